From an optimization exercise on the open Yosys and OpenROAD flow, aimed at a short achievable clock period and few clock cycles; shortcuts taken in it are not production practice.
RTL that was checked went through simulation tests only; none was proved equivalent to the original.
Runs are listed by start time; runs that overlapped did not see each other's results, and the first one shown may already differ from the original design.
Some runs may be left out. An edit can pass the tests and still lose a function that they never use.
For runs 1 to 4, 6 to 8, 10 to 14 and 17 to 20, only the layout was checked, not whether the RTL still works.
No activity file was given, so power comes from the tool's default toggle rates.

[flow/config.mk]
export PLATFORM = sky130hd
export DESIGN_NAME = srisc_top
export DESIGN_NICKNAME = srisc_top
export VERILOG_FILES = /design/flow/design.v
export SDC_FILE = /design/flow/constraint.sdc
export NUM_CORES = 4
export LEC_CHECK = 0
export CAP_MARGIN = 20
export CORE_MARGIN = 2
export CORE_UTILIZATION = 40
export SLEW_MARGIN = 20
[flow/constraint.sdc]
create_clock -name core_clock -period 5.0 [get_ports {clk}]
set_input_delay 1.0000 -clock core_clock [delete_from_list [all_inputs] [get_ports {clk}]]
set_output_delay 1.0000 -clock core_clock [all_outputs]
set_load 0.01 [all_outputs]
[flow/design.v]
module srisc_top(clk, reset, sw, ledr, halt, ram_addr, ram_write, ram_din, ram_dout);
	input clk, reset;
	input [7:0] sw;
	output reg [7:0] ledr;
	output reg halt;
	output [7:0] ram_addr;
	output ram_write;
	output [15:0] ram_din;
	input [15:0] ram_dout;
	reg [7:0] pa;           
	reg pw;                 
	reg [15:0] pd;          
	reg pf_v;               
	reg pl_v;               
	reg [2:0] pl_rd;
	reg pl_ram, pl_sw;
	reg [7:0] pcf, pcf1;    
	assign ram_addr = pa;
	assign ram_write = pw;
	assign ram_din = pd;
	reg d_v;                
	reg [7:0] d_pc, d_pc1, d_pc2;
	reg lw_v;               
	reg [2:0] lw_rd;
	reg lw_ram, lw_sw;
	reg [15:0] R [0:7];
	reg fN, fV, fZ;
	reg e_v;
	reg [7:0] e_pc, e_pc1, e_tgt, e_tgt1;
	reg [15:0] e_a, e_b, e_c;
	reg [1:0] e_sh;
	reg e_add, e_and, e_mvn;    
	reg e_wr;
	reg [2:0] e_wrd;
	reg e_cmp, e_ld, e_st, e_bcc, e_bx, e_halt, e_pred, e_rd7;
	reg [2:0] e_cond;
	reg [8:0] e_imm5;
	wire kill_e = pw & e_v & (pa == e_pc);    
	wire ex = e_v & ~kill_e & ~halt;
	reg [15:0] shB, stdata;
	always_comb begin
		case (e_sh)
			2'b00: shB = e_b;
			2'b01: shB = {e_b[14:0], 1'b0};
			2'b10: shB = {1'b0, e_b[15:1]};
			default: shB = {e_b[15], e_b[15:1]};
		endcase
		case (e_sh)
			2'b00: stdata = e_c;
			2'b01: stdata = {e_c[14:0], 1'b0};
			2'b10: stdata = {1'b0, e_c[15:1]};
			default: stdata = {e_c[15], e_c[15:1]};
		endcase
	end
	wire [15:0] sum = e_a + shB;
	wire [15:0] res = e_add ? sum : e_and ? (e_a & shB) : e_mvn ? ~shB : shB;
	wire [15:0] diff = e_a - shB;
	wire [8:0] addr9 = e_a[8:0] + e_imm5;
	reg taken;
	always_comb begin
		case (e_cond)
			3'b000: taken = 1'b1;
			3'b001: taken = fZ;
			3'b010: taken = ~fZ;
			3'b011: taken = fN ^ fV;
			default: taken = (fN ^ fV) | fZ;
		endcase
	end
	wire e_redir = ex & (e_bx | (e_bcc & (taken ^ e_pred)));
	wire [7:0] e_tsel  = e_bx ? (e_rd7 ? e_pc1 : e_c[7:0]) : (taken ? e_tgt : e_pc1);
	wire [7:0] e_tsel1 = e_bx ? (e_rd7 ? e_pc1 + 8'd1 : e_c[7:0] + 8'd1) : (taken ? e_tgt1 : e_pc1 + 8'd1);
	wire ex_ld = ex & e_ld;
	wire ex_st = ex & e_st;
	wire ex_stram = ex_st & ~addr9[8];
	wire ex_port = ex_ld | ex_stram;
	wire we_e = ex & e_wr;
	wire [15:0] I = ram_dout;
	wire [2:0] op3 = I[15:13];
	wire [1:0] op2 = I[12:11];
	wire [2:0] rn = I[10:8], rd = I[7:5], rm = I[2:0];
	wire is_movi = (op3 == 3'b110) & op2[1];
	wire is_mov  = (op3 == 3'b110) & ~op2[1];
	wire is_alu  = (op3 == 3'b101);
	wire is_add  = is_alu & (op2 == 2'b00);
	wire is_cmp  = is_alu & (op2 == 2'b01);
	wire is_and  = is_alu & (op2 == 2'b10);
	wire is_mvn  = is_alu & (op2 == 2'b11);
	wire is_ldr  = (op3 == 3'b011);
	wire is_str  = (op3 == 3'b100);
	wire is_bcc  = (op3 == 3'b001);
	wire is_br   = (op3 == 3'b010);
	wire is_bl   = is_br & (op2 == 2'b11);
	wire is_blx  = is_br & (op2 == 2'b10);
	wire is_bx   = is_br & ~op2[0];           
	wire is_halt = (op3 == 3'b111);
	wire use_rn = (is_alu & ~is_mvn) | is_ldr | is_str;
	wire use_rm = is_alu | is_mov;
	wire use_rd = is_str | is_bx;
	wire hz_e = e_v & e_ld & ((use_rn & (rn == e_wrd)) | (use_rm & (rm == e_wrd)) | (use_rd & (rd == e_wrd)));
	wire hz_p = pl_v & ((use_rn & (rn == pl_rd)) | (use_rm & (rm == pl_rd)) | (use_rd & (rd == pl_rd)));
	wire hazard = d_v & (hz_e | hz_p);
	wire skill_d = pw & d_v & (pa == d_pc);   
	wire d_redir = d_v & ((is_bcc & ((rn == 3'b000) | I[7])) | is_bl);
	wire [7:0] d_tgt  = d_pc1 + I[7:0];
	wire [7:0] d_tgt1 = d_pc2 + I[7:0];
	wire [15:0] rA = (we_e & (e_wrd == rn)) ? res : R[rn];
	wire [15:0] rB = (we_e & (e_wrd == rm)) ? res : R[rm];
	wire [15:0] rC = (we_e & (e_wrd == rd)) ? res : R[rd];
	wire d_go = d_v & ~kill_e & ~e_redir & ~skill_d & ~hazard & ~halt;
	reg [7:0] nf, nf1;
	reg squash;
	always_comb begin
		squash = 1'b1;
		if (kill_e) begin
			nf = e_pc; nf1 = e_pc1;
		end else if (e_redir) begin
			nf = e_tsel; nf1 = e_tsel1;
		end else if (skill_d | hazard) begin
			nf = d_pc; nf1 = d_pc1;
		end else if (d_redir) begin
			nf = d_tgt; nf1 = d_tgt1;
		end else begin
			nf = pcf; nf1 = pcf1; squash = 1'b0;
		end
	end
	wire [15:0] lw_data = lw_ram ? ram_dout : lw_sw ? {8'b0, sw} : 16'b0;
	wire lw_we = lw_v & ~(we_e & (e_wrd == lw_rd));
	always_ff @(posedge clk) begin
		if (we_e) R[e_wrd] <= res;
		if (lw_we) R[lw_rd] <= lw_data;
		if (ex & e_cmp) begin
			fN <= diff[15];
			fV <= (e_a[15] & ~shB[15] & ~diff[15]) | (~e_a[15] & shB[15] & diff[15]);
			fZ <= (e_a == shB);
		end
		if (ex_st & (addr9 == 9'h100)) ledr <= stdata[7:0];
		pd <= stdata;
		pl_rd <= e_wrd;
		pl_ram <= ~addr9[8];
		pl_sw <= (addr9 == 9'h140);
		if (ex_port) begin
			pa <= addr9[7:0];
			pcf <= nf; pcf1 <= nf1;
		end else begin
			pa <= nf;
			pcf <= nf1; pcf1 <= nf1 + 8'd1;
		end
		d_pc <= pa;
		d_pc1 <= pa + 8'd1;
		d_pc2 <= pa + 8'd2;
		lw_rd <= pl_rd;
		lw_ram <= pl_ram;
		lw_sw <= pl_sw;
		e_pc <= d_pc;
		e_pc1 <= d_pc1;
		e_tgt <= d_tgt;
		e_tgt1 <= d_tgt1;
		e_a <= rA;
		e_b <= is_movi ? {{8{I[7]}}, I[7:0]} : is_br ? {8'b0, d_pc1} : rB;
		e_c <= rC;
		e_sh <= (is_movi | is_br) ? 2'b00 : I[4:3];
		e_add <= is_add;
		e_and <= is_and;
		e_mvn <= is_mvn;
		e_wr <= is_movi | is_mov | is_add | is_and | is_mvn | is_bl | is_blx;
		e_wrd <= is_movi ? rn : (is_bl | is_blx) ? 3'd7 : rd;
		e_cmp <= is_cmp;
		e_ld <= is_ldr;
		e_st <= is_str;
		e_bcc <= is_bcc;
		e_bx <= is_bx;
		e_halt <= is_halt;
		e_pred <= (rn == 3'b000) | I[7];
		e_rd7 <= is_blx & (rd == 3'd7);
		e_cond <= rn;
		e_imm5 <= {{4{I[4]}}, I[4:0]};
		if (reset) begin
			pa <= 8'd0;
			pcf <= 8'd1;
			pcf1 <= 8'd2;
			pw <= 1'b0;
			pf_v <= 1'b1;
			pl_v <= 1'b0;
			d_v <= 1'b0;
			lw_v <= 1'b0;
			e_v <= 1'b0;
			halt <= 1'b0;
		end else begin
			pw <= ex_stram;
			pf_v <= ~ex_port;
			pl_v <= ex_ld;
			d_v <= pf_v & ~squash;
			lw_v <= pl_v & ~(we_e & (e_wrd == pl_rd));
			e_v <= d_go;
			if (ex & e_halt) halt <= 1'b1;
		end
	end
endmodule
[flow/run.sh]
#!/bin/bash
# synth_recipe.tcl (not shown) runs the flow's synth.tcl, then flattens the netlist and writes it again
# the make line also repeats each setting of config.mk as NAME=value (left out here)
make -C /OpenROAD-flow-scripts/flow DESIGN_CONFIG=/design/flow/config.mk WORK_HOME=/design/flow/orfs CLKGATE_MAP_FILE= SYNTH_SCRIPT=/design/flow/synth_recipe.tcl finish
==> summary.txt, run 1 <==
# TYPE chip_impl_metric gauge
chip_impl_metric{name="max-cap-violations",unit=""} 0
chip_impl_metric{name="num_antenna_cells",unit=""} 0
chip_impl_info{name="rsz0062_at_grt",value="false"} 1
chip_impl_metric{name="synth.lib_cells_used.distinct",unit=""} 89
chip_impl_metric{name="cts.repair_timing.setup_buffer_count",unit=""} 0
chip_impl_metric{name="final_clock_skew",unit="ns"} 0.0320
chip_impl_metric{name="synth.ff_latch_count",unit=""} 324
chip_impl_metric{name="drt_iter0_markers",unit=""} 1343
chip_impl_info{name="synth_largest_area_cell",value="edfxtp_1"} 1
chip_impl_info{name="worst_setup_path_start_kind",value="flip-flop"} 1
chip_impl_metric{name="clockPowerShare",unit=""} 0.386
chip_impl_metric{name="power_frac_seq",unit=""} 0.403
chip_impl_metric{name="detailroute.via_count",unit=""} 15008
chip_impl_metric{name="rr_worst_depth",unit=""} 15
chip_impl_info{name="timing.critical_path.to_type",value="flip-flop"} 1
chip_impl_metric{name="antenna_left",unit=""} 0
chip_impl_metric{name="fraction_of_layout_cells_with_a_size_suffix_above_1",unit=""} 0.156
chip_impl_metric{name="ys_async_sr_fraction",unit=""} 0
chip_impl_metric{name="cts.hold.buffers_added",unit=""} 0
chip_impl_info{name="path_class",value="flip-flop to flip-flop"} 1
chip_impl_metric{name="min_period",unit="ns"} 4.53
chip_impl_metric{name="hold_ws",unit="ns"} 0.337
chip_impl_metric{name="drt_pass1_iterations",unit=""} 5
chip_impl_metric{name="fp.dieW",unit="um"} 224
chip_impl_metric{name="vdd_drop_max",unit="uV"} 242
chip_impl_metric{name="io_pins",unit=""} 60
chip_impl_metric{name="critPathMaxFanout",unit=""} 45
chip_impl_info{name="netlist_top_cells_area",value="edfxtp_1 22%, dfxtp_1 19%, mux4_2 11%"} 1
chip_impl_metric{name="post_synthesis_area_per_instance",unit="sq um"} 10.5
chip_impl_metric{name="core_area",unit="sq um"} 47700
chip_impl_metric{name="routed_wire_length_per_instance",unit="um"} 24.6
chip_impl_metric{name="endpoints_failing_hold",unit=""} 0
chip_impl_metric{name="synth_enable_flop_cells",unit=""} 139
chip_impl_metric{name="power_density",unit="nW/um^2"} 358
chip_impl_metric{name="syn-instance-count",unit=""} 1840
chip_impl_metric{name="hpwlAfterDp",unit="um"} 42900
chip_impl_metric{name="setup_total_negative_slack",unit="ns"} 0
chip_impl_metric{name="die_y",unit="um"} 224
chip_impl_metric{name="num_rows",unit=""} 80
chip_impl_metric{name="max_freq",unit="MHz"} 221
chip_impl_info{name="regToRegEndpoint",value="R[6][14]"} 1
chip_impl_metric{name="cts_inserted_buffers",unit=""} 39
chip_impl_metric{name="arrival_time_reported_for_the_critical_path_endpoint",unit="ns"} 4.82
chip_impl_metric{name="clk_pin_slew",unit="ns"} 0.06
chip_impl_metric{name="io_buffer_count",unit=""} 59
chip_impl_metric{name="worstMarginPinSlew",unit="ns"} 0.936
chip_impl_metric{name="cp_data_required_time",unit="ns"} 5.29
chip_impl_metric{name="combinationalPowerShare",unit=""} 0.212
chip_impl_metric{name="gr_util_all_layers",unit=""} 0.245
chip_impl_metric{name="timing.final.max_slew_violations",unit=""} 0
chip_impl_metric{name="die_area",unit="sq um"} 50200
chip_impl_metric{name="num-nets-final",unit=""} 1949
chip_impl_metric{name="clk_path_buf_depth",unit=""} 3
chip_impl_metric{name="grt_first_pass_wirelength",unit="um"} 92000
chip_impl_metric{name="post_cts_resize_count",unit=""} 0
chip_impl_metric{name="holdPathStages",unit=""} 0
chip_impl_metric{name="synth.cell_area",unit="sq um"} 19400
chip_impl_info{name="tritoncts_clock_tree",value="yes"} 1
chip_impl_metric{name="postRouteWirelength",unit="um"} 61600
chip_impl_metric{name="internal_power",unit="mW"} 5.55
chip_impl_info{name="run_status",value="complete, no violations"} 1
chip_impl_metric{name="timing.max_slew.rel_slack",unit=""} 0.374
chip_impl_info{name="hold_path.class",value="flip-flop to flip-flop"} 1
chip_impl_metric{name="finalCritPeriodShare",unit=""} 0.906
chip_impl_info{name="crit-reg2reg-launch",value="e_sh[1]"} 1
chip_impl_metric{name="grt_max_degree",unit=""} 62
chip_impl_metric{name="netSwitchingFraction",unit=""} 0.296
chip_impl_metric{name="setup_violations",unit=""} 0
chip_impl_info{name="ctsRootBufferMaster",value="clkbuf_16"} 1
chip_impl_metric{name="synth_warnings",unit=""} 1
chip_impl_metric{name="worst-r2r-setup-slack",unit="ns"} 0.47
chip_impl_metric{name="area_growth_from_synthesis_to_layout",unit="%"} 13.7
chip_impl_metric{name="gp_congestion",unit=""} 0.927
chip_impl_metric{name="number_of_global_route_vias_before_repair",unit=""} 14831
chip_impl_info{name="critPathCapture",value="R[6][14]"} 1
chip_impl_metric{name="vias_per_cell",unit=""} 6.00
chip_impl_metric{name="cellLeakagePower",unit="nW"} 8.63
chip_impl_metric{name="htreeDepth",unit=""} 2
chip_impl_metric{name="cts_sinks",unit=""} 324
chip_impl_info{name="synth_ff_type",value="dfxtp_1"} 1
chip_impl_metric{name="gr-total-overflow",unit=""} 0
chip_impl_metric{name="synth-seq-area-share",unit=""} 0.406
chip_impl_metric{name="fin_util",unit=""} 0.461
chip_impl_metric{name="switching_power",unit="mW"} 2.33
chip_impl_metric{name="synthesis.nets",unit=""} 1933
chip_impl_metric{name="layout.filler_cells",unit=""} 4361
chip_impl_metric{name="synthDominantCellAreaShare",unit=""} 0.215
chip_impl_metric{name="clk_latency",unit="ns"} 0.58
chip_impl_metric{name="post-route-drc-count",unit=""} 0
chip_impl_metric{name="antenna_found_initial",unit=""} 4
chip_impl_metric{name="initial_core_util",unit=""} 0.406
chip_impl_info{name="timing.critical_path.from",value="e_sh[1]"} 1
final cells by class:
| type | instances | area (sq um) | area share |
|---|---|---|---|
| Multi-Input combinational cell | 1303 | 10700 | 0.486 |
| Inverter | 57 | 214 | 0.00971 |
| Clock buffer | 51 | 1100 | 0.0500 |
| Timing Repair Buffer | 131 | 1090 | 0.0493 |
| Tap cell | 615 | 769 | 0.0349 |
| Clock inverter | 19 | 264 | 0.0120 |
| Sequential cell | 324 | 7880 | 0.358 |
critical path: stages, from the launching register on:
cell	delay, ns
dfxtp_2	0.47
buf_4	0.43
nor2_1	0.11
a21oi_1	0.27
inv_1	0.12
ha_1	0.34
a21o_1	0.19
a21oi_1	0.22
o21bai_1	0.12
a2111oi_0	0.83
nor4_1	0.21
nor3_1	0.31
nor4_1	0.09
a211oi_1	0.20
buf_4	0.23
mux2i_1	0.10
state kept, by name, summed over array words and instances (netlist names), 16 cells and up:
| register | cells |
|---|---|
| e_a | 16 |
| R | 128 |
| pd | 16 |
| e_b | 16 |
| e_c | 16 |
synth_stat cells, types with 5 or more instances:
cell,number
a21oi_1,186
dfxtp_1,185
mux2i_1,156
edfxtp_1,139
nand2_1,119
clkbuf_1,97
mux4_2,96
nor2_1,80
xnor2_1,70
o21ai_0,66
a211oi_1,64
ha_1,63
inv_1,55
nor2b_1,55
xor2_1,41
buf_2,38
nand3_1,33
o21ai_1,27
nor3_1,23
buf_1,17
mux2_2,16
and3_1,14
nand4_1,14
a21o_1,11
or3_1,11
nand2b_1,9
o211ai_1,9
o21a_1,9
a22oi_1,8
a22o_1,7
nor3b_1,7
o21bai_1,6
and2_1,5
nor4_1,5
metal layers:
layer / track usage / vias up / wire [um]
met4: 0.0886 / 4 / 2000
met1: 0.324 / 7376 / 25900
li1: - / 6855 / -
met5: 0 / - / 25
met3: 0.0548 / 122 / 5420
met2: 0.393 / 651 / 28200
power groups by stage:
stage	Sequential [mW]	Clock (mW)	Combinational [mW]
detailed placement	3.22	0	1.64
CTS	3.17	3.08	1.65
global route	3.19	3.18	1.82
floorplan	3.13	0	1.17
global placement	3.22	0	1.62
finish	3.17	3.04	1.67
kinds of logic (layout without fill, tap and decap cells):
logic type	after synthesis	in the layout	share of synthesized area
flops	324	324	0.406
mux	271	271	0.203
simple gates	406	406	0.107
xor+xnor	111	111	0.0501
compound gates	448	448	0.144
buf+inv	213	258	0.0445
fa+ha+maj	67	67	0.0448
cells in the final DEF, fill, tap and decap left out, types with 6 or more instances in the layout:
cell type | netlist | layout
mux2_2 | 16 | 16
nand2_1 | 119 | 119
ha_1 | 63 | 63
edfxtp_1 | 139 | 139
a22oi_1 | 8 | 8
o21a_1 | 9 | 9
a21o_1 | 11 | 11
xnor2_1 | 70 | 70
nor3b_1 | 7 | 7
o211ai_1 | 9 | 9
dfxtp_1 | 185 | 182
nand2b_1 | 9 | 9
nand4_1 | 14 | 14
xor2_1 | 41 | 41
nor2b_1 | 55 | 55
nor2_1 | 80 | 78
or3_1 | 11 | 11
inv_1 | 55 | 55
clkbuf_8 | 0 | 6
clkdlybuf4s50_1 | 0 | 50
mux2i_1 | 156 | 155
mux4_2 | 96 | 96
clkbuf_16 | 0 | 40
and3_1 | 14 | 14
o21ai_1 | 27 | 27
o21ai_0 | 66 | 61
buf_4 | 4 | 72
bufinv_16 | 0 | 6
buf_2 | 38 | 9
clkinv_2 | 0 | 6
nand3_1 | 33 | 33
a21oi_1 | 186 | 186
nor3_1 | 23 | 22
a211oi_1 | 64 | 64
a22o_1 | 7 | 7
how the worst min path moves through the flow:
stage / from / to / slack [ns]
global route: pl_ram / lw_ram / 0.34
global placement: pl_ram / lw_ram / 0.32
detailed placement: pl_ram / lw_ram / 0.32
finish: pl_ram / lw_ram / 0.34
floorplan: pl_ram / lw_ram / 0.31
CTS: pl_ram / lw_ram / 0.34
metrics by stage:
stage | setup WS (ns) | cell area [sq um] | std cells | power, mW
finish | 0.471 | 22000 | 2500 | 7.88
global route | 0.114 | 22000 | 2500 | 8.19
CTS | 0.542 | 22000 | 2500 | 7.90
detailed placement | 0.466 | 20700 | 2430 | 4.87
global placement | 0.474 | 20700 | 2430 | 4.84
floorplan | 0.799 | 19400 | 1840 | 4.30
==> inputs of run 2 (changes only) <==
--- a/flow/config.mk
+++ b/flow/config.mk
@@ -5,7 +5,9 @@
 export SDC_FILE = /design/flow/constraint.sdc
 export NUM_CORES = 4
 export LEC_CHECK = 0
+export ABC_CLOCK_PERIOD_IN_PS = 2000
 export CAP_MARGIN = 20
 export CORE_MARGIN = 2
 export CORE_UTILIZATION = 40
+export SETUP_SLACK_MARGIN = 3
 export SLEW_MARGIN = 20
==> run 2 against run 1 <==
Still clean; flip-flop and latch count unchanged; count of clock-buffer cells in the layout up 5; clock power down 1%; critical path depth is 1 higher; die area stayed put; sequential share of layout area down 7.0 points; first-iteration DRC count rose by 41%; combinational power up about 50%; highest routed layer is now met4.
==> summary.txt, run 2 <==
# TYPE chip_impl_metric gauge
chip_impl_info{name="run_status",value="complete, no violations"} 1
chip_impl_metric{name="critPathMaxFanout",unit=""} 6
chip_impl_metric{name="syn-instance-count",unit=""} 1840
chip_impl_metric{name="setup_total_negative_slack",unit="ns"} 0
chip_impl_metric{name="cts.hold.buffers_added",unit=""} 0
chip_impl_metric{name="arrival_time_reported_for_the_critical_path_endpoint",unit="ns"} 3.83
chip_impl_metric{name="gr_util_all_layers",unit=""} 0.287
chip_impl_metric{name="timing.max_slew.rel_slack",unit=""} 0.393
chip_impl_metric{name="postLayoutSetupSlackWorst",unit="ns"} 1.48
chip_impl_metric{name="die_area",unit="sq um"} 50200
chip_impl_info{name="top_register",value="R"} 1
chip_impl_metric{name="clockPowerShare",unit=""} 0.344
chip_impl_metric{name="largest_reg_flops",unit=""} 128
chip_impl_info{name="synth_commonest_cells",value="186 x a21oi_1, 185 x dfxtp_1, 156 x mux2i_1, 139 x edfxtp_1, 119 x nand2_1"} 1
chip_impl_metric{name="power_density",unit="nW/um^2"} 315
chip_impl_metric{name="stdcell_count",unit=""} 2775
chip_impl_info{name="cell_with_the_most_instances_after_synthesis",value="a21oi_1"} 1
chip_impl_metric{name="grt_util_met2",unit=""} 0.460
chip_impl_metric{name="gr-usage-met3",unit=""} 0.0455
chip_impl_metric{name="num-nets-final",unit=""} 2222
chip_impl_metric{name="io_buffer_count",unit=""} 59
chip_impl_metric{name="cellLeakagePower",unit="nW"} 11.0
chip_impl_info{name="rsz0062_at_grt",value="true"} 1
chip_impl_metric{name="setup_violations",unit=""} 0
chip_impl_metric{name="final_clock_skew",unit="ns"} 0.0328
chip_impl_metric{name="power_frac_seq",unit=""} 0.367
chip_impl_metric{name="htreeDepth",unit=""} 2
chip_impl_info{name="worst_setup_path_start_kind",value="flip-flop"} 1
chip_impl_info{name="leading_cell_types_in_the_layout_fill_and_taps_excluded",value="178 x buf_4, 151 x dfxtp_1, 147 x mux2i_1"} 1
chip_impl_metric{name="vdd_drop_max",unit="uV"} 225
chip_impl_metric{name="detailroute.via_count",unit=""} 16926
chip_impl_metric{name="min_period",unit="ns"} 3.52
chip_impl_metric{name="number_of_global_route_vias_before_repair",unit=""} 16440
chip_impl_metric{name="combinationalPowerShare",unit=""} 0.289
chip_impl_metric{name="gp_congestion",unit=""} 0.911
chip_impl_info{name="hold_path.class",value="flip-flop to flip-flop"} 1
chip_impl_metric{name="core_area",unit="sq um"} 47700
chip_impl_info{name="path_class",value="flip-flop to flip-flop"} 1
chip_impl_info{name="synth_ff_type",value="dfxtp_1"} 1
chip_impl_metric{name="hold_ws",unit="ns"} 0.329
chip_impl_info{name="tritoncts_clock_tree",value="yes"} 1
chip_impl_metric{name="synth_enable_flop_cells",unit=""} 139
chip_impl_info{name="most_crowded_layer_after_global_routing",value="met2"} 1
chip_impl_info{name="synth_largest_area_cell",value="edfxtp_1"} 1
chip_impl_metric{name="placement.cell_area",unit="sq um"} 21200
chip_impl_metric{name="gr-total-overflow",unit=""} 0
chip_impl_metric{name="totalPowerFinal",unit="mW"} 8.71
chip_impl_metric{name="routed_wire_length_per_instance",unit="um"} 27.3
chip_impl_metric{name="area_growth_from_synthesis_to_layout",unit="%"} 42.6
chip_impl_info{name="ctsRootBufferMaster",value="clkbuf_16"} 1
chip_impl_metric{name="fin_util",unit=""} 0.579
chip_impl_metric{name="dp_slack",unit="ns"} 0.399
chip_impl_info{name="netlist_top_cells_area",value="edfxtp_1 22%, dfxtp_1 19%, mux4_2 11%"} 1
chip_impl_metric{name="antenna_left",unit=""} 0
chip_impl_metric{name="max_freq",unit="MHz"} 284
chip_impl_metric{name="netSwitchingFraction",unit=""} 0.316
chip_impl_metric{name="synth_warnings",unit=""} 1
chip_impl_metric{name="num_antenna_cells",unit=""} 0
chip_impl_metric{name="gr_met1_demand_resource",unit=""} 0.374
chip_impl_metric{name="timing.final.max_slew_violations",unit=""} 0
chip_impl_metric{name="internal_power",unit="mW"} 5.96
chip_impl_metric{name="fraction_of_layout_cells_with_a_size_suffix_above_1",unit=""} 0.428
chip_impl_metric{name="synthesis.nets",unit=""} 1933
chip_impl_metric{name="vias_per_cell",unit=""} 6.10
chip_impl_metric{name="finalCritPeriodShare",unit=""} 0.703
chip_impl_metric{name="clk_latency",unit="ns"} 0.60
chip_impl_metric{name="cp_data_required_time",unit="ns"} 5.31
chip_impl_metric{name="postRouteWirelength",unit="um"} 75800
chip_impl_metric{name="synth-seq-area-share",unit=""} 0.406
chip_impl_metric{name="switching_power",unit="mW"} 2.75
chip_impl_metric{name="synth.cell_area",unit="sq um"} 19400
chip_impl_metric{name="post-route-drc-count",unit=""} 0
chip_impl_metric{name="grt_first_pass_wirelength",unit="um"} 107000
chip_impl_metric{name="io_pins",unit=""} 60
chip_impl_metric{name="initial_core_util",unit=""} 0.406
chip_impl_metric{name="drt_pass1_iterations",unit=""} 6
chip_impl_info{name="timing.critical_path.to_type",value="flip-flop"} 1
chip_impl_metric{name="dpl.cell_count",unit=""} 2414
chip_impl_metric{name="synth.ff_latch_count",unit=""} 324
chip_impl_metric{name="clk_path_buf_depth",unit=""} 3
chip_impl_metric{name="cts_inserted_buffers",unit=""} 39
chip_impl_metric{name="final_design_area_no_fill",unit="sq um"} 27600
chip_impl_metric{name="synth.lib_cells_used.distinct",unit=""} 89
chip_impl_metric{name="die_y",unit="um"} 224
chip_impl_metric{name="layout.filler_cells",unit=""} 3804
chip_impl_metric{name="cts_sinks",unit=""} 324
chip_impl_metric{name="clk_pin_slew",unit="ns"} 0.06
chip_impl_info{name="layout.cells.most_common",value="buf_4"} 1
chip_impl_metric{name="ys_async_sr_fraction",unit=""} 0
chip_impl_metric{name="synthDominantCellAreaShare",unit=""} 0.215
chip_impl_metric{name="drt_iter0_markers",unit=""} 1899
chip_impl_metric{name="num_rows",unit=""} 80
chip_impl_metric{name="post_synthesis_area_per_instance",unit="sq um"} 10.5
chip_impl_metric{name="hpwlAfterDp",unit="um"} 44300
chip_impl_metric{name="antenna_found_initial",unit=""} 1
chip_impl_metric{name="fp.dieW",unit="um"} 224
chip_impl_metric{name="endpoints_failing_hold",unit=""} 0
chip_impl_metric{name="worstMarginPinSlew",unit="ns"} 0.908
chip_impl_metric{name="max-cap-violations",unit=""} 0
chip_impl_metric{name="grt_max_degree",unit=""} 54
## run 2: changes by cell type in the layout (fill, tap and decap cells not counted), sizes merged, moves of 4 or more
| cell | previous run | this run |
|---|---|---|
| clkbuf | 51 | 62 |
| bufinv | 6 | 2 |
| buf | 81 | 380 |
| clkdlybuf4s50 | 50 | 9 |
| bufbuf | 0 | 5 |
## run 2: critical path: stages, from the launching register on
cell	delay, ns
dfxtp_4	0.38
buf_12	0.13
a22o_4	0.26
ha_4	0.16
fa_2	0.36
a21o_1	0.21
a21oi_2	0.21
o21bai_4	0.09
a2111oi_4	0.29
buf_4	0.20
nor4_4	0.05
nor3_2	0.24
nor4_2	0.07
a211oi_2	0.16
buf_4	0.18
buf_8	0.15
a21oi_1	0.08
## run 2: power groups by stage
stage               clock network, mW  registers, mW  logic (mW)
floorplan                           0           3.14        1.33
global placement                    0           3.25        1.70
detailed placement                  0           3.25        1.74
CTS                              3.03           3.18        2.16
global route                     3.13           3.21        2.66
finish                           3.00           3.20        2.51
## run 2: cell type report
| cell class | count | area [sq um] | area share |
|---|---|---|---|
| well taps | 615 | 769 | 0.0278 |
| clock inverters | 16 | 143 | 0.00516 |
| flip-flops and latches | 324 | 7960 | 0.288 |
| clock buffers | 56 | 1200 | 0.0436 |
| inverters | 57 | 221 | 0.00801 |
| repair buffers | 402 | 4600 | 0.167 |
| multi-input cells | 1305 | 12700 | 0.461 |
## run 2: logic make-up after synthesis
| logic type | after synthesis | share of synthesized area |
|---|---|---|
| simple gates | 406 | 0.107 |
| buf+inv | 213 | 0.0445 |
| compound gates | 448 | 0.144 |
| mux | 271 | 0.203 |
| xor+xnor | 111 | 0.0501 |
| fa+ha+maj | 67 | 0.0448 |
| flops | 324 | 0.406 |
## run 2: routing by layer
metal,part of all wire,up-vias
met2,0.46,899
met4,0.060,0
li1,-,7426
met5,0,-
met1,0.40,8382
met3,0.088,219
## run 2: worst paths after layout
path	startpoint	endpoint	slack, ns	cells past startpoint
worst min-delay path	pl_sw	lw_sw	0.33	0
worst min register to register	pl_sw	lw_sw	0.33	0
worst max-delay path	e_sh[1]	R[2][14]	1.48	16
worst max register to register	e_sh[1]	R[2][14]	1.48	16
## run 2: repair_timing
action	4_1_cts	5_1_grt
endpoints found under the setup margin	399	384
gates resized for setup	521	176
cloned	15	11
setup buffers	177	86
pin swaps	97	71
==> inputs of run 3 (changes only) <==
--- a/flow/design.v
+++ b/flow/design.v
@@ -35,6 +35,48 @@
 	reg e_cmp, e_ld, e_st, e_bcc, e_bx, e_halt, e_pred, e_rd7;
 	reg [2:0] e_cond;
 	reg [8:0] e_imm5;
+	function automatic [15:0] add16(input [15:0] a, input [15:0] b, input cin);
+		reg [15:0] g, p, G, P, Gn, Pn;
+		integer i, d;
+		begin
+			g = a & b; p = a ^ b;
+			G = g; P = p;
+			G[0] = g[0] | (p[0] & cin);
+			for (d = 1; d < 16; d = d * 2) begin
+				Gn = G; Pn = P;
+				for (i = d; i < 16; i = i + 1) begin
+					Gn[i] = G[i] | (P[i] & G[i-d]);
+					Pn[i] = P[i] & P[i-d];
+				end
+				G = Gn; P = Pn;
+			end
+			add16 = p ^ {G[14:0], cin};
+		end
+	endfunction
+	function automatic [8:0] add9(input [8:0] a, input [8:0] b);
+		reg [8:0] g, p, G, P, Gn, Pn;
+		integer i, d;
+		begin
+			g = a & b; p = a ^ b;
+			G = g; P = p;
+			for (d = 1; d < 9; d = d * 2) begin
+				Gn = G; Pn = P;
+				for (i = d; i < 9; i = i + 1) begin
+					Gn[i] = G[i] | (P[i] & G[i-d]);
+					Pn[i] = P[i] & P[i-d];
+				end
+				G = Gn; P = Pn;
+			end
+			add9 = p ^ {G[7:0], 1'b0};
+		end
+	endfunction
+	function automatic [7:0] add8(input [7:0] a, input [7:0] b);
+		reg [8:0] r;
+		begin
+			r = add9({1'b0, a}, {1'b0, b});
+			add8 = r[7:0];
+		end
+	endfunction
 	wire kill_e = pw & e_v & (pa == e_pc);    
 	wire ex = e_v & ~kill_e & ~halt;
 	reg [15:0] shB, stdata;
@@ -52,10 +94,10 @@
 			default: stdata = {e_c[15], e_c[15:1]};
 		endcase
 	end
-	wire [15:0] sum = e_a + shB;
+	wire [15:0] sum = add16(e_a, shB, 1'b0);
 	wire [15:0] res = e_add ? sum : e_and ? (e_a & shB) : e_mvn ? ~shB : shB;
-	wire [15:0] diff = e_a - shB;
-	wire [8:0] addr9 = e_a[8:0] + e_imm5;
+	wire [15:0] diff = add16(e_a, ~shB, 1'b1);
+	wire [8:0] addr9 = add9(e_a[8:0], e_imm5);
 	reg taken;
 	always_comb begin
 		case (e_cond)
@@ -101,8 +143,8 @@
 	wire hazard = d_v & (hz_e | hz_p);
 	wire skill_d = pw & d_v & (pa == d_pc);   
 	wire d_redir = d_v & ((is_bcc & ((rn == 3'b000) | I[7])) | is_bl);
-	wire [7:0] d_tgt  = d_pc1 + I[7:0];
-	wire [7:0] d_tgt1 = d_pc2 + I[7:0];
+	wire [7:0] d_tgt  = add8(d_pc1, I[7:0]);
+	wire [7:0] d_tgt1 = add8(d_pc2, I[7:0]);
 	wire [15:0] rA = (we_e & (e_wrd == rn)) ? res : R[rn];
 	wire [15:0] rB = (we_e & (e_wrd == rm)) ? res : R[rm];
 	wire [15:0] rC = (we_e & (e_wrd == rd)) ? res : R[rd];
--- a/flow/config.mk
+++ b/flow/config.mk
@@ -5,7 +5,7 @@
 export SDC_FILE = /design/flow/constraint.sdc
 export NUM_CORES = 4
 export LEC_CHECK = 0
-export ABC_CLOCK_PERIOD_IN_PS = 2000
+export ABC_CLOCK_PERIOD_IN_PS = 1500
 export CAP_MARGIN = 20
 export CORE_MARGIN = 2
 export CORE_UTILIZATION = 40
==> run 3 against run 2 <==
Still clean; maximum frequency up 3.6%; cell area is 0.97% higher; flip-flop and latch count unchanged; combinational power increased by about 10%; critical path depth stayed put; global-route usage increased by 0.46 points; core utilization grew 0.32 points; setup slack gained 0.12 ns; clock skew fell by 0.016 ns; via count grew 1.6%; die area is 0.76% higher; register-to-register slack improved by 0.12 ns.
==> summary.txt, run 3 <==
# TYPE chip_impl_metric gauge
chip_impl_metric{name="io_pins",unit=""} 60
chip_impl_metric{name="io_buffer_count",unit=""} 59
chip_impl_metric{name="die_area",unit="sq um"} 50600
chip_impl_metric{name="cellLeakagePower",unit="nW"} 10.9
chip_impl_metric{name="power_density",unit="nW/um^2"} 322
chip_impl_metric{name="postRouteWirelength",unit="um"} 76000
chip_impl_metric{name="post_synthesis_area_per_instance",unit="sq um"} 10.5
chip_impl_metric{name="post_synthesis_xor_xnor_area_fraction",unit=""} 0.0480
chip_impl_metric{name="postLayoutSetupSlackWorst",unit="ns"} 1.61
chip_impl_metric{name="initial_core_util",unit=""} 0.407
chip_impl_metric{name="cts.hold.buffers_added",unit=""} 0
chip_impl_metric{name="number_of_global_route_vias_before_repair",unit=""} 16539
chip_impl_metric{name="largest_reg_flops",unit=""} 128
chip_impl_metric{name="antenna_left",unit=""} 0
chip_impl_metric{name="arrival_time_reported_for_the_critical_path_endpoint",unit="ns"} 3.88
chip_impl_metric{name="clk_path_buf_depth",unit=""} 3
chip_impl_info{name="leading_cell_types_in_the_layout_fill_and_taps_excluded",value="190 x buf_4, 156 x dfxtp_1, 139 x edfxtp_1"} 1
chip_impl_metric{name="vdd_drop_max",unit="uV"} 206
chip_impl_metric{name="fp.dieW",unit="um"} 225
chip_impl_metric{name="ys_async_sr_fraction",unit=""} 0
chip_impl_info{name="run_status",value="complete, no violations"} 1
chip_impl_info{name="netlist_top_cells_area",value="edfxtp_1 21%, dfxtp_1 19%, mux4_2 11%"} 1
chip_impl_metric{name="drt_iter0_markers",unit=""} 1986
chip_impl_metric{name="clk_pin_slew",unit="ns"} 0.06
chip_impl_metric{name="yosys-mux-area-fraction",unit=""} 0.198
chip_impl_metric{name="drt_pass1_iterations",unit=""} 6
chip_impl_metric{name="hpwlAfterDp",unit="um"} 44300
chip_impl_metric{name="grt_max_degree",unit=""} 68
chip_impl_metric{name="fin_util",unit=""} 0.582
chip_impl_metric{name="gr_util_all_layers",unit=""} 0.292
chip_impl_metric{name="hold_ws",unit="ns"} 0.336
chip_impl_metric{name="routed_wire_length_per_instance",unit="um"} 27.0
chip_impl_metric{name="synth-seq-area-share",unit=""} 0.403
chip_impl_info{name="synth_top_family_by_area",value="multiplexers"} 1
chip_impl_metric{name="max-cap-violations",unit=""} 0
chip_impl_metric{name="layout.filler_cells",unit=""} 3778
chip_impl_metric{name="num_rows",unit=""} 80
chip_impl_metric{name="area_growth_from_synthesis_to_layout",unit="%"} 42.8
chip_impl_metric{name="synth_compound_gate_area_share",unit=""} 0.151
chip_impl_metric{name="cts_inserted_buffers",unit=""} 41
chip_impl_info{name="tritoncts_clock_tree",value="yes"} 1
chip_impl_metric{name="setup_violations",unit=""} 0
chip_impl_metric{name="synth.ff_latch_count",unit=""} 324
chip_impl_metric{name="grt_first_pass_wirelength",unit="um"} 109000
chip_impl_info{name="hold_path.class",value="flip-flop to flip-flop"} 1
chip_impl_metric{name="htreeDepth",unit=""} 2
chip_impl_info{name="synth_commonest_cells",value="203 x a21oi_1, 185 x dfxtp_1, 139 x edfxtp_1, 139 x mux2i_1, 134 x nand2_1"} 1
chip_impl_metric{name="core_area",unit="sq um"} 47900
chip_impl_info{name="synth_largest_area_cell",value="edfxtp_1"} 1
chip_impl_info{name="top_register",value="R"} 1
chip_impl_metric{name="timing.max_slew.rel_slack",unit=""} 0.263
chip_impl_info{name="cell_with_the_most_instances_after_synthesis",value="a21oi_1"} 1
chip_impl_metric{name="clk_latency",unit="ns"} 0.57
chip_impl_metric{name="worst-r2r-setup-slack",unit="ns"} 1.61
chip_impl_metric{name="antenna_found_initial",unit=""} 3
chip_impl_info{name="worst_setup_path_start_kind",value="flip-flop"} 1
chip_impl_metric{name="yosys.area_share.simple",unit=""} 0.110
chip_impl_metric{name="worstMarginPinSlew",unit="ns"} 1.10
chip_impl_metric{name="synthDominantCellAreaShare",unit=""} 0.214
chip_impl_metric{name="setup_total_negative_slack",unit="ns"} 0
chip_impl_metric{name="die_y",unit="um"} 225
chip_impl_info{name="crit-reg2reg-launch",value="e_sh[0]"} 1
chip_impl_metric{name="syn-instance-count",unit=""} 1868
chip_impl_metric{name="finalCritPeriodShare",unit=""} 0.679
chip_impl_info{name="ctsRootBufferMaster",value="clkbuf_16"} 1
chip_impl_metric{name="timing.final.max_slew_violations",unit=""} 0
chip_impl_metric{name="synth.cell_area",unit="sq um"} 19500
chip_impl_metric{name="cp_data_required_time",unit="ns"} 5.48
chip_impl_metric{name="gp_congestion",unit=""} 0.908
chip_impl_metric{name="post-route-drc-count",unit=""} 0
chip_impl_metric{name="synth_warnings",unit=""} 1
chip_impl_metric{name="synth_enable_flop_cells",unit=""} 139
chip_impl_metric{name="endpoints_failing_hold",unit=""} 0
chip_impl_metric{name="fraction_of_layout_cells_with_a_size_suffix_above_1",unit=""} 0.449
chip_impl_metric{name="num-nets-final",unit=""} 2264
chip_impl_info{name="holdCritStartpoint",value="pl_ram"} 1
chip_impl_info{name="path_class",value="flip-flop to flip-flop"} 1
chip_impl_metric{name="synthesis.nets",unit=""} 1961
chip_impl_metric{name="min_period",unit="ns"} 3.39
chip_impl_info{name="timing.critical_path.to_type",value="flip-flop"} 1
chip_impl_info{name="timing.critical_path.from",value="e_sh[0]"} 1
chip_impl_metric{name="totalPowerFinal",unit="mW"} 8.98
chip_impl_metric{name="dp_slack",unit="ns"} 0.559
chip_impl_metric{name="vias_per_cell",unit=""} 6.10
chip_impl_metric{name="gr-total-overflow",unit=""} 0
chip_impl_metric{name="cts_sinks",unit=""} 324
chip_impl_info{name="rsz0062_at_grt",value="true"} 1
chip_impl_info{name="layout.cells.most_common",value="buf_4"} 1
chip_impl_metric{name="synth.lib_cells_used.distinct",unit=""} 83
chip_impl_metric{name="detailroute.via_count",unit=""} 17197
chip_impl_metric{name="max_freq",unit="MHz"} 295
chip_impl_metric{name="post_synth_fa_ha_maj_area_fraction",unit=""} 0.0444
chip_impl_info{name="synth_ff_type",value="dfxtp_1"} 1
chip_impl_metric{name="critPathMaxFanout",unit=""} 6
chip_impl_metric{name="final_clock_skew",unit="ns"} 0.0169
run 3: changes by cell type after synthesis, moves of 13 or more:
cell | previous run | this run
nand2_1 | 119 | 134
nand3_1 | 33 | 46
mux2i_1 | 156 | 139
o211ai_1 | 9 | 25
o21ai_1 | 27 | 2
a21oi_1 | 186 | 203
run 3: repair_timing:
item	4_1_cts	5_1_grt
pin swaps	108	75
setup buffers	203	72
setup endpoints to repair	390	386
cloned	19	3
resized for setup	552	139
run 3: where the power goes:
group | internal, mW | leakage (nW) | switching, mW | total, mW
sequential | 2.99 | 2.81 | 0.208 | 3.19
clock | 1.77 | 0.665 | 1.25 | 3.02
combinational | 1.35 | 7.43 | 1.42 | 2.77
total | 6.10 | 10.9 | 2.88 | 8.98
run 3: cells by family after synthesis:
logic type | after synthesis
multiplexers | 262
flip-flops | 324
adder cells (fa/ha/maj) | 67
XOR/XNOR | 107
AO/OA/AOI/OAI | 470
buffers and inverters | 209
AND/OR/NAND/NOR | 429
run 3: critical path, cell delays in order (launching register included):
cell and delay [ns]:
dfxtp_4 0.38, mux2i_1 0.22, nor2_1 0.07, a21oi_2 0.15, inv_2 0.06, fa_2 0.35
a21o_1 0.21, a21oi_4 0.16, o211ai_1 0.19, a311o_1 0.44, a21oi_2 0.18, xnor2_2 0.13
mux2i_2 0.08, buf_4 0.17, buf_8 0.14, mux2_2 0.26, o21ai_1 0.10
run 3: final cells by class:
cell class / count / area, sq um / share of cell area
clock inverters: 20 / 205 / 0.00735
inverters: 53 / 204 / 0.00731
flip-flops and latches: 324 / 7950 / 0.285
repair buffers: 411 / 4440 / 0.159
multi-input cells: 1340 / 13200 / 0.473
clock buffers: 55 / 1140 / 0.0409
diodes: 2 / 5.00 / 0.000179
well taps: 615 / 769 / 0.0276
run 3: final timing paths:
kind,endpoint,depth (start not counted)
setup / recovery,e_b[12],16
hold / removal,lw_ram,0
setup reg to reg,e_b[12],16
hold reg to reg,lw_ram,0
run 3: metrics by stage:
step	instances	area, sq um
2_1_floorplan	1868	21100
3_3_place_gp	2446	21600
3_5_place_dp	2446	21600
4_1_cts	2743	26700
5_1_grt	2818	27900
6_report	2820	27900
run 3: metal layers:
metal	global-route usage	vias to the layer above	share of wire
li1	-	7577	-
met1	0.381	8521	0.40
met2	0.470	871	0.47
met3	0.0535	226	0.087
met4	0.134	2	0.048
met5	0	-	0.00017
==> inputs of run 4 (changes only) <==
--- a/flow/design.v
+++ b/flow/design.v
@@ -7,34 +7,6 @@
 	output ram_write;
 	output [15:0] ram_din;
 	input [15:0] ram_dout;
-	reg [7:0] pa;           
-	reg pw;                 
-	reg [15:0] pd;          
-	reg pf_v;               
-	reg pl_v;               
-	reg [2:0] pl_rd;
-	reg pl_ram, pl_sw;
-	reg [7:0] pcf, pcf1;    
-	assign ram_addr = pa;
-	assign ram_write = pw;
-	assign ram_din = pd;
-	reg d_v;                
-	reg [7:0] d_pc, d_pc1, d_pc2;
-	reg lw_v;               
-	reg [2:0] lw_rd;
-	reg lw_ram, lw_sw;
-	reg [15:0] R [0:7];
-	reg fN, fV, fZ;
-	reg e_v;
-	reg [7:0] e_pc, e_pc1, e_tgt, e_tgt1;
-	reg [15:0] e_a, e_b, e_c;
-	reg [1:0] e_sh;
-	reg e_add, e_and, e_mvn;    
-	reg e_wr;
-	reg [2:0] e_wrd;
-	reg e_cmp, e_ld, e_st, e_bcc, e_bx, e_halt, e_pred, e_rd7;
-	reg [2:0] e_cond;
-	reg [8:0] e_imm5;
 	function automatic [15:0] add16(input [15:0] a, input [15:0] b, input cin);
 		reg [15:0] g, p, G, P, Gn, Pn;
 		integer i, d;
@@ -77,27 +49,66 @@
 			add8 = r[7:0];
 		end
 	endfunction
+	reg [7:0] pa;           
+	reg pw;                 
+	reg [15:0] pd;          
+	reg pf_v;               
+	reg pl_v;               
+	reg [2:0] pl_rd;
+	reg pl_ram, pl_sw;
+	reg [7:0] pcf;          
+	assign ram_addr = pa;
+	assign ram_write = pw;
+	assign ram_din = pd;
+	reg d_v;                
+	reg [7:0] d_pc, d_pc1, d_pc2;
+	reg lw_v;               
+	reg [2:0] lw_rd;
+	reg lw_ram, lw_sw;
+	reg [15:0] R [0:7];
+	reg fN, fV, fZ;
+	reg e_v;
+	reg [7:0] e_pc, e_pc1, e_tgt, e_tgt1;
+	reg [15:0] e_a, e_b, e_c;
+	reg e_fa, e_fc;             
+	reg [7:0] e_bsel;           
+	reg [1:0] e_sh;
+	reg e_add, e_and, e_mvn;    
+	reg e_wr;
+	reg [2:0] e_wrd;
+	reg e_cmp, e_ld, e_st, e_bcc, e_bx, e_halt, e_pred, e_rd7;
+	reg e_bxd;                  
+	reg [2:0] e_cond;
+	reg [8:0] e_imm5;
+	reg w_we;
+	reg [2:0] w_rd;
+	reg [15:0] w_res;
 	wire kill_e = pw & e_v & (pa == e_pc);    
 	wire ex = e_v & ~kill_e & ~halt;
-	reg [15:0] shB, stdata;
+	wire [15:0] opA = e_fa ? w_res : e_a;
+	wire [15:0] opC = e_fc ? w_res : e_c;
+	wire [15:0] shB =
+		({16{e_bsel[0]}} & e_b) |
+		({16{e_bsel[1]}} & {e_b[14:0], 1'b0}) |
+		({16{e_bsel[2]}} & {1'b0, e_b[15:1]}) |
+		({16{e_bsel[3]}} & {e_b[15], e_b[15:1]}) |
+		({16{e_bsel[4]}} & w_res) |
+		({16{e_bsel[5]}} & {w_res[14:0], 1'b0}) |
+		({16{e_bsel[6]}} & {1'b0, w_res[15:1]}) |
+		({16{e_bsel[7]}} & {w_res[15], w_res[15:1]});
+	reg [15:0] stdata;
 	always_comb begin
 		case (e_sh)
-			2'b00: shB = e_b;
-			2'b01: shB = {e_b[14:0], 1'b0};
-			2'b10: shB = {1'b0, e_b[15:1]};
-			default: shB = {e_b[15], e_b[15:1]};
+			2'b00: stdata = opC;
+			2'b01: stdata = {opC[14:0], 1'b0};
+			2'b10: stdata = {1'b0, opC[15:1]};
+			default: stdata = {opC[15], opC[15:1]};
 		endcase
-		case (e_sh)
-			2'b00: stdata = e_c;
-			2'b01: stdata = {e_c[14:0], 1'b0};
-			2'b10: stdata = {1'b0, e_c[15:1]};
-			default: stdata = {e_c[15], e_c[15:1]};
-		endcase
-	end
-	wire [15:0] sum = add16(e_a, shB, 1'b0);
-	wire [15:0] res = e_add ? sum : e_and ? (e_a & shB) : e_mvn ? ~shB : shB;
-	wire [15:0] diff = add16(e_a, ~shB, 1'b1);
-	wire [8:0] addr9 = add9(e_a[8:0], e_imm5);
+	end
+	wire [15:0] sum = add16(opA, shB, 1'b0);
+	wire [15:0] res = e_add ? sum : e_and ? (opA & shB) : e_mvn ? ~shB : shB;
+	wire [15:0] diff = add16(opA, ~shB, 1'b1);
+	wire [8:0] addr9 = add9(opA[8:0], e_imm5);
 	reg taken;
 	always_comb begin
 		case (e_cond)
@@ -108,9 +119,9 @@
 			default: taken = (fN ^ fV) | fZ;
 		endcase
 	end
-	wire e_redir = ex & (e_bx | (e_bcc & (taken ^ e_pred)));
-	wire [7:0] e_tsel  = e_bx ? (e_rd7 ? e_pc1 : e_c[7:0]) : (taken ? e_tgt : e_pc1);
-	wire [7:0] e_tsel1 = e_bx ? (e_rd7 ? e_pc1 + 8'd1 : e_c[7:0] + 8'd1) : (taken ? e_tgt1 : e_pc1 + 8'd1);
+	wire e_redir = ex & ((e_bx & ~e_bxd) | (e_bcc & (taken ^ e_pred)));
+	wire [7:0] e_tsel  = e_bx ? (e_rd7 ? e_pc1 : opC[7:0]) : (taken ? e_tgt : e_pc1);
+	wire [7:0] e_tsel1 = e_bx ? (e_rd7 ? e_pc1 + 8'd1 : opC[7:0] + 8'd1) : (taken ? e_tgt1 : e_pc1 + 8'd1);
 	wire ex_ld = ex & e_ld;
 	wire ex_st = ex & e_st;
 	wire ex_stram = ex_st & ~addr9[8];
@@ -142,12 +153,19 @@
 	wire hz_p = pl_v & ((use_rn & (rn == pl_rd)) | (use_rm & (rm == pl_rd)) | (use_rd & (rd == pl_rd)));
 	wire hazard = d_v & (hz_e | hz_p);
 	wire skill_d = pw & d_v & (pa == d_pc);   
-	wire d_redir = d_v & ((is_bcc & ((rn == 3'b000) | I[7])) | is_bl);
-	wire [7:0] d_tgt  = add8(d_pc1, I[7:0]);
-	wire [7:0] d_tgt1 = add8(d_pc2, I[7:0]);
-	wire [15:0] rA = (we_e & (e_wrd == rn)) ? res : R[rn];
-	wire [15:0] rB = (we_e & (e_wrd == rm)) ? res : R[rm];
-	wire [15:0] rC = (we_e & (e_wrd == rd)) ? res : R[rd];
+	wire e_w7 = e_v & e_wr & (e_wrd == 3'd7);
+	wire w_w7 = w_we & (w_rd == 3'd7);
+	wire d_bx7 = is_bx & (rd == 3'd7) & ~e_w7 & ~w_w7;
+	wire d_redir = d_v & ((is_bcc & ((rn == 3'b000) | I[7])) | is_bl | d_bx7);
+	wire [7:0] d_tgt  = ~is_br ? add8(d_pc1, I[7:0]) : (is_bl ? add8(d_pc1, I[7:0]) : op2[1] ? d_pc1 : R[7][7:0]);
+	wire [7:0] d_tgt1 = ~is_br ? add8(d_pc2, I[7:0]) : (is_bl ? add8(d_pc2, I[7:0]) : op2[1] ? d_pc2 : R[7][7:0] + 8'd1);
+	wire [15:0] rA = (w_we & (w_rd == rn)) ? w_res : R[rn];
+	wire [15:0] rB = (w_we & (w_rd == rm)) ? w_res : R[rm];
+	wire [15:0] rC = (w_we & (w_rd == rd)) ? w_res : R[rd];
+	wire fwd_n = e_v & e_wr & (e_wrd == rn);
+	wire fwd_m = e_v & e_wr & (e_wrd == rm) & (is_alu | is_mov);
+	wire fwd_d = e_v & e_wr & (e_wrd == rd);
+	wire [1:0] d_sh = (is_movi | is_br) ? 2'b00 : I[4:3];
 	wire d_go = d_v & ~kill_e & ~e_redir & ~skill_d & ~hazard & ~halt;
 	reg [7:0] nf, nf1;
 	reg squash;
@@ -162,18 +180,20 @@
 		end else if (d_redir) begin
 			nf = d_tgt; nf1 = d_tgt1;
 		end else begin
-			nf = pcf; nf1 = pcf1; squash = 1'b0;
+			nf = pcf; nf1 = pcf + 8'd1; squash = 1'b0;
 		end
 	end
 	wire [15:0] lw_data = lw_ram ? ram_dout : lw_sw ? {8'b0, sw} : 16'b0;
-	wire lw_we = lw_v & ~(we_e & (e_wrd == lw_rd));
+	wire lw_we = lw_v & ~(w_we & (w_rd == lw_rd));
 	always_ff @(posedge clk) begin
-		if (we_e) R[e_wrd] <= res;
+		if (w_we) R[w_rd] <= w_res;
 		if (lw_we) R[lw_rd] <= lw_data;
+		w_res <= res;
+		w_rd <= e_wrd;
 		if (ex & e_cmp) begin
 			fN <= diff[15];
-			fV <= (e_a[15] & ~shB[15] & ~diff[15]) | (~e_a[15] & shB[15] & diff[15]);
-			fZ <= (e_a == shB);
+			fV <= (opA[15] & ~shB[15] & ~diff[15]) | (~opA[15] & shB[15] & diff[15]);
+			fZ <= (opA == shB);
 		end
 		if (ex_st & (addr9 == 9'h100)) ledr <= stdata[7:0];
 		pd <= stdata;
@@ -182,10 +202,10 @@
 		pl_sw <= (addr9 == 9'h140);
 		if (ex_port) begin
 			pa <= addr9[7:0];
-			pcf <= nf; pcf1 <= nf1;
+			pcf <= nf;
 		end else begin
 			pa <= nf;
-			pcf <= nf1; pcf1 <= nf1 + 8'd1;
+			pcf <= nf1;
 		end
 		d_pc <= pa;
 		d_pc1 <= pa + 8'd1;
@@ -200,7 +220,11 @@
 		e_a <= rA;
 		e_b <= is_movi ? {{8{I[7]}}, I[7:0]} : is_br ? {8'b0, d_pc1} : rB;
 		e_c <= rC;
-		e_sh <= (is_movi | is_br) ? 2'b00 : I[4:3];
+		e_fa <= fwd_n;
+		e_fc <= fwd_d;
+		e_bsel <= {fwd_m & (d_sh == 2'b11), fwd_m & (d_sh == 2'b10), fwd_m & (d_sh == 2'b01), fwd_m & (d_sh == 2'b00),
+		           ~fwd_m & (d_sh == 2'b11), ~fwd_m & (d_sh == 2'b10), ~fwd_m & (d_sh == 2'b01), ~fwd_m & (d_sh == 2'b00)};
+		e_sh <= d_sh;
 		e_add <= is_add;
 		e_and <= is_and;
 		e_mvn <= is_mvn;
@@ -214,18 +238,19 @@
 		e_halt <= is_halt;
 		e_pred <= (rn == 3'b000) | I[7];
 		e_rd7 <= is_blx & (rd == 3'd7);
+		e_bxd <= d_bx7;
 		e_cond <= rn;
 		e_imm5 <= {{4{I[4]}}, I[4:0]};
 		if (reset) begin
 			pa <= 8'd0;
 			pcf <= 8'd1;
-			pcf1 <= 8'd2;
 			pw <= 1'b0;
 			pf_v <= 1'b1;
 			pl_v <= 1'b0;
 			d_v <= 1'b0;
 			lw_v <= 1'b0;
 			e_v <= 1'b0;
+			w_we <= 1'b0;
 			halt <= 1'b0;
 		end else begin
 			pw <= ex_stram;
@@ -234,7 +259,8 @@
 			d_v <= pf_v & ~squash;
 			lw_v <= pl_v & ~(we_e & (e_wrd == pl_rd));
 			e_v <= d_go;
-			if (ex & e_halt) halt <= 1'b1;
+			w_we <= we_e;
+			if ((ex & e_halt) | (d_go & is_halt & ~ex_stram)) halt <= 1'b1;
 		end
 	end
 endmodule
==> run 4 against run 3 <==
Still clean on timing, DRC and antenna; non-clock buffer count down 122; count of clock-buffer cells in the layout up 7; combinational power down 21%; power down 0.56%; core utilization down 4.4 points; wire length about the same; critical path type unchanged.
==> summary.txt, run 4 <==
# TYPE chip_impl_metric gauge
chip_impl_metric{name="antenna_left",unit=""} 0
chip_impl_metric{name="timing.max_slew.rel_slack",unit=""} 0.274
chip_impl_metric{name="syn-instance-count",unit=""} 2056
chip_impl_info{name="critPathCapture",value="ledr[6]"} 1
chip_impl_metric{name="min_period",unit="ns"} 3.34
chip_impl_metric{name="timing.final.max_slew_violations",unit=""} 0
chip_impl_metric{name="synth-seq-area-share",unit=""} 0.405
chip_impl_metric{name="max_freq",unit="MHz"} 299
chip_impl_metric{name="initial_core_util",unit=""} 0.406
chip_impl_info{name="synth_commonest_cells",value="245 x nand2_1, 211 x o21ai_0, 205 x dfxtp_1, 139 x edfxtp_1, 136 x nor2_1"} 1
chip_impl_metric{name="dp_slack",unit="ns"} 0.722
chip_impl_metric{name="stdcell_count",unit=""} 2944
chip_impl_metric{name="cts_sinks",unit=""} 344
chip_impl_metric{name="synth.cell_area",unit="sq um"} 20500
chip_impl_metric{name="synthesis.nets",unit=""} 2148
chip_impl_metric{name="fraction_of_layout_cells_with_a_size_suffix_above_1",unit=""} 0.342
chip_impl_metric{name="grt_max_degree",unit=""} 35
chip_impl_metric{name="die_y",unit="um"} 230
chip_impl_info{name="critPathMostFrequentCell",value="o21a_1"} 1
chip_impl_metric{name="postRouteWirelength",unit="um"} 76000
chip_impl_metric{name="cts_inserted_buffers",unit=""} 43
chip_impl_metric{name="postLayoutSetupSlackWorst",unit="ns"} 1.66
chip_impl_metric{name="drt_pass1_iterations",unit=""} 6
chip_impl_metric{name="core_area",unit="sq um"} 50400
chip_impl_info{name="worstPathCellList",value="buf_12 -> buf_4 -> buf_4 -> mux2_2 -> ha_4 -> o21a_1 -> o21a_1 -> o21a_1 -> xnor2_2 -> or4_4 -> nor4b_4 -> buf_6"} 1
chip_impl_metric{name="synth.lib_cells_used.distinct",unit=""} 89
chip_impl_metric{name="gr_util_all_layers",unit=""} 0.260
chip_impl_metric{name="antenna_found_initial",unit=""} 2
chip_impl_metric{name="synth_warnings",unit=""} 1
chip_impl_metric{name="finalCritPeriodShare",unit=""} 0.669
chip_impl_metric{name="io_buffer_count",unit=""} 59
chip_impl_info{name="crit-reg2reg-launch",value="e_fa"} 1
chip_impl_metric{name="totalPowerFinal",unit="mW"} 8.93
chip_impl_metric{name="clk_pin_slew",unit="ns"} 0.06
chip_impl_metric{name="cellLeakagePower",unit="nW"} 10.4
chip_impl_metric{name="num_antenna_cells",unit=""} 0
chip_impl_metric{name="layout.area.seq",unit="sq um"} 8370
chip_impl_metric{name="power_density",unit="nW/um^2"} 330
chip_impl_info{name="hold_path.class",value="flip-flop to flip-flop"} 1
chip_impl_metric{name="fin_util",unit=""} 0.538
chip_impl_metric{name="rr_worst_depth",unit=""} 12
chip_impl_metric{name="clk_latency",unit="ns"} 0.58
chip_impl_metric{name="cp_slowest_stage_delay",unit="ns"} 0.57
chip_impl_metric{name="die_area",unit="sq um"} 53000
chip_impl_metric{name="worst-r2r-setup-slack",unit="ns"} 1.66
chip_impl_metric{name="vias_per_cell",unit=""} 6.03
chip_impl_metric{name="io_pins",unit=""} 60
chip_impl_info{name="cell_with_the_most_instances_after_synthesis",value="nand2_1"} 1
chip_impl_metric{name="clk_path_buf_depth",unit=""} 3
chip_impl_info{name="leading_cell_types_in_the_layout_fill_and_taps_excluded",value="223 x nand2_1, 163 x o21ai_0, 156 x dfxtp_1"} 1
chip_impl_info{name="run_status",value="complete, no violations"} 1
chip_impl_metric{name="layout.filler_cells",unit=""} 4282
chip_impl_metric{name="fp.dieW",unit="um"} 230
chip_impl_metric{name="footprint_of_the_multi_input_gates",unit="sq um"} 12900
chip_impl_info{name="rsz0062_at_grt",value="true"} 1
chip_impl_metric{name="dpl.cell_count",unit=""} 2671
chip_impl_metric{name="setup_violations",unit=""} 0
chip_impl_metric{name="endpoints_failing_hold",unit=""} 0
chip_impl_info{name="ctsRootBufferMaster",value="clkbuf_16"} 1
chip_impl_info{name="regToRegEndpoint",value="ledr[6]"} 1
chip_impl_metric{name="routed_wire_length_per_instance",unit="um"} 25.8
chip_impl_info{name="synth_ff_type",value="dfxtp_1"} 1
chip_impl_metric{name="hpwlAfterDp",unit="um"} 46800
chip_impl_info{name="tritoncts_clock_tree",value="yes"} 1
chip_impl_metric{name="num_rows",unit=""} 82
chip_impl_metric{name="area_growth_from_synthesis_to_layout",unit="%"} 32.4
chip_impl_metric{name="synthDominantCellAreaShare",unit=""} 0.204
chip_impl_info{name="path_class",value="flip-flop to flip-flop"} 1
chip_impl_info{name="cp_slowest_cell",value="or4_4"} 1
chip_impl_metric{name="critPathMaxFanout",unit=""} 8
chip_impl_metric{name="drt_iter0_markers",unit=""} 1798
chip_impl_metric{name="num-nets-final",unit=""} 2329
chip_impl_metric{name="setup_total_negative_slack",unit="ns"} 0
chip_impl_metric{name="post_synthesis_area_per_instance",unit="sq um"} 9.95
chip_impl_info{name="synth_largest_area_cell",value="edfxtp_1"} 1
chip_impl_metric{name="final_clock_skew",unit="ns"} 0.0317
chip_impl_metric{name="post-route-drc-count",unit=""} 0
chip_impl_info{name="timing.critical_path.from",value="e_fa"} 1
chip_impl_info{name="layout.cells.most_common",value="nand2_1"} 1
chip_impl_info{name="top_register",value="R"} 1
chip_impl_metric{name="detailroute.via_count",unit=""} 17753
chip_impl_metric{name="htreeDepth",unit=""} 2
chip_impl_metric{name="grt_first_pass_wirelength",unit="um"} 104000
chip_impl_metric{name="max-cap-violations",unit=""} 0
chip_impl_info{name="worst_setup_path_start_kind",value="flip-flop"} 1
chip_impl_info{name="timing.critical_path.to_type",value="flip-flop"} 1
chip_impl_metric{name="vdd_drop_max",unit="uV"} 229
chip_impl_metric{name="gr-total-overflow",unit=""} 0
chip_impl_metric{name="ys_async_sr_fraction",unit=""} 0
chip_impl_metric{name="largest_reg_flops",unit=""} 128
chip_impl_info{name="netlist_top_cells_area",value="edfxtp_1 20%, dfxtp_1 20%, mux4_2 11%"} 1
chip_impl_metric{name="worstMarginPinSlew",unit="ns"} 1.09
chip_impl_metric{name="cp_data_required_time",unit="ns"} 5.26
chip_impl_metric{name="number_of_global_route_vias_before_repair",unit=""} 16583
chip_impl_metric{name="arrival_time_reported_for_the_critical_path_endpoint",unit="ns"} 3.60
chip_impl_metric{name="cts.hold.buffers_added",unit=""} 0
chip_impl_metric{name="synth.ff_latch_count",unit=""} 344
chip_impl_metric{name="gp_congestion",unit=""} 0.896
chip_impl_metric{name="synth_enable_flop_cells",unit=""} 139
==> run 4: changes by cell type in the layout (fill, tap and decap cells not counted), sizes merged, moves of 21 or more <==
cell    change
a211oi     -21
mux2i      -38
a21oi      -94
nand2     +113
nor2b      -37
a22oi      +42
buf       -134
clkbuf     +21
nor2       +60
o21ai     +134
==> run 4: worst min path at each step <==
stage / startpoint / end / slack [ns] / cells past startpoint
global placement: pl_sw / lw_sw / 0.32 / 0
CTS: pl_sw / lw_sw / 0.34 / 0
floorplan: pl_ram / lw_ram / 0.31 / 0
detailed placement: pl_sw / lw_sw / 0.32 / 0
finish: pl_sw / lw_sw / 0.34 / 0
global route: pl_sw / lw_sw / 0.35 / 0
==> run 4: logic make-up (layout without fill, tap and decap cells) <==
group | after synthesis | after routing | synth area share
AO/OA/AOI/OAI | 519 | 520 | 0.158
XOR/XNOR | 117 | 117 | 0.0501
adder cells (fa/ha/maj) | 66 | 66 | 0.0418
buffers and inverters | 214 | 427 | 0.0433
flip-flops | 344 | 344 | 0.405
multiplexers | 240 | 240 | 0.179
AND/OR/NAND/NOR | 556 | 558 | 0.124
==> run 4: routing by layer <==
layer	GRT usage	vias to the layer above	share of wire
met1	0.340	8645	0.39
met5	0	-	0
met4	0.118	0	0.065
li1	-	7939	-
met2	0.421	920	0.46
met3	0.0445	249	0.086
==> run 4: through the flow <==
step | hold slack (ns) | cell area [sq um]
5_1_grt | 0.352 | 27100
4_1_cts | 0.341 | 25300
6_report | 0.344 | 27100
3_3_place_gp | 0.325 | 22000
3_5_place_dp | 0.319 | 22000
2_1_floorplan | 0.310 | 21500
==> run 4: final cells by class <==
class	count	area share
repair buffers	289	0.123
clock inverters	18	0.00961
multi-input cells	1501	0.475
well taps	672	0.0310
clock buffers	62	0.0442
inverters	58	0.00841
flip-flops and latches	344	0.309
==> run 4: what timing repair did <==
| action | in CTS | in global routing |
|---|---|---|
| gates resized for setup | 427 | 195 |
| setup buffers | 95 | 72 |
| cloned | 10 | 16 |
| setup endpoints to repair | 424 | 261 |
| pin swaps | 82 | 68 |
==> run 4: worst max-delay path, delay by kind of cell, from the launching register on <==
family | cells | cell delay (ns)
DFF | 1 | 0.34
AOI/OAI and AO/OA | 3 | 0.55
buffers and inverters | 4 | 0.49
adders and majority gates | 1 | 0.26
xor gates and xnor gates | 1 | 0.15
muxes | 1 | 0.41
and+or+nand+nor | 2 | 0.81
==> run 4: power by group <==
| part | switching [mW] | internal (mW) |
|---|---|---|
| clock | 1.29 | 1.94 |
| combinational | 1.17 | 1.02 |
| sequential | 0.341 | 3.18 |
==> inputs of run 5 (changes only) <==
--- a/flow/design.v
+++ b/flow/design.v
@@ -57,16 +57,26 @@
 	reg [2:0] pl_rd;
 	reg pl_ram, pl_sw;
 	reg [7:0] pcf;          
+	localparam NBT = 4;
+	reg [NBT-1:0] bt_v;
+	reg [7:0] bt_tag [0:NBT-1];
+	reg [7:0] bt_tgt [0:NBT-1];
+	reg [7:0] bt_tgt1 [0:NBT-1];
+	reg [1:0] bt_ptr;
 	assign ram_addr = pa;
 	assign ram_write = pw;
 	assign ram_din = pd;
 	reg d_v;                
+	reg d_btb;              
 	reg [7:0] d_pc, d_pc1, d_pc2;
 	reg lw_v;               
 	reg [2:0] lw_rd;
 	reg lw_ram, lw_sw;
 	reg [15:0] R [0:7];
 	reg fN, fV, fZ;
+	reg led_w;
+	reg [8:0] led_a;
+	reg [7:0] led_d;
 	reg e_v;
 	reg [7:0] e_pc, e_pc1, e_tgt, e_tgt1;
 	reg [15:0] e_a, e_b, e_c;
@@ -156,7 +166,9 @@
 	wire e_w7 = e_v & e_wr & (e_wrd == 3'd7);
 	wire w_w7 = w_we & (w_rd == 3'd7);
 	wire d_bx7 = is_bx & (rd == 3'd7) & ~e_w7 & ~w_w7;
-	wire d_redir = d_v & ((is_bcc & ((rn == 3'b000) | I[7])) | is_bl | d_bx7);
+	wire d_pt = (is_bcc & ((rn == 3'b000) | I[7])) | is_bl;    
+	wire d_redir = d_v & ~d_btb & (d_pt | d_bx7);
+	wire d_unbtb = d_v & d_btb & ~d_pt;                          
 	wire [7:0] d_tgt  = ~is_br ? add8(d_pc1, I[7:0]) : (is_bl ? add8(d_pc1, I[7:0]) : op2[1] ? d_pc1 : R[7][7:0]);
 	wire [7:0] d_tgt1 = ~is_br ? add8(d_pc2, I[7:0]) : (is_bl ? add8(d_pc2, I[7:0]) : op2[1] ? d_pc2 : R[7][7:0] + 8'd1);
 	wire [15:0] rA = (w_we & (w_rd == rn)) ? w_res : R[rn];
@@ -167,6 +179,19 @@
 	wire fwd_d = e_v & e_wr & (e_wrd == rd);
 	wire [1:0] d_sh = (is_movi | is_br) ? 2'b00 : I[4:3];
 	wire d_go = d_v & ~kill_e & ~e_redir & ~skill_d & ~hazard & ~halt;
+	reg [NBT-1:0] bt_hv;
+	reg [7:0] bt_t, bt_t1;
+	integer bi;
+	always_comb begin
+		bt_t = 8'd0; bt_t1 = 8'd0;
+		for (bi = 0; bi < NBT; bi = bi + 1) begin
+			bt_hv[bi] = bt_v[bi] & (bt_tag[bi] == pa);
+			bt_t = bt_t | ({8{bt_hv[bi]}} & bt_tgt[bi]);
+			bt_t1 = bt_t1 | ({8{bt_hv[bi]}} & bt_tgt1[bi]);
+		end
+	end
+	wire bt_hit = pf_v & (|bt_hv);
+	wire bt_ins = d_go & d_pt & ~d_btb;
 	reg [7:0] nf, nf1;
 	reg squash;
 	always_comb begin
@@ -179,6 +204,10 @@
 			nf = d_pc; nf1 = d_pc1;
 		end else if (d_redir) begin
 			nf = d_tgt; nf1 = d_tgt1;
+		end else if (d_unbtb) begin
+			nf = d_pc1; nf1 = d_pc2;
+		end else if (bt_hit) begin
+			nf = bt_t; nf1 = bt_t1; squash = 1'b0;
 		end else begin
 			nf = pcf; nf1 = pcf + 8'd1; squash = 1'b0;
 		end
@@ -195,7 +224,9 @@
 			fV <= (opA[15] & ~shB[15] & ~diff[15]) | (~opA[15] & shB[15] & diff[15]);
 			fZ <= (opA == shB);
 		end
-		if (ex_st & (addr9 == 9'h100)) ledr <= stdata[7:0];
+		led_a <= addr9;
+		led_d <= stdata[7:0];
+		if (led_w & (led_a == 9'h100)) ledr <= led_d;
 		pd <= stdata;
 		pl_rd <= e_wrd;
 		pl_ram <= ~addr9[8];
@@ -207,6 +238,16 @@
 			pa <= nf;
 			pcf <= nf1;
 		end
+		for (bi = 0; bi < NBT; bi = bi + 1)
+			if (pw & (bt_tag[bi] == pa)) bt_v[bi] <= 1'b0;
+		if (bt_ins) begin
+			bt_v[bt_ptr] <= 1'b1;
+			bt_tag[bt_ptr] <= d_pc;
+			bt_tgt[bt_ptr] <= d_tgt;
+			bt_tgt1[bt_ptr] <= d_tgt1;
+			bt_ptr <= bt_ptr + 2'd1;
+		end
+		d_btb <= bt_hit & ~squash;
 		d_pc <= pa;
 		d_pc1 <= pa + 8'd1;
 		d_pc2 <= pa + 8'd2;
@@ -244,6 +285,8 @@
 		if (reset) begin
 			pa <= 8'd0;
 			pcf <= 8'd1;
+			bt_v <= {NBT{1'b0}};
+			bt_ptr <= 2'd0;
 			pw <= 1'b0;
 			pf_v <= 1'b1;
 			pl_v <= 1'b0;
@@ -252,7 +295,9 @@
 			e_v <= 1'b0;
 			w_we <= 1'b0;
 			halt <= 1'b0;
+			led_w <= 1'b0;
 		end else begin
+			led_w <= ex_st;
 			pw <= ex_stram;
 			pf_v <= ~ex_port;
 			pl_v <= ex_ld;
@@ -260,7 +305,7 @@
 			lw_v <= pl_v & ~(we_e & (e_wrd == pl_rd));
 			e_v <= d_go;
 			w_we <= we_e;
-			if ((ex & e_halt) | (d_go & is_halt & ~ex_stram)) halt <= 1'b1;
+			if ((ex & e_halt) | (d_go & is_halt & ~ex_st)) halt <= 1'b1;
 		end
 	end
 endmodule
--- a/flow/config.mk
+++ b/flow/config.mk
@@ -5,7 +5,7 @@
 export SDC_FILE = /design/flow/constraint.sdc
 export NUM_CORES = 4
 export LEC_CHECK = 0
-export ABC_CLOCK_PERIOD_IN_PS = 1500
+export ABC_CLOCK_PERIOD_IN_PS = 700
 export CAP_MARGIN = 20
 export CORE_MARGIN = 2
 export CORE_UTILIZATION = 40
==> run 5 against run 4 <==
Maximum frequency is 1.6% higher; power is 23% higher; first-iteration DRC count is 43% higher; global-route usage is 1.4 points higher; count of clock-buffer cells in the layout is 7 higher; synthesized area is 23% higher; clock skew is 0.023 ns higher; sequential share of layout area is 4.7 points higher; flip-flop and latch count is 113 higher; cell count is 18% higher; largest power group unchanged.
==> summary.txt, run 5 <==
# TYPE chip_impl_metric gauge
chip_impl_info{name="run_status",value="complete, no violations"} 1
chip_impl_metric{name="cp_slowest_stage_delay",unit="ns"} 0.44
chip_impl_metric{name="synth_warnings",unit=""} 1
chip_impl_metric{name="fp.dieW",unit="um"} 255
chip_impl_info{name="cp_top_family",value="compound AO/OA/AOI/OAI gates"} 1
chip_impl_info{name="timing.critical_path.from",value="w_res[3]"} 1
chip_impl_info{name="tritoncts_clock_tree",value="yes"} 1
chip_impl_info{name="hold_path.class",value="flip-flop to flip-flop"} 1
chip_impl_metric{name="setup_violations",unit=""} 0
chip_impl_metric{name="worstMarginPinSlew",unit="ns"} 0.938
chip_impl_metric{name="routed_wire_length_per_instance",unit="um"} 26.7
chip_impl_info{name="rsz0062_at_grt",value="true"} 1
chip_impl_metric{name="fin_util",unit=""} 0.520
chip_impl_metric{name="synth.ff_latch_count",unit=""} 457
chip_impl_metric{name="clk_pin_slew",unit="ns"} 0.06
chip_impl_info{name="leading_cell_types_in_the_layout_fill_and_taps_excluded",value="242 x nand2_1, 235 x edfxtp_1, 171 x dfxtp_1"} 1
chip_impl_metric{name="drt_iter0_markers",unit=""} 2568
chip_impl_metric{name="synth_enable_flop_cells",unit=""} 235
chip_impl_metric{name="max_freq",unit="MHz"} 304
chip_impl_metric{name="post-route-drc-count",unit=""} 0
chip_impl_metric{name="syn-instance-count",unit=""} 2410
chip_impl_metric{name="die_area",unit="sq um"} 65100
chip_impl_metric{name="largest_reg_flops",unit=""} 128
chip_impl_metric{name="critPathBufInv",unit=""} 2
chip_impl_info{name="netlist_top_cells_area",value="edfxtp_1 28%, dfxtp_1 18%, mux4_2 8.6%"} 1
chip_impl_metric{name="min_period",unit="ns"} 3.29
chip_impl_metric{name="grt_max_degree",unit=""} 38
chip_impl_metric{name="fraction_of_layout_cells_with_a_size_suffix_above_1",unit=""} 0.322
chip_impl_metric{name="final_clock_skew",unit="ns"} 0.0543
chip_impl_metric{name="finalCritPeriodShare",unit=""} 0.659
chip_impl_metric{name="synth.lib_cells_used.distinct",unit=""} 87
chip_impl_metric{name="arrival_time_reported_for_the_critical_path_endpoint",unit="ns"} 3.84
chip_impl_metric{name="gr-total-overflow",unit=""} 0
chip_impl_metric{name="critPathMaxFanout",unit=""} 16
chip_impl_metric{name="initial_core_util",unit=""} 0.402
chip_impl_metric{name="num_antenna_cells",unit=""} 0
chip_impl_metric{name="synthesis.nets",unit=""} 2510
chip_impl_metric{name="holdPathStages",unit=""} 0
chip_impl_info{name="whs_endpoint",value="lw_ram"} 1
chip_impl_metric{name="cp_data_required_time",unit="ns"} 5.54
chip_impl_metric{name="postRouteWirelength",unit="um"} 93100
chip_impl_metric{name="endpoints_failing_hold",unit=""} 0
chip_impl_metric{name="hold_ws",unit="ns"} 0.325
chip_impl_metric{name="cellLeakagePower",unit="nW"} 12.0
chip_impl_metric{name="drt_pass1_iterations",unit=""} 8
chip_impl_metric{name="gp_congestion",unit=""} 0.941
chip_impl_info{name="cp_slowest_cell",value="or3_4"} 1
chip_impl_info{name="layout.cells.most_common",value="nand2_1"} 1
chip_impl_metric{name="io_pins",unit=""} 60
chip_impl_metric{name="num-nets-final",unit=""} 2694
chip_impl_metric{name="synthDominantCellAreaShare",unit=""} 0.280
chip_impl_metric{name="gr_util_all_layers",unit=""} 0.274
chip_impl_metric{name="cts_inserted_buffers",unit=""} 50
chip_impl_info{name="worstPathCellList",value="buf_4 -> mux2_2 -> ha_1 -> o21a_1 -> o31a_1 -> o41ai_4 -> mux2_4 -> o21ba_4 -> or3_4 -> buf_6 -> o21ai_1"} 1
chip_impl_info{name="holdCritStartpoint",value="pl_ram"} 1
chip_impl_metric{name="totalPowerFinal",unit="mW"} 11.0
chip_impl_metric{name="num_rows",unit=""} 92
chip_impl_info{name="path_class",value="flip-flop to flip-flop"} 1
chip_impl_metric{name="vias_per_cell",unit=""} 6.10
chip_impl_metric{name="detailroute.via_count",unit=""} 21257
chip_impl_info{name="worst_setup_path_start_kind",value="flip-flop"} 1
chip_impl_metric{name="synth-seq-area-share",unit=""} 0.456
chip_impl_metric{name="grt_first_pass_wirelength",unit="um"} 131000
chip_impl_info{name="top_register",value="R"} 1
chip_impl_metric{name="antenna_left",unit=""} 0
chip_impl_info{name="cell_with_the_most_instances_after_synthesis",value="nand2_1"} 1
chip_impl_metric{name="core_area",unit="sq um"} 62700
chip_impl_info{name="ctsRootBufferMaster",value="clkbuf_16"} 1
chip_impl_info{name="timing.critical_path.to_type",value="flip-flop"} 1
chip_impl_metric{name="clk_latency",unit="ns"} 0.64
chip_impl_metric{name="area_growth_from_synthesis_to_layout",unit="%"} 29.3
chip_impl_metric{name="max-cap-violations",unit=""} 0
chip_impl_metric{name="worst-r2r-setup-slack",unit="ns"} 1.71
chip_impl_metric{name="io_buffer_count",unit=""} 59
chip_impl_info{name="regToRegEndpoint",value="pa[5]"} 1
chip_impl_info{name="synth_ff_type",value="edfxtp_1"} 1
chip_impl_metric{name="cts_sinks",unit=""} 457
chip_impl_metric{name="timing.final.max_slew_violations",unit=""} 0
chip_impl_metric{name="htreeDepth",unit=""} 2
chip_impl_metric{name="ys_async_sr_fraction",unit=""} 0
chip_impl_metric{name="hpwlAfterDp",unit="um"} 60000
chip_impl_metric{name="power_density",unit="nW/um^2"} 338
chip_impl_info{name="synth_commonest_cells",value="252 x nand2_1, 235 x edfxtp_1, 222 x dfxtp_1, 216 x o21ai_0, 136 x nor2_1"} 1
chip_impl_metric{name="setup_total_negative_slack",unit="ns"} 0
chip_impl_metric{name="timing.max_slew.rel_slack",unit=""} 0.374
chip_impl_metric{name="antenna_found_initial",unit=""} 3
chip_impl_metric{name="vdd_drop_max",unit="uV"} 222
chip_impl_metric{name="synth.cell_area",unit="sq um"} 25200
chip_impl_metric{name="number_of_global_route_vias_before_repair",unit=""} 19717
chip_impl_metric{name="rr_worst_depth",unit=""} 11
chip_impl_info{name="crit-reg2reg-launch",value="w_res[3]"} 1
chip_impl_info{name="synth_largest_area_cell",value="edfxtp_1"} 1
chip_impl_metric{name="post_synthesis_area_per_instance",unit="sq um"} 10.5
chip_impl_metric{name="clk_path_buf_depth",unit=""} 3
chip_impl_metric{name="die_y",unit="um"} 255
[run 5: cell types whose count changed after synthesis, moves of 11 or more]
cell | previous run | this run
a22oi_1 | 51 | 63
clkbuf_1 | 93 | 106
dfxtp_1 | 205 | 222
edfxtp_1 | 139 | 235
inv_1 | 57 | 75
nand3_1 | 52 | 64
nand4_1 | 6 | 30
nor3_1 | 26 | 42
o21ai_1 | 2 | 15
o22ai_1 | 4 | 15
xor2_1 | 38 | 62
[run 5: worst max path at each step]
stage,slack [ns],to,depth (start not counted)
after floorplan,1.74,pcf[2],15
after global placement,0.66,bt_tag[0][4],8
after detailed placement,0.64,bt_tag[0][0],8
after CTS,1.77,pa[5],13
after global routing,1.62,pcf[2],12
final,1.71,pa[5],11
[run 5: cell type report]
class / instances / area [sq um]
flip-flops and latches: 457 / 11600
clock inverters: 25 / 272
well taps: 846 / 1060
repair buffers: 301 / 3310
clock buffers: 69 / 1400
inverters: 77 / 299
fillers: 5378 / 30100
multi-input cells: 1707 / 14700
[run 5: where the power goes]
group | switching [mW] | total (mW) | leakage (nW) | internal (mW)
Sequential | 0.349 | 4.62 | 3.99 | 4.27
Clock | 1.63 | 3.81 | 0.807 | 2.18
Combinational | 1.45 | 2.59 | 7.24 | 1.14
Total | 3.43 | 11.0 | 12.0 | 7.59
[run 5: logic make-up (layout without fill, tap and decap cells)]
kind of cell,after synthesis,count (layout),synth area share
AO/OA/AOI/OAI,608,608,0.152
XOR/XNOR,140,140,0.0486
adder cells (fa/ha/maj),74,74,0.0379
buffers and inverters,252,472,0.0404
flip-flops,457,457,0.456
multiplexers,227,227,0.140
AND/OR/NAND/NOR,652,658,0.125
[run 5: per-stage QoR]
step,instances,area [sq um],setup WS (ns)
global placement,3207,27400,0.658
floorplan,2410,26500,1.74
global route,3482,32600,1.62
finish,3482,32600,1.71
detailed placement,3207,27400,0.644
CTS,3420,31400,1.77
[run 5: layer usage]
| layer | part of all wire | wire (um) | global-route usage | vias to the layer above |
|---|---|---|---|---|
| li1 | - | - | - | 9387 |
| met1 | 0.41 | 38500 | 0.391 | 10426 |
| met2 | 0.44 | 41300 | 0.426 | 1219 |
| met3 | 0.11 | 9790 | 0.0502 | 223 |
| met4 | 0.038 | 3490 | 0.0760 | 2 |
| met5 | 0.00014 | 13 | 0 | - |
[run 5: worst register-to-register path, cell delays in order, from the launching register on]
cell and delay (ns):
dfxtp_1 0.30, buf_4 0.20, mux2_2 0.35, ha_1 0.35, o21a_1 0.21, o31a_1 0.15
o41ai_4 0.39, mux2_4 0.37, o21ba_4 0.22, or3_4 0.44, buf_6 0.15, o21ai_1 0.10
[run 5: timing repair]
| item | in CTS | in global routing |
|---|---|---|
| setup endpoints to repair | 596 | 421 |
| buffers inserted | 104 | 54 |
| pin swaps | 73 | 34 |
| hold buffers | 0 | 0 |
| gates cloned | 15 | 8 |
| resized for setup | 482 | 135 |
Testbench counts for the RTL of run 5, summed over its fixed seeds: cycles 44,260.
==> inputs of run 6 (changes only) <==
--- a/flow/design.v
+++ b/flow/design.v
@@ -68,6 +68,8 @@
 	assign ram_din = pd;
 	reg d_v;                
 	reg d_btb;              
+	reg d_hold;             
+	reg [15:0] hold_ir;
 	reg [7:0] d_pc, d_pc1, d_pc2;
 	reg lw_v;               
 	reg [2:0] lw_rd;
@@ -80,9 +82,7 @@
 	reg e_v;
 	reg [7:0] e_pc, e_pc1, e_tgt, e_tgt1;
 	reg [15:0] e_a, e_b, e_c;
-	reg e_fa, e_fc;             
-	reg [7:0] e_bsel;           
-	reg [1:0] e_sh;
+	reg e_ins;                  
 	reg e_add, e_and, e_mvn;    
 	reg e_wr;
 	reg [2:0] e_wrd;
@@ -95,28 +95,13 @@
 	reg [15:0] w_res;
 	wire kill_e = pw & e_v & (pa == e_pc);    
 	wire ex = e_v & ~kill_e & ~halt;
-	wire [15:0] opA = e_fa ? w_res : e_a;
-	wire [15:0] opC = e_fc ? w_res : e_c;
-	wire [15:0] shB =
-		({16{e_bsel[0]}} & e_b) |
-		({16{e_bsel[1]}} & {e_b[14:0], 1'b0}) |
-		({16{e_bsel[2]}} & {1'b0, e_b[15:1]}) |
-		({16{e_bsel[3]}} & {e_b[15], e_b[15:1]}) |
-		({16{e_bsel[4]}} & w_res) |
-		({16{e_bsel[5]}} & {w_res[14:0], 1'b0}) |
-		({16{e_bsel[6]}} & {1'b0, w_res[15:1]}) |
-		({16{e_bsel[7]}} & {w_res[15], w_res[15:1]});
-	reg [15:0] stdata;
-	always_comb begin
-		case (e_sh)
-			2'b00: stdata = opC;
-			2'b01: stdata = {opC[14:0], 1'b0};
-			2'b10: stdata = {1'b0, opC[15:1]};
-			default: stdata = {opC[15], opC[15:1]};
-		endcase
-	end
+	wire [15:0] opA = e_a;
+	wire [15:0] shB = e_b;      
+	wire [15:0] opC = e_c;
+	wire [15:0] stdata = e_c;   
 	wire [15:0] sum = add16(opA, shB, 1'b0);
-	wire [15:0] res = e_add ? sum : e_and ? (opA & shB) : e_mvn ? ~shB : shB;
+	wire [15:0] ee = e_and ? (opA & shB) : e_mvn ? ~shB : shB;    
+	wire [15:0] res = e_add ? sum : ee;
 	wire [15:0] diff = add16(opA, ~shB, 1'b1);
 	wire [8:0] addr9 = add9(opA[8:0], e_imm5);
 	reg taken;
@@ -135,9 +120,9 @@
 	wire ex_ld = ex & e_ld;
 	wire ex_st = ex & e_st;
 	wire ex_stram = ex_st & ~addr9[8];
-	wire ex_port = ex_ld | ex_stram;
+	wire ex_port = ex_ld | ex_st;      
 	wire we_e = ex & e_wr;
-	wire [15:0] I = ram_dout;
+	wire [15:0] I = d_hold ? hold_ir : ram_dout;
 	wire [2:0] op3 = I[15:13];
 	wire [1:0] op2 = I[12:11];
 	wire [2:0] rn = I[10:8], rd = I[7:5], rm = I[2:0];
@@ -166,19 +151,34 @@
 	wire e_w7 = e_v & e_wr & (e_wrd == 3'd7);
 	wire w_w7 = w_we & (w_rd == 3'd7);
 	wire d_bx7 = is_bx & (rd == 3'd7) & ~e_w7 & ~w_w7;
-	wire d_pt = (is_bcc & ((rn == 3'b000) | I[7])) | is_bl;    
+	wire z_now = (e_v & e_cmp) ? (e_a == e_b) : fZ;
+	wire d_zc = (rn == 3'b001) | (rn == 3'b010);
+	wire d_bt = (rn == 3'b000) | (d_zc ? (z_now ^ rn[1]) : I[7]);
+	wire d_pt = (is_bcc & d_bt) | is_bl;    
 	wire d_redir = d_v & ~d_btb & (d_pt | d_bx7);
 	wire d_unbtb = d_v & d_btb & ~d_pt;                          
-	wire [7:0] d_tgt  = ~is_br ? add8(d_pc1, I[7:0]) : (is_bl ? add8(d_pc1, I[7:0]) : op2[1] ? d_pc1 : R[7][7:0]);
-	wire [7:0] d_tgt1 = ~is_br ? add8(d_pc2, I[7:0]) : (is_bl ? add8(d_pc2, I[7:0]) : op2[1] ? d_pc2 : R[7][7:0] + 8'd1);
-	wire [15:0] rA = (w_we & (w_rd == rn)) ? w_res : R[rn];
-	wire [15:0] rB = (w_we & (w_rd == rm)) ? w_res : R[rm];
-	wire [15:0] rC = (w_we & (w_rd == rd)) ? w_res : R[rd];
-	wire fwd_n = e_v & e_wr & (e_wrd == rn);
-	wire fwd_m = e_v & e_wr & (e_wrd == rm) & (is_alu | is_mov);
-	wire fwd_d = e_v & e_wr & (e_wrd == rd);
+	wire d_isbx = is_br & ~is_bl;
+	wire [7:0] d_tgt  = d_isbx ? (op2[1] ? d_pc1 : R[7][7:0]) : add8(d_pc1, I[7:0]);
+	wire [7:0] d_tgt1 = d_isbx ? (op2[1] ? d_pc2 : R[7][7:0] + 8'd1) : add8(d_pc2, I[7:0]);
+	wire e_early = e_v & e_wr & ~e_add;
+	wire [15:0] rA = (e_early & (e_wrd == rn)) ? ee : (w_we & (w_rd == rn)) ? w_res : R[rn];
+	wire [15:0] rB = (e_early & (e_wrd == rm)) ? ee : (w_we & (w_rd == rm)) ? w_res : R[rm];
+	wire [15:0] rC = (e_early & (e_wrd == rd)) ? ee : (w_we & (w_rd == rd)) ? w_res : R[rd];
 	wire [1:0] d_sh = (is_movi | is_br) ? 2'b00 : I[4:3];
-	wire d_go = d_v & ~kill_e & ~e_redir & ~skill_d & ~hazard & ~halt;
+	wire [1:0] d_shc = is_str ? I[4:3] : 2'b00;
+	function automatic [15:0] shf(input [15:0] x, input [1:0] sh);
+		case (sh)
+			2'b00: shf = x;
+			2'b01: shf = {x[14:0], 1'b0};
+			2'b10: shf = {1'b0, x[15:1]};
+			default: shf = {x[15], x[15:1]};
+		endcase
+	endfunction
+	wire dstall = d_v & e_v & e_wr & e_add &
+		((use_rn & (rn == e_wrd)) | (use_rm & (rm == e_wrd)) | (use_rd & (rd == e_wrd)));
+	wire d_ok = d_v & ~kill_e & ~e_redir & ~skill_d & ~hazard & ~halt;
+	wire d_go = d_ok & ~dstall;
+	wire d_wait = d_ok & dstall;
 	reg [NBT-1:0] bt_hv;
 	reg [7:0] bt_t, bt_t1;
 	integer bi;
@@ -191,27 +191,36 @@
 		end
 	end
 	wire bt_hit = pf_v & (|bt_hv);
-	wire bt_ins = d_go & d_pt & ~d_btb;
-	reg [7:0] nf, nf1;
+	wire sel_e = kill_e | e_redir | skill_d;
+	wire [7:0] nfa  = kill_e ? e_pc  : e_redir ? e_tsel  : d_pc;
+	wire [7:0] nfa1 = kill_e ? e_pc1 : e_redir ? e_tsel1 : d_pc1;
+	wire use_tgt = ~sel_e & ~hazard & ~dstall & d_redir;
+	reg [7:0] nfo, nfo1;
 	reg squash;
 	always_comb begin
 		squash = 1'b1;
-		if (kill_e) begin
-			nf = e_pc; nf1 = e_pc1;
-		end else if (e_redir) begin
-			nf = e_tsel; nf1 = e_tsel1;
-		end else if (skill_d | hazard) begin
-			nf = d_pc; nf1 = d_pc1;
+		if (sel_e) begin
+			nfo = nfa; nfo1 = nfa1;
+		end else if (hazard) begin
+			nfo = d_pc; nfo1 = d_pc1;
+		end else if (dstall) begin
+			if (pf_v) begin
+				nfo = pa; nfo1 = pcf;
+			end else begin
+				nfo = pcf; nfo1 = pcf + 8'd1; squash = 1'b0;
+			end
 		end else if (d_redir) begin
-			nf = d_tgt; nf1 = d_tgt1;
+			nfo = pcf; nfo1 = pcf;           
 		end else if (d_unbtb) begin
-			nf = d_pc1; nf1 = d_pc2;
+			nfo = d_pc1; nfo1 = d_pc2;
 		end else if (bt_hit) begin
-			nf = bt_t; nf1 = bt_t1; squash = 1'b0;
+			nfo = bt_t; nfo1 = bt_t1; squash = 1'b0;
 		end else begin
-			nf = pcf; nf1 = pcf + 8'd1; squash = 1'b0;
+			nfo = pcf; nfo1 = pcf + 8'd1; squash = 1'b0;
 		end
 	end
+	wire [7:0] nf  = use_tgt ? d_tgt  : nfo;
+	wire [7:0] nf1 = use_tgt ? d_tgt1 : nfo1;
 	wire [15:0] lw_data = lw_ram ? ram_dout : lw_sw ? {8'b0, sw} : 16'b0;
 	wire lw_we = lw_v & ~(w_we & (w_rd == lw_rd));
 	always_ff @(posedge clk) begin
@@ -240,17 +249,20 @@
 		end
 		for (bi = 0; bi < NBT; bi = bi + 1)
 			if (pw & (bt_tag[bi] == pa)) bt_v[bi] <= 1'b0;
-		if (bt_ins) begin
+		if (ex & e_ins) begin
 			bt_v[bt_ptr] <= 1'b1;
-			bt_tag[bt_ptr] <= d_pc;
-			bt_tgt[bt_ptr] <= d_tgt;
-			bt_tgt1[bt_ptr] <= d_tgt1;
+			bt_tag[bt_ptr] <= e_pc;
+			bt_tgt[bt_ptr] <= e_tgt;
+			bt_tgt1[bt_ptr] <= e_tgt1;
 			bt_ptr <= bt_ptr + 2'd1;
 		end
-		d_btb <= bt_hit & ~squash;
-		d_pc <= pa;
-		d_pc1 <= pa + 8'd1;
-		d_pc2 <= pa + 8'd2;
+		hold_ir <= I;
+		if (~d_wait) begin
+			d_btb <= bt_hit & ~squash;
+			d_pc <= pa;
+			d_pc1 <= pa + 8'd1;
+			d_pc2 <= pa + 8'd2;
+		end
 		lw_rd <= pl_rd;
 		lw_ram <= pl_ram;
 		lw_sw <= pl_sw;
@@ -259,13 +271,9 @@
 		e_tgt <= d_tgt;
 		e_tgt1 <= d_tgt1;
 		e_a <= rA;
-		e_b <= is_movi ? {{8{I[7]}}, I[7:0]} : is_br ? {8'b0, d_pc1} : rB;
-		e_c <= rC;
-		e_fa <= fwd_n;
-		e_fc <= fwd_d;
-		e_bsel <= {fwd_m & (d_sh == 2'b11), fwd_m & (d_sh == 2'b10), fwd_m & (d_sh == 2'b01), fwd_m & (d_sh == 2'b00),
-		           ~fwd_m & (d_sh == 2'b11), ~fwd_m & (d_sh == 2'b10), ~fwd_m & (d_sh == 2'b01), ~fwd_m & (d_sh == 2'b00)};
-		e_sh <= d_sh;
+		e_b <= is_movi ? {{8{I[7]}}, I[7:0]} : is_br ? {8'b0, d_pc1} : shf(rB, d_sh);
+		e_c <= shf(rC, d_shc);
+		e_ins <= d_pt & ~d_btb;
 		e_add <= is_add;
 		e_and <= is_and;
 		e_mvn <= is_mvn;
@@ -277,7 +285,7 @@
 		e_bcc <= is_bcc;
 		e_bx <= is_bx;
 		e_halt <= is_halt;
-		e_pred <= (rn == 3'b000) | I[7];
+		e_pred <= d_bt;
 		e_rd7 <= is_blx & (rd == 3'd7);
 		e_bxd <= d_bx7;
 		e_cond <= rn;
@@ -291,6 +299,7 @@
 			pf_v <= 1'b1;
 			pl_v <= 1'b0;
 			d_v <= 1'b0;
+			d_hold <= 1'b0;
 			lw_v <= 1'b0;
 			e_v <= 1'b0;
 			w_we <= 1'b0;
@@ -301,7 +310,8 @@
 			pw <= ex_stram;
 			pf_v <= ~ex_port;
 			pl_v <= ex_ld;
-			d_v <= pf_v & ~squash;
+			d_v <= d_wait | (pf_v & ~squash);
+			d_hold <= d_wait;
 			lw_v <= pl_v & ~(we_e & (e_wrd == pl_rd));
 			e_v <= d_go;
 			w_we <= we_e;
--- a/flow/config.mk
+++ b/flow/config.mk
@@ -5,7 +5,7 @@
 export SDC_FILE = /design/flow/constraint.sdc
 export NUM_CORES = 4
 export LEC_CHECK = 0
-export ABC_CLOCK_PERIOD_IN_PS = 700
+export ABC_CLOCK_PERIOD_IN_PS = 1500
 export CAP_MARGIN = 20
 export CORE_MARGIN = 2
 export CORE_UTILIZATION = 40
==> run 6 against run 5 <==
Clock skew is 0.024 ns lower; still clean on timing, DRC and antenna; flip-flop and latch count is 2 lower; power is 9.0% higher; critical path type unchanged.
==> summary.txt, run 6 <==
# TYPE chip_impl_metric gauge
chip_impl_metric{name="gp_congestion",unit=""} 0.988
chip_impl_metric{name="dr_wl_met3",unit="um"} 16600
chip_impl_metric{name="io_pins",unit=""} 60
chip_impl_metric{name="critPathBufInv",unit=""} 7
chip_impl_info{name="path_class",value="flip-flop to flip-flop"} 1
chip_impl_info{name="synth_ff_type",value="edfxtp_1"} 1
chip_impl_metric{name="core_area",unit="sq um"} 65500
chip_impl_metric{name="vias_per_cell",unit=""} 6.57
chip_impl_metric{name="cp_data_required_time",unit="ns"} 5.52
chip_impl_metric{name="synth.cell_area",unit="sq um"} 26400
chip_impl_metric{name="fin_util",unit=""} 0.582
chip_impl_metric{name="die_y",unit="um"} 261
chip_impl_metric{name="num-nets-final",unit=""} 3465
chip_impl_metric{name="synth.ff_latch_count",unit=""} 455
chip_impl_info{name="netlist_top_cells_area",value="edfxtp_1 29%, dfxtp_1 15%, nand2_1 9.9%"} 1
chip_impl_metric{name="layout.filler_cells",unit=""} 5332
chip_impl_metric{name="io_buffer_count",unit=""} 59
chip_impl_metric{name="grt_max_degree",unit=""} 63
chip_impl_metric{name="holdPathStages",unit=""} 0
chip_impl_metric{name="min_period",unit="ns"} 3.46
chip_impl_metric{name="rr_worst_depth",unit=""} 17
chip_impl_metric{name="cts.hold.buffers_added",unit=""} 0
chip_impl_metric{name="layout.area.seq",unit="sq um"} 11800
chip_impl_metric{name="met2_length",unit="um"} 56400
chip_impl_metric{name="timing.max_slew.rel_slack",unit=""} 0.406
chip_impl_metric{name="number_of_global_route_vias_before_repair",unit=""} 26070
chip_impl_metric{name="initial_core_util",unit=""} 0.403
chip_impl_metric{name="cp_slowest_stage_delay",unit="ns"} 0.56
chip_impl_metric{name="final_clock_skew",unit="ns"} 0.0301
chip_impl_metric{name="synthDominantCellAreaShare",unit=""} 0.295
chip_impl_metric{name="fp.dieW",unit="um"} 261
chip_impl_metric{name="cp.depth",unit=""} 17
chip_impl_info{name="top_register",value="R"} 1
chip_impl_metric{name="antenna_left",unit=""} 0
chip_impl_metric{name="finalCritPeriodShare",unit=""} 0.691
chip_impl_info{name="cp_top_family",value="compound AO/OA/AOI/OAI gates"} 1
chip_impl_metric{name="ys_async_sr_fraction",unit=""} 0
chip_impl_info{name="cell_with_the_most_instances_after_synthesis",value="nand2_1"} 1
chip_impl_metric{name="dp_slack",unit="ns"} 0.457
chip_impl_metric{name="max_freq",unit="MHz"} 289
chip_impl_metric{name="worstMarginPinSlew",unit="ns"} 0.890
chip_impl_metric{name="gr_util_all_layers",unit=""} 0.359
chip_impl_metric{name="largest_reg_flops",unit=""} 128
chip_impl_info{name="timing.critical_path.to_type",value="flip-flop"} 1
chip_impl_metric{name="footprint_of_the_multi_input_gates",unit="sq um"} 16700
chip_impl_metric{name="clk_pin_slew",unit="ns"} 0.06
chip_impl_metric{name="cts_sinks",unit=""} 455
chip_impl_metric{name="arrival_time_reported_for_the_critical_path_endpoint",unit="ns"} 3.97
chip_impl_info{name="synth_commonest_cells",value="697 x nand2_1, 259 x edfxtp_1, 244 x o21ai_0, 196 x dfxtp_1, 156 x clkbuf_1"} 1
chip_impl_metric{name="num_antenna_cells",unit=""} 0
chip_impl_metric{name="clk_latency",unit="ns"} 0.65
chip_impl_info{name="rsz0062_at_grt",value="true"} 1
chip_impl_info{name="tritoncts_clock_tree",value="yes"} 1
chip_impl_metric{name="critPathMaxFanout",unit=""} 8
chip_impl_metric{name="routed_wire_length_per_instance",unit="um"} 31.4
chip_impl_metric{name="clk_path_buf_depth",unit=""} 3
chip_impl_info{name="worstPathCellList",value="buf_12 -> mux2i_4 -> inv_4 -> buf_12 -> buf_4 -> buf_12 -> clkbuf_16 -> buf_12 -> nand2_1 -> and3_1 -> a31oi_1 -> a21oi_2 -> a211oi_2 -> a21oi_2 -> a21oi_1 -> o211ai_1 -> a22oi_1"} 1
chip_impl_metric{name="syn-instance-count",unit=""} 3010
chip_impl_metric{name="vdd_drop_max",unit="uV"} 270
chip_impl_metric{name="endpoints_failing_hold",unit=""} 0
chip_impl_info{name="ctsRootBufferMaster",value="clkbuf_16"} 1
chip_impl_metric{name="power_density",unit="nW/um^2"} 315
chip_impl_metric{name="synth_enable_flop_cells",unit=""} 259
chip_impl_metric{name="hpwlAfterDp",unit="um"} 74800
chip_impl_metric{name="synthesis.nets",unit=""} 3109
chip_impl_metric{name="max-cap-violations",unit=""} 0
chip_impl_metric{name="die_area",unit="sq um"} 68000
chip_impl_metric{name="detailroute.via_count",unit=""} 28093
chip_impl_metric{name="post-route-drc-count",unit=""} 0
chip_impl_info{name="worst_setup_path_start_kind",value="flip-flop"} 1
chip_impl_metric{name="timing.final.max_slew_violations",unit=""} 0
chip_impl_info{name="synth_largest_area_cell",value="edfxtp_1"} 1
chip_impl_metric{name="setup_violations",unit=""} 0
chip_impl_metric{name="synth_warnings",unit=""} 1
chip_impl_info{name="hold_path.class",value="flip-flop to flip-flop"} 1
chip_impl_metric{name="htreeDepth",unit=""} 2
chip_impl_info{name="layout.cells.most_common",value="nand2_1"} 1
chip_impl_metric{name="area_growth_from_synthesis_to_layout",unit="%"} 44.5
chip_impl_metric{name="postRouteWirelength",unit="um"} 134000
chip_impl_metric{name="num_rows",unit=""} 94
chip_impl_metric{name="m1WireLength",unit="um"} 46400
chip_impl_info{name="run_status",value="complete, no violations"} 1
chip_impl_metric{name="synth-seq-area-share",unit=""} 0.443
chip_impl_metric{name="setup_total_negative_slack",unit="ns"} 0
chip_impl_metric{name="drt_pass1_iterations",unit=""} 8
chip_impl_metric{name="antenna_found_initial",unit=""} 3
chip_impl_metric{name="postLayoutSetupSlackWorst",unit="ns"} 1.54
chip_impl_metric{name="cellLeakagePower",unit="nW"} 14.8
chip_impl_metric{name="drt_iter0_markers",unit=""} 3960
chip_impl_metric{name="post_synthesis_area_per_instance",unit="sq um"} 8.77
chip_impl_metric{name="cts_inserted_buffers",unit=""} 52
chip_impl_info{name="leading_cell_types_in_the_layout_fill_and_taps_excluded",value="641 x nand2_1, 259 x edfxtp_1, 237 x buf_4"} 1
chip_impl_info{name="top_layer",value="met5"} 1
chip_impl_metric{name="worst-r2r-setup-slack",unit="ns"} 1.54
chip_impl_info{name="critPathMostFrequentCell",value="buf_12"} 1
chip_impl_metric{name="fraction_of_layout_cells_with_a_size_suffix_above_1",unit=""} 0.349
chip_impl_metric{name="synth.lib_cells_used.distinct",unit=""} 93
chip_impl_metric{name="gr-total-overflow",unit=""} 0
chip_impl_metric{name="grt_first_pass_wirelength",unit="um"} 179000
chip_impl_info{name="cp_slowest_cell",value="a21oi_2"} 1
[run 6: changes by cell type in the layout (fill, tap and decap cells not counted), moves of 59 or more]
cell     previous run  this run
nand2_1           242       641
mux4_2             96         0
nand3_1            48       123
o21ai_1            42       101
o21ai_0           165       100
buf_4             148       237
[run 6: routing by layer]
layer	vias up	track usage
met3	839	0.0852
met5	-	0
met2	2222	0.557
met1	13404	0.432
li1	11622	-
met4	6	0.274
[run 6: kinds of logic after synthesis]
logic type                 count (synthesis)  share of synthesized area
AOI/OAI and AO/OA                        784                      0.195
xor gates and xnor gates                 152                     0.0504
adders and majority gates                 73                     0.0357
buffers and inverters                    307                     0.0475
DFF                                      455                      0.443
muxes                                     59                     0.0279
and+or+nand+nor                         1180                      0.200
[run 6: timing repair]
action / in CTS / in global routing
endpoints found under the setup margin: 541 / 512
setup buffers: 224 / 87
cloned: 48 / 21
pin swaps: 173 / 146
gates resized for setup: 827 / 313
[run 6: path summary, 6_finish.rpt]
kind,to,start
hold reg to reg,lw_ram,pl_ram
setup / recovery,e_b[6],d_hold
setup reg to reg,e_b[6],d_hold
hold / removal,lw_ram,pl_ram
[run 6: worst reg2reg max path: cells and delay by family (launching register included)]
kind,cells,cell delay (ns)
AND/OR/NAND/NOR,2,0.22
flip-flops,1,0.40
buffers and inverters,7,1.02
multiplexers,1,0.33
AO/OA/AOI/OAI,7,1.38
[run 6: where the power goes]
part	leakage, nW	switching, mW	total (mW)	internal, mW
Sequential	4.06	0.499	4.80	4.30
Combinational	9.86	1.70	3.02	1.31
Clock	0.907	1.72	4.20	2.48
[run 6: cell type report]
type | count | share of cell area
Clock inverter | 27 | 0.00951
Timing Repair Buffer | 511 | 0.165
Sequential cell | 455 | 0.310
Multi-Input combinational cell | 2265 | 0.439
Clock buffer | 71 | 0.0393
Tap cell | 864 | 0.0283
Inverter | 81 | 0.00892
[run 6: through the flow]
step	cells	hold WS (ns)	power (mW)	instance area, sq um
floorplan	3010	0.310	5.95	27100
global placement	3796	0.316	6.76	28300
detailed placement	3796	0.316	6.80	28300
CTS	4166	0.328	11.5	35800
global route	4274	0.329	12.3	38100
finish	4274	0.327	12.0	38100
==> inputs of run 7 (changes only) <==
--- a/flow/design.v
+++ b/flow/design.v
@@ -67,10 +67,16 @@
 	assign ram_write = pw;
 	assign ram_din = pd;
 	reg d_v;                
-	reg d_btb;              
+	reg d_btbr;             
 	reg d_hold;             
 	reg [15:0] hold_ir;
-	reg [7:0] d_pc, d_pc1, d_pc2;
+	reg [7:0] d_pcr, d_pc1r, d_pc2r;    
+	reg [7:0] h_pc, h_pc1, h_pc2;       
+	reg h_btb;
+	wire [7:0] d_pc  = d_hold ? h_pc  : d_pcr;
+	wire [7:0] d_pc1 = d_hold ? h_pc1 : d_pc1r;
+	wire [7:0] d_pc2 = d_hold ? h_pc2 : d_pc2r;
+	wire d_btb = d_hold ? h_btb : d_btbr;
 	reg lw_v;               
 	reg [2:0] lw_rd;
 	reg lw_ram, lw_sw;
@@ -151,15 +157,31 @@
 	wire e_w7 = e_v & e_wr & (e_wrd == 3'd7);
 	wire w_w7 = w_we & (w_rd == 3'd7);
 	wire d_bx7 = is_bx & (rd == 3'd7) & ~e_w7 & ~w_w7;
-	wire z_now = (e_v & e_cmp) ? (e_a == e_b) : fZ;
-	wire d_zc = (rn == 3'b001) | (rn == 3'b010);
-	wire d_bt = (rn == 3'b000) | (d_zc ? (z_now ^ rn[1]) : I[7]);
-	wire d_pt = (is_bcc & d_bt) | is_bl;    
-	wire d_redir = d_v & ~d_btb & (d_pt | d_bx7);
+	wire e_cmpv = e_v & e_cmp;
+	wire z_now = e_cmpv ? (e_a == e_b) : fZ;
+	wire lt_now = e_cmpv ? ($signed(e_a) < $signed(e_b)) : (fN ^ fV);
+	wire [15:0] Ir = ram_dout;
+	wire r_bcc = (Ir[15:13] == 3'b001);
+	wire r_bl  = (Ir[15:11] == 5'b01011);
+	reg d_bt;
+	always_comb begin
+		case (Ir[10:8])
+			3'b000: d_bt = 1'b1;
+			3'b001: d_bt = z_now;
+			3'b010: d_bt = ~z_now;
+			3'b011: d_bt = lt_now;
+			3'b100: d_bt = lt_now | z_now;
+			default: d_bt = Ir[7];
+		endcase
+	end
+	wire d_pt = ~d_hold & ((r_bcc & d_bt) | r_bl);    
+	wire d_redir = d_v & ~d_btb & d_pt;
+	wire d_redir7 = d_v & ~d_btb & d_bx7;
 	wire d_unbtb = d_v & d_btb & ~d_pt;                          
-	wire d_isbx = is_br & ~is_bl;
-	wire [7:0] d_tgt  = d_isbx ? (op2[1] ? d_pc1 : R[7][7:0]) : add8(d_pc1, I[7:0]);
-	wire [7:0] d_tgt1 = d_isbx ? (op2[1] ? d_pc2 : R[7][7:0] + 8'd1) : add8(d_pc2, I[7:0]);
+	wire [7:0] d_tgt  = add8(d_pc1r, Ir[7:0]);
+	wire [7:0] d_tgt1 = add8(d_pc2r, Ir[7:0]);
+	wire [7:0] d_tgt7  = op2[1] ? d_pc1 : R[7][7:0];
+	wire [7:0] d_tgt71 = op2[1] ? d_pc2 : R[7][7:0] + 8'd1;
 	wire e_early = e_v & e_wr & ~e_add;
 	wire [15:0] rA = (e_early & (e_wrd == rn)) ? ee : (w_we & (w_rd == rn)) ? w_res : R[rn];
 	wire [15:0] rB = (e_early & (e_wrd == rm)) ? ee : (w_we & (w_rd == rm)) ? w_res : R[rm];
@@ -194,7 +216,7 @@
 	wire sel_e = kill_e | e_redir | skill_d;
 	wire [7:0] nfa  = kill_e ? e_pc  : e_redir ? e_tsel  : d_pc;
 	wire [7:0] nfa1 = kill_e ? e_pc1 : e_redir ? e_tsel1 : d_pc1;
-	wire use_tgt = ~sel_e & ~hazard & ~dstall & d_redir;
+	wire use_tgt = ~sel_e & d_redir;
 	reg [7:0] nfo, nfo1;
 	reg squash;
 	always_comb begin
@@ -211,6 +233,8 @@
 			end
 		end else if (d_redir) begin
 			nfo = pcf; nfo1 = pcf;           
+		end else if (d_redir7) begin
+			nfo = d_tgt7; nfo1 = d_tgt71;
 		end else if (d_unbtb) begin
 			nfo = d_pc1; nfo1 = d_pc2;
 		end else if (bt_hit) begin
@@ -257,12 +281,14 @@
 			bt_ptr <= bt_ptr + 2'd1;
 		end
 		hold_ir <= I;
-		if (~d_wait) begin
-			d_btb <= bt_hit & ~squash;
-			d_pc <= pa;
-			d_pc1 <= pa + 8'd1;
-			d_pc2 <= pa + 8'd2;
-		end
+		d_btbr <= bt_hit & ~squash;
+		d_pcr <= pa;
+		d_pc1r <= pa + 8'd1;
+		d_pc2r <= pa + 8'd2;
+		h_btb <= d_btb;
+		h_pc <= d_pc;
+		h_pc1 <= d_pc1;
+		h_pc2 <= d_pc2;
 		lw_rd <= pl_rd;
 		lw_ram <= pl_ram;
 		lw_sw <= pl_sw;
==> run 7 against run 6 <==
Core utilization up 0.62 points; critical path type unchanged; critical path depth down 4; highest routed layer is now met4; worst hold slack improved by 0.0039 ns.
==> summary.txt, run 7 <==
# TYPE chip_impl_metric gauge
chip_impl_metric{name="cts.hold.buffers_added",unit=""} 0
chip_impl_metric{name="initial_core_util",unit=""} 0.403
chip_impl_metric{name="power_density",unit="nW/um^2"} 316
chip_impl_metric{name="synth_warnings",unit=""} 1
chip_impl_metric{name="synth.ff_latch_count",unit=""} 464
chip_impl_info{name="timing.critical_path.to_type",value="flip-flop"} 1
chip_impl_metric{name="gp_congestion",unit=""} 1.04
chip_impl_info{name="ctsRootBufferMaster",value="clkbuf_16"} 1
chip_impl_info{name="leading_cell_types_in_the_layout_fill_and_taps_excluded",value="629 x nand2_1, 269 x buf_4, 235 x edfxtp_1"} 1
chip_impl_metric{name="synthesis.nets",unit=""} 3142
chip_impl_metric{name="synth.cell_area",unit="sq um"} 26400
chip_impl_metric{name="synth_enable_flop_cells",unit=""} 235
chip_impl_metric{name="max_freq",unit="MHz"} 286
chip_impl_info{name="crit-reg2reg-launch",value="e_b[15]"} 1
chip_impl_metric{name="io_buffer_count",unit=""} 59
chip_impl_metric{name="hpwlAfterDp",unit="um"} 77200
chip_impl_metric{name="ys_async_sr_fraction",unit=""} 0
chip_impl_metric{name="cp_data_required_time",unit="ns"} 5.46
chip_impl_metric{name="dpl.cell_count",unit=""} 3855
chip_impl_metric{name="footprint_of_the_multi_input_gates",unit="sq um"} 17000
chip_impl_metric{name="critPathMaxFanout",unit=""} 7
chip_impl_metric{name="htreeDepth",unit=""} 2
chip_impl_metric{name="synth-seq-area-share",unit=""} 0.441
chip_impl_metric{name="min_period",unit="ns"} 3.50
chip_impl_metric{name="drt_iter0_markers",unit=""} 3523
chip_impl_metric{name="grt_first_pass_wirelength",unit="um"} 180000
chip_impl_metric{name="worstMarginPinSlew",unit="ns"} 0.870
chip_impl_info{name="layout.cells.most_common",value="nand2_1"} 1
chip_impl_metric{name="gr_util_all_layers",unit=""} 0.363
chip_impl_metric{name="detailroute.via_count",unit=""} 27694
chip_impl_info{name="run_status",value="complete, no violations"} 1
chip_impl_metric{name="gr-total-overflow",unit=""} 0
chip_impl_metric{name="vdd_drop_max",unit="uV"} 336
chip_impl_info{name="synth_ff_type",value="edfxtp_1"} 1
chip_impl_metric{name="antenna_left",unit=""} 0
chip_impl_metric{name="layout.area.seq",unit="sq um"} 11800
chip_impl_info{name="tritoncts_clock_tree",value="yes"} 1
chip_impl_info{name="synth_largest_area_cell",value="edfxtp_1"} 1
chip_impl_metric{name="holdPathStages",unit=""} 0
chip_impl_metric{name="cts_sinks",unit=""} 464
chip_impl_metric{name="synthDominantCellAreaShare",unit=""} 0.267
chip_impl_info{name="worst_setup_path_start_kind",value="flip-flop"} 1
chip_impl_metric{name="max-cap-violations",unit=""} 0
chip_impl_metric{name="worst-r2r-setup-slack",unit="ns"} 1.50
chip_impl_metric{name="die_area",unit="sq um"} 68100
chip_impl_info{name="path_class",value="flip-flop to flip-flop"} 1
chip_impl_metric{name="number_of_global_route_vias_before_repair",unit=""} 25861
chip_impl_metric{name="placement.cell_area",unit="sq um"} 28900
chip_impl_metric{name="final_design_area_no_fill",unit="sq um"} 38500
chip_impl_metric{name="io_pins",unit=""} 60
chip_impl_metric{name="antenna_found_initial",unit=""} 3
chip_impl_metric{name="die_y",unit="um"} 261
chip_impl_metric{name="final_clock_skew",unit="ns"} 0.0350
chip_impl_metric{name="grt_max_degree",unit=""} 66
chip_impl_metric{name="syn-instance-count",unit=""} 3043
chip_impl_metric{name="rr_worst_depth",unit=""} 13
chip_impl_metric{name="clk_latency",unit="ns"} 0.63
chip_impl_info{name="rsz0062_at_grt",value="true"} 1
chip_impl_metric{name="area_growth_from_synthesis_to_layout",unit="%"} 46.0
chip_impl_metric{name="largest_reg_flops",unit=""} 128
chip_impl_metric{name="timing.final.max_slew_violations",unit=""} 0
chip_impl_metric{name="timing.max_slew.rel_slack",unit=""} 0.414
chip_impl_metric{name="fp.dieW",unit="um"} 261
chip_impl_info{name="top_register",value="R"} 1
chip_impl_metric{name="cellLeakagePower",unit="nW"} 15.1
chip_impl_info{name="cell_with_the_most_instances_after_synthesis",value="nand2_1"} 1
chip_impl_info{name="holdCritStartpoint",value="pl_ram"} 1
chip_impl_metric{name="postRouteWirelength",unit="um"} 134000
chip_impl_info{name="hold_path.class",value="flip-flop to flip-flop"} 1
chip_impl_metric{name="arrival_time_reported_for_the_critical_path_endpoint",unit="ns"} 3.96
chip_impl_metric{name="routed_wire_length_per_instance",unit="um"} 30.9
chip_impl_info{name="netlist_top_cells_area",value="edfxtp_1 27%, dfxtp_1 17%, nand2_1 10%"} 1
chip_impl_metric{name="dp_slack",unit="ns"} 0.553
chip_impl_metric{name="layout.filler_cells",unit=""} 5391
chip_impl_metric{name="postLayoutSetupSlackWorst",unit="ns"} 1.50
chip_impl_metric{name="clk_pin_slew",unit="ns"} 0.06
chip_impl_metric{name="num-nets-final",unit=""} 3528
chip_impl_metric{name="cts_inserted_buffers",unit=""} 54
chip_impl_metric{name="endpoints_failing_hold",unit=""} 0
chip_impl_metric{name="core_area",unit="sq um"} 65500
chip_impl_info{name="timing.critical_path.from",value="e_b[15]"} 1
chip_impl_metric{name="post_synthesis_area_per_instance",unit="sq um"} 8.67
chip_impl_info{name="synth_commonest_cells",value="704 x nand2_1, 236 x o21ai_0, 235 x edfxtp_1, 229 x dfxtp_1, 145 x nor2_1"} 1
chip_impl_metric{name="num_rows",unit=""} 94
chip_impl_metric{name="stdcell_count",unit=""} 4341
chip_impl_metric{name="synth.lib_cells_used.distinct",unit=""} 97
chip_impl_metric{name="hold_ws",unit="ns"} 0.331
chip_impl_metric{name="drt_pass1_iterations",unit=""} 15
chip_impl_metric{name="setup_total_negative_slack",unit="ns"} 0
chip_impl_metric{name="vias_per_cell",unit=""} 6.38
chip_impl_metric{name="post-route-drc-count",unit=""} 0
chip_impl_metric{name="clk_path_buf_depth",unit=""} 3
chip_impl_metric{name="finalCritPeriodShare",unit=""} 0.699
chip_impl_metric{name="setup_violations",unit=""} 0
chip_impl_metric{name="fraction_of_layout_cells_with_a_size_suffix_above_1",unit=""} 0.364
[run 7: layout make-up]
type / count / share of cell area
Sequential cell: 464 / 0.305
Tap cell: 864 / 0.0280
Clock inverter: 32 / 0.00889
Antenna cell: 3 / 0.000195
Inverter: 99 / 0.0112
Multi-Input combinational cell: 2276 / 0.440
Timing Repair Buffer: 531 / 0.166
Timing Repair inverter: 3 / 0.000812
Clock buffer: 69 / 0.0392
[run 7: power breakdown]
part           total (mW)  switching (mW)  internal [mW]  leakage, nW
combinational        3.13            1.75           1.39         10.1
clock                4.20            1.74           2.45        0.916
sequential           4.86           0.494           4.36         4.04
[run 7: cells by family (layout without fill, tap and decap cells)]
group / after synthesis / after routing / share of synthesized area
AOI/OAI and AO/OA: 771 / 774 / 0.192
buffers and inverters: 319 / 734 / 0.0487
DFF: 464 / 464 / 0.441
and+or+nand+nor: 1176 / 1189 / 0.195
other: 0 / 3 / 0
adders and majority gates: 73 / 73 / 0.0357
xor gates and xnor gates: 160 / 160 / 0.0531
muxes: 80 / 80 / 0.0345
[run 7: repair_timing]
item | CTS | global route
pin swaps | 198 | 124
endpoints found under the setup margin | 524 | 495
gates resized for setup | 753 | 384
gates cloned | 51 | 19
setup buffers | 232 | 80
[run 7: routing by layer]
metal / share of wire / wire (um) / global-route usage
met5: 0 / 0 / 0
met1: 0.36 / 48300 / 0.446
met2: 0.43 / 58300 / 0.581
met3: 0.10 / 14100 / 0.0651
met4: 0.10 / 13600 / 0.249
[run 7: worst paths after layout]
| check | endpoint |
|---|---|
| max | pcf[7] |
| min | lw_ram |
| max reg2reg | pcf[7] |
| min reg2reg | lw_ram |
[run 7: worst max-delay path, stage by stage, from the launching register on]
cell,delay [ns]
dfxtp_1,0.39
ha_4,0.31
nand4_1,0.20
nor4_4,0.26
buf_4,0.19
mux2i_2,0.23
a21oi_2,0.10
o31a_4,0.35
a2111o_1,0.57
buf_4,0.19
o22ai_2,0.15
a211oi_2,0.07
nor3_2,0.20
a211oi_1,0.11
[run 7: metrics by stage]
stage               power (mW)  utilization
floorplan                 6.09            -
global placement          6.96        0.441
detailed placement        6.99        0.441
CTS                       11.7        0.552
global route              12.5        0.588
finish                    12.2        0.588
==> inputs of run 8 (changes only) <==
--- a/flow/design.v
+++ b/flow/design.v
@@ -89,6 +89,7 @@
 	reg [7:0] e_pc, e_pc1, e_tgt, e_tgt1;
 	reg [15:0] e_a, e_b, e_c;
 	reg e_ins;                  
+	reg e_z8;                   
 	reg e_add, e_and, e_mvn;    
 	reg e_wr;
 	reg [2:0] e_wrd;
@@ -120,7 +121,7 @@
 			default: taken = (fN ^ fV) | fZ;
 		endcase
 	end
-	wire e_redir = ex & ((e_bx & ~e_bxd) | (e_bcc & (taken ^ e_pred)));
+	wire e_redir = ex & ((e_bx & ~e_bxd) | (e_bcc & (taken ^ e_pred) & ~e_z8));
 	wire [7:0] e_tsel  = e_bx ? (e_rd7 ? e_pc1 : opC[7:0]) : (taken ? e_tgt : e_pc1);
 	wire [7:0] e_tsel1 = e_bx ? (e_rd7 ? e_pc1 + 8'd1 : opC[7:0] + 8'd1) : (taken ? e_tgt1 : e_pc1 + 8'd1);
 	wire ex_ld = ex & e_ld;
@@ -150,13 +151,30 @@
 	wire use_rn = (is_alu & ~is_mvn) | is_ldr | is_str;
 	wire use_rm = is_alu | is_mov;
 	wire use_rd = is_str | is_bx;
-	wire hz_e = e_v & e_ld & ((use_rn & (rn == e_wrd)) | (use_rm & (rm == e_wrd)) | (use_rd & (rd == e_wrd)));
-	wire hz_p = pl_v & ((use_rn & (rn == pl_rd)) | (use_rm & (rm == pl_rd)) | (use_rd & (rd == pl_rd)));
-	wire hazard = d_v & (hz_e | hz_p);
+	wire [15:0] lw_data = lw_ram ? ram_dout : lw_sw ? {8'b0, sw} : 16'b0;
+	reg [15:0] Rb [0:7];
+	reg [7:0] blk;
+	integer ri;
+	always_comb begin
+		for (ri = 0; ri < 8; ri = ri + 1) begin
+			if (e_early & (e_wrd == ri)) Rb[ri] = ee;
+			else if (w_we & (w_rd == ri)) Rb[ri] = w_res;
+			else if (lw_v & (lw_rd == ri)) Rb[ri] = lw_data;
+			else Rb[ri] = R[ri];
+			blk[ri] = (e_v & (e_add | e_ld) & (e_wrd == ri)) | (pl_v & (pl_rd == ri));
+		end
+	end
+	function automatic [15:0] rsel(input [2:0] idx);
+		integer k;
+		begin
+			rsel = 16'd0;
+			for (k = 0; k < 8; k = k + 1)
+				rsel = rsel | ({16{idx == k}} & Rb[k]);
+		end
+	endfunction
 	wire skill_d = pw & d_v & (pa == d_pc);   
-	wire e_w7 = e_v & e_wr & (e_wrd == 3'd7);
-	wire w_w7 = w_we & (w_rd == 3'd7);
-	wire d_bx7 = is_bx & (rd == 3'd7) & ~e_w7 & ~w_w7;
+	wire d_bx7 = is_bx & (rd == 3'd7) & ~(lw_v & (lw_rd == 3'd7));
+	wire [15:0] R7b = (e_early & (e_wrd == 3'd7)) ? ee : (w_we & (w_rd == 3'd7)) ? w_res : R[7];
 	wire e_cmpv = e_v & e_cmp;
 	wire z_now = e_cmpv ? (e_a == e_b) : fZ;
 	wire lt_now = e_cmpv ? ($signed(e_a) < $signed(e_b)) : (fN ^ fV);
@@ -174,18 +192,17 @@
 			default: d_bt = Ir[7];
 		endcase
 	end
-	wire d_pt = ~d_hold & ((r_bcc & d_bt) | r_bl);    
-	wire d_redir = d_v & ~d_btb & d_pt;
+	wire d_z8 = (Ir[7:0] == 8'd0);
+	wire d_pt = ~d_hold & ~d_z8 & ((r_bcc & d_bt) | r_bl);
 	wire d_redir7 = d_v & ~d_btb & d_bx7;
-	wire d_unbtb = d_v & d_btb & ~d_pt;                          
 	wire [7:0] d_tgt  = add8(d_pc1r, Ir[7:0]);
 	wire [7:0] d_tgt1 = add8(d_pc2r, Ir[7:0]);
-	wire [7:0] d_tgt7  = op2[1] ? d_pc1 : R[7][7:0];
-	wire [7:0] d_tgt71 = op2[1] ? d_pc2 : R[7][7:0] + 8'd1;
+	wire [7:0] d_tgt7  = op2[1] ? d_pc1 : R7b[7:0];
+	wire [7:0] d_tgt71 = op2[1] ? d_pc2 : R7b[7:0] + 8'd1;
 	wire e_early = e_v & e_wr & ~e_add;
-	wire [15:0] rA = (e_early & (e_wrd == rn)) ? ee : (w_we & (w_rd == rn)) ? w_res : R[rn];
-	wire [15:0] rB = (e_early & (e_wrd == rm)) ? ee : (w_we & (w_rd == rm)) ? w_res : R[rm];
-	wire [15:0] rC = (e_early & (e_wrd == rd)) ? ee : (w_we & (w_rd == rd)) ? w_res : R[rd];
+	wire [15:0] rA = rsel(rn);
+	wire [15:0] rB = rsel(rm);
+	wire [15:0] rC = rsel(rd);
 	wire [1:0] d_sh = (is_movi | is_br) ? 2'b00 : I[4:3];
 	wire [1:0] d_shc = is_str ? I[4:3] : 2'b00;
 	function automatic [15:0] shf(input [15:0] x, input [1:0] sh);
@@ -196,9 +213,8 @@
 			default: shf = {x[15], x[15:1]};
 		endcase
 	endfunction
-	wire dstall = d_v & e_v & e_wr & e_add &
-		((use_rn & (rn == e_wrd)) | (use_rm & (rm == e_wrd)) | (use_rd & (rd == e_wrd)));
-	wire d_ok = d_v & ~kill_e & ~e_redir & ~skill_d & ~hazard & ~halt;
+	wire dstall = d_v & ((use_rn & blk[rn]) | (use_rm & blk[rm]) | (use_rd & blk[rd]));
+	wire d_ok = d_v & ~kill_e & ~e_redir & ~skill_d & ~halt;
 	wire d_go = d_ok & ~dstall;
 	wire d_wait = d_ok & dstall;
 	reg [NBT-1:0] bt_hv;
@@ -216,36 +232,37 @@
 	wire sel_e = kill_e | e_redir | skill_d;
 	wire [7:0] nfa  = kill_e ? e_pc  : e_redir ? e_tsel  : d_pc;
 	wire [7:0] nfa1 = kill_e ? e_pc1 : e_redir ? e_tsel1 : d_pc1;
-	wire use_tgt = ~sel_e & d_redir;
-	reg [7:0] nfo, nfo1;
-	reg squash;
+	wire pri = sel_e | dstall;
+	reg [7:0] nfb, nfb1;
+	reg sqb;
 	always_comb begin
-		squash = 1'b1;
+		sqb = 1'b1;
 		if (sel_e) begin
-			nfo = nfa; nfo1 = nfa1;
-		end else if (hazard) begin
-			nfo = d_pc; nfo1 = d_pc1;
+			nfb = nfa; nfb1 = nfa1;
 		end else if (dstall) begin
 			if (pf_v) begin
-				nfo = pa; nfo1 = pcf;
+				nfb = pa; nfb1 = pcf;
 			end else begin
-				nfo = pcf; nfo1 = pcf + 8'd1; squash = 1'b0;
+				nfb = pcf; nfb1 = pcf + 8'd1; sqb = 1'b0;
 			end
-		end else if (d_redir) begin
-			nfo = pcf; nfo1 = pcf;           
 		end else if (d_redir7) begin
-			nfo = d_tgt7; nfo1 = d_tgt71;
-		end else if (d_unbtb) begin
-			nfo = d_pc1; nfo1 = d_pc2;
+			nfb = d_tgt7; nfb1 = d_tgt71;
 		end else if (bt_hit) begin
-			nfo = bt_t; nfo1 = bt_t1; squash = 1'b0;
+			nfb = bt_t; nfb1 = bt_t1; sqb = 1'b0;
 		end else begin
-			nfo = pcf; nfo1 = pcf + 8'd1; squash = 1'b0;
+			nfb = pcf; nfb1 = pcf + 8'd1; sqb = 1'b0;
 		end
 	end
-	wire [7:0] nf  = use_tgt ? d_tgt  : nfo;
-	wire [7:0] nf1 = use_tgt ? d_tgt1 : nfo1;
-	wire [15:0] lw_data = lw_ram ? ram_dout : lw_sw ? {8'b0, sw} : 16'b0;
+	wire gate = ~pri & d_v;
+	wire use_tgt = gate & ~d_btb;     
+	wire use_undo = gate & d_btb;     
+	wire [7:0] nfT  = use_tgt ? d_tgt : nfb;
+	wire [7:0] nfT1 = use_tgt ? d_tgt1 : nfb1;
+	wire [7:0] nfN  = use_undo ? d_pc1 : nfb;
+	wire [7:0] nfN1 = use_undo ? d_pc2 : nfb1;
+	wire [7:0] nf  = d_pt ? nfT : nfN;
+	wire [7:0] nf1 = d_pt ? nfT1 : nfN1;
+	wire squash = sqb | (d_pt ? use_tgt : use_undo);
 	wire lw_we = lw_v & ~(w_we & (w_rd == lw_rd));
 	always_ff @(posedge clk) begin
 		if (w_we) R[w_rd] <= w_res;
@@ -312,8 +329,9 @@
 		e_bx <= is_bx;
 		e_halt <= is_halt;
 		e_pred <= d_bt;
+		e_z8 <= d_z8;
 		e_rd7 <= is_blx & (rd == 3'd7);
-		e_bxd <= d_bx7;
+		e_bxd <= d_bx7 & ~d_btb;
 		e_cond <= rn;
 		e_imm5 <= {{4{I[4]}}, I[4:0]};
 		if (reset) begin
==> run 8 against run 7 <==
Cell count up 14%; critical path depth up 3; synthesized area increased by 10%; via count grew 21%; cell area grew 16%; register-to-register slack better by 0.19 ns; clock skew fell by 0.0073 ns; core utilization increased by 3.5 points; flip-flop and latch count rose by 1; clock power is 1% lower; maximum frequency rose by 5.6%.
==> summary.txt, run 8 <==
# TYPE chip_impl_metric gauge
chip_impl_metric{name="detailroute.via_count",unit=""} 33384
chip_impl_info{name="cell_with_the_most_instances_after_synthesis",value="nand2_1"} 1
chip_impl_metric{name="min_period",unit="ns"} 3.31
chip_impl_metric{name="synth-seq-area-share",unit=""} 0.401
chip_impl_metric{name="max-cap-violations",unit=""} 0
chip_impl_metric{name="endpoints_failing_hold",unit=""} 0
chip_impl_metric{name="ys_async_sr_fraction",unit=""} 0
chip_impl_metric{name="layout.filler_cells",unit=""} 5795
chip_impl_metric{name="initial_core_util",unit=""} 0.405
chip_impl_metric{name="vdd_drop_max",unit="uV"} 259
chip_impl_info{name="run_status",value="complete, no violations"} 1
chip_impl_info{name="worstPathCellList",value="buf_6 -> buf_12 -> mux2i_4 -> buf_6 -> nand3_1 -> a21oi_1 -> nand3_1 -> or3_4 -> a21boi_4 -> buf_12 -> buf_8 -> buf_6 -> a22oi_2 -> o21ai_2 -> a21oi_1 -> o221ai_1"} 1
chip_impl_metric{name="vias_per_cell",unit=""} 6.75
chip_impl_metric{name="synthDominantCellAreaShare",unit=""} 0.243
chip_impl_metric{name="cp_slowest_stage_delay",unit="ns"} 0.50
chip_impl_metric{name="fraction_of_layout_cells_with_a_size_suffix_above_1",unit=""} 0.447
chip_impl_metric{name="num_rows",unit=""} 98
chip_impl_metric{name="cts_sinks",unit=""} 465
chip_impl_metric{name="synth.cell_area",unit="sq um"} 29100
chip_impl_metric{name="drt_pass1_iterations",unit=""} 9
chip_impl_metric{name="cts_inserted_buffers",unit=""} 54
chip_impl_metric{name="clk_pin_slew",unit="ns"} 0.06
chip_impl_metric{name="htreeDepth",unit=""} 2
chip_impl_metric{name="setup_total_negative_slack",unit="ns"} 0
chip_impl_info{name="cp_slowest_cell",value="or3_4"} 1
chip_impl_metric{name="gp_congestion",unit=""} 1.07
chip_impl_metric{name="area_growth_from_synthesis_to_layout",unit="%"} 53.7
chip_impl_metric{name="cp_data_required_time",unit="ns"} 5.57
chip_impl_metric{name="fp.dieW",unit="um"} 274
chip_impl_metric{name="cellLeakagePower",unit="nW"} 17.0
chip_impl_metric{name="final_clock_skew",unit="ns"} 0.0276
chip_impl_metric{name="power_density",unit="nW/um^2"} 347
chip_impl_metric{name="clk_latency",unit="ns"} 0.68
chip_impl_metric{name="max_freq",unit="MHz"} 302
chip_impl_metric{name="hold_ws",unit="ns"} 0.320
chip_impl_info{name="cp_top_family",value="compound AO/OA/AOI/OAI gates"} 1
chip_impl_metric{name="gr_util_all_layers",unit=""} 0.414
chip_impl_info{name="synth_largest_area_cell",value="edfxtp_1"} 1
chip_impl_info{name="ctsRootBufferMaster",value="clkbuf_16"} 1
chip_impl_metric{name="antenna_found_initial",unit=""} 3
chip_impl_metric{name="synth.ff_latch_count",unit=""} 465
chip_impl_metric{name="io_pins",unit=""} 60
chip_impl_metric{name="largest_reg_flops",unit=""} 128
chip_impl_info{name="critPathMostFrequentCell",value="buf_6"} 1
chip_impl_metric{name="arrival_time_reported_for_the_critical_path_endpoint",unit="ns"} 3.88
chip_impl_metric{name="timing.final.max_slew_violations",unit=""} 0
chip_impl_metric{name="synth.lib_cells_used.distinct",unit=""} 103
chip_impl_metric{name="totalPowerFinal",unit="mW"} 15.5
chip_impl_info{name="layout.cells.most_common",value="buf_4"} 1
chip_impl_info{name="leading_cell_types_in_the_layout_fill_and_taps_excluded",value="473 x buf_4, 309 x nand2_1, 283 x nor2_1"} 1
chip_impl_metric{name="drt_iter0_markers",unit=""} 4946
chip_impl_metric{name="routed_wire_length_per_instance",unit="um"} 33.4
chip_impl_metric{name="synth_warnings",unit=""} 2
chip_impl_info{name="tritoncts_clock_tree",value="yes"} 1
chip_impl_metric{name="setup_violations",unit=""} 0
chip_impl_metric{name="hpwlAfterDp",unit="um"} 104000
chip_impl_info{name="synth_commonest_cells",value="379 x nand2_1, 321 x nor2_1, 235 x edfxtp_1, 234 x o21ai_0, 230 x dfxtp_1"} 1
chip_impl_info{name="rsz0062_at_grt",value="true"} 1
chip_impl_metric{name="die_y",unit="um"} 274
chip_impl_metric{name="antenna_left",unit=""} 0
chip_impl_metric{name="number_of_global_route_vias_before_repair",unit=""} 30775
chip_impl_info{name="netlist_top_cells_area",value="edfxtp_1 24%, dfxtp_1 16%, nand2_1 4.9%"} 1
chip_impl_info{name="path_class",value="flip-flop to flip-flop"} 1
chip_impl_info{name="worst_setup_path_start_kind",value="flip-flop"} 1
chip_impl_metric{name="grt_max_degree",unit=""} 47
chip_impl_metric{name="critPathBufInv",unit=""} 6
chip_impl_metric{name="timing.max_slew.rel_slack",unit=""} 0.349
chip_impl_metric{name="gr-total-overflow",unit=""} 0
chip_impl_metric{name="critPathMaxFanout",unit=""} 8
chip_impl_metric{name="io_buffer_count",unit=""} 59
chip_impl_metric{name="grt_first_pass_wirelength",unit="um"} 223000
chip_impl_metric{name="cts.hold.buffers_added",unit=""} 0
chip_impl_info{name="hold_path.class",value="flip-flop to flip-flop"} 1
chip_impl_metric{name="num-nets-final",unit=""} 4046
chip_impl_info{name="synth_ff_type",value="edfxtp_1"} 1
chip_impl_metric{name="post_synthesis_area_per_instance",unit="sq um"} 8.63
chip_impl_info{name="top_register",value="R"} 1
chip_impl_metric{name="worstMarginPinSlew",unit="ns"} 0.975
chip_impl_metric{name="synthesis.nets",unit=""} 3470
chip_impl_metric{name="finalCritPeriodShare",unit=""} 0.662
chip_impl_metric{name="die_area",unit="sq um"} 74900
chip_impl_metric{name="postRouteWirelength",unit="um"} 165000
chip_impl_metric{name="syn-instance-count",unit=""} 3371
chip_impl_metric{name="core_area",unit="sq um"} 71700
chip_impl_metric{name="synth_enable_flop_cells",unit=""} 235
chip_impl_metric{name="clk_path_buf_depth",unit=""} 3
chip_impl_metric{name="post-route-drc-count",unit=""} 0
chip_impl_info{name="timing.critical_path.to_type",value="flip-flop"} 1
-- run 8: per-stage QoR --
stage | util | std cells | instance area, sq um | worst slack, ns
finish | 0.623 | 4945 | 44700 | 1.69
global placement | 0.450 | 4274 | 32300 | 0.447
detailed placement | 0.450 | 4275 | 32300 | 0.431
floorplan | - | 3371 | 30700 | 1.60
global route | 0.623 | 4942 | 44700 | 1.65
CTS | 0.576 | 4788 | 41300 | 1.85
-- run 8: final cells by class --
class | instances | area, sq um | share of cell area
repair buffers | 783 | 7840 | 0.175
flip-flops and latches | 465 | 11800 | 0.265
diodes | 3 | 7.51 | 0.000168
clock buffers | 64 | 1430 | 0.0320
clock inverters | 37 | 397 | 0.00887
multi-input cells | 2547 | 21600 | 0.484
inverters | 96 | 393 | 0.00879
well taps | 950 | 1190 | 0.0266
-- run 8: metal layers --
| layer | part of all wire | GRT usage | wire length (um) |
|---|---|---|---|
| met5 | 0.00090 | 0.00385 | 148 |
| met4 | 0.11 | 0.343 | 18400 |
| met3 | 0.12 | 0.122 | 20100 |
| met2 | 0.42 | 0.629 | 70200 |
| met1 | 0.34 | 0.483 | 56400 |
-- run 8: report_power, final --
part | total (mW) | switching (mW) | internal, mW
sequential | 5.21 | 0.616 | 4.60
clock | 4.15 | 1.83 | 2.33
combinational | 6.13 | 3.65 | 2.49
-- run 8: path summary, 6_finish.rpt --
check / to / cells after the start / slack (ns) / start
worst max-delay path: pa[2] / 16 / 1.69 / d_hold
worst min-delay path: pd[13] / 0 / 0.32 / e_c[13]
worst max register to register: pa[2] / 16 / 1.69 / d_hold
worst min register to register: pd[13] / 0 / 0.32 / e_c[13]
-- run 8: logic make-up after synthesis --
| family | count (synthesis) | share of synthesized area |
|---|---|---|
| adder cells (fa/ha/maj) | 73 | 0.0324 |
| AO/OA/AOI/OAI | 1085 | 0.248 |
| flip-flops | 465 | 0.401 |
| buffers and inverters | 383 | 0.0540 |
| multiplexers | 118 | 0.0431 |
| AND/OR/NAND/NOR | 1101 | 0.177 |
| XOR/XNOR | 146 | 0.0440 |
-- run 8: timing repair --
action | in CTS | in global routing
setup buffers | 387 | 135
pin swaps | 246 | 262
hold endpoints to repair | 0 | 0
endpoints found under the setup margin | 518 | 459
gates resized for setup | 1092 | 430
cloned | 25 | 19
==> inputs of run 9 (changes only) <==
==> flow/design.v: back to that of run 5 <==
==> run 9 against run 8 <==
Still clean on timing, DRC and antenna; sequential power decreased by 11%; clock power decreased by 8.2%; synthesized area decreased by 13%; register-to-register slack improved by 0.02 ns; critical path depth decreased by 5; global-route usage decreased by 14 points; setup slack improved by 0.017 ns.
==> summary.txt, run 9 <==
# TYPE chip_impl_metric gauge
chip_impl_metric{name="post_synthesis_xor_xnor_area_fraction",unit=""} 0.0486
chip_impl_metric{name="grt_max_degree",unit=""} 38
chip_impl_metric{name="cts.hold.buffers_added",unit=""} 0
chip_impl_metric{name="final_clock_skew",unit="ns"} 0.0543
chip_impl_metric{name="ys_async_sr_fraction",unit=""} 0
chip_impl_metric{name="drt_pass1_iterations",unit=""} 8
chip_impl_metric{name="stdcell_count",unit=""} 3482
chip_impl_metric{name="fraction_of_layout_cells_with_a_size_suffix_above_1",unit=""} 0.322
chip_impl_info{name="synth_top_family_by_area",value="compound AO/OA/AOI/OAI gates"} 1
chip_impl_metric{name="routed_wire_length_per_instance",unit="um"} 26.7
chip_impl_metric{name="vias_per_cell",unit=""} 6.10
chip_impl_info{name="top_register",value="R"} 1
chip_impl_info{name="tritoncts_clock_tree",value="yes"} 1
chip_impl_metric{name="totalPowerFinal",unit="mW"} 11.0
chip_impl_metric{name="synth_enable_flop_cells",unit=""} 235
chip_impl_metric{name="arrival_time_reported_for_the_critical_path_endpoint",unit="ns"} 3.84
chip_impl_metric{name="placement.cell_area",unit="sq um"} 27400
chip_impl_metric{name="io_buffer_count",unit=""} 59
chip_impl_metric{name="detailroute.via_count",unit=""} 21257
chip_impl_info{name="rsz0062_at_grt",value="true"} 1
chip_impl_metric{name="critPathMaxFanout",unit=""} 16
chip_impl_metric{name="clk_pin_slew",unit="ns"} 0.06
chip_impl_metric{name="initial_core_util",unit=""} 0.402
chip_impl_metric{name="synth.cell_area",unit="sq um"} 25200
chip_impl_info{name="run_status",value="complete, no violations"} 1
chip_impl_metric{name="hpwlAfterDp",unit="um"} 60000
chip_impl_info{name="timing.critical_path.to_type",value="flip-flop"} 1
chip_impl_metric{name="number_of_global_route_vias_before_repair",unit=""} 19717
chip_impl_metric{name="yosys-mux-area-fraction",unit=""} 0.140
chip_impl_metric{name="post_synth_fa_ha_maj_area_fraction",unit=""} 0.0379
chip_impl_metric{name="htreeDepth",unit=""} 2
chip_impl_info{name="worst_setup_path_start_kind",value="flip-flop"} 1
chip_impl_metric{name="post_synthesis_area_per_instance",unit="sq um"} 10.5
chip_impl_metric{name="cp_data_required_time",unit="ns"} 5.54
chip_impl_metric{name="cellLeakagePower",unit="nW"} 12.0
chip_impl_metric{name="yosys.area_share.simple",unit=""} 0.125
chip_impl_metric{name="synthDominantCellAreaShare",unit=""} 0.280
chip_impl_metric{name="timing.final.max_slew_violations",unit=""} 0
chip_impl_metric{name="antenna_found_initial",unit=""} 3
chip_impl_metric{name="vdd_drop_max",unit="uV"} 222
chip_impl_info{name="ctsRootBufferMaster",value="clkbuf_16"} 1
chip_impl_info{name="synth_largest_area_cell",value="edfxtp_1"} 1
chip_impl_metric{name="postRouteWirelength",unit="um"} 93100
chip_impl_metric{name="die_area",unit="sq um"} 65100
chip_impl_metric{name="timing.max_slew.rel_slack",unit=""} 0.374
chip_impl_metric{name="fp.dieW",unit="um"} 255
chip_impl_metric{name="clk_latency",unit="ns"} 0.64
chip_impl_metric{name="post-route-drc-count",unit=""} 0
chip_impl_metric{name="final_design_area_no_fill",unit="sq um"} 32600
chip_impl_metric{name="num_antenna_cells",unit=""} 0
chip_impl_metric{name="finalCritPeriodShare",unit=""} 0.659
chip_impl_metric{name="layout.area.seq",unit="sq um"} 11600
chip_impl_metric{name="die_y",unit="um"} 255
chip_impl_info{name="cell_with_the_most_instances_after_synthesis",value="nand2_1"} 1
chip_impl_metric{name="antenna_left",unit=""} 0
chip_impl_metric{name="num_rows",unit=""} 92
chip_impl_metric{name="max_freq",unit="MHz"} 304
chip_impl_metric{name="clk_path_buf_depth",unit=""} 3
chip_impl_metric{name="syn-instance-count",unit=""} 2410
chip_impl_metric{name="synth_compound_gate_area_share",unit=""} 0.152
chip_impl_metric{name="min_period",unit="ns"} 3.29
chip_impl_metric{name="cts_sinks",unit=""} 457
chip_impl_metric{name="setup_total_negative_slack",unit="ns"} 0
chip_impl_metric{name="endpoints_failing_hold",unit=""} 0
chip_impl_metric{name="synth-seq-area-share",unit=""} 0.456
chip_impl_metric{name="power_density",unit="nW/um^2"} 338
chip_impl_metric{name="worstMarginPinSlew",unit="ns"} 0.938
chip_impl_info{name="leading_cell_types_in_the_layout_fill_and_taps_excluded",value="242 x nand2_1, 235 x edfxtp_1, 171 x dfxtp_1"} 1
chip_impl_metric{name="synth.ff_latch_count",unit=""} 457
chip_impl_info{name="netlist_top_cells_area",value="edfxtp_1 28%, dfxtp_1 18%, mux4_2 8.6%"} 1
chip_impl_metric{name="io_pins",unit=""} 60
chip_impl_metric{name="footprint_of_the_multi_input_gates",unit="sq um"} 14700
chip_impl_metric{name="synthesis.nets",unit=""} 2510
chip_impl_metric{name="gr-total-overflow",unit=""} 0
chip_impl_info{name="path_class",value="flip-flop to flip-flop"} 1
chip_impl_metric{name="layout.filler_cells",unit=""} 5378
chip_impl_metric{name="grt_first_pass_wirelength",unit="um"} 131000
chip_impl_metric{name="drt_iter0_markers",unit=""} 2568
chip_impl_metric{name="largest_reg_flops",unit=""} 128
chip_impl_info{name="synth_commonest_cells",value="252 x nand2_1, 235 x edfxtp_1, 222 x dfxtp_1, 216 x o21ai_0, 136 x nor2_1"} 1
chip_impl_metric{name="setup_violations",unit=""} 0
chip_impl_metric{name="synth.lib_cells_used.distinct",unit=""} 87
chip_impl_metric{name="num-nets-final",unit=""} 2694
chip_impl_metric{name="max-cap-violations",unit=""} 0
chip_impl_metric{name="gr_util_all_layers",unit=""} 0.274
chip_impl_metric{name="area_growth_from_synthesis_to_layout",unit="%"} 29.3
chip_impl_metric{name="dpl.cell_count",unit=""} 3207
chip_impl_metric{name="cts_inserted_buffers",unit=""} 50
chip_impl_info{name="synth_ff_type",value="edfxtp_1"} 1
chip_impl_info{name="layout.cells.most_common",value="nand2_1"} 1
chip_impl_metric{name="core_area",unit="sq um"} 62700
chip_impl_metric{name="synth_warnings",unit=""} 1
chip_impl_metric{name="gp_congestion",unit=""} 0.941
chip_impl_info{name="hold_path.class",value="flip-flop to flip-flop"} 1
-- run 9: cell types whose count changed after synthesis, sizes merged, moves of 25 or more --
cell	before	now
o22ai	163	15
a211oi	142	43
a211o	40	7
buf	102	69
clkbuf	185	106
mux4	0	96
o22a	25	0
and2	40	11
a21oi	154	114
o311ai	31	5
nand2	379	252
nor3	104	42
o21ai	260	231
nor2	322	137
-- run 9: stage by stage --
stage	util	hold WS (ns)	setup slack (ns)
detailed placement	0.437	0.312	0.644
CTS	0.501	0.328	1.77
finish	0.520	0.325	1.71
global route	0.520	0.332	1.62
global placement	0.437	0.310	0.658
floorplan	-	0.310	1.74
-- run 9: metal layers --
metal	vias to the layer above	GRT usage	wire length [um]	part of all wire
met4	2	0.0760	3490	0.038
met2	1219	0.426	41300	0.44
met5	-	0	13	0.00014
met3	223	0.0502	9790	0.11
met1	10426	0.391	38500	0.41
li1	9387	-	-	-
-- run 9: kinds of logic (layout without fill, tap and decap cells) --
logic type,Yosys count,in the layout
buffers and inverters,252,472
and+or+nand+nor,652,658
AOI/OAI and AO/OA,608,608
muxes,227,227
adders and majority gates,74,74
xor gates and xnor gates,140,140
DFF,457,457
-- run 9: layout make-up --
cell class	instances	share of cell area
tap	846	0.0325
multi-input combinational	1707	0.450
inverter	77	0.00917
clock inverter	25	0.00833
sequential	457	0.356
timing repair buffer	301	0.101
clock buffer	69	0.0431
-- run 9: timing repair --
item,CTS,global route
pin swaps,73,34
gates cloned,15,8
setup endpoints to repair,596,421
buffers inserted,104,54
gates resized for setup,482,135
-- run 9: where the power goes --
part           switching (mW)  internal (mW)  leakage (nW)  total [mW]
sequential              0.349           4.27          3.99        4.62
combinational            1.45           1.14          7.24        2.59
clock                    1.63           2.18         0.807        3.81
-- run 9: critical path, cell delays in order, from the launching register on --
cell	delay [ns]
dfxtp_1	0.30
buf_4	0.20
mux2_2	0.35
ha_1	0.35
o21a_1	0.21
o31a_1	0.15
o41ai_4	0.39
mux2_4	0.37
o21ba_4	0.21
or3_4	0.44
buf_6	0.15
o21ai_1	0.10
-- run 9: worst paths after layout --
| path | slack, ns | cells past startpoint | end | from |
|---|---|---|---|---|
| worst max-delay path | 1.71 | 11 | pa[5] | w_res[3] |
| worst min-delay path | 0.33 | 0 | lw_ram | pl_ram |
| worst max register to register | 1.71 | 11 | pa[5] | w_res[3] |
| worst min register to register | 0.33 | 0 | lw_ram | pl_ram |
Testbench counts for the RTL of run 9, summed over its fixed seeds: cycles 44,260.
==> inputs of run 10 (changes only) <==
==> flow/design.v (replaced) <==
module srisc_top(clk, reset, sw, ledr, halt, ram_addr, ram_write, ram_din, ram_dout);
	input clk, reset;
	input [7:0] sw;
	output reg [7:0] ledr;
	output reg halt;
	output [7:0] ram_addr;
	output ram_write;
	output [15:0] ram_din;
	input [15:0] ram_dout;
	function automatic [15:0] add16(input [15:0] a, input [15:0] b, input cin);
		reg [15:0] g, p, G, P, Gn, Pn;
		integer i, d;
		begin
			g = a & b; p = a ^ b;
			G = g; P = p;
			G[0] = g[0] | (p[0] & cin);
			for (d = 1; d < 16; d = d * 2) begin
				Gn = G; Pn = P;
				for (i = d; i < 16; i = i + 1) begin
					Gn[i] = G[i] | (P[i] & G[i-d]);
					Pn[i] = P[i] & P[i-d];
				end
				G = Gn; P = Pn;
			end
			add16 = p ^ {G[14:0], cin};
		end
	endfunction
	function automatic [8:0] add9(input [8:0] a, input [8:0] b);
		reg [8:0] g, p, G, P, Gn, Pn;
		integer i, d;
		begin
			g = a & b; p = a ^ b;
			G = g; P = p;
			for (d = 1; d < 9; d = d * 2) begin
				Gn = G; Pn = P;
				for (i = d; i < 9; i = i + 1) begin
					Gn[i] = G[i] | (P[i] & G[i-d]);
					Pn[i] = P[i] & P[i-d];
				end
				G = Gn; P = Pn;
			end
			add9 = p ^ {G[7:0], 1'b0};
		end
	endfunction
	function automatic [7:0] add8(input [7:0] a, input [7:0] b);
		reg [8:0] r;
		begin
			r = add9({1'b0, a}, {1'b0, b});
			add8 = r[7:0];
		end
	endfunction
	reg [7:0] pa;           
	reg pw;                 
	reg [7:0] pa_n;
	reg pw_n;
	wire [7:0] pai = ~pa_n;
	wire pwi = ~pw_n;
	reg [15:0] pd;          
	reg pf_v;               
	reg pl_v;               
	reg [2:0] pl_rd;
	reg pl_ram, pl_sw;
	reg [7:0] pcf;          
	localparam NBT = 4;
	reg [NBT-1:0] bt_v;
	reg [7:0] bt_tag [0:NBT-1];
	reg [7:0] bt_tgt [0:NBT-1];
	reg [7:0] bt_tgt1 [0:NBT-1];
	reg [1:0] bt_ptr;
	assign ram_addr = pa;
	assign ram_write = pw;
	assign ram_din = pd;
	reg d_v;                
	reg d_btbr;             
	reg d_hold;             
	reg [15:0] hold_ir;
	reg [7:0] d_pcr, d_pc1r, d_pc2r;    
	reg [7:0] h_pc, h_pc1, h_pc2;       
	reg h_btb;
	wire [7:0] d_pc  = d_hold ? h_pc  : d_pcr;
	wire [7:0] d_pc1 = d_hold ? h_pc1 : d_pc1r;
	wire [7:0] d_pc2 = d_hold ? h_pc2 : d_pc2r;
	wire d_btb = d_hold ? h_btb : d_btbr;
	reg lw_v;               
	reg [2:0] lw_rd;
	reg lw_ram, lw_sw;
	reg [15:0] R [0:7];
	reg fN, fV, fZ;
	reg led_w;
	reg [8:0] led_a;
	reg [7:0] led_d;
	reg e_v;
	reg [7:0] e_pc, e_pc1, e_tgt, e_tgt1;
	reg [15:0] e_a, e_b, e_c;
	reg e_ins;                  
	reg e_z8;                   
	reg e_add, e_and, e_mvn;    
	reg e_wr;
	reg [2:0] e_wrd;
	reg e_cmp, e_ld, e_st, e_bcc, e_bx, e_halt, e_pred, e_rd7;
	reg e_bxd;                  
	reg [2:0] e_cond;
	reg [8:0] e_imm5;
	reg w_we;
	reg [2:0] w_rd;
	reg [15:0] w_res;
	wire kill_e = pwi & e_v & (pai == e_pc);    
	wire ex = e_v & ~kill_e & ~halt;
	wire [15:0] opA = e_a;
	wire [15:0] shB = e_b;      
	wire [15:0] opC = e_c;
	wire [15:0] stdata = e_c;   
	wire [15:0] sum = add16(opA, shB, 1'b0);
	wire [15:0] ee = e_and ? (opA & shB) : e_mvn ? ~shB : shB;    
	wire [15:0] res = e_add ? sum : ee;
	wire [15:0] diff = add16(opA, ~shB, 1'b1);
	wire [8:0] addr9 = add9(opA[8:0], e_imm5);
	reg taken;
	always_comb begin
		case (e_cond)
			3'b000: taken = 1'b1;
			3'b001: taken = fZ;
			3'b010: taken = ~fZ;
			3'b011: taken = fN ^ fV;
			default: taken = (fN ^ fV) | fZ;
		endcase
	end
	wire e_redir = ex & ((e_bx & ~e_bxd) | (e_bcc & (taken ^ e_pred) & ~e_z8));
	wire [7:0] e_tsel  = e_bx ? (e_rd7 ? e_pc1 : opC[7:0]) : (taken ? e_tgt : e_pc1);
	wire [7:0] e_tsel1 = e_bx ? (e_rd7 ? e_pc1 + 8'd1 : opC[7:0] + 8'd1) : (taken ? e_tgt1 : e_pc1 + 8'd1);
	wire ex_ld = ex & e_ld;
	wire ex_st = ex & e_st;
	wire ex_stram = ex_st & ~addr9[8];
	wire ex_port = ex_ld | ex_st;      
	wire we_e = ex & e_wr;
	wire [15:0] I = d_hold ? hold_ir : ram_dout;
	wire [2:0] op3 = I[15:13];
	wire [1:0] op2 = I[12:11];
	wire [2:0] rn = I[10:8], rd = I[7:5], rm = I[2:0];
	wire is_movi = (op3 == 3'b110) & op2[1];
	wire is_mov  = (op3 == 3'b110) & ~op2[1];
	wire is_alu  = (op3 == 3'b101);
	wire is_add  = is_alu & (op2 == 2'b00);
	wire is_cmp  = is_alu & (op2 == 2'b01);
	wire is_and  = is_alu & (op2 == 2'b10);
	wire is_mvn  = is_alu & (op2 == 2'b11);
	wire is_ldr  = (op3 == 3'b011);
	wire is_str  = (op3 == 3'b100);
	wire is_bcc  = (op3 == 3'b001);
	wire is_br   = (op3 == 3'b010);
	wire is_bl   = is_br & (op2 == 2'b11);
	wire is_blx  = is_br & (op2 == 2'b10);
	wire is_bx   = is_br & ~op2[0];           
	wire is_halt = (op3 == 3'b111);
	wire use_rn = (is_alu & ~is_mvn) | is_ldr | is_str;
	wire use_rm = is_alu | is_mov;
	wire use_rd = is_str | is_bx;
	wire [15:0] lw_data = lw_ram ? ram_dout : lw_sw ? {8'b0, sw} : 16'b0;
	reg [15:0] Rb [0:7];
	reg [7:0] blk;
	integer ri;
	always_comb begin
		for (ri = 0; ri < 8; ri = ri + 1) begin
			if (e_early & (e_wrd == ri)) Rb[ri] = ee;
			else if (w_we & (w_rd == ri)) Rb[ri] = w_res;
			else if (lw_v & (lw_rd == ri)) Rb[ri] = lw_data;
			else Rb[ri] = R[ri];
			blk[ri] = (e_v & (e_add | e_ld) & (e_wrd == ri)) | (pl_v & (pl_rd == ri));
		end
	end
	function automatic [15:0] rsel(input [2:0] idx);
		integer k;
		begin
			rsel = 16'd0;
			for (k = 0; k < 8; k = k + 1)
				rsel = rsel | ({16{idx == k}} & Rb[k]);
		end
	endfunction
	wire skill_d = pwi & d_v & (pai == d_pc);   
	wire d_bx7 = is_bx & (rd == 3'd7) & ~(lw_v & (lw_rd == 3'd7));
	wire [15:0] R7b = (e_early & (e_wrd == 3'd7)) ? ee : (w_we & (w_rd == 3'd7)) ? w_res : R[7];
	wire e_cmpv = e_v & e_cmp;
	wire z_now = e_cmpv ? (e_a == e_b) : fZ;
	wire lt_now = e_cmpv ? ($signed(e_a) < $signed(e_b)) : (fN ^ fV);
	wire [15:0] Ir = ram_dout;
	wire r_bcc = (Ir[15:13] == 3'b001);
	wire r_bl  = (Ir[15:11] == 5'b01011);
	reg d_bt;
	always_comb begin
		case (Ir[10:8])
			3'b000: d_bt = 1'b1;
			3'b001: d_bt = z_now;
			3'b010: d_bt = ~z_now;
			3'b011: d_bt = lt_now;
			3'b100: d_bt = lt_now | z_now;
			default: d_bt = Ir[7];
		endcase
	end
	wire d_z8 = (Ir[7:0] == 8'd0);
	wire d_pt = ~d_hold & ~d_z8 & ((r_bcc & d_bt) | r_bl);
	wire d_redir7 = d_v & ~d_btb & d_bx7;
	wire [7:0] d_tgt  = add8(d_pc1r, Ir[7:0]);
	wire [7:0] d_tgt1 = add8(d_pc2r, Ir[7:0]);
	wire [7:0] d_tgt7  = op2[1] ? d_pc1 : R7b[7:0];
	wire [7:0] d_tgt71 = op2[1] ? d_pc2 : R7b[7:0] + 8'd1;
	wire e_early = e_v & e_wr & ~e_add;
	wire [15:0] rA = rsel(rn);
	wire [15:0] rB = rsel(rm);
	wire [15:0] rC = rsel(rd);
	wire [1:0] d_sh = (is_movi | is_br) ? 2'b00 : I[4:3];
	wire [1:0] d_shc = is_str ? I[4:3] : 2'b00;
	function automatic [15:0] shf(input [15:0] x, input [1:0] sh);
		case (sh)
			2'b00: shf = x;
			2'b01: shf = {x[14:0], 1'b0};
			2'b10: shf = {1'b0, x[15:1]};
			default: shf = {x[15], x[15:1]};
		endcase
	endfunction
	wire dstall = d_v & ((use_rn & blk[rn]) | (use_rm & blk[rm]) | (use_rd & blk[rd]));
	wire d_ok = d_v & ~kill_e & ~e_redir & ~skill_d & ~halt;
	wire d_go = d_ok & ~dstall;
	wire d_wait = d_ok & dstall;
	reg [NBT-1:0] bt_hv;
	reg [7:0] bt_t, bt_t1;
	integer bi;
	always_comb begin
		bt_t = 8'd0; bt_t1 = 8'd0;
		for (bi = 0; bi < NBT; bi = bi + 1) begin
			bt_hv[bi] = bt_v[bi] & (bt_tag[bi] == pai);
			bt_t = bt_t | ({8{bt_hv[bi]}} & bt_tgt[bi]);
			bt_t1 = bt_t1 | ({8{bt_hv[bi]}} & bt_tgt1[bi]);
		end
	end
	wire bt_hit = pf_v & (|bt_hv);
	wire sel_e = kill_e | e_redir | skill_d;
	wire [7:0] nfa  = kill_e ? e_pc  : e_redir ? e_tsel  : d_pc;
	wire [7:0] nfa1 = kill_e ? e_pc1 : e_redir ? e_tsel1 : d_pc1;
	wire pri = sel_e | dstall;
	reg [7:0] nfb, nfb1;
	reg sqb;
	always_comb begin
		sqb = 1'b1;
		if (sel_e) begin
			nfb = nfa; nfb1 = nfa1;
		end else if (dstall) begin
			if (pf_v) begin
				nfb = pai; nfb1 = pcf;
			end else begin
				nfb = pcf; nfb1 = pcf + 8'd1; sqb = 1'b0;
			end
		end else if (d_redir7) begin
			nfb = d_tgt7; nfb1 = d_tgt71;
		end else if (bt_hit) begin
			nfb = bt_t; nfb1 = bt_t1; sqb = 1'b0;
		end else begin
			nfb = pcf; nfb1 = pcf + 8'd1; sqb = 1'b0;
		end
	end
	wire gate = ~pri & d_v;
	wire use_tgt = gate & ~d_btb;     
	wire use_undo = gate & d_btb;     
	wire [7:0] nfT  = use_tgt ? d_tgt : nfb;
	wire [7:0] nfT1 = use_tgt ? d_tgt1 : nfb1;
	wire [7:0] nfN  = use_undo ? d_pc1 : nfb;
	wire [7:0] nfN1 = use_undo ? d_pc2 : nfb1;
	wire [7:0] nf  = d_pt ? nfT : nfN;
	wire [7:0] nf1 = d_pt ? nfT1 : nfN1;
	wire squash = sqb | (d_pt ? use_tgt : use_undo);
	wire lw_we = lw_v & ~(w_we & (w_rd == lw_rd));
	always_ff @(posedge clk) begin
		if (w_we) R[w_rd] <= w_res;
		if (lw_we) R[lw_rd] <= lw_data;
		w_res <= res;
		w_rd <= e_wrd;
		if (ex & e_cmp) begin
			fN <= diff[15];
			fV <= (opA[15] & ~shB[15] & ~diff[15]) | (~opA[15] & shB[15] & diff[15]);
			fZ <= (opA == shB);
		end
		led_a <= addr9;
		led_d <= stdata[7:0];
		if (led_w & (led_a == 9'h100)) ledr <= led_d;
		pd <= stdata;
		pl_rd <= e_wrd;
		pl_ram <= ~addr9[8];
		pl_sw <= (addr9 == 9'h140);
		if (ex_port) begin
			pa <= addr9[7:0];
			pa_n <= ~addr9[7:0];
			pcf <= nf;
		end else begin
			pa <= nf;
			pa_n <= ~nf;
			pcf <= nf1;
		end
		for (bi = 0; bi < NBT; bi = bi + 1)
			if (pwi & (bt_tag[bi] == pai)) bt_v[bi] <= 1'b0;
		if (ex & e_ins) begin
			bt_v[bt_ptr] <= 1'b1;
			bt_tag[bt_ptr] <= e_pc;
			bt_tgt[bt_ptr] <= e_tgt;
			bt_tgt1[bt_ptr] <= e_tgt1;
			bt_ptr <= bt_ptr + 2'd1;
		end
		hold_ir <= I;
		d_btbr <= bt_hit & ~squash;
		d_pcr <= pai;
		d_pc1r <= pai + 8'd1;
		d_pc2r <= pai + 8'd2;
		h_btb <= d_btb;
		h_pc <= d_pc;
		h_pc1 <= d_pc1;
		h_pc2 <= d_pc2;
		lw_rd <= pl_rd;
		lw_ram <= pl_ram;
		lw_sw <= pl_sw;
		e_pc <= d_pc;
		e_pc1 <= d_pc1;
		e_tgt <= d_tgt;
		e_tgt1 <= d_tgt1;
		e_a <= rA;
		e_b <= is_movi ? {{8{I[7]}}, I[7:0]} : is_br ? {8'b0, d_pc1} : shf(rB, d_sh);
		e_c <= shf(rC, d_shc);
		e_ins <= d_pt & ~d_btb;
		e_add <= is_add;
		e_and <= is_and;
		e_mvn <= is_mvn;
		e_wr <= is_movi | is_mov | is_add | is_and | is_mvn | is_bl | is_blx;
		e_wrd <= is_movi ? rn : (is_bl | is_blx) ? 3'd7 : rd;
		e_cmp <= is_cmp;
		e_ld <= is_ldr;
		e_st <= is_str;
		e_bcc <= is_bcc;
		e_bx <= is_bx;
		e_halt <= is_halt;
		e_pred <= d_bt;
		e_z8 <= d_z8;
		e_rd7 <= is_blx & (rd == 3'd7);
		e_bxd <= d_bx7 & ~d_btb;
		e_cond <= rn;
		e_imm5 <= {{4{I[4]}}, I[4:0]};
		if (reset) begin
			pa <= 8'd0;
			pa_n <= 8'hff;
			pcf <= 8'd1;
			bt_v <= {NBT{1'b0}};
			bt_ptr <= 2'd0;
			pw <= 1'b0;
			pw_n <= 1'b1;
			pf_v <= 1'b1;
			pl_v <= 1'b0;
			d_v <= 1'b0;
			d_hold <= 1'b0;
			lw_v <= 1'b0;
			e_v <= 1'b0;
			w_we <= 1'b0;
			halt <= 1'b0;
			led_w <= 1'b0;
		end else begin
			led_w <= ex_st;
			pw <= ex_stram;
			pw_n <= ~ex_stram;
			pf_v <= ~ex_port;
			pl_v <= ex_ld;
			d_v <= d_wait | (pf_v & ~squash);
			d_hold <= d_wait;
			lw_v <= pl_v & ~(we_e & (e_wrd == pl_rd));
			e_v <= d_go;
			w_we <= we_e;
			if ((ex & e_halt) | (d_go & is_halt & ~ex_st)) halt <= 1'b1;
		end
	end
endmodule
==> run 10 against run 9 <==
Cell count rose by 42%; largest cell class unchanged; register-to-register slack worse by 0.22 ns; critical path depth increased by 1; clock power is 15% higher; still clean on timing, DRC and antenna; largest power group is now combinational logic; global-route usage rose by 13 points; cell area grew 37%.
==> summary.txt, run 10 <==
# TYPE chip_impl_metric gauge
chip_impl_metric{name="grt_first_pass_wirelength",unit="um"} 220000
chip_impl_metric{name="drt_iter0_markers",unit=""} 5044
chip_impl_metric{name="synth.cell_area",unit="sq um"} 29500
chip_impl_metric{name="timing.final.max_slew_violations",unit=""} 0
chip_impl_metric{name="dpl.cell_count",unit=""} 4332
chip_impl_metric{name="num_rows",unit=""} 99
chip_impl_metric{name="die_y",unit="um"} 276
chip_impl_metric{name="die_area",unit="sq um"} 76000
chip_impl_metric{name="min_period",unit="ns"} 3.51
chip_impl_metric{name="holdPathStages",unit=""} 0
chip_impl_metric{name="io_pins",unit=""} 60
chip_impl_metric{name="synth.lib_cells_used.distinct",unit=""} 100
chip_impl_metric{name="vdd_drop_max",unit="uV"} 298
chip_impl_metric{name="fraction_of_layout_cells_with_a_size_suffix_above_1",unit=""} 0.427
chip_impl_info{name="regToRegEndpoint",value="pcf[7]"} 1
chip_impl_metric{name="hold_ws",unit="ns"} 0.318
chip_impl_metric{name="routed_wire_length_per_instance",unit="um"} 33.2
chip_impl_info{name="whs_endpoint",value="pd[13]"} 1
chip_impl_metric{name="max_freq",unit="MHz"} 285
chip_impl_metric{name="synth_enable_flop_cells",unit=""} 235
chip_impl_metric{name="antenna_found_initial",unit=""} 3
chip_impl_metric{name="hpwlAfterDp",unit="um"} 103000
chip_impl_metric{name="num-nets-final",unit=""} 4051
chip_impl_info{name="timing.critical_path.to_type",value="flip-flop"} 1
chip_impl_metric{name="rr_worst_depth",unit=""} 12
chip_impl_metric{name="worstMarginPinSlew",unit="ns"} 1.04
chip_impl_metric{name="setup_total_negative_slack",unit="ns"} 0
chip_impl_metric{name="syn-instance-count",unit=""} 3430
chip_impl_metric{name="htreeDepth",unit=""} 2
chip_impl_metric{name="synthesis.nets",unit=""} 3529
chip_impl_metric{name="max-cap-violations",unit=""} 0
chip_impl_metric{name="postRouteWirelength",unit="um"} 165000
chip_impl_metric{name="grt_max_degree",unit=""} 48
chip_impl_info{name="netlist_top_cells_area",value="edfxtp_1 24%, dfxtp_1 16%, nand2_1 5.0%"} 1
chip_impl_metric{name="cellLeakagePower",unit="nW"} 17.0
chip_impl_info{name="synth_commonest_cells",value="392 x nand2_1, 344 x nor2_1, 257 x o21ai_0, 239 x dfxtp_1, 235 x edfxtp_1"} 1
chip_impl_metric{name="gr_util_all_layers",unit=""} 0.403
chip_impl_metric{name="cts_inserted_buffers",unit=""} 54
chip_impl_metric{name="cp_data_required_time",unit="ns"} 5.58
chip_impl_metric{name="number_of_global_route_vias_before_repair",unit=""} 30648
chip_impl_metric{name="dp_slack",unit="ns"} 0.276
chip_impl_info{name="layout.cells.most_common",value="buf_4"} 1
chip_impl_info{name="run_status",value="complete, no violations"} 1
chip_impl_metric{name="fp.dieW",unit="um"} 276
chip_impl_metric{name="endpoints_failing_hold",unit=""} 0
chip_impl_info{name="crit-reg2reg-launch",value="pl_rd[0]"} 1
chip_impl_metric{name="clk_latency",unit="ns"} 0.66
chip_impl_metric{name="setup_violations",unit=""} 0
chip_impl_metric{name="vias_per_cell",unit=""} 6.78
chip_impl_metric{name="synth-seq-area-share",unit=""} 0.401
chip_impl_metric{name="clk_pin_slew",unit="ns"} 0.07
chip_impl_metric{name="timing.max_slew.rel_slack",unit=""} 0.300
chip_impl_metric{name="cp_slowest_stage_delay",unit="ns"} 0.46
chip_impl_metric{name="postLayoutSetupSlackWorst",unit="ns"} 1.49
chip_impl_info{name="worstPathCellList",value="buf_12 -> nand4_1 -> buf_6 -> nand2_1 -> a22o_2 -> or3_1 -> nor4_2 -> mux2i_2 -> a22oi_2 -> a311oi_1 -> o221a_2 -> a211o_1"} 1
chip_impl_info{name="path_class",value="flip-flop to flip-flop"} 1
chip_impl_metric{name="ys_async_sr_fraction",unit=""} 0
chip_impl_metric{name="critPathBufInv",unit=""} 2
chip_impl_metric{name="io_buffer_count",unit=""} 59
chip_impl_info{name="cell_with_the_most_instances_after_synthesis",value="nand2_1"} 1
chip_impl_metric{name="gr-total-overflow",unit=""} 0
chip_impl_metric{name="antenna_left",unit=""} 0
chip_impl_metric{name="post-route-drc-count",unit=""} 0
chip_impl_metric{name="cts.hold.buffers_added",unit=""} 0
chip_impl_metric{name="critPathMaxFanout",unit=""} 20
chip_impl_info{name="synth_ff_type",value="dfxtp_1"} 1
chip_impl_metric{name="finalCritPeriodShare",unit=""} 0.703
chip_impl_info{name="holdCritStartpoint",value="e_c[13]"} 1
chip_impl_info{name="hold_path.class",value="flip-flop to flip-flop"} 1
chip_impl_metric{name="initial_core_util",unit=""} 0.404
chip_impl_info{name="worst_setup_path_start_kind",value="flip-flop"} 1
chip_impl_metric{name="fin_util",unit=""} 0.611
chip_impl_info{name="leading_cell_types_in_the_layout_fill_and_taps_excluded",value="420 x buf_4, 321 x nand2_1, 309 x nor2_1"} 1
chip_impl_metric{name="final_clock_skew",unit="ns"} 0.0560
chip_impl_info{name="cp_top_family",value="compound AO/OA/AOI/OAI gates"} 1
chip_impl_info{name="tritoncts_clock_tree",value="yes"} 1
chip_impl_info{name="ctsRootBufferMaster",value="clkbuf_16"} 1
chip_impl_metric{name="largest_reg_flops",unit=""} 128
chip_impl_metric{name="cts_sinks",unit=""} 474
chip_impl_metric{name="area_growth_from_synthesis_to_layout",unit="%"} 51.3
chip_impl_metric{name="clk_path_buf_depth",unit=""} 3
chip_impl_metric{name="drt_pass1_iterations",unit=""} 19
chip_impl_info{name="synth_largest_area_cell",value="edfxtp_1"} 1
chip_impl_metric{name="power_density",unit="nW/um^2"} 344
chip_impl_metric{name="worst-r2r-setup-slack",unit="ns"} 1.49
chip_impl_metric{name="post_synthesis_area_per_instance",unit="sq um"} 8.61
chip_impl_metric{name="synth_warnings",unit=""} 2
chip_impl_metric{name="gp_congestion",unit=""} 1.04
chip_impl_info{name="cp_slowest_cell",value="or3_1"} 1
chip_impl_metric{name="synth.ff_latch_count",unit=""} 474
chip_impl_metric{name="arrival_time_reported_for_the_critical_path_endpoint",unit="ns"} 4.09
chip_impl_metric{name="core_area",unit="sq um"} 73100
chip_impl_info{name="rsz0062_at_grt",value="true"} 1
chip_impl_metric{name="detailroute.via_count",unit=""} 33606
chip_impl_info{name="top_register",value="R"} 1
chip_impl_metric{name="synthDominantCellAreaShare",unit=""} 0.239
chip_impl_metric{name="stdcell_count",unit=""} 4959
## run 10: timing repair
action / in CTS / in global routing
pin swaps: 252 / 200
cloned: 46 / 17
gates resized for setup: 1139 / 412
setup endpoints to repair: 532 / 516
buffers inserted: 313 / 147
## run 10: worst register-to-register path: stages (launching register included)
cell and delay (ns):
dfxtp_4 0.39, buf_12 0.18, nand4_1 0.18, buf_6 0.24, nand2_1 0.08, a22o_2 0.32
or3_1 0.47, nor4_2 0.38, mux2i_2 0.44, a22oi_2 0.14, a311oi_1 0.32, o221a_2 0.23
a211o_1 0.09
## run 10: worst max-delay path by stage
stage                  from  endpoint  slack, ns  depth (start not counted)
2_1_floorplan   ram_dout[9]    pcf[7]       1.51                         13
3_3_place_gp   ram_dout[13]   pa_n[7]       0.28                         13
3_5_place_dp   ram_dout[13]   pa_n[7]       0.28                         13
4_1_cts              e_a[0]    pcf[7]       1.59                         14
5_1_grt            pl_rd[0]    pcf[4]       1.48                         15
6_report           pl_rd[0]    pcf[7]       1.49                         12
## run 10: cells by family after synthesis
logic type | synth area share
and+or+nand+nor | 0.177
AOI/OAI and AO/OA | 0.249
DFF | 0.401
buffers and inverters | 0.0522
xor gates and xnor gates | 0.0436
muxes | 0.0457
adders and majority gates | 0.0319
## run 10: cell type report
| class | instances | area [sq um] |
|---|---|---|
| fillers | 5897 | 28400 |
| multi-input cells | 2603 | 21600 |
| flip-flops and latches | 474 | 12000 |
| repair buffers | 728 | 7530 |
| clock buffers | 68 | 1550 |
| well taps | 959 | 1200 |
| clock inverters | 32 | 385 |
| inverters | 91 | 349 |
| diodes | 4 | 10.0 |
## run 10: routing by layer
metal	part of all wire	GRT usage	vias up	wire length [um]
met1	0.34	0.474	16004	55900
met3	0.11	0.0856	984	18900
met4	0.12	0.345	4	19300
li1	-	-	13871	-
met2	0.43	0.627	2743	70400
met5	0.00014	0	-	23
## run 10: power breakdown
part           leakage [nW]  internal [mW]  switching [mW]  total (mW)
Clock                 0.936           2.53            1.85        4.38
Sequential             4.13           4.68           0.747        5.43
Combinational          11.9           2.29            3.28        5.57
Total                  17.0           9.50            5.87        15.4
## run 10: through the flow
step	power, mW	instance area [sq um]
after floorplan	7.71	30900
after global placement	9.31	32500
after CTS	14.6	41700
final	15.4	44700
after global routing	15.7	44700
after detailed placement	9.32	32500
==> inputs of run 11 (changes only) <==
--- a/flow/design.v
+++ b/flow/design.v
@@ -59,7 +59,8 @@
 	reg pf_v;               
 	reg pl_v;               
 	reg [2:0] pl_rd;
-	reg pl_ram, pl_sw;
+	reg pl_ram;
+	reg [8:0] pl_a9;
 	reg [7:0] pcf;          
 	localparam NBT = 4;
 	reg [NBT-1:0] bt_v;
@@ -74,6 +75,7 @@
 	reg d_btbr;             
 	reg d_hold;             
 	reg [15:0] hold_ir;
+	reg [7:0] h_seln, h_selm, h_seld;
 	reg [7:0] d_pcr, d_pc1r, d_pc2r;    
 	reg [7:0] h_pc, h_pc1, h_pc2;       
 	reg h_btb;
@@ -168,17 +170,22 @@
 			blk[ri] = (e_v & (e_add | e_ld) & (e_wrd == ri)) | (pl_v & (pl_rd == ri));
 		end
 	end
-	function automatic [15:0] rsel(input [2:0] idx);
+	function automatic [15:0] rsel(input [7:0] oh);
 		integer k;
 		begin
 			rsel = 16'd0;
 			for (k = 0; k < 8; k = k + 1)
-				rsel = rsel | ({16{idx == k}} & Rb[k]);
+				rsel = rsel | ({16{oh[k]}} & Rb[k]);
 		end
 	endfunction
+	wire [7:0] seln = d_hold ? h_seln : (8'd1 << ram_dout[10:8]);
+	wire [7:0] selm = d_hold ? h_selm : (8'd1 << ram_dout[2:0]);
+	wire [7:0] seld = d_hold ? h_seld : (8'd1 << ram_dout[7:5]);
 	wire skill_d = pwi & d_v & (pai == d_pc);   
-	wire d_bx7 = is_bx & (rd == 3'd7) & ~(lw_v & (lw_rd == 3'd7));
-	wire [15:0] R7b = (e_early & (e_wrd == 3'd7)) ? ee : (w_we & (w_rd == 3'd7)) ? w_res : R[7];
+	wire d_bx7 = is_bx & (rd == 3'd7) & ~(lw_v & (lw_rd == 3'd7)) & ~(e_v & e_wr & (e_wrd == 3'd7));
+	wire w_w7 = w_we & (w_rd == 3'd7);
+	wire [7:0] R7b  = w_w7 ? w_res[7:0] : R[7][7:0];
+	wire [7:0] R7b1 = w_w7 ? w_res[7:0] + 8'd1 : R[7][7:0] + 8'd1;
 	wire e_cmpv = e_v & e_cmp;
 	wire z_now = e_cmpv ? (e_a == e_b) : fZ;
 	wire lt_now = e_cmpv ? ($signed(e_a) < $signed(e_b)) : (fN ^ fV);
@@ -201,12 +208,12 @@
 	wire d_redir7 = d_v & ~d_btb & d_bx7;
 	wire [7:0] d_tgt  = add8(d_pc1r, Ir[7:0]);
 	wire [7:0] d_tgt1 = add8(d_pc2r, Ir[7:0]);
-	wire [7:0] d_tgt7  = op2[1] ? d_pc1 : R7b[7:0];
-	wire [7:0] d_tgt71 = op2[1] ? d_pc2 : R7b[7:0] + 8'd1;
+	wire [7:0] d_tgt7  = op2[1] ? d_pc1 : R7b;
+	wire [7:0] d_tgt71 = op2[1] ? d_pc2 : R7b1;
 	wire e_early = e_v & e_wr & ~e_add;
-	wire [15:0] rA = rsel(rn);
-	wire [15:0] rB = rsel(rm);
-	wire [15:0] rC = rsel(rd);
+	wire [15:0] rA = rsel(seln);
+	wire [15:0] rB = rsel(selm);
+	wire [15:0] rC = rsel(seld);
 	wire [1:0] d_sh = (is_movi | is_br) ? 2'b00 : I[4:3];
 	wire [1:0] d_shc = is_str ? I[4:3] : 2'b00;
 	function automatic [15:0] shf(input [15:0] x, input [1:0] sh);
@@ -217,7 +224,7 @@
 			default: shf = {x[15], x[15:1]};
 		endcase
 	endfunction
-	wire dstall = d_v & ((use_rn & blk[rn]) | (use_rm & blk[rm]) | (use_rd & blk[rd]));
+	wire dstall = d_v & ((use_rn & (|(seln & blk))) | (use_rm & (|(selm & blk))) | (use_rd & (|(seld & blk))));
 	wire d_ok = d_v & ~kill_e & ~e_redir & ~skill_d & ~halt;
 	wire d_go = d_ok & ~dstall;
 	wire d_wait = d_ok & dstall;
@@ -266,7 +273,9 @@
 	wire [7:0] nfN1 = use_undo ? d_pc2 : nfb1;
 	wire [7:0] nf  = d_pt ? nfT : nfN;
 	wire [7:0] nf1 = d_pt ? nfT1 : nfN1;
-	wire squash = sqb | (d_pt ? use_tgt : use_undo);
+	wire sqT = sqb | use_tgt;
+	wire sqN = sqb | use_undo;
+	wire squash = d_pt ? sqT : sqN;
 	wire lw_we = lw_v & ~(w_we & (w_rd == lw_rd));
 	always_ff @(posedge clk) begin
 		if (w_we) R[w_rd] <= w_res;
@@ -284,7 +293,7 @@
 		pd <= stdata;
 		pl_rd <= e_wrd;
 		pl_ram <= ~addr9[8];
-		pl_sw <= (addr9 == 9'h140);
+		pl_a9 <= addr9;
 		if (ex_port) begin
 			pa <= addr9[7:0];
 			pa_n <= ~addr9[7:0];
@@ -304,7 +313,10 @@
 			bt_ptr <= bt_ptr + 2'd1;
 		end
 		hold_ir <= I;
-		d_btbr <= bt_hit & ~squash;
+		h_seln <= seln;
+		h_selm <= selm;
+		h_seld <= seld;
+		d_btbr <= d_pt ? (bt_hit & ~sqT) : (bt_hit & ~sqN);
 		d_pcr <= pai;
 		d_pc1r <= pai + 8'd1;
 		d_pc2r <= pai + 8'd2;
@@ -314,7 +326,7 @@
 		h_pc2 <= d_pc2;
 		lw_rd <= pl_rd;
 		lw_ram <= pl_ram;
-		lw_sw <= pl_sw;
+		lw_sw <= (pl_a9 == 9'h140);
 		e_pc <= d_pc;
 		e_pc1 <= d_pc1;
 		e_tgt <= d_tgt;
@@ -363,12 +375,12 @@
 			pw_n <= ~ex_stram;
 			pf_v <= ~ex_port;
 			pl_v <= ex_ld;
-			d_v <= d_wait | (pf_v & ~squash);
+			d_v <= d_pt ? (d_wait | (pf_v & ~sqT)) : (d_wait | (pf_v & ~sqN));
 			d_hold <= d_wait;
 			lw_v <= pl_v & ~(we_e & (e_wrd == pl_rd));
 			e_v <= d_go;
 			w_we <= we_e;
-			if ((ex & e_halt) | (d_go & is_halt & ~ex_st)) halt <= 1'b1;
+			if ((ex & e_halt) | (d_ok & ~d_hold & (Ir[15:13] == 3'b111) & ~ex_st)) halt <= 1'b1;
 		end
 	end
 endmodule
==> run 11 against run 10 <==
Power fell by 13%; die area rose by 1.0%; register-to-register slack improved by 0.22 ns; core utilization rose by 0.096 points; flip-flop and latch count rose by 23; critical path type unchanged; global-route usage fell by 4.2 points; largest cell class unchanged; critical path depth fell by 3.
==> summary.txt, run 11 <==
# TYPE chip_impl_metric gauge
chip_impl_metric{name="antenna_left",unit=""} 0
chip_impl_metric{name="cp_data_required_time",unit="ns"} 5.62
chip_impl_metric{name="cts_sinks",unit=""} 497
chip_impl_metric{name="setup_violations",unit=""} 0
chip_impl_metric{name="combinationalPowerShare",unit=""} 0.279
chip_impl_info{name="hold_path.class",value="flip-flop to flip-flop"} 1
chip_impl_metric{name="clk_path_buf_depth",unit=""} 3
chip_impl_metric{name="grt_max_degree",unit=""} 32
chip_impl_metric{name="fraction_of_layout_cells_with_a_size_suffix_above_1",unit=""} 0.446
chip_impl_info{name="cell_with_the_most_instances_after_synthesis",value="nand2_1"} 1
chip_impl_metric{name="drt_iter0_markers",unit=""} 5318
chip_impl_info{name="worst_setup_path_start_kind",value="flip-flop"} 1
chip_impl_metric{name="detailroute.via_count",unit=""} 33736
chip_impl_metric{name="layout.filler_cells",unit=""} 5940
chip_impl_metric{name="routed_wire_length_per_instance",unit="um"} 31.3
chip_impl_metric{name="synthDominantCellAreaShare",unit=""} 0.236
chip_impl_metric{name="min_period",unit="ns"} 3.30
chip_impl_metric{name="clk_latency",unit="ns"} 0.68
chip_impl_metric{name="timing.final.max_slew_violations",unit=""} 0
chip_impl_metric{name="clockPowerShare",unit=""} 0.328
chip_impl_metric{name="syn-instance-count",unit=""} 3403
chip_impl_metric{name="max-cap-violations",unit=""} 0
chip_impl_metric{name="synth_warnings",unit=""} 2
chip_impl_metric{name="netSwitchingFraction",unit=""} 0.351
chip_impl_metric{name="clk_pin_slew",unit="ns"} 0.07
chip_impl_metric{name="gr-total-overflow",unit=""} 0
chip_impl_metric{name="area_growth_from_synthesis_to_layout",unit="%"} 52.2
chip_impl_info{name="path_class",value="flip-flop to flip-flop"} 1
chip_impl_metric{name="power_density",unit="nW/um^2"} 295
chip_impl_metric{name="switching_power",unit="mW"} 4.70
chip_impl_info{name="rsz0062_at_grt",value="true"} 1
chip_impl_metric{name="initial_core_util",unit=""} 0.402
chip_impl_metric{name="worstMarginPinSlew",unit="ns"} 1.15
chip_impl_metric{name="totalPowerFinal",unit="mW"} 13.4
chip_impl_metric{name="synth-seq-area-share",unit=""} 0.412
chip_impl_metric{name="cellLeakagePower",unit="nW"} 17.3
chip_impl_metric{name="number_of_global_route_vias_before_repair",unit=""} 28948
chip_impl_metric{name="cts_inserted_buffers",unit=""} 57
chip_impl_metric{name="gp_congestion",unit=""} 1.06
chip_impl_metric{name="largest_reg_flops",unit=""} 128
chip_impl_info{name="ctsRootBufferMaster",value="clkbuf_16"} 1
chip_impl_info{name="netlist_top_cells_area",value="edfxtp_1 24%, dfxtp_1 18%, nand2_1 4.4%"} 1
chip_impl_metric{name="io_pins",unit=""} 60
chip_impl_info{name="tritoncts_clock_tree",value="yes"} 1
chip_impl_metric{name="arrival_time_reported_for_the_critical_path_endpoint",unit="ns"} 3.92
chip_impl_info{name="run_status",value="complete, no violations"} 1
chip_impl_metric{name="fin_util",unit=""} 0.612
chip_impl_metric{name="post_synthesis_area_per_instance",unit="sq um"} 8.77
chip_impl_metric{name="drt_pass1_iterations",unit=""} 10
chip_impl_metric{name="final_clock_skew",unit="ns"} 0.0528
chip_impl_metric{name="hpwlAfterDp",unit="um"} 98100
chip_impl_metric{name="fp.dieW",unit="um"} 277
chip_impl_metric{name="critPathMaxFanout",unit=""} 17
chip_impl_metric{name="num-nets-final",unit=""} 4108
chip_impl_metric{name="layout.area.seq",unit="sq um"} 12500
chip_impl_metric{name="post-route-drc-count",unit=""} 0
chip_impl_metric{name="cts.hold.buffers_added",unit=""} 0
chip_impl_info{name="synth_largest_area_cell",value="edfxtp_1"} 1
chip_impl_metric{name="synth.lib_cells_used.distinct",unit=""} 101
chip_impl_info{name="top_register",value="R"} 1
chip_impl_metric{name="num_rows",unit=""} 100
chip_impl_info{name="timing.critical_path.to_type",value="flip-flop"} 1
chip_impl_metric{name="vdd_drop_max",unit="uV"} 240
chip_impl_metric{name="gr_util_all_layers",unit=""} 0.361
chip_impl_metric{name="synth_enable_flop_cells",unit=""} 235
chip_impl_info{name="synth_ff_type",value="dfxtp_1"} 1
chip_impl_metric{name="grt_first_pass_wirelength",unit="um"} 206000
chip_impl_info{name="layout.cells.most_common",value="buf_4"} 1
chip_impl_metric{name="antenna_found_initial",unit=""} 7
chip_impl_metric{name="postRouteWirelength",unit="um"} 157000
chip_impl_metric{name="footprint_of_the_multi_input_gates",unit="sq um"} 21400
chip_impl_metric{name="max_freq",unit="MHz"} 303
chip_impl_metric{name="setup_total_negative_slack",unit="ns"} 0
chip_impl_metric{name="endpoints_failing_hold",unit=""} 0
chip_impl_metric{name="synth.cell_area",unit="sq um"} 29800
chip_impl_metric{name="finalCritPeriodShare",unit=""} 0.660
chip_impl_info{name="synth_commonest_cells",value="350 x nand2_1, 337 x nor2_1, 262 x dfxtp_1, 236 x o21ai_0, 235 x edfxtp_1"} 1
chip_impl_metric{name="synth.ff_latch_count",unit=""} 497
chip_impl_metric{name="power_frac_seq",unit=""} 0.393
chip_impl_metric{name="die_y",unit="um"} 277
chip_impl_metric{name="core_area",unit="sq um"} 74200
chip_impl_metric{name="ys_async_sr_fraction",unit=""} 0
chip_impl_metric{name="internal_power",unit="mW"} 8.69
chip_impl_metric{name="timing.max_slew.rel_slack",unit=""} 0.230
chip_impl_metric{name="io_buffer_count",unit=""} 59
chip_impl_metric{name="htreeDepth",unit=""} 2
chip_impl_metric{name="synthesis.nets",unit=""} 3502
chip_impl_metric{name="vias_per_cell",unit=""} 6.71
chip_impl_info{name="leading_cell_types_in_the_layout_fill_and_taps_excluded",value="494 x buf_4, 293 x nor2_1, 277 x nand2_1"} 1
chip_impl_metric{name="die_area",unit="sq um"} 76800
==> run 11: cell types whose count changed in the layout (fill, tap and decap cells not counted), sizes merged, moves of 12 or more <==
cell	before	now
o22ai	149	180
inv	92	118
a211o	55	42
a31oi	29	17
or2	17	4
nor4	33	50
and2	40	25
buf	700	763
dfxtp	239	262
nand2	406	363
nor3	93	113
o211ai	44	31
==> run 11: kinds of logic (layout without fill, tap and decap cells) <==
logic type	after synthesis	in the layout	share of synthesized area
AO/OA/AOI/OAI	1087	1088	0.243
XOR/XNOR	146	146	0.0428
adder cells (fa/ha/maj)	73	73	0.0316
buffers and inverters	398	1024	0.0552
flip-flops	497	497	0.412
multiplexers	108	108	0.0387
other	0	4	0
AND/OR/NAND/NOR	1094	1121	0.176
==> run 11: final timing paths <==
check | from | endpoint | slack (ns) | cells past startpoint
setup / recovery | w_res[2] | pcf[5] | 1.70 | 9
hold / removal | e_c[15] | pd[15] | 0.33 | 0
setup reg to reg | w_res[2] | pcf[5] | 1.70 | 9
hold reg to reg | e_c[15] | pd[15] | 0.33 | 0
==> run 11: worst max-delay path, cell delays in order, from the launching register on <==
cell	delay (ns)
dfxtp_1	0.98
mux2i_2	0.48
a21oi_1	0.61
nand2_1	0.14
a221o_1	0.37
a21oi_1	0.18
o21ai_2	0.08
o211ai_1	0.15
o211ai_1	0.15
nand4_1	0.10
==> run 11: layout make-up <==
type                    instances  area share
flip-flops and latches        497       0.275
diodes                          4    0.000220
clock inverters                40     0.00879
well taps                     969      0.0267
repair buffers                798       0.175
multi-input cells            2536       0.471
inverters                     119      0.0102
clock buffers                  67      0.0331
==> run 11: repair_timing <==
action,in CTS,in global routing
buffers inserted,296,250
endpoints found under the hold margin,0,0
pin swaps,145,219
gates cloned,23,35
gates resized for setup,890,635
setup endpoints to repair,547,416
==> run 11: routing by layer <==
metal,track usage,up-vias,routed length (um)
met1,0.499,16139,59000
met2,0.535,2840,64900
met5,0,-,29
met3,0.0954,827,22100
li1,-,13926,-
met4,0.147,4,11100
==> run 11: power groups by stage <==
stage	logic [mW]	clock network [mW]	registers, mW
floorplan	1.73	0	4.91
global placement	2.41	0	5.31
global route	3.86	4.54	5.26
finish	3.73	4.39	5.26
detailed placement	2.40	0	5.31
CTS	3.10	4.37	5.22
==> run 11: per-stage QoR <==
| step | instances | setup slack [ns] | hold slack (ns) | cell area (sq um) |
|---|---|---|---|---|
| floorplan | 3403 | 1.60 | 0.310 | 31400 |
| global placement | 4315 | 0.328 | 0.312 | 32800 |
| detailed placement | 4315 | 0.397 | 0.312 | 32800 |
| CTS | 4741 | 1.79 | 0.326 | 40100 |
| global route | 5027 | 1.68 | 0.333 | 45400 |
| finish | 5030 | 1.70 | 0.326 | 45400 |
==> inputs of run 12 (changes only) <==
--- a/flow/design.v
+++ b/flow/design.v
@@ -94,6 +94,7 @@
 	reg e_v;
 	reg [7:0] e_pc, e_pc1, e_tgt, e_tgt1;
 	reg [15:0] e_a, e_b, e_c;
+	reg [15:0] e_an, e_bn;      
 	reg e_ins;                  
 	reg e_z8;                   
 	reg e_add, e_and, e_mvn;    
@@ -108,11 +109,11 @@
 	reg [15:0] w_res;
 	wire kill_e = pwi & e_v & (pai == e_pc);    
 	wire ex = e_v & ~kill_e & ~halt;
-	wire [15:0] opA = e_a;
-	wire [15:0] shB = e_b;      
+	wire [15:0] opA = ~e_an;
+	wire [15:0] shB = ~e_bn;    
 	wire [15:0] opC = e_c;
 	wire [15:0] stdata = e_c;   
-	wire [15:0] sum = add16(opA, shB, 1'b0);
+	wire [15:0] sum = add16(e_a, e_b, 1'b0);
 	wire [15:0] ee = e_and ? (opA & shB) : e_mvn ? ~shB : shB;    
 	wire [15:0] res = e_add ? sum : ee;
 	wire [15:0] diff = add16(opA, ~shB, 1'b1);
@@ -187,8 +188,8 @@
 	wire [7:0] R7b  = w_w7 ? w_res[7:0] : R[7][7:0];
 	wire [7:0] R7b1 = w_w7 ? w_res[7:0] + 8'd1 : R[7][7:0] + 8'd1;
 	wire e_cmpv = e_v & e_cmp;
-	wire z_now = e_cmpv ? (e_a == e_b) : fZ;
-	wire lt_now = e_cmpv ? ($signed(e_a) < $signed(e_b)) : (fN ^ fV);
+	wire z_now = e_cmpv ? (opA == shB) : fZ;
+	wire lt_now = e_cmpv ? ($signed(opA) < $signed(shB)) : (fN ^ fV);
 	wire [15:0] Ir = ram_dout;
 	wire r_bcc = (Ir[15:13] == 3'b001);
 	wire r_bl  = (Ir[15:11] == 5'b01011);
@@ -224,6 +225,7 @@
 			default: shf = {x[15], x[15:1]};
 		endcase
 	endfunction
+	wire [15:0] d_bv = is_movi ? {{8{I[7]}}, I[7:0]} : is_br ? {8'b0, d_pc1} : shf(rB, d_sh);
 	wire dstall = d_v & ((use_rn & (|(seln & blk))) | (use_rm & (|(selm & blk))) | (use_rd & (|(seld & blk))));
 	wire d_ok = d_v & ~kill_e & ~e_redir & ~skill_d & ~halt;
 	wire d_go = d_ok & ~dstall;
@@ -332,7 +334,9 @@
 		e_tgt <= d_tgt;
 		e_tgt1 <= d_tgt1;
 		e_a <= rA;
-		e_b <= is_movi ? {{8{I[7]}}, I[7:0]} : is_br ? {8'b0, d_pc1} : shf(rB, d_sh);
+		e_b <= d_bv;
+		e_an <= ~rA;
+		e_bn <= ~d_bv;
 		e_c <= shf(rC, d_shc);
 		e_ins <= d_pt & ~d_btb;
 		e_add <= is_add;
--- a/flow/config.mk
+++ b/flow/config.mk
@@ -9,5 +9,5 @@
 export CAP_MARGIN = 20
 export CORE_MARGIN = 2
 export CORE_UTILIZATION = 40
-export SETUP_SLACK_MARGIN = 3
+export SETUP_SLACK_MARGIN = 1.8
 export SLEW_MARGIN = 20
==> run 12 against run 11 <==
Sequential power grew 2%; synthesized cell count grew 2.9%; wire length shrank 11%; critical path depth grew 6; clock power grew 8.9%; cell count shrank 6.5%; sequential share of layout area grew 6.9 points; core utilization shrank 11 points; critical path type unchanged.
==> summary.txt, run 12 <==
# TYPE chip_impl_metric gauge
chip_impl_metric{name="syn-instance-count",unit=""} 3501
chip_impl_info{name="timing.critical_path.from",value="e_bn[8]"} 1
chip_impl_info{name="rsz0062_at_grt",value="true"} 1
chip_impl_metric{name="footprint_of_the_multi_input_gates",unit="sq um"} 17400
chip_impl_metric{name="power_density",unit="nW/um^2"} 344
chip_impl_info{name="cell_with_the_most_instances_after_synthesis",value="nand2_1"} 1
chip_impl_metric{name="finalCritPeriodShare",unit=""} 0.797
chip_impl_metric{name="grt_max_degree",unit=""} 34
chip_impl_metric{name="die_y",unit="um"} 280
chip_impl_metric{name="worst-r2r-setup-slack",unit="ns"} 1.02
chip_impl_metric{name="min_period",unit="ns"} 3.98
chip_impl_metric{name="synth.lib_cells_used.distinct",unit=""} 81
chip_impl_metric{name="cts_inserted_buffers",unit=""} 60
chip_impl_metric{name="fp.dieW",unit="um"} 280
chip_impl_metric{name="post-route-drc-count",unit=""} 0
chip_impl_metric{name="timing.final.max_slew_violations",unit=""} 0
chip_impl_metric{name="postRouteWirelength",unit="um"} 140000
chip_impl_metric{name="post_synthesis_area_per_instance",unit="sq um"} 8.70
chip_impl_metric{name="timing.max_slew.rel_slack",unit=""} 0.195
chip_impl_metric{name="totalPowerFinal",unit="mW"} 13.0
chip_impl_info{name="synth_ff_type",value="dfxtp_1"} 1
chip_impl_info{name="ctsRootBufferMaster",value="clkbuf_16"} 1
chip_impl_metric{name="max-cap-violations",unit=""} 0
chip_impl_metric{name="critPathBufInv",unit=""} 4
chip_impl_metric{name="area_growth_from_synthesis_to_layout",unit="%"} 24.0
chip_impl_metric{name="num_rows",unit=""} 101
chip_impl_metric{name="vdd_drop_max",unit="uV"} 281
chip_impl_info{name="run_status",value="complete, no violations"} 1
chip_impl_metric{name="io_pins",unit=""} 60
chip_impl_metric{name="arrival_time_reported_for_the_critical_path_endpoint",unit="ns"} 4.49
chip_impl_metric{name="io_buffer_count",unit=""} 59
chip_impl_metric{name="clk_path_buf_depth",unit=""} 3
chip_impl_metric{name="synthDominantCellAreaShare",unit=""} 0.232
chip_impl_metric{name="synthesis.nets",unit=""} 3613
chip_impl_metric{name="num-nets-final",unit=""} 3782
chip_impl_info{name="worstPathCellList",value="inv_2 -> ha_4 -> or4_4 -> or4_4 -> o31a_1 -> mux2i_1 -> a21oi_2 -> nor4_4 -> o21a_2 -> buf_12 -> mux2i_4 -> buf_4 -> buf_6 -> and3_4 -> o32ai_2"} 1
chip_impl_metric{name="grt_first_pass_wirelength",unit="um"} 196000
chip_impl_info{name="whs_endpoint",value="pd[13]"} 1
chip_impl_metric{name="gp_congestion",unit=""} 0.988
chip_impl_metric{name="clk_latency",unit="ns"} 0.66
chip_impl_info{name="critPathMostFrequentCell",value="or4_4"} 1
chip_impl_metric{name="cts.hold.buffers_added",unit=""} 0
chip_impl_info{name="hold_path.class",value="flip-flop to flip-flop"} 1
chip_impl_info{name="crit-reg2reg-launch",value="e_bn[8]"} 1
chip_impl_metric{name="die_area",unit="sq um"} 78400
chip_impl_metric{name="synth_enable_flop_cells",unit=""} 235
chip_impl_metric{name="gr-total-overflow",unit=""} 0
chip_impl_metric{name="max_freq",unit="MHz"} 251
chip_impl_metric{name="drt_pass1_iterations",unit=""} 6
chip_impl_metric{name="synth_warnings",unit=""} 2
chip_impl_metric{name="final_clock_skew",unit="ns"} 0.0420
chip_impl_metric{name="antenna_left",unit=""} 0
chip_impl_metric{name="number_of_global_route_vias_before_repair",unit=""} 27301
chip_impl_metric{name="synth.cell_area",unit="sq um"} 30500
chip_impl_metric{name="layout.area.seq",unit="sq um"} 13000
chip_impl_metric{name="cp_slowest_stage_delay",unit="ns"} 0.57
chip_impl_info{name="synth_commonest_cells",value="374 x nand2_1, 342 x nor2_1, 294 x dfxtp_1, 241 x clkbuf_1, 241 x o21ai_0"} 1
chip_impl_metric{name="hpwlAfterDp",unit="um"} 99600
chip_impl_metric{name="holdPathStages",unit=""} 0
chip_impl_info{name="layout.cells.most_common",value="nand2_1"} 1
chip_impl_info{name="timing.critical_path.to_type",value="flip-flop"} 1
chip_impl_metric{name="setup_violations",unit=""} 0
chip_impl_metric{name="synth.ff_latch_count",unit=""} 529
chip_impl_info{name="cp_slowest_cell",value="or4_4"} 1
chip_impl_metric{name="layout.filler_cells",unit=""} 7085
chip_impl_metric{name="gr_util_all_layers",unit=""} 0.342
chip_impl_metric{name="cp_data_required_time",unit="ns"} 5.51
chip_impl_metric{name="synth-seq-area-share",unit=""} 0.425
chip_impl_metric{name="setup_total_negative_slack",unit="ns"} 0
chip_impl_metric{name="htreeDepth",unit=""} 2
chip_impl_metric{name="fraction_of_layout_cells_with_a_size_suffix_above_1",unit=""} 0.209
chip_impl_metric{name="vias_per_cell",unit=""} 6.46
chip_impl_metric{name="drt_iter0_markers",unit=""} 4495
chip_impl_metric{name="cts_sinks",unit=""} 529
chip_impl_info{name="regToRegEndpoint",value="pcf[7]"} 1
chip_impl_info{name="path_class",value="flip-flop to flip-flop"} 1
chip_impl_metric{name="critPathMaxFanout",unit=""} 8
chip_impl_metric{name="core_area",unit="sq um"} 75700
chip_impl_info{name="synth_largest_area_cell",value="edfxtp_1"} 1
chip_impl_info{name="tritoncts_clock_tree",value="yes"} 1
chip_impl_metric{name="ys_async_sr_fraction",unit=""} 0
chip_impl_metric{name="antenna_found_initial",unit=""} 4
chip_impl_info{name="holdCritStartpoint",value="e_c[13]"} 1
chip_impl_metric{name="detailroute.via_count",unit=""} 30376
chip_impl_metric{name="endpoints_failing_hold",unit=""} 0
chip_impl_metric{name="routed_wire_length_per_instance",unit="um"} 29.7
chip_impl_info{name="leading_cell_types_in_the_layout_fill_and_taps_excluded",value="363 x nand2_1, 331 x nor2_1, 269 x buf_4"} 1
chip_impl_info{name="worst_setup_path_start_kind",value="flip-flop"} 1
chip_impl_metric{name="cellLeakagePower",unit="nW"} 14.6
chip_impl_metric{name="clk_pin_slew",unit="ns"} 0.07
chip_impl_metric{name="largest_reg_flops",unit=""} 128
chip_impl_metric{name="initial_core_util",unit=""} 0.403
chip_impl_info{name="cp_top_family",value="simple AND/OR/NAND/NOR gates"} 1
chip_impl_info{name="netlist_top_cells_area",value="edfxtp_1 23%, dfxtp_1 19%, nand2_1 4.6%"} 1
chip_impl_metric{name="worstMarginPinSlew",unit="ns"} 1.19
chip_impl_info{name="top_register",value="R"} 1
chip_impl_metric{name="rr_worst_depth",unit=""} 15
-- run 12: how the worst max path moves through the flow --
stage | to | slack [ns] | cells past startpoint
floorplan | pcf[6] | 1.25 | 13
global placement | e_b[12] | 0.39 | 13
detailed placement | e_c[10] | 0.35 | 13
CTS | pa_n[4] | 1.0 | 13
global route | pcf[7] | 0.90 | 15
finish | pcf[7] | 1.02 | 15
-- run 12: cells by family (layout without fill, tap and decap cells) --
| kind of cell | count (synthesis) | after routing | synth area share |
|---|---|---|---|
| compound gates | 1127 | 1127 | 0.245 |
| fa+ha+maj | 86 | 86 | 0.0363 |
| flops | 529 | 529 | 0.425 |
| other cells | 0 | 5 | 0 |
| xor+xnor | 146 | 146 | 0.0420 |
| buf+inv | 435 | 654 | 0.0542 |
| simple gates | 1075 | 1077 | 0.163 |
| mux | 103 | 103 | 0.0347 |
-- run 12: layout make-up --
class	instances	share of cell area
timing repair buffer	385	0.0899
antenna	5	0.000331
sequential	529	0.344
inverter	154	0.0155
clock inverter	39	0.0115
timing repair inverter	1	0.000199
clock buffer	75	0.0449
multi-input combinational	2539	0.461
tap	978	0.0324
-- run 12: through the flow --
stage / std cells / cell area [sq um] / hold WS, ns / util / setup slack [ns]
after floorplan: 3501 / 30600 / 0.310 / - / 1.25
after global placement: 4460 / 33000 / 0.311 / 0.436 / 0.388
after detailed placement: 4460 / 33000 / 0.312 / 0.436 / 0.352
after CTS: 4639 / 36500 / 0.326 / 0.483 / 0.996
after global routing: 4700 / 37800 / 0.328 / 0.499 / 0.899
final: 4705 / 37800 / 0.325 / 0.499 / 1.02
-- run 12: what timing repair did --
action	in CTS	in global routing
pin swaps	48	47
gates cloned	4	4
endpoints found under the setup margin	151	81
gates resized for setup	220	202
endpoints found under the hold margin	0	0
setup buffers	61	57
-- run 12: report_power, final --
group / total [mW] / switching [mW] / internal [mW]
clock: 4.78 / 1.99 / 2.78
sequential: 5.39 / 0.466 / 4.93
combinational: 2.84 / 1.77 / 1.07
total: 13.0 / 4.23 / 8.78
-- run 12: per-layer routing --
metal  routed length (um)  GRT usage  vias to the layer above
met5                   39          0                        -
met4                 5520      0.110                        6
met3                18800     0.0953                      367
met2                56000      0.482                     2177
met1                59300      0.501                    14597
li1                     -          -                    13229
-- run 12: worst reg2reg max path: stages (launching register included) --
cell and delay, ns:
dfxtp_2 0.36, inv_2 0.05, ha_4 0.21, or4_4 0.54, or4_4 0.57, o31a_1 0.36
mux2i_1 0.21, a21oi_2 0.08, nor4_4 0.18, o21a_2 0.23, buf_12 0.12, mux2i_4 0.42
buf_4 0.19, buf_6 0.08, and3_4 0.18, o32ai_2 0.07
==> inputs of run 13 (changes only) <==
--- a/flow/design.v
+++ b/flow/design.v
@@ -245,19 +245,14 @@
 	wire sel_e = kill_e | e_redir | skill_d;
 	wire [7:0] nfa  = kill_e ? e_pc  : e_redir ? e_tsel  : d_pc;
 	wire [7:0] nfa1 = kill_e ? e_pc1 : e_redir ? e_tsel1 : d_pc1;
-	wire pri = sel_e | dstall;
+	wire [7:0] nfs  = sel_e ? nfa  : pf_v ? pai : pcf;
+	wire [7:0] nfs1 = sel_e ? nfa1 : pf_v ? pcf : pcf + 8'd1;
 	reg [7:0] nfb, nfb1;
 	reg sqb;
 	always_comb begin
 		sqb = 1'b1;
 		if (sel_e) begin
 			nfb = nfa; nfb1 = nfa1;
-		end else if (dstall) begin
-			if (pf_v) begin
-				nfb = pai; nfb1 = pcf;
-			end else begin
-				nfb = pcf; nfb1 = pcf + 8'd1; sqb = 1'b0;
-			end
 		end else if (d_redir7) begin
 			nfb = d_tgt7; nfb1 = d_tgt71;
 		end else if (bt_hit) begin
@@ -266,18 +261,18 @@
 			nfb = pcf; nfb1 = pcf + 8'd1; sqb = 1'b0;
 		end
 	end
-	wire gate = ~pri & d_v;
+	wire gate = ~sel_e & d_v;
 	wire use_tgt = gate & ~d_btb;     
 	wire use_undo = gate & d_btb;     
 	wire [7:0] nfT  = use_tgt ? d_tgt : nfb;
 	wire [7:0] nfT1 = use_tgt ? d_tgt1 : nfb1;
 	wire [7:0] nfN  = use_undo ? d_pc1 : nfb;
 	wire [7:0] nfN1 = use_undo ? d_pc2 : nfb1;
-	wire [7:0] nf  = d_pt ? nfT : nfN;
-	wire [7:0] nf1 = d_pt ? nfT1 : nfN1;
+	wire [7:0] nf  = dstall ? nfs  : d_pt ? nfT : nfN;
+	wire [7:0] nf1 = dstall ? nfs1 : d_pt ? nfT1 : nfN1;
 	wire sqT = sqb | use_tgt;
 	wire sqN = sqb | use_undo;
-	wire squash = d_pt ? sqT : sqN;
+	wire squash = dstall ? (sel_e | pf_v) : d_pt ? sqT : sqN;
 	wire lw_we = lw_v & ~(w_we & (w_rd == lw_rd));
 	always_ff @(posedge clk) begin
 		if (w_we) R[w_rd] <= w_res;
@@ -379,7 +374,7 @@
 			pw_n <= ~ex_stram;
 			pf_v <= ~ex_port;
 			pl_v <= ex_ld;
-			d_v <= d_pt ? (d_wait | (pf_v & ~sqT)) : (d_wait | (pf_v & ~sqN));
+			d_v <= dstall ? d_ok : d_pt ? (pf_v & ~sqT) : (pf_v & ~sqN);
 			d_hold <= d_wait;
 			lw_v <= pl_v & ~(we_e & (e_wrd == pl_rd));
 			e_v <= d_go;
==> run 13 against run 12 <==
Clock skew fell by 0.0090 ns; wire length is 1.6% higher; die area grew 1.6%; via count rose by 0.28%; maximum frequency increased by 23%; combinational power decreased by 7.0%; worst hold slack is essentially flat; sequential share of layout area increased by 0.19 points; synthesized cell count up 1.7%; cell count is 1.4% higher; largest power group unchanged.
==> summary.txt, run 13 <==
# TYPE chip_impl_metric gauge
chip_impl_info{name="run_status",value="complete, no violations"} 1
chip_impl_metric{name="synthDominantCellAreaShare",unit=""} 0.228
chip_impl_info{name="critPathCapture",value="pcf[3]"} 1
chip_impl_metric{name="number_of_global_route_vias_before_repair",unit=""} 28660
chip_impl_metric{name="grt_first_pass_wirelength",unit="um"} 200000
chip_impl_metric{name="critPathBufInv",unit=""} 3
chip_impl_info{name="ctsRootBufferMaster",value="clkbuf_16"} 1
chip_impl_info{name="cp_slowest_cell",value="a211oi_2"} 1
chip_impl_metric{name="arrival_time_reported_for_the_critical_path_endpoint",unit="ns"} 3.85
chip_impl_info{name="holdCritStartpoint",value="pl_ram"} 1
chip_impl_metric{name="clk_pin_slew",unit="ns"} 0.07
chip_impl_metric{name="endpoints_failing_hold",unit=""} 0
chip_impl_metric{name="post_synthesis_xor_xnor_area_fraction",unit=""} 0.0404
chip_impl_info{name="synth_largest_area_cell",value="edfxtp_1"} 1
chip_impl_info{name="tritoncts_clock_tree",value="yes"} 1
chip_impl_metric{name="hpwlAfterDp",unit="um"} 102000
chip_impl_metric{name="gr-total-overflow",unit=""} 0
chip_impl_info{name="netlist_top_cells_area",value="edfxtp_1 23%, dfxtp_1 19%, nor2_1 4.6%"} 1
chip_impl_info{name="top_register",value="R"} 1
chip_impl_metric{name="worstMarginPinSlew",unit="ns"} 1.22
chip_impl_metric{name="layout.filler_cells",unit=""} 7382
chip_impl_metric{name="cellLeakagePower",unit="nW"} 14.5
chip_impl_info{name="cell_with_the_most_instances_after_synthesis",value="nor2_1"} 1
chip_impl_metric{name="io_buffer_count",unit=""} 59
chip_impl_info{name="timing.critical_path.from",value="e_bn[2]"} 1
chip_impl_metric{name="power_frac_seq",unit=""} 0.435
chip_impl_metric{name="cp.depth",unit=""} 14
chip_impl_metric{name="initial_core_util",unit=""} 0.402
chip_impl_metric{name="antenna_left",unit=""} 0
chip_impl_info{name="hold_path.class",value="flip-flop to flip-flop"} 1
chip_impl_info{name="leading_cell_types_in_the_layout_fill_and_taps_excluded",value="363 x nor2_1, 349 x nand2_1, 256 x dfxtp_1"} 1
chip_impl_metric{name="clk_path_buf_depth",unit=""} 3
chip_impl_metric{name="cts_sinks",unit=""} 529
chip_impl_metric{name="die_y",unit="um"} 282
chip_impl_info{name="worst_setup_path_start_kind",value="flip-flop"} 1
chip_impl_metric{name="setup_violations",unit=""} 0
chip_impl_metric{name="num-nets-final",unit=""} 3786
chip_impl_metric{name="netSwitchingFraction",unit=""} 0.331
chip_impl_metric{name="synth_warnings",unit=""} 2
chip_impl_metric{name="postRouteWirelength",unit="um"} 142000
chip_impl_metric{name="htreeDepth",unit=""} 2
chip_impl_info{name="crit-reg2reg-launch",value="e_bn[2]"} 1
chip_impl_metric{name="gp_congestion",unit=""} 1.06
chip_impl_metric{name="gr_util_all_layers",unit=""} 0.346
chip_impl_metric{name="syn-instance-count",unit=""} 3562
chip_impl_metric{name="holdPathStages",unit=""} 0
chip_impl_metric{name="drt_iter0_markers",unit=""} 3884
chip_impl_info{name="synth_commonest_cells",value="382 x nor2_1, 366 x nand2_1, 294 x dfxtp_1, 248 x o21ai_0, 235 x edfxtp_1"} 1
chip_impl_info{name="synth_top_family_by_area",value="compound AO/OA/AOI/OAI gates"} 1
chip_impl_metric{name="die_area",unit="sq um"} 79700
chip_impl_metric{name="vdd_drop_max",unit="uV"} 266
chip_impl_metric{name="max_freq",unit="MHz"} 308
chip_impl_metric{name="timing.max_slew.rel_slack",unit=""} 0.181
chip_impl_metric{name="fin_util",unit=""} 0.489
chip_impl_info{name="rsz0062_at_grt",value="true"} 1
chip_impl_info{name="cp_top_family",value="compound AO/OA/AOI/OAI gates"} 1
chip_impl_metric{name="worst-r2r-setup-slack",unit="ns"} 1.76
chip_impl_metric{name="final_clock_skew",unit="ns"} 0.0330
chip_impl_metric{name="layout.area.seq",unit="sq um"} 13000
chip_impl_metric{name="post_synth_fa_ha_maj_area_fraction",unit=""} 0.0357
chip_impl_metric{name="grt_max_degree",unit=""} 37
chip_impl_metric{name="hold_ws",unit="ns"} 0.325
chip_impl_metric{name="synth.lib_cells_used.distinct",unit=""} 107
chip_impl_metric{name="synth-seq-area-share",unit=""} 0.418
chip_impl_metric{name="num_rows",unit=""} 102
chip_impl_metric{name="vias_per_cell",unit=""} 6.39
chip_impl_metric{name="core_area",unit="sq um"} 77100
chip_impl_info{name="timing.critical_path.to_type",value="flip-flop"} 1
chip_impl_metric{name="post_synthesis_area_per_instance",unit="sq um"} 8.69
chip_impl_metric{name="synth_enable_flop_cells",unit=""} 235
chip_impl_metric{name="yosys-mux-area-fraction",unit=""} 0.0293
chip_impl_metric{name="rr_worst_depth",unit=""} 14
chip_impl_metric{name="synth_compound_gate_area_share",unit=""} 0.236
chip_impl_metric{name="critPathMaxFanout",unit=""} 6
chip_impl_info{name="layout.cells.most_common",value="nor2_1"} 1
chip_impl_metric{name="switching_power",unit="mW"} 4.18
chip_impl_metric{name="clockPowerShare",unit=""} 0.356
chip_impl_info{name="worstPathCellList",value="inv_1 -> ha_4 -> nor4_4 -> nand4_1 -> o311ai_2 -> o2111ai_1 -> a211oi_2 -> o21ai_4 -> buf_12 -> buf_8 -> nor2_4 -> o21ai_1 -> a311oi_1 -> o21a_1"} 1
chip_impl_metric{name="io_pins",unit=""} 60
chip_impl_metric{name="synth.ff_latch_count",unit=""} 529
chip_impl_metric{name="area_growth_from_synthesis_to_layout",unit="%"} 21.6
chip_impl_metric{name="synth.cell_area",unit="sq um"} 31000
chip_impl_metric{name="max-cap-violations",unit=""} 0
chip_impl_metric{name="drt_pass1_iterations",unit=""} 8
chip_impl_metric{name="setup_total_negative_slack",unit="ns"} 0
chip_impl_metric{name="cts.hold.buffers_added",unit=""} 0
chip_impl_metric{name="finalCritPeriodShare",unit=""} 0.649
chip_impl_metric{name="fraction_of_layout_cells_with_a_size_suffix_above_1",unit=""} 0.209
chip_impl_metric{name="yosys.area_share.simple",unit=""} 0.181
chip_impl_metric{name="largest_reg_flops",unit=""} 128
chip_impl_metric{name="footprint_of_the_multi_input_gates",unit="sq um"} 17900
chip_impl_info{name="synth_ff_type",value="dfxtp_1"} 1
chip_impl_metric{name="min_period",unit="ns"} 3.24
chip_impl_metric{name="timing.final.max_slew_violations",unit=""} 0
chip_impl_info{name="regToRegEndpoint",value="pcf[3]"} 1
chip_impl_metric{name="combinationalPowerShare",unit=""} 0.209
chip_impl_metric{name="power_density",unit="nW/um^2"} 335
chip_impl_metric{name="ys_async_sr_fraction",unit=""} 0
chip_impl_metric{name="routed_wire_length_per_instance",unit="um"} 29.8
chip_impl_metric{name="cts_inserted_buffers",unit=""} 60
chip_impl_metric{name="internal_power",unit="mW"} 8.44
chip_impl_metric{name="post-route-drc-count",unit=""} 0
chip_impl_metric{name="fp.dieW",unit="um"} 282
chip_impl_metric{name="detailroute.via_count",unit=""} 30460
chip_impl_metric{name="antenna_found_initial",unit=""} 6
chip_impl_metric{name="cp_slowest_stage_delay",unit="ns"} 0.36
chip_impl_info{name="path_class",value="flip-flop to flip-flop"} 1
chip_impl_metric{name="cp_data_required_time",unit="ns"} 5.61
chip_impl_metric{name="synthesis.nets",unit=""} 3674
chip_impl_metric{name="clk_latency",unit="ns"} 0.65
-- run 13: layout make-up --
type / count / share of cell area
multi-input combinational: 2600 / 0.475
sequential: 529 / 0.346
timing repair buffer: 329 / 0.0756
clock buffer: 79 / 0.0459
tap: 1040 / 0.0345
inverter: 154 / 0.0154
clock inverter: 35 / 0.00754
antenna: 3 / 0.000199
-- run 13: repair_timing --
item,in CTS,in global routing
gates resized for setup,230,257
pin swaps,27,44
gates cloned,2,2
setup endpoints to repair,123,91
buffers inserted,59,41
-- run 13: worst min-delay path by stage --
| stage | slack (ns) | endpoint |
|---|---|---|
| floorplan | 0.31 | lw_ram |
| global placement | 0.31 | lw_ram |
| detailed placement | 0.31 | pd[15] |
| CTS | 0.33 | pd[15] |
| global route | 0.33 | pd[9] |
| finish | 0.33 | lw_ram |
-- run 13: per-layer routing --
metal / track usage / share of wire
met1: 0.438 / 0.39
met5: 0 / 0.00027
met3: 0.0681 / 0.098
met4: 0.222 / 0.077
met2: 0.539 / 0.44
-- run 13: stage by stage --
| step | setup WS, ns | cell area (sq um) | cells | power [mW] |
|---|---|---|---|---|
| after floorplan | 1.79 | 31100 | 3562 | 6.75 |
| after global placement | 0.315 | 33100 | 4547 | 7.83 |
| after detailed placement | 0.260 | 33100 | 4548 | 7.84 |
| after CTS | 1.78 | 36300 | 4723 | 12.4 |
| after global routing | 1.62 | 37700 | 4767 | 13.0 |
| final | 1.76 | 37700 | 4769 | 12.6 |
-- run 13: kinds of logic (layout without fill, tap and decap cells) --
| family | Yosys count | in the layout |
|---|---|---|
| simple gates | 1185 | 1188 |
| flops | 529 | 529 |
| mux | 86 | 86 |
| fa+ha+maj | 86 | 86 |
| other cells | 0 | 3 |
| compound gates | 1097 | 1097 |
| buf+inv | 436 | 597 |
| xor+xnor | 143 | 143 |
-- run 13: power groups by stage --
stage | clock network, mW | registers (mW) | logic [mW]
detailed placement | 0 | 5.56 | 2.28
finish | 4.50 | 5.49 | 2.64
CTS | 4.53 | 5.47 | 2.43
floorplan | 0 | 5.18 | 1.57
global route | 4.71 | 5.51 | 2.80
global placement | 0 | 5.56 | 2.27
==> inputs of run 14 (changes only) <==
--- a/flow/config.mk
+++ b/flow/config.mk
@@ -8,6 +8,7 @@
 export ABC_CLOCK_PERIOD_IN_PS = 1500
 export CAP_MARGIN = 20
 export CORE_MARGIN = 2
-export CORE_UTILIZATION = 40
-export SETUP_SLACK_MARGIN = 1.8
+export CORE_UTILIZATION = 60
+export PLACE_DENSITY = 0.75
+export SETUP_SLACK_MARGIN = 3
 export SLEW_MARGIN = 20
==> run 14 against run 13 <==
The flow now stops in global routing; synthesized cell count unchanged; synthesized area unchanged.
==> summary.txt, run 14 <==
# TYPE chip_impl_metric gauge
chip_impl_metric{name="ys_async_sr_fraction",unit=""} 0
chip_impl_metric{name="die_y",unit="um"} 231
chip_impl_metric{name="post_synthesis_area_per_instance",unit="sq um"} 8.69
chip_impl_metric{name="io_buffer_count",unit=""} 59
chip_impl_info{name="ctsRootBufferMaster",value="clkbuf_16"} 1
chip_impl_info{name="first-error",value="[ERROR GRT-0116] Global routing finished with congestion. Check the congestion regions in the DRC Viewer."} 1
chip_impl_metric{name="htreeDepth",unit=""} 2
chip_impl_metric{name="grt_first_pass_wirelength",unit="um"} 343000
chip_impl_metric{name="synth_warnings",unit=""} 2
chip_impl_metric{name="synthDominantCellAreaShare",unit=""} 0.228
chip_impl_metric{name="syn-instance-count",unit=""} 3562
chip_impl_info{name="cell_with_the_most_instances_after_synthesis",value="nor2_1"} 1
chip_impl_info{name="synth_largest_area_cell",value="edfxtp_1"} 1
chip_impl_info{name="last-stage-reached",value="global routing"} 1
chip_impl_metric{name="synth-seq-area-share",unit=""} 0.418
chip_impl_metric{name="synth.lib_cells_used.distinct",unit=""} 107
chip_impl_metric{name="synth.cell_area",unit="sq um"} 31000
chip_impl_metric{name="gr-total-overflow",unit=""} 1309
chip_impl_metric{name="cts_sinks",unit=""} 529
chip_impl_metric{name="number_of_global_route_vias_before_repair",unit=""} 45560
chip_impl_metric{name="grt_max_degree",unit=""} 34
chip_impl_metric{name="io_pins",unit=""} 60
chip_impl_metric{name="synth_enable_flop_cells",unit=""} 235
chip_impl_metric{name="gr_util_all_layers",unit=""} 0.866
chip_impl_info{name="netlist_top_cells_area",value="edfxtp_1 23%, dfxtp_1 19%, nor2_1 4.6%"} 1
chip_impl_metric{name="synthesis.nets",unit=""} 3674
chip_impl_metric{name="clk_path_buf_depth",unit=""} 3
chip_impl_metric{name="initial_core_util",unit=""} 0.605
chip_impl_info{name="run_status",value="stopped before the end"} 1
chip_impl_metric{name="fp.dieW",unit="um"} 231
chip_impl_metric{name="cts_inserted_buffers",unit=""} 56
chip_impl_metric{name="cts.hold.buffers_added",unit=""} 0
chip_impl_metric{name="synth.ff_latch_count",unit=""} 529
chip_impl_metric{name="hpwlAfterDp",unit="um"} 103000
chip_impl_info{name="synth_ff_type",value="dfxtp_1"} 1
chip_impl_metric{name="gp_congestion",unit=""} 1.12
chip_impl_info{name="synth_commonest_cells",value="382 x nor2_1, 366 x nand2_1, 294 x dfxtp_1, 248 x o21ai_0, 235 x edfxtp_1"} 1
chip_impl_metric{name="num_rows",unit=""} 83
==> run 14: timing repair <==
item,4_1_cts
resized for setup,1318
pin swaps,301
buffers inserted,457
gates cloned,38
setup endpoints to repair,594
==> run 14: logic make-up after synthesis <==
| kind of cell | share of synthesized area |
|---|---|
| buffers and inverters | 0.0591 |
| adders and majority gates | 0.0357 |
| and+or+nand+nor | 0.181 |
| DFF | 0.418 |
| AOI/OAI and AO/OA | 0.236 |
| xor gates and xnor gates | 0.0404 |
| muxes | 0.0293 |
==> run 14: worst max path at each step <==
stage / cells after the start / slack, ns / end
3_3_place_gp: 12 / 0.49 / pa_n[5]
2_1_floorplan: 10 / 1.86 / pa[1]
4_1_cts: 15 / 1.86 / pcf[3]
3_5_place_dp: 11 / 0.53 / pcf[3]
==> run 14: stage by stage <==
| step | power (mW) | utilization | std cells | setup WS (ns) | instance area (sq um) |
|---|---|---|---|---|---|
| after CTS | 13.2 | 0.870 | 4773 | 1.86 | 44500 |
| after detailed placement | 8.00 | 0.654 | 4175 | 0.533 | 33500 |
| after global placement | 7.90 | 0.654 | 4175 | 0.494 | 33500 |
| after floorplan | 6.95 | - | 3562 | 1.86 | 32500 |
==> run 14: per-layer routing <==
layer,overflow,global-route usage
met2,861,1.04
met4,383,0.914
met3,29,0.716
met5,3,0.396
met1,33,0.840
==> run 14: power by group through the flow <==
| stage | combinational [mW] | clock, mW | sequential, mW |
|---|---|---|---|
| 2_1_floorplan | 1.76 | 0 | 5.19 |
| 3_3_place_gp | 2.37 | 0 | 5.53 |
| 3_5_place_dp | 2.45 | 0 | 5.55 |
| 4_1_cts | 3.36 | 4.42 | 5.46 |
==> inputs of run 15 (changes only) <==
--- a/flow/design.v
+++ b/flow/design.v
@@ -189,7 +189,7 @@
 	wire [7:0] R7b1 = w_w7 ? w_res[7:0] + 8'd1 : R[7][7:0] + 8'd1;
 	wire e_cmpv = e_v & e_cmp;
 	wire z_now = e_cmpv ? (opA == shB) : fZ;
-	wire lt_now = e_cmpv ? ($signed(opA) < $signed(shB)) : (fN ^ fV);
+	wire lt_now = e_cmpv ? ((opA[15] ^ shB[15]) ? opA[15] : (opA[14:0] < shB[14:0])) : (fN ^ fV);
 	wire [15:0] Ir = ram_dout;
 	wire r_bcc = (Ir[15:13] == 3'b001);
 	wire r_bl  = (Ir[15:11] == 5'b01011);
--- a/flow/config.mk
+++ b/flow/config.mk
@@ -8,7 +8,6 @@
 export ABC_CLOCK_PERIOD_IN_PS = 1500
 export CAP_MARGIN = 20
 export CORE_MARGIN = 2
-export CORE_UTILIZATION = 60
-export PLACE_DENSITY = 0.75
-export SETUP_SLACK_MARGIN = 3
+export CORE_UTILIZATION = 40
+export SETUP_SLACK_MARGIN = 1.8
 export SLEW_MARGIN = 20
==> run 15 against run 14 <==
Now clean on timing, DRC and antenna; synthesized cell count fell by 1.3%; synthesized area fell by 0.30%.
==> summary.txt, run 15 <==
# TYPE chip_impl_metric gauge
chip_impl_info{name="run_status",value="complete, no violations"} 1
chip_impl_metric{name="dp_slack",unit="ns"} 0.394
chip_impl_metric{name="min_period",unit="ns"} 3.45
chip_impl_metric{name="timing.max_slew.rel_slack",unit=""} 0.227
chip_impl_metric{name="worstMarginPinSlew",unit="ns"} 1.15
chip_impl_info{name="cp_top_family",value="simple AND/OR/NAND/NOR gates"} 1
chip_impl_metric{name="initial_core_util",unit=""} 0.405
chip_impl_metric{name="gr_util_all_layers",unit=""} 0.352
chip_impl_metric{name="cp_slowest_stage_delay",unit="ns"} 0.52
chip_impl_metric{name="num_rows",unit=""} 101
chip_impl_metric{name="fp.dieW",unit="um"} 282
chip_impl_info{name="leading_cell_types_in_the_layout_fill_and_taps_excluded",value="360 x nor2_1, 319 x nand2_1, 293 x buf_4"} 1
chip_impl_info{name="tritoncts_clock_tree",value="yes"} 1
chip_impl_metric{name="finalCritPeriodShare",unit=""} 0.690
chip_impl_metric{name="number_of_global_route_vias_before_repair",unit=""} 28887
chip_impl_metric{name="power_density",unit="nW/um^2"} 338
chip_impl_metric{name="critPathMaxFanout",unit=""} 29
chip_impl_metric{name="fin_util",unit=""} 0.514
chip_impl_metric{name="hpwlAfterDp",unit="um"} 101000
chip_impl_metric{name="arrival_time_reported_for_the_critical_path_endpoint",unit="ns"} 4.06
chip_impl_metric{name="cts.hold.buffers_added",unit=""} 0
chip_impl_metric{name="setup_violations",unit=""} 0
chip_impl_metric{name="synth_compound_gate_area_share",unit=""} 0.243
chip_impl_metric{name="setup_total_negative_slack",unit="ns"} 0
chip_impl_metric{name="die_area",unit="sq um"} 79400
chip_impl_info{name="synth_commonest_cells",value="369 x nor2_1, 333 x nand2_1, 294 x dfxtp_1, 236 x o21ai_0, 235 x edfxtp_1"} 1
chip_impl_metric{name="grt_max_degree",unit=""} 37
chip_impl_metric{name="grt_first_pass_wirelength",unit="um"} 203000
chip_impl_metric{name="clk_pin_slew",unit="ns"} 0.06
chip_impl_metric{name="area_growth_from_synthesis_to_layout",unit="%"} 26.9
chip_impl_info{name="worstPathCellList",value="buf_12 -> buf_16 -> mux2i_4 -> inv_2 -> nor2_1 -> a21boi_0 -> o311ai_2 -> buf_4 -> and2_1 -> buf_6 -> o21ai_1 -> and4_1 -> or4_1 -> a31oi_1"} 1
chip_impl_metric{name="post-route-drc-count",unit=""} 0
chip_impl_metric{name="antenna_left",unit=""} 0
chip_impl_metric{name="postRouteWirelength",unit="um"} 146000
chip_impl_metric{name="final_clock_skew",unit="ns"} 0.0460
chip_impl_metric{name="totalPowerFinal",unit="mW"} 13.2
chip_impl_metric{name="hold_ws",unit="ns"} 0.325
chip_impl_metric{name="gr-total-overflow",unit=""} 0
chip_impl_info{name="cell_with_the_most_instances_after_synthesis",value="nor2_1"} 1
chip_impl_info{name="top_register",value="R"} 1
chip_impl_metric{name="synth.cell_area",unit="sq um"} 30900
chip_impl_metric{name="die_y",unit="um"} 282
chip_impl_metric{name="synth_enable_flop_cells",unit=""} 235
chip_impl_metric{name="post_synthesis_area_per_instance",unit="sq um"} 8.78
chip_impl_metric{name="detailroute.via_count",unit=""} 30885
chip_impl_info{name="synth_ff_type",value="dfxtp_1"} 1
chip_impl_metric{name="fraction_of_layout_cells_with_a_size_suffix_above_1",unit=""} 0.249
chip_impl_metric{name="syn-instance-count",unit=""} 3515
chip_impl_metric{name="io_pins",unit=""} 60
chip_impl_metric{name="num-nets-final",unit=""} 3862
chip_impl_metric{name="synth_warnings",unit=""} 2
chip_impl_metric{name="postLayoutSetupSlackWorst",unit="ns"} 1.55
chip_impl_metric{name="vias_per_cell",unit=""} 6.39
chip_impl_metric{name="gp_congestion",unit=""} 1.04
chip_impl_metric{name="cts_inserted_buffers",unit=""} 60
chip_impl_metric{name="layout.area.seq",unit="sq um"} 13100
chip_impl_info{name="rsz0062_at_grt",value="true"} 1
chip_impl_info{name="ctsRootBufferMaster",value="clkbuf_16"} 1
chip_impl_metric{name="max-cap-violations",unit=""} 0
chip_impl_metric{name="post_synth_fa_ha_maj_area_fraction",unit=""} 0.0366
chip_impl_info{name="timing.critical_path.to_type",value="flip-flop"} 1
chip_impl_metric{name="critPathBufInv",unit=""} 5
chip_impl_metric{name="cellLeakagePower",unit="nW"} 15.2
chip_impl_metric{name="clk_latency",unit="ns"} 0.68
chip_impl_metric{name="yosys-mux-area-fraction",unit=""} 0.0257
chip_impl_info{name="netlist_top_cells_area",value="edfxtp_1 23%, dfxtp_1 19%, nor2_1 4.5%"} 1
chip_impl_metric{name="drt_pass1_iterations",unit=""} 9
chip_impl_metric{name="synth-seq-area-share",unit=""} 0.419
chip_impl_info{name="synth_top_family_by_area",value="compound AO/OA/AOI/OAI gates"} 1
chip_impl_info{name="hold_path.class",value="flip-flop to flip-flop"} 1
chip_impl_metric{name="synth.ff_latch_count",unit=""} 529
chip_impl_info{name="path_class",value="flip-flop to flip-flop"} 1
chip_impl_metric{name="synthDominantCellAreaShare",unit=""} 0.229
chip_impl_metric{name="io_buffer_count",unit=""} 59
chip_impl_info{name="layout.cells.most_common",value="nor2_1"} 1
chip_impl_metric{name="antenna_found_initial",unit=""} 5
chip_impl_metric{name="htreeDepth",unit=""} 2
chip_impl_metric{name="cts_sinks",unit=""} 529
chip_impl_info{name="cp_slowest_cell",value="or4_1"} 1
chip_impl_metric{name="endpoints_failing_hold",unit=""} 0
chip_impl_metric{name="post_synthesis_xor_xnor_area_fraction",unit=""} 0.0406
chip_impl_metric{name="ys_async_sr_fraction",unit=""} 0
chip_impl_metric{name="largest_reg_flops",unit=""} 128
chip_impl_metric{name="synth.lib_cells_used.distinct",unit=""} 115
chip_impl_info{name="synth_largest_area_cell",value="edfxtp_1"} 1
chip_impl_metric{name="timing.final.max_slew_violations",unit=""} 0
chip_impl_metric{name="layout.filler_cells",unit=""} 7075
chip_impl_metric{name="vdd_drop_max",unit="uV"} 247
chip_impl_metric{name="synthesis.nets",unit=""} 3629
chip_impl_metric{name="clk_path_buf_depth",unit=""} 3
chip_impl_metric{name="routed_wire_length_per_instance",unit="um"} 30.2
chip_impl_metric{name="max_freq",unit="MHz"} 290
chip_impl_metric{name="cp_data_required_time",unit="ns"} 5.61
chip_impl_metric{name="footprint_of_the_multi_input_gates",unit="sq um"} 18100
chip_impl_metric{name="core_area",unit="sq um"} 76200
chip_impl_metric{name="yosys.area_share.simple",unit=""} 0.175
chip_impl_metric{name="drt_iter0_markers",unit=""} 4007
chip_impl_info{name="worst_setup_path_start_kind",value="flip-flop"} 1
-- run 15: timing repair --
action | in CTS | in global routing
endpoints found under the setup margin | 123 | 95
endpoints found under the hold margin | 0 | 0
buffers inserted | 104 | 79
pin swaps | 77 | 70
gates cloned | 4 | 7
resized for setup | 339 | 217
-- run 15: logic make-up (layout without fill, tap and decap cells) --
| group | count (synthesis) | after routing |
|---|---|---|
| mux | 75 | 75 |
| xor+xnor | 143 | 143 |
| simple gates | 1128 | 1133 |
| buf+inv | 434 | 712 |
| flops | 529 | 529 |
| compound gates | 1118 | 1118 |
| other cells | 0 | 2 |
| fa+ha+maj | 88 | 88 |
-- run 15: cell type report --
| type | count | area share |
|---|---|---|
| diodes | 2 | 0.000128 |
| clock buffers | 71 | 0.0415 |
| clock inverters | 41 | 0.0126 |
| inverters | 151 | 0.0145 |
| multi-input cells | 2557 | 0.461 |
| flip-flops and latches | 529 | 0.333 |
| well taps | 1030 | 0.0329 |
| repair buffers | 449 | 0.104 |
-- run 15: power by group --
part | total (mW) | switching (mW) | internal [mW]
Combinational | 2.99 | 1.83 | 1.16
Clock | 4.78 | 1.99 | 2.79
Sequential | 5.44 | 0.504 | 4.94
-- run 15: worst paths after layout --
| check | from | to | slack [ns] | cells past startpoint |
|---|---|---|---|---|
| worst max register to register | d_hold | pcf[6] | 1.55 | 14 |
| worst min register to register | pl_ram | lw_ram | 0.33 | 0 |
| worst min-delay path | pl_ram | lw_ram | 0.33 | 0 |
| worst max-delay path | d_hold | pcf[6] | 1.55 | 14 |
-- run 15: stage by stage --
step | cell area (sq um) | std cells
finish | 39200 | 4830
floorplan | 31200 | 3515
CTS | 37700 | 4742
global placement | 33300 | 4522
detailed placement | 33300 | 4522
global route | 39200 | 4829
-- run 15: routing by layer --
layer  wire [um]  global-route usage
met5          59                   0
met4       11900               0.236
met3       14800              0.0791
met2       64100               0.552
met1       55000               0.433
Testbench counts for the RTL of run 15, summed over its fixed seeds: cycles 43,063.
==> inputs of run 16 (changes only) <==
--- a/flow/design.v
+++ b/flow/design.v
@@ -183,10 +183,10 @@
 	wire [7:0] selm = d_hold ? h_selm : (8'd1 << ram_dout[2:0]);
 	wire [7:0] seld = d_hold ? h_seld : (8'd1 << ram_dout[7:5]);
 	wire skill_d = pwi & d_v & (pai == d_pc);   
-	wire d_bx7 = is_bx & (rd == 3'd7) & ~(lw_v & (lw_rd == 3'd7)) & ~(e_v & e_wr & (e_wrd == 3'd7));
 	wire w_w7 = w_we & (w_rd == 3'd7);
-	wire [7:0] R7b  = w_w7 ? w_res[7:0] : R[7][7:0];
-	wire [7:0] R7b1 = w_w7 ? w_res[7:0] + 8'd1 : R[7][7:0] + 8'd1;
+	wire d_bx7 = is_bx & (rd == 3'd7) & ~(lw_v & (lw_rd == 3'd7)) & ~(e_v & e_wr & (e_wrd == 3'd7)) & ~w_w7;
+	wire [7:0] R7b  = R[7][7:0];
+	wire [7:0] R7b1 = R[7][7:0] + 8'd1;
 	wire e_cmpv = e_v & e_cmp;
 	wire z_now = e_cmpv ? (opA == shB) : fZ;
 	wire lt_now = e_cmpv ? ((opA[15] ^ shB[15]) ? opA[15] : (opA[14:0] < shB[14:0])) : (fN ^ fV);
==> run 16 against run 15 <==
Still clean on timing, DRC and antenna; combinational power shrank about 10%; wire length shrank 6.4%; synthesized area shrank 0.91%; worst hold slack gained 0.00067 ns; synthesized cell count shrank 1.3%; sequential power grew 1%; cell area shrank 2.0%; via count shrank 2.6%; first-iteration DRC count shrank 9.7%; count of clock-buffer cells in the layout grew 7; sequential share of layout area grew 0.70 points; register-to-register slack gained 0.13 ns; largest cell class unchanged.
==> summary.txt, run 16 <==
# TYPE chip_impl_metric gauge
chip_impl_info{name="run_status",value="complete, no violations"} 1
chip_impl_metric{name="totalPowerFinal",unit="mW"} 12.8
chip_impl_metric{name="io_pins",unit=""} 60
chip_impl_metric{name="cellLeakagePower",unit="nW"} 14.8
chip_impl_info{name="top_register",value="R"} 1
chip_impl_metric{name="synth.cell_area",unit="sq um"} 30600
chip_impl_info{name="layout.cells.most_common",value="nand2_1"} 1
chip_impl_metric{name="dp_slack",unit="ns"} 0.175
chip_impl_metric{name="initial_core_util",unit=""} 0.403
chip_impl_metric{name="cp_data_required_time",unit="ns"} 5.58
chip_impl_metric{name="vdd_drop_max",unit="uV"} 239
chip_impl_info{name="critPathMostFrequentCell",value="o21bai_1"} 1
chip_impl_metric{name="cts_sinks",unit=""} 529
chip_impl_metric{name="ys_async_sr_fraction",unit=""} 0
chip_impl_info{name="leading_cell_types_in_the_layout_fill_and_taps_excluded",value="341 x nand2_1, 325 x nor2_1, 280 x buf_4"} 1
chip_impl_metric{name="syn-instance-count",unit=""} 3468
chip_impl_metric{name="grt_first_pass_wirelength",unit="um"} 193000
chip_impl_info{name="netlist_top_cells_area",value="edfxtp_1 23%, dfxtp_1 19%, nand2_1 4.3%"} 1
chip_impl_metric{name="setup_total_negative_slack",unit="ns"} 0
chip_impl_metric{name="die_area",unit="sq um"} 78700
chip_impl_metric{name="number_of_global_route_vias_before_repair",unit=""} 27609
chip_impl_metric{name="worstMarginPinSlew",unit="ns"} 1.20
chip_impl_metric{name="synthesis.nets",unit=""} 3582
chip_impl_metric{name="timing.max_slew.rel_slack",unit=""} 0.193
chip_impl_metric{name="synth_warnings",unit=""} 2
chip_impl_info{name="worstPathCellList",value="clkdlybuf4s15_2 -> ha_1 -> fa_1 -> a21o_1 -> a21oi_2 -> o21bai_1 -> a21oi_1 -> xnor2_1 -> and2_4 -> o32ai_2 -> o21bai_1 -> a31oi_1 -> or2_4"} 1
chip_impl_metric{name="gp_congestion",unit=""} 1.03
chip_impl_info{name="timing.critical_path.to_type",value="flip-flop"} 1
chip_impl_info{name="path_class",value="input port to flip-flop"} 1
chip_impl_info{name="ctsRootBufferMaster",value="clkbuf_16"} 1
chip_impl_metric{name="layout.filler_cells",unit=""} 7076
chip_impl_metric{name="antenna_left",unit=""} 0
chip_impl_metric{name="synth_enable_flop_cells",unit=""} 235
chip_impl_metric{name="min_period",unit="ns"} 3.48
chip_impl_metric{name="grt_max_degree",unit=""} 36
chip_impl_metric{name="postRouteWirelength",unit="um"} 136000
chip_impl_metric{name="stdcell_count",unit=""} 4675
chip_impl_metric{name="endpoints_failing_hold",unit=""} 0
chip_impl_metric{name="largest_reg_flops",unit=""} 128
chip_impl_metric{name="power_density",unit="nW/um^2"} 333
chip_impl_metric{name="post_synthesis_area_per_instance",unit="sq um"} 8.82
chip_impl_info{name="worst_setup_path_start_kind",value="input port"} 1
chip_impl_info{name="cell_with_the_most_instances_after_synthesis",value="nand2_1"} 1
chip_impl_metric{name="vias_per_cell",unit=""} 6.44
chip_impl_metric{name="critPathMaxFanout",unit=""} 7
chip_impl_metric{name="synth.ff_latch_count",unit=""} 529
chip_impl_info{name="synth_commonest_cells",value="354 x nand2_1, 341 x nor2_1, 294 x dfxtp_1, 246 x o21ai_0, 235 x edfxtp_1"} 1
chip_impl_metric{name="core_area",unit="sq um"} 75800
chip_impl_metric{name="antenna_found_initial",unit=""} 4
chip_impl_info{name="synth_ff_type",value="dfxtp_1"} 1
chip_impl_metric{name="num-nets-final",unit=""} 3759
chip_impl_metric{name="die_y",unit="um"} 281
chip_impl_metric{name="finalCritPeriodShare",unit=""} 0.696
chip_impl_metric{name="drt_pass1_iterations",unit=""} 7
chip_impl_metric{name="num_rows",unit=""} 101
chip_impl_metric{name="timing.final.max_slew_violations",unit=""} 0
chip_impl_metric{name="synth-seq-area-share",unit=""} 0.423
chip_impl_metric{name="fp.dieW",unit="um"} 281
chip_impl_metric{name="area_growth_from_synthesis_to_layout",unit="%"} 25.4
chip_impl_info{name="rsz0062_at_grt",value="true"} 1
chip_impl_info{name="synth_largest_area_cell",value="edfxtp_1"} 1
chip_impl_metric{name="routed_wire_length_per_instance",unit="um"} 29.2
chip_impl_metric{name="htreeDepth",unit=""} 2
chip_impl_metric{name="layout.area.seq",unit="sq um"} 13100
chip_impl_metric{name="drt_iter0_markers",unit=""} 3617
chip_impl_metric{name="final_clock_skew",unit="ns"} 0.0710
chip_impl_metric{name="clk_path_buf_depth",unit=""} 3
chip_impl_metric{name="arrival_time_reported_for_the_critical_path_endpoint",unit="ns"} 4.06
chip_impl_metric{name="postLayoutSetupSlackWorst",unit="ns"} 1.52
chip_impl_metric{name="clk_latency",unit="ns"} 0.69
chip_impl_metric{name="hpwlAfterDp",unit="um"} 96800
chip_impl_info{name="hold_path.class",value="flip-flop to flip-flop"} 1
chip_impl_metric{name="max_freq",unit="MHz"} 287
chip_impl_metric{name="cp_slowest_stage_delay",unit="ns"} 0.41
chip_impl_metric{name="clk_pin_slew",unit="ns"} 0.06
chip_impl_info{name="tritoncts_clock_tree",value="yes"} 1
chip_impl_metric{name="synth.lib_cells_used.distinct",unit=""} 94
chip_impl_metric{name="dpl.cell_count",unit=""} 4394
chip_impl_metric{name="max-cap-violations",unit=""} 0
chip_impl_metric{name="io_buffer_count",unit=""} 59
chip_impl_metric{name="gr_util_all_layers",unit=""} 0.333
chip_impl_info{name="cp_slowest_cell",value="xnor2_1"} 1
chip_impl_metric{name="detailroute.via_count",unit=""} 30087
chip_impl_metric{name="synthDominantCellAreaShare",unit=""} 0.231
chip_impl_metric{name="fraction_of_layout_cells_with_a_size_suffix_above_1",unit=""} 0.236
chip_impl_metric{name="gr-total-overflow",unit=""} 0
chip_impl_metric{name="footprint_of_the_multi_input_gates",unit="sq um"} 18000
chip_impl_metric{name="setup_violations",unit=""} 0
chip_impl_metric{name="post-route-drc-count",unit=""} 0
chip_impl_metric{name="cts_inserted_buffers",unit=""} 58
## run 16: timing repair
action	CTS	global route
hold buffers	0	0
pin swaps	28	71
endpoints found under the hold margin	0	0
setup endpoints to repair	218	74
gates cloned	1	7
setup buffers	86	75
gates resized for setup	285	265
## run 16: per-layer routing
metal | track usage | share of wire | vias to the layer above
met5 | 0 | 0 | -
met4 | 0.227 | 0.090 | 0
met3 | 0.0603 | 0.097 | 573
met2 | 0.522 | 0.44 | 2033
met1 | 0.418 | 0.38 | 14260
li1 | - | - | 13221
## run 16: worst paths after layout
kind	to	startpoint	cells after the start	slack (ns)
setup / recovery	pa_n[6]	ram_dout[0]	13	1.52
hold / removal	pd[11]	e_c[11]	0	0.33
setup reg to reg	pa_n[6]	pa_n[3]	13	1.68
hold reg to reg	pd[11]	e_c[11]	0	0.33
## run 16: kinds of logic after synthesis
family,after synthesis,synth area share
AO/OA/AOI/OAI,1108,0.245
AND/OR/NAND/NOR,1087,0.169
flip-flops,529,0.423
buffers and inverters,431,0.0568
XOR/XNOR,138,0.0395
adder cells (fa/ha/maj),88,0.0370
multiplexers,87,0.0298
## run 16: critical path, delay by kind of cell
family	cells	cell delay, ns
adders and majority gates	2	0.69
xor gates and xnor gates	1	0.41
and+or+nand+nor	2	0.58
buffers and inverters	1	0.30
AOI/OAI and AO/OA	7	1.06
## run 16: area by class of cell
cell class,count,share of cell area
Tap cell,978,0.0319
Clock inverter,31,0.0107
Multi-Input combinational cell,2509,0.469
Clock buffer,78,0.0425
Inverter,148,0.0147
Sequential cell,529,0.340
Antenna cell,3,0.000196
Timing Repair Buffer,399,0.0911
## run 16: where the power goes
part | switching, mW | total [mW] | leakage (nW) | internal (mW)
registers | 0.573 | 5.51 | 4.58 | 4.94
logic | 1.62 | 2.69 | 9.23 | 1.07
clock network | 1.92 | 4.59 | 1.00 | 2.67
total | 4.12 | 12.8 | 14.8 | 8.67
## run 16: stage by stage
step	hold slack (ns)	instance area, sq um	utilization
after floorplan	0.310	30800	-
after global placement	0.310	32800	0.432
after detailed placement	0.315	32800	0.432
after CTS	0.329	36500	0.482
after global routing	0.330	38400	0.506
final	0.326	38400	0.506
Testbench counts for the RTL of run 16, summed over its fixed seeds: cycles 43,063.
==> inputs of run 17 (changes only) <==
--- a/flow/design.v
+++ b/flow/design.v
@@ -268,8 +268,14 @@
 	wire [7:0] nfT1 = use_tgt ? d_tgt1 : nfb1;
 	wire [7:0] nfN  = use_undo ? d_pc1 : nfb;
 	wire [7:0] nfN1 = use_undo ? d_pc2 : nfb1;
-	wire [7:0] nf  = dstall ? nfs  : d_pt ? nfT : nfN;
-	wire [7:0] nf1 = dstall ? nfs1 : d_pt ? nfT1 : nfN1;
+	wire [7:0] nfNs  = dstall ? nfs  : nfN;
+	wire [7:0] nfNs1 = dstall ? nfs1 : nfN1;
+	wire [7:0] nf  = d_pt ? nfT : nfNs;
+	wire [7:0] nf1 = d_pt ? nfT1 : nfNs1;
+	wire [7:0] paT  = ex_port ? addr9[7:0] : nfT;
+	wire [7:0] paN  = ex_port ? addr9[7:0] : nfNs;
+	wire [7:0] pcfT = ex_port ? nfT : nfT1;
+	wire [7:0] pcfN = ex_port ? nfNs : nfNs1;
 	wire sqT = sqb | use_tgt;
 	wire sqN = sqb | use_undo;
 	wire squash = dstall ? (sel_e | pf_v) : d_pt ? sqT : sqN;
@@ -291,15 +297,9 @@
 		pl_rd <= e_wrd;
 		pl_ram <= ~addr9[8];
 		pl_a9 <= addr9;
-		if (ex_port) begin
-			pa <= addr9[7:0];
-			pa_n <= ~addr9[7:0];
-			pcf <= nf;
-		end else begin
-			pa <= nf;
-			pa_n <= ~nf;
-			pcf <= nf1;
-		end
+		pa <= d_pt ? paT : paN;
+		pa_n <= d_pt ? ~paT : ~paN;
+		pcf <= d_pt ? pcfT : pcfN;
 		for (bi = 0; bi < NBT; bi = bi + 1)
 			if (pwi & (bt_tag[bi] == pai)) bt_v[bi] <= 1'b0;
 		if (ex & e_ins) begin
==> run 17 against run 16 <==
Synthesized area is 0.42% higher; clock skew down 0.022 ns; die area up 0.41%; worst hold slack got worse by 0.0015 ns; synthesized cell count decreased by 0.84%; largest power group unchanged.
==> summary.txt, run 17 <==
# TYPE chip_impl_metric gauge
chip_impl_info{name="run_status",value="complete, no violations"} 1
chip_impl_metric{name="max-cap-violations",unit=""} 0
chip_impl_metric{name="critPathBufInv",unit=""} 4
chip_impl_metric{name="synth-seq-area-share",unit=""} 0.421
chip_impl_metric{name="synth_enable_flop_cells",unit=""} 235
chip_impl_metric{name="holdPathStages",unit=""} 0
chip_impl_metric{name="gr_util_all_layers",unit=""} 0.347
chip_impl_metric{name="hpwlAfterDp",unit="um"} 99900
chip_impl_metric{name="stdcell_count",unit=""} 4686
chip_impl_metric{name="number_of_global_route_vias_before_repair",unit=""} 27684
chip_impl_metric{name="io_buffer_count",unit=""} 59
chip_impl_metric{name="timing.final.max_slew_violations",unit=""} 0
chip_impl_metric{name="htreeDepth",unit=""} 2
chip_impl_info{name="synth_commonest_cells",value="362 x nor2_1, 318 x nand2_1, 294 x dfxtp_1, 235 x edfxtp_1, 212 x o21ai_0"} 1
chip_impl_metric{name="synth.lib_cells_used.distinct",unit=""} 104
chip_impl_info{name="layout.cells.most_common",value="nor2_1"} 1
chip_impl_metric{name="gr_met1_demand_resource",unit=""} 0.486
chip_impl_metric{name="max_freq",unit="MHz"} 303
chip_impl_metric{name="worst-r2r-setup-slack",unit="ns"} 1.70
chip_impl_metric{name="clockPowerShare",unit=""} 0.370
chip_impl_info{name="top_register",value="R"} 1
chip_impl_metric{name="internal_power",unit="mW"} 8.93
chip_impl_metric{name="die_area",unit="sq um"} 79000
chip_impl_metric{name="switching_power",unit="mW"} 4.35
chip_impl_metric{name="dpl.cell_count",unit=""} 4438
chip_impl_metric{name="die_y",unit="um"} 281
chip_impl_metric{name="antenna_found_initial",unit=""} 4
chip_impl_metric{name="endpoints_failing_hold",unit=""} 0
chip_impl_metric{name="io_pins",unit=""} 60
chip_impl_metric{name="drt_pass1_iterations",unit=""} 9
chip_impl_metric{name="core_area",unit="sq um"} 75900
chip_impl_metric{name="vdd_drop_max",unit="uV"} 212
chip_impl_info{name="holdCritStartpoint",value="pl_ram"} 1
chip_impl_info{name="synth_largest_area_cell",value="edfxtp_1"} 1
chip_impl_info{name="cp_slowest_cell",value="dfxtp_4"} 1
chip_impl_info{name="path_class",value="flip-flop to flip-flop"} 1
chip_impl_metric{name="clk_latency",unit="ns"} 0.68
chip_impl_metric{name="detailroute.via_count",unit=""} 30453
chip_impl_metric{name="postRouteWirelength",unit="um"} 142000
chip_impl_info{name="regToRegEndpoint",value="pa_n[3]"} 1
chip_impl_metric{name="grt_first_pass_wirelength",unit="um"} 200000
chip_impl_info{name="synth_ff_type",value="dfxtp_1"} 1
chip_impl_metric{name="netSwitchingFraction",unit=""} 0.327
chip_impl_metric{name="grt_max_degree",unit=""} 33
chip_impl_metric{name="worstMarginPinSlew",unit="ns"} 1.38
chip_impl_metric{name="setup_total_negative_slack",unit="ns"} 0
chip_impl_metric{name="setup_violations",unit=""} 0
chip_impl_metric{name="largest_reg_flops",unit=""} 128
chip_impl_metric{name="timing.max_slew.rel_slack",unit=""} 0.0757
chip_impl_metric{name="cts_inserted_buffers",unit=""} 60
chip_impl_metric{name="synth.ff_latch_count",unit=""} 529
chip_impl_metric{name="cts.hold.buffers_added",unit=""} 0
chip_impl_metric{name="antenna_left",unit=""} 0
chip_impl_metric{name="num-nets-final",unit=""} 3714
chip_impl_metric{name="clk_pin_slew",unit="ns"} 0.08
chip_impl_metric{name="arrival_time_reported_for_the_critical_path_endpoint",unit="ns"} 3.86
chip_impl_info{name="worstPathCellList",value="buf_8 -> mux2i_2 -> buf_4 -> inv_1 -> o21ai_1 -> o41ai_2 -> o311ai_4 -> nand2_1 -> buf_12 -> a211oi_1 -> o31a_1 -> a211oi_2 -> or3_1"} 1
chip_impl_metric{name="num_rows",unit=""} 101
chip_impl_info{name="most_crowded_layer_after_global_routing",value="met2"} 1
chip_impl_metric{name="gp_congestion",unit=""} 1.04
chip_impl_metric{name="area_growth_from_synthesis_to_layout",unit="%"} 24.3
chip_impl_metric{name="synthDominantCellAreaShare",unit=""} 0.230
chip_impl_metric{name="post-route-drc-count",unit=""} 0
chip_impl_info{name="ctsRootBufferMaster",value="clkbuf_16"} 1
chip_impl_metric{name="grt_util_met2",unit=""} 0.493
chip_impl_metric{name="finalCritPeriodShare",unit=""} 0.661
chip_impl_info{name="worst_setup_path_start_kind",value="flip-flop"} 1
chip_impl_info{name="timing.critical_path.to_type",value="flip-flop"} 1
chip_impl_metric{name="synth.cell_area",unit="sq um"} 30700
chip_impl_info{name="hold_path.class",value="flip-flop to flip-flop"} 1
chip_impl_metric{name="syn-instance-count",unit=""} 3439
chip_impl_metric{name="dp_slack",unit="ns"} 0.383
chip_impl_metric{name="routed_wire_length_per_instance",unit="um"} 30.3
chip_impl_metric{name="synthesis.nets",unit=""} 3553
chip_impl_info{name="whs_endpoint",value="lw_ram"} 1
chip_impl_info{name="cp_top_family",value="compound AO/OA/AOI/OAI gates"} 1
chip_impl_info{name="timing.critical_path.from",value="d_hold"} 1
chip_impl_metric{name="fraction_of_layout_cells_with_a_size_suffix_above_1",unit=""} 0.240
chip_impl_metric{name="fp.dieW",unit="um"} 281
chip_impl_metric{name="rr_worst_depth",unit=""} 13
chip_impl_metric{name="combinationalPowerShare",unit=""} 0.217
chip_impl_metric{name="clk_path_buf_depth",unit=""} 3
chip_impl_metric{name="gr-usage-met3",unit=""} 0.105
chip_impl_info{name="cell_with_the_most_instances_after_synthesis",value="nor2_1"} 1
chip_impl_metric{name="min_period",unit="ns"} 3.30
chip_impl_metric{name="synth_warnings",unit=""} 2
chip_impl_metric{name="power_density",unit="nW/um^2"} 348
chip_impl_metric{name="ys_async_sr_fraction",unit=""} 0
chip_impl_metric{name="drt_iter0_markers",unit=""} 4752
chip_impl_info{name="tritoncts_clock_tree",value="yes"} 1
chip_impl_metric{name="power_frac_seq",unit=""} 0.413
chip_impl_info{name="crit-reg2reg-launch",value="d_hold"} 1
chip_impl_metric{name="cp_data_required_time",unit="ns"} 5.55
chip_impl_metric{name="initial_core_util",unit=""} 0.405
chip_impl_metric{name="final_clock_skew",unit="ns"} 0.0495
chip_impl_metric{name="vias_per_cell",unit=""} 6.50
chip_impl_info{name="leading_cell_types_in_the_layout_fill_and_taps_excluded",value="340 x nor2_1, 305 x nand2_1, 266 x buf_4"} 1
chip_impl_metric{name="cellLeakagePower",unit="nW"} 14.7
chip_impl_metric{name="cp_slowest_stage_delay",unit="ns"} 0.43
chip_impl_info{name="rsz0062_at_grt",value="true"} 1
chip_impl_metric{name="cts_sinks",unit=""} 529
chip_impl_metric{name="post_synthesis_area_per_instance",unit="sq um"} 8.93
chip_impl_metric{name="critPathMaxFanout",unit=""} 22
chip_impl_metric{name="gr-total-overflow",unit=""} 0
chip_impl_metric{name="postLayoutSetupSlackWorst",unit="ns"} 1.70
chip_impl_info{name="netlist_top_cells_area",value="edfxtp_1 23%, dfxtp_1 19%, nor2_1 4.4%"} 1
==> run 17: cell count changes in the layout (fill, tap and decap cells not counted), sizes merged, moves of 11 or more <==
cell / delta
mux2i: -16
inv: -11
o211ai: -19
nor3: +11
nor2: +20
xor2: +13
o22ai: +20
xnor2: -11
a22oi: +17
nand2: -35
a211oi: +29
buf: -24
o21ai: -23
a31o: -11
==> run 17: what timing repair did <==
action | in CTS | in global routing
buffers inserted | 72 | 48
pin swaps | 45 | 70
gates resized for setup | 275 | 230
setup endpoints to repair | 189 | 73
gates cloned | 5 | 5
==> run 17: metrics by stage <==
| stage | power (mW) | hold WS [ns] | util | instance area [sq um] |
|---|---|---|---|---|
| after floorplan | 6.71 | 0.310 | - | 31000 |
| after global placement | 7.85 | 0.310 | 0.435 | 33000 |
| after detailed placement | 7.86 | 0.312 | 0.435 | 33000 |
| after CTS | 13.0 | 0.327 | 0.486 | 36900 |
| after global routing | 13.6 | 0.329 | 0.503 | 38200 |
| final | 13.3 | 0.325 | 0.503 | 38200 |
==> run 17: cell type report <==
class / count / area (sq um)
fill: 7095 / 37800
multi-input combinational: 2501 / 17900
sequential: 529 / 13100
timing repair buffer: 373 / 3300
clock buffer: 72 / 1600
tap: 1030 / 1290
clock inverter: 42 / 583
inverter: 135 / 507
antenna: 4 / 10.0
==> run 17: kinds of logic (layout without fill, tap and decap cells) <==
logic type	Yosys count	in the layout	share of synthesized area
compound gates	1117	1117	0.248
simple gates	1076	1080	0.169
xor+xnor	140	140	0.0399
mux	76	76	0.0269
flops	529	529	0.421
other cells	0	4	0
fa+ha+maj	88	88	0.0368
buf+inv	413	622	0.0577
==> run 17: worst max-delay path by stage <==
stage | endpoint | cells past startpoint
detailed placement | e_b[15] | 13
finish | pa_n[3] | 13
global route | pa_n[2] | 14
CTS | pcf[0] | 11
global placement | e_b[15] | 13
floorplan | pcf[7] | 12
==> run 17: routing by layer <==
metal  up-vias  wire (um)
li1      13143          -
met1     14662      58500
met2      2203      57900
met3       439      19000
met4         6       6630
met5         -        135
==> run 17: power groups by stage <==
stage	logic, mW	registers, mW	clock network, mW
6_report	2.89	5.49	4.91
5_1_grt	3.02	5.50	5.10
4_1_cts	2.59	5.45	4.93
3_5_place_dp	2.33	5.52	0
3_3_place_gp	2.32	5.53	0
2_1_floorplan	1.53	5.17	0
==> inputs of run 18 (changes only) <==
--- a/flow/design.v
+++ b/flow/design.v
@@ -49,6 +49,16 @@
 			add8 = r[7:0];
 		end
 	endfunction
+	function automatic [7:0] addcs8(input [7:0] a, input [7:0] b);
+		reg [4:0] lo;
+		reg [3:0] h0, h1;
+		begin
+			lo = {1'b0, a[3:0]} + {1'b0, b[3:0]};
+			h0 = a[7:4] + b[7:4];
+			h1 = a[7:4] + b[7:4] + 4'd1;
+			addcs8 = {lo[4] ? h1 : h0, lo[3:0]};
+		end
+	endfunction
 	reg [7:0] pa;           
 	reg pw;                 
 	reg [7:0] pa_n;
@@ -207,8 +217,8 @@
 	wire d_z8 = (Ir[7:0] == 8'd0);
 	wire d_pt = ~d_hold & ~d_z8 & ((r_bcc & d_bt) | r_bl);
 	wire d_redir7 = d_v & ~d_btb & d_bx7;
-	wire [7:0] d_tgt  = add8(d_pc1r, Ir[7:0]);
-	wire [7:0] d_tgt1 = add8(d_pc2r, Ir[7:0]);
+	wire [7:0] d_tgt  = addcs8(d_pc1r, Ir[7:0]);
+	wire [7:0] d_tgt1 = addcs8(d_pc2r, Ir[7:0]);
 	wire [7:0] d_tgt7  = op2[1] ? d_pc1 : R7b;
 	wire [7:0] d_tgt71 = op2[1] ? d_pc2 : R7b1;
 	wire e_early = e_v & e_wr & ~e_add;
==> run 18 against run 17 <==
Global-route usage decreased by 0.22 points; worst hold slack improved by 0.0021 ns; via count is essentially flat; core utilization hardly changed; sequential share of layout area shrank 0.58 points; synthesized area increased by 1.2%; non-clock buffer count rose by 23; sequential power is essentially flat; critical endpoint is now pcf[1].
==> summary.txt, run 18 <==
# TYPE chip_impl_metric gauge
chip_impl_info{name="run_status",value="complete, no violations"} 1
chip_impl_metric{name="cts_sinks",unit=""} 529
chip_impl_info{name="path_class",value="flip-flop to flip-flop"} 1
chip_impl_info{name="whs_endpoint",value="pd[10]"} 1
chip_impl_metric{name="rr_worst_depth",unit=""} 14
chip_impl_metric{name="synth_enable_flop_cells",unit=""} 235
chip_impl_metric{name="synthesis.nets",unit=""} 3624
chip_impl_metric{name="clockPowerShare",unit=""} 0.357
chip_impl_metric{name="max-cap-violations",unit=""} 0
chip_impl_metric{name="clk_pin_slew",unit="ns"} 0.06
chip_impl_metric{name="fp.dieW",unit="um"} 283
chip_impl_metric{name="synth-seq-area-share",unit=""} 0.416
chip_impl_metric{name="synth.ff_latch_count",unit=""} 529
chip_impl_metric{name="detailroute.via_count",unit=""} 30425
chip_impl_metric{name="hpwlAfterDp",unit="um"} 100000
chip_impl_metric{name="grt_first_pass_wirelength",unit="um"} 200000
chip_impl_metric{name="finalCritPeriodShare",unit=""} 0.677
chip_impl_metric{name="grt_max_degree",unit=""} 37
chip_impl_metric{name="clk_path_buf_depth",unit=""} 3
chip_impl_info{name="regToRegEndpoint",value="pcf[1]"} 1
chip_impl_metric{name="fraction_of_layout_cells_with_a_size_suffix_above_1",unit=""} 0.245
chip_impl_info{name="synth_commonest_cells",value="362 x nor2_1, 350 x nand2_1, 294 x dfxtp_1, 235 x edfxtp_1, 214 x o21ai_0"} 1
chip_impl_metric{name="footprint_of_the_multi_input_gates",unit="sq um"} 18300
chip_impl_metric{name="max_freq",unit="MHz"} 295
chip_impl_metric{name="internal_power",unit="mW"} 8.75
chip_impl_metric{name="layout.area.seq",unit="sq um"} 13000
chip_impl_info{name="crit-reg2reg-launch",value="e_bn[13]"} 1
chip_impl_metric{name="antenna_found_initial",unit=""} 6
chip_impl_metric{name="initial_core_util",unit=""} 0.403
chip_impl_info{name="netlist_top_cells_area",value="edfxtp_1 23%, dfxtp_1 19%, nor2_1 4.4%"} 1
chip_impl_info{name="worst_setup_path_start_kind",value="flip-flop"} 1
chip_impl_metric{name="io_pins",unit=""} 60
chip_impl_metric{name="syn-instance-count",unit=""} 3506
chip_impl_metric{name="cellLeakagePower",unit="nW"} 14.9
chip_impl_metric{name="timing.final.max_slew_violations",unit=""} 0
chip_impl_info{name="ctsRootBufferMaster",value="clkbuf_16"} 1
chip_impl_metric{name="synthDominantCellAreaShare",unit=""} 0.227
chip_impl_metric{name="core_area",unit="sq um"} 77200
chip_impl_metric{name="setup_total_negative_slack",unit="ns"} 0
chip_impl_metric{name="routed_wire_length_per_instance",unit="um"} 29.9
chip_impl_metric{name="timing.max_slew.rel_slack",unit=""} 0.266
chip_impl_metric{name="power_density",unit="nW/um^2"} 333
chip_impl_info{name="rsz0062_at_grt",value="true"} 1
chip_impl_metric{name="arrival_time_reported_for_the_critical_path_endpoint",unit="ns"} 3.94
chip_impl_metric{name="number_of_global_route_vias_before_repair",unit=""} 28135
chip_impl_metric{name="synth_warnings",unit=""} 2
chip_impl_metric{name="setup_violations",unit=""} 0
chip_impl_info{name="layout.cells.most_common",value="nor2_1"} 1
chip_impl_metric{name="io_buffer_count",unit=""} 59
chip_impl_metric{name="final_design_area_no_fill",unit="sq um"} 38800
chip_impl_metric{name="placement.cell_area",unit="sq um"} 33500
chip_impl_metric{name="post-route-drc-count",unit=""} 0
chip_impl_metric{name="holdPathStages",unit=""} 0
chip_impl_metric{name="drt_iter0_markers",unit=""} 3463
chip_impl_metric{name="switching_power",unit="mW"} 4.18
chip_impl_metric{name="postRouteWirelength",unit="um"} 143000
chip_impl_metric{name="combinationalPowerShare",unit=""} 0.221
chip_impl_metric{name="drt_pass1_iterations",unit=""} 8
chip_impl_metric{name="cts_inserted_buffers",unit=""} 61
chip_impl_metric{name="endpoints_failing_hold",unit=""} 0
chip_impl_metric{name="power_frac_seq",unit=""} 0.422
chip_impl_info{name="leading_cell_types_in_the_layout_fill_and_taps_excluded",value="344 x nor2_1, 340 x nand2_1, 276 x buf_4"} 1
chip_impl_info{name="synth_ff_type",value="dfxtp_1"} 1
chip_impl_metric{name="final_clock_skew",unit="ns"} 0.0419
chip_impl_info{name="timing.critical_path.to_type",value="flip-flop"} 1
chip_impl_info{name="synth_largest_area_cell",value="edfxtp_1"} 1
chip_impl_metric{name="netSwitchingFraction",unit=""} 0.323
chip_impl_metric{name="die_y",unit="um"} 283
chip_impl_metric{name="gr-total-overflow",unit=""} 0
chip_impl_metric{name="htreeDepth",unit=""} 2
chip_impl_metric{name="area_growth_from_synthesis_to_layout",unit="%"} 24.9
chip_impl_metric{name="antenna_left",unit=""} 0
chip_impl_metric{name="largest_reg_flops",unit=""} 128
chip_impl_info{name="cell_with_the_most_instances_after_synthesis",value="nor2_1"} 1
chip_impl_info{name="holdCritStartpoint",value="e_c[10]"} 1
chip_impl_metric{name="synth.lib_cells_used.distinct",unit=""} 110
chip_impl_metric{name="ys_async_sr_fraction",unit=""} 0
chip_impl_metric{name="num-nets-final",unit=""} 3806
chip_impl_metric{name="layout.filler_cells",unit=""} 7211
chip_impl_info{name="tritoncts_clock_tree",value="yes"} 1
chip_impl_metric{name="vdd_drop_max",unit="uV"} 292
chip_impl_metric{name="vias_per_cell",unit=""} 6.37
chip_impl_metric{name="min_period",unit="ns"} 3.39
chip_impl_metric{name="worst-r2r-setup-slack",unit="ns"} 1.61
chip_impl_metric{name="die_area",unit="sq um"} 80000
chip_impl_info{name="hold_path.class",value="flip-flop to flip-flop"} 1
chip_impl_metric{name="clk_latency",unit="ns"} 0.67
chip_impl_metric{name="num_rows",unit=""} 102
chip_impl_metric{name="critPathMaxFanout",unit=""} 5
chip_impl_info{name="top_register",value="R"} 1
chip_impl_metric{name="gp_congestion",unit=""} 0.991
chip_impl_metric{name="worstMarginPinSlew",unit="ns"} 1.09
chip_impl_metric{name="post_synthesis_area_per_instance",unit="sq um"} 8.87
chip_impl_metric{name="gr_util_all_layers",unit=""} 0.344
chip_impl_metric{name="cp_data_required_time",unit="ns"} 5.56
chip_impl_metric{name="synth.cell_area",unit="sq um"} 31100
[run 18: worst max-delay path, stage by stage (launching register included)]
cell	delay [ns]
dfxtp_2	0.35
inv_2	0.05
ha_4	0.21
or4_4	0.58
buf_6	0.15
nor4_4	0.35
mux2i_4	0.15
mux2_4	0.30
nand4_1	0.20
nand2_2	0.15
buf_12	0.19
buf_4	0.16
nand2_1	0.07
and3b_1	0.19
a211oi_2	0.18
[run 18: logic make-up after synthesis]
family,Yosys count,synth area share
AOI/OAI and AO/OA,1112,0.247
xor gates and xnor gates,143,0.0403
adders and majority gates,92,0.0385
buffers and inverters,438,0.0587
DFF,529,0.416
muxes,85,0.0304
and+or+nand+nor,1107,0.169
[run 18: per-stage QoR]
step | setup slack [ns] | power (mW) | std cells | hold WS, ns | util
after floorplan | 1.64 | 6.73 | 3506 | 0.310 | -
after global placement | 0.337 | 7.88 | 4514 | 0.312 | 0.434
after detailed placement | 0.325 | 7.89 | 4514 | 0.314 | 0.434
after CTS | 1.68 | 12.7 | 4706 | 0.330 | 0.483
after global routing | 1.54 | 13.3 | 4776 | 0.330 | 0.503
final | 1.61 | 12.9 | 4779 | 0.327 | 0.503
[run 18: layout make-up]
| cell class | count | area share |
|---|---|---|
| multi-input cells | 2541 | 0.471 |
| flip-flops and latches | 529 | 0.336 |
| repair buffers | 396 | 0.0910 |
| clock buffers | 84 | 0.0457 |
| well taps | 1040 | 0.0335 |
| inverters | 159 | 0.0156 |
| clock inverters | 27 | 0.00744 |
| diodes | 3 | 0.000193 |
[run 18: how the worst max path moves through the flow]
| stage | start | endpoint | slack (ns) |
|---|---|---|---|
| finish | e_bn[13] | pcf[1] | 1.61 |
| global route | e_bn[13] | d_v | 1.54 |
| CTS | e_an[12] | pa_n[3] | 1.68 |
| detailed placement | ram_dout[0] | pcf[7] | 0.33 |
| global placement | ram_dout[2] | e_b[3] | 0.34 |
| floorplan | ram_dout[8] | pa_n[3] | 1.64 |
[run 18: power groups by stage]
stage	logic [mW]	clock network [mW]	registers (mW)
2_1_floorplan	1.55	0	5.18
3_3_place_gp	2.37	0	5.51
3_5_place_dp	2.38	0	5.51
4_1_cts	2.58	4.65	5.43
5_1_grt	3.02	4.83	5.48
6_report	2.85	4.61	5.46
[run 18: what timing repair did]
action / CTS / global route
hold buffers: 0 / 0
endpoints found under the setup margin: 120 / 64
gates resized for setup: 286 / 241
gates cloned: 3 / 10
setup buffers: 78 / 59
pin swaps: 49 / 61
[run 18: metal layers]
metal / vias up / GRT usage / share of wire
met5: - / 0 / 0
met4: 0 / 0.248 / 0.098
met3: 622 / 0.0591 / 0.090
met2: 1822 / 0.547 / 0.44
met1: 14623 / 0.424 / 0.38
li1: 13358 / - / -
==> inputs of run 19 (changes only) <==
--- a/flow/design.v
+++ b/flow/design.v
@@ -49,16 +49,6 @@
 			add8 = r[7:0];
 		end
 	endfunction
-	function automatic [7:0] addcs8(input [7:0] a, input [7:0] b);
-		reg [4:0] lo;
-		reg [3:0] h0, h1;
-		begin
-			lo = {1'b0, a[3:0]} + {1'b0, b[3:0]};
-			h0 = a[7:4] + b[7:4];
-			h1 = a[7:4] + b[7:4] + 4'd1;
-			addcs8 = {lo[4] ? h1 : h0, lo[3:0]};
-		end
-	endfunction
 	reg [7:0] pa;           
 	reg pw;                 
 	reg [7:0] pa_n;
@@ -217,8 +207,8 @@
 	wire d_z8 = (Ir[7:0] == 8'd0);
 	wire d_pt = ~d_hold & ~d_z8 & ((r_bcc & d_bt) | r_bl);
 	wire d_redir7 = d_v & ~d_btb & d_bx7;
-	wire [7:0] d_tgt  = addcs8(d_pc1r, Ir[7:0]);
-	wire [7:0] d_tgt1 = addcs8(d_pc2r, Ir[7:0]);
+	wire [7:0] d_tgt  = add8(d_pc1r, Ir[7:0]);
+	wire [7:0] d_tgt1 = add8(d_pc2r, Ir[7:0]);
 	wire [7:0] d_tgt7  = op2[1] ? d_pc1 : R7b;
 	wire [7:0] d_tgt71 = op2[1] ? d_pc2 : R7b1;
 	wire e_early = e_v & e_wr & ~e_add;
--- a/flow/config.mk
+++ b/flow/config.mk
@@ -9,5 +9,5 @@
 export CAP_MARGIN = 20
 export CORE_MARGIN = 2
 export CORE_UTILIZATION = 40
-export SETUP_SLACK_MARGIN = 1.8
+export SETUP_SLACK_MARGIN = 2.5
 export SLEW_MARGIN = 20
==> run 19 against run 18 <==
Worst hold slack got worse by 0.0042 ns; via count increased by 7.1%; wire length increased by 2.6%; largest power group unchanged; core utilization rose by 6.6 points; global-route usage rose by 0.61 points; cell count is 4.0% higher.
==> summary.txt, run 19 <==
# TYPE chip_impl_metric gauge
chip_impl_metric{name="synth.ff_latch_count",unit=""} 529
chip_impl_metric{name="gp_congestion",unit=""} 1.07
chip_impl_info{name="synth_ff_type",value="dfxtp_1"} 1
chip_impl_metric{name="worstMarginPinSlew",unit="ns"} 1.22
chip_impl_metric{name="fin_util",unit=""} 0.569
chip_impl_metric{name="post_synthesis_area_per_instance",unit="sq um"} 8.93
chip_impl_metric{name="vias_per_cell",unit=""} 6.56
chip_impl_metric{name="antenna_found_initial",unit=""} 3
chip_impl_metric{name="synthDominantCellAreaShare",unit=""} 0.230
chip_impl_metric{name="area_growth_from_synthesis_to_layout",unit="%"} 40.7
chip_impl_metric{name="die_area",unit="sq um"} 79000
chip_impl_metric{name="timing.final.max_slew_violations",unit=""} 0
chip_impl_info{name="timing.critical_path.to_type",value="flip-flop"} 1
chip_impl_metric{name="hpwlAfterDp",unit="um"} 95500
chip_impl_metric{name="ys_async_sr_fraction",unit=""} 0
chip_impl_metric{name="power_density",unit="nW/um^2"} 317
chip_impl_info{name="netlist_top_cells_area",value="edfxtp_1 23%, dfxtp_1 19%, nor2_1 4.4%"} 1
chip_impl_metric{name="routed_wire_length_per_instance",unit="um"} 29.5
chip_impl_metric{name="drt_pass1_iterations",unit=""} 10
chip_impl_info{name="worst_setup_path_start_kind",value="flip-flop"} 1
chip_impl_metric{name="drt_iter0_markers",unit=""} 5239
chip_impl_metric{name="cp_data_required_time",unit="ns"} 5.52
chip_impl_metric{name="hold_ws",unit="ns"} 0.322
chip_impl_info{name="leading_cell_types_in_the_layout_fill_and_taps_excluded",value="411 x buf_4, 312 x nor2_1, 291 x nand2_1"} 1
chip_impl_metric{name="cp_slowest_stage_delay",unit="ns"} 0.45
chip_impl_metric{name="antenna_left",unit=""} 0
chip_impl_metric{name="cts.hold.buffers_added",unit=""} 0
chip_impl_info{name="ctsRootBufferMaster",value="clkbuf_16"} 1
chip_impl_info{name="rsz0062_at_grt",value="true"} 1
chip_impl_metric{name="synth_warnings",unit=""} 2
chip_impl_metric{name="synth_enable_flop_cells",unit=""} 235
chip_impl_metric{name="dp_slack",unit="ns"} 0.529
chip_impl_info{name="tritoncts_clock_tree",value="yes"} 1
chip_impl_metric{name="fp.dieW",unit="um"} 281
chip_impl_metric{name="endpoints_failing_hold",unit=""} 0
chip_impl_metric{name="postRouteWirelength",unit="um"} 146000
chip_impl_metric{name="grt_max_degree",unit=""} 34
chip_impl_metric{name="core_area",unit="sq um"} 75900
chip_impl_metric{name="final_clock_skew",unit="ns"} 0.0540
chip_impl_metric{name="arrival_time_reported_for_the_critical_path_endpoint",unit="ns"} 3.84
chip_impl_metric{name="clk_latency",unit="ns"} 0.66
chip_impl_metric{name="vdd_drop_max",unit="uV"} 285
chip_impl_metric{name="cts_sinks",unit=""} 529
chip_impl_metric{name="clk_pin_slew",unit="ns"} 0.07
chip_impl_metric{name="max_freq",unit="MHz"} 301
chip_impl_metric{name="setup_total_negative_slack",unit="ns"} 0
chip_impl_metric{name="die_y",unit="um"} 281
chip_impl_metric{name="cts_inserted_buffers",unit=""} 59
chip_impl_info{name="path_class",value="flip-flop to flip-flop"} 1
chip_impl_info{name="synth_largest_area_cell",value="edfxtp_1"} 1
chip_impl_metric{name="num-nets-final",unit=""} 4001
chip_impl_metric{name="grt_first_pass_wirelength",unit="um"} 204000
chip_impl_metric{name="timing.max_slew.rel_slack",unit=""} 0.185
chip_impl_metric{name="finalCritPeriodShare",unit=""} 0.664
chip_impl_metric{name="setup_violations",unit=""} 0
chip_impl_metric{name="io_pins",unit=""} 60
chip_impl_metric{name="synth.cell_area",unit="sq um"} 30700
chip_impl_metric{name="synth.lib_cells_used.distinct",unit=""} 104
chip_impl_metric{name="gr-total-overflow",unit=""} 0
chip_impl_metric{name="num_rows",unit=""} 101
chip_impl_metric{name="critPathMaxFanout",unit=""} 4
chip_impl_metric{name="max-cap-violations",unit=""} 0
chip_impl_info{name="worstPathCellList",value="buf_12 -> buf_12 -> nor4b_4 -> buf_6 -> buf_6 -> buf_6 -> a211oi_2 -> a211o_1 -> o21ai_2 -> o22ai_2 -> nor4_4 -> buf_6 -> buf_4 -> buf_6 -> o22a_1 -> nor2_1 -> a2111o_1"} 1
chip_impl_metric{name="gr_util_all_layers",unit=""} 0.351
chip_impl_metric{name="synth-seq-area-share",unit=""} 0.421
chip_impl_info{name="layout.cells.most_common",value="buf_4"} 1
chip_impl_info{name="critPathMostFrequentCell",value="buf_6"} 1
chip_impl_metric{name="largest_reg_flops",unit=""} 128
chip_impl_metric{name="totalPowerFinal",unit="mW"} 13.7
chip_impl_metric{name="clk_path_buf_depth",unit=""} 3
chip_impl_metric{name="number_of_global_route_vias_before_repair",unit=""} 29386
chip_impl_metric{name="synthesis.nets",unit=""} 3553
chip_impl_info{name="hold_path.class",value="flip-flop to flip-flop"} 1
chip_impl_metric{name="io_buffer_count",unit=""} 59
chip_impl_metric{name="fraction_of_layout_cells_with_a_size_suffix_above_1",unit=""} 0.380
chip_impl_metric{name="postLayoutSetupSlackWorst",unit="ns"} 1.68
chip_impl_info{name="synth_commonest_cells",value="362 x nor2_1, 318 x nand2_1, 294 x dfxtp_1, 235 x edfxtp_1, 212 x o21ai_0"} 1
chip_impl_metric{name="detailroute.via_count",unit=""} 32589
chip_impl_metric{name="cellLeakagePower",unit="nW"} 17.0
chip_impl_metric{name="htreeDepth",unit=""} 2
chip_impl_info{name="run_status",value="complete, no violations"} 1
chip_impl_metric{name="syn-instance-count",unit=""} 3439
chip_impl_metric{name="post-route-drc-count",unit=""} 0
chip_impl_info{name="top_register",value="R"} 1
chip_impl_metric{name="initial_core_util",unit=""} 0.405
chip_impl_metric{name="min_period",unit="ns"} 3.32
chip_impl_info{name="cp_slowest_cell",value="nor4_4"} 1
chip_impl_info{name="cell_with_the_most_instances_after_synthesis",value="nor2_1"} 1
run 19: critical path, delay by kind of cell, from the launching register on:
family,cells,cell delay [ns]
simple gates,3,0.80
buf+inv,8,1.02
compound gates,6,0.99
flops,1,0.36
run 19: repair_timing:
item | 4_1_cts | 5_1_grt
resized for setup | 724 | 347
endpoints found under the setup margin | 439 | 235
pin swaps | 214 | 159
setup buffers | 298 | 125
gates cloned | 17 | 3
run 19: routing by layer:
layer,track usage,vias up,wire length [um]
met5,0,-,187
met4,0.171,6,9220
met3,0.122,686,21400
met2,0.492,2628,59100
met1,0.476,15514,56500
li1,-,13755,-
run 19: cell type report:
type | instances | area, sq um
Tap cell | 1030 | 1290
Timing Repair Buffer | 659 | 6190
Clock buffer | 75 | 1650
Multi-Input combinational cell | 2503 | 20000
Clock inverter | 37 | 482
Sequential cell | 529 | 13100
Antenna cell | 2 | 5.00
Inverter | 135 | 514
Fill cell | 6491 | 32700
run 19: cell families (layout without fill, tap and decap cells):
group,Yosys count,count (layout),synth area share
AOI/OAI and AO/OA,1117,1117,0.248
and+or+nand+nor,1076,1082,0.169
DFF,529,529,0.421
buffers and inverters,413,906,0.0577
xor gates and xnor gates,140,140,0.0399
adders and majority gates,88,88,0.0368
muxes,76,76,0.0269
other,0,2,0
run 19: where the power goes:
group	switching (mW)	internal, mW	total, mW
logic	2.00	1.42	3.43
clock network	1.94	2.86	4.80
registers	0.547	4.93	5.48
run 19: path summary, 6_finish.rpt:
| path | start | endpoint | cells past startpoint | slack (ns) |
|---|---|---|---|---|
| setup / recovery | lw_rd[0] | e_b[7] | 17 | 1.68 |
| hold / removal | pl_ram | lw_ram | 0 | 0.32 |
| setup reg to reg | lw_rd[0] | e_b[7] | 17 | 1.68 |
| hold reg to reg | pl_ram | lw_ram | 0 | 0.32 |
run 19: through the flow:
step	instances	instance area, sq um
floorplan	3439	31600
global placement	4413	33200
detailed placement	4413	33200
CTS	4840	40600
global route	4969	43200
finish	4970	43200
==> inputs of run 20 (changes only) <==
--- a/flow/design.v
+++ b/flow/design.v
@@ -49,6 +49,16 @@
 			add8 = r[7:0];
 		end
 	endfunction
+	function automatic [7:0] addcs8(input [7:0] a, input [7:0] b);
+		reg [4:0] lo;
+		reg [3:0] h0, h1;
+		begin
+			lo = {1'b0, a[3:0]} + {1'b0, b[3:0]};
+			h0 = a[7:4] + b[7:4];
+			h1 = a[7:4] + b[7:4] + 4'd1;
+			addcs8 = {lo[4] ? h1 : h0, lo[3:0]};
+		end
+	endfunction
 	reg [7:0] pa;           
 	reg pw;                 
 	reg [7:0] pa_n;
@@ -207,8 +217,8 @@
 	wire d_z8 = (Ir[7:0] == 8'd0);
 	wire d_pt = ~d_hold & ~d_z8 & ((r_bcc & d_bt) | r_bl);
 	wire d_redir7 = d_v & ~d_btb & d_bx7;
-	wire [7:0] d_tgt  = add8(d_pc1r, Ir[7:0]);
-	wire [7:0] d_tgt1 = add8(d_pc2r, Ir[7:0]);
+	wire [7:0] d_tgt  = addcs8(d_pc1r, Ir[7:0]);
+	wire [7:0] d_tgt1 = addcs8(d_pc2r, Ir[7:0]);
 	wire [7:0] d_tgt7  = op2[1] ? d_pc1 : R7b;
 	wire [7:0] d_tgt71 = op2[1] ? d_pc2 : R7b1;
 	wire e_early = e_v & e_wr & ~e_add;
==> run 20 against run 19 <==
Still clean on timing, DRC and antenna; via count is 0.82% higher; maximum frequency is 2.3% lower; flip-flop and latch count stayed put; clock skew is 0.018 ns lower; non-clock buffer count is 83 higher; critical path type unchanged; critical endpoint is now pa[6]; largest cell class unchanged; largest power group unchanged.
==> summary.txt, run 20 <==
# TYPE chip_impl_metric gauge
chip_impl_info{name="run_status",value="complete, no violations"} 1
chip_impl_metric{name="routed_wire_length_per_instance",unit="um"} 30.9
chip_impl_metric{name="cp_data_required_time",unit="ns"} 5.54
chip_impl_metric{name="max_freq",unit="MHz"} 295
chip_impl_metric{name="synth.lib_cells_used.distinct",unit=""} 110
chip_impl_metric{name="timing.max_slew.rel_slack",unit=""} 0.232
chip_impl_metric{name="area_growth_from_synthesis_to_layout",unit="%"} 46.1
chip_impl_info{name="regToRegEndpoint",value="pa[6]"} 1
chip_impl_metric{name="gp_congestion",unit=""} 1.02
chip_impl_info{name="crit-reg2reg-launch",value="fZ"} 1
chip_impl_metric{name="synth-seq-area-share",unit=""} 0.416
chip_impl_metric{name="antenna_found_initial",unit=""} 4
chip_impl_metric{name="finalCritPeriodShare",unit=""} 0.679
chip_impl_info{name="synth_top_family_by_area",value="compound AO/OA/AOI/OAI gates"} 1
chip_impl_metric{name="worst-r2r-setup-slack",unit="ns"} 1.61
chip_impl_info{name="layout.cells.most_common",value="buf_4"} 1
chip_impl_info{name="hold_path.class",value="flip-flop to flip-flop"} 1
chip_impl_metric{name="holdPathStages",unit=""} 0
chip_impl_metric{name="max-cap-violations",unit=""} 0
chip_impl_info{name="timing.critical_path.to_type",value="flip-flop"} 1
chip_impl_metric{name="post_synthesis_xor_xnor_area_fraction",unit=""} 0.0403
chip_impl_metric{name="ys_async_sr_fraction",unit=""} 0
chip_impl_metric{name="vdd_drop_max",unit="uV"} 277
chip_impl_metric{name="stdcell_count",unit=""} 5135
chip_impl_metric{name="cts_inserted_buffers",unit=""} 61
chip_impl_metric{name="postRouteWirelength",unit="um"} 159000
chip_impl_metric{name="detailroute.via_count",unit=""} 32857
chip_impl_metric{name="final_clock_skew",unit="ns"} 0.0358
chip_impl_metric{name="num_rows",unit=""} 102
chip_impl_metric{name="setup_total_negative_slack",unit="ns"} 0
chip_impl_info{name="path_class",value="flip-flop to flip-flop"} 1
chip_impl_metric{name="number_of_global_route_vias_before_repair",unit=""} 31163
chip_impl_metric{name="synth.cell_area",unit="sq um"} 31100
chip_impl_metric{name="cts.hold.buffers_added",unit=""} 0
chip_impl_metric{name="clk_pin_slew",unit="ns"} 0.06
chip_impl_metric{name="gr-total-overflow",unit=""} 0
chip_impl_metric{name="largest_reg_flops",unit=""} 128
chip_impl_metric{name="die_area",unit="sq um"} 80000
chip_impl_metric{name="post_synth_fa_ha_maj_area_fraction",unit=""} 0.0385
chip_impl_metric{name="fp.dieW",unit="um"} 283
chip_impl_metric{name="synth.ff_latch_count",unit=""} 529
chip_impl_metric{name="drt_pass1_iterations",unit=""} 7
chip_impl_metric{name="min_period",unit="ns"} 3.39
chip_impl_info{name="synth_ff_type",value="dfxtp_1"} 1
chip_impl_metric{name="fraction_of_layout_cells_with_a_size_suffix_above_1",unit=""} 0.413
chip_impl_metric{name="gr_util_all_layers",unit=""} 0.382
chip_impl_info{name="leading_cell_types_in_the_layout_fill_and_taps_excluded",value="459 x buf_4, 325 x nand2_1, 301 x nor2_1"} 1
chip_impl_metric{name="io_buffer_count",unit=""} 59
chip_impl_metric{name="yosys-mux-area-fraction",unit=""} 0.0304
chip_impl_metric{name="critPathMaxFanout",unit=""} 5
chip_impl_metric{name="yosys.area_share.simple",unit=""} 0.169
chip_impl_info{name="synth_largest_area_cell",value="edfxtp_1"} 1
chip_impl_info{name="synth_commonest_cells",value="362 x nor2_1, 350 x nand2_1, 294 x dfxtp_1, 235 x edfxtp_1, 214 x o21ai_0"} 1
chip_impl_metric{name="num-nets-final",unit=""} 4159
chip_impl_info{name="holdCritStartpoint",value="e_c[13]"} 1
chip_impl_metric{name="hpwlAfterDp",unit="um"} 103000
chip_impl_metric{name="postLayoutSetupSlackWorst",unit="ns"} 1.61
chip_impl_metric{name="grt_max_degree",unit=""} 35
chip_impl_metric{name="clk_latency",unit="ns"} 0.66
chip_impl_metric{name="post-route-drc-count",unit=""} 0
chip_impl_info{name="whs_endpoint",value="pd[13]"} 1
chip_impl_metric{name="core_area",unit="sq um"} 77200
chip_impl_info{name="top_register",value="R"} 1
chip_impl_metric{name="die_y",unit="um"} 283
chip_impl_metric{name="dp_slack",unit="ns"} 0.287
chip_impl_metric{name="synth_compound_gate_area_share",unit=""} 0.247
chip_impl_metric{name="cellLeakagePower",unit="nW"} 17.8
chip_impl_metric{name="synthesis.nets",unit=""} 3624
chip_impl_info{name="netlist_top_cells_area",value="edfxtp_1 23%, dfxtp_1 19%, nor2_1 4.4%"} 1
chip_impl_metric{name="fin_util",unit=""} 0.589
chip_impl_metric{name="timing.final.max_slew_violations",unit=""} 0
chip_impl_metric{name="post_synthesis_area_per_instance",unit="sq um"} 8.87
chip_impl_metric{name="syn-instance-count",unit=""} 3506
chip_impl_metric{name="layout.area.seq",unit="sq um"} 13100
chip_impl_info{name="worst_setup_path_start_kind",value="flip-flop"} 1
chip_impl_info{name="timing.critical_path.from",value="fZ"} 1
chip_impl_metric{name="vias_per_cell",unit=""} 6.40
chip_impl_metric{name="clk_path_buf_depth",unit=""} 3
chip_impl_info{name="tritoncts_clock_tree",value="yes"} 1
chip_impl_metric{name="io_pins",unit=""} 60
chip_impl_metric{name="synth_enable_flop_cells",unit=""} 235
chip_impl_metric{name="footprint_of_the_multi_input_gates",unit="sq um"} 21400
chip_impl_info{name="rsz0062_at_grt",value="true"} 1
chip_impl_metric{name="synth_warnings",unit=""} 2
chip_impl_metric{name="grt_first_pass_wirelength",unit="um"} 220000
chip_impl_metric{name="arrival_time_reported_for_the_critical_path_endpoint",unit="ns"} 3.94
chip_impl_metric{name="endpoints_failing_hold",unit=""} 0
chip_impl_metric{name="synthDominantCellAreaShare",unit=""} 0.227
chip_impl_metric{name="layout.filler_cells",unit=""} 6502
chip_impl_metric{name="antenna_left",unit=""} 0
chip_impl_metric{name="initial_core_util",unit=""} 0.403
chip_impl_metric{name="rr_worst_depth",unit=""} 11
chip_impl_metric{name="setup_violations",unit=""} 0
chip_impl_metric{name="power_density",unit="nW/um^2"} 300
chip_impl_metric{name="dpl.cell_count",unit=""} 4517
chip_impl_metric{name="cts_sinks",unit=""} 529
chip_impl_metric{name="htreeDepth",unit=""} 2
chip_impl_info{name="cell_with_the_most_instances_after_synthesis",value="nor2_1"} 1
chip_impl_info{name="ctsRootBufferMaster",value="clkbuf_16"} 1
chip_impl_metric{name="drt_iter0_markers",unit=""} 4120
chip_impl_metric{name="worstMarginPinSlew",unit="ns"} 1.14
-- run 20: cell count changes in the layout (fill, tap and decap cells not counted), sizes merged, moves of 13 or more --
cell,previous run,this run
a211o,48,68
o211ai,19,32
xnor2,86,101
nand2,318,351
a211oi,161,110
a31o,5,50
inv,132,154
nor4,33,46
buf,604,688
-- run 20: power breakdown --
group	switching, mW	internal [mW]	total [mW]
registers	0.513	4.94	5.45
clock network	1.92	2.73	4.64
logic	2.06	1.45	3.52
-- run 20: stage by stage --
stage               hold WS, ns  total power [mW]  instance area, sq um
floorplan                 0.310              6.85                 32300
global placement          0.312              7.99                 34000
detailed placement        0.314              7.99                 34000
CTS                       0.328              13.2                 42600
global route              0.331              14.0                 45400
finish                    0.323              13.6                 45400
-- run 20: layout make-up --
| cell class | instances | area share |
|---|---|---|
| Sequential cell | 529 | 0.287 |
| Multi-Input combinational cell | 2548 | 0.470 |
| Clock buffer | 84 | 0.0382 |
| Antenna cell | 2 | 0.000110 |
| Inverter | 159 | 0.0135 |
| Timing Repair Buffer | 742 | 0.155 |
| Tap cell | 1040 | 0.0286 |
| Clock inverter | 31 | 0.00716 |
-- run 20: metal layers --
metal	wire [um]	vias up	track usage
met5	0	-	0
met4	18600	0	0.360
met3	14700	832	0.0832
met2	69100	2226	0.592
met1	56000	15724	0.438
li1	-	14075	-
-- run 20: cell families after synthesis --
family	count (synthesis)
fa+ha+maj	92
buf+inv	438
flops	529
simple gates	1107
compound gates	1112
mux	85
xor+xnor	143
-- run 20: what timing repair did --
item	CTS	global route
gates cloned	18	4
resized for setup	902	340
endpoints found under the setup margin	442	245
setup buffers	340	139
hold endpoints to repair	0	0
pin swaps	265	230
-- run 20: how the worst max path moves through the flow --
stage               to  slack [ns]
6_report         pa[6]        1.61
5_1_grt          pa[4]        1.61
4_1_cts        pa_n[4]        1.72
3_5_place_dp    pcf[1]        0.29
3_3_place_gp    pcf[1]        0.31
2_1_floorplan  pa_n[3]        1.64
-- run 20: critical path, stage by stage, from the launching register on --
cell	delay [ns]
edfxtp_1	0.48
and3b_2	0.30
a211o_4	0.37
nor3_4	0.32
o21a_4	0.28
buf_4	0.14
o211ai_1	0.25
a31oi_1	0.49
a31oi_1	0.10
nand2_1	0.09
o211ai_1	0.15
a32o_1	0.31
==> inputs of run 21 (changes only) <==
--- a/flow/design.v
+++ b/flow/design.v
@@ -49,16 +49,6 @@
 			add8 = r[7:0];
 		end
 	endfunction
-	function automatic [7:0] addcs8(input [7:0] a, input [7:0] b);
-		reg [4:0] lo;
-		reg [3:0] h0, h1;
-		begin
-			lo = {1'b0, a[3:0]} + {1'b0, b[3:0]};
-			h0 = a[7:4] + b[7:4];
-			h1 = a[7:4] + b[7:4] + 4'd1;
-			addcs8 = {lo[4] ? h1 : h0, lo[3:0]};
-		end
-	endfunction
 	reg [7:0] pa;           
 	reg pw;                 
 	reg [7:0] pa_n;
@@ -217,8 +207,8 @@
 	wire d_z8 = (Ir[7:0] == 8'd0);
 	wire d_pt = ~d_hold & ~d_z8 & ((r_bcc & d_bt) | r_bl);
 	wire d_redir7 = d_v & ~d_btb & d_bx7;
-	wire [7:0] d_tgt  = addcs8(d_pc1r, Ir[7:0]);
-	wire [7:0] d_tgt1 = addcs8(d_pc2r, Ir[7:0]);
+	wire [7:0] d_tgt  = add8(d_pc1r, Ir[7:0]);
+	wire [7:0] d_tgt1 = add8(d_pc2r, Ir[7:0]);
 	wire [7:0] d_tgt7  = op2[1] ? d_pc1 : R7b;
 	wire [7:0] d_tgt71 = op2[1] ? d_pc2 : R7b1;
 	wire e_early = e_v & e_wr & ~e_add;
@@ -278,14 +268,8 @@
 	wire [7:0] nfT1 = use_tgt ? d_tgt1 : nfb1;
 	wire [7:0] nfN  = use_undo ? d_pc1 : nfb;
 	wire [7:0] nfN1 = use_undo ? d_pc2 : nfb1;
-	wire [7:0] nfNs  = dstall ? nfs  : nfN;
-	wire [7:0] nfNs1 = dstall ? nfs1 : nfN1;
-	wire [7:0] nf  = d_pt ? nfT : nfNs;
-	wire [7:0] nf1 = d_pt ? nfT1 : nfNs1;
-	wire [7:0] paT  = ex_port ? addr9[7:0] : nfT;
-	wire [7:0] paN  = ex_port ? addr9[7:0] : nfNs;
-	wire [7:0] pcfT = ex_port ? nfT : nfT1;
-	wire [7:0] pcfN = ex_port ? nfNs : nfNs1;
+	wire [7:0] nf  = dstall ? nfs  : d_pt ? nfT : nfN;
+	wire [7:0] nf1 = dstall ? nfs1 : d_pt ? nfT1 : nfN1;
 	wire sqT = sqb | use_tgt;
 	wire sqN = sqb | use_undo;
 	wire squash = dstall ? (sel_e | pf_v) : d_pt ? sqT : sqN;
@@ -307,9 +291,15 @@
 		pl_rd <= e_wrd;
 		pl_ram <= ~addr9[8];
 		pl_a9 <= addr9;
-		pa <= d_pt ? paT : paN;
-		pa_n <= d_pt ? ~paT : ~paN;
-		pcf <= d_pt ? pcfT : pcfN;
+		if (ex_port) begin
+			pa <= addr9[7:0];
+			pa_n <= ~addr9[7:0];
+			pcf <= nf;
+		end else begin
+			pa <= nf;
+			pa_n <= ~nf;
+			pcf <= nf1;
+		end
 		for (bi = 0; bi < NBT; bi = bi + 1)
 			if (pwi & (bt_tag[bi] == pai)) bt_v[bi] <= 1'b0;
 		if (ex & e_ins) begin
==> run 21 against run 20 <==
Still clean; core utilization increased by 0.30 points; worst hold slack is essentially flat; combinational power is 5% lower; clock power is 5.4% higher; register-to-register slack improved by 0.13 ns; maximum frequency rose by 3.9%; critical path depth up 2.
==> summary.txt, run 21 <==
# TYPE chip_impl_metric gauge
chip_impl_metric{name="antenna_left",unit=""} 0
chip_impl_info{name="run_status",value="complete, no violations"} 1
chip_impl_metric{name="area_growth_from_synthesis_to_layout",unit="%"} 46.6
chip_impl_metric{name="syn-instance-count",unit=""} 3468
chip_impl_metric{name="cts.hold.buffers_added",unit=""} 0
chip_impl_metric{name="min_period",unit="ns"} 3.27
chip_impl_metric{name="netSwitchingFraction",unit=""} 0.331
chip_impl_metric{name="final_clock_skew",unit="ns"} 0.0702
chip_impl_info{name="cp_top_family",value="compound AO/OA/AOI/OAI gates"} 1
chip_impl_metric{name="synth-seq-area-share",unit=""} 0.423
chip_impl_info{name="top_register",value="R"} 1
chip_impl_metric{name="synth.lib_cells_used.distinct",unit=""} 94
chip_impl_metric{name="core_area",unit="sq um"} 75800
chip_impl_metric{name="gr-total-overflow",unit=""} 0
chip_impl_metric{name="antenna_found_initial",unit=""} 5
chip_impl_metric{name="vdd_drop_max",unit="uV"} 319
chip_impl_metric{name="layout.area.seq",unit="sq um"} 13100
chip_impl_metric{name="synth.cell_area",unit="sq um"} 30600
chip_impl_metric{name="power_frac_seq",unit=""} 0.401
chip_impl_metric{name="synth_warnings",unit=""} 2
chip_impl_info{name="whs_endpoint",value="lw_ram"} 1
chip_impl_metric{name="num-nets-final",unit=""} 4096
chip_impl_metric{name="timing.final.max_slew_violations",unit=""} 0
chip_impl_metric{name="fraction_of_layout_cells_with_a_size_suffix_above_1",unit=""} 0.405
chip_impl_metric{name="layout.filler_cells",unit=""} 6311
chip_impl_metric{name="clk_latency",unit="ns"} 0.71
chip_impl_info{name="synth_commonest_cells",value="354 x nand2_1, 341 x nor2_1, 294 x dfxtp_1, 246 x o21ai_0, 235 x edfxtp_1"} 1
chip_impl_info{name="cell_with_the_most_instances_after_synthesis",value="nand2_1"} 1
chip_impl_metric{name="rr_worst_depth",unit=""} 13
chip_impl_metric{name="detailroute.via_count",unit=""} 33468
chip_impl_info{name="regToRegEndpoint",value="pcf[2]"} 1
chip_impl_info{name="synth_ff_type",value="dfxtp_1"} 1
chip_impl_metric{name="cp_data_required_time",unit="ns"} 5.58
chip_impl_metric{name="gp_congestion",unit=""} 1.02
chip_impl_metric{name="worstMarginPinSlew",unit="ns"} 1.33
chip_impl_info{name="crit-reg2reg-launch",value="fZ"} 1
chip_impl_metric{name="synth_enable_flop_cells",unit=""} 235
chip_impl_metric{name="grt_first_pass_wirelength",unit="um"} 215000
chip_impl_metric{name="cts_inserted_buffers",unit=""} 59
chip_impl_info{name="worstPathCellList",value="and3b_2 -> a211o_4 -> mux2i_4 -> or2_4 -> buf_6 -> nor3_4 -> buf_6 -> buf_12 -> nand2_1 -> o221ai_1 -> o221a_2 -> o22ai_1 -> o311a_1"} 1
chip_impl_metric{name="drt_pass1_iterations",unit=""} 15
chip_impl_metric{name="arrival_time_reported_for_the_critical_path_endpoint",unit="ns"} 3.85
chip_impl_metric{name="finalCritPeriodShare",unit=""} 0.653
chip_impl_info{name="worst_setup_path_start_kind",value="flip-flop"} 1
chip_impl_metric{name="clk_path_buf_depth",unit=""} 3
chip_impl_metric{name="die_area",unit="sq um"} 78700
chip_impl_metric{name="hpwlAfterDp",unit="um"} 99100
chip_impl_metric{name="fp.dieW",unit="um"} 281
chip_impl_metric{name="max-cap-violations",unit=""} 0
chip_impl_metric{name="critPathBufInv",unit=""} 3
chip_impl_metric{name="gr_util_all_layers",unit=""} 0.373
chip_impl_metric{name="grt_max_degree",unit=""} 34
chip_impl_info{name="cp_slowest_cell",value="edfxtp_1"} 1
chip_impl_info{name="timing.critical_path.to_type",value="flip-flop"} 1
chip_impl_metric{name="number_of_global_route_vias_before_repair",unit=""} 30774
chip_impl_metric{name="synthDominantCellAreaShare",unit=""} 0.231
chip_impl_metric{name="io_pins",unit=""} 60
chip_impl_metric{name="switching_power",unit="mW"} 4.55
chip_impl_metric{name="critPathMaxFanout",unit=""} 7
chip_impl_metric{name="num_rows",unit=""} 101
chip_impl_metric{name="setup_total_negative_slack",unit="ns"} 0
chip_impl_info{name="leading_cell_types_in_the_layout_fill_and_taps_excluded",value="453 x buf_4, 315 x nand2_1, 292 x nor2_1"} 1
chip_impl_metric{name="combinationalPowerShare",unit=""} 0.243
chip_impl_metric{name="synthesis.nets",unit=""} 3582
chip_impl_info{name="rsz0062_at_grt",value="true"} 1
chip_impl_info{name="tritoncts_clock_tree",value="yes"} 1
chip_impl_info{name="hold_path.class",value="flip-flop to flip-flop"} 1
chip_impl_metric{name="max_freq",unit="MHz"} 306
chip_impl_metric{name="vias_per_cell",unit=""} 6.68
chip_impl_info{name="netlist_top_cells_area",value="edfxtp_1 23%, dfxtp_1 19%, nand2_1 4.3%"} 1
chip_impl_metric{name="io_buffer_count",unit=""} 59
chip_impl_metric{name="worst-r2r-setup-slack",unit="ns"} 1.73
chip_impl_info{name="path_class",value="flip-flop to flip-flop"} 1
chip_impl_metric{name="clockPowerShare",unit=""} 0.356
chip_impl_metric{name="cp_slowest_stage_delay",unit="ns"} 0.45
chip_impl_info{name="critPathMostFrequentCell",value="buf_6"} 1
chip_impl_metric{name="footprint_of_the_multi_input_gates",unit="sq um"} 21000
chip_impl_metric{name="cellLeakagePower",unit="nW"} 17.5
chip_impl_metric{name="holdPathStages",unit=""} 0
chip_impl_metric{name="timing.max_slew.rel_slack",unit=""} 0.0964
chip_impl_metric{name="setup_violations",unit=""} 0
chip_impl_metric{name="synth.ff_latch_count",unit=""} 529
chip_impl_metric{name="post-route-drc-count",unit=""} 0
chip_impl_metric{name="drt_iter0_markers",unit=""} 5122
chip_impl_info{name="synth_largest_area_cell",value="edfxtp_1"} 1
chip_impl_info{name="layout.cells.most_common",value="buf_4"} 1
chip_impl_metric{name="endpoints_failing_hold",unit=""} 0
chip_impl_metric{name="die_y",unit="um"} 281
chip_impl_metric{name="internal_power",unit="mW"} 9.19
chip_impl_metric{name="clk_pin_slew",unit="ns"} 0.07
chip_impl_metric{name="post_synthesis_area_per_instance",unit="sq um"} 8.82
chip_impl_metric{name="totalPowerFinal",unit="mW"} 13.7
chip_impl_metric{name="cts_sinks",unit=""} 529
chip_impl_metric{name="routed_wire_length_per_instance",unit="um"} 31.6
chip_impl_metric{name="htreeDepth",unit=""} 2
chip_impl_metric{name="postRouteWirelength",unit="um"} 158000
chip_impl_metric{name="power_density",unit="nW/um^2"} 306
chip_impl_metric{name="largest_reg_flops",unit=""} 128
chip_impl_info{name="ctsRootBufferMaster",value="clkbuf_16"} 1
chip_impl_metric{name="initial_core_util",unit=""} 0.403
chip_impl_metric{name="ys_async_sr_fraction",unit=""} 0
chip_impl_info{name="holdCritStartpoint",value="pl_ram"} 1
[run 21: power groups by stage]
| stage | Clock (mW) | Sequential (mW) | Combinational, mW |
|---|---|---|---|
| 6_report | 4.89 | 5.51 | 3.34 |
| 2_1_floorplan | 0 | 5.18 | 1.60 |
| 4_1_cts | 4.87 | 5.46 | 2.90 |
| 3_3_place_gp | 0 | 5.55 | 2.28 |
| 3_5_place_dp | 0 | 5.55 | 2.29 |
| 5_1_grt | 5.09 | 5.52 | 3.48 |
[run 21: per-stage QoR]
step | setup slack (ns) | instances | utilization | hold WS [ns] | area, sq um
2_1_floorplan | 1.64 | 3468 | - | 0.310 | 31400
3_3_place_gp | 0.436 | 4388 | 0.437 | 0.311 | 33100
3_5_place_dp | 0.417 | 4388 | 0.437 | 0.312 | 33100
4_1_cts | 1.84 | 4832 | 0.545 | 0.326 | 41300
5_1_grt | 1.67 | 5012 | 0.591 | 0.329 | 44800
6_report | 1.73 | 5013 | 0.592 | 0.324 | 44800
[run 21: worst reg2reg max path: stages, from the launching register on]
cell	delay (ns)
edfxtp_1	0.45
and3b_2	0.26
a211o_4	0.35
mux2i_4	0.19
or2_4	0.30
buf_6	0.13
nor3_4	0.23
buf_6	0.14
buf_12	0.12
nand2_1	0.11
o221ai_1	0.20
o221a_2	0.25
o22ai_1	0.09
o311a_1	0.30
[run 21: logic make-up (layout without fill, tap and decap cells)]
kind of cell	after synthesis	after routing	share of synthesized area
xor gates and xnor gates	138	138	0.0395
AOI/OAI and AO/OA	1108	1108	0.245
DFF	529	529	0.423
and+or+nand+nor	1087	1102	0.169
other	0	2	0
buffers and inverters	431	980	0.0568
adders and majority gates	88	88	0.0370
muxes	87	88	0.0298
[run 21: cell type report]
type	instances	share of cell area
Sequential cell	529	0.291
Timing Repair Buffer	720	0.151
Tap cell	978	0.0273
Inverter	148	0.0128
Clock buffer	73	0.0359
Clock inverter	39	0.0124
Antenna cell	2	0.000112
Multi-Input combinational cell	2524	0.469
[run 21: repair_timing]
item | 4_1_cts | 5_1_grt
buffers inserted | 312 | 166
pin swaps | 242 | 178
gates cloned | 20 | 13
endpoints found under the setup margin | 457 | 320
gates resized for setup | 873 | 421
[run 21: worst max path at each step]
stage	from	endpoint	slack, ns	depth (start not counted)
2_1_floorplan	ram_dout[1]	pa_n[5]	1.64	10
3_3_place_gp	ram_dout[5]	pa[5]	0.44	10
3_5_place_dp	ram_dout[5]	pa_n[1]	0.42	12
4_1_cts	e_bn[1]	pa_n[4]	1.84	14
5_1_grt	e_bn[1]	pa[2]	1.67	17
6_report	fZ	pcf[2]	1.73	13
[run 21: layer usage]
| metal | vias up | GRT usage | routed length (um) | part of all wire |
|---|---|---|---|---|
| li1 | 13916 | - | - | - |
| met1 | 15905 | 0.443 | 55300 | 0.35 |
| met2 | 2637 | 0.572 | 66900 | 0.42 |
| met3 | 1006 | 0.0989 | 18800 | 0.12 |
| met4 | 4 | 0.294 | 17200 | 0.11 |
| met5 | - | 0 | 77 | 0.00049 |
Testbench counts for the RTL of run 21, summed over its fixed seeds: cycles 43,063.
==> inputs of run 22 (changes only) <==
--- a/flow/config.mk
+++ b/flow/config.mk
@@ -8,6 +8,6 @@
 export ABC_CLOCK_PERIOD_IN_PS = 1500
 export CAP_MARGIN = 20
 export CORE_MARGIN = 2
-export CORE_UTILIZATION = 40
+export CORE_UTILIZATION = 30
 export SETUP_SLACK_MARGIN = 2.5
 export SLEW_MARGIN = 20
==> run 22 against run 21 <==
Core utilization decreased by 15 points; clock skew decreased by 0.045 ns; still clean; global-route usage decreased by 8.6 points; critical path depth increased by 2.
==> summary.txt, run 22 <==
# TYPE chip_impl_metric gauge
chip_impl_metric{name="gp_congestion",unit=""} 1.03
chip_impl_metric{name="antenna_found_initial",unit=""} 7
chip_impl_metric{name="io_buffer_count",unit=""} 59
chip_impl_metric{name="cp_data_required_time",unit="ns"} 5.61
chip_impl_info{name="timing.critical_path.to_type",value="flip-flop"} 1
chip_impl_metric{name="cp_slowest_stage_delay",unit="ns"} 0.34
chip_impl_metric{name="post-route-drc-count",unit=""} 0
chip_impl_info{name="critPathMostFrequentCell",value="buf_4"} 1
chip_impl_metric{name="clk_latency",unit="ns"} 0.72
chip_impl_metric{name="detailroute.via_count",unit=""} 33000
chip_impl_info{name="worst_setup_path_start_kind",value="flip-flop"} 1
chip_impl_metric{name="dpl.cell_count",unit=""} 4787
chip_impl_metric{name="num-nets-final",unit=""} 4104
chip_impl_metric{name="rr_worst_depth",unit=""} 15
chip_impl_metric{name="vias_per_cell",unit=""} 6.10
chip_impl_metric{name="dr_wl_met3",unit="um"} 18700
chip_impl_info{name="leading_cell_types_in_the_layout_fill_and_taps_excluded",value="453 x buf_4, 311 x nand2_1, 297 x nor2_1"} 1
chip_impl_metric{name="endpoints_failing_hold",unit=""} 0
chip_impl_info{name="synth_commonest_cells",value="354 x nand2_1, 341 x nor2_1, 294 x dfxtp_1, 246 x o21ai_0, 235 x edfxtp_1"} 1
chip_impl_metric{name="synth-seq-area-share",unit=""} 0.423
chip_impl_metric{name="cts_inserted_buffers",unit=""} 61
chip_impl_info{name="layout.cells.most_common",value="buf_4"} 1
chip_impl_metric{name="timing.final.max_slew_violations",unit=""} 0
chip_impl_metric{name="cts_sinks",unit=""} 529
chip_impl_info{name="ctsRootBufferMaster",value="clkbuf_16"} 1
chip_impl_metric{name="htreeDepth",unit=""} 2
chip_impl_metric{name="timing.max_slew.rel_slack",unit=""} 0.134
chip_impl_metric{name="post_synthesis_area_per_instance",unit="sq um"} 8.82
chip_impl_metric{name="final_design_area_no_fill",unit="sq um"} 45000
chip_impl_metric{name="number_of_global_route_vias_before_repair",unit=""} 30107
chip_impl_metric{name="clk_path_buf_depth",unit=""} 3
chip_impl_metric{name="synth.lib_cells_used.distinct",unit=""} 94
chip_impl_info{name="worstPathCellList",value="inv_4 -> ha_4 -> nor4_4 -> buf_4 -> nand4_1 -> buf_4 -> o221ai_4 -> o21ai_2 -> buf_6 -> o22a_1 -> o211ai_1 -> buf_4 -> a211oi_2 -> o31a_1 -> a211o_1"} 1
chip_impl_metric{name="cts.hold.buffers_added",unit=""} 0
chip_impl_info{name="top_layer",value="met5"} 1
chip_impl_metric{name="postRouteWirelength",unit="um"} 160000
chip_impl_metric{name="synth.ff_latch_count",unit=""} 529
chip_impl_info{name="path_class",value="flip-flop to flip-flop"} 1
chip_impl_metric{name="syn-instance-count",unit=""} 3468
chip_impl_metric{name="die_area",unit="sq um"} 105000
chip_impl_metric{name="routed_wire_length_per_instance",unit="um"} 29.5
chip_impl_metric{name="m1WireLength",unit="um"} 59700
chip_impl_metric{name="area_growth_from_synthesis_to_layout",unit="%"} 47.1
chip_impl_metric{name="grt_first_pass_wirelength",unit="um"} 218000
chip_impl_metric{name="setup_total_negative_slack",unit="ns"} 0
chip_impl_metric{name="largest_reg_flops",unit=""} 128
chip_impl_metric{name="cellLeakagePower",unit="nW"} 17.5
chip_impl_metric{name="synthDominantCellAreaShare",unit=""} 0.231
chip_impl_info{name="rsz0062_at_grt",value="true"} 1
chip_impl_info{name="cp_slowest_cell",value="dfxtp_2"} 1
chip_impl_metric{name="clk_pin_slew",unit="ns"} 0.07
chip_impl_metric{name="gr_util_all_layers",unit=""} 0.287
chip_impl_info{name="netlist_top_cells_area",value="edfxtp_1 23%, dfxtp_1 19%, nand2_1 4.3%"} 1
chip_impl_metric{name="arrival_time_reported_for_the_critical_path_endpoint",unit="ns"} 3.92
chip_impl_metric{name="initial_core_util",unit=""} 0.302
chip_impl_metric{name="fraction_of_layout_cells_with_a_size_suffix_above_1",unit=""} 0.401
chip_impl_metric{name="die_y",unit="um"} 323
chip_impl_metric{name="critPathMaxFanout",unit=""} 3
chip_impl_info{name="cp_top_family",value="compound AO/OA/AOI/OAI gates"} 1
chip_impl_metric{name="antenna_left",unit=""} 0
chip_impl_metric{name="fp.dieW",unit="um"} 323
chip_impl_info{name="top_register",value="R"} 1
chip_impl_info{name="synth_largest_area_cell",value="edfxtp_1"} 1
chip_impl_metric{name="placement.cell_area",unit="sq um"} 33700
chip_impl_metric{name="power_density",unit="nW/um^2"} 297
chip_impl_metric{name="synth.cell_area",unit="sq um"} 30600
chip_impl_info{name="synth_ff_type",value="dfxtp_1"} 1
chip_impl_metric{name="core_area",unit="sq um"} 101000
chip_impl_metric{name="holdPathStages",unit=""} 0
chip_impl_metric{name="num_rows",unit=""} 117
chip_impl_metric{name="fin_util",unit=""} 0.444
chip_impl_info{name="run_status",value="complete, no violations"} 1
chip_impl_metric{name="synth_warnings",unit=""} 2
chip_impl_metric{name="setup_violations",unit=""} 0
chip_impl_metric{name="max_freq",unit="MHz"} 302
chip_impl_metric{name="met2_length",unit="um"} 66700
chip_impl_metric{name="finalCritPeriodShare",unit=""} 0.662
chip_impl_metric{name="drt_pass1_iterations",unit=""} 9
chip_impl_metric{name="hpwlAfterDp",unit="um"} 99700
chip_impl_metric{name="stdcell_count",unit=""} 5414
chip_impl_metric{name="drt_iter0_markers",unit=""} 4512
chip_impl_metric{name="critPathBufInv",unit=""} 5
chip_impl_metric{name="worst-r2r-setup-slack",unit="ns"} 1.69
chip_impl_metric{name="max-cap-violations",unit=""} 0
chip_impl_metric{name="cp.depth",unit=""} 15
chip_impl_metric{name="min_period",unit="ns"} 3.31
chip_impl_metric{name="vdd_drop_max",unit="uV"} 299
chip_impl_metric{name="synthesis.nets",unit=""} 3582
chip_impl_metric{name="worstMarginPinSlew",unit="ns"} 1.30
chip_impl_metric{name="ys_async_sr_fraction",unit=""} 0
chip_impl_info{name="tritoncts_clock_tree",value="yes"} 1
chip_impl_metric{name="gr-total-overflow",unit=""} 0
chip_impl_metric{name="grt_max_degree",unit=""} 47
chip_impl_metric{name="io_pins",unit=""} 60
chip_impl_metric{name="synth_enable_flop_cells",unit=""} 235
chip_impl_info{name="cell_with_the_most_instances_after_synthesis",value="nand2_1"} 1
chip_impl_metric{name="final_clock_skew",unit="ns"} 0.0248
chip_impl_info{name="hold_path.class",value="flip-flop to flip-flop"} 1
[run 22: cell types whose count changed in the layout (fill, tap and decap cells not counted), sizes merged, moves of 3 or more]
| cell | before | now |
|---|---|---|
| dlymetal6s2s | 5 | 0 |
| buf | 663 | 674 |
| dlygate4sd2 | 31 | 39 |
| clkinvlp | 9 | 5 |
| clkbuf | 82 | 93 |
| bufinv | 11 | 0 |
| clkdlybuf4s50 | 7 | 4 |
| inv | 144 | 150 |
[run 22: cell type report]
type / count / area (sq um)
Timing Repair Buffer: 729 / 7000
Fill cell: 9367 / 56400
Tap cell: 1368 / 1710
Sequential cell: 529 / 13100
Multi-Input combinational cell: 2521 / 20700
Clock inverter: 28 / 210
Inverter: 148 / 579
Clock buffer: 87 / 1750
Antenna cell: 4 / 10.0
[run 22: worst register-to-register path, delay by kind of cell, from the launching register on]
| kind | cells | cell delay (ns) |
|---|---|---|
| compound gates | 7 | 1.31 |
| fa+ha+maj | 1 | 0.24 |
| flops | 1 | 0.34 |
| buf+inv | 5 | 0.81 |
| simple gates | 2 | 0.52 |
[run 22: worst paths after layout]
kind | from | endpoint
worst max register to register | e_an[6] | pa_n[5]
worst min register to register | pl_ram | lw_ram
worst max-delay path | e_an[6] | pa_n[5]
worst min-delay path | pl_ram | lw_ram
[run 22: logic make-up (layout without fill, tap and decap cells)]
logic type	count (synthesis)	count (layout)	synth area share
other cells	0	4	0
xor+xnor	138	138	0.0395
fa+ha+maj	88	88	0.0370
flops	529	529	0.423
simple gates	1087	1100	0.169
compound gates	1108	1108	0.245
buf+inv	431	992	0.0568
mux	87	87	0.0298
[run 22: per-stage QoR]
stage | power (mW) | setup WS, ns | hold WS, ns
global route | 13.7 | 1.61 | 0.332
CTS | 13.0 | 1.83 | 0.328
global placement | 7.87 | 0.337 | 0.315
floorplan | 6.78 | 1.64 | 0.310
detailed placement | 7.88 | 0.354 | 0.314
finish | 13.4 | 1.69 | 0.325
[run 22: repair_timing]
| item | 4_1_cts | 5_1_grt |
|---|---|---|
| pin swaps | 226 | 210 |
| buffers inserted | 328 | 147 |
| endpoints found under the setup margin | 509 | 301 |
| gates cloned | 27 | 6 |
| resized for setup | 916 | 372 |
[run 22: power by group]
group	internal, mW	switching (mW)	leakage [nW]	total, mW
Clock	2.44	2.06	0.963	4.51
Combinational	1.36	1.96	11.9	3.32
Sequential	4.94	0.589	4.59	5.53
[run 22: metal layers]
metal,global-route usage,up-vias
met5,0,-
met4,0.192,4
met3,0.0808,793
met2,0.429,2457
met1,0.359,15804
li1,-,13942

==> port drivers added, routing unchanged <==
In the flow no input, the clock included, has a driving cell. The finished layouts below were timed again as built, in two steps.
Step 1 (the two cells are an assumption about what drives the block):
set clk [get_ports {clk}]
set_driving_cell -lib_cell sky130_fd_sc_hd__clkbuf_16 $clk
set_driving_cell -lib_cell sky130_fd_sc_hd__buf_2 [delete_from_list [all_inputs] $clk]
Step 2 times the ports against the registers' clock, not the clock port: input delays grow and output delays shrink by t, the midpoint of the rising clock arrivals with the driver on.
Slacks: ideal / step 1 / step 2; pairs: ideal / step 1.
run	t (ns)	setup WS [ns]	worst hold slack (ns)	worst register clock-pin slew, ns	cell pins on the clock port's net
run 1	0.616	0.471 / 0.471 / 0.395	0.337 / 0.337 / 0.337	0.06 / 0.06	1
run 2	0.636	1.484 / 1.484 / 1.265	0.329 / 0.329 / 0.329	0.07 / 0.07	1
run 3	0.625	1.606 / 1.606 / 1.408	0.336 / 0.336 / 0.336	0.06 / 0.06	1
run 4	0.617	1.656 / 1.656 / 1.556	0.344 / 0.344 / 0.344	0.06 / 0.06	1
run 5	0.675	1.707 / 1.707 / 1.488	0.325 / 0.325 / 0.325	0.07 / 0.07	1
run 6	0.691	1.544 / 1.544 / 0.983	0.327 / 0.327 / 0.327	0.07 / 0.07	1
run 7	0.679	1.505 / 1.505 / 0.914	0.331 / 0.331 / 0.331	0.07 / 0.07	1
run 8	0.733	1.690 / 1.690 / 1.036	0.320 / 0.320 / 0.320	0.07 / 0.07	1
run 9	0.675	1.707 / 1.707 / 1.488	0.325 / 0.325 / 0.325	0.07 / 0.07	1
run 10	0.691	1.487 / 1.487 / 0.857	0.318 / 0.318 / 0.318	0.07 / 0.07	1
run 11	0.724	1.702 / 1.702 / 1.151	0.326 / 0.326 / 0.326	0.07 / 0.07	1
run 12	0.714	1.016 / 1.016 / 0.818	0.325 / 0.325 / 0.325	0.08 / 0.08	1
run 13	0.699	1.757 / 1.753 / 1.054	0.325 / 0.325 / 0.325	0.07 / 0.07	1
run 15	0.726	1.550 / 1.550 / 0.903	0.325 / 0.325 / 0.325	0.07 / 0.07	1
run 16	0.715	1.519 / 1.558 / 0.843	0.326 / 0.326 / 0.326	0.07 / 0.07	1
run 17	0.727	1.696 / 1.659 / 0.932	0.325 / 0.325 / 0.325	0.08 / 0.08	1
run 18	0.719	1.614 / 1.614 / 1.035	0.327 / 0.327 / 0.327	0.07 / 0.07	1
run 19	0.711	1.682 / 1.682 / 1.036	0.322 / 0.322 / 0.322	0.07 / 0.07	1
run 20	0.720	1.605 / 1.605 / 1.022	0.323 / 0.323 / 0.323	0.07 / 0.07	1
run 21	0.752	1.734 / 1.734 / 1.052	0.324 / 0.324 / 0.324	0.07 / 0.07	1
run 22	0.784	1.690 / 1.690 / 0.917	0.325 / 0.325 / 0.325	0.07 / 0.07	1
After both steps setup and hold are still met in every run listed. The setup slack of run 22, which loses most, moves by 0.000 ns with the drivers and by -0.773 ns with both steps.
